What follows belongs to an exercise in optimizing a design on an open flow for small area; a production flow would make more cautious choices.
Where RTL was checked, it was by simulation tests only, not by an equivalence proof against the original.
Runs are listed by start time; runs that overlapped did not see each other's results, and the first one shown may already differ from the original design.
The series may have gaps, and a smaller design here may also do less where the tests do not look.
Function not checked in runs 2 to 4 and 7 to 9: the RTL went through the layout flow alone.
Power figures rest on the tool's default switching activity, not on a simulated workload.

--- flow/design.v ---
module filter(
input                       clk,
input                       rst,
input                       fclk,
input[15:0]                rd_left_data,
input[15:0]                rd_right_data,
output[31:0]               tx_left_data,
output[31:0]               tx_right_data,
input[3:0]                 gain_one,
input[3:0]                 gain_two,
input[3:0]                 gain_thr,
input[3:0]                 gain_fou,
input[3:0]                 gain_fiv,
input[3:0]                 gain_six,
input[3:0]                 gain_sev
    );
reg  [4:0] ph;           
reg        busy;         
reg  [2:0] band;         
reg  [4:0] k;            
reg        fin;          
reg        xpend;        
reg        xact;         
reg  [4:0] xc;           
always @(posedge clk)
  if (rst) ph <= 5'd0;
  else     ph <= (ph == 5'd21) ? 5'd0 : ph + 5'd1;
wire strobe = fclk & ~rst;
wire last_k = (k == 5'd21);
always @(posedge clk)
  if (rst) begin
    busy <= 1'b0; band <= 3'd0; k <= 5'd0; fin <= 1'b0;
    xpend <= 1'b0; xact <= 1'b0; xc <= 5'd0;
  end else begin
    fin <= busy & last_k & (band == 3'd5);
    if (strobe) begin
      busy <= 1'b1; band <= 3'd0; k <= 5'd0;
    end else if (busy) begin
      k <= last_k ? 5'd0 : k + 5'd1;
      if (last_k) begin
        band <= band + 3'd1;
        if (band == 3'd5) begin busy <= 1'b0; xpend <= 1'b1; end
      end
    end
    if (xpend & (ph == 5'd20)) begin
      xpend <= 1'b0; xact <= 1'b1; xc <= 5'd0;
    end else if (xact) begin
      xc <= xc + 5'd1;
      if (xc == 5'd22) xact <= 1'b0;
    end
  end
wire a_splice = xact & (xc != 5'd0);
wire b_bypass = xact & (xc <= 5'd20);
wire b_insert = xact & (xc == 5'd21);
reg signed [14:0] coef;
always @(*) begin
  case ({band,ph})
    {3'd0,5'd0}: coef = 15'sd0;
    {3'd0,5'd1}: coef = 15'sd0;
    {3'd0,5'd2}: coef = 15'sd1;
    {3'd0,5'd3}: coef = 15'sd2;
    {3'd0,5'd4}: coef = 15'sd3;
    {3'd0,5'd5}: coef = 15'sd5;
    {3'd0,5'd6}: coef = 15'sd9;
    {3'd0,5'd7}: coef = 15'sd13;
    {3'd0,5'd8}: coef = 15'sd19;
    {3'd0,5'd9}: coef = 15'sd27;
    {3'd0,5'd10}: coef = 15'sd36;
    {3'd0,5'd11}: coef = 15'sd47;
    {3'd0,5'd12}: coef = 15'sd59;
    {3'd0,5'd13}: coef = 15'sd73;
    {3'd0,5'd14}: coef = 15'sd87;
    {3'd0,5'd15}: coef = 15'sd100;
    {3'd0,5'd16}: coef = 15'sd120;
    {3'd0,5'd17}: coef = 15'sd130;
    {3'd0,5'd18}: coef = 15'sd140;
    {3'd0,5'd19}: coef = 15'sd150;
    {3'd0,5'd20}: coef = 15'sd160;
    {3'd0,5'd21}: coef = 15'sd170;
    {3'd1,5'd0}: coef = 15'sd0;
    {3'd1,5'd1}: coef = 15'sd2;
    {3'd1,5'd2}: coef = 15'sd4;
    {3'd1,5'd3}: coef = 15'sd10;
    {3'd1,5'd4}: coef = 15'sd19;
    {3'd1,5'd5}: coef = 15'sd35;
    {3'd1,5'd6}: coef = 15'sd58;
    {3'd1,5'd7}: coef = 15'sd92;
    {3'd1,5'd8}: coef = 15'sd140;
    {3'd1,5'd9}: coef = 15'sd200;
    {3'd1,5'd10}: coef = 15'sd270;
    {3'd1,5'd11}: coef = 15'sd360;
    {3'd1,5'd12}: coef = 15'sd470;
    {3'd1,5'd13}: coef = 15'sd590;
    {3'd1,5'd14}: coef = 15'sd710;
    {3'd1,5'd15}: coef = 15'sd850;
    {3'd1,5'd16}: coef = 15'sd980;
    {3'd1,5'd17}: coef = 15'sd1110;
    {3'd1,5'd18}: coef = 15'sd1230;
    {3'd1,5'd19}: coef = 15'sd1320;
    {3'd1,5'd20}: coef = 15'sd1400;
    {3'd1,5'd21}: coef = 15'sd1440;
    {3'd2,5'd0}: coef = -15'sd1;
    {3'd2,5'd1}: coef = -15'sd4;
    {3'd2,5'd2}: coef = -15'sd14;
    {3'd2,5'd3}: coef = -15'sd32;
    {3'd2,5'd4}: coef = -15'sd65;
    {3'd2,5'd5}: coef = -15'sd110;
    {3'd2,5'd6}: coef = -15'sd180;
    {3'd2,5'd7}: coef = -15'sd260;
    {3'd2,5'd8}: coef = -15'sd340;
    {3'd2,5'd9}: coef = -15'sd400;
    {3'd2,5'd10}: coef = -15'sd410;
    {3'd2,5'd11}: coef = -15'sd330;
    {3'd2,5'd12}: coef = -15'sd120;
    {3'd2,5'd13}: coef = 15'sd230;
    {3'd2,5'd14}: coef = 15'sd760;
    {3'd2,5'd15}: coef = 15'sd1460;
    {3'd2,5'd16}: coef = 15'sd2290;
    {3'd2,5'd17}: coef = 15'sd3200;
    {3'd2,5'd18}: coef = 15'sd4130;
    {3'd2,5'd19}: coef = 15'sd4970;
    {3'd2,5'd20}: coef = 15'sd5650;
    {3'd2,5'd21}: coef = 15'sd6100;
    {3'd3,5'd0}: coef = 15'sd1;
    {3'd3,5'd1}: coef = 15'sd4;
    {3'd3,5'd2}: coef = 15'sd10;
    {3'd3,5'd3}: coef = 15'sd14;
    {3'd3,5'd4}: coef = 15'sd10;
    {3'd3,5'd5}: coef = -15'sd2;
    {3'd3,5'd6}: coef = 15'sd0;
    {3'd3,5'd7}: coef = 15'sd55;
    {3'd3,5'd8}: coef = 15'sd200;
    {3'd3,5'd9}: coef = 15'sd420;
    {3'd3,5'd10}: coef = 15'sd580;
    {3'd3,5'd11}: coef = 15'sd440;
    {3'd3,5'd12}: coef = -15'sd270;
    {3'd3,5'd13}: coef = -15'sd1680;
    {3'd3,5'd14}: coef = -15'sd3600;
    {3'd3,5'd15}: coef = -15'sd5440;
    {3'd3,5'd16}: coef = -15'sd6320;
    {3'd3,5'd17}: coef = -15'sd5450;
    {3'd3,5'd18}: coef = -15'sd2490;
    {3'd3,5'd19}: coef = 15'sd2110;
    {3'd3,5'd20}: coef = 15'sd7130;
    {3'd3,5'd21}: coef = 15'sd11030;
    {3'd4,5'd0}: coef = -15'sd1;
    {3'd4,5'd1}: coef = -15'sd2;
    {3'd4,5'd2}: coef = 15'sd3;
    {3'd4,5'd3}: coef = 15'sd17;
    {3'd4,5'd4}: coef = 15'sd24;
    {3'd4,5'd5}: coef = 15'sd8;
    {3'd4,5'd6}: coef = 15'sd0;
    {3'd4,5'd7}: coef = 15'sd65;
    {3'd4,5'd8}: coef = 15'sd160;
    {3'd4,5'd9}: coef = 15'sd29;
    {3'd4,5'd10}: coef = -15'sd580;
    {3'd4,5'd11}: coef = -15'sd1350;
    {3'd4,5'd12}: coef = -15'sd1270;
    {3'd4,5'd13}: coef = 15'sd590;
    {3'd4,5'd14}: coef = 15'sd3600;
    {3'd4,5'd15}: coef = 15'sd5160;
    {3'd4,5'd16}: coef = 15'sd2620;
    {3'd4,5'd17}: coef = -15'sd3650;
    {3'd4,5'd18}: coef = -15'sd9280;
    {3'd4,5'd19}: coef = -15'sd8970;
    {3'd4,5'd20}: coef = -15'sd1530;
    {3'd4,5'd21}: coef = 15'sd8110;
    {3'd5,5'd0}: coef = 15'sd0;
    {3'd5,5'd1}: coef = 15'sd2;
    {3'd5,5'd2}: coef = 15'sd0;
    {3'd5,5'd3}: coef = -15'sd19;
    {3'd5,5'd4}: coef = -15'sd34;
    {3'd5,5'd5}: coef = 15'sd37;
    {3'd5,5'd6}: coef = 15'sd180;
    {3'd5,5'd7}: coef = 15'sd120;
    {3'd5,5'd8}: coef = -15'sd360;
    {3'd5,5'd9}: coef = -15'sd730;
    {3'd5,5'd10}: coef = 15'sd0;
    {3'd5,5'd11}: coef = 15'sd1500;
    {3'd5,5'd12}: coef = 15'sd1550;
    {3'd5,5'd13}: coef = -15'sd1090;
    {3'd5,5'd14}: coef = -15'sd3600;
    {3'd5,5'd15}: coef = -15'sd1690;
    {3'd5,5'd16}: coef = 15'sd3700;
    {3'd5,5'd17}: coef = 15'sd5590;
    {3'd5,5'd18}: coef = 15'sd0;
    {3'd5,5'd19}: coef = -15'sd6870;
    {3'd5,5'd20}: coef = -15'sd5600;
    {3'd5,5'd21}: coef = 15'sd3150;
    default: coef = 15'sd0;
  endcase
end
reg [3:0] gdiv;
reg [4:0] dc;            
reg       dact;
always @(posedge clk)
  if (rst) begin dact <= 1'b0; dc <= 5'd0; end
  else if (((busy & (k == 5'd0) & (band != 3'd0)) | fin)) begin
    dact <= 1'b1; dc <= 5'd0;
  end else if (dact) begin
    dc <= dc + 5'd1;
    if (dc == 5'd12) dact <= 1'b0;
  end
always @(posedge clk)
  if ((busy & (k == 5'd0) & (band != 3'd0)) | fin)
    case (band)
      3'd1: gdiv <= gain_one;
      3'd2: gdiv <= gain_thr;
      3'd3: gdiv <= gain_fou;
      3'd4: gdiv <= gain_fiv;
      3'd5: gdiv <= gain_six;
      default: gdiv <= gain_sev;
    endcase
wire dload = (busy & (k == 5'd0) & (band != 3'd0)) | fin;
wire dstep = dact & (dc < 5'd12);
wire dacc  = dact & (dc == 5'd12);
wire oclr  = strobe;
chan L(.clk(clk), .in(rd_left_data), .strobe(strobe), .ph(ph), .busy(busy), .first(k == 5'd0),
       .coef(coef), .a_splice(a_splice), .b_bypass(b_bypass), .b_insert(b_insert),
       .dload(dload), .dstep(dstep), .dacc(dacc), .gain(gdiv), .oclr(oclr), .out(tx_left_data));
chan R(.clk(clk), .in(rd_right_data), .strobe(strobe), .ph(ph), .busy(busy), .first(k == 5'd0),
       .coef(coef), .a_splice(a_splice), .b_bypass(b_bypass), .b_insert(b_insert),
       .dload(dload), .dstep(dstep), .dacc(dacc), .gain(gdiv), .oclr(oclr), .out(tx_right_data));
endmodule
module chan(
input             clk,
input [15:0]      in,
input             strobe,
input [4:0]       ph,
input             busy,
input             first,
input signed [14:0] coef,
input             a_splice,
input             b_bypass,
input             b_insert,
input             dload,
input             dstep,
input             dacc,
input [3:0]       gain,
input             oclr,
output [31:0]     out
);
reg [15:0] ra [0:21];
reg [15:0] rb [0:21];
reg [15:0] y;
integer i;
always @(posedge clk) begin
  for (i = 1; i < 22; i = i + 1) begin
    ra[i] <= ra[i-1];
    rb[i] <= rb[i-1];
  end
  ra[0] <= a_splice ? y : ra[21];
  rb[0] <= b_insert ? ra[20] : (b_bypass ? rb[20] : rb[21]);
  if (strobe)        y <= in;
  else if (a_splice) y <= ra[21];
end
wire [15:0] av = (ph == 5'd0) ? y : ra[0];
wire signed [15:0] avs = av;
wire signed [15:0] bvs = rb[0];
wire signed [16:0] p = avs + bvs;
wire signed [31:0] prd = coef * p;
reg [31:0] acc;
always @(posedge clk)
  if (busy) acc <= (first ? 32'd0 : acc) + prd;
wire        sg_n = acc[31];
wire [23:0] nab  = sg_n ? (~acc[31:8] + {23'd0, (acc[7:0] == 8'd0)}) : acc[31:8];
reg        sg;
reg [11:0] rr;
reg [11:0] nq;
wire [12:0] tt = {rr, nq[11]};
wire        ge = (tt >= 13'd3125);
wire [12:0] td = tt - 13'd3125;
always @(posedge clk)
  if (dload) begin
    sg <= sg_n; rr <= nab[23:12]; nq <= nab[11:0];
  end else if (dstep) begin
    rr <= ge ? td[11:0] : tt[11:0];
    nq <= {nq[10:0], ge};
  end
wire [15:0] prod = nq * gain;
reg  [18:0] o;
always @(posedge clk)
  if (oclr) o <= 19'd0;
  else if (dacc) o <= sg ? o - {3'd0, prod} : o + {3'd0, prod};
assign out = {{13{o[18]}}, o};
endmodule
--- flow/run.sh ---
#!/bin/bash
# synth_recipe.tcl (not shown) runs the flow's synth.tcl, then flattens the netlist and writes it again
# the make line also repeats each setting of config.mk as NAME=value (left out here)
make -C /OpenROAD-flow-scripts/flow DESIGN_CONFIG=/design/flow/config.mk WORK_HOME=/design/flow/orfs CLKGATE_MAP_FILE= SYNTH_SCRIPT=/design/flow/synth_recipe.tcl finish
--- flow/config.mk ---
export PLATFORM = sky130hd
export DESIGN_NAME = filter
export DESIGN_NICKNAME = filter
export VERILOG_FILES = /design/flow/design.v
export SDC_FILE = /design/flow/constraint.sdc
export NUM_CORES = 4
export LEC_CHECK = 0
export CAP_MARGIN = 20
export CORE_MARGIN = 2
export CORE_UTILIZATION = 40
export PLACE_DENSITY = 0.6
export SLEW_MARGIN = 20
--- flow/constraint.sdc ---
create_clock -name core_clock -period 100.0 [get_ports {clk}]
set_input_delay 20.0000 -clock core_clock [delete_from_list [all_inputs] [get_ports {clk}]]
set_output_delay 20.0000 -clock core_clock [all_outputs]
set_load 0.01 [all_outputs]
==> results by group, run 1 <==
Floorplan
  – Die W: 420 um
  – Core footprint: 0.172 sq mm
  – Die area: 0.176 sq mm
  – I/O pin count: 127
  – Die height: 420 um
  – Row count: 152
  – Starting Density: 0.403

CTS
  – PostCTS Resize Cnt: 0
  – CTS max path bufs: 3
  – Root Buffer: clkbuf_16
  – CTS tree: yes
  – Post-CTS Hold Buffers: 0
  – TritonCTS Sinks: 1,624
  – Post-CTS setup buffers: 0
  – Worst-skew pair later-pin latency: 820 ps
  – Worst-path clk slew: 70 ps
  – Inserted Clock Buffers: 152
  – H-tree depth: 4

Logic synthesis
  – Largest family of logic cells by synthesized area: adder cells
  – Synthesized area per cell: 11.2 sq um
  – Synth Area in Simple Gates: 0.0969
  – Synth top area share: 0.427
  – Top cells by area, synth: dfxtp_1 43%, fa_1 17%, edfxtp_1 6.5%
  – Syn Inst Count: 6,203
  – Post-Synth Adder-Cell Area: 0.234
  – Multiplexer area fraction after synthesis: 0.0175
  – Cell taking the most area after synthesis: dfxtp_1
  – FF+latch count, synth: 1,624
  – Top post-synthesis cells by count: 1,474 x dfxtp_1, 770 x inv_1, 597 x fa_1, 550 x nand2_1, 478 x nor2_1
  – EDFF count, synth: 150
  – Synth Area in Compound Gates: 0.0695
  – Async set-or-reset flop fraction in the synthesized netlist: 0
  – Xor/xnor share of the synthesized area: 0.0356
  – Register area share after synthesis: 0.492
  – Synth Cell Area: 0.0692 sq mm
  – Yosys warnings: 4
  – Netlist cell types: 76
  – Main flop type after synthesis: dfxtp_1
  – Count leader, synth: dfxtp_1

Critical path
  – CP peak stage delay: 960 ps
  – Buf+Inv Stages, Crit Path: 2
  – RR Startpoint: ph[1]$_SDFF_PP0_
  – Critical path cell sequence: clkdlybuf4s50_1 -> nor2b_4 -> buf_4 -> nor3_1 -> nor2_1 -> nor2_1
  – CP top delay family: buffers and inverters
  – Crit-path slowest cell: nor2b_4
  – R2r worst-path depth: 40
  – Crit-path max FO: 36
  – Most used cell, CP: nor2_1
  – R2R Path End: L.acc[24]$_DFFE_PP_
  – CP Capture Type: register
  – CP Launch Type: primary input
  – CP required: 100,650 ps
  – R2R setup slack: 87,750 ps
  – Arr. time, crit path: 22,840 ps
  – Critical path class: primary input to register

Timing
  – Fin Setup TNS: 0 ps
  – Fmax: 45.1 MHz
  – Final hold vios: 0
  – Final Setup Violations: 0
  – Share of the cycle needed by the critical path after routing: 0.222
  – Post-route setup slack: 77,800 ps
  – Crit path time final: 22,200 ps
  – Fin. max-slew vios: 0
  – RSZ-0062 raised after global routing: false
  – Worst-margin pin slew: 1170 ps
  – Final Skew: 93.8 ps
  – Rel. slew slack: 0.218

Drt
  – TritonRoute pass-1 iters: 6
  – DR WL/cell: 16.8 um
  – DR vias/cell: 4.77
  – Iter 0 DRT Violations: 2,434
  – Vias: 41.8k
  – Remaining DRCs: 0
  – DRT Wirelength: 147,000 um
  – Post-route ant nets: 0

Place
  – Routability Congestion: 0.890
  – Dpl hpwl: 106,000 um
  – DP Worst Slack: 76,990 ps
  – Dpl cell area: 0.0730 sq mm
  – Port Buffer Count: 122

Power
  – Cell Pwr Density: 17.0 mW/mm^2
  – Total power draw: 1.33 mW
  – LEAKAGE: 34.2 nW
  – VDD IR max: 0.0000174 V

Cells and area
  – Layout cell share with drive strength beyond 1: 0.0680
  – Design Area, Final: 0.0784 sq mm
  – Util after Layout: 0.457
  – Filler instances: 15.8k
  – Nets: 7,325
  – Area Growth Syn to Fin: 13.4%

Global route
  – Grt ovf: 0
  – All-Layer GR Usage: 0.170
  – Vias in the first global route: 43.3k
  – Antenna violations before repair: 1
  – Largest net degree at the start of global routing: 89
  – First-pass GRT wire length: 236,000 um

Hold path
  – Min-Delay Path Class: register to register
  – Worst Hold Endpoint: L.ra[3][14]$_DFF_P_
  – Hold Path Cell Cnt: 0
  – Min-delay src: L.ra[2][14]$_DFF_P_

Job
  – Max-cap check violation count: 0

Status
  – Status: complete, no violations
==> flip-flops by register name, indices dropped and copies added, names as in the netlist, 19 cells and up <==
register	count
L.acc	32
L.o	19
L.ra	352
L.rb	352
R.acc	32
R.o	19
R.ra	352
R.rb	352
==> per-layer routing <==
metal,global-route usage,up-vias,wire length (um)
met2,0.277,852,69100
met3,0.0264,234,6040
met1,0.228,20700,66900
met4,0.0650,0,5020
met5,0,-,0
li1,-,20000,-
==> power breakdown <==
group / internal (mW) / switching [mW]
clock: 0.343 / 0.251
combinational: 0.0261 / 0.0469
sequential: 0.662 / 0.00409
==> kinds of logic (layout without fill, tap and decap cells) <==
family          Yosys count  after routing
compound gates          779            779
simple gates           1483           1483
buf+inv                 989           1238
flops                  1624           1624
fa+ha+maj               934            934
mux                     113            113
other cells               0              6
xor+xnor                281            281
==> worst max path at each step <==
stage / endpoint / cells past startpoint / slack (ps) / start
after global routing: xpend$_SDFFE_PP0P_ / 6 / 77590 / rst
after detailed placement: R.y[4]$_DFFE_PP_ / 5 / 76990 / rst
after CTS: xpend$_SDFFE_PP0P_ / 6 / 77830 / rst
final: xpend$_SDFFE_PP0P_ / 6 / 77800 / rst
after floorplan: L.y[0]$_DFFE_PP_ / 5 / 78050 / rst
after global placement: xpend$_SDFFE_PP0P_ / 6 / 77020 / rst
==> placed cells by master (no fill, tap or decap), types with 12 or more instances in the layout <==
cell             netlist  routed
clkbuf_16              0     155
o22ai_1               17      16
o21bai_1              19      19
xnor2_1              184     183
a21oi_1              271     270
inv_1                770     769
clkbuf_1             177      25
o21ai_0              189     188
a31oi_1               29      28
clkinv_2               0      26
mux2i_1               47      46
or3_1                 12      12
dfxtp_1             1474    1471
and2_1                81      81
fa_1                 597     597
nor3_1                48      47
nor2_1               478     477
o21a_1                24      23
edfxtp_1             150     150
nor2b_1              102     101
clkdlybuf4s50_1        0     122
or2_2                 12      12
buf_4                 26      61
clkbuf_8               0      29
mux2_2                66      66
nand2b_1              83      82
xor2_1                97      97
nand2_1              550     549
bufinv_16              0      12
o31ai_1               16      16
nand3_1               35      35
a21o_1                59      59
o211ai_1              17      17
a211oi_1              33      33
nor4_1                12      12
ha_1                 337     337
==> worst reg2reg max path: cells and delay by family, from the launching register on <==
family / cells / cell delay (ps)
AOI/OAI and AO/OA: 14 / 3690
xor gates and xnor gates: 2 / 780
adders and majority gates: 9 / 4100
buffers and inverters: 8 / 1670
DFF: 1 / 290
muxes: 1 / 460
and+or+nand+nor: 6 / 980
==> layout make-up <==
type                    count  area [sq um]  area share
multi-input cells        3590         31500       0.402
inverters                 776          2910      0.0371
repair buffers            184          1700      0.0217
flip-flops and latches   1624         34000       0.434
clock buffers             209          4370      0.0557
clock inverters            69           992      0.0127
diodes                      6          15.0    0.000191
well taps                2310          2890      0.0369
==> through the flow <==
step / hold WS [ps] / cells
after floorplan: 310 / 6203
after global placement: 309 / 8482
after detailed placement: 312 / 8483
after CTS: 284 / 8761
after global routing: 303 / 8762
final: 289 / 8768
==> inputs of run 2 (changes only) <==
==> flow/design.v (replaced) <==
module filter(
input                       clk,                          
input                       rst,                          
input                       fclk,                         
input[15:0]                rd_left_data,
input[15:0]                rd_right_data,
output[31:0]               tx_left_data,
output[31:0]               tx_right_data,
input[3:0]                 gain_one,
input[3:0]                 gain_two,
input[3:0]                 gain_thr,
input[3:0]                 gain_fou,
input[3:0]                 gain_fiv,
input[3:0]                 gain_six,
input[3:0]                 gain_sev
    );
integer i;
wire [15:0] in_l = rd_left_data;
wire [15:0] in_r = rd_right_data;
wire strobe = fclk & ~rst;
reg  [4:0] ph;           
reg        pend;         
reg        busy;         
reg  [2:0] band;         
reg        fin;          
reg        xact;         
reg        dval;         
wire ph0  = (ph == 5'd0);
wire ph21 = (ph == 5'd21);
wire start = (strobe | pend) & ph21;
wire lastpass = busy & (band == 3'd5) & ph21;
always @(posedge clk)
  if (rst) begin
    ph <= 5'd0; pend <= 1'b0; busy <= 1'b0; band <= 3'd0; fin <= 1'b0; xact <= 1'b0; dval <= 1'b0;
  end else begin
    ph <= ph21 ? 5'd0 : ph + 5'd1;
    pend <= (pend | strobe) & ~start;
    fin <= lastpass;
    if (start) begin
      busy <= 1'b1; band <= 3'd0;
    end else if (busy & ph21) begin
      band <= band + 3'd1;
      if (band == 3'd5) busy <= 1'b0;
    end
    if (lastpass) xact <= 1'b1;
    else if (ph21) xact <= 1'b0;
    if (dload) dval <= 1'b1;
    else if (ph == 5'd17) dval <= 1'b0;
  end
wire a_splice = xact;
wire b_bypass = lastpass | (xact & (ph <= 5'd19));
wire b_insert = xact & (ph == 5'd20);
wire dload = (busy & ph0 & (band != 3'd0)) | fin;
wire dstep = (ph >= 5'd1) & (ph <= 5'd12);
wire dcorr = dval & (ph == 5'd13);
reg  [3:0] gdiv;         
always @(*)
  case (band)
    3'd1: gdiv = gain_one;
    3'd2: gdiv = gain_thr;
    3'd3: gdiv = gain_fou;
    3'd4: gdiv = gain_fiv;
    3'd5: gdiv = gain_six;
    default: gdiv = gain_sev;
  endcase
wire gbit = dval & (((ph == 5'd14) & gdiv[0]) | ((ph == 5'd15) & gdiv[1]) |
                    ((ph == 5'd16) & gdiv[2]) | ((ph == 5'd17) & gdiv[3]));
wire [14:0] gmask = {ph == 5'd17, ph >= 5'd16, ph >= 5'd15, 12'hfff};
reg  signed [14:0] coef;
always @(*)
  case ({band, ph})
    {3'd0,5'd0}: coef = 15'sd0;
    {3'd0,5'd1}: coef = 15'sd0;
    {3'd0,5'd2}: coef = 15'sd1;
    {3'd0,5'd3}: coef = 15'sd2;
    {3'd0,5'd4}: coef = 15'sd3;
    {3'd0,5'd5}: coef = 15'sd5;
    {3'd0,5'd6}: coef = 15'sd9;
    {3'd0,5'd7}: coef = 15'sd13;
    {3'd0,5'd8}: coef = 15'sd19;
    {3'd0,5'd9}: coef = 15'sd27;
    {3'd0,5'd10}: coef = 15'sd36;
    {3'd0,5'd11}: coef = 15'sd47;
    {3'd0,5'd12}: coef = 15'sd59;
    {3'd0,5'd13}: coef = 15'sd73;
    {3'd0,5'd14}: coef = 15'sd87;
    {3'd0,5'd15}: coef = 15'sd100;
    {3'd0,5'd16}: coef = 15'sd120;
    {3'd0,5'd17}: coef = 15'sd130;
    {3'd0,5'd18}: coef = 15'sd140;
    {3'd0,5'd19}: coef = 15'sd150;
    {3'd0,5'd20}: coef = 15'sd160;
    {3'd0,5'd21}: coef = 15'sd170;
    {3'd1,5'd0}: coef = 15'sd0;
    {3'd1,5'd1}: coef = 15'sd2;
    {3'd1,5'd2}: coef = 15'sd4;
    {3'd1,5'd3}: coef = 15'sd10;
    {3'd1,5'd4}: coef = 15'sd19;
    {3'd1,5'd5}: coef = 15'sd35;
    {3'd1,5'd6}: coef = 15'sd58;
    {3'd1,5'd7}: coef = 15'sd92;
    {3'd1,5'd8}: coef = 15'sd140;
    {3'd1,5'd9}: coef = 15'sd200;
    {3'd1,5'd10}: coef = 15'sd270;
    {3'd1,5'd11}: coef = 15'sd360;
    {3'd1,5'd12}: coef = 15'sd470;
    {3'd1,5'd13}: coef = 15'sd590;
    {3'd1,5'd14}: coef = 15'sd710;
    {3'd1,5'd15}: coef = 15'sd850;
    {3'd1,5'd16}: coef = 15'sd980;
    {3'd1,5'd17}: coef = 15'sd1110;
    {3'd1,5'd18}: coef = 15'sd1230;
    {3'd1,5'd19}: coef = 15'sd1320;
    {3'd1,5'd20}: coef = 15'sd1400;
    {3'd1,5'd21}: coef = 15'sd1440;
    {3'd2,5'd0}: coef = -15'sd1;
    {3'd2,5'd1}: coef = -15'sd4;
    {3'd2,5'd2}: coef = -15'sd14;
    {3'd2,5'd3}: coef = -15'sd32;
    {3'd2,5'd4}: coef = -15'sd65;
    {3'd2,5'd5}: coef = -15'sd110;
    {3'd2,5'd6}: coef = -15'sd180;
    {3'd2,5'd7}: coef = -15'sd260;
    {3'd2,5'd8}: coef = -15'sd340;
    {3'd2,5'd9}: coef = -15'sd400;
    {3'd2,5'd10}: coef = -15'sd410;
    {3'd2,5'd11}: coef = -15'sd330;
    {3'd2,5'd12}: coef = -15'sd120;
    {3'd2,5'd13}: coef = 15'sd230;
    {3'd2,5'd14}: coef = 15'sd760;
    {3'd2,5'd15}: coef = 15'sd1460;
    {3'd2,5'd16}: coef = 15'sd2290;
    {3'd2,5'd17}: coef = 15'sd3200;
    {3'd2,5'd18}: coef = 15'sd4130;
    {3'd2,5'd19}: coef = 15'sd4970;
    {3'd2,5'd20}: coef = 15'sd5650;
    {3'd2,5'd21}: coef = 15'sd6100;
    {3'd3,5'd0}: coef = 15'sd1;
    {3'd3,5'd1}: coef = 15'sd4;
    {3'd3,5'd2}: coef = 15'sd10;
    {3'd3,5'd3}: coef = 15'sd14;
    {3'd3,5'd4}: coef = 15'sd10;
    {3'd3,5'd5}: coef = -15'sd2;
    {3'd3,5'd6}: coef = 15'sd0;
    {3'd3,5'd7}: coef = 15'sd55;
    {3'd3,5'd8}: coef = 15'sd200;
    {3'd3,5'd9}: coef = 15'sd420;
    {3'd3,5'd10}: coef = 15'sd580;
    {3'd3,5'd11}: coef = 15'sd440;
    {3'd3,5'd12}: coef = -15'sd270;
    {3'd3,5'd13}: coef = -15'sd1680;
    {3'd3,5'd14}: coef = -15'sd3600;
    {3'd3,5'd15}: coef = -15'sd5440;
    {3'd3,5'd16}: coef = -15'sd6320;
    {3'd3,5'd17}: coef = -15'sd5450;
    {3'd3,5'd18}: coef = -15'sd2490;
    {3'd3,5'd19}: coef = 15'sd2110;
    {3'd3,5'd20}: coef = 15'sd7130;
    {3'd3,5'd21}: coef = 15'sd11030;
    {3'd4,5'd0}: coef = -15'sd1;
    {3'd4,5'd1}: coef = -15'sd2;
    {3'd4,5'd2}: coef = 15'sd3;
    {3'd4,5'd3}: coef = 15'sd17;
    {3'd4,5'd4}: coef = 15'sd24;
    {3'd4,5'd5}: coef = 15'sd8;
    {3'd4,5'd6}: coef = 15'sd0;
    {3'd4,5'd7}: coef = 15'sd65;
    {3'd4,5'd8}: coef = 15'sd160;
    {3'd4,5'd9}: coef = 15'sd29;
    {3'd4,5'd10}: coef = -15'sd580;
    {3'd4,5'd11}: coef = -15'sd1350;
    {3'd4,5'd12}: coef = -15'sd1270;
    {3'd4,5'd13}: coef = 15'sd590;
    {3'd4,5'd14}: coef = 15'sd3600;
    {3'd4,5'd15}: coef = 15'sd5160;
    {3'd4,5'd16}: coef = 15'sd2620;
    {3'd4,5'd17}: coef = -15'sd3650;
    {3'd4,5'd18}: coef = -15'sd9280;
    {3'd4,5'd19}: coef = -15'sd8970;
    {3'd4,5'd20}: coef = -15'sd1530;
    {3'd4,5'd21}: coef = 15'sd8110;
    {3'd5,5'd0}: coef = 15'sd0;
    {3'd5,5'd1}: coef = 15'sd2;
    {3'd5,5'd2}: coef = 15'sd0;
    {3'd5,5'd3}: coef = -15'sd19;
    {3'd5,5'd4}: coef = -15'sd34;
    {3'd5,5'd5}: coef = 15'sd37;
    {3'd5,5'd6}: coef = 15'sd180;
    {3'd5,5'd7}: coef = 15'sd120;
    {3'd5,5'd8}: coef = -15'sd360;
    {3'd5,5'd9}: coef = -15'sd730;
    {3'd5,5'd10}: coef = 15'sd0;
    {3'd5,5'd11}: coef = 15'sd1500;
    {3'd5,5'd12}: coef = 15'sd1550;
    {3'd5,5'd13}: coef = -15'sd1090;
    {3'd5,5'd14}: coef = -15'sd3600;
    {3'd5,5'd15}: coef = -15'sd1690;
    {3'd5,5'd16}: coef = 15'sd3700;
    {3'd5,5'd17}: coef = 15'sd5590;
    {3'd5,5'd18}: coef = 15'sd0;
    {3'd5,5'd19}: coef = -15'sd6870;
    {3'd5,5'd20}: coef = -15'sd5600;
    {3'd5,5'd21}: coef = 15'sd3150;
    default: coef = 15'sd0;
  endcase
wire [7:0] one, two, neg;
assign one[0] = coef[0] ^ 1'b0;
assign two[0] = (coef[1] & ~coef[0] & ~1'b0) | (~coef[1] & coef[0] & 1'b0);
assign neg[0] = coef[1];
assign one[1] = coef[2] ^ coef[1];
assign two[1] = (coef[3] & ~coef[2] & ~coef[1]) | (~coef[3] & coef[2] & coef[1]);
assign neg[1] = coef[3];
assign one[2] = coef[4] ^ coef[3];
assign two[2] = (coef[5] & ~coef[4] & ~coef[3]) | (~coef[5] & coef[4] & coef[3]);
assign neg[2] = coef[5];
assign one[3] = coef[6] ^ coef[5];
assign two[3] = (coef[7] & ~coef[6] & ~coef[5]) | (~coef[7] & coef[6] & coef[5]);
assign neg[3] = coef[7];
assign one[4] = coef[8] ^ coef[7];
assign two[4] = (coef[9] & ~coef[8] & ~coef[7]) | (~coef[9] & coef[8] & coef[7]);
assign neg[4] = coef[9];
assign one[5] = coef[10] ^ coef[9];
assign two[5] = (coef[11] & ~coef[10] & ~coef[9]) | (~coef[11] & coef[10] & coef[9]);
assign neg[5] = coef[11];
assign one[6] = coef[12] ^ coef[11];
assign two[6] = (coef[13] & ~coef[12] & ~coef[11]) | (~coef[13] & coef[12] & coef[11]);
assign neg[6] = coef[13];
assign one[7] = coef[14] ^ coef[13];
assign two[7] = (coef[14] & ~coef[14] & ~coef[13]) | (~coef[14] & coef[14] & coef[13]);
assign neg[7] = coef[14];
reg  [15:0] ra_l [0:21];    
reg  [15:0] rb_l [0:21];    
reg  [15:0] y_l;            
always @(posedge clk) begin
  for (i = 1; i < 22; i = i + 1) begin
    ra_l[i] <= ra_l[i-1];
    rb_l[i] <= rb_l[i-1];
  end
  ra_l[0] <= a_splice ? y_l : ra_l[21];
  rb_l[0] <= b_insert ? ra_l[20] : (b_bypass ? rb_l[20] : rb_l[21]);
  if (strobe)        y_l <= in_l;
  else if (a_splice) y_l <= ra_l[21];
end
wire [15:0] av_l = (ph == 5'd0) ? y_l : ra_l[0];
wire [15:0] bv_l = rb_l[0];
wire pa_l_s0, pa_l_c0;
fa pa_l_fa0 (.a(av_l[0]), .b(bv_l[0]), .c(1'b0), .s(pa_l_s0), .co(pa_l_c0));
wire pa_l_s1, pa_l_c1;
fa pa_l_fa1 (.a(av_l[1]), .b(bv_l[1]), .c(pa_l_c0), .s(pa_l_s1), .co(pa_l_c1));
wire pa_l_s2, pa_l_c2;
fa pa_l_fa2 (.a(av_l[2]), .b(bv_l[2]), .c(pa_l_c1), .s(pa_l_s2), .co(pa_l_c2));
wire pa_l_s3, pa_l_c3;
fa pa_l_fa3 (.a(av_l[3]), .b(bv_l[3]), .c(pa_l_c2), .s(pa_l_s3), .co(pa_l_c3));
wire pa_l_s4, pa_l_c4;
fa pa_l_fa4 (.a(av_l[4]), .b(bv_l[4]), .c(pa_l_c3), .s(pa_l_s4), .co(pa_l_c4));
wire pa_l_s5, pa_l_c5;
fa pa_l_fa5 (.a(av_l[5]), .b(bv_l[5]), .c(pa_l_c4), .s(pa_l_s5), .co(pa_l_c5));
wire pa_l_s6, pa_l_c6;
fa pa_l_fa6 (.a(av_l[6]), .b(bv_l[6]), .c(pa_l_c5), .s(pa_l_s6), .co(pa_l_c6));
wire pa_l_s7, pa_l_c7;
fa pa_l_fa7 (.a(av_l[7]), .b(bv_l[7]), .c(pa_l_c6), .s(pa_l_s7), .co(pa_l_c7));
wire pa_l_s8, pa_l_c8;
fa pa_l_fa8 (.a(av_l[8]), .b(bv_l[8]), .c(pa_l_c7), .s(pa_l_s8), .co(pa_l_c8));
wire pa_l_s9, pa_l_c9;
fa pa_l_fa9 (.a(av_l[9]), .b(bv_l[9]), .c(pa_l_c8), .s(pa_l_s9), .co(pa_l_c9));
wire pa_l_s10, pa_l_c10;
fa pa_l_fa10 (.a(av_l[10]), .b(bv_l[10]), .c(pa_l_c9), .s(pa_l_s10), .co(pa_l_c10));
wire pa_l_s11, pa_l_c11;
fa pa_l_fa11 (.a(av_l[11]), .b(bv_l[11]), .c(pa_l_c10), .s(pa_l_s11), .co(pa_l_c11));
wire pa_l_s12, pa_l_c12;
fa pa_l_fa12 (.a(av_l[12]), .b(bv_l[12]), .c(pa_l_c11), .s(pa_l_s12), .co(pa_l_c12));
wire pa_l_s13, pa_l_c13;
fa pa_l_fa13 (.a(av_l[13]), .b(bv_l[13]), .c(pa_l_c12), .s(pa_l_s13), .co(pa_l_c13));
wire pa_l_s14, pa_l_c14;
fa pa_l_fa14 (.a(av_l[14]), .b(bv_l[14]), .c(pa_l_c13), .s(pa_l_s14), .co(pa_l_c14));
wire pa_l_s15, pa_l_c15;
fa pa_l_fa15 (.a(av_l[15]), .b(bv_l[15]), .c(pa_l_c14), .s(pa_l_s15), .co(pa_l_c15));
wire [16:0] p_l = {av_l[15] ^ bv_l[15] ^ pa_l_c15, pa_l_s15, pa_l_s14, pa_l_s13, pa_l_s12, pa_l_s11, pa_l_s10, pa_l_s9, pa_l_s8, pa_l_s7, pa_l_s6, pa_l_s5, pa_l_s4, pa_l_s3, pa_l_s2, pa_l_s1, pa_l_s0};
reg  [31:0] acc_l;
wire [31:0] sum_l;
bmac m_l (.p(p_l), .one(one), .two(two), .neg(neg), .acc((ph == 5'd0) ? 32'd1432616960 : acc_l), .sum(sum_l));
always @(posedge clk) acc_l <= sum_l;
reg         sg_l;     
reg         z_l;      
reg  [11:0] rr_l;     
reg  [11:0] nq_l;     
wire [12:0] tt_l = {rr_l, nq_l[11]};
wire [12:0] td_l = tt_l + 13'd5067;    
wire        ge_l = dstep & (tt_l >= 13'd3125);
wire [23:0] ld_l = acc_l[31:8] ^ {24{acc_l[31]}};
always @(posedge clk) begin
  if (dload) begin
    sg_l <= acc_l[31];
    z_l  <= acc_l[31] & (acc_l[7:0] == 8'd0);
  end
  rr_l <= dload ? ld_l[23:12] : (ge_l ? td_l[11:0] : tt_l[11:0]);
  nq_l <= dload ? ld_l[11:0] : {nq_l[10:0], ge_l};
end
wire        corr_l = dcorr & z_l & (rr_l == 12'd3124);
wire [14:0] win_l = {rr_l[3:0], nq_l[11:1]} & gmask;
wire [14:0] ad_l = corr_l ? {11'd0, gdiv} : (gbit ? win_l : 15'd0);
wire        sx_l = sg_l & (dcorr | gbit);
reg  [18:0] o_l;
wire oa_l_s0, oa_l_c0;
fa oa_l_fa0 (.a(o_l[0]), .b((ad_l[0] ^ sx_l)), .c(sx_l), .s(oa_l_s0), .co(oa_l_c0));
wire oa_l_s1, oa_l_c1;
fa oa_l_fa1 (.a(o_l[1]), .b((ad_l[1] ^ sx_l)), .c(oa_l_c0), .s(oa_l_s1), .co(oa_l_c1));
wire oa_l_s2, oa_l_c2;
fa oa_l_fa2 (.a(o_l[2]), .b((ad_l[2] ^ sx_l)), .c(oa_l_c1), .s(oa_l_s2), .co(oa_l_c2));
wire oa_l_s3, oa_l_c3;
fa oa_l_fa3 (.a(o_l[3]), .b((ad_l[3] ^ sx_l)), .c(oa_l_c2), .s(oa_l_s3), .co(oa_l_c3));
wire oa_l_s4, oa_l_c4;
fa oa_l_fa4 (.a(o_l[4]), .b((ad_l[4] ^ sx_l)), .c(oa_l_c3), .s(oa_l_s4), .co(oa_l_c4));
wire oa_l_s5, oa_l_c5;
fa oa_l_fa5 (.a(o_l[5]), .b((ad_l[5] ^ sx_l)), .c(oa_l_c4), .s(oa_l_s5), .co(oa_l_c5));
wire oa_l_s6, oa_l_c6;
fa oa_l_fa6 (.a(o_l[6]), .b((ad_l[6] ^ sx_l)), .c(oa_l_c5), .s(oa_l_s6), .co(oa_l_c6));
wire oa_l_s7, oa_l_c7;
fa oa_l_fa7 (.a(o_l[7]), .b((ad_l[7] ^ sx_l)), .c(oa_l_c6), .s(oa_l_s7), .co(oa_l_c7));
wire oa_l_s8, oa_l_c8;
fa oa_l_fa8 (.a(o_l[8]), .b((ad_l[8] ^ sx_l)), .c(oa_l_c7), .s(oa_l_s8), .co(oa_l_c8));
wire oa_l_s9, oa_l_c9;
fa oa_l_fa9 (.a(o_l[9]), .b((ad_l[9] ^ sx_l)), .c(oa_l_c8), .s(oa_l_s9), .co(oa_l_c9));
wire oa_l_s10, oa_l_c10;
fa oa_l_fa10 (.a(o_l[10]), .b((ad_l[10] ^ sx_l)), .c(oa_l_c9), .s(oa_l_s10), .co(oa_l_c10));
wire oa_l_s11, oa_l_c11;
fa oa_l_fa11 (.a(o_l[11]), .b((ad_l[11] ^ sx_l)), .c(oa_l_c10), .s(oa_l_s11), .co(oa_l_c11));
wire oa_l_s12, oa_l_c12;
fa oa_l_fa12 (.a(o_l[12]), .b((ad_l[12] ^ sx_l)), .c(oa_l_c11), .s(oa_l_s12), .co(oa_l_c12));
wire oa_l_s13, oa_l_c13;
fa oa_l_fa13 (.a(o_l[13]), .b((ad_l[13] ^ sx_l)), .c(oa_l_c12), .s(oa_l_s13), .co(oa_l_c13));
wire oa_l_s14, oa_l_c14;
fa oa_l_fa14 (.a(o_l[14]), .b((ad_l[14] ^ sx_l)), .c(oa_l_c13), .s(oa_l_s14), .co(oa_l_c14));
wire oa_l_s15, oa_l_c15;
fa oa_l_fa15 (.a(o_l[15]), .b(sx_l), .c(oa_l_c14), .s(oa_l_s15), .co(oa_l_c15));
wire oa_l_s16, oa_l_c16;
fa oa_l_fa16 (.a(o_l[16]), .b(sx_l), .c(oa_l_c15), .s(oa_l_s16), .co(oa_l_c16));
wire oa_l_s17, oa_l_c17;
fa oa_l_fa17 (.a(o_l[17]), .b(sx_l), .c(oa_l_c16), .s(oa_l_s17), .co(oa_l_c17));
wire oa_l_s18, oa_l_c18;
fa oa_l_fa18 (.a(o_l[18]), .b(sx_l), .c(oa_l_c17), .s(oa_l_s18), .co(oa_l_c18));
always @(posedge clk) o_l <= strobe ? 19'd0 : {oa_l_s18, oa_l_s17, oa_l_s16, oa_l_s15, oa_l_s14, oa_l_s13, oa_l_s12, oa_l_s11, oa_l_s10, oa_l_s9, oa_l_s8, oa_l_s7, oa_l_s6, oa_l_s5, oa_l_s4, oa_l_s3, oa_l_s2, oa_l_s1, oa_l_s0};
reg  [15:0] ra_r [0:21];    
reg  [15:0] rb_r [0:21];    
reg  [15:0] y_r;            
always @(posedge clk) begin
  for (i = 1; i < 22; i = i + 1) begin
    ra_r[i] <= ra_r[i-1];
    rb_r[i] <= rb_r[i-1];
  end
  ra_r[0] <= a_splice ? y_r : ra_r[21];
  rb_r[0] <= b_insert ? ra_r[20] : (b_bypass ? rb_r[20] : rb_r[21]);
  if (strobe)        y_r <= in_r;
  else if (a_splice) y_r <= ra_r[21];
end
wire [15:0] av_r = (ph == 5'd0) ? y_r : ra_r[0];
wire [15:0] bv_r = rb_r[0];
wire pa_r_s0, pa_r_c0;
fa pa_r_fa0 (.a(av_r[0]), .b(bv_r[0]), .c(1'b0), .s(pa_r_s0), .co(pa_r_c0));
wire pa_r_s1, pa_r_c1;
fa pa_r_fa1 (.a(av_r[1]), .b(bv_r[1]), .c(pa_r_c0), .s(pa_r_s1), .co(pa_r_c1));
wire pa_r_s2, pa_r_c2;
fa pa_r_fa2 (.a(av_r[2]), .b(bv_r[2]), .c(pa_r_c1), .s(pa_r_s2), .co(pa_r_c2));
wire pa_r_s3, pa_r_c3;
fa pa_r_fa3 (.a(av_r[3]), .b(bv_r[3]), .c(pa_r_c2), .s(pa_r_s3), .co(pa_r_c3));
wire pa_r_s4, pa_r_c4;
fa pa_r_fa4 (.a(av_r[4]), .b(bv_r[4]), .c(pa_r_c3), .s(pa_r_s4), .co(pa_r_c4));
wire pa_r_s5, pa_r_c5;
fa pa_r_fa5 (.a(av_r[5]), .b(bv_r[5]), .c(pa_r_c4), .s(pa_r_s5), .co(pa_r_c5));
wire pa_r_s6, pa_r_c6;
fa pa_r_fa6 (.a(av_r[6]), .b(bv_r[6]), .c(pa_r_c5), .s(pa_r_s6), .co(pa_r_c6));
wire pa_r_s7, pa_r_c7;
fa pa_r_fa7 (.a(av_r[7]), .b(bv_r[7]), .c(pa_r_c6), .s(pa_r_s7), .co(pa_r_c7));
wire pa_r_s8, pa_r_c8;
fa pa_r_fa8 (.a(av_r[8]), .b(bv_r[8]), .c(pa_r_c7), .s(pa_r_s8), .co(pa_r_c8));
wire pa_r_s9, pa_r_c9;
fa pa_r_fa9 (.a(av_r[9]), .b(bv_r[9]), .c(pa_r_c8), .s(pa_r_s9), .co(pa_r_c9));
wire pa_r_s10, pa_r_c10;
fa pa_r_fa10 (.a(av_r[10]), .b(bv_r[10]), .c(pa_r_c9), .s(pa_r_s10), .co(pa_r_c10));
wire pa_r_s11, pa_r_c11;
fa pa_r_fa11 (.a(av_r[11]), .b(bv_r[11]), .c(pa_r_c10), .s(pa_r_s11), .co(pa_r_c11));
wire pa_r_s12, pa_r_c12;
fa pa_r_fa12 (.a(av_r[12]), .b(bv_r[12]), .c(pa_r_c11), .s(pa_r_s12), .co(pa_r_c12));
wire pa_r_s13, pa_r_c13;
fa pa_r_fa13 (.a(av_r[13]), .b(bv_r[13]), .c(pa_r_c12), .s(pa_r_s13), .co(pa_r_c13));
wire pa_r_s14, pa_r_c14;
fa pa_r_fa14 (.a(av_r[14]), .b(bv_r[14]), .c(pa_r_c13), .s(pa_r_s14), .co(pa_r_c14));
wire pa_r_s15, pa_r_c15;
fa pa_r_fa15 (.a(av_r[15]), .b(bv_r[15]), .c(pa_r_c14), .s(pa_r_s15), .co(pa_r_c15));
wire [16:0] p_r = {av_r[15] ^ bv_r[15] ^ pa_r_c15, pa_r_s15, pa_r_s14, pa_r_s13, pa_r_s12, pa_r_s11, pa_r_s10, pa_r_s9, pa_r_s8, pa_r_s7, pa_r_s6, pa_r_s5, pa_r_s4, pa_r_s3, pa_r_s2, pa_r_s1, pa_r_s0};
reg  [31:0] acc_r;
wire [31:0] sum_r;
bmac m_r (.p(p_r), .one(one), .two(two), .neg(neg), .acc((ph == 5'd0) ? 32'd1432616960 : acc_r), .sum(sum_r));
always @(posedge clk) acc_r <= sum_r;
reg         sg_r;     
reg         z_r;      
reg  [11:0] rr_r;     
reg  [11:0] nq_r;     
wire [12:0] tt_r = {rr_r, nq_r[11]};
wire [12:0] td_r = tt_r + 13'd5067;    
wire        ge_r = dstep & (tt_r >= 13'd3125);
wire [23:0] ld_r = acc_r[31:8] ^ {24{acc_r[31]}};
always @(posedge clk) begin
  if (dload) begin
    sg_r <= acc_r[31];
    z_r  <= acc_r[31] & (acc_r[7:0] == 8'd0);
  end
  rr_r <= dload ? ld_r[23:12] : (ge_r ? td_r[11:0] : tt_r[11:0]);
  nq_r <= dload ? ld_r[11:0] : {nq_r[10:0], ge_r};
end
wire        corr_r = dcorr & z_r & (rr_r == 12'd3124);
wire [14:0] win_r = {rr_r[3:0], nq_r[11:1]} & gmask;
wire [14:0] ad_r = corr_r ? {11'd0, gdiv} : (gbit ? win_r : 15'd0);
wire        sx_r = sg_r & (dcorr | gbit);
reg  [18:0] o_r;
wire oa_r_s0, oa_r_c0;
fa oa_r_fa0 (.a(o_r[0]), .b((ad_r[0] ^ sx_r)), .c(sx_r), .s(oa_r_s0), .co(oa_r_c0));
wire oa_r_s1, oa_r_c1;
fa oa_r_fa1 (.a(o_r[1]), .b((ad_r[1] ^ sx_r)), .c(oa_r_c0), .s(oa_r_s1), .co(oa_r_c1));
wire oa_r_s2, oa_r_c2;
fa oa_r_fa2 (.a(o_r[2]), .b((ad_r[2] ^ sx_r)), .c(oa_r_c1), .s(oa_r_s2), .co(oa_r_c2));
wire oa_r_s3, oa_r_c3;
fa oa_r_fa3 (.a(o_r[3]), .b((ad_r[3] ^ sx_r)), .c(oa_r_c2), .s(oa_r_s3), .co(oa_r_c3));
wire oa_r_s4, oa_r_c4;
fa oa_r_fa4 (.a(o_r[4]), .b((ad_r[4] ^ sx_r)), .c(oa_r_c3), .s(oa_r_s4), .co(oa_r_c4));
wire oa_r_s5, oa_r_c5;
fa oa_r_fa5 (.a(o_r[5]), .b((ad_r[5] ^ sx_r)), .c(oa_r_c4), .s(oa_r_s5), .co(oa_r_c5));
wire oa_r_s6, oa_r_c6;
fa oa_r_fa6 (.a(o_r[6]), .b((ad_r[6] ^ sx_r)), .c(oa_r_c5), .s(oa_r_s6), .co(oa_r_c6));
wire oa_r_s7, oa_r_c7;
fa oa_r_fa7 (.a(o_r[7]), .b((ad_r[7] ^ sx_r)), .c(oa_r_c6), .s(oa_r_s7), .co(oa_r_c7));
wire oa_r_s8, oa_r_c8;
fa oa_r_fa8 (.a(o_r[8]), .b((ad_r[8] ^ sx_r)), .c(oa_r_c7), .s(oa_r_s8), .co(oa_r_c8));
wire oa_r_s9, oa_r_c9;
fa oa_r_fa9 (.a(o_r[9]), .b((ad_r[9] ^ sx_r)), .c(oa_r_c8), .s(oa_r_s9), .co(oa_r_c9));
wire oa_r_s10, oa_r_c10;
fa oa_r_fa10 (.a(o_r[10]), .b((ad_r[10] ^ sx_r)), .c(oa_r_c9), .s(oa_r_s10), .co(oa_r_c10));
wire oa_r_s11, oa_r_c11;
fa oa_r_fa11 (.a(o_r[11]), .b((ad_r[11] ^ sx_r)), .c(oa_r_c10), .s(oa_r_s11), .co(oa_r_c11));
wire oa_r_s12, oa_r_c12;
fa oa_r_fa12 (.a(o_r[12]), .b((ad_r[12] ^ sx_r)), .c(oa_r_c11), .s(oa_r_s12), .co(oa_r_c12));
wire oa_r_s13, oa_r_c13;
fa oa_r_fa13 (.a(o_r[13]), .b((ad_r[13] ^ sx_r)), .c(oa_r_c12), .s(oa_r_s13), .co(oa_r_c13));
wire oa_r_s14, oa_r_c14;
fa oa_r_fa14 (.a(o_r[14]), .b((ad_r[14] ^ sx_r)), .c(oa_r_c13), .s(oa_r_s14), .co(oa_r_c14));
wire oa_r_s15, oa_r_c15;
fa oa_r_fa15 (.a(o_r[15]), .b(sx_r), .c(oa_r_c14), .s(oa_r_s15), .co(oa_r_c15));
wire oa_r_s16, oa_r_c16;
fa oa_r_fa16 (.a(o_r[16]), .b(sx_r), .c(oa_r_c15), .s(oa_r_s16), .co(oa_r_c16));
wire oa_r_s17, oa_r_c17;
fa oa_r_fa17 (.a(o_r[17]), .b(sx_r), .c(oa_r_c16), .s(oa_r_s17), .co(oa_r_c17));
wire oa_r_s18, oa_r_c18;
fa oa_r_fa18 (.a(o_r[18]), .b(sx_r), .c(oa_r_c17), .s(oa_r_s18), .co(oa_r_c18));
always @(posedge clk) o_r <= strobe ? 19'd0 : {oa_r_s18, oa_r_s17, oa_r_s16, oa_r_s15, oa_r_s14, oa_r_s13, oa_r_s12, oa_r_s11, oa_r_s10, oa_r_s9, oa_r_s8, oa_r_s7, oa_r_s6, oa_r_s5, oa_r_s4, oa_r_s3, oa_r_s2, oa_r_s1, oa_r_s0};
assign tx_left_data  = {{13{o_l[18]}}, o_l};
assign tx_right_data = {{13{o_r[18]}}, o_r};
endmodule
module bmac(
input  [16:0] p,
input  [7:0]  one,
input  [7:0]  two,
input  [7:0]  neg,
input  [31:0] acc,
output [31:0] sum
);
  wire n1 = ((one[0] & p[0])) ^ neg[0];
  wire n2 = ((one[0] & p[1]) | (two[0] & p[0])) ^ neg[0];
  wire n3 = ((one[0] & p[2]) | (two[0] & p[1])) ^ neg[0];
  wire n4 = ((one[0] & p[3]) | (two[0] & p[2])) ^ neg[0];
  wire n5 = ((one[0] & p[4]) | (two[0] & p[3])) ^ neg[0];
  wire n6 = ((one[0] & p[5]) | (two[0] & p[4])) ^ neg[0];
  wire n7 = ((one[0] & p[6]) | (two[0] & p[5])) ^ neg[0];
  wire n8 = ((one[0] & p[7]) | (two[0] & p[6])) ^ neg[0];
  wire n9 = ((one[0] & p[8]) | (two[0] & p[7])) ^ neg[0];
  wire n10 = ((one[0] & p[9]) | (two[0] & p[8])) ^ neg[0];
  wire n11 = ((one[0] & p[10]) | (two[0] & p[9])) ^ neg[0];
  wire n12 = ((one[0] & p[11]) | (two[0] & p[10])) ^ neg[0];
  wire n13 = ((one[0] & p[12]) | (two[0] & p[11])) ^ neg[0];
  wire n14 = ((one[0] & p[13]) | (two[0] & p[12])) ^ neg[0];
  wire n15 = ((one[0] & p[14]) | (two[0] & p[13])) ^ neg[0];
  wire n16 = ((one[0] & p[15]) | (two[0] & p[14])) ^ neg[0];
  wire n17 = ((one[0] & p[16]) | (two[0] & p[15])) ^ neg[0];
  wire n18 = ~(((one[0] & p[16]) | (two[0] & p[16])) ^ neg[0]);
  wire n19 = ((one[1] & p[0])) ^ neg[1];
  wire n20 = ((one[1] & p[1]) | (two[1] & p[0])) ^ neg[1];
  wire n21 = ((one[1] & p[2]) | (two[1] & p[1])) ^ neg[1];
  wire n22 = ((one[1] & p[3]) | (two[1] & p[2])) ^ neg[1];
  wire n23 = ((one[1] & p[4]) | (two[1] & p[3])) ^ neg[1];
  wire n24 = ((one[1] & p[5]) | (two[1] & p[4])) ^ neg[1];
  wire n25 = ((one[1] & p[6]) | (two[1] & p[5])) ^ neg[1];
  wire n26 = ((one[1] & p[7]) | (two[1] & p[6])) ^ neg[1];
  wire n27 = ((one[1] & p[8]) | (two[1] & p[7])) ^ neg[1];
  wire n28 = ((one[1] & p[9]) | (two[1] & p[8])) ^ neg[1];
  wire n29 = ((one[1] & p[10]) | (two[1] & p[9])) ^ neg[1];
  wire n30 = ((one[1] & p[11]) | (two[1] & p[10])) ^ neg[1];
  wire n31 = ((one[1] & p[12]) | (two[1] & p[11])) ^ neg[1];
  wire n32 = ((one[1] & p[13]) | (two[1] & p[12])) ^ neg[1];
  wire n33 = ((one[1] & p[14]) | (two[1] & p[13])) ^ neg[1];
  wire n34 = ((one[1] & p[15]) | (two[1] & p[14])) ^ neg[1];
  wire n35 = ((one[1] & p[16]) | (two[1] & p[15])) ^ neg[1];
  wire n36 = ~(((one[1] & p[16]) | (two[1] & p[16])) ^ neg[1]);
  wire n37 = ((one[2] & p[0])) ^ neg[2];
  wire n38 = ((one[2] & p[1]) | (two[2] & p[0])) ^ neg[2];
  wire n39 = ((one[2] & p[2]) | (two[2] & p[1])) ^ neg[2];
  wire n40 = ((one[2] & p[3]) | (two[2] & p[2])) ^ neg[2];
  wire n41 = ((one[2] & p[4]) | (two[2] & p[3])) ^ neg[2];
  wire n42 = ((one[2] & p[5]) | (two[2] & p[4])) ^ neg[2];
  wire n43 = ((one[2] & p[6]) | (two[2] & p[5])) ^ neg[2];
  wire n44 = ((one[2] & p[7]) | (two[2] & p[6])) ^ neg[2];
  wire n45 = ((one[2] & p[8]) | (two[2] & p[7])) ^ neg[2];
  wire n46 = ((one[2] & p[9]) | (two[2] & p[8])) ^ neg[2];
  wire n47 = ((one[2] & p[10]) | (two[2] & p[9])) ^ neg[2];
  wire n48 = ((one[2] & p[11]) | (two[2] & p[10])) ^ neg[2];
  wire n49 = ((one[2] & p[12]) | (two[2] & p[11])) ^ neg[2];
  wire n50 = ((one[2] & p[13]) | (two[2] & p[12])) ^ neg[2];
  wire n51 = ((one[2] & p[14]) | (two[2] & p[13])) ^ neg[2];
  wire n52 = ((one[2] & p[15]) | (two[2] & p[14])) ^ neg[2];
  wire n53 = ((one[2] & p[16]) | (two[2] & p[15])) ^ neg[2];
  wire n54 = ~(((one[2] & p[16]) | (two[2] & p[16])) ^ neg[2]);
  wire n55 = ((one[3] & p[0])) ^ neg[3];
  wire n56 = ((one[3] & p[1]) | (two[3] & p[0])) ^ neg[3];
  wire n57 = ((one[3] & p[2]) | (two[3] & p[1])) ^ neg[3];
  wire n58 = ((one[3] & p[3]) | (two[3] & p[2])) ^ neg[3];
  wire n59 = ((one[3] & p[4]) | (two[3] & p[3])) ^ neg[3];
  wire n60 = ((one[3] & p[5]) | (two[3] & p[4])) ^ neg[3];
  wire n61 = ((one[3] & p[6]) | (two[3] & p[5])) ^ neg[3];
  wire n62 = ((one[3] & p[7]) | (two[3] & p[6])) ^ neg[3];
  wire n63 = ((one[3] & p[8]) | (two[3] & p[7])) ^ neg[3];
  wire n64 = ((one[3] & p[9]) | (two[3] & p[8])) ^ neg[3];
  wire n65 = ((one[3] & p[10]) | (two[3] & p[9])) ^ neg[3];
  wire n66 = ((one[3] & p[11]) | (two[3] & p[10])) ^ neg[3];
  wire n67 = ((one[3] & p[12]) | (two[3] & p[11])) ^ neg[3];
  wire n68 = ((one[3] & p[13]) | (two[3] & p[12])) ^ neg[3];
  wire n69 = ((one[3] & p[14]) | (two[3] & p[13])) ^ neg[3];
  wire n70 = ((one[3] & p[15]) | (two[3] & p[14])) ^ neg[3];
  wire n71 = ((one[3] & p[16]) | (two[3] & p[15])) ^ neg[3];
  wire n72 = ~(((one[3] & p[16]) | (two[3] & p[16])) ^ neg[3]);
  wire n73 = ((one[4] & p[0])) ^ neg[4];
  wire n74 = ((one[4] & p[1]) | (two[4] & p[0])) ^ neg[4];
  wire n75 = ((one[4] & p[2]) | (two[4] & p[1])) ^ neg[4];
  wire n76 = ((one[4] & p[3]) | (two[4] & p[2])) ^ neg[4];
  wire n77 = ((one[4] & p[4]) | (two[4] & p[3])) ^ neg[4];
  wire n78 = ((one[4] & p[5]) | (two[4] & p[4])) ^ neg[4];
  wire n79 = ((one[4] & p[6]) | (two[4] & p[5])) ^ neg[4];
  wire n80 = ((one[4] & p[7]) | (two[4] & p[6])) ^ neg[4];
  wire n81 = ((one[4] & p[8]) | (two[4] & p[7])) ^ neg[4];
  wire n82 = ((one[4] & p[9]) | (two[4] & p[8])) ^ neg[4];
  wire n83 = ((one[4] & p[10]) | (two[4] & p[9])) ^ neg[4];
  wire n84 = ((one[4] & p[11]) | (two[4] & p[10])) ^ neg[4];
  wire n85 = ((one[4] & p[12]) | (two[4] & p[11])) ^ neg[4];
  wire n86 = ((one[4] & p[13]) | (two[4] & p[12])) ^ neg[4];
  wire n87 = ((one[4] & p[14]) | (two[4] & p[13])) ^ neg[4];
  wire n88 = ((one[4] & p[15]) | (two[4] & p[14])) ^ neg[4];
  wire n89 = ((one[4] & p[16]) | (two[4] & p[15])) ^ neg[4];
  wire n90 = ~(((one[4] & p[16]) | (two[4] & p[16])) ^ neg[4]);
  wire n91 = ((one[5] & p[0])) ^ neg[5];
  wire n92 = ((one[5] & p[1]) | (two[5] & p[0])) ^ neg[5];
  wire n93 = ((one[5] & p[2]) | (two[5] & p[1])) ^ neg[5];
  wire n94 = ((one[5] & p[3]) | (two[5] & p[2])) ^ neg[5];
  wire n95 = ((one[5] & p[4]) | (two[5] & p[3])) ^ neg[5];
  wire n96 = ((one[5] & p[5]) | (two[5] & p[4])) ^ neg[5];
  wire n97 = ((one[5] & p[6]) | (two[5] & p[5])) ^ neg[5];
  wire n98 = ((one[5] & p[7]) | (two[5] & p[6])) ^ neg[5];
  wire n99 = ((one[5] & p[8]) | (two[5] & p[7])) ^ neg[5];
  wire n100 = ((one[5] & p[9]) | (two[5] & p[8])) ^ neg[5];
  wire n101 = ((one[5] & p[10]) | (two[5] & p[9])) ^ neg[5];
  wire n102 = ((one[5] & p[11]) | (two[5] & p[10])) ^ neg[5];
  wire n103 = ((one[5] & p[12]) | (two[5] & p[11])) ^ neg[5];
  wire n104 = ((one[5] & p[13]) | (two[5] & p[12])) ^ neg[5];
  wire n105 = ((one[5] & p[14]) | (two[5] & p[13])) ^ neg[5];
  wire n106 = ((one[5] & p[15]) | (two[5] & p[14])) ^ neg[5];
  wire n107 = ((one[5] & p[16]) | (two[5] & p[15])) ^ neg[5];
  wire n108 = ~(((one[5] & p[16]) | (two[5] & p[16])) ^ neg[5]);
  wire n109 = ((one[6] & p[0])) ^ neg[6];
  wire n110 = ((one[6] & p[1]) | (two[6] & p[0])) ^ neg[6];
  wire n111 = ((one[6] & p[2]) | (two[6] & p[1])) ^ neg[6];
  wire n112 = ((one[6] & p[3]) | (two[6] & p[2])) ^ neg[6];
  wire n113 = ((one[6] & p[4]) | (two[6] & p[3])) ^ neg[6];
  wire n114 = ((one[6] & p[5]) | (two[6] & p[4])) ^ neg[6];
  wire n115 = ((one[6] & p[6]) | (two[6] & p[5])) ^ neg[6];
  wire n116 = ((one[6] & p[7]) | (two[6] & p[6])) ^ neg[6];
  wire n117 = ((one[6] & p[8]) | (two[6] & p[7])) ^ neg[6];
  wire n118 = ((one[6] & p[9]) | (two[6] & p[8])) ^ neg[6];
  wire n119 = ((one[6] & p[10]) | (two[6] & p[9])) ^ neg[6];
  wire n120 = ((one[6] & p[11]) | (two[6] & p[10])) ^ neg[6];
  wire n121 = ((one[6] & p[12]) | (two[6] & p[11])) ^ neg[6];
  wire n122 = ((one[6] & p[13]) | (two[6] & p[12])) ^ neg[6];
  wire n123 = ((one[6] & p[14]) | (two[6] & p[13])) ^ neg[6];
  wire n124 = ((one[6] & p[15]) | (two[6] & p[14])) ^ neg[6];
  wire n125 = ((one[6] & p[16]) | (two[6] & p[15])) ^ neg[6];
  wire n126 = ~(((one[6] & p[16]) | (two[6] & p[16])) ^ neg[6]);
  wire n127 = ((one[7] & p[0])) ^ neg[7];
  wire n128 = ((one[7] & p[1]) | (two[7] & p[0])) ^ neg[7];
  wire n129 = ((one[7] & p[2]) | (two[7] & p[1])) ^ neg[7];
  wire n130 = ((one[7] & p[3]) | (two[7] & p[2])) ^ neg[7];
  wire n131 = ((one[7] & p[4]) | (two[7] & p[3])) ^ neg[7];
  wire n132 = ((one[7] & p[5]) | (two[7] & p[4])) ^ neg[7];
  wire n133 = ((one[7] & p[6]) | (two[7] & p[5])) ^ neg[7];
  wire n134 = ((one[7] & p[7]) | (two[7] & p[6])) ^ neg[7];
  wire n135 = ((one[7] & p[8]) | (two[7] & p[7])) ^ neg[7];
  wire n136 = ((one[7] & p[9]) | (two[7] & p[8])) ^ neg[7];
  wire n137 = ((one[7] & p[10]) | (two[7] & p[9])) ^ neg[7];
  wire n138 = ((one[7] & p[11]) | (two[7] & p[10])) ^ neg[7];
  wire n139 = ((one[7] & p[12]) | (two[7] & p[11])) ^ neg[7];
  wire n140 = ((one[7] & p[13]) | (two[7] & p[12])) ^ neg[7];
  wire n141 = ((one[7] & p[14]) | (two[7] & p[13])) ^ neg[7];
  wire n142 = ((one[7] & p[15]) | (two[7] & p[14])) ^ neg[7];
  wire n143 = ((one[7] & p[16]) | (two[7] & p[15])) ^ neg[7];
  wire n144 = ~(((one[7] & p[16]) | (two[7] & p[16])) ^ neg[7]);
  wire s145, c145;
  fa u145 (.a(n1), .b(neg[0]), .c(acc[0]), .s(s145), .co(c145));
  wire s146, c146;
  fa u146 (.a(n2), .b(acc[1]), .c(c145), .s(s146), .co(c146));
  wire s147, c147;
  fa u147 (.a(n3), .b(n19), .c(neg[1]), .s(s147), .co(c147));
  wire s148, c148;
  fa u148 (.a(acc[2]), .b(c146), .c(s147), .s(s148), .co(c148));
  wire s149, c149;
  fa u149 (.a(n4), .b(n20), .c(acc[3]), .s(s149), .co(c149));
  wire s150, c150;
  fa u150 (.a(c147), .b(c148), .c(s149), .s(s150), .co(c150));
  wire s151, c151;
  fa u151 (.a(n5), .b(n21), .c(n37), .s(s151), .co(c151));
  wire s152, c152;
  fa u152 (.a(neg[2]), .b(acc[4]), .c(c149), .s(s152), .co(c152));
  wire s153, c153;
  fa u153 (.a(c150), .b(s151), .c(s152), .s(s153), .co(c153));
  wire s154, c154;
  fa u154 (.a(n6), .b(n22), .c(n38), .s(s154), .co(c154));
  wire s155, c155;
  fa u155 (.a(acc[5]), .b(c151), .c(c152), .s(s155), .co(c155));
  wire s156, c156;
  fa u156 (.a(c153), .b(s154), .c(s155), .s(s156), .co(c156));
  wire s157, c157;
  fa u157 (.a(n7), .b(n23), .c(n39), .s(s157), .co(c157));
  wire s158, c158;
  fa u158 (.a(n55), .b(neg[3]), .c(acc[6]), .s(s158), .co(c158));
  wire s159, c159;
  fa u159 (.a(c154), .b(c155), .c(c156), .s(s159), .co(c159));
  wire s160, c160;
  fa u160 (.a(s157), .b(s158), .c(s159), .s(s160), .co(c160));
  wire s161, c161;
  fa u161 (.a(n8), .b(n24), .c(n40), .s(s161), .co(c161));
  wire s162, c162;
  fa u162 (.a(n56), .b(acc[7]), .c(c157), .s(s162), .co(c162));
  wire s163, c163;
  fa u163 (.a(c158), .b(c159), .c(c160), .s(s163), .co(c163));
  wire s164, c164;
  fa u164 (.a(s161), .b(s162), .c(s163), .s(s164), .co(c164));
  wire s165, c165;
  fa u165 (.a(n9), .b(n25), .c(n41), .s(s165), .co(c165));
  wire s166, c166;
  fa u166 (.a(n57), .b(n73), .c(neg[4]), .s(s166), .co(c166));
  wire s167, c167;
  fa u167 (.a(acc[8]), .b(c161), .c(c162), .s(s167), .co(c167));
  wire s168, c168;
  fa u168 (.a(c163), .b(c164), .c(s165), .s(s168), .co(c168));
  wire s169, c169;
  fa u169 (.a(s166), .b(s167), .c(s168), .s(s169), .co(c169));
  wire s170, c170;
  fa u170 (.a(n10), .b(n26), .c(n42), .s(s170), .co(c170));
  wire s171, c171;
  fa u171 (.a(n58), .b(n74), .c(acc[9]), .s(s171), .co(c171));
  wire s172, c172;
  fa u172 (.a(c165), .b(c166), .c(c167), .s(s172), .co(c172));
  wire s173, c173;
  fa u173 (.a(c168), .b(c169), .c(s170), .s(s173), .co(c173));
  wire s174, c174;
  fa u174 (.a(s171), .b(s172), .c(s173), .s(s174), .co(c174));
  wire s175, c175;
  fa u175 (.a(n11), .b(n27), .c(n43), .s(s175), .co(c175));
  wire s176, c176;
  fa u176 (.a(n59), .b(n75), .c(n91), .s(s176), .co(c176));
  wire s177, c177;
  fa u177 (.a(neg[5]), .b(acc[10]), .c(c170), .s(s177), .co(c177));
  wire s178, c178;
  fa u178 (.a(c171), .b(c172), .c(c173), .s(s178), .co(c178));
  wire s179, c179;
  fa u179 (.a(c174), .b(s175), .c(s176), .s(s179), .co(c179));
  wire s180, c180;
  fa u180 (.a(s177), .b(s178), .c(s179), .s(s180), .co(c180));
  wire s181, c181;
  fa u181 (.a(n12), .b(n28), .c(n44), .s(s181), .co(c181));
  wire s182, c182;
  fa u182 (.a(n60), .b(n76), .c(n92), .s(s182), .co(c182));
  wire s183, c183;
  fa u183 (.a(acc[11]), .b(c175), .c(c176), .s(s183), .co(c183));
  wire s184, c184;
  fa u184 (.a(c177), .b(c178), .c(c179), .s(s184), .co(c184));
  wire s185, c185;
  fa u185 (.a(c180), .b(s181), .c(s182), .s(s185), .co(c185));
  wire s186, c186;
  fa u186 (.a(s183), .b(s184), .c(s185), .s(s186), .co(c186));
  wire s187, c187;
  fa u187 (.a(n13), .b(n29), .c(n45), .s(s187), .co(c187));
  wire s188, c188;
  fa u188 (.a(n61), .b(n77), .c(n93), .s(s188), .co(c188));
  wire s189, c189;
  fa u189 (.a(n109), .b(neg[6]), .c(acc[12]), .s(s189), .co(c189));
  wire s190, c190;
  fa u190 (.a(c181), .b(c182), .c(c183), .s(s190), .co(c190));
  wire s191, c191;
  fa u191 (.a(c184), .b(c185), .c(c186), .s(s191), .co(c191));
  wire s192, c192;
  fa u192 (.a(s187), .b(s188), .c(s189), .s(s192), .co(c192));
  wire s193, c193;
  fa u193 (.a(s190), .b(s191), .c(s192), .s(s193), .co(c193));
  wire s194, c194;
  fa u194 (.a(n14), .b(n30), .c(n46), .s(s194), .co(c194));
  wire s195, c195;
  fa u195 (.a(n62), .b(n78), .c(n94), .s(s195), .co(c195));
  wire s196, c196;
  fa u196 (.a(n110), .b(acc[13]), .c(c187), .s(s196), .co(c196));
  wire s197, c197;
  fa u197 (.a(c188), .b(c189), .c(c190), .s(s197), .co(c197));
  wire s198, c198;
  fa u198 (.a(c191), .b(c192), .c(c193), .s(s198), .co(c198));
  wire s199, c199;
  fa u199 (.a(s194), .b(s195), .c(s196), .s(s199), .co(c199));
  wire s200, c200;
  fa u200 (.a(s197), .b(s198), .c(s199), .s(s200), .co(c200));
  wire s201, c201;
  fa u201 (.a(n15), .b(n31), .c(n47), .s(s201), .co(c201));
  wire s202, c202;
  fa u202 (.a(n63), .b(n79), .c(n95), .s(s202), .co(c202));
  wire s203, c203;
  fa u203 (.a(n111), .b(n127), .c(neg[7]), .s(s203), .co(c203));
  wire s204, c204;
  fa u204 (.a(acc[14]), .b(c194), .c(c195), .s(s204), .co(c204));
  wire s205, c205;
  fa u205 (.a(c196), .b(c197), .c(c198), .s(s205), .co(c205));
  wire s206, c206;
  fa u206 (.a(c199), .b(c200), .c(s201), .s(s206), .co(c206));
  wire s207, c207;
  fa u207 (.a(s202), .b(s203), .c(s204), .s(s207), .co(c207));
  wire s208, c208;
  fa u208 (.a(s205), .b(s206), .c(s207), .s(s208), .co(c208));
  wire s209, c209;
  fa u209 (.a(n16), .b(n32), .c(n48), .s(s209), .co(c209));
  wire s210, c210;
  fa u210 (.a(n64), .b(n80), .c(n96), .s(s210), .co(c210));
  wire s211, c211;
  fa u211 (.a(n112), .b(n128), .c(acc[15]), .s(s211), .co(c211));
  wire s212, c212;
  fa u212 (.a(c201), .b(c202), .c(c203), .s(s212), .co(c212));
  wire s213, c213;
  fa u213 (.a(c204), .b(c205), .c(c206), .s(s213), .co(c213));
  wire s214, c214;
  fa u214 (.a(c207), .b(c208), .c(s209), .s(s214), .co(c214));
  wire s215, c215;
  fa u215 (.a(s210), .b(s211), .c(s212), .s(s215), .co(c215));
  wire s216, c216;
  fa u216 (.a(s213), .b(s214), .c(s215), .s(s216), .co(c216));
  wire s217, c217;
  fa u217 (.a(n17), .b(n33), .c(n49), .s(s217), .co(c217));
  wire s218, c218;
  fa u218 (.a(n65), .b(n81), .c(n97), .s(s218), .co(c218));
  wire s219, c219;
  fa u219 (.a(n113), .b(n129), .c(acc[16]), .s(s219), .co(c219));
  wire s220, c220;
  fa u220 (.a(c209), .b(c210), .c(c211), .s(s220), .co(c220));
  wire s221, c221;
  fa u221 (.a(c212), .b(c213), .c(c214), .s(s221), .co(c221));
  wire s222, c222;
  fa u222 (.a(c215), .b(c216), .c(s217), .s(s222), .co(c222));
  wire s223, c223;
  fa u223 (.a(s218), .b(s219), .c(s220), .s(s223), .co(c223));
  wire s224, c224;
  fa u224 (.a(s221), .b(s222), .c(s223), .s(s224), .co(c224));
  wire s225, c225;
  fa u225 (.a(n18), .b(n34), .c(n50), .s(s225), .co(c225));
  wire s226, c226;
  fa u226 (.a(n66), .b(n82), .c(n98), .s(s226), .co(c226));
  wire s227, c227;
  fa u227 (.a(n114), .b(n130), .c(acc[17]), .s(s227), .co(c227));
  wire s228, c228;
  fa u228 (.a(c217), .b(c218), .c(c219), .s(s228), .co(c228));
  wire s229, c229;
  fa u229 (.a(c220), .b(c221), .c(c222), .s(s229), .co(c229));
  wire s230, c230;
  fa u230 (.a(c223), .b(c224), .c(s225), .s(s230), .co(c230));
  wire s231, c231;
  fa u231 (.a(s226), .b(s227), .c(s228), .s(s231), .co(c231));
  wire s232, c232;
  fa u232 (.a(s229), .b(s230), .c(s231), .s(s232), .co(c232));
  wire s233, c233;
  fa u233 (.a(n35), .b(n51), .c(n67), .s(s233), .co(c233));
  wire s234, c234;
  fa u234 (.a(n83), .b(n99), .c(n115), .s(s234), .co(c234));
  wire s235, c235;
  fa u235 (.a(n131), .b(acc[18]), .c(c225), .s(s235), .co(c235));
  wire s236, c236;
  fa u236 (.a(c226), .b(c227), .c(c228), .s(s236), .co(c236));
  wire s237, c237;
  fa u237 (.a(c229), .b(c230), .c(c231), .s(s237), .co(c237));
  wire s238, c238;
  fa u238 (.a(c232), .b(s233), .c(s234), .s(s238), .co(c238));
  wire s239, c239;
  fa u239 (.a(s235), .b(s236), .c(s237), .s(s239), .co(c239));
  wire s240, c240;
  ha u240 (.a(s238), .b(s239), .s(s240), .co(c240));
  wire s241, c241;
  fa u241 (.a(n36), .b(n52), .c(n68), .s(s241), .co(c241));
  wire s242, c242;
  fa u242 (.a(n84), .b(n100), .c(n116), .s(s242), .co(c242));
  wire s243, c243;
  fa u243 (.a(n132), .b(acc[19]), .c(c233), .s(s243), .co(c243));
  wire s244, c244;
  fa u244 (.a(c234), .b(c235), .c(c236), .s(s244), .co(c244));
  wire s245, c245;
  fa u245 (.a(c237), .b(c238), .c(c239), .s(s245), .co(c245));
  wire s246, c246;
  fa u246 (.a(c240), .b(s241), .c(s242), .s(s246), .co(c246));
  wire s247, c247;
  fa u247 (.a(s243), .b(s244), .c(s245), .s(s247), .co(c247));
  wire s248, c248;
  ha u248 (.a(s246), .b(s247), .s(s248), .co(c248));
  wire s249, c249;
  fa u249 (.a(n53), .b(n69), .c(n85), .s(s249), .co(c249));
  wire s250, c250;
  fa u250 (.a(n101), .b(n117), .c(n133), .s(s250), .co(c250));
  wire s251, c251;
  fa u251 (.a(acc[20]), .b(c241), .c(c242), .s(s251), .co(c251));
  wire s252, c252;
  fa u252 (.a(c243), .b(c244), .c(c245), .s(s252), .co(c252));
  wire s253, c253;
  fa u253 (.a(c246), .b(c247), .c(c248), .s(s253), .co(c253));
  wire s254, c254;
  fa u254 (.a(s249), .b(s250), .c(s251), .s(s254), .co(c254));
  wire s255, c255;
  fa u255 (.a(s252), .b(s253), .c(s254), .s(s255), .co(c255));
  wire s256, c256;
  fa u256 (.a(n54), .b(n70), .c(n86), .s(s256), .co(c256));
  wire s257, c257;
  fa u257 (.a(n102), .b(n118), .c(n134), .s(s257), .co(c257));
  wire s258, c258;
  fa u258 (.a(acc[21]), .b(c249), .c(c250), .s(s258), .co(c258));
  wire s259, c259;
  fa u259 (.a(c251), .b(c252), .c(c253), .s(s259), .co(c259));
  wire s260, c260;
  fa u260 (.a(c254), .b(c255), .c(s256), .s(s260), .co(c260));
  wire s261, c261;
  fa u261 (.a(s257), .b(s258), .c(s259), .s(s261), .co(c261));
  wire s262, c262;
  ha u262 (.a(s260), .b(s261), .s(s262), .co(c262));
  wire s263, c263;
  fa u263 (.a(n71), .b(n87), .c(n103), .s(s263), .co(c263));
  wire s264, c264;
  fa u264 (.a(n119), .b(n135), .c(acc[22]), .s(s264), .co(c264));
  wire s265, c265;
  fa u265 (.a(c256), .b(c257), .c(c258), .s(s265), .co(c265));
  wire s266, c266;
  fa u266 (.a(c259), .b(c260), .c(c261), .s(s266), .co(c266));
  wire s267, c267;
  fa u267 (.a(c262), .b(s263), .c(s264), .s(s267), .co(c267));
  wire s268, c268;
  fa u268 (.a(s265), .b(s266), .c(s267), .s(s268), .co(c268));
  wire s269, c269;
  fa u269 (.a(n72), .b(n88), .c(n104), .s(s269), .co(c269));
  wire s270, c270;
  fa u270 (.a(n120), .b(n136), .c(acc[23]), .s(s270), .co(c270));
  wire s271, c271;
  fa u271 (.a(c263), .b(c264), .c(c265), .s(s271), .co(c271));
  wire s272, c272;
  fa u272 (.a(c266), .b(c267), .c(c268), .s(s272), .co(c272));
  wire s273, c273;
  fa u273 (.a(s269), .b(s270), .c(s271), .s(s273), .co(c273));
  wire s274, c274;
  ha u274 (.a(s272), .b(s273), .s(s274), .co(c274));
  wire s275, c275;
  fa u275 (.a(n89), .b(n105), .c(n121), .s(s275), .co(c275));
  wire s276, c276;
  fa u276 (.a(n137), .b(acc[24]), .c(c269), .s(s276), .co(c276));
  wire s277, c277;
  fa u277 (.a(c270), .b(c271), .c(c272), .s(s277), .co(c277));
  wire s278, c278;
  fa u278 (.a(c273), .b(c274), .c(s275), .s(s278), .co(c278));
  wire s279, c279;
  fa u279 (.a(s276), .b(s277), .c(s278), .s(s279), .co(c279));
  wire s280, c280;
  fa u280 (.a(n90), .b(n106), .c(n122), .s(s280), .co(c280));
  wire s281, c281;
  fa u281 (.a(n138), .b(acc[25]), .c(c275), .s(s281), .co(c281));
  wire s282, c282;
  fa u282 (.a(c276), .b(c277), .c(c278), .s(s282), .co(c282));
  wire s283, c283;
  fa u283 (.a(c279), .b(s280), .c(s281), .s(s283), .co(c283));
  wire s284, c284;
  ha u284 (.a(s282), .b(s283), .s(s284), .co(c284));
  wire s285, c285;
  fa u285 (.a(n107), .b(n123), .c(n139), .s(s285), .co(c285));
  wire s286, c286;
  fa u286 (.a(acc[26]), .b(c280), .c(c281), .s(s286), .co(c286));
  wire s287, c287;
  fa u287 (.a(c282), .b(c283), .c(c284), .s(s287), .co(c287));
  wire s288, c288;
  fa u288 (.a(s285), .b(s286), .c(s287), .s(s288), .co(c288));
  wire s289, c289;
  fa u289 (.a(n108), .b(n124), .c(n140), .s(s289), .co(c289));
  wire s290, c290;
  fa u290 (.a(acc[27]), .b(c285), .c(c286), .s(s290), .co(c290));
  wire s291, c291;
  fa u291 (.a(c287), .b(c288), .c(s289), .s(s291), .co(c291));
  wire s292, c292;
  ha u292 (.a(s290), .b(s291), .s(s292), .co(c292));
  wire s293, c293;
  fa u293 (.a(n125), .b(n141), .c(acc[28]), .s(s293), .co(c293));
  wire s294, c294;
  fa u294 (.a(c289), .b(c290), .c(c291), .s(s294), .co(c294));
  wire s295, c295;
  fa u295 (.a(c292), .b(s293), .c(s294), .s(s295), .co(c295));
  wire s296, c296;
  fa u296 (.a(n126), .b(n142), .c(acc[29]), .s(s296), .co(c296));
  wire s297, c297;
  fa u297 (.a(c293), .b(c294), .c(c295), .s(s297), .co(c297));
  wire s298, c298;
  ha u298 (.a(s296), .b(s297), .s(s298), .co(c298));
  wire s299, c299;
  fa u299 (.a(n143), .b(acc[30]), .c(c296), .s(s299), .co(c299));
  wire s300, c300;
  fa u300 (.a(c297), .b(c298), .c(s299), .s(s300), .co(c300));
  wire s301, c301;
  fa u301 (.a(n144), .b(acc[31]), .c(c299), .s(s301), .co(c301));
  wire s302, c302;
  ha u302 (.a(c300), .b(s301), .s(s302), .co(c302));
  assign sum = {s302, s300, s298, s295, s292, s288, s284, s279, s274, s268, s262, s255, s248, s240, s232, s224, s216, s208, s200, s193, s186, s180, s174, s169, s164, s160, s156, s153, s150, s148, s146, s145};
endmodule
module fa(input a, input b, input c, output s, output co);
  assign s  = a ^ b ^ c;
  assign co = (a & b) | (a & c) | (b & c);
endmodule
module ha(input a, input b, output s, output co);
  assign s  = a ^ b;
  assign co = a & b;
endmodule
--- a/flow/config.mk
+++ b/flow/config.mk
@@ -9,4 +9,4 @@
 export CORE_MARGIN = 2
-export CORE_UTILIZATION = 40
-export PLACE_DENSITY = 0.6
+export CORE_UTILIZATION = 60
+export PLACE_DENSITY = 0.7
 export SLEW_MARGIN = 20
==> run 2 against run 1 <==
  * Setup slack got worse by 6900 ps
  * Via count fell by 14%
  * Final cell count decreased by 28%
  * Flip-flop and latch count down 17
  * Die area down 45%
  * Non-clock buffer count rose by 24
  * Fmax fell by 24%
==> results by group, run 2 <==
Place
  – Dpl cell area: 0.0585 sq mm
  – Dpl hpwl: 86,300 um
  – Port Buffer Count: 122
  – Routability Congestion: 0.964

Cells and area
  – Layout cell share with drive strength beyond 1: 0.0946
  – Area Growth Syn to Fin: 12.1%
  – Commonest cells after routing, fill and taps aside: 1,567 x dfxtp_1, 412 x inv_1, 387 x nand2_1
  – Area of the multi-input gates: 0.0210 sq mm
  – Register area: 0.0325 sq mm
  – Nets: 5,367
  – Design Area, Final: 0.0637 sq mm
  – Util after Layout: 0.681
  – Commonest non-fill, non-tap cell in the layout: dfxtp_1
  – Filler instances: 6,922

Global route
  – Grt met2 use: 0.434
  – Layer with the highest usage: met2
  – Grt ovf: 0
  – Vias in the first global route: 36.1k
  – First-pass GRT wire length: 211,000 um
  – Antenna violations before repair: 1
  – Largest net degree at the start of global routing: 72
  – Met1 Use GR: 0.376
  – All-Layer GR Usage: 0.281
  – Grt met3 use: 0.0697

Timing
  – Worst-margin pin slew: 1150 ps
  – Fin Setup TNS: 0 ps
  – Crit path time final: 29,140 ps
  – RSZ-0062 raised after global routing: false
  – Final Setup Violations: 0
  – Fin. max-slew vios: 0
  – Fmax: 34.3 MHz
  – Final hold vios: 0
  – Share of the cycle needed by the critical path after routing: 0.291
  – Rel. slew slack: 0.227
  – Final Skew: 69.0 ps

Critical path
  – CP peak stage delay: 480 ps
  – Critical path class: primary input to register
  – Arr. time, crit path: 29,730 ps
  – CP Launch Type: primary input
  – Crit-path max FO: 22
  – CP Capture Type: register
  – Crit-path slowest cell: fa_1
  – CP required: 100,600 ps
  – Buf+Inv Stages, Crit Path: 5
  – CP top delay family: adder cells
  – Most used cell, CP: fa_1

Power
  – VDD IR max: 0.0000172 V
  – LEAKAGE: 26.0 nW
  – Internal Power: 1.10 mW
  – Clock power share: 0.385
  – Psw: 0.409 mW
  – Cell Pwr Density: 23.6 mW/mm^2
  – Logic pwr share: 0.153
  – Part of the power in registers: 0.462
  – Sw frac: 0.272

Logic synthesis
  – Synthesized area per cell: 11.5 sq um
  – Synth top area share: 0.553
  – Cell taking the most area after synthesis: dfxtp_1
  – Top post-synthesis cells by count: 1,571 x dfxtp_1, 412 x inv_1, 389 x nand2_1, 350 x fa_1, 254 x o21ai_0
  – Async set-or-reset flop fraction in the synthesized netlist: 0
  – Syn Inst Count: 4,957
  – Count leader, synth: dfxtp_1
  – Synth Cell Area: 0.0568 sq mm
  – Main flop type after synthesis: dfxtp_1
  – Register area share after synthesis: 0.572
  – Netlist cell types: 94
  – Yosys warnings: 5
  – EDFF count, synth: 36
  – Top cells by area, synth: dfxtp_1 55%, fa_1 12%, inv_1 2.7%
  – FF+latch count, synth: 1,607

Job
  – Max-cap check violation count: 0

CTS
  – Root Buffer: clkbuf_16
  – Inserted Clock Buffers: 146
  – Worst-skew pair later-pin latency: 770 ps
  – CTS max path bufs: 3
  – CTS tree: yes
  – PostCTS Resize Cnt: 0
  – Post-CTS Hold Buffers: 0
  – TritonCTS Sinks: 1,607
  – H-tree depth: 4
  – Post-CTS setup buffers: 0
  – Worst-path clk slew: 80 ps

Floorplan
  – Die area: 0.0972 sq mm
  – Die W: 312 um
  – Die height: 312 um
  – Row count: 112
  – Core footprint: 0.0936 sq mm
  – I/O pin count: 127
  – Starting Density: 0.607

Drt
  – Post-route ant nets: 0
  – TritonRoute pass-1 iters: 7
  – Remaining DRCs: 0
  – DRT Wirelength: 135,000 um
  – DR WL/cell: 21.5 um
  – DR vias/cell: 5.71
  – Vias: 35.9k
  – Iter 0 DRT Violations: 3,628

Hold path
  – Min-Delay Path Class: register to register

Status
  – Status: complete, no violations
==> run 2: cell count changes after synthesis, sizes merged, moves of 61 or more <==
cell,before,now
nor2,478,209
nand2,550,389
nor2b,102,26
dfxtp,1474,1571
a31oi,29,128
ha,337,40
clkbuf,177,251
fa,597,350
a221oi,10,71
xnor2,184,61
buf,36,148
edfxtp,150,36
a21oi,271,170
inv,771,414
==> run 2: final cells by class <==
cell class,count,area share
Multi-Input combinational cell,2529,0.329
Sequential cell,1607,0.511
Tap cell,1254,0.0246
Clock buffer,207,0.0671
Timing Repair Buffer,208,0.0293
Inverter,422,0.0249
Antenna cell,3,0.000118
Clock inverter,57,0.0142
==> run 2: power by group through the flow <==
| stage | Sequential [mW] | Clock [mW] | Combinational (mW) |
|---|---|---|---|
| floorplan | 0.698 | 0 | 0.169 |
| global placement | 0.709 | 0 | 0.219 |
| detailed placement | 0.709 | 0 | 0.227 |
| CTS | 0.695 | 0.592 | 0.231 |
| global route | 0.698 | 0.617 | 0.266 |
| finish | 0.697 | 0.580 | 0.230 |
==> run 2: per-stage QoR <==
step / worst slack, ps / hold WS [ps] / instances / power, mW
after floorplan: 71430 / 310 / 4957 / 0.867
after global placement: 70220 / 310 / 6019 / 0.928
after detailed placement: 70070 / 312 / 6020 / 0.937
after CTS: 70820 / 289 / 6284 / 1.52
after global routing: 70270 / 294 / 6284 / 1.58
final: 70860 / 293 / 6287 / 1.51
==> run 2: routing by layer <==
| layer | share of wire | wire (um) |
|---|---|---|
| met5 | 0 | 0 |
| met3 | 0.098 | 13200 |
| met1 | 0.41 | 56000 |
| met4 | 0.043 | 5860 |
| met2 | 0.44 | 60100 |
==> run 2: kinds of logic after synthesis <==
group,count (synthesis),synth area share
adder cells (fa/ha/maj),393,0.133
AND/OR/NAND/NOR,895,0.0720
buffers and inverters,821,0.0611
flip-flops,1607,0.572
AO/OA/AOI/OAI,952,0.111
XOR/XNOR,112,0.0177
multiplexers,177,0.0331
==> run 2: path summary, 6_finish.rpt <==
kind	cells after the start	from	to	slack [ps]
max	31	gain_sev[0]	o_r[18]$_SDFF_PP0_	70860
min	0	rb_l[10][15]$_DFF_P_	rb_l[11][15]$_DFF_P_	290
max reg2reg	96	ph[1]$_SDFF_PP0_	acc_r[31]$_DFF_P_	71430
min reg2reg	0	rb_l[10][15]$_DFF_P_	rb_l[11][15]$_DFF_P_	290
==> inputs of run 3 (changes only) <==
--- a/flow/design.v
+++ b/flow/design.v
@@ -286,6 +286,6 @@
 reg  [11:0] nq_l;     
-wire [12:0] tt_l = {rr_l, nq_l[11]};
+wire [12:0] tt_l = {rr_l, nq_l[11] ^ (sg_l & dstep)};
 wire [12:0] td_l = tt_l + 13'd5067;    
 wire        ge_l = dstep & (tt_l >= 13'd3125);
-wire [23:0] ld_l = acc_l[31:8] ^ {24{acc_l[31]}};
+wire [11:0] ld_l = acc_l[31:20] ^ {12{acc_l[31]}};
 always @(posedge clk) begin
@@ -295,4 +295,4 @@
   end
-  rr_l <= dload ? ld_l[23:12] : (ge_l ? td_l[11:0] : tt_l[11:0]);
-  nq_l <= dload ? ld_l[11:0] : {nq_l[10:0], ge_l};
+  rr_l <= dload ? ld_l : (ge_l ? td_l[11:0] : tt_l[11:0]);
+  nq_l <= dload ? acc_l[19:8] : {nq_l[10:0], ge_l};
 end
@@ -398,6 +398,6 @@
 reg  [11:0] nq_r;     
-wire [12:0] tt_r = {rr_r, nq_r[11]};
+wire [12:0] tt_r = {rr_r, nq_r[11] ^ (sg_r & dstep)};
 wire [12:0] td_r = tt_r + 13'd5067;    
 wire        ge_r = dstep & (tt_r >= 13'd3125);
-wire [23:0] ld_r = acc_r[31:8] ^ {24{acc_r[31]}};
+wire [11:0] ld_r = acc_r[31:20] ^ {12{acc_r[31]}};
 always @(posedge clk) begin
@@ -407,4 +407,4 @@
   end
-  rr_r <= dload ? ld_r[23:12] : (ge_r ? td_r[11:0] : tt_r[11:0]);
-  nq_r <= dload ? ld_r[11:0] : {nq_r[10:0], ge_r};
+  rr_r <= dload ? ld_r : (ge_r ? td_r[11:0] : tt_r[11:0]);
+  nq_r <= dload ? acc_r[19:8] : {nq_r[10:0], ge_r};
 end
==> flow/flow/run.sh (new file) <==
#!/bin/bash
# Own layout flow: the standard ORFS flow (standard.sh), with
#  - port buffers of the smallest buffer cell,
#  - clock tree synthesis without dummy loads and with the buffer list below.
# Each step's full log stays in orfs/logs/; this script's own output goes to run.log.
set -euo pipefail
exec > >(tee -a run.log) 2>&1
export BUFFER_PORTS_ARGS="-buffer_cell sky130_fd_sc_hd__buf_1"
export CTS_ARGS="-sink_clustering_enable -repair_clock_nets -dont_use_dummy_load ${CTS_EXTRA:-}"
bash standard.sh
==> flow/standard.sh (new file) <==
#!/bin/bash
# synth_recipe.tcl (not shown) runs the flow's synth.tcl, then flattens the netlist and writes it again
# the make line also repeats each setting of config.mk as NAME=value (left out here)
make -C /OpenROAD-flow-scripts/flow DESIGN_CONFIG=/design/flow/config.mk WORK_HOME=/design/flow/orfs CLKGATE_MAP_FILE= SYNTH_SCRIPT=/design/flow/synth_recipe.tcl "${@:-finish}"
removed: flow/run.sh
==> run 3 against run 2 <==
  * Setup slack improved by 360 ps
  * Largest power group unchanged
  * Combinational power fell by 21%
  * Hold slack lost 32 ps
  * Die area up 0.92%
  * Critical path depth down 3
  * Cell area decreased by 3.0%
  * Still clean on timing, DRC and antenna
  * Clock power down about 20%
  * Final cell count down 0.86%
==> results by group, run 3 <==
Timing
  – Share of the cycle needed by the critical path after routing: 0.288
  – Rel. slew slack: 0.267
  – Final Setup Violations: 0
  – Worst-margin pin slew: 1100 ps
  – Crit path time final: 28,780 ps
  – Fmax: 34.8 MHz
  – Fin. max-slew vios: 0
  – Fin Setup TNS: 0 ps
  – RSZ-0062 raised after global routing: false
  – Final Skew: 111 ps
  – Final hold vios: 0

Status
  – Status: complete, no violations

CTS
  – Root Buffer: clkbuf_16
  – Post-CTS Hold Buffers: 0
  – Post-CTS setup buffers: 0
  – Worst-path clk slew: 60 ps
  – TritonCTS Sinks: 1,607
  – PostCTS Resize Cnt: 0
  – CTS tree: yes
  – Worst-skew pair later-pin latency: 770 ps
  – Inserted Clock Buffers: 146
  – CTS max path bufs: 3
  – H-tree depth: 4

Logic synthesis
  – Top cells by area, synth: dfxtp_1 55%, fa_1 12%, inv_1 2.6%
  – Count leader, synth: dfxtp_1
  – Synthesized area per cell: 11.4 sq um
  – Yosys warnings: 5
  – EDFF count, synth: 36
  – Register area share after synthesis: 0.567
  – Top post-synthesis cells by count: 1,571 x dfxtp_1, 395 x inv_1, 355 x nand2_1, 350 x fa_1, 259 x a21oi_1
  – Netlist cell types: 108
  – Syn Inst Count: 5,016
  – Synth Cell Area: 0.0574 sq mm
  – Main flop type after synthesis: dfxtp_1
  – Cell taking the most area after synthesis: dfxtp_1
  – Async set-or-reset flop fraction in the synthesized netlist: 0
  – FF+latch count, synth: 1,607
  – Synth top area share: 0.548

Cells and area
  – Filler instances: 7,278
  – Commonest non-fill, non-tap cell in the layout: dfxtp_1
  – Commonest cells after routing, fill and taps aside: 1,567 x dfxtp_1, 395 x inv_1, 355 x nand2_1
  – Design Area, Final: 0.0618 sq mm
  – Non-filler cells in the finished layout: 6,233
  – ANT cells: 0
  – Nets: 5,423
  – Area Growth Syn to Fin: 7.74%
  – Layout cell share with drive strength beyond 1: 0.0737

Floorplan
  – Die height: 313 um
  – Starting Density: 0.605
  – Die area: 0.0981 sq mm
  – I/O pin count: 127
  – Row count: 113
  – Core footprint: 0.0949 sq mm
  – Die W: 313 um

Global route
  – All-Layer GR Usage: 0.281
  – Largest net degree at the start of global routing: 82
  – First-pass GRT wire length: 211,000 um
  – Grt ovf: 0
  – Vias in the first global route: 36.2k
  – Antenna violations before repair: 6

Power
  – Cell Pwr Density: 21.7 mW/mm^2
  – LEAKAGE: 24.6 nW
  – VDD IR max: 0.0000175 V

Drt
  – Post-route ant nets: 0
  – Vias: 36.3k
  – Iter 0 DRT Violations: 3,931
  – Remaining DRCs: 0
  – DR WL/cell: 21.9 um
  – TritonRoute pass-1 iters: 7
  – DR vias/cell: 5.83
  – DRT Wirelength: 136,000 um

Critical path
  – CP required: 100,570 ps
  – Crit-path max FO: 14
  – CP Launch Type: primary input
  – Most used cell, CP: fa_1
  – Arr. time, crit path: 29,350 ps
  – Critical path class: primary input to register
  – CP Capture Type: register
  – CP peak stage delay: 480 ps
  – Crit-path slowest cell: nand2_1

Place
  – Dpl cell area: 0.0582 sq mm
  – Port Buffer Count: 122
  – Routability Congestion: 1.00
  – Placed cell count: 6,087
  – Dpl hpwl: 89,000 um

Job
  – Max-cap check violation count: 0

Hold path
  – Min-Delay Path Class: register to register
[run 3: worst max-delay path: cells and delay by family]
kind                     cells  cell delay (ps)
AND/OR/NAND/NOR              3              690
adder cells (fa/ha/maj)     17             6940
AO/OA/AOI/OAI                4             1040
XOR/XNOR                     1              180
buffers and inverters        3              480
[run 3: report_power, final]
part           switching [mW]  leakage [nW]  internal (mW)
Sequential             0.0294          13.1          0.670
Combinational           0.110          9.72         0.0708
Clock                   0.207          1.80          0.255
Total                   0.347          24.6          0.996
[run 3: path summary, 6_finish.rpt]
path                        from                  end  slack [ps]  depth (start not counted)
min          ra_r[10][6]$_DFF_P_  ra_r[11][6]$_DFF_P_         260                          0
max                  gain_fiv[2]   o_r[17]$_SDFF_PP0_       71220                         28
min reg2reg  ra_r[10][6]$_DFF_P_  ra_r[11][6]$_DFF_P_         260                          0
max reg2reg     ph[1]$_SDFF_PP0_    acc_l[31]$_DFF_P_       71260                        101
[run 3: routing by layer]
layer	vias to the layer above	global-route usage	share of wire
li1	16500	-	-
met1	17400	0.381	0.42
met2	1933	0.430	0.44
met3	443	0.0672	0.098
met4	6	0.128	0.043
met5	-	0	0.00029
[run 3: per-stage QoR]
step	hold WS (ps)	utilization	worst slack [ps]	power, mW
2_1_floorplan	310	-	71520	0.832
3_3_place_gp	310	0.613	70580	0.884
3_5_place_dp	312	0.613	70480	0.891
4_1_cts	254	0.652	71210	1.35
5_1_grt	259	0.652	70050	1.41
6_report	261	0.652	71220	1.34
[run 3: layout make-up]
class | instances | area, sq um | area share
Sequential cell | 1607 | 32500 | 0.526
Timing Repair Buffer | 207 | 1100 | 0.0177
Inverter | 412 | 1550 | 0.0250
Tap cell | 1265 | 1580 | 0.0256
Clock buffer | 146 | 3650 | 0.0591
Multi-Input combinational cell | 2596 | 21400 | 0.346
[run 3: logic make-up (layout without fill, tap and decap cells)]
| kind of cell | count (synthesis) | count (layout) | share of synthesized area |
|---|---|---|---|
| xor gates and xnor gates | 80 | 80 | 0.0129 |
| adders and majority gates | 393 | 393 | 0.131 |
| muxes | 188 | 188 | 0.0343 |
| DFF | 1607 | 1607 | 0.567 |
| buffers and inverters | 813 | 765 | 0.0619 |
| AOI/OAI and AO/OA | 1046 | 1046 | 0.122 |
| and+or+nand+nor | 889 | 889 | 0.0704 |
==> inputs of run 4 (changes only) <==
==> flow/design.v (replaced) <==
module filter(
input                       clk,                          
input                       rst,                          
input                       fclk,                         
input[15:0]                rd_left_data,
input[15:0]                rd_right_data,
output[31:0]               tx_left_data,
output[31:0]               tx_right_data,
input[3:0]                 gain_one,
input[3:0]                 gain_two,
input[3:0]                 gain_thr,
input[3:0]                 gain_fou,
input[3:0]                 gain_fiv,
input[3:0]                 gain_six,
input[3:0]                 gain_sev
    );
integer i;
wire [15:0] in_l = rd_left_data;
wire [15:0] in_r = rd_right_data;
wire strobe = fclk & ~rst;
reg  [4:0] ph;           
reg        pend;         
reg        busy;         
reg  [2:0] band;         
reg        fin;          
reg        xact;         
reg        dval;         
wire ph0  = (ph == 5'd0);
wire ph21 = (ph == 5'd21);
wire start = (strobe | pend) & ph21;
wire lastpass = busy & (band == 3'd5) & ph21;
always @(posedge clk)
  if (rst) begin
    ph <= 5'd0; pend <= 1'b0; busy <= 1'b0; band <= 3'd0; fin <= 1'b0; xact <= 1'b0; dval <= 1'b0;
  end else begin
    ph <= ph21 ? 5'd0 : ph + 5'd1;
    pend <= (pend | strobe) & ~start;
    fin <= lastpass;
    if (start) begin
      busy <= 1'b1; band <= 3'd0;
    end else if (busy & ph21) begin
      band <= band + 3'd1;
      if (band == 3'd5) busy <= 1'b0;
    end
    if (lastpass) xact <= 1'b1;
    else if (ph21) xact <= 1'b0;
    if (dload) dval <= 1'b1;
    else if (ph == 5'd17) dval <= 1'b0;
  end
wire a_splice = xact;
wire b_bypass = lastpass | (xact & (ph <= 5'd19));
wire b_insert = xact & (ph == 5'd20);
wire dload = (busy & ph0 & (band != 3'd0)) | fin;
wire dstep = (ph >= 5'd1) & (ph <= 5'd12);
wire dcorr = dval & (ph == 5'd13);
reg  [3:0] gdiv;         
always @(*)
  case (band)
    3'd1: gdiv = gain_one;
    3'd2: gdiv = gain_thr;
    3'd3: gdiv = gain_fou;
    3'd4: gdiv = gain_fiv;
    3'd5: gdiv = gain_six;
    default: gdiv = gain_sev;
  endcase
wire gbit = dval & (((ph == 5'd14) & gdiv[0]) | ((ph == 5'd15) & gdiv[1]) |
                    ((ph == 5'd16) & gdiv[2]) | ((ph == 5'd17) & gdiv[3]));
wire [14:0] gmask = {ph == 5'd17, ph >= 5'd16, ph >= 5'd15, 12'hfff};
reg  [14:0] coef;         
always @(*)
  case ({band, ph})
    {3'd0,5'd0}: coef = {1'b0, 14'sd0};
    {3'd0,5'd1}: coef = {1'b0, 14'sd0};
    {3'd0,5'd2}: coef = {1'b0, 14'sd1};
    {3'd0,5'd3}: coef = {1'b0, 14'sd2};
    {3'd0,5'd4}: coef = {1'b0, 14'sd3};
    {3'd0,5'd5}: coef = {1'b0, 14'sd5};
    {3'd0,5'd6}: coef = {1'b0, 14'sd9};
    {3'd0,5'd7}: coef = {1'b0, 14'sd13};
    {3'd0,5'd8}: coef = {1'b0, 14'sd19};
    {3'd0,5'd9}: coef = {1'b0, 14'sd27};
    {3'd0,5'd10}: coef = {1'b0, 14'sd36};
    {3'd0,5'd11}: coef = {1'b0, 14'sd47};
    {3'd0,5'd12}: coef = {1'b0, 14'sd59};
    {3'd0,5'd13}: coef = {1'b0, 14'sd73};
    {3'd0,5'd14}: coef = {1'b0, 14'sd87};
    {3'd0,5'd15}: coef = {1'b0, 14'sd100};
    {3'd0,5'd16}: coef = {1'b0, 14'sd120};
    {3'd0,5'd17}: coef = {1'b0, 14'sd130};
    {3'd0,5'd18}: coef = {1'b0, 14'sd140};
    {3'd0,5'd19}: coef = {1'b0, 14'sd150};
    {3'd0,5'd20}: coef = {1'b0, 14'sd160};
    {3'd0,5'd21}: coef = {1'b0, 14'sd170};
    {3'd1,5'd0}: coef = {1'b0, 14'sd0};
    {3'd1,5'd1}: coef = {1'b0, 14'sd2};
    {3'd1,5'd2}: coef = {1'b0, 14'sd4};
    {3'd1,5'd3}: coef = {1'b0, 14'sd10};
    {3'd1,5'd4}: coef = {1'b0, 14'sd19};
    {3'd1,5'd5}: coef = {1'b0, 14'sd35};
    {3'd1,5'd6}: coef = {1'b0, 14'sd58};
    {3'd1,5'd7}: coef = {1'b0, 14'sd92};
    {3'd1,5'd8}: coef = {1'b0, 14'sd140};
    {3'd1,5'd9}: coef = {1'b0, 14'sd200};
    {3'd1,5'd10}: coef = {1'b0, 14'sd270};
    {3'd1,5'd11}: coef = {1'b0, 14'sd360};
    {3'd1,5'd12}: coef = {1'b0, 14'sd470};
    {3'd1,5'd13}: coef = {1'b0, 14'sd590};
    {3'd1,5'd14}: coef = {1'b0, 14'sd710};
    {3'd1,5'd15}: coef = {1'b0, 14'sd850};
    {3'd1,5'd16}: coef = {1'b0, 14'sd980};
    {3'd1,5'd17}: coef = {1'b0, 14'sd1110};
    {3'd1,5'd18}: coef = {1'b0, 14'sd1230};
    {3'd1,5'd19}: coef = {1'b0, 14'sd1320};
    {3'd1,5'd20}: coef = {1'b0, 14'sd1400};
    {3'd1,5'd21}: coef = {1'b0, 14'sd1440};
    {3'd2,5'd0}: coef = {1'b0, -14'sd1};
    {3'd2,5'd1}: coef = {1'b0, -14'sd4};
    {3'd2,5'd2}: coef = {1'b0, -14'sd14};
    {3'd2,5'd3}: coef = {1'b0, -14'sd32};
    {3'd2,5'd4}: coef = {1'b0, -14'sd65};
    {3'd2,5'd5}: coef = {1'b0, -14'sd110};
    {3'd2,5'd6}: coef = {1'b0, -14'sd180};
    {3'd2,5'd7}: coef = {1'b0, -14'sd260};
    {3'd2,5'd8}: coef = {1'b0, -14'sd340};
    {3'd2,5'd9}: coef = {1'b0, -14'sd400};
    {3'd2,5'd10}: coef = {1'b0, -14'sd410};
    {3'd2,5'd11}: coef = {1'b0, -14'sd330};
    {3'd2,5'd12}: coef = {1'b0, -14'sd120};
    {3'd2,5'd13}: coef = {1'b0, 14'sd230};
    {3'd2,5'd14}: coef = {1'b0, 14'sd760};
    {3'd2,5'd15}: coef = {1'b0, 14'sd1460};
    {3'd2,5'd16}: coef = {1'b0, 14'sd2290};
    {3'd2,5'd17}: coef = {1'b0, 14'sd3200};
    {3'd2,5'd18}: coef = {1'b0, 14'sd4130};
    {3'd2,5'd19}: coef = {1'b0, 14'sd4970};
    {3'd2,5'd20}: coef = {1'b0, 14'sd5650};
    {3'd2,5'd21}: coef = {1'b0, 14'sd6100};
    {3'd3,5'd0}: coef = {1'b0, 14'sd1};
    {3'd3,5'd1}: coef = {1'b0, 14'sd4};
    {3'd3,5'd2}: coef = {1'b0, 14'sd10};
    {3'd3,5'd3}: coef = {1'b0, 14'sd14};
    {3'd3,5'd4}: coef = {1'b0, 14'sd10};
    {3'd3,5'd5}: coef = {1'b0, -14'sd2};
    {3'd3,5'd6}: coef = {1'b0, 14'sd0};
    {3'd3,5'd7}: coef = {1'b0, 14'sd55};
    {3'd3,5'd8}: coef = {1'b0, 14'sd200};
    {3'd3,5'd9}: coef = {1'b0, 14'sd420};
    {3'd3,5'd10}: coef = {1'b0, 14'sd580};
    {3'd3,5'd11}: coef = {1'b0, 14'sd440};
    {3'd3,5'd12}: coef = {1'b0, -14'sd270};
    {3'd3,5'd13}: coef = {1'b0, -14'sd1680};
    {3'd3,5'd14}: coef = {1'b0, -14'sd3600};
    {3'd3,5'd15}: coef = {1'b0, -14'sd5440};
    {3'd3,5'd16}: coef = {1'b0, -14'sd6320};
    {3'd3,5'd17}: coef = {1'b0, -14'sd5450};
    {3'd3,5'd18}: coef = {1'b0, -14'sd2490};
    {3'd3,5'd19}: coef = {1'b0, 14'sd2110};
    {3'd3,5'd20}: coef = {1'b0, 14'sd7130};
    {3'd3,5'd21}: coef = {1'b1, 14'sd5515};
    {3'd4,5'd0}: coef = {1'b0, -14'sd1};
    {3'd4,5'd1}: coef = {1'b0, -14'sd2};
    {3'd4,5'd2}: coef = {1'b0, 14'sd3};
    {3'd4,5'd3}: coef = {1'b0, 14'sd17};
    {3'd4,5'd4}: coef = {1'b0, 14'sd24};
    {3'd4,5'd5}: coef = {1'b0, 14'sd8};
    {3'd4,5'd6}: coef = {1'b0, 14'sd0};
    {3'd4,5'd7}: coef = {1'b0, 14'sd65};
    {3'd4,5'd8}: coef = {1'b0, 14'sd160};
    {3'd4,5'd9}: coef = {1'b0, 14'sd29};
    {3'd4,5'd10}: coef = {1'b0, -14'sd580};
    {3'd4,5'd11}: coef = {1'b0, -14'sd1350};
    {3'd4,5'd12}: coef = {1'b0, -14'sd1270};
    {3'd4,5'd13}: coef = {1'b0, 14'sd590};
    {3'd4,5'd14}: coef = {1'b0, 14'sd3600};
    {3'd4,5'd15}: coef = {1'b0, 14'sd5160};
    {3'd4,5'd16}: coef = {1'b0, 14'sd2620};
    {3'd4,5'd17}: coef = {1'b0, -14'sd3650};
    {3'd4,5'd18}: coef = {1'b1, -14'sd4640};
    {3'd4,5'd19}: coef = {1'b1, -14'sd4485};
    {3'd4,5'd20}: coef = {1'b0, -14'sd1530};
    {3'd4,5'd21}: coef = {1'b0, 14'sd8110};
    {3'd5,5'd0}: coef = {1'b0, 14'sd0};
    {3'd5,5'd1}: coef = {1'b0, 14'sd2};
    {3'd5,5'd2}: coef = {1'b0, 14'sd0};
    {3'd5,5'd3}: coef = {1'b0, -14'sd19};
    {3'd5,5'd4}: coef = {1'b0, -14'sd34};
    {3'd5,5'd5}: coef = {1'b0, 14'sd37};
    {3'd5,5'd6}: coef = {1'b0, 14'sd180};
    {3'd5,5'd7}: coef = {1'b0, 14'sd120};
    {3'd5,5'd8}: coef = {1'b0, -14'sd360};
    {3'd5,5'd9}: coef = {1'b0, -14'sd730};
    {3'd5,5'd10}: coef = {1'b0, 14'sd0};
    {3'd5,5'd11}: coef = {1'b0, 14'sd1500};
    {3'd5,5'd12}: coef = {1'b0, 14'sd1550};
    {3'd5,5'd13}: coef = {1'b0, -14'sd1090};
    {3'd5,5'd14}: coef = {1'b0, -14'sd3600};
    {3'd5,5'd15}: coef = {1'b0, -14'sd1690};
    {3'd5,5'd16}: coef = {1'b0, 14'sd3700};
    {3'd5,5'd17}: coef = {1'b0, 14'sd5590};
    {3'd5,5'd18}: coef = {1'b0, 14'sd0};
    {3'd5,5'd19}: coef = {1'b0, -14'sd6870};
    {3'd5,5'd20}: coef = {1'b0, -14'sd5600};
    {3'd5,5'd21}: coef = {1'b0, 14'sd3150};
    default: coef = 15'd0;
  endcase
wire dbl = coef[14];
wire [6:0] one, two, neg;
assign one[0] = coef[0] ^ 1'b0;
assign two[0] = (coef[1] & ~coef[0] & ~1'b0) | (~coef[1] & coef[0] & 1'b0);
assign neg[0] = coef[1];
assign one[1] = coef[2] ^ coef[1];
assign two[1] = (coef[3] & ~coef[2] & ~coef[1]) | (~coef[3] & coef[2] & coef[1]);
assign neg[1] = coef[3];
assign one[2] = coef[4] ^ coef[3];
assign two[2] = (coef[5] & ~coef[4] & ~coef[3]) | (~coef[5] & coef[4] & coef[3]);
assign neg[2] = coef[5];
assign one[3] = coef[6] ^ coef[5];
assign two[3] = (coef[7] & ~coef[6] & ~coef[5]) | (~coef[7] & coef[6] & coef[5]);
assign neg[3] = coef[7];
assign one[4] = coef[8] ^ coef[7];
assign two[4] = (coef[9] & ~coef[8] & ~coef[7]) | (~coef[9] & coef[8] & coef[7]);
assign neg[4] = coef[9];
assign one[5] = coef[10] ^ coef[9];
assign two[5] = (coef[11] & ~coef[10] & ~coef[9]) | (~coef[11] & coef[10] & coef[9]);
assign neg[5] = coef[11];
assign one[6] = coef[12] ^ coef[11];
assign two[6] = (coef[13] & ~coef[12] & ~coef[11]) | (~coef[13] & coef[12] & coef[11]);
assign neg[6] = coef[13];
reg  [15:0] ra_l [0:21];    
reg  [15:0] rb_l [0:21];    
reg  [15:0] y_l;            
always @(posedge clk) begin
  for (i = 1; i < 22; i = i + 1) begin
    ra_l[i] <= ra_l[i-1];
    rb_l[i] <= rb_l[i-1];
  end
  ra_l[0] <= a_splice ? y_l : ra_l[21];
  rb_l[0] <= b_insert ? ra_l[20] : (b_bypass ? rb_l[20] : rb_l[21]);
  if (strobe)        y_l <= in_l;
  else if (a_splice) y_l <= ra_l[21];
end
wire [15:0] av_l = (ph == 5'd0) ? y_l : ra_l[0];
wire [15:0] bv_l = rb_l[0];
wire pa_l_s0, pa_l_c0;
fa pa_l_fa0 (.a(av_l[0]), .b(bv_l[0]), .c(1'b0), .s(pa_l_s0), .co(pa_l_c0));
wire pa_l_s1, pa_l_c1;
fa pa_l_fa1 (.a(av_l[1]), .b(bv_l[1]), .c(pa_l_c0), .s(pa_l_s1), .co(pa_l_c1));
wire pa_l_s2, pa_l_c2;
fa pa_l_fa2 (.a(av_l[2]), .b(bv_l[2]), .c(pa_l_c1), .s(pa_l_s2), .co(pa_l_c2));
wire pa_l_s3, pa_l_c3;
fa pa_l_fa3 (.a(av_l[3]), .b(bv_l[3]), .c(pa_l_c2), .s(pa_l_s3), .co(pa_l_c3));
wire pa_l_s4, pa_l_c4;
fa pa_l_fa4 (.a(av_l[4]), .b(bv_l[4]), .c(pa_l_c3), .s(pa_l_s4), .co(pa_l_c4));
wire pa_l_s5, pa_l_c5;
fa pa_l_fa5 (.a(av_l[5]), .b(bv_l[5]), .c(pa_l_c4), .s(pa_l_s5), .co(pa_l_c5));
wire pa_l_s6, pa_l_c6;
fa pa_l_fa6 (.a(av_l[6]), .b(bv_l[6]), .c(pa_l_c5), .s(pa_l_s6), .co(pa_l_c6));
wire pa_l_s7, pa_l_c7;
fa pa_l_fa7 (.a(av_l[7]), .b(bv_l[7]), .c(pa_l_c6), .s(pa_l_s7), .co(pa_l_c7));
wire pa_l_s8, pa_l_c8;
fa pa_l_fa8 (.a(av_l[8]), .b(bv_l[8]), .c(pa_l_c7), .s(pa_l_s8), .co(pa_l_c8));
wire pa_l_s9, pa_l_c9;
fa pa_l_fa9 (.a(av_l[9]), .b(bv_l[9]), .c(pa_l_c8), .s(pa_l_s9), .co(pa_l_c9));
wire pa_l_s10, pa_l_c10;
fa pa_l_fa10 (.a(av_l[10]), .b(bv_l[10]), .c(pa_l_c9), .s(pa_l_s10), .co(pa_l_c10));
wire pa_l_s11, pa_l_c11;
fa pa_l_fa11 (.a(av_l[11]), .b(bv_l[11]), .c(pa_l_c10), .s(pa_l_s11), .co(pa_l_c11));
wire pa_l_s12, pa_l_c12;
fa pa_l_fa12 (.a(av_l[12]), .b(bv_l[12]), .c(pa_l_c11), .s(pa_l_s12), .co(pa_l_c12));
wire pa_l_s13, pa_l_c13;
fa pa_l_fa13 (.a(av_l[13]), .b(bv_l[13]), .c(pa_l_c12), .s(pa_l_s13), .co(pa_l_c13));
wire pa_l_s14, pa_l_c14;
fa pa_l_fa14 (.a(av_l[14]), .b(bv_l[14]), .c(pa_l_c13), .s(pa_l_s14), .co(pa_l_c14));
wire pa_l_s15, pa_l_c15;
fa pa_l_fa15 (.a(av_l[15]), .b(bv_l[15]), .c(pa_l_c14), .s(pa_l_s15), .co(pa_l_c15));
wire [16:0] p_l = {av_l[15] ^ bv_l[15] ^ pa_l_c15, pa_l_s15, pa_l_s14, pa_l_s13, pa_l_s12, pa_l_s11, pa_l_s10, pa_l_s9, pa_l_s8, pa_l_s7, pa_l_s6, pa_l_s5, pa_l_s4, pa_l_s3, pa_l_s2, pa_l_s1, pa_l_s0};
wire [17:0] pd_l = dbl ? {p_l, 1'b0} : {p_l[16], p_l};
reg  [31:0] acc_l;
wire [31:0] sum_l;
bmac m_l (.p(pd_l), .one(one), .two(two), .neg(neg), .acc((ph == 5'd0) ? 32'd2865233920 : acc_l), .sum(sum_l));
always @(posedge clk) acc_l <= sum_l;
reg         sg_l;     
reg         z_l;      
reg  [11:0] rr_l;     
reg  [11:0] nq_l;     
wire [12:0] tt_l = {rr_l, nq_l[11] ^ (sg_l & dstep)};
wire [12:0] td_l = tt_l + 13'd5067;    
wire        ge_l = dstep & (tt_l >= 13'd3125);
wire [11:0] ld_l = acc_l[31:20] ^ {12{acc_l[31]}};
always @(posedge clk) begin
  if (dload) begin
    sg_l <= acc_l[31];
    z_l  <= acc_l[31] & (acc_l[7:0] == 8'd0);
  end
  rr_l <= dload ? ld_l : (ge_l ? td_l[11:0] : tt_l[11:0]);
  nq_l <= dload ? acc_l[19:8] : {nq_l[10:0], ge_l};
end
wire        corr_l = dcorr & z_l & (rr_l == 12'd3124);
wire [14:0] win_l = {rr_l[3:0], nq_l[11:1]} & gmask;
wire [14:0] ad_l = corr_l ? {11'd0, gdiv} : (gbit ? win_l : 15'd0);
wire        sx_l = sg_l & (dcorr | gbit);
reg  [18:0] o_l;
wire oa_l_s0, oa_l_c0;
fa oa_l_fa0 (.a(o_l[0]), .b((ad_l[0] ^ sx_l)), .c(sx_l), .s(oa_l_s0), .co(oa_l_c0));
wire oa_l_s1, oa_l_c1;
fa oa_l_fa1 (.a(o_l[1]), .b((ad_l[1] ^ sx_l)), .c(oa_l_c0), .s(oa_l_s1), .co(oa_l_c1));
wire oa_l_s2, oa_l_c2;
fa oa_l_fa2 (.a(o_l[2]), .b((ad_l[2] ^ sx_l)), .c(oa_l_c1), .s(oa_l_s2), .co(oa_l_c2));
wire oa_l_s3, oa_l_c3;
fa oa_l_fa3 (.a(o_l[3]), .b((ad_l[3] ^ sx_l)), .c(oa_l_c2), .s(oa_l_s3), .co(oa_l_c3));
wire oa_l_s4, oa_l_c4;
fa oa_l_fa4 (.a(o_l[4]), .b((ad_l[4] ^ sx_l)), .c(oa_l_c3), .s(oa_l_s4), .co(oa_l_c4));
wire oa_l_s5, oa_l_c5;
fa oa_l_fa5 (.a(o_l[5]), .b((ad_l[5] ^ sx_l)), .c(oa_l_c4), .s(oa_l_s5), .co(oa_l_c5));
wire oa_l_s6, oa_l_c6;
fa oa_l_fa6 (.a(o_l[6]), .b((ad_l[6] ^ sx_l)), .c(oa_l_c5), .s(oa_l_s6), .co(oa_l_c6));
wire oa_l_s7, oa_l_c7;
fa oa_l_fa7 (.a(o_l[7]), .b((ad_l[7] ^ sx_l)), .c(oa_l_c6), .s(oa_l_s7), .co(oa_l_c7));
wire oa_l_s8, oa_l_c8;
fa oa_l_fa8 (.a(o_l[8]), .b((ad_l[8] ^ sx_l)), .c(oa_l_c7), .s(oa_l_s8), .co(oa_l_c8));
wire oa_l_s9, oa_l_c9;
fa oa_l_fa9 (.a(o_l[9]), .b((ad_l[9] ^ sx_l)), .c(oa_l_c8), .s(oa_l_s9), .co(oa_l_c9));
wire oa_l_s10, oa_l_c10;
fa oa_l_fa10 (.a(o_l[10]), .b((ad_l[10] ^ sx_l)), .c(oa_l_c9), .s(oa_l_s10), .co(oa_l_c10));
wire oa_l_s11, oa_l_c11;
fa oa_l_fa11 (.a(o_l[11]), .b((ad_l[11] ^ sx_l)), .c(oa_l_c10), .s(oa_l_s11), .co(oa_l_c11));
wire oa_l_s12, oa_l_c12;
fa oa_l_fa12 (.a(o_l[12]), .b((ad_l[12] ^ sx_l)), .c(oa_l_c11), .s(oa_l_s12), .co(oa_l_c12));
wire oa_l_s13, oa_l_c13;
fa oa_l_fa13 (.a(o_l[13]), .b((ad_l[13] ^ sx_l)), .c(oa_l_c12), .s(oa_l_s13), .co(oa_l_c13));
wire oa_l_s14, oa_l_c14;
fa oa_l_fa14 (.a(o_l[14]), .b((ad_l[14] ^ sx_l)), .c(oa_l_c13), .s(oa_l_s14), .co(oa_l_c14));
wire oa_l_s15, oa_l_c15;
fa oa_l_fa15 (.a(o_l[15]), .b(sx_l), .c(oa_l_c14), .s(oa_l_s15), .co(oa_l_c15));
wire oa_l_s16, oa_l_c16;
fa oa_l_fa16 (.a(o_l[16]), .b(sx_l), .c(oa_l_c15), .s(oa_l_s16), .co(oa_l_c16));
wire oa_l_s17, oa_l_c17;
fa oa_l_fa17 (.a(o_l[17]), .b(sx_l), .c(oa_l_c16), .s(oa_l_s17), .co(oa_l_c17));
wire oa_l_s18, oa_l_c18;
fa oa_l_fa18 (.a(o_l[18]), .b(sx_l), .c(oa_l_c17), .s(oa_l_s18), .co(oa_l_c18));
always @(posedge clk) o_l <= strobe ? 19'd0 : {oa_l_s18, oa_l_s17, oa_l_s16, oa_l_s15, oa_l_s14, oa_l_s13, oa_l_s12, oa_l_s11, oa_l_s10, oa_l_s9, oa_l_s8, oa_l_s7, oa_l_s6, oa_l_s5, oa_l_s4, oa_l_s3, oa_l_s2, oa_l_s1, oa_l_s0};
reg  [15:0] ra_r [0:21];    
reg  [15:0] rb_r [0:21];    
reg  [15:0] y_r;            
always @(posedge clk) begin
  for (i = 1; i < 22; i = i + 1) begin
    ra_r[i] <= ra_r[i-1];
    rb_r[i] <= rb_r[i-1];
  end
  ra_r[0] <= a_splice ? y_r : ra_r[21];
  rb_r[0] <= b_insert ? ra_r[20] : (b_bypass ? rb_r[20] : rb_r[21]);
  if (strobe)        y_r <= in_r;
  else if (a_splice) y_r <= ra_r[21];
end
wire [15:0] av_r = (ph == 5'd0) ? y_r : ra_r[0];
wire [15:0] bv_r = rb_r[0];
wire pa_r_s0, pa_r_c0;
fa pa_r_fa0 (.a(av_r[0]), .b(bv_r[0]), .c(1'b0), .s(pa_r_s0), .co(pa_r_c0));
wire pa_r_s1, pa_r_c1;
fa pa_r_fa1 (.a(av_r[1]), .b(bv_r[1]), .c(pa_r_c0), .s(pa_r_s1), .co(pa_r_c1));
wire pa_r_s2, pa_r_c2;
fa pa_r_fa2 (.a(av_r[2]), .b(bv_r[2]), .c(pa_r_c1), .s(pa_r_s2), .co(pa_r_c2));
wire pa_r_s3, pa_r_c3;
fa pa_r_fa3 (.a(av_r[3]), .b(bv_r[3]), .c(pa_r_c2), .s(pa_r_s3), .co(pa_r_c3));
wire pa_r_s4, pa_r_c4;
fa pa_r_fa4 (.a(av_r[4]), .b(bv_r[4]), .c(pa_r_c3), .s(pa_r_s4), .co(pa_r_c4));
wire pa_r_s5, pa_r_c5;
fa pa_r_fa5 (.a(av_r[5]), .b(bv_r[5]), .c(pa_r_c4), .s(pa_r_s5), .co(pa_r_c5));
wire pa_r_s6, pa_r_c6;
fa pa_r_fa6 (.a(av_r[6]), .b(bv_r[6]), .c(pa_r_c5), .s(pa_r_s6), .co(pa_r_c6));
wire pa_r_s7, pa_r_c7;
fa pa_r_fa7 (.a(av_r[7]), .b(bv_r[7]), .c(pa_r_c6), .s(pa_r_s7), .co(pa_r_c7));
wire pa_r_s8, pa_r_c8;
fa pa_r_fa8 (.a(av_r[8]), .b(bv_r[8]), .c(pa_r_c7), .s(pa_r_s8), .co(pa_r_c8));
wire pa_r_s9, pa_r_c9;
fa pa_r_fa9 (.a(av_r[9]), .b(bv_r[9]), .c(pa_r_c8), .s(pa_r_s9), .co(pa_r_c9));
wire pa_r_s10, pa_r_c10;
fa pa_r_fa10 (.a(av_r[10]), .b(bv_r[10]), .c(pa_r_c9), .s(pa_r_s10), .co(pa_r_c10));
wire pa_r_s11, pa_r_c11;
fa pa_r_fa11 (.a(av_r[11]), .b(bv_r[11]), .c(pa_r_c10), .s(pa_r_s11), .co(pa_r_c11));
wire pa_r_s12, pa_r_c12;
fa pa_r_fa12 (.a(av_r[12]), .b(bv_r[12]), .c(pa_r_c11), .s(pa_r_s12), .co(pa_r_c12));
wire pa_r_s13, pa_r_c13;
fa pa_r_fa13 (.a(av_r[13]), .b(bv_r[13]), .c(pa_r_c12), .s(pa_r_s13), .co(pa_r_c13));
wire pa_r_s14, pa_r_c14;
fa pa_r_fa14 (.a(av_r[14]), .b(bv_r[14]), .c(pa_r_c13), .s(pa_r_s14), .co(pa_r_c14));
wire pa_r_s15, pa_r_c15;
fa pa_r_fa15 (.a(av_r[15]), .b(bv_r[15]), .c(pa_r_c14), .s(pa_r_s15), .co(pa_r_c15));
wire [16:0] p_r = {av_r[15] ^ bv_r[15] ^ pa_r_c15, pa_r_s15, pa_r_s14, pa_r_s13, pa_r_s12, pa_r_s11, pa_r_s10, pa_r_s9, pa_r_s8, pa_r_s7, pa_r_s6, pa_r_s5, pa_r_s4, pa_r_s3, pa_r_s2, pa_r_s1, pa_r_s0};
wire [17:0] pd_r = dbl ? {p_r, 1'b0} : {p_r[16], p_r};
reg  [31:0] acc_r;
wire [31:0] sum_r;
bmac m_r (.p(pd_r), .one(one), .two(two), .neg(neg), .acc((ph == 5'd0) ? 32'd2865233920 : acc_r), .sum(sum_r));
always @(posedge clk) acc_r <= sum_r;
reg         sg_r;     
reg         z_r;      
reg  [11:0] rr_r;     
reg  [11:0] nq_r;     
wire [12:0] tt_r = {rr_r, nq_r[11] ^ (sg_r & dstep)};
wire [12:0] td_r = tt_r + 13'd5067;    
wire        ge_r = dstep & (tt_r >= 13'd3125);
wire [11:0] ld_r = acc_r[31:20] ^ {12{acc_r[31]}};
always @(posedge clk) begin
  if (dload) begin
    sg_r <= acc_r[31];
    z_r  <= acc_r[31] & (acc_r[7:0] == 8'd0);
  end
  rr_r <= dload ? ld_r : (ge_r ? td_r[11:0] : tt_r[11:0]);
  nq_r <= dload ? acc_r[19:8] : {nq_r[10:0], ge_r};
end
wire        corr_r = dcorr & z_r & (rr_r == 12'd3124);
wire [14:0] win_r = {rr_r[3:0], nq_r[11:1]} & gmask;
wire [14:0] ad_r = corr_r ? {11'd0, gdiv} : (gbit ? win_r : 15'd0);
wire        sx_r = sg_r & (dcorr | gbit);
reg  [18:0] o_r;
wire oa_r_s0, oa_r_c0;
fa oa_r_fa0 (.a(o_r[0]), .b((ad_r[0] ^ sx_r)), .c(sx_r), .s(oa_r_s0), .co(oa_r_c0));
wire oa_r_s1, oa_r_c1;
fa oa_r_fa1 (.a(o_r[1]), .b((ad_r[1] ^ sx_r)), .c(oa_r_c0), .s(oa_r_s1), .co(oa_r_c1));
wire oa_r_s2, oa_r_c2;
fa oa_r_fa2 (.a(o_r[2]), .b((ad_r[2] ^ sx_r)), .c(oa_r_c1), .s(oa_r_s2), .co(oa_r_c2));
wire oa_r_s3, oa_r_c3;
fa oa_r_fa3 (.a(o_r[3]), .b((ad_r[3] ^ sx_r)), .c(oa_r_c2), .s(oa_r_s3), .co(oa_r_c3));
wire oa_r_s4, oa_r_c4;
fa oa_r_fa4 (.a(o_r[4]), .b((ad_r[4] ^ sx_r)), .c(oa_r_c3), .s(oa_r_s4), .co(oa_r_c4));
wire oa_r_s5, oa_r_c5;
fa oa_r_fa5 (.a(o_r[5]), .b((ad_r[5] ^ sx_r)), .c(oa_r_c4), .s(oa_r_s5), .co(oa_r_c5));
wire oa_r_s6, oa_r_c6;
fa oa_r_fa6 (.a(o_r[6]), .b((ad_r[6] ^ sx_r)), .c(oa_r_c5), .s(oa_r_s6), .co(oa_r_c6));
wire oa_r_s7, oa_r_c7;
fa oa_r_fa7 (.a(o_r[7]), .b((ad_r[7] ^ sx_r)), .c(oa_r_c6), .s(oa_r_s7), .co(oa_r_c7));
wire oa_r_s8, oa_r_c8;
fa oa_r_fa8 (.a(o_r[8]), .b((ad_r[8] ^ sx_r)), .c(oa_r_c7), .s(oa_r_s8), .co(oa_r_c8));
wire oa_r_s9, oa_r_c9;
fa oa_r_fa9 (.a(o_r[9]), .b((ad_r[9] ^ sx_r)), .c(oa_r_c8), .s(oa_r_s9), .co(oa_r_c9));
wire oa_r_s10, oa_r_c10;
fa oa_r_fa10 (.a(o_r[10]), .b((ad_r[10] ^ sx_r)), .c(oa_r_c9), .s(oa_r_s10), .co(oa_r_c10));
wire oa_r_s11, oa_r_c11;
fa oa_r_fa11 (.a(o_r[11]), .b((ad_r[11] ^ sx_r)), .c(oa_r_c10), .s(oa_r_s11), .co(oa_r_c11));
wire oa_r_s12, oa_r_c12;
fa oa_r_fa12 (.a(o_r[12]), .b((ad_r[12] ^ sx_r)), .c(oa_r_c11), .s(oa_r_s12), .co(oa_r_c12));
wire oa_r_s13, oa_r_c13;
fa oa_r_fa13 (.a(o_r[13]), .b((ad_r[13] ^ sx_r)), .c(oa_r_c12), .s(oa_r_s13), .co(oa_r_c13));
wire oa_r_s14, oa_r_c14;
fa oa_r_fa14 (.a(o_r[14]), .b((ad_r[14] ^ sx_r)), .c(oa_r_c13), .s(oa_r_s14), .co(oa_r_c14));
wire oa_r_s15, oa_r_c15;
fa oa_r_fa15 (.a(o_r[15]), .b(sx_r), .c(oa_r_c14), .s(oa_r_s15), .co(oa_r_c15));
wire oa_r_s16, oa_r_c16;
fa oa_r_fa16 (.a(o_r[16]), .b(sx_r), .c(oa_r_c15), .s(oa_r_s16), .co(oa_r_c16));
wire oa_r_s17, oa_r_c17;
fa oa_r_fa17 (.a(o_r[17]), .b(sx_r), .c(oa_r_c16), .s(oa_r_s17), .co(oa_r_c17));
wire oa_r_s18, oa_r_c18;
fa oa_r_fa18 (.a(o_r[18]), .b(sx_r), .c(oa_r_c17), .s(oa_r_s18), .co(oa_r_c18));
always @(posedge clk) o_r <= strobe ? 19'd0 : {oa_r_s18, oa_r_s17, oa_r_s16, oa_r_s15, oa_r_s14, oa_r_s13, oa_r_s12, oa_r_s11, oa_r_s10, oa_r_s9, oa_r_s8, oa_r_s7, oa_r_s6, oa_r_s5, oa_r_s4, oa_r_s3, oa_r_s2, oa_r_s1, oa_r_s0};
assign tx_left_data  = {{13{o_l[18]}}, o_l};
assign tx_right_data = {{13{o_r[18]}}, o_r};
endmodule
module bmac(
input  [17:0] p,
input  [6:0]  one,
input  [6:0]  two,
input  [6:0]  neg,
input  [31:0] acc,
output [31:0] sum
);
  wire n1 = ((one[0] & p[0])) ^ neg[0];
  wire n2 = ((one[0] & p[1]) | (two[0] & p[0])) ^ neg[0];
  wire n3 = ((one[0] & p[2]) | (two[0] & p[1])) ^ neg[0];
  wire n4 = ((one[0] & p[3]) | (two[0] & p[2])) ^ neg[0];
  wire n5 = ((one[0] & p[4]) | (two[0] & p[3])) ^ neg[0];
  wire n6 = ((one[0] & p[5]) | (two[0] & p[4])) ^ neg[0];
  wire n7 = ((one[0] & p[6]) | (two[0] & p[5])) ^ neg[0];
  wire n8 = ((one[0] & p[7]) | (two[0] & p[6])) ^ neg[0];
  wire n9 = ((one[0] & p[8]) | (two[0] & p[7])) ^ neg[0];
  wire n10 = ((one[0] & p[9]) | (two[0] & p[8])) ^ neg[0];
  wire n11 = ((one[0] & p[10]) | (two[0] & p[9])) ^ neg[0];
  wire n12 = ((one[0] & p[11]) | (two[0] & p[10])) ^ neg[0];
  wire n13 = ((one[0] & p[12]) | (two[0] & p[11])) ^ neg[0];
  wire n14 = ((one[0] & p[13]) | (two[0] & p[12])) ^ neg[0];
  wire n15 = ((one[0] & p[14]) | (two[0] & p[13])) ^ neg[0];
  wire n16 = ((one[0] & p[15]) | (two[0] & p[14])) ^ neg[0];
  wire n17 = ((one[0] & p[16]) | (two[0] & p[15])) ^ neg[0];
  wire n18 = ((one[0] & p[17]) | (two[0] & p[16])) ^ neg[0];
  wire n19 = ~(((one[0] & p[17]) | (two[0] & p[17])) ^ neg[0]);
  wire n20 = ((one[1] & p[0])) ^ neg[1];
  wire n21 = ((one[1] & p[1]) | (two[1] & p[0])) ^ neg[1];
  wire n22 = ((one[1] & p[2]) | (two[1] & p[1])) ^ neg[1];
  wire n23 = ((one[1] & p[3]) | (two[1] & p[2])) ^ neg[1];
  wire n24 = ((one[1] & p[4]) | (two[1] & p[3])) ^ neg[1];
  wire n25 = ((one[1] & p[5]) | (two[1] & p[4])) ^ neg[1];
  wire n26 = ((one[1] & p[6]) | (two[1] & p[5])) ^ neg[1];
  wire n27 = ((one[1] & p[7]) | (two[1] & p[6])) ^ neg[1];
  wire n28 = ((one[1] & p[8]) | (two[1] & p[7])) ^ neg[1];
  wire n29 = ((one[1] & p[9]) | (two[1] & p[8])) ^ neg[1];
  wire n30 = ((one[1] & p[10]) | (two[1] & p[9])) ^ neg[1];
  wire n31 = ((one[1] & p[11]) | (two[1] & p[10])) ^ neg[1];
  wire n32 = ((one[1] & p[12]) | (two[1] & p[11])) ^ neg[1];
  wire n33 = ((one[1] & p[13]) | (two[1] & p[12])) ^ neg[1];
  wire n34 = ((one[1] & p[14]) | (two[1] & p[13])) ^ neg[1];
  wire n35 = ((one[1] & p[15]) | (two[1] & p[14])) ^ neg[1];
  wire n36 = ((one[1] & p[16]) | (two[1] & p[15])) ^ neg[1];
  wire n37 = ((one[1] & p[17]) | (two[1] & p[16])) ^ neg[1];
  wire n38 = ~(((one[1] & p[17]) | (two[1] & p[17])) ^ neg[1]);
  wire n39 = ((one[2] & p[0])) ^ neg[2];
  wire n40 = ((one[2] & p[1]) | (two[2] & p[0])) ^ neg[2];
  wire n41 = ((one[2] & p[2]) | (two[2] & p[1])) ^ neg[2];
  wire n42 = ((one[2] & p[3]) | (two[2] & p[2])) ^ neg[2];
  wire n43 = ((one[2] & p[4]) | (two[2] & p[3])) ^ neg[2];
  wire n44 = ((one[2] & p[5]) | (two[2] & p[4])) ^ neg[2];
  wire n45 = ((one[2] & p[6]) | (two[2] & p[5])) ^ neg[2];
  wire n46 = ((one[2] & p[7]) | (two[2] & p[6])) ^ neg[2];
  wire n47 = ((one[2] & p[8]) | (two[2] & p[7])) ^ neg[2];
  wire n48 = ((one[2] & p[9]) | (two[2] & p[8])) ^ neg[2];
  wire n49 = ((one[2] & p[10]) | (two[2] & p[9])) ^ neg[2];
  wire n50 = ((one[2] & p[11]) | (two[2] & p[10])) ^ neg[2];
  wire n51 = ((one[2] & p[12]) | (two[2] & p[11])) ^ neg[2];
  wire n52 = ((one[2] & p[13]) | (two[2] & p[12])) ^ neg[2];
  wire n53 = ((one[2] & p[14]) | (two[2] & p[13])) ^ neg[2];
  wire n54 = ((one[2] & p[15]) | (two[2] & p[14])) ^ neg[2];
  wire n55 = ((one[2] & p[16]) | (two[2] & p[15])) ^ neg[2];
  wire n56 = ((one[2] & p[17]) | (two[2] & p[16])) ^ neg[2];
  wire n57 = ~(((one[2] & p[17]) | (two[2] & p[17])) ^ neg[2]);
  wire n58 = ((one[3] & p[0])) ^ neg[3];
  wire n59 = ((one[3] & p[1]) | (two[3] & p[0])) ^ neg[3];
  wire n60 = ((one[3] & p[2]) | (two[3] & p[1])) ^ neg[3];
  wire n61 = ((one[3] & p[3]) | (two[3] & p[2])) ^ neg[3];
  wire n62 = ((one[3] & p[4]) | (two[3] & p[3])) ^ neg[3];
  wire n63 = ((one[3] & p[5]) | (two[3] & p[4])) ^ neg[3];
  wire n64 = ((one[3] & p[6]) | (two[3] & p[5])) ^ neg[3];
  wire n65 = ((one[3] & p[7]) | (two[3] & p[6])) ^ neg[3];
  wire n66 = ((one[3] & p[8]) | (two[3] & p[7])) ^ neg[3];
  wire n67 = ((one[3] & p[9]) | (two[3] & p[8])) ^ neg[3];
  wire n68 = ((one[3] & p[10]) | (two[3] & p[9])) ^ neg[3];
  wire n69 = ((one[3] & p[11]) | (two[3] & p[10])) ^ neg[3];
  wire n70 = ((one[3] & p[12]) | (two[3] & p[11])) ^ neg[3];
  wire n71 = ((one[3] & p[13]) | (two[3] & p[12])) ^ neg[3];
  wire n72 = ((one[3] & p[14]) | (two[3] & p[13])) ^ neg[3];
  wire n73 = ((one[3] & p[15]) | (two[3] & p[14])) ^ neg[3];
  wire n74 = ((one[3] & p[16]) | (two[3] & p[15])) ^ neg[3];
  wire n75 = ((one[3] & p[17]) | (two[3] & p[16])) ^ neg[3];
  wire n76 = ~(((one[3] & p[17]) | (two[3] & p[17])) ^ neg[3]);
  wire n77 = ((one[4] & p[0])) ^ neg[4];
  wire n78 = ((one[4] & p[1]) | (two[4] & p[0])) ^ neg[4];
  wire n79 = ((one[4] & p[2]) | (two[4] & p[1])) ^ neg[4];
  wire n80 = ((one[4] & p[3]) | (two[4] & p[2])) ^ neg[4];
  wire n81 = ((one[4] & p[4]) | (two[4] & p[3])) ^ neg[4];
  wire n82 = ((one[4] & p[5]) | (two[4] & p[4])) ^ neg[4];
  wire n83 = ((one[4] & p[6]) | (two[4] & p[5])) ^ neg[4];
  wire n84 = ((one[4] & p[7]) | (two[4] & p[6])) ^ neg[4];
  wire n85 = ((one[4] & p[8]) | (two[4] & p[7])) ^ neg[4];
  wire n86 = ((one[4] & p[9]) | (two[4] & p[8])) ^ neg[4];
  wire n87 = ((one[4] & p[10]) | (two[4] & p[9])) ^ neg[4];
  wire n88 = ((one[4] & p[11]) | (two[4] & p[10])) ^ neg[4];
  wire n89 = ((one[4] & p[12]) | (two[4] & p[11])) ^ neg[4];
  wire n90 = ((one[4] & p[13]) | (two[4] & p[12])) ^ neg[4];
  wire n91 = ((one[4] & p[14]) | (two[4] & p[13])) ^ neg[4];
  wire n92 = ((one[4] & p[15]) | (two[4] & p[14])) ^ neg[4];
  wire n93 = ((one[4] & p[16]) | (two[4] & p[15])) ^ neg[4];
  wire n94 = ((one[4] & p[17]) | (two[4] & p[16])) ^ neg[4];
  wire n95 = ~(((one[4] & p[17]) | (two[4] & p[17])) ^ neg[4]);
  wire n96 = ((one[5] & p[0])) ^ neg[5];
  wire n97 = ((one[5] & p[1]) | (two[5] & p[0])) ^ neg[5];
  wire n98 = ((one[5] & p[2]) | (two[5] & p[1])) ^ neg[5];
  wire n99 = ((one[5] & p[3]) | (two[5] & p[2])) ^ neg[5];
  wire n100 = ((one[5] & p[4]) | (two[5] & p[3])) ^ neg[5];
  wire n101 = ((one[5] & p[5]) | (two[5] & p[4])) ^ neg[5];
  wire n102 = ((one[5] & p[6]) | (two[5] & p[5])) ^ neg[5];
  wire n103 = ((one[5] & p[7]) | (two[5] & p[6])) ^ neg[5];
  wire n104 = ((one[5] & p[8]) | (two[5] & p[7])) ^ neg[5];
  wire n105 = ((one[5] & p[9]) | (two[5] & p[8])) ^ neg[5];
  wire n106 = ((one[5] & p[10]) | (two[5] & p[9])) ^ neg[5];
  wire n107 = ((one[5] & p[11]) | (two[5] & p[10])) ^ neg[5];
  wire n108 = ((one[5] & p[12]) | (two[5] & p[11])) ^ neg[5];
  wire n109 = ((one[5] & p[13]) | (two[5] & p[12])) ^ neg[5];
  wire n110 = ((one[5] & p[14]) | (two[5] & p[13])) ^ neg[5];
  wire n111 = ((one[5] & p[15]) | (two[5] & p[14])) ^ neg[5];
  wire n112 = ((one[5] & p[16]) | (two[5] & p[15])) ^ neg[5];
  wire n113 = ((one[5] & p[17]) | (two[5] & p[16])) ^ neg[5];
  wire n114 = ~(((one[5] & p[17]) | (two[5] & p[17])) ^ neg[5]);
  wire n115 = ((one[6] & p[0])) ^ neg[6];
  wire n116 = ((one[6] & p[1]) | (two[6] & p[0])) ^ neg[6];
  wire n117 = ((one[6] & p[2]) | (two[6] & p[1])) ^ neg[6];
  wire n118 = ((one[6] & p[3]) | (two[6] & p[2])) ^ neg[6];
  wire n119 = ((one[6] & p[4]) | (two[6] & p[3])) ^ neg[6];
  wire n120 = ((one[6] & p[5]) | (two[6] & p[4])) ^ neg[6];
  wire n121 = ((one[6] & p[6]) | (two[6] & p[5])) ^ neg[6];
  wire n122 = ((one[6] & p[7]) | (two[6] & p[6])) ^ neg[6];
  wire n123 = ((one[6] & p[8]) | (two[6] & p[7])) ^ neg[6];
  wire n124 = ((one[6] & p[9]) | (two[6] & p[8])) ^ neg[6];
  wire n125 = ((one[6] & p[10]) | (two[6] & p[9])) ^ neg[6];
  wire n126 = ((one[6] & p[11]) | (two[6] & p[10])) ^ neg[6];
  wire n127 = ((one[6] & p[12]) | (two[6] & p[11])) ^ neg[6];
  wire n128 = ((one[6] & p[13]) | (two[6] & p[12])) ^ neg[6];
  wire n129 = ((one[6] & p[14]) | (two[6] & p[13])) ^ neg[6];
  wire n130 = ((one[6] & p[15]) | (two[6] & p[14])) ^ neg[6];
  wire n131 = ((one[6] & p[16]) | (two[6] & p[15])) ^ neg[6];
  wire n132 = ((one[6] & p[17]) | (two[6] & p[16])) ^ neg[6];
  wire n133 = ~(((one[6] & p[17]) | (two[6] & p[17])) ^ neg[6]);
  wire s134, c134;
  fa u134 (.a(n1), .b(neg[0]), .c(acc[0]), .s(s134), .co(c134));
  wire s135, c135;
  fa u135 (.a(n2), .b(acc[1]), .c(c134), .s(s135), .co(c135));
  wire s136, c136;
  fa u136 (.a(n3), .b(n20), .c(neg[1]), .s(s136), .co(c136));
  wire s137, c137;
  fa u137 (.a(acc[2]), .b(c135), .c(s136), .s(s137), .co(c137));
  wire s138, c138;
  fa u138 (.a(n4), .b(n21), .c(acc[3]), .s(s138), .co(c138));
  wire s139, c139;
  fa u139 (.a(c136), .b(c137), .c(s138), .s(s139), .co(c139));
  wire s140, c140;
  fa u140 (.a(n5), .b(n22), .c(n39), .s(s140), .co(c140));
  wire s141, c141;
  fa u141 (.a(neg[2]), .b(acc[4]), .c(c138), .s(s141), .co(c141));
  wire s142, c142;
  fa u142 (.a(c139), .b(s140), .c(s141), .s(s142), .co(c142));
  wire s143, c143;
  fa u143 (.a(n6), .b(n23), .c(n40), .s(s143), .co(c143));
  wire s144, c144;
  fa u144 (.a(acc[5]), .b(c140), .c(c141), .s(s144), .co(c144));
  wire s145, c145;
  fa u145 (.a(c142), .b(s143), .c(s144), .s(s145), .co(c145));
  wire s146, c146;
  fa u146 (.a(n7), .b(n24), .c(n41), .s(s146), .co(c146));
  wire s147, c147;
  fa u147 (.a(n58), .b(neg[3]), .c(acc[6]), .s(s147), .co(c147));
  wire s148, c148;
  fa u148 (.a(c143), .b(c144), .c(c145), .s(s148), .co(c148));
  wire s149, c149;
  fa u149 (.a(s146), .b(s147), .c(s148), .s(s149), .co(c149));
  wire s150, c150;
  fa u150 (.a(n8), .b(n25), .c(n42), .s(s150), .co(c150));
  wire s151, c151;
  fa u151 (.a(n59), .b(acc[7]), .c(c146), .s(s151), .co(c151));
  wire s152, c152;
  fa u152 (.a(c147), .b(c148), .c(c149), .s(s152), .co(c152));
  wire s153, c153;
  fa u153 (.a(s150), .b(s151), .c(s152), .s(s153), .co(c153));
  wire s154, c154;
  fa u154 (.a(n9), .b(n26), .c(n43), .s(s154), .co(c154));
  wire s155, c155;
  fa u155 (.a(n60), .b(n77), .c(neg[4]), .s(s155), .co(c155));
  wire s156, c156;
  fa u156 (.a(acc[8]), .b(c150), .c(c151), .s(s156), .co(c156));
  wire s157, c157;
  fa u157 (.a(c152), .b(c153), .c(s154), .s(s157), .co(c157));
  wire s158, c158;
  fa u158 (.a(s155), .b(s156), .c(s157), .s(s158), .co(c158));
  wire s159, c159;
  fa u159 (.a(n10), .b(n27), .c(n44), .s(s159), .co(c159));
  wire s160, c160;
  fa u160 (.a(n61), .b(n78), .c(acc[9]), .s(s160), .co(c160));
  wire s161, c161;
  fa u161 (.a(c154), .b(c155), .c(c156), .s(s161), .co(c161));
  wire s162, c162;
  fa u162 (.a(c157), .b(c158), .c(s159), .s(s162), .co(c162));
  wire s163, c163;
  fa u163 (.a(s160), .b(s161), .c(s162), .s(s163), .co(c163));
  wire s164, c164;
  fa u164 (.a(n11), .b(n28), .c(n45), .s(s164), .co(c164));
  wire s165, c165;
  fa u165 (.a(n62), .b(n79), .c(n96), .s(s165), .co(c165));
  wire s166, c166;
  fa u166 (.a(neg[5]), .b(acc[10]), .c(c159), .s(s166), .co(c166));
  wire s167, c167;
  fa u167 (.a(c160), .b(c161), .c(c162), .s(s167), .co(c167));
  wire s168, c168;
  fa u168 (.a(c163), .b(s164), .c(s165), .s(s168), .co(c168));
  wire s169, c169;
  fa u169 (.a(s166), .b(s167), .c(s168), .s(s169), .co(c169));
  wire s170, c170;
  fa u170 (.a(n12), .b(n29), .c(n46), .s(s170), .co(c170));
  wire s171, c171;
  fa u171 (.a(n63), .b(n80), .c(n97), .s(s171), .co(c171));
  wire s172, c172;
  fa u172 (.a(acc[11]), .b(c164), .c(c165), .s(s172), .co(c172));
  wire s173, c173;
  fa u173 (.a(c166), .b(c167), .c(c168), .s(s173), .co(c173));
  wire s174, c174;
  fa u174 (.a(c169), .b(s170), .c(s171), .s(s174), .co(c174));
  wire s175, c175;
  fa u175 (.a(s172), .b(s173), .c(s174), .s(s175), .co(c175));
  wire s176, c176;
  fa u176 (.a(n13), .b(n30), .c(n47), .s(s176), .co(c176));
  wire s177, c177;
  fa u177 (.a(n64), .b(n81), .c(n98), .s(s177), .co(c177));
  wire s178, c178;
  fa u178 (.a(n115), .b(neg[6]), .c(acc[12]), .s(s178), .co(c178));
  wire s179, c179;
  fa u179 (.a(c170), .b(c171), .c(c172), .s(s179), .co(c179));
  wire s180, c180;
  fa u180 (.a(c173), .b(c174), .c(c175), .s(s180), .co(c180));
  wire s181, c181;
  fa u181 (.a(s176), .b(s177), .c(s178), .s(s181), .co(c181));
  wire s182, c182;
  fa u182 (.a(s179), .b(s180), .c(s181), .s(s182), .co(c182));
  wire s183, c183;
  fa u183 (.a(n14), .b(n31), .c(n48), .s(s183), .co(c183));
  wire s184, c184;
  fa u184 (.a(n65), .b(n82), .c(n99), .s(s184), .co(c184));
  wire s185, c185;
  fa u185 (.a(n116), .b(acc[13]), .c(c176), .s(s185), .co(c185));
  wire s186, c186;
  fa u186 (.a(c177), .b(c178), .c(c179), .s(s186), .co(c186));
  wire s187, c187;
  fa u187 (.a(c180), .b(c181), .c(c182), .s(s187), .co(c187));
  wire s188, c188;
  fa u188 (.a(s183), .b(s184), .c(s185), .s(s188), .co(c188));
  wire s189, c189;
  fa u189 (.a(s186), .b(s187), .c(s188), .s(s189), .co(c189));
  wire s190, c190;
  fa u190 (.a(n15), .b(n32), .c(n49), .s(s190), .co(c190));
  wire s191, c191;
  fa u191 (.a(n66), .b(n83), .c(n100), .s(s191), .co(c191));
  wire s192, c192;
  fa u192 (.a(n117), .b(acc[14]), .c(c183), .s(s192), .co(c192));
  wire s193, c193;
  fa u193 (.a(c184), .b(c185), .c(c186), .s(s193), .co(c193));
  wire s194, c194;
  fa u194 (.a(c187), .b(c188), .c(c189), .s(s194), .co(c194));
  wire s195, c195;
  fa u195 (.a(s190), .b(s191), .c(s192), .s(s195), .co(c195));
  wire s196, c196;
  fa u196 (.a(s193), .b(s194), .c(s195), .s(s196), .co(c196));
  wire s197, c197;
  fa u197 (.a(n16), .b(n33), .c(n50), .s(s197), .co(c197));
  wire s198, c198;
  fa u198 (.a(n67), .b(n84), .c(n101), .s(s198), .co(c198));
  wire s199, c199;
  fa u199 (.a(n118), .b(acc[15]), .c(c190), .s(s199), .co(c199));
  wire s200, c200;
  fa u200 (.a(c191), .b(c192), .c(c193), .s(s200), .co(c200));
  wire s201, c201;
  fa u201 (.a(c194), .b(c195), .c(c196), .s(s201), .co(c201));
  wire s202, c202;
  fa u202 (.a(s197), .b(s198), .c(s199), .s(s202), .co(c202));
  wire s203, c203;
  fa u203 (.a(s200), .b(s201), .c(s202), .s(s203), .co(c203));
  wire s204, c204;
  fa u204 (.a(n17), .b(n34), .c(n51), .s(s204), .co(c204));
  wire s205, c205;
  fa u205 (.a(n68), .b(n85), .c(n102), .s(s205), .co(c205));
  wire s206, c206;
  fa u206 (.a(n119), .b(acc[16]), .c(c197), .s(s206), .co(c206));
  wire s207, c207;
  fa u207 (.a(c198), .b(c199), .c(c200), .s(s207), .co(c207));
  wire s208, c208;
  fa u208 (.a(c201), .b(c202), .c(c203), .s(s208), .co(c208));
  wire s209, c209;
  fa u209 (.a(s204), .b(s205), .c(s206), .s(s209), .co(c209));
  wire s210, c210;
  fa u210 (.a(s207), .b(s208), .c(s209), .s(s210), .co(c210));
  wire s211, c211;
  fa u211 (.a(n18), .b(n35), .c(n52), .s(s211), .co(c211));
  wire s212, c212;
  fa u212 (.a(n69), .b(n86), .c(n103), .s(s212), .co(c212));
  wire s213, c213;
  fa u213 (.a(n120), .b(acc[17]), .c(c204), .s(s213), .co(c213));
  wire s214, c214;
  fa u214 (.a(c205), .b(c206), .c(c207), .s(s214), .co(c214));
  wire s215, c215;
  fa u215 (.a(c208), .b(c209), .c(c210), .s(s215), .co(c215));
  wire s216, c216;
  fa u216 (.a(s211), .b(s212), .c(s213), .s(s216), .co(c216));
  wire s217, c217;
  fa u217 (.a(s214), .b(s215), .c(s216), .s(s217), .co(c217));
  wire s218, c218;
  fa u218 (.a(n19), .b(n36), .c(n53), .s(s218), .co(c218));
  wire s219, c219;
  fa u219 (.a(n70), .b(n87), .c(n104), .s(s219), .co(c219));
  wire s220, c220;
  fa u220 (.a(n121), .b(acc[18]), .c(c211), .s(s220), .co(c220));
  wire s221, c221;
  fa u221 (.a(c212), .b(c213), .c(c214), .s(s221), .co(c221));
  wire s222, c222;
  fa u222 (.a(c215), .b(c216), .c(c217), .s(s222), .co(c222));
  wire s223, c223;
  fa u223 (.a(s218), .b(s219), .c(s220), .s(s223), .co(c223));
  wire s224, c224;
  fa u224 (.a(s221), .b(s222), .c(s223), .s(s224), .co(c224));
  wire s225, c225;
  fa u225 (.a(n37), .b(n54), .c(n71), .s(s225), .co(c225));
  wire s226, c226;
  fa u226 (.a(n88), .b(n105), .c(n122), .s(s226), .co(c226));
  wire s227, c227;
  fa u227 (.a(acc[19]), .b(c218), .c(c219), .s(s227), .co(c227));
  wire s228, c228;
  fa u228 (.a(c220), .b(c221), .c(c222), .s(s228), .co(c228));
  wire s229, c229;
  fa u229 (.a(c223), .b(c224), .c(s225), .s(s229), .co(c229));
  wire s230, c230;
  fa u230 (.a(s226), .b(s227), .c(s228), .s(s230), .co(c230));
  wire s231, c231;
  ha u231 (.a(s229), .b(s230), .s(s231), .co(c231));
  wire s232, c232;
  fa u232 (.a(n38), .b(n55), .c(n72), .s(s232), .co(c232));
  wire s233, c233;
  fa u233 (.a(n89), .b(n106), .c(n123), .s(s233), .co(c233));
  wire s234, c234;
  fa u234 (.a(acc[20]), .b(c225), .c(c226), .s(s234), .co(c234));
  wire s235, c235;
  fa u235 (.a(c227), .b(c228), .c(c229), .s(s235), .co(c235));
  wire s236, c236;
  fa u236 (.a(c230), .b(c231), .c(s232), .s(s236), .co(c236));
  wire s237, c237;
  fa u237 (.a(s233), .b(s234), .c(s235), .s(s237), .co(c237));
  wire s238, c238;
  ha u238 (.a(s236), .b(s237), .s(s238), .co(c238));
  wire s239, c239;
  fa u239 (.a(n56), .b(n73), .c(n90), .s(s239), .co(c239));
  wire s240, c240;
  fa u240 (.a(n107), .b(n124), .c(acc[21]), .s(s240), .co(c240));
  wire s241, c241;
  fa u241 (.a(c232), .b(c233), .c(c234), .s(s241), .co(c241));
  wire s242, c242;
  fa u242 (.a(c235), .b(c236), .c(c237), .s(s242), .co(c242));
  wire s243, c243;
  fa u243 (.a(c238), .b(s239), .c(s240), .s(s243), .co(c243));
  wire s244, c244;
  fa u244 (.a(s241), .b(s242), .c(s243), .s(s244), .co(c244));
  wire s245, c245;
  fa u245 (.a(n57), .b(n74), .c(n91), .s(s245), .co(c245));
  wire s246, c246;
  fa u246 (.a(n108), .b(n125), .c(acc[22]), .s(s246), .co(c246));
  wire s247, c247;
  fa u247 (.a(c239), .b(c240), .c(c241), .s(s247), .co(c247));
  wire s248, c248;
  fa u248 (.a(c242), .b(c243), .c(c244), .s(s248), .co(c248));
  wire s249, c249;
  fa u249 (.a(s245), .b(s246), .c(s247), .s(s249), .co(c249));
  wire s250, c250;
  ha u250 (.a(s248), .b(s249), .s(s250), .co(c250));
  wire s251, c251;
  fa u251 (.a(n75), .b(n92), .c(n109), .s(s251), .co(c251));
  wire s252, c252;
  fa u252 (.a(n126), .b(acc[23]), .c(c245), .s(s252), .co(c252));
  wire s253, c253;
  fa u253 (.a(c246), .b(c247), .c(c248), .s(s253), .co(c253));
  wire s254, c254;
  fa u254 (.a(c249), .b(c250), .c(s251), .s(s254), .co(c254));
  wire s255, c255;
  fa u255 (.a(s252), .b(s253), .c(s254), .s(s255), .co(c255));
  wire s256, c256;
  fa u256 (.a(n76), .b(n93), .c(n110), .s(s256), .co(c256));
  wire s257, c257;
  fa u257 (.a(n127), .b(acc[24]), .c(c251), .s(s257), .co(c257));
  wire s258, c258;
  fa u258 (.a(c252), .b(c253), .c(c254), .s(s258), .co(c258));
  wire s259, c259;
  fa u259 (.a(c255), .b(s256), .c(s257), .s(s259), .co(c259));
  wire s260, c260;
  ha u260 (.a(s258), .b(s259), .s(s260), .co(c260));
  wire s261, c261;
  fa u261 (.a(n94), .b(n111), .c(n128), .s(s261), .co(c261));
  wire s262, c262;
  fa u262 (.a(acc[25]), .b(c256), .c(c257), .s(s262), .co(c262));
  wire s263, c263;
  fa u263 (.a(c258), .b(c259), .c(c260), .s(s263), .co(c263));
  wire s264, c264;
  fa u264 (.a(s261), .b(s262), .c(s263), .s(s264), .co(c264));
  wire s265, c265;
  fa u265 (.a(n95), .b(n112), .c(n129), .s(s265), .co(c265));
  wire s266, c266;
  fa u266 (.a(acc[26]), .b(c261), .c(c262), .s(s266), .co(c266));
  wire s267, c267;
  fa u267 (.a(c263), .b(c264), .c(s265), .s(s267), .co(c267));
  wire s268, c268;
  ha u268 (.a(s266), .b(s267), .s(s268), .co(c268));
  wire s269, c269;
  fa u269 (.a(n113), .b(n130), .c(acc[27]), .s(s269), .co(c269));
  wire s270, c270;
  fa u270 (.a(c265), .b(c266), .c(c267), .s(s270), .co(c270));
  wire s271, c271;
  fa u271 (.a(c268), .b(s269), .c(s270), .s(s271), .co(c271));
  wire s272, c272;
  fa u272 (.a(n114), .b(n131), .c(acc[28]), .s(s272), .co(c272));
  wire s273, c273;
  fa u273 (.a(c269), .b(c270), .c(c271), .s(s273), .co(c273));
  wire s274, c274;
  ha u274 (.a(s272), .b(s273), .s(s274), .co(c274));
  wire s275, c275;
  fa u275 (.a(n132), .b(acc[29]), .c(c272), .s(s275), .co(c275));
  wire s276, c276;
  fa u276 (.a(c273), .b(c274), .c(s275), .s(s276), .co(c276));
  wire s277, c277;
  fa u277 (.a(n133), .b(acc[30]), .c(c275), .s(s277), .co(c277));
  wire s278, c278;
  ha u278 (.a(c276), .b(s277), .s(s278), .co(c278));
  wire s279, c279;
  fa u279 (.a(acc[31]), .b(c277), .c(c278), .s(s279), .co(c279));
  assign sum = {s279, s278, s276, s274, s271, s268, s264, s260, s255, s250, s244, s238, s231, s224, s217, s210, s203, s196, s189, s182, s175, s169, s163, s158, s153, s149, s145, s142, s139, s137, s135, s134};
endmodule
module fa(input a, input b, input c, output s, output co);
  assign s  = a ^ b ^ c;
  assign co = (a & b) | (a & c) | (b & c);
endmodule
module ha(input a, input b, output s, output co);
  assign s  = a ^ b;
  assign co = a & b;
endmodule
--- a/flow/flow/run.sh
+++ b/flow/flow/run.sh
@@ -8,3 +8,3 @@
 export BUFFER_PORTS_ARGS="-buffer_cell sky130_fd_sc_hd__buf_1"
-export CTS_ARGS="-sink_clustering_enable -repair_clock_nets -dont_use_dummy_load ${CTS_EXTRA:-}"
+export CTS_ARGS="-sink_clustering_enable -repair_clock_nets -dont_use_dummy_load -buf_list sky130_fd_sc_hd__clkbuf_8"
 bash standard.sh
--- a/flow/config.mk
+++ b/flow/config.mk
@@ -9,4 +9,5 @@
 export CORE_MARGIN = 2
-export CORE_UTILIZATION = 60
-export PLACE_DENSITY = 0.7
+export CORE_UTILIZATION = 55
+export PLACE_DENSITY = 0.65
 export SLEW_MARGIN = 20
+export SYNTH_HIERARCHICAL = 1
==> run 4 against run 3 <==
  * Combinational power fell by 14%
  * Die area rose by 5.8%
  * Routed wire length fell by 19%
  * Hold slack improved by 7.9 ps
  * Non-clock buffer count fell by 21
  * Largest power group unchanged
==> results by group, run 4 <==
Status
  – Status: complete, no violations

Timing
  – Final Skew: 111 ps
  – Share of the cycle needed by the critical path after routing: 0.295
  – Crit path time final: 29,480 ps
  – Final hold vios: 0
  – Fin. max-slew vios: 0
  – Fmax: 33.9 MHz
  – RSZ-0062 raised after global routing: false
  – Worst-margin pin slew: 1000 ps
  – WHS: 269 ps
  – Post-route setup slack: 70,520 ps
  – Fin Setup TNS: 0 ps
  – Final Setup Violations: 0
  – Rel. slew slack: 0.332

Drt
  – TritonRoute pass-1 iters: 6
  – DR vias/cell: 5.33
  – DR WL/cell: 20.4 um
  – Remaining DRCs: 0
  – DRT Wirelength: 110,000 um
  – Iter 0 DRT Violations: 1,857
  – Post-route ant nets: 0
  – Vias: 28.8k

Logic synthesis
  – Cell taking the most area after synthesis: dfxtp_1
  – Count leader, synth: dfxtp_1
  – Top post-synthesis cells by count: 1,571 x dfxtp_1, 348 x fa_1, 294 x xnor2_1, 238 x a22oi_2, 211 x nand2_1
  – Xor/xnor share of the synthesized area: 0.0528
  – Synth Area in Compound Gates: 0.0966
  – Synth Area in Simple Gates: 0.0523
  – Largest family of logic cells by synthesized area: adder cells
  – Main flop type after synthesis: dfxtp_1
  – FF+latch count, synth: 1,607
  – Syn Inst Count: 4,020
  – Post-Synth Adder-Cell Area: 0.133
  – Multiplexer area fraction after synthesis: 0.0347
  – Register area share after synthesis: 0.584
  – Netlist cell types: 94
  – Synthesized area per cell: 13.8 sq um
  – Synth Cell Area: 0.0557 sq mm
  – Top cells by area, synth: dfxtp_1 56%, fa_1 13%, a22oi_2 5.3%
  – Synth top area share: 0.565
  – Async set-or-reset flop fraction in the synthesized netlist: 0
  – Yosys warnings: 11
  – EDFF count, synth: 36

Place
  – Port Buffer Count: 122
  – Routability Congestion: 0.925
  – DP Worst Slack: 69,810 ps
  – Dpl cell area: 0.0560 sq mm
  – Dpl hpwl: 70,600 um
  – Placed cell count: 5,173

Global route
  – Antenna violations before repair: 1
  – Largest net degree at the start of global routing: 82
  – First-pass GRT wire length: 175,000 um
  – Vias in the first global route: 30.4k
  – Grt ovf: 0
  – All-Layer GR Usage: 0.220

Critical path
  – CP required: 100,710 ps
  – CP Launch Type: primary input
  – Crit-path slowest cell: nand4_2
  – RR Startpoint: ph[1]$_SDFF_PP0_
  – CP Capture Type: register
  – Arr. time, crit path: 30,190 ps
  – Crit-path max FO: 28
  – Critical path class: primary input to register
  – CP peak stage delay: 610 ps
  – Most used cell, CP: fa_1
  – Origin of the worst setup path: gain_six[3]

Hold path
  – Min-Delay Path Class: register to register
  – Min-delay src: ra_r[14][9]$_DFF_P_

CTS
  – CTS max path bufs: 3
  – PostCTS Resize Cnt: 0
  – Worst-skew pair later-pin latency: 900 ps
  – TritonCTS Sinks: 1,607
  – Post-CTS setup buffers: 0
  – Post-CTS Hold Buffers: 0
  – Root Buffer: clkbuf_8
  – CTS tree: yes
  – Inserted Clock Buffers: 227
  – Worst-path clk slew: 70 ps
  – H-tree depth: 4

Cells and area
  – Commonest cells after routing, fill and taps aside: 1,568 x dfxtp_1, 348 x fa_1, 289 x xnor2_1
  – Area Growth Syn to Fin: 6.23%
  – Register area: 0.0325 sq mm
  – Nets: 4,552
  – Design Area, Final: 0.0591 sq mm
  – Non-filler cells in the finished layout: 5,403
  – Layout cell share with drive strength beyond 1: 0.180
  – Area of the multi-input gates: 0.0208 sq mm
  – Commonest non-fill, non-tap cell in the layout: dfxtp_1
  – Filler instances: 7,983

Job
  – Max-cap check violation count: 0

Floorplan
  – I/O pin count: 127
  – Die height: 322 um
  – Core footprint: 0.100 sq mm
  – Starting Density: 0.556
  – Row count: 116
  – Die W: 322 um
  – Die area: 0.104 sq mm

Power
  – LEAKAGE: 23.3 nW
  – VDD IR max: 0.0000168 V
  – Cell Pwr Density: 21.2 mW/mm^2
==> run 4: report_power, final <==
group          internal [mW]  switching [mW]
registers              0.671          0.0255
logic                 0.0671          0.0883
clock network          0.199           0.201
==> run 4: layout make-up <==
| class | instances | share of cell area |
|---|---|---|
| timing repair buffer | 186 | 0.0159 |
| tap | 1298 | 0.0275 |
| sequential | 1607 | 0.550 |
| multi-input combinational | 2059 | 0.352 |
| clock buffer | 227 | 0.0528 |
| antenna | 3 | 0.000127 |
| inverter | 23 | 0.00146 |
==> run 4: worst paths after layout <==
check | endpoint | slack [ps] | depth (start not counted)
worst min-delay path | ra_r[15][9]$_DFF_P_ | 270 | 0
worst max-delay path | o_l[18]$_SDFF_PP0_ | 70520 | 27
worst min register to register | ra_r[15][9]$_DFF_P_ | 270 | 0
worst max register to register | acc_r[31]$_DFF_P_ | 72500 | 66
==> run 4: kinds of logic (layout without fill, tap and decap cells) <==
group,count (synthesis),after routing
other,1,5
adders and majority gates,385,385
muxes,176,176
AOI/OAI and AO/OA,597,597
DFF,1607,1607
xor gates and xnor gates,335,335
buffers and inverters,355,436
and+or+nand+nor,564,564
==> run 4: modules after synthesis (local to each module, per instance) <==
module / cells inside / flip-flops and latches
filter: 2942 / 1607
ha: 1 / 0
bmac: 358 / 0
fa: 1 / 0
==> run 4: worst max-delay path: cells and delay by family <==
| family | cells | cell delay [ps] |
|---|---|---|
| buf+inv | 1 | 70 |
| fa+ha+maj | 19 | 7670 |
| simple gates | 4 | 1170 |
| compound gates | 3 | 1240 |
==> run 4: through the flow <==
step / util / total power [mW]
5_1_grt: 0.591 / 1.32
4_1_cts: 0.590 / 1.27
3_5_place_dp: 0.559 / 0.866
3_3_place_gp: 0.559 / 0.863
2_1_floorplan: - / 0.858
6_report: 0.591 / 1.25
==> run 4: metal layers <==
layer / track usage / vias to the layer above / wire length, um
li1: - / 13400 / -
met1: 0.301 / 14400 / 49900
met2: 0.341 / 807 / 50500
met3: 0.0439 / 234 / 6030
met4: 0.0969 / 0 / 3920
met5: 0 / - / 0
==> inputs of run 5 (changes only) <==
--- a/flow/design.v
+++ b/flow/design.v
@@ -70,135 +70,135 @@
 always @(*)
-  case ({band, ph})
-    {3'd0,5'd0}: coef = {1'b0, 14'sd0};
-    {3'd0,5'd1}: coef = {1'b0, 14'sd0};
-    {3'd0,5'd2}: coef = {1'b0, 14'sd1};
-    {3'd0,5'd3}: coef = {1'b0, 14'sd2};
-    {3'd0,5'd4}: coef = {1'b0, 14'sd3};
-    {3'd0,5'd5}: coef = {1'b0, 14'sd5};
-    {3'd0,5'd6}: coef = {1'b0, 14'sd9};
-    {3'd0,5'd7}: coef = {1'b0, 14'sd13};
-    {3'd0,5'd8}: coef = {1'b0, 14'sd19};
-    {3'd0,5'd9}: coef = {1'b0, 14'sd27};
-    {3'd0,5'd10}: coef = {1'b0, 14'sd36};
-    {3'd0,5'd11}: coef = {1'b0, 14'sd47};
-    {3'd0,5'd12}: coef = {1'b0, 14'sd59};
-    {3'd0,5'd13}: coef = {1'b0, 14'sd73};
-    {3'd0,5'd14}: coef = {1'b0, 14'sd87};
-    {3'd0,5'd15}: coef = {1'b0, 14'sd100};
-    {3'd0,5'd16}: coef = {1'b0, 14'sd120};
-    {3'd0,5'd17}: coef = {1'b0, 14'sd130};
-    {3'd0,5'd18}: coef = {1'b0, 14'sd140};
-    {3'd0,5'd19}: coef = {1'b0, 14'sd150};
-    {3'd0,5'd20}: coef = {1'b0, 14'sd160};
-    {3'd0,5'd21}: coef = {1'b0, 14'sd170};
-    {3'd1,5'd0}: coef = {1'b0, 14'sd0};
-    {3'd1,5'd1}: coef = {1'b0, 14'sd2};
-    {3'd1,5'd2}: coef = {1'b0, 14'sd4};
-    {3'd1,5'd3}: coef = {1'b0, 14'sd10};
-    {3'd1,5'd4}: coef = {1'b0, 14'sd19};
-    {3'd1,5'd5}: coef = {1'b0, 14'sd35};
-    {3'd1,5'd6}: coef = {1'b0, 14'sd58};
-    {3'd1,5'd7}: coef = {1'b0, 14'sd92};
-    {3'd1,5'd8}: coef = {1'b0, 14'sd140};
-    {3'd1,5'd9}: coef = {1'b0, 14'sd200};
-    {3'd1,5'd10}: coef = {1'b0, 14'sd270};
-    {3'd1,5'd11}: coef = {1'b0, 14'sd360};
-    {3'd1,5'd12}: coef = {1'b0, 14'sd470};
-    {3'd1,5'd13}: coef = {1'b0, 14'sd590};
-    {3'd1,5'd14}: coef = {1'b0, 14'sd710};
-    {3'd1,5'd15}: coef = {1'b0, 14'sd850};
-    {3'd1,5'd16}: coef = {1'b0, 14'sd980};
-    {3'd1,5'd17}: coef = {1'b0, 14'sd1110};
-    {3'd1,5'd18}: coef = {1'b0, 14'sd1230};
-    {3'd1,5'd19}: coef = {1'b0, 14'sd1320};
-    {3'd1,5'd20}: coef = {1'b0, 14'sd1400};
-    {3'd1,5'd21}: coef = {1'b0, 14'sd1440};
-    {3'd2,5'd0}: coef = {1'b0, -14'sd1};
-    {3'd2,5'd1}: coef = {1'b0, -14'sd4};
-    {3'd2,5'd2}: coef = {1'b0, -14'sd14};
-    {3'd2,5'd3}: coef = {1'b0, -14'sd32};
-    {3'd2,5'd4}: coef = {1'b0, -14'sd65};
-    {3'd2,5'd5}: coef = {1'b0, -14'sd110};
-    {3'd2,5'd6}: coef = {1'b0, -14'sd180};
-    {3'd2,5'd7}: coef = {1'b0, -14'sd260};
-    {3'd2,5'd8}: coef = {1'b0, -14'sd340};
-    {3'd2,5'd9}: coef = {1'b0, -14'sd400};
-    {3'd2,5'd10}: coef = {1'b0, -14'sd410};
-    {3'd2,5'd11}: coef = {1'b0, -14'sd330};
-    {3'd2,5'd12}: coef = {1'b0, -14'sd120};
-    {3'd2,5'd13}: coef = {1'b0, 14'sd230};
-    {3'd2,5'd14}: coef = {1'b0, 14'sd760};
-    {3'd2,5'd15}: coef = {1'b0, 14'sd1460};
-    {3'd2,5'd16}: coef = {1'b0, 14'sd2290};
-    {3'd2,5'd17}: coef = {1'b0, 14'sd3200};
-    {3'd2,5'd18}: coef = {1'b0, 14'sd4130};
-    {3'd2,5'd19}: coef = {1'b0, 14'sd4970};
-    {3'd2,5'd20}: coef = {1'b0, 14'sd5650};
-    {3'd2,5'd21}: coef = {1'b0, 14'sd6100};
-    {3'd3,5'd0}: coef = {1'b0, 14'sd1};
-    {3'd3,5'd1}: coef = {1'b0, 14'sd4};
-    {3'd3,5'd2}: coef = {1'b0, 14'sd10};
-    {3'd3,5'd3}: coef = {1'b0, 14'sd14};
-    {3'd3,5'd4}: coef = {1'b0, 14'sd10};
-    {3'd3,5'd5}: coef = {1'b0, -14'sd2};
-    {3'd3,5'd6}: coef = {1'b0, 14'sd0};
-    {3'd3,5'd7}: coef = {1'b0, 14'sd55};
-    {3'd3,5'd8}: coef = {1'b0, 14'sd200};
-    {3'd3,5'd9}: coef = {1'b0, 14'sd420};
-    {3'd3,5'd10}: coef = {1'b0, 14'sd580};
-    {3'd3,5'd11}: coef = {1'b0, 14'sd440};
-    {3'd3,5'd12}: coef = {1'b0, -14'sd270};
-    {3'd3,5'd13}: coef = {1'b0, -14'sd1680};
-    {3'd3,5'd14}: coef = {1'b0, -14'sd3600};
-    {3'd3,5'd15}: coef = {1'b0, -14'sd5440};
-    {3'd3,5'd16}: coef = {1'b0, -14'sd6320};
-    {3'd3,5'd17}: coef = {1'b0, -14'sd5450};
-    {3'd3,5'd18}: coef = {1'b0, -14'sd2490};
-    {3'd3,5'd19}: coef = {1'b0, 14'sd2110};
-    {3'd3,5'd20}: coef = {1'b0, 14'sd7130};
-    {3'd3,5'd21}: coef = {1'b1, 14'sd5515};
-    {3'd4,5'd0}: coef = {1'b0, -14'sd1};
-    {3'd4,5'd1}: coef = {1'b0, -14'sd2};
-    {3'd4,5'd2}: coef = {1'b0, 14'sd3};
-    {3'd4,5'd3}: coef = {1'b0, 14'sd17};
-    {3'd4,5'd4}: coef = {1'b0, 14'sd24};
-    {3'd4,5'd5}: coef = {1'b0, 14'sd8};
-    {3'd4,5'd6}: coef = {1'b0, 14'sd0};
-    {3'd4,5'd7}: coef = {1'b0, 14'sd65};
-    {3'd4,5'd8}: coef = {1'b0, 14'sd160};
-    {3'd4,5'd9}: coef = {1'b0, 14'sd29};
-    {3'd4,5'd10}: coef = {1'b0, -14'sd580};
-    {3'd4,5'd11}: coef = {1'b0, -14'sd1350};
-    {3'd4,5'd12}: coef = {1'b0, -14'sd1270};
-    {3'd4,5'd13}: coef = {1'b0, 14'sd590};
-    {3'd4,5'd14}: coef = {1'b0, 14'sd3600};
-    {3'd4,5'd15}: coef = {1'b0, 14'sd5160};
-    {3'd4,5'd16}: coef = {1'b0, 14'sd2620};
-    {3'd4,5'd17}: coef = {1'b0, -14'sd3650};
-    {3'd4,5'd18}: coef = {1'b1, -14'sd4640};
-    {3'd4,5'd19}: coef = {1'b1, -14'sd4485};
-    {3'd4,5'd20}: coef = {1'b0, -14'sd1530};
-    {3'd4,5'd21}: coef = {1'b0, 14'sd8110};
-    {3'd5,5'd0}: coef = {1'b0, 14'sd0};
-    {3'd5,5'd1}: coef = {1'b0, 14'sd2};
-    {3'd5,5'd2}: coef = {1'b0, 14'sd0};
-    {3'd5,5'd3}: coef = {1'b0, -14'sd19};
-    {3'd5,5'd4}: coef = {1'b0, -14'sd34};
-    {3'd5,5'd5}: coef = {1'b0, 14'sd37};
-    {3'd5,5'd6}: coef = {1'b0, 14'sd180};
-    {3'd5,5'd7}: coef = {1'b0, 14'sd120};
-    {3'd5,5'd8}: coef = {1'b0, -14'sd360};
-    {3'd5,5'd9}: coef = {1'b0, -14'sd730};
-    {3'd5,5'd10}: coef = {1'b0, 14'sd0};
-    {3'd5,5'd11}: coef = {1'b0, 14'sd1500};
-    {3'd5,5'd12}: coef = {1'b0, 14'sd1550};
-    {3'd5,5'd13}: coef = {1'b0, -14'sd1090};
-    {3'd5,5'd14}: coef = {1'b0, -14'sd3600};
-    {3'd5,5'd15}: coef = {1'b0, -14'sd1690};
-    {3'd5,5'd16}: coef = {1'b0, 14'sd3700};
-    {3'd5,5'd17}: coef = {1'b0, 14'sd5590};
-    {3'd5,5'd18}: coef = {1'b0, 14'sd0};
-    {3'd5,5'd19}: coef = {1'b0, -14'sd6870};
-    {3'd5,5'd20}: coef = {1'b0, -14'sd5600};
-    {3'd5,5'd21}: coef = {1'b0, 14'sd3150};
+  casez ({band, ph})
+    8'b00000000: coef = {1'b0, 14'sd0};
+    8'b00000001: coef = {1'b0, 14'sd0};
+    8'b00000010: coef = {1'b0, 14'sd1};
+    8'b00000011: coef = {1'b0, 14'sd2};
+    8'b00000100: coef = {1'b0, 14'sd3};
+    8'b00000101: coef = {1'b0, 14'sd5};
+    8'b00000110: coef = {1'b0, 14'sd9};
+    8'b00000111: coef = {1'b0, 14'sd13};
+    8'b00001000: coef = {1'b0, 14'sd19};
+    8'b00001001: coef = {1'b0, 14'sd27};
+    8'b00001010: coef = {1'b0, 14'sd36};
+    8'b00001011: coef = {1'b0, 14'sd47};
+    8'b00001100: coef = {1'b0, 14'sd59};
+    8'b00001101: coef = {1'b0, 14'sd73};
+    8'b00001110: coef = {1'b0, 14'sd87};
+    8'b00001111: coef = {1'b0, 14'sd100};
+    8'b0001?000: coef = {1'b0, 14'sd120};
+    8'b0001?001: coef = {1'b0, 14'sd130};
+    8'b0001?010: coef = {1'b0, 14'sd140};
+    8'b0001?011: coef = {1'b0, 14'sd150};
+    8'b0001?100: coef = {1'b0, 14'sd160};
+    8'b0001?101: coef = {1'b0, 14'sd170};
+    8'b00100000: coef = {1'b0, 14'sd0};
+    8'b00100001: coef = {1'b0, 14'sd2};
+    8'b00100010: coef = {1'b0, 14'sd4};
+    8'b00100011: coef = {1'b0, 14'sd10};
+    8'b00100100: coef = {1'b0, 14'sd19};
+    8'b00100101: coef = {1'b0, 14'sd35};
+    8'b00100110: coef = {1'b0, 14'sd58};
+    8'b00100111: coef = {1'b0, 14'sd92};
+    8'b00101000: coef = {1'b0, 14'sd140};
+    8'b00101001: coef = {1'b0, 14'sd200};
+    8'b00101010: coef = {1'b0, 14'sd270};
+    8'b00101011: coef = {1'b0, 14'sd360};
+    8'b00101100: coef = {1'b0, 14'sd470};
+    8'b00101101: coef = {1'b0, 14'sd590};
+    8'b00101110: coef = {1'b0, 14'sd710};
+    8'b00101111: coef = {1'b0, 14'sd850};
+    8'b0011?000: coef = {1'b0, 14'sd980};
+    8'b0011?001: coef = {1'b0, 14'sd1110};
+    8'b0011?010: coef = {1'b0, 14'sd1230};
+    8'b0011?011: coef = {1'b0, 14'sd1320};
+    8'b0011?100: coef = {1'b0, 14'sd1400};
+    8'b0011?101: coef = {1'b0, 14'sd1440};
+    8'b01000000: coef = {1'b0, -14'sd1};
+    8'b01000001: coef = {1'b0, -14'sd4};
+    8'b01000010: coef = {1'b0, -14'sd14};
+    8'b01000011: coef = {1'b0, -14'sd32};
+    8'b01000100: coef = {1'b0, -14'sd65};
+    8'b01000101: coef = {1'b0, -14'sd110};
+    8'b01000110: coef = {1'b0, -14'sd180};
+    8'b01000111: coef = {1'b0, -14'sd260};
+    8'b01001000: coef = {1'b0, -14'sd340};
+    8'b01001001: coef = {1'b0, -14'sd400};
+    8'b01001010: coef = {1'b0, -14'sd410};
+    8'b01001011: coef = {1'b0, -14'sd330};
+    8'b01001100: coef = {1'b0, -14'sd120};
+    8'b01001101: coef = {1'b0, 14'sd230};
+    8'b01001110: coef = {1'b0, 14'sd760};
+    8'b01001111: coef = {1'b0, 14'sd1460};
+    8'b0101?000: coef = {1'b0, 14'sd2290};
+    8'b0101?001: coef = {1'b0, 14'sd3200};
+    8'b0101?010: coef = {1'b0, 14'sd4130};
+    8'b0101?011: coef = {1'b0, 14'sd4970};
+    8'b0101?100: coef = {1'b0, 14'sd5650};
+    8'b0101?101: coef = {1'b0, 14'sd6100};
+    8'b01100000: coef = {1'b0, 14'sd1};
+    8'b01100001: coef = {1'b0, 14'sd4};
+    8'b01100010: coef = {1'b0, 14'sd10};
+    8'b01100011: coef = {1'b0, 14'sd14};
+    8'b01100100: coef = {1'b0, 14'sd10};
+    8'b01100101: coef = {1'b0, -14'sd2};
+    8'b01100110: coef = {1'b0, 14'sd0};
+    8'b01100111: coef = {1'b0, 14'sd55};
+    8'b01101000: coef = {1'b0, 14'sd200};
+    8'b01101001: coef = {1'b0, 14'sd420};
+    8'b01101010: coef = {1'b0, 14'sd580};
+    8'b01101011: coef = {1'b0, 14'sd440};
+    8'b01101100: coef = {1'b0, -14'sd270};
+    8'b01101101: coef = {1'b0, -14'sd1680};
+    8'b01101110: coef = {1'b0, -14'sd3600};
+    8'b01101111: coef = {1'b0, -14'sd5440};
+    8'b0111?000: coef = {1'b0, -14'sd6320};
+    8'b0111?001: coef = {1'b0, -14'sd5450};
+    8'b0111?010: coef = {1'b0, -14'sd2490};
+    8'b0111?011: coef = {1'b0, 14'sd2110};
+    8'b0111?100: coef = {1'b0, 14'sd7130};
+    8'b0111?101: coef = {1'b1, 14'sd5515};
+    8'b1?000000: coef = {1'b0, -14'sd1};
+    8'b1?000001: coef = {1'b0, -14'sd2};
+    8'b1?000010: coef = {1'b0, 14'sd3};
+    8'b1?000011: coef = {1'b0, 14'sd17};
+    8'b1?000100: coef = {1'b0, 14'sd24};
+    8'b1?000101: coef = {1'b0, 14'sd8};
+    8'b1?000110: coef = {1'b0, 14'sd0};
+    8'b1?000111: coef = {1'b0, 14'sd65};
+    8'b1?001000: coef = {1'b0, 14'sd160};
+    8'b1?001001: coef = {1'b0, 14'sd29};
+    8'b1?001010: coef = {1'b0, -14'sd580};
+    8'b1?001011: coef = {1'b0, -14'sd1350};
+    8'b1?001100: coef = {1'b0, -14'sd1270};
+    8'b1?001101: coef = {1'b0, 14'sd590};
+    8'b1?001110: coef = {1'b0, 14'sd3600};
+    8'b1?001111: coef = {1'b0, 14'sd5160};
+    8'b1?01?000: coef = {1'b0, 14'sd2620};
+    8'b1?01?001: coef = {1'b0, -14'sd3650};
+    8'b1?01?010: coef = {1'b1, -14'sd4640};
+    8'b1?01?011: coef = {1'b1, -14'sd4485};
+    8'b1?01?100: coef = {1'b0, -14'sd1530};
+    8'b1?01?101: coef = {1'b0, 14'sd8110};
+    8'b1?100000: coef = {1'b0, 14'sd0};
+    8'b1?100001: coef = {1'b0, 14'sd2};
+    8'b1?100010: coef = {1'b0, 14'sd0};
+    8'b1?100011: coef = {1'b0, -14'sd19};
+    8'b1?100100: coef = {1'b0, -14'sd34};
+    8'b1?100101: coef = {1'b0, 14'sd37};
+    8'b1?100110: coef = {1'b0, 14'sd180};
+    8'b1?100111: coef = {1'b0, 14'sd120};
+    8'b1?101000: coef = {1'b0, -14'sd360};
+    8'b1?101001: coef = {1'b0, -14'sd730};
+    8'b1?101010: coef = {1'b0, 14'sd0};
+    8'b1?101011: coef = {1'b0, 14'sd1500};
+    8'b1?101100: coef = {1'b0, 14'sd1550};
+    8'b1?101101: coef = {1'b0, -14'sd1090};
+    8'b1?101110: coef = {1'b0, -14'sd3600};
+    8'b1?101111: coef = {1'b0, -14'sd1690};
+    8'b1?11?000: coef = {1'b0, 14'sd3700};
+    8'b1?11?001: coef = {1'b0, 14'sd5590};
+    8'b1?11?010: coef = {1'b0, 14'sd0};
+    8'b1?11?011: coef = {1'b0, -14'sd6870};
+    8'b1?11?100: coef = {1'b0, -14'sd5600};
+    8'b1?11?101: coef = {1'b0, 14'sd3150};
     default: coef = 15'd0;
==> flow/flow/run.sh (replaced) <==
#!/bin/bash
# Own layout flow: the standard ORFS flow (standard.sh, which runs the
# standard synthesis unchanged), with these changes to how the layout is made:
#  - the buffers that synthesis (abc) inserted are removed at floorplan
#    (REMOVE_ABC_BUFFERS), and every cell is swapped to the smallest cell of its
#    family (flow/downsize.tcl); placement's repair_design then re-buffers and
#    re-sizes where slew, capacitance or fanout need it;
#  - ports are buffered with the smallest buffer cell;
#  - clock tree synthesis uses clkbuf_8 with larger sink clusters and no dummy loads.
# ORFS keeps each step's full log in orfs/logs/; this script's output goes to run.log.
set -euo pipefail
exec > >(tee -a run.log) 2>&1
here=$(pwd)
export REMOVE_ABC_BUFFERS=1
export POST_FLOORPLAN_TCL="$here/flow/post_floorplan.tcl"
export BUFFER_PORTS_ARGS="-buffer_cell sky130_fd_sc_hd__buf_1"
export CTS_ARGS="-sink_clustering_enable -repair_clock_nets -dont_use_dummy_load -buf_list sky130_fd_sc_hd__clkbuf_8 -sink_clustering_size 14 -sink_clustering_max_diameter 60"
bash standard.sh
==> flow/flow/downsize.tcl (new file) <==
# Swap every standard cell to the smallest cell of its family (same function, same
# footprint name in the library), then let repair_design fix slew/cap/fanout.
proc my_downsize {} {
  set fam {}
  foreach lc [get_lib_cells sky130_fd_sc_hd__*] {
    set n [get_name $lc]
    if {![regexp {^(sky130_fd_sc_hd__[a-z0-9]+)_([0-9]+)$} $n -> base drv]} { continue }
    if {[get_property $lc dont_use]} { continue }
    set a [get_property $lc area]
    if {![dict exists $fam $base] || $a < [lindex [dict get $fam $base] 1]} { dict set fam $base [list $n $a] }
  }
  set cnt 0; set saved 0.0
  foreach inst [get_cells *] {
    set m [get_property $inst ref_name]
    if {![regexp {^(sky130_fd_sc_hd__[a-z0-9]+)_([0-9]+)$} $m -> base drv]} { continue }
    if {[string match "*tap*" $base] || [string match "*clkbuf*" $base] || [string match "*clkinv*" $base] || [string match "*conb*" $base]} { continue }
    if {![dict exists $fam $base]} { continue }
    lassign [dict get $fam $base] small sa
    if {$small ne $m} {
      set oa [get_property [get_lib_cells */$m] area]
      if {$sa < $oa} {
        replace_cell $inst $small
        incr cnt; set saved [expr $saved + $oa - $sa]
      }
    }
  }
  puts "my_downsize: swapped $cnt cells, saved $saved um2"
}
==> flow/flow/post_floorplan.tcl (new file) <==
# Sourced by ORFS at the end of the floorplan step (POST_FLOORPLAN_TCL).
source [file join [file dirname [info script]] downsize.tcl]
my_downsize
==> run 5 against run 4 <==
  * Still clean
  * Sequential share of layout area grew 3.1 points
  * First-iteration DRC count grew 6.4%
  * Register-to-register slack is essentially flat
  * Setup slack gained 390 ps
  * Routed wire length shrank 4.5%
  * Synthesized area shrank 1.2%
  * Global-route usage shrank 0.86 points
==> results by group, run 5 <==
Drt
  – DR WL/cell: 20.0 um
  – Vias: 28.0k
  – Remaining DRCs: 0
  – DRT Wirelength: 105,000 um
  – Post-route ant nets: 0
  – DR vias/cell: 5.32
  – TritonRoute pass-1 iters: 6
  – Iter 0 DRT Violations: 1,975

Job
  – Max-cap check violation count: 0

Timing
  – Final hold vios: 0
  – Rel. slew slack: 0.219
  – Fmax: 34.4 MHz
  – Fin. max-slew vios: 0
  – Share of the cycle needed by the critical path after routing: 0.291
  – Fin Setup TNS: 0 ps
  – RSZ-0062 raised after global routing: false
  – Worst-margin pin slew: 1170 ps
  – WHS: 293 ps
  – Final Skew: 80.4 ps
  – Crit path time final: 29,100 ps
  – Final Setup Violations: 0

Power
  – Internal Power: 0.851 mW
  – Cell Pwr Density: 20.3 mW/mm^2
  – Part of the power in registers: 0.607
  – Psw: 0.286 mW
  – LEAKAGE: 22.6 nW
  – VDD IR max: 0.0000156 V
  – Sw frac: 0.252
  – Logic pwr share: 0.120
  – Clock power share: 0.273

Critical path
  – CP top delay family: adder cells
  – Crit-path max FO: 36
  – Crit-path slowest cell: fa_1
  – Most used cell, CP: fa_1
  – Critical path class: primary input to register
  – Buf+Inv Stages, Crit Path: 4
  – Arr. time, crit path: 29,800 ps
  – CP Launch Type: primary input
  – CP peak stage delay: 460 ps
  – CP required: 100,710 ps
  – CP Capture Type: register

Logic synthesis
  – Async set-or-reset flop fraction in the synthesized netlist: 0
  – Top cells by area, synth: dfxtp_1 57%, fa_1 13%, a22oi_2 5.4%
  – Cell taking the most area after synthesis: dfxtp_1
  – Count leader, synth: dfxtp_1
  – Synth top area share: 0.572
  – Yosys warnings: 11
  – FF+latch count, synth: 1,607
  – Synthesized area per cell: 13.9 sq um
  – Netlist cell types: 86
  – Syn Inst Count: 3,952
  – Top post-synthesis cells by count: 1,571 x dfxtp_1, 348 x fa_1, 265 x xnor2_1, 238 x a22oi_2, 178 x nand2_1
  – EDFF count, synth: 36
  – Main flop type after synthesis: dfxtp_1
  – Synth Cell Area: 0.0550 sq mm
  – Register area share after synthesis: 0.591

Floorplan
  – Die height: 320 um
  – Die W: 320 um
  – Core footprint: 0.0996 sq mm
  – Die area: 0.103 sq mm
  – I/O pin count: 127
  – Row count: 116
  – Starting Density: 0.553

Cells and area
  – Layout cell share with drive strength beyond 1: 0.0945
  – Commonest cells after routing, fill and taps aside: 1,569 x dfxtp_1, 348 x fa_1, 261 x xnor2_1
  – Commonest non-fill, non-tap cell in the layout: dfxtp_1
  – Area Growth Syn to Fin: 1.76%
  – Filler instances: 8,251
  – Nets: 4,398

Global route
  – Grt ovf: 0
  – Antenna violations before repair: 1
  – All-Layer GR Usage: 0.211
  – First-pass GRT wire length: 169,000 um
  – Largest net degree at the start of global routing: 57
  – Vias in the first global route: 29.2k

CTS
  – Root Buffer: clkbuf_8
  – Worst-skew pair later-pin latency: 820 ps
  – Inserted Clock Buffers: 140
  – Post-CTS Hold Buffers: 0
  – PostCTS Resize Cnt: 0
  – CTS tree: yes
  – CTS max path bufs: 3
  – Post-CTS setup buffers: 0
  – Worst-path clk slew: 80 ps
  – H-tree depth: 4
  – TritonCTS Sinks: 1,607

Place
  – Routability Congestion: 0.896
  – Dpl hpwl: 67,700 um
  – Port Buffer Count: 122

Status
  – Status: complete, no violations

Hold path
  – Min-Delay Path Class: register to register
-- run 5: cell types whose count changed in the layout (fill, tap and decap cells not counted), sizes merged, moves of 18 or more --
cell,previous run,this run
nand3,26,44
nand3b,2,22
nand2,211,179
xnor2,295,265
o22ai,6,27
nor2,73,92
clkbuf,227,140
a31o,21,0
a21oi,82,55
-- run 5: kinds of logic after synthesis --
logic type | count (synthesis) | share of synthesized area
compound gates | 526 | 0.0867
xor+xnor | 322 | 0.0513
fa+ha+maj | 377 | 0.133
mux | 182 | 0.0361
other cells | 1 | 0.0000682
simple gates | 593 | 0.0566
flops | 1607 | 0.591
buf+inv | 344 | 0.0449
-- run 5: metrics by stage --
| step | setup WS [ps] | instances | cell area [sq um] | power [mW] | utilization |
|---|---|---|---|---|---|
| final | 70910 | 5257 | 56000 | 1.14 | 0.562 |
| after global routing | 70630 | 5257 | 56000 | 1.20 | 0.562 |
| after CTS | 70950 | 5254 | 56000 | 1.15 | 0.562 |
| after detailed placement | 70030 | 5114 | 54100 | 0.843 | 0.543 |
| after global placement | 70220 | 5114 | 54100 | 0.839 | 0.543 |
| after floorplan | 70110 | 3641 | 52700 | 0.801 | - |
-- run 5: power by group through the flow --
stage	clock network [mW]	registers, mW	logic (mW)
after floorplan	0	0.697	0.104
after global placement	0	0.705	0.135
after detailed placement	0	0.705	0.138
after CTS	0.325	0.690	0.139
after global routing	0.350	0.693	0.158
final	0.311	0.690	0.137
-- run 5: layout make-up --
| class | instances | area [sq um] | share of cell area |
|---|---|---|---|
| Sequential cell | 1607 | 32500 | 0.581 |
| Antenna cell | 3 | 7.51 | 0.000134 |
| Clock buffer | 140 | 1930 | 0.0344 |
| Multi-Input combinational cell | 2002 | 18900 | 0.338 |
| Inverter | 32 | 120 | 0.00215 |
| Tap cell | 1298 | 1620 | 0.0290 |
| Timing Repair Buffer | 175 | 868 | 0.0155 |
-- run 5: path summary, 6_finish.rpt --
| check | cells after the start | slack (ps) | startpoint | to |
|---|---|---|---|---|
| max reg2reg | 66 | 72500 | band[0]$_SDFFE_PP0P_ | acc_l[31]$_DFF_P_ |
| min reg2reg | 0 | 290 | ra_l[14][10]$_DFF_P_ | ra_l[15][10]$_DFF_P_ |
| min | 0 | 290 | ra_l[14][10]$_DFF_P_ | ra_l[15][10]$_DFF_P_ |
| max | 30 | 70910 | gain_six[3] | o_l[18]$_SDFF_PP0_ |
-- run 5: metal layers --
layer	vias to the layer above	wire, um	global-route usage
met1	13900	47300	0.293
met5	-	0	0
met3	229	5860	0.0355
met2	864	48100	0.329
li1	13000	-	-
met4	0	3960	0.0907
-- run 5: Yosys stat by module (local to each module, per instance) --
module / copies in the design / cell area [sq um]
bmac: 2 / 3570
fa: 348 / 20.0
filter: 1 / 40700
ha: 14 / 12.5
-- run 5: worst reg2reg max path, delay by kind of cell (launching register included) --
family | cells | cell delay, ps
adder cells (fa/ha/maj) | 54 | 22740
AND/OR/NAND/NOR | 5 | 2000
XOR/XNOR | 2 | 470
flip-flops | 1 | 750
buffers and inverters | 4 | 1190
AO/OA/AOI/OAI | 1 | 230
==> inputs of run 6 (changes only) <==
--- a/flow/flow/run.sh
+++ b/flow/flow/run.sh
@@ -8,3 +8,3 @@
 #  - ports are buffered with the smallest buffer cell;
-#  - clock tree synthesis uses clkbuf_8 with larger sink clusters and no dummy loads.
+#  - clock tree synthesis uses clkbuf_4 with larger sink clusters and no dummy loads.
 # ORFS keeps each step's full log in orfs/logs/; this script's output goes to run.log.
@@ -16,3 +16,3 @@
 export BUFFER_PORTS_ARGS="-buffer_cell sky130_fd_sc_hd__buf_1"
-export CTS_ARGS="-sink_clustering_enable -repair_clock_nets -dont_use_dummy_load -buf_list sky130_fd_sc_hd__clkbuf_8 -sink_clustering_size 14 -sink_clustering_max_diameter 60"
+export CTS_ARGS="-sink_clustering_enable -repair_clock_nets -dont_use_dummy_load -buf_list sky130_fd_sc_hd__clkbuf_4 -sink_clustering_size 10 -sink_clustering_max_diameter 40"
 bash standard.sh
--- a/flow/config.mk
+++ b/flow/config.mk
@@ -7,3 +7,3 @@
 export LEC_CHECK = 0
-export CAP_MARGIN = 20
+export CAP_MARGIN = 10
 export CORE_MARGIN = 2
@@ -11,3 +11,3 @@
 export PLACE_DENSITY = 0.65
-export SLEW_MARGIN = 20
+export SLEW_MARGIN = 10
 export SYNTH_HIERARCHICAL = 1
==> run 6 against run 5 <==
  * Cell area is 0.76% lower
  * Critical endpoint unchanged
  * Still clean
  * Combinational power hardly changed
  * Critical path type unchanged
  * Synthesized area unchanged
  * Synthesized cell count stayed put
  * Flip-flop and latch count unchanged
==> results by group, run 6 <==
Status
  – Status: complete, no violations

Logic synthesis
  – Post-Synth Adder-Cell Area: 0.133
  – Synthesized area per cell: 13.9 sq um
  – Syn Inst Count: 3,952
  – Top post-synthesis cells by count: 1,571 x dfxtp_1, 348 x fa_1, 265 x xnor2_1, 238 x a22oi_2, 178 x nand2_1
  – Top cells by area, synth: dfxtp_1 57%, fa_1 13%, a22oi_2 5.4%
  – Synth Area in Compound Gates: 0.0867
  – Synth Area in Simple Gates: 0.0566
  – Yosys warnings: 11
  – Synth Cell Area: 0.0550 sq mm
  – Synth top area share: 0.572
  – Async set-or-reset flop fraction in the synthesized netlist: 0
  – FF+latch count, synth: 1,607
  – Cell taking the most area after synthesis: dfxtp_1
  – Largest family of logic cells by synthesized area: adder cells
  – Main flop type after synthesis: dfxtp_1
  – EDFF count, synth: 36
  – Multiplexer area fraction after synthesis: 0.0361
  – Count leader, synth: dfxtp_1
  – Netlist cell types: 86
  – Xor/xnor share of the synthesized area: 0.0513
  – Register area share after synthesis: 0.591

Floorplan
  – I/O pin count: 127
  – Core footprint: 0.0996 sq mm
  – Starting Density: 0.553
  – Die area: 0.103 sq mm
  – Die height: 320 um
  – Die W: 320 um
  – Row count: 116

CTS
  – Worst-path clk slew: 100 ps
  – Post-CTS setup buffers: 0
  – H-tree depth: 4
  – CTS tree: yes
  – CTS max path bufs: 3
  – PostCTS Resize Cnt: 0
  – Root Buffer: clkbuf_4
  – Post-CTS Hold Buffers: 0
  – TritonCTS Sinks: 1,607
  – Inserted Clock Buffers: 200
  – Worst-skew pair later-pin latency: 1120 ps

Global route
  – Layer with the highest usage: met2
  – Grt met2 use: 0.328
  – Met1 Use GR: 0.292
  – Grt ovf: 0
  – All-Layer GR Usage: 0.212
  – Vias in the first global route: 29.7k
  – Grt met3 use: 0.0410
  – Largest net degree at the start of global routing: 57
  – First-pass GRT wire length: 169,000 um
  – Antenna violations before repair: 2

Drt
  – DRT Wirelength: 105,000 um
  – DR vias/cell: 5.31
  – Remaining DRCs: 0
  – TritonRoute pass-1 iters: 5
  – Post-route ant nets: 0
  – Iter 0 DRT Violations: 1,913
  – Vias: 28.3k
  – DR WL/cell: 19.8 um

Timing
  – Fin Setup TNS: 0 ps
  – Post-route setup slack: 71,140 ps
  – Final Skew: 160 ps
  – Worst-margin pin slew: 1180 ps
  – Fin. max-slew vios: 0
  – Final hold vios: 0
  – Rel. slew slack: 0.207
  – Fmax: 34.6 MHz
  – Final Setup Violations: 0
  – Share of the cycle needed by the critical path after routing: 0.289
  – Crit path time final: 28,860 ps
  – RSZ-0062 raised after global routing: false

Place
  – Dpl hpwl: 67,700 um
  – DP Worst Slack: 70,030 ps
  – Port Buffer Count: 122
  – Routability Congestion: 0.896

Cells and area
  – Commonest non-fill, non-tap cell in the layout: dfxtp_1
  – Layout cell share with drive strength beyond 1: 0.108
  – Area Growth Syn to Fin: 0.989%
  – Filler instances: 8,360
  – Commonest cells after routing, fill and taps aside: 1,569 x dfxtp_1, 348 x fa_1, 261 x xnor2_1
  – Area of the multi-input gates: 0.0189 sq mm
  – Register area: 0.0325 sq mm
  – Nets: 4,458

Critical path
  – Critical path class: primary input to register
  – R2R Path End: acc_l[31]$_DFF_P_
  – Arr. time, crit path: 29,800 ps
  – Crit-path max FO: 36
  – R2R setup slack: 72,450 ps
  – CP required: 100,940 ps
  – CP top delay family: adder cells
  – CP peak stage delay: 460 ps
  – CP Capture Type: register
  – Buf+Inv Stages, Crit Path: 4
  – Critical Path Stages: 30
  – Most used cell, CP: fa_1
  – RR Startpoint: band[0]$_SDFFE_PP0P_
  – CP Launch Type: primary input
  – Crit-path slowest cell: fa_1
  – R2r worst-path depth: 66

Power
  – VDD IR max: 0.0000140 V
  – Cell Pwr Density: 19.8 mW/mm^2
  – LEAKAGE: 22.5 nW

Hold path
  – Min-delay src: rb_r[14][10]$_DFF_P_
  – Worst Hold Endpoint: rb_r[15][10]$_DFF_P_
  – Min-Delay Path Class: register to register
  – Hold Path Cell Cnt: 0

Job
  – Max-cap check violation count: 0
==> run 6: cell counts after synthesis <==
Identical to the previous run, type by type.
==> run 6: kinds of logic (layout without fill, tap and decap cells) <==
logic type      Yosys count  count (layout)
mux                     182             182
xor+xnor                322             322
buf+inv                 344             407
flops                  1607            1607
simple gates            593             593
compound gates          526             526
other cells               1               8
fa+ha+maj               377             377
==> run 6: through the flow <==
step / instance area [sq um] / power, mW / util / hold WS [ps] / instances
CTS: 55600 / 1.12 / 0.558 / 144 / 5314
finish: 55600 / 1.10 / 0.558 / 158 / 5320
global route: 55600 / 1.17 / 0.558 / 124 / 5317
detailed placement: 54100 / 0.843 / 0.543 / 312 / 5114
floorplan: 52700 / 0.801 / - / 310 / 3641
global placement: 54100 / 0.839 / 0.543 / 310 / 5114
==> run 6: report_power, final <==
| part | internal, mW | switching, mW | leakage [nW] |
|---|---|---|---|
| Combinational | 0.0576 | 0.0789 | 8.51 |
| Clock | 0.0914 | 0.184 | 0.920 |
| Sequential | 0.669 | 0.0213 | 13.1 |
==> run 6: per-module statistics from Yosys (local to each module, per instance) <==
module / flip-flops and latches / cells inside / copies in the design / area [sq um]
fa: 0 / 1 / 348 / 20.0
ha: 0 / 1 / 14 / 12.5
bmac: 0 / 358 / 2 / 3570
filter: 1607 / 2874 / 1 / 40700
==> run 6: worst max path at each step <==
stage           startpoint                  to  slack (ps)
2_1_floorplan  gain_thr[0]  o_r[18]$_SDFF_PP0_       70110
3_3_place_gp   gain_six[3]  o_l[18]$_SDFF_PP0_       70220
3_5_place_dp   gain_thr[3]  o_l[18]$_SDFF_PP0_       70030
4_1_cts        gain_six[3]  o_l[18]$_SDFF_PP0_       71250
5_1_grt        gain_thr[1]  o_l[18]$_SDFF_PP0_       70910
6_report       gain_six[3]  o_l[18]$_SDFF_PP0_       71140
==> run 6: worst reg2reg max path: cells and delay by family, from the launching register on <==
kind                       cells  cell delay [ps]
buffers and inverters          4             1210
xor gates and xnor gates       2              460
adders and majority gates     54            22770
and+or+nand+nor                5             2040
AOI/OAI and AO/OA              1              240
DFF                            1              750
==> run 6: final cells by class <==
| cell class | instances | area share |
|---|---|---|
| Sequential cell | 1607 | 0.585 |
| Multi-Input combinational cell | 2002 | 0.340 |
| Tap cell | 1298 | 0.0292 |
| Clock buffer | 200 | 0.0270 |
| Timing Repair Buffer | 175 | 0.0156 |
| Inverter | 32 | 0.00216 |
| Antenna cell | 6 | 0.000270 |
==> run 6: layer usage <==
| layer | vias to the layer above | wire (um) |
|---|---|---|
| li1 | 13200 | - |
| met1 | 14000 | 47700 |
| met2 | 866 | 47900 |
| met3 | 230 | 5780 |
| met4 | 0 | 4120 |
| met5 | - | 0 |
==> inputs of run 7 (changes only) <==
--- a/flow/design.v
+++ b/flow/design.v
@@ -22,4 +22,3 @@
 reg        pend;         
-reg        busy;         
-reg  [2:0] band;         
+reg  [5:0] bh;           
 reg        fin;          
@@ -30,6 +29,7 @@
 wire start = (strobe | pend) & ph21;
-wire lastpass = busy & (band == 3'd5) & ph21;
+wire busy = |bh;         
+wire lastpass = bh[5] & ph21;
 always @(posedge clk)
   if (rst) begin
-    ph <= 5'd0; pend <= 1'b0; busy <= 1'b0; band <= 3'd0; fin <= 1'b0; xact <= 1'b0; dval <= 1'b0;
+    ph <= 5'd0; pend <= 1'b0; bh <= 6'd0; fin <= 1'b0; xact <= 1'b0; dval <= 1'b0;
   end else begin
@@ -38,8 +38,4 @@
     fin <= lastpass;
-    if (start) begin
-      busy <= 1'b1; band <= 3'd0;
-    end else if (busy & ph21) begin
-      band <= band + 3'd1;
-      if (band == 3'd5) busy <= 1'b0;
-    end
+    if (start) bh <= 6'd1;
+    else if (ph21) bh <= {bh[4:0], 1'b0};
     if (lastpass) xact <= 1'b1;
@@ -52,15 +48,7 @@
 wire b_insert = xact & (ph == 5'd20);
-wire dload = (busy & ph0 & (band != 3'd0)) | fin;
+wire dload = (busy & ph0 & ~bh[0]) | fin;
 wire dstep = (ph >= 5'd1) & (ph <= 5'd12);
 wire dcorr = dval & (ph == 5'd13);
-reg  [3:0] gdiv;         
-always @(*)
-  case (band)
-    3'd1: gdiv = gain_one;
-    3'd2: gdiv = gain_thr;
-    3'd3: gdiv = gain_fou;
-    3'd4: gdiv = gain_fiv;
-    3'd5: gdiv = gain_six;
-    default: gdiv = gain_sev;
-  endcase
+wire [3:0] gdiv = ({4{bh[1]}} & gain_one) | ({4{bh[2]}} & gain_thr) | ({4{bh[3]}} & gain_fou) |
+                  ({4{bh[4]}} & gain_fiv) | ({4{bh[5]}} & gain_six) | ({4{~busy}} & gain_sev);
 wire gbit = dval & (((ph == 5'd14) & gdiv[0]) | ((ph == 5'd15) & gdiv[1]) |
@@ -68,139 +56,170 @@
 wire [14:0] gmask = {ph == 5'd17, ph >= 5'd16, ph >= 5'd15, 12'hfff};
-reg  [14:0] coef;         
+reg  [14:0] cb0;     
+always @(*)
+  casez (ph)
+    5'b00000: cb0 = {1'b0, 14'sd0};
+    5'b00001: cb0 = {1'b0, 14'sd0};
+    5'b00010: cb0 = {1'b0, 14'sd1};
+    5'b00011: cb0 = {1'b0, 14'sd2};
+    5'b00100: cb0 = {1'b0, 14'sd3};
+    5'b00101: cb0 = {1'b0, 14'sd5};
+    5'b00110: cb0 = {1'b0, 14'sd9};
+    5'b00111: cb0 = {1'b0, 14'sd13};
+    5'b01000: cb0 = {1'b0, 14'sd19};
+    5'b01001: cb0 = {1'b0, 14'sd27};
+    5'b01010: cb0 = {1'b0, 14'sd36};
+    5'b01011: cb0 = {1'b0, 14'sd47};
+    5'b01100: cb0 = {1'b0, 14'sd59};
+    5'b01101: cb0 = {1'b0, 14'sd73};
+    5'b01110: cb0 = {1'b0, 14'sd87};
+    5'b01111: cb0 = {1'b0, 14'sd100};
+    5'b1?000: cb0 = {1'b0, 14'sd120};
+    5'b1?001: cb0 = {1'b0, 14'sd130};
+    5'b1?010: cb0 = {1'b0, 14'sd140};
+    5'b1?011: cb0 = {1'b0, 14'sd150};
+    5'b1?100: cb0 = {1'b0, 14'sd160};
+    5'b1?101: cb0 = {1'b0, 14'sd170};
+    default: cb0 = 15'd0;
+  endcase
+reg  [14:0] cb1;     
+always @(*)
+  casez (ph)
+    5'b00000: cb1 = {1'b0, 14'sd0};
+    5'b00001: cb1 = {1'b0, 14'sd2};
+    5'b00010: cb1 = {1'b0, 14'sd4};
+    5'b00011: cb1 = {1'b0, 14'sd10};
+    5'b00100: cb1 = {1'b0, 14'sd19};
+    5'b00101: cb1 = {1'b0, 14'sd35};
+    5'b00110: cb1 = {1'b0, 14'sd58};
+    5'b00111: cb1 = {1'b0, 14'sd92};
+    5'b01000: cb1 = {1'b0, 14'sd140};
+    5'b01001: cb1 = {1'b0, 14'sd200};
+    5'b01010: cb1 = {1'b0, 14'sd270};
+    5'b01011: cb1 = {1'b0, 14'sd360};
+    5'b01100: cb1 = {1'b0, 14'sd470};
+    5'b01101: cb1 = {1'b0, 14'sd590};
+    5'b01110: cb1 = {1'b0, 14'sd710};
+    5'b01111: cb1 = {1'b0, 14'sd850};
+    5'b1?000: cb1 = {1'b0, 14'sd980};
+    5'b1?001: cb1 = {1'b0, 14'sd1110};
+    5'b1?010: cb1 = {1'b0, 14'sd1230};
+    5'b1?011: cb1 = {1'b0, 14'sd1320};
+    5'b1?100: cb1 = {1'b0, 14'sd1400};
+    5'b1?101: cb1 = {1'b0, 14'sd1440};
+    default: cb1 = 15'd0;
+  endcase
+reg  [14:0] cb2;     
+always @(*)
+  casez (ph)
+    5'b00000: cb2 = {1'b0, -14'sd1};
+    5'b00001: cb2 = {1'b0, -14'sd4};
+    5'b00010: cb2 = {1'b0, -14'sd14};
+    5'b00011: cb2 = {1'b0, -14'sd32};
+    5'b00100: cb2 = {1'b0, -14'sd65};
+    5'b00101: cb2 = {1'b0, -14'sd110};
+    5'b00110: cb2 = {1'b0, -14'sd180};
+    5'b00111: cb2 = {1'b0, -14'sd260};
+    5'b01000: cb2 = {1'b0, -14'sd340};
+    5'b01001: cb2 = {1'b0, -14'sd400};
+    5'b01010: cb2 = {1'b0, -14'sd410};
+    5'b01011: cb2 = {1'b0, -14'sd330};
+    5'b01100: cb2 = {1'b0, -14'sd120};
+    5'b01101: cb2 = {1'b0, 14'sd230};
+    5'b01110: cb2 = {1'b0, 14'sd760};
+    5'b01111: cb2 = {1'b0, 14'sd1460};
+    5'b1?000: cb2 = {1'b0, 14'sd2290};
+    5'b1?001: cb2 = {1'b0, 14'sd3200};
+    5'b1?010: cb2 = {1'b0, 14'sd4130};
+    5'b1?011: cb2 = {1'b0, 14'sd4970};
+    5'b1?100: cb2 = {1'b0, 14'sd5650};
+    5'b1?101: cb2 = {1'b0, 14'sd6100};
+    default: cb2 = 15'd0;
+  endcase
+reg  [14:0] cb3;     
+always @(*)
+  casez (ph)
+    5'b00000: cb3 = {1'b0, 14'sd1};
+    5'b00001: cb3 = {1'b0, 14'sd4};
+    5'b00010: cb3 = {1'b0, 14'sd10};
+    5'b00011: cb3 = {1'b0, 14'sd14};
+    5'b00100: cb3 = {1'b0, 14'sd10};
+    5'b00101: cb3 = {1'b0, -14'sd2};
+    5'b00110: cb3 = {1'b0, 14'sd0};
+    5'b00111: cb3 = {1'b0, 14'sd55};
+    5'b01000: cb3 = {1'b0, 14'sd200};
+    5'b01001: cb3 = {1'b0, 14'sd420};
+    5'b01010: cb3 = {1'b0, 14'sd580};
+    5'b01011: cb3 = {1'b0, 14'sd440};
+    5'b01100: cb3 = {1'b0, -14'sd270};
+    5'b01101: cb3 = {1'b0, -14'sd1680};
+    5'b01110: cb3 = {1'b0, -14'sd3600};
+    5'b01111: cb3 = {1'b0, -14'sd5440};
+    5'b1?000: cb3 = {1'b0, -14'sd6320};
+    5'b1?001: cb3 = {1'b0, -14'sd5450};
+    5'b1?010: cb3 = {1'b0, -14'sd2490};
+    5'b1?011: cb3 = {1'b0, 14'sd2110};
+    5'b1?100: cb3 = {1'b0, 14'sd7130};
+    5'b1?101: cb3 = {1'b1, 14'sd5515};
+    default: cb3 = 15'd0;
+  endcase
+reg  [14:0] cb4;     
+always @(*)
+  casez (ph)
+    5'b00000: cb4 = {1'b0, -14'sd1};
+    5'b00001: cb4 = {1'b0, -14'sd2};
+    5'b00010: cb4 = {1'b0, 14'sd3};
+    5'b00011: cb4 = {1'b0, 14'sd17};
+    5'b00100: cb4 = {1'b0, 14'sd24};
+    5'b00101: cb4 = {1'b0, 14'sd8};
+    5'b00110: cb4 = {1'b0, 14'sd0};
+    5'b00111: cb4 = {1'b0, 14'sd65};
+    5'b01000: cb4 = {1'b0, 14'sd160};
+    5'b01001: cb4 = {1'b0, 14'sd29};
+    5'b01010: cb4 = {1'b0, -14'sd580};
+    5'b01011: cb4 = {1'b0, -14'sd1350};
+    5'b01100: cb4 = {1'b0, -14'sd1270};
+    5'b01101: cb4 = {1'b0, 14'sd590};
+    5'b01110: cb4 = {1'b0, 14'sd3600};
+    5'b01111: cb4 = {1'b0, 14'sd5160};
+    5'b1?000: cb4 = {1'b0, 14'sd2620};
+    5'b1?001: cb4 = {1'b0, -14'sd3650};
+    5'b1?010: cb4 = {1'b1, -14'sd4640};
+    5'b1?011: cb4 = {1'b1, -14'sd4485};
+    5'b1?100: cb4 = {1'b0, -14'sd1530};
+    5'b1?101: cb4 = {1'b0, 14'sd8110};
+    default: cb4 = 15'd0;
+  endcase
+reg  [14:0] cb5;     
 always @(*)
-  casez ({band, ph})
-    8'b00000000: coef = {1'b0, 14'sd0};
-    8'b00000001: coef = {1'b0, 14'sd0};
-    8'b00000010: coef = {1'b0, 14'sd1};
-    8'b00000011: coef = {1'b0, 14'sd2};
-    8'b00000100: coef = {1'b0, 14'sd3};
-    8'b00000101: coef = {1'b0, 14'sd5};
-    8'b00000110: coef = {1'b0, 14'sd9};
-    8'b00000111: coef = {1'b0, 14'sd13};
-    8'b00001000: coef = {1'b0, 14'sd19};
-    8'b00001001: coef = {1'b0, 14'sd27};
-    8'b00001010: coef = {1'b0, 14'sd36};
-    8'b00001011: coef = {1'b0, 14'sd47};
-    8'b00001100: coef = {1'b0, 14'sd59};
-    8'b00001101: coef = {1'b0, 14'sd73};
-    8'b00001110: coef = {1'b0, 14'sd87};
-    8'b00001111: coef = {1'b0, 14'sd100};
-    8'b0001?000: coef = {1'b0, 14'sd120};
-    8'b0001?001: coef = {1'b0, 14'sd130};
-    8'b0001?010: coef = {1'b0, 14'sd140};
-    8'b0001?011: coef = {1'b0, 14'sd150};
-    8'b0001?100: coef = {1'b0, 14'sd160};
-    8'b0001?101: coef = {1'b0, 14'sd170};
-    8'b00100000: coef = {1'b0, 14'sd0};
-    8'b00100001: coef = {1'b0, 14'sd2};
-    8'b00100010: coef = {1'b0, 14'sd4};
-    8'b00100011: coef = {1'b0, 14'sd10};
-    8'b00100100: coef = {1'b0, 14'sd19};
-    8'b00100101: coef = {1'b0, 14'sd35};
-    8'b00100110: coef = {1'b0, 14'sd58};
-    8'b00100111: coef = {1'b0, 14'sd92};
-    8'b00101000: coef = {1'b0, 14'sd140};
-    8'b00101001: coef = {1'b0, 14'sd200};
-    8'b00101010: coef = {1'b0, 14'sd270};
-    8'b00101011: coef = {1'b0, 14'sd360};
-    8'b00101100: coef = {1'b0, 14'sd470};
-    8'b00101101: coef = {1'b0, 14'sd590};
-    8'b00101110: coef = {1'b0, 14'sd710};
-    8'b00101111: coef = {1'b0, 14'sd850};
-    8'b0011?000: coef = {1'b0, 14'sd980};
-    8'b0011?001: coef = {1'b0, 14'sd1110};
-    8'b0011?010: coef = {1'b0, 14'sd1230};
-    8'b0011?011: coef = {1'b0, 14'sd1320};
-    8'b0011?100: coef = {1'b0, 14'sd1400};
-    8'b0011?101: coef = {1'b0, 14'sd1440};
-    8'b01000000: coef = {1'b0, -14'sd1};
-    8'b01000001: coef = {1'b0, -14'sd4};
-    8'b01000010: coef = {1'b0, -14'sd14};
-    8'b01000011: coef = {1'b0, -14'sd32};
-    8'b01000100: coef = {1'b0, -14'sd65};
-    8'b01000101: coef = {1'b0, -14'sd110};
-    8'b01000110: coef = {1'b0, -14'sd180};
-    8'b01000111: coef = {1'b0, -14'sd260};
-    8'b01001000: coef = {1'b0, -14'sd340};
-    8'b01001001: coef = {1'b0, -14'sd400};
-    8'b01001010: coef = {1'b0, -14'sd410};
-    8'b01001011: coef = {1'b0, -14'sd330};
-    8'b01001100: coef = {1'b0, -14'sd120};
-    8'b01001101: coef = {1'b0, 14'sd230};
-    8'b01001110: coef = {1'b0, 14'sd760};
-    8'b01001111: coef = {1'b0, 14'sd1460};
-    8'b0101?000: coef = {1'b0, 14'sd2290};
-    8'b0101?001: coef = {1'b0, 14'sd3200};
-    8'b0101?010: coef = {1'b0, 14'sd4130};
-    8'b0101?011: coef = {1'b0, 14'sd4970};
-    8'b0101?100: coef = {1'b0, 14'sd5650};
-    8'b0101?101: coef = {1'b0, 14'sd6100};
-    8'b01100000: coef = {1'b0, 14'sd1};
-    8'b01100001: coef = {1'b0, 14'sd4};
-    8'b01100010: coef = {1'b0, 14'sd10};
-    8'b01100011: coef = {1'b0, 14'sd14};
-    8'b01100100: coef = {1'b0, 14'sd10};
-    8'b01100101: coef = {1'b0, -14'sd2};
-    8'b01100110: coef = {1'b0, 14'sd0};
-    8'b01100111: coef = {1'b0, 14'sd55};
-    8'b01101000: coef = {1'b0, 14'sd200};
-    8'b01101001: coef = {1'b0, 14'sd420};
-    8'b01101010: coef = {1'b0, 14'sd580};
-    8'b01101011: coef = {1'b0, 14'sd440};
-    8'b01101100: coef = {1'b0, -14'sd270};
-    8'b01101101: coef = {1'b0, -14'sd1680};
-    8'b01101110: coef = {1'b0, -14'sd3600};
-    8'b01101111: coef = {1'b0, -14'sd5440};
-    8'b0111?000: coef = {1'b0, -14'sd6320};
-    8'b0111?001: coef = {1'b0, -14'sd5450};
-    8'b0111?010: coef = {1'b0, -14'sd2490};
-    8'b0111?011: coef = {1'b0, 14'sd2110};
-    8'b0111?100: coef = {1'b0, 14'sd7130};
-    8'b0111?101: coef = {1'b1, 14'sd5515};
-    8'b1?000000: coef = {1'b0, -14'sd1};
-    8'b1?000001: coef = {1'b0, -14'sd2};
-    8'b1?000010: coef = {1'b0, 14'sd3};
-    8'b1?000011: coef = {1'b0, 14'sd17};
-    8'b1?000100: coef = {1'b0, 14'sd24};
-    8'b1?000101: coef = {1'b0, 14'sd8};
-    8'b1?000110: coef = {1'b0, 14'sd0};
-    8'b1?000111: coef = {1'b0, 14'sd65};
-    8'b1?001000: coef = {1'b0, 14'sd160};
-    8'b1?001001: coef = {1'b0, 14'sd29};
-    8'b1?001010: coef = {1'b0, -14'sd580};
-    8'b1?001011: coef = {1'b0, -14'sd1350};
-    8'b1?001100: coef = {1'b0, -14'sd1270};
-    8'b1?001101: coef = {1'b0, 14'sd590};
-    8'b1?001110: coef = {1'b0, 14'sd3600};
-    8'b1?001111: coef = {1'b0, 14'sd5160};
-    8'b1?01?000: coef = {1'b0, 14'sd2620};
-    8'b1?01?001: coef = {1'b0, -14'sd3650};
-    8'b1?01?010: coef = {1'b1, -14'sd4640};
-    8'b1?01?011: coef = {1'b1, -14'sd4485};
-    8'b1?01?100: coef = {1'b0, -14'sd1530};
-    8'b1?01?101: coef = {1'b0, 14'sd8110};
-    8'b1?100000: coef = {1'b0, 14'sd0};
-    8'b1?100001: coef = {1'b0, 14'sd2};
-    8'b1?100010: coef = {1'b0, 14'sd0};
-    8'b1?100011: coef = {1'b0, -14'sd19};
-    8'b1?100100: coef = {1'b0, -14'sd34};
-    8'b1?100101: coef = {1'b0, 14'sd37};
-    8'b1?100110: coef = {1'b0, 14'sd180};
-    8'b1?100111: coef = {1'b0, 14'sd120};
-    8'b1?101000: coef = {1'b0, -14'sd360};
-    8'b1?101001: coef = {1'b0, -14'sd730};
-    8'b1?101010: coef = {1'b0, 14'sd0};
-    8'b1?101011: coef = {1'b0, 14'sd1500};
-    8'b1?101100: coef = {1'b0, 14'sd1550};
-    8'b1?101101: coef = {1'b0, -14'sd1090};
-    8'b1?101110: coef = {1'b0, -14'sd3600};
-    8'b1?101111: coef = {1'b0, -14'sd1690};
-    8'b1?11?000: coef = {1'b0, 14'sd3700};
-    8'b1?11?001: coef = {1'b0, 14'sd5590};
-    8'b1?11?010: coef = {1'b0, 14'sd0};
-    8'b1?11?011: coef = {1'b0, -14'sd6870};
-    8'b1?11?100: coef = {1'b0, -14'sd5600};
-    8'b1?11?101: coef = {1'b0, 14'sd3150};
-    default: coef = 15'd0;
+  casez (ph)
+    5'b00000: cb5 = {1'b0, 14'sd0};
+    5'b00001: cb5 = {1'b0, 14'sd2};
+    5'b00010: cb5 = {1'b0, 14'sd0};
+    5'b00011: cb5 = {1'b0, -14'sd19};
+    5'b00100: cb5 = {1'b0, -14'sd34};
+    5'b00101: cb5 = {1'b0, 14'sd37};
+    5'b00110: cb5 = {1'b0, 14'sd180};
+    5'b00111: cb5 = {1'b0, 14'sd120};
+    5'b01000: cb5 = {1'b0, -14'sd360};
+    5'b01001: cb5 = {1'b0, -14'sd730};
+    5'b01010: cb5 = {1'b0, 14'sd0};
+    5'b01011: cb5 = {1'b0, 14'sd1500};
+    5'b01100: cb5 = {1'b0, 14'sd1550};
+    5'b01101: cb5 = {1'b0, -14'sd1090};
+    5'b01110: cb5 = {1'b0, -14'sd3600};
+    5'b01111: cb5 = {1'b0, -14'sd1690};
+    5'b1?000: cb5 = {1'b0, 14'sd3700};
+    5'b1?001: cb5 = {1'b0, 14'sd5590};
+    5'b1?010: cb5 = {1'b0, 14'sd0};
+    5'b1?011: cb5 = {1'b0, -14'sd6870};
+    5'b1?100: cb5 = {1'b0, -14'sd5600};
+    5'b1?101: cb5 = {1'b0, 14'sd3150};
+    default: cb5 = 15'd0;
   endcase
+wire [14:0] coef = ({15{bh[0]}} & cb0) |
+                  ({15{bh[1]}} & cb1) |
+                  ({15{bh[2]}} & cb2) |
+                  ({15{bh[3]}} & cb3) |
+                  ({15{bh[4]}} & cb4) |
+                  ({15{bh[5]}} & cb5);
 wire dbl = coef[14];
==> run 7 against run 6 <==
  * Still clean
  * Die area increased by 0.76%
  * First-iteration DRC count increased by 9.3%
  * Final cell count increased by 0.53%
  * Combinational power decreased by 18%
  * Via count increased by 1.5%
  * Register-to-register slack got worse by 300 ps
  * Sequential power decreased by 1%
  * Highest routed layer is now met5
==> results by group, run 7 <==
CTS
  – Worst-skew pair later-pin latency: 1160 ps
  – Post-CTS Hold Buffers: 0
  – PostCTS Resize Cnt: 0
  – Worst-path clk slew: 90 ps
  – Inserted Clock Buffers: 197
  – H-tree depth: 4
  – Root Buffer: clkbuf_4
  – CTS tree: yes
  – CTS max path bufs: 3
  – Post-CTS setup buffers: 0
  – TritonCTS Sinks: 1,609

Critical path
  – CP required: 101,010 ps
  – Arr. time, crit path: 29,830 ps
  – Critical path class: primary input to register
  – Buf+Inv Stages, Crit Path: 3
  – Crit-path max FO: 13
  – Crit-path slowest cell: fa_1
  – CP top delay family: adder cells
  – Most used cell, CP: fa_1
  – CP peak stage delay: 470 ps
  – CP Launch Type: primary input
  – CP Capture Type: register

Cells and area
  – Nets: 4,478
  – Commonest non-fill, non-tap cell in the layout: dfxtp_1
  – Filler instances: 8,305
  – Design Area, Final: 0.0558 sq mm
  – Layout cell share with drive strength beyond 1: 0.108
  – Area Growth Syn to Fin: 0.720%
  – Non-filler cells in the finished layout: 5,348
  – Commonest cells after routing, fill and taps aside: 1,570 x dfxtp_1, 348 x fa_1, 275 x xnor2_1

Logic synthesis
  – Main flop type after synthesis: dfxtp_1
  – Syn Inst Count: 4,003
  – FF+latch count, synth: 1,609
  – Synth Cell Area: 0.0555 sq mm
  – Count leader, synth: dfxtp_1
  – Cell taking the most area after synthesis: dfxtp_1
  – Register area share after synthesis: 0.587
  – EDFF count, synth: 36
  – Synth top area share: 0.568
  – Top post-synthesis cells by count: 1,573 x dfxtp_1, 348 x fa_1, 281 x xnor2_1, 239 x a22oi_2, 217 x nand2_1
  – Netlist cell types: 96
  – Top cells by area, synth: dfxtp_1 57%, fa_1 13%, a22oi_2 5.4%
  – Async set-or-reset flop fraction in the synthesized netlist: 0
  – Yosys warnings: 11
  – Synthesized area per cell: 13.9 sq um

Place
  – Dpl hpwl: 66,600 um
  – Dpl cell area: 0.0544 sq mm
  – Routability Congestion: 0.938
  – DP Worst Slack: 70,030 ps
  – Placed cell count: 5,145
  – Port Buffer Count: 122

Timing
  – Fmax: 34.7 MHz
  – Worst-margin pin slew: 1210 ps
  – RSZ-0062 raised after global routing: false
  – Final Setup Violations: 0
  – Final hold vios: 0
  – Fin Setup TNS: 0 ps
  – Rel. slew slack: 0.190
  – Fin. max-slew vios: 0
  – Post-route setup slack: 71,180 ps
  – Crit path time final: 28,820 ps
  – Share of the cycle needed by the critical path after routing: 0.288
  – Final Skew: 126 ps

Drt
  – Vias: 28.7k
  – Post-route ant nets: 0
  – DR vias/cell: 5.36
  – TritonRoute pass-1 iters: 6
  – Iter 0 DRT Violations: 2,091
  – DR WL/cell: 20.0 um
  – Remaining DRCs: 0
  – DRT Wirelength: 107,000 um

Global route
  – Grt met3 use: 0.0422
  – Met1 Use GR: 0.296
  – Layer with the highest usage: met2
  – All-Layer GR Usage: 0.214
  – Largest net degree at the start of global routing: 57
  – Vias in the first global route: 29.7k
  – Grt met2 use: 0.325
  – First-pass GRT wire length: 171,000 um
  – Antenna violations before repair: 3
  – Grt ovf: 0

Hold path
  – Min-Delay Path Class: register to register

Power
  – Cell Pwr Density: 19.1 mW/mm^2
  – VDD IR max: 0.0000162 V
  – Total power draw: 1.07 mW
  – LEAKAGE: 22.5 nW

Status
  – Status: complete, no violations

Floorplan
  – Core footprint: 0.100 sq mm
  – Die area: 0.103 sq mm
  – I/O pin count: 127
  – Die W: 322 um
  – Starting Density: 0.555
  – Die height: 322 um
  – Row count: 116

Job
  – Max-cap check violation count: 0
## run 7: cell count changes in the layout (fill, tap and decap cells not counted), moves of 14 or more
cell,before,now
o22ai_1,26,5
nor3_1,30,14
o21ai_0,61,112
nand3b_1,22,4
xnor2_1,261,275
nand2_1,179,216
xor2_1,55,38
nor2_1,90,59
o21ai_1,48,21
## run 7: metal layers
layer	vias to the layer above	part of all wire	wire (um)
met5	-	0.00012	13
met4	2	0.040	4330
met3	284	0.066	7020
met2	1017	0.45	47800
met1	14100	0.45	47800
li1	13300	-	-
## run 7: path summary, 6_finish.rpt
kind / start / to / slack (ps) / cells after the start
setup / recovery: gain_one[2] / o_r[18]$_SDFF_PP0_ / 71180 / 29
hold / removal: ra_l[10][0]$_DFF_P_ / ra_l[11][0]$_DFF_P_ / 260 / 0
setup reg to reg: ph[0]$_SDFF_PP0_ / acc_l[31]$_DFF_P_ / 72150 / 65
hold reg to reg: ra_l[10][0]$_DFF_P_ / ra_l[11][0]$_DFF_P_ / 260 / 0
## run 7: where the power goes
| part | leakage, nW | total (mW) | internal, mW | switching (mW) |
|---|---|---|---|---|
| clock | 0.906 | 0.275 | 0.0902 | 0.185 |
| combinational | 8.61 | 0.111 | 0.0449 | 0.0664 |
| sequential | 13.0 | 0.681 | 0.662 | 0.0193 |
## run 7: cell type report
cell class / instances / area, sq um / share of cell area
inverter: 29 / 109 / 0.00195
antenna: 6 / 15.0 / 0.000269
timing repair buffer: 180 / 893 / 0.0160
multi-input combinational: 2029 / 19200 / 0.343
clock buffer: 197 / 1480 / 0.0265
sequential: 1609 / 32600 / 0.583
tap: 1298 / 1620 / 0.0291
## run 7: cells by family (layout without fill, tap and decap cells)
kind of cell    after synthesis  in the layout  synth area share
buf+inv                     366            406            0.0470
simple gates                549            549            0.0499
xor+xnor                    320            320            0.0505
other cells                   1              8         0.0000676
fa+ha+maj                   369            369             0.130
mux                         188            188            0.0368
compound gates              601            601            0.0979
flops                      1609           1609             0.587
## run 7: modules after synthesis, one instance, submodules excluded
| module | times used | area [sq um] |
|---|---|---|
| fa | 348 | 20.0 |
| bmac | 2 | 3570 |
| ha | 14 | 12.5 |
| filter | 1 | 41200 |
## run 7: metrics by stage
stage	util	hold slack (ps)
2_1_floorplan	-	310
3_3_place_gp	0.544	310
3_5_place_dp	0.544	312
4_1_cts	0.558	243
5_1_grt	0.558	233
6_report	0.558	261
==> inputs of run 8 (changes only) <==
--- a/flow/flow/run.sh
+++ b/flow/flow/run.sh
@@ -16,3 +16,3 @@
 export BUFFER_PORTS_ARGS="-buffer_cell sky130_fd_sc_hd__buf_1"
-export CTS_ARGS="-sink_clustering_enable -repair_clock_nets -dont_use_dummy_load -buf_list sky130_fd_sc_hd__clkbuf_4 -sink_clustering_size 10 -sink_clustering_max_diameter 40"
+export CTS_ARGS="-sink_clustering_enable -repair_clock_nets -dont_use_dummy_load -buf_list sky130_fd_sc_hd__clkbuf_4 -sink_clustering_size 11 -sink_clustering_max_diameter 50"
 bash standard.sh
==> run 8 against run 7 <==
  * Sequential power about the same
  * Flip-flop and latch count is the same
  * Clock power fell by 4%
  * Cell area fell by 0.27%
  * Synthesized area unchanged
  * Fmax is 0.10% lower
  * Core utilization fell by 0.15 points
  * Critical path depth did not move
  * Still clean
  * Sequential share of layout area up 0.16 points
  * Non-clock buffer count unchanged
  * Routed wire length is 0.36% lower
  * Hold slack improved by 3.1 ps
  * Largest cell class unchanged
  * Critical endpoint unchanged
==> results by group, run 8 <==
Status
  – Status: complete, no violations

Logic synthesis
  – Synthesized area per cell: 13.9 sq um
  – Synth Cell Area: 0.0555 sq mm
  – FF+latch count, synth: 1,609
  – Top post-synthesis cells by count: 1,573 x dfxtp_1, 348 x fa_1, 281 x xnor2_1, 239 x a22oi_2, 217 x nand2_1
  – Yosys warnings: 11
  – Top cells by area, synth: dfxtp_1 57%, fa_1 13%, a22oi_2 5.4%
  – Main flop type after synthesis: dfxtp_1
  – Register area share after synthesis: 0.587
  – Count leader, synth: dfxtp_1
  – Synth top area share: 0.568
  – Syn Inst Count: 4,003
  – Async set-or-reset flop fraction in the synthesized netlist: 0
  – EDFF count, synth: 36
  – Netlist cell types: 96
  – Cell taking the most area after synthesis: dfxtp_1

Job
  – Max-cap check violation count: 0

Critical path
  – CP peak stage delay: 480 ps
  – CP Capture Type: register
  – CP top delay family: adder cells
  – CP required: 100,990 ps
  – Critical Path Stages: 29
  – Critical path class: primary input to register
  – Buf+Inv Stages, Crit Path: 3
  – Most used cell, CP: fa_1
  – R2R setup slack: 72,250 ps
  – R2r worst-path depth: 65
  – Crit-path max FO: 13
  – Crit-path slowest cell: fa_1
  – Arr. time, crit path: 29,840 ps
  – CP Launch Type: primary input

Timing
  – Share of the cycle needed by the critical path after routing: 0.288
  – Final hold vios: 0
  – Worst-margin pin slew: 1230 ps
  – Crit path time final: 28,850 ps
  – Fin. max-slew vios: 0
  – Rel. slew slack: 0.172
  – Final Setup Violations: 0
  – Final Skew: 136 ps
  – Fin Setup TNS: 0 ps
  – Fmax: 34.7 MHz
  – RSZ-0062 raised after global routing: false

Floorplan
  – Die height: 322 um
  – Row count: 116
  – Die area: 0.103 sq mm
  – I/O pin count: 127
  – Core footprint: 0.100 sq mm
  – Die W: 322 um
  – Starting Density: 0.555

CTS
  – Post-CTS setup buffers: 0
  – H-tree depth: 4
  – TritonCTS Sinks: 1,609
  – PostCTS Resize Cnt: 0
  – Post-CTS Hold Buffers: 0
  – Inserted Clock Buffers: 176
  – Worst-skew pair later-pin latency: 1140 ps
  – Worst-path clk slew: 110 ps
  – Root Buffer: clkbuf_4
  – CTS max path bufs: 3
  – CTS tree: yes

Drt
  – Post-route ant nets: 0
  – TritonRoute pass-1 iters: 6
  – DR vias/cell: 5.34
  – Iter 0 DRT Violations: 2,295
  – DRT Wirelength: 107,000 um
  – Remaining DRCs: 0
  – DR WL/cell: 20.0 um
  – Vias: 28.5k

Global route
  – Grt ovf: 0
  – First-pass GRT wire length: 170,000 um
  – Antenna violations before repair: 3
  – Grt met2 use: 0.323
  – All-Layer GR Usage: 0.213
  – Grt met3 use: 0.0409
  – Layer with the highest usage: met2
  – Largest net degree at the start of global routing: 57
  – Met1 Use GR: 0.298
  – Vias in the first global route: 29.5k

Power
  – VDD IR max: 0.0000163 V
  – Total power draw: 1.06 mW
  – Cell Pwr Density: 18.9 mW/mm^2
  – LEAKAGE: 22.4 nW

Cells and area
  – Commonest cells after routing, fill and taps aside: 1,570 x dfxtp_1, 348 x fa_1, 275 x xnor2_1
  – Commonest non-fill, non-tap cell in the layout: dfxtp_1
  – Area Growth Syn to Fin: 0.449%
  – Layout cell share with drive strength beyond 1: 0.104
  – Nets: 4,457

Place
  – Dpl hpwl: 66,600 um
  – Port Buffer Count: 122
  – Routability Congestion: 0.938

Hold path
  – Min-Delay Path Class: register to register
  – Hold Path Cell Cnt: 0
-- run 8: cell counts after synthesis --
No cell type changed its count.
-- run 8: cell type report --
cell class / instances / area (sq um)
sequential: 1609 / 32600
multi-input combinational: 2029 / 19200
tap: 1298 / 1620
timing repair buffer: 180 / 893
fill: 8307 / 44300
antenna: 9 / 22.5
inverter: 29 / 109
clock buffer: 176 / 1320
-- run 8: logic make-up (layout without fill, tap and decap cells) --
family | count (synthesis) | in the layout | share of synthesized area
flip-flops | 1609 | 1609 | 0.587
adder cells (fa/ha/maj) | 369 | 369 | 0.130
multiplexers | 188 | 188 | 0.0368
XOR/XNOR | 320 | 320 | 0.0505
buffers and inverters | 366 | 385 | 0.0470
other | 1 | 11 | 0.0000676
AO/OA/AOI/OAI | 601 | 601 | 0.0979
AND/OR/NAND/NOR | 549 | 549 | 0.0499
-- run 8: metal layers --
metal  part of all wire  routed length, um  up-vias
met4              0.037               3920        0
met3              0.062               6630      242
met5                  0                  0        -
met1               0.45              48300    14000
met2               0.45              47800      983
li1                   -                  -    13200
-- run 8: metrics by stage --
stage | worst slack, ps | utilization | cells | hold WS (ps) | area, sq um
after CTS | 71290 | 0.557 | 5321 | 252 | 55700
after detailed placement | 70030 | 0.544 | 5145 | 312 | 54400
after floorplan | 68990 | - | 3667 | 310 | 53000
after global placement | 70140 | 0.544 | 5145 | 310 | 54400
final | 71150 | 0.557 | 5330 | 264 | 55700
after global routing | 70930 | 0.557 | 5329 | 236 | 55700
-- run 8: path summary, 6_finish.rpt --
check	start	to
worst max-delay path	gain_one[0]	o_r[18]$_SDFF_PP0_
worst min-delay path	ra_r[14][3]$_DFF_P_	ra_r[15][3]$_DFF_P_
worst max register to register	ph[0]$_SDFF_PP0_	acc_l[31]$_DFF_P_
worst min register to register	ra_r[14][3]$_DFF_P_	ra_r[15][3]$_DFF_P_
-- run 8: power by group --
part | internal (mW) | total [mW] | switching [mW]
Clock | 0.0810 | 0.263 | 0.182
Sequential | 0.662 | 0.681 | 0.0191
Combinational | 0.0448 | 0.111 | 0.0663
-- run 8: worst register-to-register path: cells and delay by family, from the launching register on --
kind | cells | cell delay, ps
adder cells (fa/ha/maj) | 54 | 23100
AO/OA/AOI/OAI | 5 | 1550
AND/OR/NAND/NOR | 2 | 1340
buffers and inverters | 3 | 1150
flip-flops | 1 | 390
XOR/XNOR | 1 | 200
-- run 8: modules after synthesis (local to each module, per instance) --
| module | times used | flops+latches |
|---|---|---|
| filter | 1 | 1609 |
| ha | 14 | 0 |
| fa | 348 | 0 |
| bmac | 2 | 0 |
==> inputs of run 9 (changes only) <==
--- a/flow/design.v
+++ b/flow/design.v
@@ -22,3 +22,4 @@
 reg        pend;         
-reg  [5:0] bh;           
+reg        busy;         
+reg  [2:0] band;         
 reg        fin;          
@@ -29,7 +30,6 @@
 wire start = (strobe | pend) & ph21;
-wire busy = |bh;         
-wire lastpass = bh[5] & ph21;
+wire lastpass = busy & (band == 3'd5) & ph21;
 always @(posedge clk)
   if (rst) begin
-    ph <= 5'd0; pend <= 1'b0; bh <= 6'd0; fin <= 1'b0; xact <= 1'b0; dval <= 1'b0;
+    ph <= 5'd0; pend <= 1'b0; busy <= 1'b0; band <= 3'd0; fin <= 1'b0; xact <= 1'b0; dval <= 1'b0;
   end else begin
@@ -38,4 +38,8 @@
     fin <= lastpass;
-    if (start) bh <= 6'd1;
-    else if (ph21) bh <= {bh[4:0], 1'b0};
+    if (start) begin
+      busy <= 1'b1; band <= 3'd0;
+    end else if (busy & ph21) begin
+      band <= band + 3'd1;
+      if (band == 3'd5) busy <= 1'b0;
+    end
     if (lastpass) xact <= 1'b1;
@@ -48,7 +52,15 @@
 wire b_insert = xact & (ph == 5'd20);
-wire dload = (busy & ph0 & ~bh[0]) | fin;
+wire dload = (busy & ph0 & (band != 3'd0)) | fin;
 wire dstep = (ph >= 5'd1) & (ph <= 5'd12);
 wire dcorr = dval & (ph == 5'd13);
-wire [3:0] gdiv = ({4{bh[1]}} & gain_one) | ({4{bh[2]}} & gain_thr) | ({4{bh[3]}} & gain_fou) |
-                  ({4{bh[4]}} & gain_fiv) | ({4{bh[5]}} & gain_six) | ({4{~busy}} & gain_sev);
+reg  [3:0] gdiv;         
+always @(*)
+  case (band)
+    3'd1: gdiv = gain_one;
+    3'd2: gdiv = gain_thr;
+    3'd3: gdiv = gain_fou;
+    3'd4: gdiv = gain_fiv;
+    3'd5: gdiv = gain_six;
+    default: gdiv = gain_sev;
+  endcase
 wire gbit = dval & (((ph == 5'd14) & gdiv[0]) | ((ph == 5'd15) & gdiv[1]) |
@@ -56,170 +68,139 @@
 wire [14:0] gmask = {ph == 5'd17, ph >= 5'd16, ph >= 5'd15, 12'hfff};
-reg  [14:0] cb0;     
-always @(*)
-  casez (ph)
-    5'b00000: cb0 = {1'b0, 14'sd0};
-    5'b00001: cb0 = {1'b0, 14'sd0};
-    5'b00010: cb0 = {1'b0, 14'sd1};
-    5'b00011: cb0 = {1'b0, 14'sd2};
-    5'b00100: cb0 = {1'b0, 14'sd3};
-    5'b00101: cb0 = {1'b0, 14'sd5};
-    5'b00110: cb0 = {1'b0, 14'sd9};
-    5'b00111: cb0 = {1'b0, 14'sd13};
-    5'b01000: cb0 = {1'b0, 14'sd19};
-    5'b01001: cb0 = {1'b0, 14'sd27};
-    5'b01010: cb0 = {1'b0, 14'sd36};
-    5'b01011: cb0 = {1'b0, 14'sd47};
-    5'b01100: cb0 = {1'b0, 14'sd59};
-    5'b01101: cb0 = {1'b0, 14'sd73};
-    5'b01110: cb0 = {1'b0, 14'sd87};
-    5'b01111: cb0 = {1'b0, 14'sd100};
-    5'b1?000: cb0 = {1'b0, 14'sd120};
-    5'b1?001: cb0 = {1'b0, 14'sd130};
-    5'b1?010: cb0 = {1'b0, 14'sd140};
-    5'b1?011: cb0 = {1'b0, 14'sd150};
-    5'b1?100: cb0 = {1'b0, 14'sd160};
-    5'b1?101: cb0 = {1'b0, 14'sd170};
-    default: cb0 = 15'd0;
-  endcase
-reg  [14:0] cb1;     
-always @(*)
-  casez (ph)
-    5'b00000: cb1 = {1'b0, 14'sd0};
-    5'b00001: cb1 = {1'b0, 14'sd2};
-    5'b00010: cb1 = {1'b0, 14'sd4};
-    5'b00011: cb1 = {1'b0, 14'sd10};
-    5'b00100: cb1 = {1'b0, 14'sd19};
-    5'b00101: cb1 = {1'b0, 14'sd35};
-    5'b00110: cb1 = {1'b0, 14'sd58};
-    5'b00111: cb1 = {1'b0, 14'sd92};
-    5'b01000: cb1 = {1'b0, 14'sd140};
-    5'b01001: cb1 = {1'b0, 14'sd200};
-    5'b01010: cb1 = {1'b0, 14'sd270};
-    5'b01011: cb1 = {1'b0, 14'sd360};
-    5'b01100: cb1 = {1'b0, 14'sd470};
-    5'b01101: cb1 = {1'b0, 14'sd590};
-    5'b01110: cb1 = {1'b0, 14'sd710};
-    5'b01111: cb1 = {1'b0, 14'sd850};
-    5'b1?000: cb1 = {1'b0, 14'sd980};
-    5'b1?001: cb1 = {1'b0, 14'sd1110};
-    5'b1?010: cb1 = {1'b0, 14'sd1230};
-    5'b1?011: cb1 = {1'b0, 14'sd1320};
-    5'b1?100: cb1 = {1'b0, 14'sd1400};
-    5'b1?101: cb1 = {1'b0, 14'sd1440};
-    default: cb1 = 15'd0;
-  endcase
-reg  [14:0] cb2;     
-always @(*)
-  casez (ph)
-    5'b00000: cb2 = {1'b0, -14'sd1};
-    5'b00001: cb2 = {1'b0, -14'sd4};
-    5'b00010: cb2 = {1'b0, -14'sd14};
-    5'b00011: cb2 = {1'b0, -14'sd32};
-    5'b00100: cb2 = {1'b0, -14'sd65};
-    5'b00101: cb2 = {1'b0, -14'sd110};
-    5'b00110: cb2 = {1'b0, -14'sd180};
-    5'b00111: cb2 = {1'b0, -14'sd260};
-    5'b01000: cb2 = {1'b0, -14'sd340};
-    5'b01001: cb2 = {1'b0, -14'sd400};
-    5'b01010: cb2 = {1'b0, -14'sd410};
-    5'b01011: cb2 = {1'b0, -14'sd330};
-    5'b01100: cb2 = {1'b0, -14'sd120};
-    5'b01101: cb2 = {1'b0, 14'sd230};
-    5'b01110: cb2 = {1'b0, 14'sd760};
-    5'b01111: cb2 = {1'b0, 14'sd1460};
-    5'b1?000: cb2 = {1'b0, 14'sd2290};
-    5'b1?001: cb2 = {1'b0, 14'sd3200};
-    5'b1?010: cb2 = {1'b0, 14'sd4130};
-    5'b1?011: cb2 = {1'b0, 14'sd4970};
-    5'b1?100: cb2 = {1'b0, 14'sd5650};
-    5'b1?101: cb2 = {1'b0, 14'sd6100};
-    default: cb2 = 15'd0;
-  endcase
-reg  [14:0] cb3;     
-always @(*)
-  casez (ph)
-    5'b00000: cb3 = {1'b0, 14'sd1};
-    5'b00001: cb3 = {1'b0, 14'sd4};
-    5'b00010: cb3 = {1'b0, 14'sd10};
-    5'b00011: cb3 = {1'b0, 14'sd14};
-    5'b00100: cb3 = {1'b0, 14'sd10};
-    5'b00101: cb3 = {1'b0, -14'sd2};
-    5'b00110: cb3 = {1'b0, 14'sd0};
-    5'b00111: cb3 = {1'b0, 14'sd55};
-    5'b01000: cb3 = {1'b0, 14'sd200};
-    5'b01001: cb3 = {1'b0, 14'sd420};
-    5'b01010: cb3 = {1'b0, 14'sd580};
-    5'b01011: cb3 = {1'b0, 14'sd440};
-    5'b01100: cb3 = {1'b0, -14'sd270};
-    5'b01101: cb3 = {1'b0, -14'sd1680};
-    5'b01110: cb3 = {1'b0, -14'sd3600};
-    5'b01111: cb3 = {1'b0, -14'sd5440};
-    5'b1?000: cb3 = {1'b0, -14'sd6320};
-    5'b1?001: cb3 = {1'b0, -14'sd5450};
-    5'b1?010: cb3 = {1'b0, -14'sd2490};
-    5'b1?011: cb3 = {1'b0, 14'sd2110};
-    5'b1?100: cb3 = {1'b0, 14'sd7130};
-    5'b1?101: cb3 = {1'b1, 14'sd5515};
-    default: cb3 = 15'd0;
-  endcase
-reg  [14:0] cb4;     
-always @(*)
-  casez (ph)
-    5'b00000: cb4 = {1'b0, -14'sd1};
-    5'b00001: cb4 = {1'b0, -14'sd2};
-    5'b00010: cb4 = {1'b0, 14'sd3};
-    5'b00011: cb4 = {1'b0, 14'sd17};
-    5'b00100: cb4 = {1'b0, 14'sd24};
-    5'b00101: cb4 = {1'b0, 14'sd8};
-    5'b00110: cb4 = {1'b0, 14'sd0};
-    5'b00111: cb4 = {1'b0, 14'sd65};
-    5'b01000: cb4 = {1'b0, 14'sd160};
-    5'b01001: cb4 = {1'b0, 14'sd29};
-    5'b01010: cb4 = {1'b0, -14'sd580};
-    5'b01011: cb4 = {1'b0, -14'sd1350};
-    5'b01100: cb4 = {1'b0, -14'sd1270};
-    5'b01101: cb4 = {1'b0, 14'sd590};
-    5'b01110: cb4 = {1'b0, 14'sd3600};
-    5'b01111: cb4 = {1'b0, 14'sd5160};
-    5'b1?000: cb4 = {1'b0, 14'sd2620};
-    5'b1?001: cb4 = {1'b0, -14'sd3650};
-    5'b1?010: cb4 = {1'b1, -14'sd4640};
-    5'b1?011: cb4 = {1'b1, -14'sd4485};
-    5'b1?100: cb4 = {1'b0, -14'sd1530};
-    5'b1?101: cb4 = {1'b0, 14'sd8110};
-    default: cb4 = 15'd0;
-  endcase
-reg  [14:0] cb5;     
+reg  [14:0] coef;         
 always @(*)
-  casez (ph)
-    5'b00000: cb5 = {1'b0, 14'sd0};
-    5'b00001: cb5 = {1'b0, 14'sd2};
-    5'b00010: cb5 = {1'b0, 14'sd0};
-    5'b00011: cb5 = {1'b0, -14'sd19};
-    5'b00100: cb5 = {1'b0, -14'sd34};
-    5'b00101: cb5 = {1'b0, 14'sd37};
-    5'b00110: cb5 = {1'b0, 14'sd180};
-    5'b00111: cb5 = {1'b0, 14'sd120};
-    5'b01000: cb5 = {1'b0, -14'sd360};
-    5'b01001: cb5 = {1'b0, -14'sd730};
-    5'b01010: cb5 = {1'b0, 14'sd0};
-    5'b01011: cb5 = {1'b0, 14'sd1500};
-    5'b01100: cb5 = {1'b0, 14'sd1550};
-    5'b01101: cb5 = {1'b0, -14'sd1090};
-    5'b01110: cb5 = {1'b0, -14'sd3600};
-    5'b01111: cb5 = {1'b0, -14'sd1690};
-    5'b1?000: cb5 = {1'b0, 14'sd3700};
-    5'b1?001: cb5 = {1'b0, 14'sd5590};
-    5'b1?010: cb5 = {1'b0, 14'sd0};
-    5'b1?011: cb5 = {1'b0, -14'sd6870};
-    5'b1?100: cb5 = {1'b0, -14'sd5600};
-    5'b1?101: cb5 = {1'b0, 14'sd3150};
-    default: cb5 = 15'd0;
+  casez ({band, ph})
+    8'b00000000: coef = {1'b0, 14'sd0};
+    8'b00000001: coef = {1'b0, 14'sd0};
+    8'b00000010: coef = {1'b0, 14'sd1};
+    8'b00000011: coef = {1'b0, 14'sd2};
+    8'b00000100: coef = {1'b0, 14'sd3};
+    8'b00000101: coef = {1'b0, 14'sd5};
+    8'b00000110: coef = {1'b0, 14'sd9};
+    8'b00000111: coef = {1'b0, 14'sd13};
+    8'b00001000: coef = {1'b0, 14'sd19};
+    8'b00001001: coef = {1'b0, 14'sd27};
+    8'b00001010: coef = {1'b0, 14'sd36};
+    8'b00001011: coef = {1'b0, 14'sd47};
+    8'b00001100: coef = {1'b0, 14'sd59};
+    8'b00001101: coef = {1'b0, 14'sd73};
+    8'b00001110: coef = {1'b0, 14'sd87};
+    8'b00001111: coef = {1'b0, 14'sd100};
+    8'b0001?000: coef = {1'b0, 14'sd120};
+    8'b0001?001: coef = {1'b0, 14'sd130};
+    8'b0001?010: coef = {1'b0, 14'sd140};
+    8'b0001?011: coef = {1'b0, 14'sd150};
+    8'b0001?100: coef = {1'b0, 14'sd160};
+    8'b0001?101: coef = {1'b0, 14'sd170};
+    8'b00100000: coef = {1'b0, 14'sd0};
+    8'b00100001: coef = {1'b0, 14'sd2};
+    8'b00100010: coef = {1'b0, 14'sd4};
+    8'b00100011: coef = {1'b0, 14'sd10};
+    8'b00100100: coef = {1'b0, 14'sd19};
+    8'b00100101: coef = {1'b0, 14'sd35};
+    8'b00100110: coef = {1'b0, 14'sd58};
+    8'b00100111: coef = {1'b0, 14'sd92};
+    8'b00101000: coef = {1'b0, 14'sd140};
+    8'b00101001: coef = {1'b0, 14'sd200};
+    8'b00101010: coef = {1'b0, 14'sd270};
+    8'b00101011: coef = {1'b0, 14'sd360};
+    8'b00101100: coef = {1'b0, 14'sd470};
+    8'b00101101: coef = {1'b0, 14'sd590};
+    8'b00101110: coef = {1'b0, 14'sd710};
+    8'b00101111: coef = {1'b0, 14'sd850};
+    8'b0011?000: coef = {1'b0, 14'sd980};
+    8'b0011?001: coef = {1'b0, 14'sd1110};
+    8'b0011?010: coef = {1'b0, 14'sd1230};
+    8'b0011?011: coef = {1'b0, 14'sd1320};
+    8'b0011?100: coef = {1'b0, 14'sd1400};
+    8'b0011?101: coef = {1'b0, 14'sd1440};
+    8'b01000000: coef = {1'b0, -14'sd1};
+    8'b01000001: coef = {1'b0, -14'sd4};
+    8'b01000010: coef = {1'b0, -14'sd14};
+    8'b01000011: coef = {1'b0, -14'sd32};
+    8'b01000100: coef = {1'b0, -14'sd65};
+    8'b01000101: coef = {1'b0, -14'sd110};
+    8'b01000110: coef = {1'b0, -14'sd180};
+    8'b01000111: coef = {1'b0, -14'sd260};
+    8'b01001000: coef = {1'b0, -14'sd340};
+    8'b01001001: coef = {1'b0, -14'sd400};
+    8'b01001010: coef = {1'b0, -14'sd410};
+    8'b01001011: coef = {1'b0, -14'sd330};
+    8'b01001100: coef = {1'b0, -14'sd120};
+    8'b01001101: coef = {1'b0, 14'sd230};
+    8'b01001110: coef = {1'b0, 14'sd760};
+    8'b01001111: coef = {1'b0, 14'sd1460};
+    8'b0101?000: coef = {1'b0, 14'sd2290};
+    8'b0101?001: coef = {1'b0, 14'sd3200};
+    8'b0101?010: coef = {1'b0, 14'sd4130};
+    8'b0101?011: coef = {1'b0, 14'sd4970};
+    8'b0101?100: coef = {1'b0, 14'sd5650};
+    8'b0101?101: coef = {1'b0, 14'sd6100};
+    8'b01100000: coef = {1'b0, 14'sd1};
+    8'b01100001: coef = {1'b0, 14'sd4};
+    8'b01100010: coef = {1'b0, 14'sd10};
+    8'b01100011: coef = {1'b0, 14'sd14};
+    8'b01100100: coef = {1'b0, 14'sd10};
+    8'b01100101: coef = {1'b0, -14'sd2};
+    8'b01100110: coef = {1'b0, 14'sd0};
+    8'b01100111: coef = {1'b0, 14'sd55};
+    8'b01101000: coef = {1'b0, 14'sd200};
+    8'b01101001: coef = {1'b0, 14'sd420};
+    8'b01101010: coef = {1'b0, 14'sd580};
+    8'b01101011: coef = {1'b0, 14'sd440};
+    8'b01101100: coef = {1'b0, -14'sd270};
+    8'b01101101: coef = {1'b0, -14'sd1680};
+    8'b01101110: coef = {1'b0, -14'sd3600};
+    8'b01101111: coef = {1'b0, -14'sd5440};
+    8'b0111?000: coef = {1'b0, -14'sd6320};
+    8'b0111?001: coef = {1'b0, -14'sd5450};
+    8'b0111?010: coef = {1'b0, -14'sd2490};
+    8'b0111?011: coef = {1'b0, 14'sd2110};
+    8'b0111?100: coef = {1'b0, 14'sd7130};
+    8'b0111?101: coef = {1'b1, 14'sd5515};
+    8'b1?000000: coef = {1'b0, -14'sd1};
+    8'b1?000001: coef = {1'b0, -14'sd2};
+    8'b1?000010: coef = {1'b0, 14'sd3};
+    8'b1?000011: coef = {1'b0, 14'sd17};
+    8'b1?000100: coef = {1'b0, 14'sd24};
+    8'b1?000101: coef = {1'b0, 14'sd8};
+    8'b1?000110: coef = {1'b0, 14'sd0};
+    8'b1?000111: coef = {1'b0, 14'sd65};
+    8'b1?001000: coef = {1'b0, 14'sd160};
+    8'b1?001001: coef = {1'b0, 14'sd29};
+    8'b1?001010: coef = {1'b0, -14'sd580};
+    8'b1?001011: coef = {1'b0, -14'sd1350};
+    8'b1?001100: coef = {1'b0, -14'sd1270};
+    8'b1?001101: coef = {1'b0, 14'sd590};
+    8'b1?001110: coef = {1'b0, 14'sd3600};
+    8'b1?001111: coef = {1'b0, 14'sd5160};
+    8'b1?01?000: coef = {1'b0, 14'sd2620};
+    8'b1?01?001: coef = {1'b0, -14'sd3650};
+    8'b1?01?010: coef = {1'b1, -14'sd4640};
+    8'b1?01?011: coef = {1'b1, -14'sd4485};
+    8'b1?01?100: coef = {1'b0, -14'sd1530};
+    8'b1?01?101: coef = {1'b0, 14'sd8110};
+    8'b1?100000: coef = {1'b0, 14'sd0};
+    8'b1?100001: coef = {1'b0, 14'sd2};
+    8'b1?100010: coef = {1'b0, 14'sd0};
+    8'b1?100011: coef = {1'b0, -14'sd19};
+    8'b1?100100: coef = {1'b0, -14'sd34};
+    8'b1?100101: coef = {1'b0, 14'sd37};
+    8'b1?100110: coef = {1'b0, 14'sd180};
+    8'b1?100111: coef = {1'b0, 14'sd120};
+    8'b1?101000: coef = {1'b0, -14'sd360};
+    8'b1?101001: coef = {1'b0, -14'sd730};
+    8'b1?101010: coef = {1'b0, 14'sd0};
+    8'b1?101011: coef = {1'b0, 14'sd1500};
+    8'b1?101100: coef = {1'b0, 14'sd1550};
+    8'b1?101101: coef = {1'b0, -14'sd1090};
+    8'b1?101110: coef = {1'b0, -14'sd3600};
+    8'b1?101111: coef = {1'b0, -14'sd1690};
+    8'b1?11?000: coef = {1'b0, 14'sd3700};
+    8'b1?11?001: coef = {1'b0, 14'sd5590};
+    8'b1?11?010: coef = {1'b0, 14'sd0};
+    8'b1?11?011: coef = {1'b0, -14'sd6870};
+    8'b1?11?100: coef = {1'b0, -14'sd5600};
+    8'b1?11?101: coef = {1'b0, 14'sd3150};
+    default: coef = 15'bx;    
   endcase
-wire [14:0] coef = ({15{bh[0]}} & cb0) |
-                  ({15{bh[1]}} & cb1) |
-                  ({15{bh[2]}} & cb2) |
-                  ({15{bh[3]}} & cb3) |
-                  ({15{bh[4]}} & cb4) |
-                  ({15{bh[5]}} & cb5);
 wire dbl = coef[14];
--- a/flow/flow/run.sh
+++ b/flow/flow/run.sh
@@ -16,3 +16,3 @@
 export BUFFER_PORTS_ARGS="-buffer_cell sky130_fd_sc_hd__buf_1"
-export CTS_ARGS="-sink_clustering_enable -repair_clock_nets -dont_use_dummy_load -buf_list sky130_fd_sc_hd__clkbuf_4 -sink_clustering_size 11 -sink_clustering_max_diameter 50"
+export CTS_ARGS="-sink_clustering_enable -repair_clock_nets -dont_use_dummy_load -buf_list sky130_fd_sc_hd__clkbuf_4 -sink_clustering_size 10 -sink_clustering_max_diameter 40"
 bash standard.sh
==> run 9 against run 8 <==
  * Register-to-register slack improved by 380 ps
  * Via count up 1.2%
  * Die area rose by 0.27%
  * Clock power increased by 5%
  * Routed wire length up 3.9%
  * First-iteration DRC count shrank 6.8%
  * Combinational power increased by 41%
  * Count of clock-buffer cells in the layout up 26
  * Largest cell class unchanged
==> results by group, run 9 <==
CTS
  – CTS tree: yes
  – Post-CTS Hold Buffers: 0
  – PostCTS Resize Cnt: 0
  – Root Buffer: clkbuf_4
  – H-tree depth: 4
  – Worst-path clk slew: 100 ps
  – Post-CTS setup buffers: 0
  – Worst-skew pair later-pin latency: 1080 ps
  – TritonCTS Sinks: 1,607
  – Inserted Clock Buffers: 202
  – CTS max path bufs: 3

Floorplan
  – I/O pin count: 127
  – Row count: 116
  – Core footprint: 0.100 sq mm
  – Die height: 322 um
  – Die W: 322 um
  – Starting Density: 0.555
  – Die area: 0.104 sq mm

Drt
  – Remaining DRCs: 0
  – Vias: 28.8k
  – Post-route ant nets: 0
  – DRT Wirelength: 111,000 um
  – TritonRoute pass-1 iters: 5
  – DR WL/cell: 20.6 um
  – DR vias/cell: 5.36
  – Iter 0 DRT Violations: 2,140

Critical path
  – Crit-path max FO: 13
  – Buf+Inv Stages, Crit Path: 2
  – CP peak stage delay: 470 ps
  – Crit-path slowest cell: nand3_1
  – RR Startpoint: band[2]$_SDFFE_PP0P_
  – R2r worst-path depth: 67
  – CP Launch Type: primary input
  – Arr. time, crit path: 29,860 ps
  – CP top delay family: adder cells
  – R2R setup slack: 72,630 ps
  – Most used cell, CP: fa_1
  – CP Capture Type: register
  – Critical path class: primary input to register
  – CP required: 100,900 ps
  – R2R Path End: acc_l[31]$_DFF_P_

Power
  – Cell Pwr Density: 20.1 mW/mm^2
  – Clock power share: 0.246
  – Part of the power in registers: 0.616
  – VDD IR max: 0.0000160 V
  – Internal Power: 0.830 mW
  – Sw frac: 0.265
  – Psw: 0.299 mW
  – Total power draw: 1.13 mW
  – LEAKAGE: 22.6 nW
  – Logic pwr share: 0.138

Global route
  – All-Layer GR Usage: 0.220
  – Vias in the first global route: 29.9k
  – Largest net degree at the start of global routing: 78
  – Grt ovf: 0
  – First-pass GRT wire length: 175,000 um
  – Antenna violations before repair: 4

Status
  – Status: complete, no violations

Timing
  – Fin Setup TNS: 0 ps
  – Final hold vios: 0
  – Final Skew: 157 ps
  – RSZ-0062 raised after global routing: false
  – Crit path time final: 28,960 ps
  – WHS: 258 ps
  – Share of the cycle needed by the critical path after routing: 0.290
  – Fin. max-slew vios: 0
  – Rel. slew slack: 0.179
  – Fmax: 34.5 MHz
  – Final Setup Violations: 0
  – Worst-margin pin slew: 1230 ps

Logic synthesis
  – Top post-synthesis cells by count: 1,571 x dfxtp_1, 348 x fa_1, 276 x xnor2_1, 239 x a22oi_2, 188 x nand2_1
  – Synthesized area per cell: 13.8 sq um
  – FF+latch count, synth: 1,607
  – Netlist cell types: 91
  – Count leader, synth: dfxtp_1
  – Cell taking the most area after synthesis: dfxtp_1
  – Syn Inst Count: 4,026
  – Yosys warnings: 11
  – Register area share after synthesis: 0.585
  – EDFF count, synth: 36
  – Synth top area share: 0.566
  – Main flop type after synthesis: dfxtp_1
  – Synth Cell Area: 0.0556 sq mm
  – Top cells by area, synth: dfxtp_1 57%, fa_1 13%, a22oi_2 5.4%
  – Async set-or-reset flop fraction in the synthesized netlist: 0

Cells and area
  – Layout cell share with drive strength beyond 1: 0.111
  – Filler instances: 8,365
  – Commonest non-fill, non-tap cell in the layout: dfxtp_1
  – Area Growth Syn to Fin: 0.965%
  – Design Area, Final: 0.0561 sq mm
  – Commonest cells after routing, fill and taps aside: 1,568 x dfxtp_1, 348 x fa_1, 272 x xnor2_1
  – Nets: 4,515

Hold path
  – Worst Hold Endpoint: rb_r[7][11]$_DFF_P_
  – Min-delay src: rb_r[6][11]$_DFF_P_
  – Min-Delay Path Class: register to register
  – Hold Path Cell Cnt: 0

Place
  – Routability Congestion: 0.949
  – Dpl cell area: 0.0546 sq mm
  – Port Buffer Count: 122
  – Dpl hpwl: 71,700 um

Job
  – Max-cap check violation count: 0
-- run 9: how the worst max path moves through the flow --
stage                                start                  to  slack [ps]  cells after the start
final                          gain_six[1]  o_l[18]$_SDFF_PP0_       71040                     28
after global routing           gain_six[1]  o_l[18]$_SDFF_PP0_       70850                     28
after CTS                      gain_six[1]  o_l[18]$_SDFF_PP0_       71220                     28
after detailed placement       gain_six[1]  o_l[18]$_SDFF_PP0_       70070                     28
after global placement         gain_six[1]  o_l[18]$_SDFF_PP0_       70120                     28
after floorplan           ph[2]$_SDFF_PP0_   acc_l[31]$_DFF_P_       65050                     62
-- run 9: cell type report --
class                           instances  area (sq um)  share of cell area
Inverter                               27           101             0.00181
Timing Repair Buffer                  177           871              0.0155
Sequential cell                      1607         32500               0.580
Antenna cell                            6          15.0            0.000267
Tap cell                             1298          1620              0.0289
Clock buffer                          202          1520              0.0270
Multi-Input combinational cell       2061         19500               0.347
-- run 9: cells by family after synthesis --
group | share of synthesized area
AOI/OAI and AO/OA | 0.0889
xor gates and xnor gates | 0.0521
adders and majority gates | 0.132
buffers and inverters | 0.0456
DFF | 0.585
muxes | 0.0360
other | 0.0000674
and+or+nand+nor | 0.0605
-- run 9: modules after synthesis, one instance, submodules excluded --
module / area [sq um] / flip-flops and latches / cells inside / copies in the design
bmac: 3570 / 0 / 358 / 2
filter: 41300 / 1607 / 2948 / 1
ha: 12.5 / 0 / 1 / 14
fa: 20.0 / 0 / 1 / 348
-- run 9: stage by stage --
stage / setup slack (ps) / util / std cells
6_report: 71040 / 0.561 / 5378
4_1_cts: 71220 / 0.560 / 5372
3_5_place_dp: 70070 / 0.545 / 5170
3_3_place_gp: 70120 / 0.545 / 5170
5_1_grt: 70850 / 0.561 / 5377
2_1_floorplan: 65050 / - / 3695
-- run 9: worst reg2reg max path, delay by kind of cell (launching register included) --
| family | cells | cell delay, ps |
|---|---|---|
| flip-flops | 1 | 300 |
| buffers and inverters | 4 | 1330 |
| AND/OR/NAND/NOR | 5 | 1450 |
| adder cells (fa/ha/maj) | 54 | 22660 |
| XOR/XNOR | 2 | 310 |
| AO/OA/AOI/OAI | 2 | 1300 |
-- run 9: layer usage --
metal	vias up	part of all wire	global-route usage
met3	240	0.055	0.0465
met4	2	0.038	0.0972
met1	14300	0.45	0.301
met2	849	0.45	0.337
met5	-	0.00016	0
li1	13400	-	-
-- run 9: power groups by stage --
stage	Sequential (mW)	Clock, mW	Combinational (mW)
after floorplan	0.699	0	0.123
after global routing	0.699	0.319	0.180
after global placement	0.710	0	0.154
final	0.696	0.277	0.156
after detailed placement	0.710	0	0.158
after CTS	0.696	0.292	0.159
==> inputs of run 10 (changes only) <==
--- a/flow/design.v
+++ b/flow/design.v
@@ -25,3 +25,3 @@
 reg        fin;          
-reg        xact;         
+reg  [1:0] xl;           
 reg        dval;         
@@ -33,5 +33,5 @@
   if (rst) begin
-    ph <= 5'd0; pend <= 1'b0; busy <= 1'b0; band <= 3'd0; fin <= 1'b0; xact <= 1'b0; dval <= 1'b0;
+    ph <= 5'd0; pend <= 1'b0; busy <= 1'b0; band <= 3'd0; fin <= 1'b0; xl <= 2'd0; dval <= 1'b0;
   end else begin
-    ph <= ph21 ? 5'd0 : ph + 5'd1;
+    if (~(xl == 2'd3)) ph <= ph21 ? 5'd0 : ph + 5'd1;
     pend <= (pend | strobe) & ~start;
@@ -44,4 +44,5 @@
     end
-    if (lastpass) xact <= 1'b1;
-    else if (ph21) xact <= 1'b0;
+    if (lastpass) xl <= 2'd1;
+    else if ((xl != 2'd0) & ph21) xl <= xl + 2'd1;
+    else if ((xl == 2'd3) & ph0) xl <= 2'd0;
     if (dload) dval <= 1'b1;
@@ -49,5 +50,4 @@
   end
-wire a_splice = xact;
-wire b_bypass = lastpass | (xact & (ph <= 5'd19));
-wire b_insert = xact & (ph == 5'd20);
+wire a_splice = (xl != 2'd0);
+wire b_insert = lastpass;
 wire dload = (busy & ph0 & (band != 3'd0)) | fin;
@@ -203,3 +203,3 @@
     8'b1?11?101: coef = {1'b0, 14'sd3150};
-    default: coef = 15'bx;    
+    default: coef = 15'd0;
   endcase
@@ -237,3 +237,3 @@
   ra_l[0] <= a_splice ? y_l : ra_l[21];
-  rb_l[0] <= b_insert ? ra_l[20] : (b_bypass ? rb_l[20] : rb_l[21]);
+  rb_l[0] <= b_insert ? ra_l[21] : rb_l[21];
   if (strobe)        y_l <= in_l;
@@ -350,3 +350,3 @@
   ra_r[0] <= a_splice ? y_r : ra_r[21];
-  rb_r[0] <= b_insert ? ra_r[20] : (b_bypass ? rb_r[20] : rb_r[21]);
+  rb_r[0] <= b_insert ? ra_r[21] : rb_r[21];
   if (strobe)        y_r <= in_r;
==> run 10 against run 9 <==
  * Critical path depth rose by 1
  * Fmax rose by 0.50%
  * Largest cell class unchanged
  * Power fell by 1.3%
  * Synthesized cell count barely moved
  * Core utilization fell by 0.30 points
  * Sequential power barely moved
  * Synthesized area fell by 0.37%
  * Via count fell by 0.36%
  * Register-to-register slack got worse by 340 ps
  * Clock skew fell by 25 ps
  * Flip-flop and latch count rose by 1
  * Setup slack improved by 140 ps
  * Largest power group unchanged
  * Still clean
==> results by group, run 10 <==
Timing
  – Fin Setup TNS: 0 ps
  – Final hold vios: 0
  – RSZ-0062 raised after global routing: false
  – Final Skew: 131 ps
  – Worst-margin pin slew: 1170 ps
  – Rel. slew slack: 0.213
  – Crit path time final: 28,820 ps
  – Fin. max-slew vios: 0
  – Post-route setup slack: 71,180 ps
  – Fmax: 34.7 MHz
  – Share of the cycle needed by the critical path after routing: 0.288
  – Final Setup Violations: 0

Critical path
  – Crit-path slowest cell: fa_1
  – Critical path class: primary input to register
  – CP top delay family: adder cells
  – R2R Path End: acc_r[31]$_DFF_P_
  – CP peak stage delay: 460 ps
  – R2r worst-path depth: 67
  – CP required: 101,020 ps
  – CP Capture Type: register
  – R2R setup slack: 72,290 ps
  – Origin of the worst setup path: gain_six[1]
  – Arr. time, crit path: 29,840 ps
  – Crit-path max FO: 45
  – Most used cell, CP: fa_1
  – CP Launch Type: primary input
  – RR Startpoint: band[2]$_SDFFE_PP0P_
  – Buf+Inv Stages, Crit Path: 2

Logic synthesis
  – Main flop type after synthesis: dfxtp_1
  – Top cells by area, synth: dfxtp_1 57%, fa_1 13%, a22oi_2 5.4%
  – Register area share after synthesis: 0.588
  – Post-Synth Adder-Cell Area: 0.133
  – Synth Cell Area: 0.0554 sq mm
  – Yosys warnings: 11
  – Xor/xnor share of the synthesized area: 0.0496
  – Synthesized area per cell: 13.8 sq um
  – Multiplexer area fraction after synthesis: 0.0290
  – EDFF count, synth: 36
  – Top post-synthesis cells by count: 1,572 x dfxtp_1, 348 x fa_1, 268 x xnor2_1, 258 x nand2_1, 238 x a22oi_2
  – Synth Area in Simple Gates: 0.0632
  – Async set-or-reset flop fraction in the synthesized netlist: 0
  – Synth top area share: 0.568
  – Netlist cell types: 97
  – FF+latch count, synth: 1,608
  – Syn Inst Count: 4,023
  – Cell taking the most area after synthesis: dfxtp_1
  – Count leader, synth: dfxtp_1
  – Synth Area in Compound Gates: 0.0918
  – Largest family of logic cells by synthesized area: adder cells

Global route
  – Vias in the first global route: 29.8k
  – Largest net degree at the start of global routing: 72
  – Grt ovf: 0
  – Antenna violations before repair: 2
  – First-pass GRT wire length: 170,000 um
  – All-Layer GR Usage: 0.214

Floorplan
  – Die area: 0.103 sq mm
  – I/O pin count: 127
  – Die W: 321 um
  – Core footprint: 0.100 sq mm
  – Row count: 116
  – Die height: 321 um
  – Starting Density: 0.554

CTS
  – Root Buffer: clkbuf_4
  – H-tree depth: 4
  – Post-CTS setup buffers: 0
  – Worst-path clk slew: 100 ps
  – TritonCTS Sinks: 1,608
  – CTS max path bufs: 3
  – PostCTS Resize Cnt: 0
  – CTS tree: yes
  – Inserted Clock Buffers: 193
  – Post-CTS Hold Buffers: 0
  – Worst-skew pair later-pin latency: 1100 ps

Cells and area
  – Nets: 4,505
  – Non-filler cells in the finished layout: 5,368
  – Area Growth Syn to Fin: 0.648%
  – Layout cell share with drive strength beyond 1: 0.104
  – Commonest cells after routing, fill and taps aside: 1,571 x dfxtp_1, 348 x fa_1, 262 x xnor2_1
  – Commonest non-fill, non-tap cell in the layout: dfxtp_1

Drt
  – DR WL/cell: 20.0 um
  – TritonRoute pass-1 iters: 6
  – Vias: 28.7k
  – DRT Wirelength: 107,000 um
  – Post-route ant nets: 0
  – DR vias/cell: 5.35
  – Iter 0 DRT Violations: 2,134
  – Remaining DRCs: 0

Status
  – Status: complete, no violations

Power
  – LEAKAGE: 22.4 nW
  – VDD IR max: 0.0000172 V
  – Total power draw: 1.11 mW
  – Cell Pwr Density: 20.0 mW/mm^2

Hold path
  – Worst Hold Endpoint: rb_r[9][3]$_DFF_P_
  – Hold Path Cell Cnt: 0
  – Min-Delay Path Class: register to register
  – Min-delay src: rb_r[8][3]$_DFF_P_

Place
  – Port Buffer Count: 122
  – Placed cell count: 5,167
  – Routability Congestion: 0.928
  – Dpl hpwl: 67,900 um
  – DP Worst Slack: 70,110 ps

Job
  – Max-cap check violation count: 0
-- run 10: Yosys stat by module, one instance, submodules excluded --
module | cells | times used | cell area (sq um)
filter | 2945 | 1 | 41100
bmac | 358 | 2 | 3570
fa | 1 | 348 | 20.0
ha | 1 | 14 | 12.5
-- run 10: metal layers --
metal  routed length (um)  track usage
met5                    0            0
met4                 4880        0.111
met3                 5940       0.0402
met2                47000        0.316
met1                49400        0.301
-- run 10: layout make-up --
| type | count | area (sq um) |
|---|---|---|
| Antenna cell | 8 | 20.0 |
| Clock buffer | 193 | 1450 |
| Fill cell | 8284 | 44200 |
| Inverter | 28 | 105 |
| Multi-Input combinational cell | 2059 | 19200 |
| Sequential cell | 1608 | 32600 |
| Tap cell | 1298 | 1620 |
| Timing Repair Buffer | 174 | 848 |
-- run 10: worst reg2reg max path: cells and delay by family, from the launching register on --
| kind | cells | cell delay [ps] |
|---|---|---|
| adder cells (fa/ha/maj) | 54 | 22580 |
| AND/OR/NAND/NOR | 5 | 2530 |
| buffers and inverters | 5 | 1390 |
| XOR/XNOR | 2 | 460 |
| flip-flops | 1 | 310 |
| AO/OA/AOI/OAI | 1 | 270 |
-- run 10: where the power goes --
part / total [mW] / leakage, nW / internal, mW / switching [mW]
Clock: 0.272 / 0.888 / 0.0884 / 0.184
Sequential: 0.698 / 13.1 / 0.672 / 0.0268
Combinational: 0.144 / 8.46 / 0.0614 / 0.0827
-- run 10: cell families (layout without fill, tap and decap cells) --
logic type / after synthesis / in the layout
DFF: 1608 / 1608
buffers and inverters: 357 / 395
adders and majority gates: 378 / 378
xor gates and xnor gates: 314 / 314
and+or+nand+nor: 670 / 670
other: 1 / 10
AOI/OAI and AO/OA: 551 / 551
muxes: 144 / 144
-- run 10: worst max-delay path by stage --
stage / end / cells after the start
after floorplan: o_r[18]$_SDFF_PP0_ / 27
after global placement: o_r[18]$_SDFF_PP0_ / 29
after detailed placement: o_r[18]$_SDFF_PP0_ / 29
after CTS: o_r[18]$_SDFF_PP0_ / 29
after global routing: o_r[18]$_SDFF_PP0_ / 29
final: o_r[18]$_SDFF_PP0_ / 29
-- run 10: per-stage QoR --
step | hold WS, ps | utilization | instance area, sq um
floorplan | 310 | - | 52900
global placement | 310 | 0.543 | 54300
detailed placement | 312 | 0.543 | 54300
CTS | 239 | 0.557 | 55700
global route | 245 | 0.558 | 55800
finish | 261 | 0.558 | 55800
==> inputs of run 11 (changes only) <==
--- a/flow/design.v
+++ b/flow/design.v
@@ -25,3 +25,3 @@
 reg        fin;          
-reg  [1:0] xl;           
+reg        xact;         
 reg        dval;         
@@ -33,5 +33,5 @@
   if (rst) begin
-    ph <= 5'd0; pend <= 1'b0; busy <= 1'b0; band <= 3'd0; fin <= 1'b0; xl <= 2'd0; dval <= 1'b0;
+    ph <= 5'd0; pend <= 1'b0; busy <= 1'b0; band <= 3'd0; fin <= 1'b0; xact <= 1'b0; dval <= 1'b0;
   end else begin
-    if (~(xl == 2'd3)) ph <= ph21 ? 5'd0 : ph + 5'd1;
+    ph <= ph21 ? 5'd0 : ph + 5'd1;
     pend <= (pend | strobe) & ~start;
@@ -44,5 +44,4 @@
     end
-    if (lastpass) xl <= 2'd1;
-    else if ((xl != 2'd0) & ph21) xl <= xl + 2'd1;
-    else if ((xl == 2'd3) & ph0) xl <= 2'd0;
+    if (lastpass) xact <= 1'b1;
+    else if (ph21) xact <= 1'b0;
     if (dload) dval <= 1'b1;
@@ -50,4 +49,5 @@
   end
-wire a_splice = (xl != 2'd0);
-wire b_insert = lastpass;
+wire a_splice = xact;
+wire b_bypass = lastpass | (xact & (ph <= 5'd19));
+wire b_insert = xact & (ph == 5'd20);
 wire dload = (busy & ph0 & (band != 3'd0)) | fin;
@@ -237,3 +237,3 @@
   ra_l[0] <= a_splice ? y_l : ra_l[21];
-  rb_l[0] <= b_insert ? ra_l[21] : rb_l[21];
+  rb_l[0] <= b_insert ? ra_l[20] : (b_bypass ? rb_l[20] : rb_l[21]);
   if (strobe)        y_l <= in_l;
@@ -350,3 +350,3 @@
   ra_r[0] <= a_splice ? y_r : ra_r[21];
-  rb_r[0] <= b_insert ? ra_r[21] : rb_r[21];
+  rb_r[0] <= b_insert ? ra_r[20] : (b_bypass ? rb_r[20] : rb_r[21]);
   if (strobe)        y_r <= in_r;
--- a/flow/flow/run.sh
+++ b/flow/flow/run.sh
@@ -16,3 +16,3 @@
 export BUFFER_PORTS_ARGS="-buffer_cell sky130_fd_sc_hd__buf_1"
-export CTS_ARGS="-sink_clustering_enable -repair_clock_nets -dont_use_dummy_load -buf_list sky130_fd_sc_hd__clkbuf_4 -sink_clustering_size 10 -sink_clustering_max_diameter 40"
+export CTS_ARGS="-sink_clustering_enable -repair_clock_nets -dont_use_dummy_load -buf_list sky130_fd_sc_hd__clkbuf_4 -sink_clustering_size 11 -sink_clustering_max_diameter 50"
 bash standard.sh
--- a/flow/config.mk
+++ b/flow/config.mk
@@ -7,3 +7,3 @@
 export LEC_CHECK = 0
-export CAP_MARGIN = 10
+export CAP_MARGIN = 0
 export CORE_MARGIN = 2
@@ -11,3 +11,3 @@
 export PLACE_DENSITY = 0.65
-export SLEW_MARGIN = 10
+export SLEW_MARGIN = 0
 export SYNTH_HIERARCHICAL = 1
==> run 11 against run 10 <==
  * Hold slack got worse by 34 ps
  * Sequential share of layout area increased by 0.35 points
  * Non-clock buffer count increased by 1
  * Die area decreased by 0.67%
  * Power decreased by 2.2%
  * Synthesized cell count decreased by 1.8%
  * First-iteration DRC count decreased by 10%
  * Via count decreased by 1.7%
  * Critical path type unchanged
==> results by group, run 11 <==
CTS
  – Post-CTS setup buffers: 0
  – CTS max path bufs: 3
  – TritonCTS Sinks: 1,607
  – Root Buffer: clkbuf_4
  – H-tree depth: 4
  – Worst-skew pair later-pin latency: 1140 ps
  – CTS tree: yes
  – Worst-path clk slew: 110 ps
  – PostCTS Resize Cnt: 0
  – Post-CTS Hold Buffers: 0
  – Inserted Clock Buffers: 176

Cells and area
  – Commonest non-fill, non-tap cell in the layout: dfxtp_1
  – Area Growth Syn to Fin: 0.671%
  – Filler instances: 8,368
  – Register area: 0.0325 sq mm
  – Area of the multi-input gates: 0.0189 sq mm
  – Nets: 4,434
  – Layout cell share with drive strength beyond 1: 0.102
  – Commonest cells after routing, fill and taps aside: 1,569 x dfxtp_1, 348 x fa_1, 261 x xnor2_1

Critical path
  – Crit-path max FO: 36
  – Crit-path slowest cell: fa_1
  – CP Capture Type: register
  – Most used cell, CP: fa_1
  – R2R setup slack: 72,400 ps
  – CP top delay family: adder cells
  – Buf+Inv Stages, Crit Path: 4
  – CP required: 100,980 ps
  – Critical path class: primary input to register
  – CP peak stage delay: 460 ps
  – CP Launch Type: primary input
  – R2r worst-path depth: 66
  – R2R Path End: acc_l[31]$_DFF_P_
  – Arr. time, crit path: 29,800 ps
  – RR Startpoint: band[0]$_SDFFE_PP0P_

Logic synthesis
  – Synth Area in Compound Gates: 0.0867
  – Synth Cell Area: 0.0550 sq mm
  – Cell taking the most area after synthesis: dfxtp_1
  – EDFF count, synth: 36
  – Async set-or-reset flop fraction in the synthesized netlist: 0
  – Synth Area in Simple Gates: 0.0566
  – Xor/xnor share of the synthesized area: 0.0513
  – Synthesized area per cell: 13.9 sq um
  – Multiplexer area fraction after synthesis: 0.0361
  – Top post-synthesis cells by count: 1,571 x dfxtp_1, 348 x fa_1, 265 x xnor2_1, 238 x a22oi_2, 178 x nand2_1
  – Netlist cell types: 86
  – Syn Inst Count: 3,952
  – Synth top area share: 0.572
  – Largest family of logic cells by synthesized area: adder cells
  – Yosys warnings: 11
  – Main flop type after synthesis: dfxtp_1
  – Register area share after synthesis: 0.591
  – FF+latch count, synth: 1,607
  – Post-Synth Adder-Cell Area: 0.133
  – Count leader, synth: dfxtp_1
  – Top cells by area, synth: dfxtp_1 57%, fa_1 13%, a22oi_2 5.4%

Drt
  – DRT Wirelength: 106,000 um
  – TritonRoute pass-1 iters: 6
  – Iter 0 DRT Violations: 1,917
  – DR vias/cell: 5.32
  – Vias: 28.2k
  – Post-route ant nets: 0
  – DR WL/cell: 19.9 um
  – Remaining DRCs: 0

Timing
  – Fmax: 34.7 MHz
  – Fin. max-slew vios: 0
  – Final Setup Violations: 0
  – Final Skew: 151 ps
  – RSZ-0062 raised after global routing: false
  – Worst-margin pin slew: 1170 ps
  – Fin Setup TNS: 0 ps
  – Crit path time final: 28,820 ps
  – Final hold vios: 0
  – Share of the cycle needed by the critical path after routing: 0.288
  – WHS: 227 ps
  – Rel. slew slack: 0.219

Floorplan
  – Die W: 320 um
  – Die area: 0.103 sq mm
  – I/O pin count: 127
  – Starting Density: 0.553
  – Row count: 116
  – Die height: 320 um
  – Core footprint: 0.0996 sq mm

Global route
  – All-Layer GR Usage: 0.212
  – Largest net degree at the start of global routing: 57
  – Vias in the first global route: 29.5k
  – First-pass GRT wire length: 169,000 um
  – Grt ovf: 0
  – Antenna violations before repair: 2

Hold path
  – Min-delay src: ra_l[1][2]$_DFF_P_
  – Hold Path Cell Cnt: 0
  – Worst Hold Endpoint: ra_l[2][2]$_DFF_P_
  – Min-Delay Path Class: register to register

Status
  – Status: complete, no violations

Place
  – Dpl hpwl: 67,700 um
  – Port Buffer Count: 122
  – Routability Congestion: 0.896

Job
  – Max-cap check violation count: 0

Power
  – LEAKAGE: 22.4 nW
  – VDD IR max: 0.0000133 V
  – Cell Pwr Density: 19.7 mW/mm^2
-- run 11: cell types whose count changed after synthesis, sizes merged, moves of 14 or more --
| cell | previous run | this run |
|---|---|---|
| nand2 | 258 | 179 |
| nor2 | 73 | 92 |
| nand3 | 25 | 44 |
| and2 | 59 | 45 |
| a22o | 19 | 5 |
| clkbuf | 87 | 67 |
| o21ai | 87 | 109 |
| mux2i | 15 | 54 |
-- run 11: report_power, final --
| part | switching, mW | internal, mW | total (mW) |
|---|---|---|---|
| clock | 0.182 | 0.0810 | 0.263 |
| sequential | 0.0215 | 0.669 | 0.691 |
| combinational | 0.0789 | 0.0575 | 0.136 |
| total | 0.283 | 0.808 | 1.09 |
-- run 11: per-layer routing --
layer  vias to the layer above  global-route usage  share of wire
li1                      13100                   -              -
met2                       874               0.329           0.46
met3                       239              0.0367          0.057
met1                     14000               0.293           0.45
met5                         -                   0              0
met4                         0              0.0961          0.038
-- run 11: worst max path at each step --
stage,start,end,slack (ps),cells past startpoint
detailed placement,gain_thr[3],o_l[18]$_SDFF_PP0_,70030,30
global route,gain_thr[1],o_l[18]$_SDFF_PP0_,70970,30
CTS,gain_six[3],o_l[18]$_SDFF_PP0_,71270,30
finish,gain_six[3],o_l[18]$_SDFF_PP0_,71180,30
global placement,gain_six[3],o_l[18]$_SDFF_PP0_,70220,30
floorplan,gain_thr[0],o_r[18]$_SDFF_PP0_,70110,27
-- run 11: worst reg2reg max path, delay by kind of cell, from the launching register on --
| family | cells | cell delay (ps) |
|---|---|---|
| AOI/OAI and AO/OA | 1 | 250 |
| xor gates and xnor gates | 2 | 460 |
| adders and majority gates | 54 | 22740 |
| buffers and inverters | 4 | 1200 |
| DFF | 1 | 770 |
| and+or+nand+nor | 5 | 2030 |
-- run 11: cells by family (layout without fill, tap and decap cells) --
family                   after synthesis  in the layout
AO/OA/AOI/OAI                        526            526
XOR/XNOR                             322            322
adder cells (fa/ha/maj)              377            377
buffers and inverters                344            383
flip-flops                          1607           1607
multiplexers                         182            182
other                                  1             10
AND/OR/NAND/NOR                      593            593
-- run 11: cell type report --
cell class              instances  share of cell area
diodes                          8            0.000361
clock buffers                 176              0.0239
inverters                      32             0.00217
multi-input cells            2002               0.341
flip-flops and latches       1607               0.587
well taps                    1298              0.0293
repair buffers                175              0.0157
-- run 11: per-stage QoR --
step	cell area (sq um)	setup WS (ps)	power [mW]	cells	util
after floorplan	52700	70110	0.801	3641	-
after global placement	54100	70220	0.839	5114	0.543
after detailed placement	54100	70030	0.843	5114	0.543
after CTS	55400	71270	1.11	5290	0.556
after global routing	55400	70970	1.16	5298	0.556
final	55400	71180	1.09	5298	0.556
-- run 11: Yosys stat by module, one instance, submodules excluded --
module	flip-flops and latches	copies in the design
filter	1607	1
bmac	0	2
fa	0	348
ha	0	14
==> inputs of run 12 (changes only) <==
--- a/flow/design.v
+++ b/flow/design.v
@@ -25,3 +25,3 @@
 reg        fin;          
-reg        xact;         
+reg  [1:0] xl;           
 reg        dval;         
@@ -33,5 +33,5 @@
   if (rst) begin
-    ph <= 5'd0; pend <= 1'b0; busy <= 1'b0; band <= 3'd0; fin <= 1'b0; xact <= 1'b0; dval <= 1'b0;
+    ph <= 5'd0; pend <= 1'b0; busy <= 1'b0; band <= 3'd0; fin <= 1'b0; xl <= 2'd0; dval <= 1'b0;
   end else begin
-    ph <= ph21 ? 5'd0 : ph + 5'd1;
+    if (~(xl == 2'd3)) ph <= ph21 ? 5'd0 : ph + 5'd1;
     pend <= (pend | strobe) & ~start;
@@ -44,4 +44,5 @@
     end
-    if (lastpass) xact <= 1'b1;
-    else if (ph21) xact <= 1'b0;
+    if (lastpass) xl <= 2'd1;
+    else if ((xl != 2'd0) & ph21) xl <= xl + 2'd1;
+    else if ((xl == 2'd3) & ph0) xl <= 2'd0;
     if (dload) dval <= 1'b1;
@@ -49,5 +50,4 @@
   end
-wire a_splice = xact;
-wire b_bypass = lastpass | (xact & (ph <= 5'd19));
-wire b_insert = xact & (ph == 5'd20);
+wire a_splice = (xl != 2'd0);
+wire b_insert = lastpass;
 wire dload = (busy & ph0 & (band != 3'd0)) | fin;
@@ -237,3 +237,3 @@
   ra_l[0] <= a_splice ? y_l : ra_l[21];
-  rb_l[0] <= b_insert ? ra_l[20] : (b_bypass ? rb_l[20] : rb_l[21]);
+  rb_l[0] <= b_insert ? ra_l[21] : rb_l[21];
   if (strobe)        y_l <= in_l;
@@ -350,3 +350,3 @@
   ra_r[0] <= a_splice ? y_r : ra_r[21];
-  rb_r[0] <= b_insert ? ra_r[20] : (b_bypass ? rb_r[20] : rb_r[21]);
+  rb_r[0] <= b_insert ? ra_r[21] : rb_r[21];
   if (strobe)        y_r <= in_r;
==> run 12 against run 11 <==
  * Fmax fell by 0.22%
  * Power rose by 1.1%
  * Count of clock-buffer cells in the layout fell by 3
  * Synthesized cell count rose by 1.8%
  * Clock skew fell by 45 ps
  * Critical path depth fell by 1
  * Routed wire length rose by 1.4%
  * Final cell count rose by 0.92%
  * Clock power barely moved
  * Critical path type unchanged
  * Critical endpoint is now o_r[18]$_SDFF_PP0_
  * Largest cell class unchanged
==> results by group, run 12 <==
Floorplan
  – Die height: 321 um
  – Row count: 116
  – Starting Density: 0.554
  – Core footprint: 0.100 sq mm
  – Die W: 321 um
  – Die area: 0.103 sq mm
  – I/O pin count: 127

Cells and area
  – Commonest non-fill, non-tap cell in the layout: dfxtp_1
  – Nets: 4,485
  – Area Growth Syn to Fin: 0.373%
  – Commonest cells after routing, fill and taps aside: 1,571 x dfxtp_1, 348 x fa_1, 262 x xnor2_1
  – Layout cell share with drive strength beyond 1: 0.0995

Timing
  – RSZ-0062 raised after global routing: false
  – Final Setup Violations: 0
  – Crit path time final: 28,880 ps
  – Rel. slew slack: 0.189
  – Worst-margin pin slew: 1200 ps
  – Fin. max-slew vios: 0
  – Post-route setup slack: 71,120 ps
  – Final Skew: 106 ps
  – Final hold vios: 0
  – Share of the cycle needed by the critical path after routing: 0.289
  – WHS: 253 ps
  – Fin Setup TNS: 0 ps
  – Fmax: 34.6 MHz

Drt
  – TritonRoute pass-1 iters: 5
  – DR vias/cell: 5.34
  – Iter 0 DRT Violations: 2,131
  – Remaining DRCs: 0
  – Post-route ant nets: 0
  – DR WL/cell: 20.0 um
  – DRT Wirelength: 107,000 um
  – Vias: 28.6k

Status
  – Status: complete, no violations

Critical path
  – Crit-path slowest cell: fa_1
  – CP required: 100,940 ps
  – CP Launch Type: primary input
  – Arr. time, crit path: 29,820 ps
  – Most used cell, CP: fa_1
  – CP Capture Type: register
  – Critical path class: primary input to register
  – Crit-path max FO: 45
  – R2R setup slack: 72,380 ps
  – CP peak stage delay: 470 ps

Logic synthesis
  – Synthesized area per cell: 13.8 sq um
  – Post-Synth Adder-Cell Area: 0.133
  – Cell taking the most area after synthesis: dfxtp_1
  – EDFF count, synth: 36
  – Register area share after synthesis: 0.588
  – Xor/xnor share of the synthesized area: 0.0496
  – Main flop type after synthesis: dfxtp_1
  – Synth Area in Simple Gates: 0.0632
  – Largest family of logic cells by synthesized area: adder cells
  – Top post-synthesis cells by count: 1,572 x dfxtp_1, 348 x fa_1, 268 x xnor2_1, 258 x nand2_1, 238 x a22oi_2
  – Top cells by area, synth: dfxtp_1 57%, fa_1 13%, a22oi_2 5.4%
  – Count leader, synth: dfxtp_1
  – FF+latch count, synth: 1,608
  – Multiplexer area fraction after synthesis: 0.0290
  – Synth top area share: 0.568
  – Netlist cell types: 97
  – Synth Area in Compound Gates: 0.0918
  – Async set-or-reset flop fraction in the synthesized netlist: 0
  – Synth Cell Area: 0.0554 sq mm
  – Yosys warnings: 11
  – Syn Inst Count: 4,023

Global route
  – Vias in the first global route: 29.7k
  – First-pass GRT wire length: 170,000 um
  – All-Layer GR Usage: 0.214
  – Grt met3 use: 0.0412
  – Largest net degree at the start of global routing: 72
  – Grt met2 use: 0.317
  – Antenna violations before repair: 2
  – Met1 Use GR: 0.300
  – Grt ovf: 0
  – Layer with the highest usage: met2

CTS
  – CTS max path bufs: 3
  – Root Buffer: clkbuf_4
  – Post-CTS setup buffers: 0
  – Worst-path clk slew: 110 ps
  – CTS tree: yes
  – Worst-skew pair later-pin latency: 1080 ps
  – TritonCTS Sinks: 1,608
  – Post-CTS Hold Buffers: 0
  – Inserted Clock Buffers: 173
  – H-tree depth: 4
  – PostCTS Resize Cnt: 0

Place
  – Port Buffer Count: 122
  – DP Worst Slack: 70,110 ps
  – Dpl hpwl: 67,900 um
  – Routability Congestion: 0.928

Power
  – Total power draw: 1.10 mW
  – Cell Pwr Density: 19.8 mW/mm^2
  – LEAKAGE: 22.3 nW
  – VDD IR max: 0.0000138 V

Hold path
  – Min-Delay Path Class: register to register

Job
  – Max-cap check violation count: 0
==> run 12: path summary, 6_finish.rpt <==
kind / startpoint / to / depth (start not counted)
worst max register to register: band[2]$_SDFFE_PP0P_ / acc_l[31]$_DFF_P_ / 67
worst min-delay path: rb_l[20][8]$_DFF_P_ / rb_l[21][8]$_DFF_P_ / 0
worst max-delay path: gain_fou[2] / o_r[18]$_SDFF_PP0_ / 29
worst min register to register: rb_l[20][8]$_DFF_P_ / rb_l[21][8]$_DFF_P_ / 0
==> run 12: modules after synthesis, one instance, submodules excluded <==
module / area [sq um] / copies in the design / flip-flops and latches / cells
filter: 41100 / 1 / 1608 / 2945
bmac: 3570 / 2 / 0 / 358
fa: 20.0 / 348 / 0 / 1
ha: 12.5 / 14 / 0 / 1
==> run 12: cells by family (layout without fill, tap and decap cells) <==
kind of cell,after synthesis,in the layout
other,1,9
muxes,144,144
adders and majority gates,378,378
buffers and inverters,357,375
xor gates and xnor gates,314,314
AOI/OAI and AO/OA,551,551
DFF,1608,1608
and+or+nand+nor,670,670
==> run 12: layer usage <==
layer	up-vias	part of all wire
met3	261	0.060
li1	13300	-
met5	-	0
met1	14000	0.46
met2	914	0.44
met4	0	0.047
==> run 12: through the flow <==
stage	cells	util	area, sq um
2_1_floorplan	3695	-	52900
3_3_place_gp	5167	0.543	54300
3_5_place_dp	5167	0.543	54300
4_1_cts	5340	0.556	55600
5_1_grt	5346	0.556	55600
6_report	5347	0.556	55600
==> run 12: cell type report <==
class	count	area [sq um]
antenna	7	17.5
clock buffer	173	1300
fill	8349	44400
inverter	28	105
multi-input combinational	2059	19200
sequential	1608	32600
tap	1298	1620
timing repair buffer	174	848
==> run 12: power by group <==
| group | internal [mW] | switching [mW] | total (mW) |
|---|---|---|---|
| combinational | 0.0614 | 0.0826 | 0.144 |
| clock | 0.0797 | 0.180 | 0.260 |
| sequential | 0.672 | 0.0268 | 0.699 |
==> run 12: worst max-delay path, delay by kind of cell <==
family / cells / cell delay (ps)
AND/OR/NAND/NOR: 3 / 580
adder cells (fa/ha/maj): 19 / 7560
buffers and inverters: 2 / 480
AO/OA/AOI/OAI: 5 / 1170

-- what the ideal ports hide --
The results above use ideal ports. As a check the final layouts listed here were re-extracted and re-timed, cells and wires unchanged.
Step 1 sets driving cells, clkbuf_16 on the clock port and buf_2 on the other inputs (assumed; they add their load-dependent delay and slew).
Step 2 times the ports against the registers' clock, not the clock port: input delays grow and output delays shrink by t, the midpoint of the rising clock arrivals with the driver on.
Three values: no drivers, after step 1, after step 2; two values: the first two.
run | t (ns) | setup WS [ns] | clock arrival spread, ns | worst slew at a driven data input, ns
run 1 | 0.851 | 77.804 / 77.834 / 76.983 | 0.094 / 0.094 | 0.09
run 2 | 0.800 | 70.861 / 70.903 / 70.103 | 0.070 / 0.070 | 0.05
run 3 | 0.780 | 71.224 / 71.259 / 70.488 | 0.118 / 0.118 | 0.07
run 4 | 0.909 | 70.519 / 70.560 / 69.651 | 0.115 / 0.116 | 0.06
run 5 | 0.841 | 70.905 / 70.950 / 70.109 | 0.081 / 0.081 | 0.04
run 6 | 1.103 | 71.137 / 71.178 / 70.074 | 0.165 / 0.165 | 0.04
run 7 | 1.153 | 71.180 / 71.221 / 70.067 | 0.153 / 0.153 | 0.05
run 8 | 1.132 | 71.150 / 71.190 / 70.058 | 0.135 / 0.136 | 0.05
run 9 | 1.073 | 71.039 / 71.085 / 70.011 | 0.157 / 0.157 | 0.14
run 10 | 1.107 | 71.183 / 71.221 / 70.113 | 0.149 / 0.149 | 0.04
run 11 | 1.134 | 71.180 / 71.227 / 70.094 | 0.160 / 0.159 | 0.04
run 12 | 1.084 | 71.117 / 71.158 / 70.074 | 0.106 / 0.106 | 0.04
After both steps every run listed still meets setup and hold. For run 7, which loses most, drivers alone change the setup slack by +0.041 ns; drivers and shift together by -1.113 ns.
